Source: an optimization exercise on an open RTL-to-GDS flow (aim: small area and a short achievable clock period). Production flows keep margins and buffers that such runs may drop. Where RTL was checked, it was by simulation tests only, not by an equivalence proof against the original. Order is by start time. A run may have started before the one above it ended, and the first run may already hold edits. The series may have gaps, and a smaller design here may also do less where the tests do not look. Only the layout flow was run in runs 3 to 12, 15, 17, 19 and 28; the RTL was not checked for function there.

==> config.mk <==
export PLATFORM = sky130hd
export DESIGN_NAME = top_level
export DESIGN_NICKNAME = top_level
export VERILOG_FILES = /design/flow/design.v
export SDC_FILE = /design/flow/constraint.sdc
export NUM_CORES = 4
export LEC_CHECK = 0
export CAP_MARGIN = 20
export CORE_MARGIN = 2
export CORE_UTILIZATION = 40
export SLEW_MARGIN = 20
==> constraint.sdc <==
create_clock -name core_clock -period 13.5 [get_ports {clk}]
set_input_delay 2.7000 -clock core_clock [delete_from_list [all_inputs] [get_ports {clk}]]
set_output_delay 2.7000 -clock core_clock [all_outputs]
set_load 0.01 [all_outputs]
==> design.v <==
module top_level(f1,f2,p,in_1,in_2,out,clk,clk2);
input [7:0]in_1, in_2;
input clk;
input clk2;
input [15:0]p;   
input [15:0]f1,f2;  
output [15:0]out;
wire [15:0]a,b;
wire [15:0]r1,r2,r3,r4,r5;
convert inst_1(.float(a), .int8(in_1), .clk(clk));  
convert inst_2(.float(b), .int8(in_2), .clk(clk));
mult inst_3(.B(f1), .C(r1), .A(a), .clk(clk));   
mult inst_4(.B(f2), .C(r2), .A(b), .clk(clk));
main_adder inst_5 (.AA(r1), .BB(r2),.clk(clk), .R_add(r3)); 
mux inst_6(.in1(r4), .in2(p), .sel(clk2), .out(r5));  
main_adder inst_7 (.AA(r3), .BB(r5),.clk(clk), .R_add(r4));  
assign out=r4;
endmodule
module convert( float, int8,clk);
input clk;
output [15:0] float;
input [7:0] int8;
reg [4:0] exp;
reg [9:0] mantissa;
integer i;
always @(negedge clk)
begin
if(int8 != 8'b0) 
begin
for(i = 0; i < 8; i = i + 1)
    if(int8[i]) 
      exp = i;
      if(exp < 10)
      mantissa = int8 << (10 - exp);
      else
      mantissa = int8;
      exp = exp + 15;
 end
else begin
 mantissa=0;
exp=0;
    end
end
assign float = {1'b0, exp, mantissa};
endmodule
module mult(B,C, A, clk);
input  [15:0]A;
input clk;
input [15:0]B;
output reg    [15:0]C;
wire          [5:0]e;   
wire           [21:0]m;  
wire            [10:0]A_m;     
wire            [10:0]B_m;     
reg           [4:0]C_e;  
wire            C_sign;  
reg           [9:0]C_m;  
assign C_sign=(A[15]^B[15]); 
assign e[5:0]=(A[14:10]+B[14:10]-4'b1111); 
assign A_m[10:0]={1'b1, A[9:0]};
assign B_m[10:0]={1'b1, B[9:0]};
assign m[21:0]=(A_m[10:0])*(B_m[10:0]);   
always@(posedge clk)
begin
if (A==0)   
  begin
  C<=16'b0;
  end
else begin
    if (m[21]==1'b1) 
    begin
    C_m=m[20:11];
    C_e=e[4:0]+m[21];
    C<={C_sign,C_e[4:0],C_m[9:0]};
    end 
    else begin
    C_m=m[19:10];
    C_e=e[4:0]+m[21];
    C<={C_sign,C_e[4:0],C_m[9:0]};
    end
end
end
endmodule
module main_adder (AA, BB,clk, R_add);
input [15:0] AA, BB; 
input clk;             
output  [15:0] R_add;                
wire [14:0]temp_Sum_M_C; 
wire [13:0]temp_Sub_M_C, temp_lza_count_reg;
wire [15:0]temp_L, temp_S;
compare_adder inst_1  (.C_L(temp_L), .C_S(temp_S), .A(AA), .B(BB),.clk(clk));  
shift_adder inst_2    ( temp_sign, temp_Sum_M_C, temp_Sub_M_C, temp_lza_count_reg, temp_L, temp_S,clk);
adder inst_3          (R_add, temp_L, temp_S, temp_sign, temp_Sum_M_C, temp_Sub_M_C, temp_lza_count_reg,clk );
endmodule
module compare_adder (C_L, C_S, A, B,clk);
input [15:0] A, B;
input clk;
output reg[15:0] C_L, C_S;
always@ (posedge clk)
if (A[14:0]>=B[14:0])
 begin
C_L<=A[15:0]; C_S<=B[15:0];
 end
 else begin
C_L<=B[15:0]; C_S<=A[15:0];
 end
endmodule
module shift_adder ( sign, Sum_M_C, Sub_M_C, lza_count_reg,L, S,clk);
input [15:0] L, S;  
input clk;             
output reg sign;                       
reg [13:0] M_C_L, M_C_S;        
reg [13:0]M_C_Lnew, M_C_Snew;   
output  reg[14:0] Sum_M_C;             
output  reg[13:0] Sub_M_C;            
reg [13:0] Sub_M_CS;                     
output reg [13:0] lza_count_reg;                
reg [4:0] count; 
always@ (*)
begin
M_C_L[13:0]={1'b1, L[9:0], 3'b000};                      
M_C_S[13:0]={1'b1, S[9:0], 3'b000};
sign=L[15];                                              
M_C_Snew[13:0]=M_C_S[13:0]>>(L[14:10]-S[14:10]);         
M_C_Lnew[13:0]=M_C_L[13:0];                              
Sum_M_C[14:0]=M_C_Lnew[13:0]+ M_C_Snew[13:0];            
Sub_M_C[13:0]=M_C_Lnew[13:0]- M_C_Snew[13:0];            
begin 
lza_count_reg=14;                                            
for( count=0; count<14; count=count+1 ) 
if( Sub_M_C[ count ] ) 
lza_count_reg=13-count; 
end 
end
endmodule
module adder(R_add, L, S, sign, Sum_M_C, Sub_M_C,lza_count_reg,clk );
input clk;
input [15:0] L, S;               
input sign;                       
input [14:0] Sum_M_C;             
input [13:0] Sub_M_C;            
reg [13:0] Sub_M_CS;                     
input [13:0] lza_count_reg;                
output reg [15:0] R_add;                
always @(posedge clk)
begin
if (L==0 &  S==0)
  begin
  R_add<=16'b0;
  end
  else begin
if (L[15]^S[15]==0)            
 begin
R_add[15]<=sign;                      
R_add[14:10]<=L[14:10]+Sum_M_C[14];   
 if (Sum_M_C[14]==1)
 begin
 R_add[9:0]<=Sum_M_C[13:4];
 end 
 else begin
 R_add[9:0]<=Sum_M_C[12:3];             
 end
 end 
 else begin                         
R_add[15]<=sign;
R_add[14:10]<=L[14:10]-lza_count_reg;
Sub_M_CS[13:0]=(Sub_M_C[13:0]<<lza_count_reg);
R_add[9:0]<=Sub_M_CS[12:3];          
end
end
end
endmodule
module mux(in1, in2, sel, out);  
input [15:0]in1,in2;
input sel;
output reg [15:0]out;
 always @ (*)  
 begin : MUX        
   if (sel == 1'b0) begin
      out = in1;
   end else begin
       out = in2 ;
   end
end
endmodule  
==> run.sh <==
#!/bin/bash
# synth_recipe.tcl (not shown) runs the flow's synth.tcl, then flattens the netlist and writes it again
# the make line also repeats each setting of config.mk as NAME=value (left out here)
make -C /OpenROAD-flow-scripts/flow DESIGN_CONFIG=/design/flow/config.mk WORK_HOME=/design/flow/orfs CLKGATE_MAP_FILE= SYNTH_SCRIPT=/design/flow/synth_recipe.tcl finish
==> metrics.json, run 1 <==
{
  "run_status": {"value": "timing/DRC/antenna clean"},
  "setup_viol": {"value": 0},
  "drt-vias-per-instance": {"value": 5.44},
  "groute.layer.met3.usage": {"value": 0.0260},
  "floorplan.die.height": {"value": 231, "unit": "um"},
  "tightestPinTransition": {"value": 1.00, "unit": "ns"},
  "layout.cells.most_common": {"value": "inv_1"},
  "hold_violations": {"value": 0},
  "io_buffer_count": {"value": 81},
  "slew_headroom": {"value": 0.327},
  "place_hpwl": {"value": 46600, "unit": "um"},
  "globalRouteMet2Util": {"value": 0.381},
  "grtUsageTotal": {"value": 0.214},
  "synth.net_count": {"value": 2990},
  "clock_pin_slew_of_the_registers_on_the_worst_case_setup_and_hold_paths": {"value": 0.07, "unit": "ns"},
  "drc": {"value": 0},
  "grt_setup_unrepaired": {"value": "true"},
  "initial_utilization": {"value": 0.403},
  "most_used_cells_in_the_layout_excluding_fill_and_tap_cells": {"value": "inv_1 (368), nand2_1 (234), ha_1 (225), nor2_1 (180), fa_1 (165)"},
  "kind_of_end_point_of_the_critical_path": {"value": "flop"},
  "drt.antenna.violating_nets": {"value": 0},
  "dpl_worst_slack": {"value": -0.0516, "unit": "ns"},
  "gr-max-usage-layer": {"value": "met2"},
  "antenna_found_initial": {"value": 0},
  "drt-initial-drc-count": {"value": 1156},
  "drt-wirelength-per-cell": {"value": 17.1, "unit": "um"},
  "design.final.nets": {"value": 3061},
  "numCtsBuffers": {"value": 17},
  "clockBufferDepth": {"value": 2},
  "worst_ep_arrival_time": {"value": 13.58, "unit": "ns"},
  "syn-cell-area": {"value": 0.0206, "unit": "mm^2"},
  "synth_flop_cell": {"value": "dfxtp_1"},
  "regToRegStartpoint": {"value": "inst_1.mantissa[6]"},
  "fill_cells": {"value": 5063},
  "cts_sinks": {"value": 158},
  "netlist-cell-type-count": {"value": 110},
  "rows": {"value": 83},
  "final.setup_skew": {"value": 0.0337, "unit": "ns"},
  "grt_first_pass_wirelength": {"value": 92600, "unit": "um"},
  "insertion_delay": {"value": 0.48, "unit": "ns"},
  "timing.critical_path.buf_inv": {"value": 5},
  "cpMaxStageDelayCell": {"value": "fa_1"},
  "antenna-diode-count": {"value": 0},
  "finalWirelength": {"value": 56300, "unit": "um"},
  "design.core.area": {"value": 0.0512, "unit": "mm^2"},
  "via_count": {"value": 17900},
  "criticalPathCategory": {"value": "flop to flop"},
  "grt_max_degree": {"value": 64},
  "floorplan.io_pins": {"value": 82},
  "syn2layout_area_growth": {"value": 11.9, "unit": "%"},
  "cp-start-kind": {"value": "flop"},
  "seqCellArea": {"value": 0.00318, "unit": "mm^2"},
  "gpl.final_weighted_congestion": {"value": 0.976},
  "crit_required": {"value": 13.82, "unit": "ns"},
  "via_count_of_the_first_global_routing_pass": {"value": 18200},
  "synthesis.area_per_instance": {"value": 8.15, "unit": "um^2"},
  "synth.yosys.warnings": {"value": 7},
  "portion_of_the_post_synthesis_area_used_by_sequential_elements": {"value": 0.153},
  "crit_start": {"value": "inst_1.mantissa[6]"},
  "synth_edf_count": {"value": 0},
  "die-width": {"value": 231, "unit": "um"},
  "layout-drive-gt1-share": {"value": 0.0833},
  "dr.pass1.iters": {"value": 5},
  "synth_cells": {"value": 2532},
  "multiInputGateArea": {"value": 0.0158, "unit": "mm^2"},
  "cts_root_buffer": {"value": "clkbuf_16"},
  "cpLargestDelayFamily": {"value": "adder cells"},
  "postLayoutCoreUtil": {"value": 0.451},
  "grt_use_met1": {"value": 0.267},
  "grt_overflow": {"value": 0},
  "die-area": {"value": 0.0534, "unit": "mm^2"},
  "tritoncts": {"value": "built"},
  "hold_class": {"value": "flop to flop"},
  "maxCapViolCount": {"value": 0},
  "holdBufCountCts": {"value": 0},
  "min-delay-start": {"value": "inst_5.inst_1.C_L[15]"},
  "post-route-worst-setup-slack": {"value": 0.238, "unit": "ns"},
  "drv_slew": {"value": 0},
  "async_reset_ff_frac": {"value": 0},
  "critical-path-max-stage-delay": {"value": 0.53, "unit": "ns"},
  "worst-path-max-fanout": {"value": 3},
  "postSynthRegisterBits": {"value": 158},
  "clock_tree.htree_level_count": {"value": 4}
}
-- worst register-to-register path: cells and delay by family (launching register included) --
kind / cells / cell delay (ns)
XOR/XNOR: 1 / 0.12
adder cells (fa/ha/maj): 8 / 3.31
buffers and inverters: 5 / 0.26
flip-flops: 1 / 0.37
AO/OA/AOI/OAI: 7 / 1.23
AND/OR/NAND/NOR: 7 / 1.06
-- repair_timing --
action | 4_1_cts | 5_1_grt
setup buffers | 0 | 1
resized for setup | 3 | 23
pin swaps | 0 | 4
endpoints found under the setup margin | 1 | 6
-- final cells by class --
class,count,area share
Multi-Input combinational cell,1920,0.685
Sequential cell,158,0.138
Inverter,343,0.0557
Timing Repair Buffer,133,0.0529
Tap cell,680,0.0368
Clock buffer,21,0.0213
Clock inverter,41,0.0107
-- stage by stage --
| stage | area (um^2) | std cells | hold WS (ns) | setup TNS [ns] |
|---|---|---|---|---|
| global route | 23100 | 3296 | 0.439 | -0.0315 |
| global placement | 22300 | 3234 | 0.407 | 0 |
| CTS | 23000 | 3295 | 0.425 | 0 |
| finish | 23100 | 3296 | 0.425 | 0 |
| detailed placement | 22300 | 3234 | 0.414 | -0.0516 |
| floorplan | 20700 | 2532 | 0.426 | 0 |
-- final timing paths --
kind | end | slack (ns) | cells after the start
worst max-delay path | inst_3.C[14] | 0.24 | 28
worst min-delay path | inst_5.inst_3.R_add[15] | 0.43 | 0
worst max register to register | inst_3.C[14] | 0.24 | 28
worst min register to register | inst_5.inst_3.R_add[15] | 0.43 | 0
-- sequential cells by signal (all words and copies together) (netlist names) --
name                 cells
inst_7.inst_3.R_add     16
inst_5.inst_1.C_L       16
inst_4.C                16
inst_7.inst_1.C_S       16
inst_5.inst_3.R_add     16
inst_7.inst_1.C_L       16
inst_1.exp               5
inst_3.C                16
inst_5.inst_1.C_S       16
inst_2.mantissa         10
inst_2.exp               5
inst_1.mantissa         10
-- cells in the mapped netlist, types with 25 or more instances --
cell	n	area [um^2]
o211ai_1	29	218
nand3_1	34	170
o21ai_0	112	561
xor2_1	29	254
inv_1	339	1270
fa_1	166	3320
nor2b_1	25	156
ha_1	226	2830
nand2_1	235	882
mux2_2	53	597
dfxtp_1	158	3160
a21o_1	40	300
clkbuf_1	83	312
nor2_1	181	679
mux2i_1	60	601
a21oi_1	144	721
and2_1	87	544
xnor2_1	56	490
nor3_1	57	285
nor4_1	34	213
nand2b_1	30	188
-- cells by family after synthesis --
logic type | after synthesis | share of synthesized area
compound gates | 541 | 0.178
xor+xnor | 87 | 0.0376
fa+ha+maj | 392 | 0.298
buf+inv | 454 | 0.0846
flops | 158 | 0.153
mux | 115 | 0.0598
simple gates | 785 | 0.188
-- routing by layer --
layer	vias up	routed length (um)
met5	-	0
met4	0	1680
met3	91	2270
met2	498	27600
met1	8572	24800
li1	8767	-
Power of run 1 is not shown: default switching activity piles up to over one toggle a cycle in this logic, so the estimate is an artifact.
==> run 2: changes to the inputs <==
==> design.v (replaced) <==
module top_level(f1,f2,p,in_1,in_2,out,clk,clk2);
input [7:0]in_1, in_2;
input clk;
input clk2;
input [15:0]p;   
input [15:0]f1,f2;  
output [15:0]out;
wire       nz1_d, nz2_d;
wire [2:0] k1_d, k2_d;
wire [6:0] xf1_d, xf2_d;
convert cv1 (.int8(in_1), .nz(nz1_d), .k(k1_d), .xf(xf1_d));
convert cv2 (.int8(in_2), .nz(nz2_d), .k(k2_d), .xf(xf2_d));
reg        nz1, nz2, s1, s2;
reg  [4:0] e1, e2;
reg  [6:0] xf1, xf2;
reg  [9:0] bm1, bm2;
always @(posedge clk) begin
  nz1 <= nz1_d;  nz2 <= nz2_d;
  s1  <= f1[15]; s2  <= f2[15];
  e1  <= f1[14:10] + {2'b00, k1_d};
  e2  <= f2[14:10] + {2'b00, k2_d};
  xf1 <= xf1_d;  xf2 <= xf2_d;
  bm1 <= f1[9:0]; bm2 <= f2[9:0];
end
wire [15:0] m1_d, m2_d;
mult mu1 (.nz(nz1), .xf(xf1), .e(e1), .s(s1), .bm(bm1), .C(m1_d));
mult mu2 (.nz(nz2), .xf(xf2), .e(e2), .s(s2), .bm(bm2), .C(m2_d));
reg [15:0] m1, m2;
always @(posedge clk) begin
  m1 <= m1_d;
  m2 <= m2_d;
end
wire [14:0] sR_d;
wire [4:0]  sLe_d;
wire        sLs_d, sbz_d;
main_adder ad1 (.AA(m1), .BB(m2), .R(sR_d), .Le(sLe_d), .Ls(sLs_d), .bz(sbz_d));
reg [14:0] sR;
reg [4:0]  sLe;
reg        sLs, sbz;
always @(posedge clk) begin
  sR  <= sR_d;
  sLe <= sLe_d;
  sLs <= sLs_d;
  sbz <= sbz_d;
end
wire [3:0]  slz;
wire [15:0] S_sum;
lzc15 lz1 (.R(sR), .lz(slz));
adder no1 (.R(sR), .Le(sLe), .Ls(sLs), .bz(sbz), .lz(slz), .R_add(S_sum));
wire [15:0] Y;
mux mx (.in1(out), .in2(p), .sel(clk2), .out(Y));
wire ge_d;
compare_adder cp2 (.A(S_sum), .B(Y), .ge(ge_d));
reg [15:0] aA, aB;
reg        age;
always @(posedge clk) begin
  aA  <= S_sum;
  aB  <= Y;
  age <= ge_d;
end
wire [14:0] oR_d;
wire [4:0]  oLe_d;
wire        oLs_d, obz_d;
wire [3:0]  olz_d;
shift_adder sa2 (.A(aA), .B(aB), .ge(age), .R(oR_d), .Le(oLe_d), .Ls(oLs_d), .bz(obz_d));
lzc15 lz2 (.R(oR_d), .lz(olz_d));
reg [14:0] oR;
reg [4:0]  oLe;
reg        oLs, obz;
reg [3:0]  olz;
always @(posedge clk) begin
  oR  <= oR_d;
  oLe <= oLe_d;
  oLs <= oLs_d;
  obz <= obz_d;
  olz <= olz_d;
end
adder no2 (.R(oR), .Le(oLe), .Ls(oLs), .bz(obz), .lz(olz), .R_add(out));
endmodule
module convert(int8, nz, k, xf);
input  [7:0] int8;
output       nz;
output reg [2:0] k;
output [6:0] xf;
integer i;
always @(*) begin
  k = 3'd0;
  for (i = 0; i < 8; i = i + 1)
    if (int8[i]) k = i;
end
wire [7:0] sh = int8 << (3'd7 - k);
assign nz = |int8;
assign xf = sh[6:0];
endmodule
module mult(nz, xf, e, s, bm, C);
input        nz;
input  [6:0] xf;
input  [4:0] e;
input        s;
input  [9:0] bm;
output [15:0] C;
wire [18:0] P = {1'b1, xf} * {1'b1, bm};
wire        n = P[18];
wire [9:0]  m = n ? P[17:8] : P[16:7];
wire [4:0]  E = e + n;
assign C = nz ? {s, E, m} : 16'h0000;
endmodule
module main_adder(AA, BB, R, Le, Ls, bz);
input  [15:0] AA, BB;
output [14:0] R;
output [4:0]  Le;
output        Ls;
output        bz;
wire ge;
compare_adder u_c (.A(AA), .B(BB), .ge(ge));
shift_adder   u_s (.A(AA), .B(BB), .ge(ge), .R(R), .Le(Le), .Ls(Ls), .bz(bz));
endmodule
module compare_adder(A, B, ge);
input  [15:0] A, B;
output        ge;
assign ge = A[14:0] >= B[14:0];
endmodule
module shift_adder(A, B, ge, R, Le, Ls, bz);
input  [15:0] A, B;
input         ge;
output [14:0] R;
output [4:0]  Le;
output        Ls;
output        bz;
wire [15:0] L = ge ? A : B;
wire [15:0] S = ge ? B : A;
wire [4:0]  d_ab = A[14:10] - B[14:10];
wire [4:0]  d_ba = B[14:10] - A[14:10];
wire [4:0]  sh = ge ? d_ab : d_ba;
wire [13:0] ML = {1'b1, L[9:0], 3'b000};
wire [13:0] MS = {1'b1, S[9:0], 3'b000} >> sh;
wire        op = A[15] ^ B[15];
assign R  = op ? {1'b0, ML - MS} : ({1'b0, ML} + {1'b0, MS});
assign Le = L[14:10];
assign Ls = L[15];
assign bz = (A == 16'h0000) & (B == 16'h0000);
endmodule
module lzc15(R, lz);
input  [14:0] R;
output reg [3:0] lz;
integer i;
always @(*) begin
  lz = 4'd15;
  for (i = 0; i < 15; i = i + 1)
    if (R[i]) lz = 14 - i;
end
endmodule
module adder(R, Le, Ls, bz, lz, R_add);
input  [14:0] R;
input  [4:0]  Le;
input         Ls;
input         bz;
input  [3:0]  lz;
output [15:0] R_add;
wire [14:0] Rn = R << lz;
wire [4:0]  E  = Le + 5'd1 - {1'b0, lz};
assign R_add = bz ? 16'h0000 : {Ls, E, Rn[13:4]};
endmodule
module mux(in1, in2, sel, out);
input  [15:0] in1, in2;
input         sel;
output [15:0] out;
assign out = sel ? in2 : in1;
endmodule
==> metrics.json, run 2 <==
{
  "run_status": {"value": "timing/DRC/antenna clean"},
  "drt-wirelength-per-cell": {"value": 15.9, "unit": "um"},
  "numCtsBuffers": {"value": 17},
  "synth_top_cells_by_count": {"value": "inv_1 (275), ha_1 (179), nand2_1 (175)"},
  "antenna_found_initial": {"value": 2},
  "grt_overflow": {"value": 0},
  "maxCapViolCount": {"value": 0},
  "cp-start-kind": {"value": "flop"},
  "synth_cells": {"value": 2090},
  "hold_violations": {"value": 0},
  "initial_utilization": {"value": 0.404},
  "via_count_of_the_first_global_routing_pass": {"value": 14100},
  "cts_sinks": {"value": 160},
  "grt_setup_unrepaired": {"value": "false"},
  "multiInputGateArea": {"value": 0.0128, "unit": "mm^2"},
  "synth_top_cell_by_area": {"value": "dfxtp_1"},
  "fill_cells": {"value": 4301},
  "post_cts.resized_instances": {"value": 0},
  "synthesis.area_per_instance": {"value": 8.29, "unit": "um^2"},
  "tightestPinTransition": {"value": 1.02, "unit": "ns"},
  "final.setup_skew": {"value": 0.0216, "unit": "ns"},
  "design.core.area": {"value": 0.0429, "unit": "mm^2"},
  "grtUsageTotal": {"value": 0.197},
  "insertion_delay": {"value": 0.45, "unit": "ns"},
  "portion_of_the_post_synthesis_area_used_by_sequential_elements": {"value": 0.185},
  "worst-path-max-fanout": {"value": 13},
  "gpl.final_weighted_congestion": {"value": 0.892},
  "design.final.nets": {"value": 2492},
  "criticalPathCategory": {"value": "flop to flop"},
  "synth_flop_cell": {"value": "dfxtp_1"},
  "async_reset_ff_frac": {"value": 0},
  "final_period_utilization": {"value": 0.510},
  "seqCellArea": {"value": 0.00320, "unit": "mm^2"},
  "holdBufCountCts": {"value": 0},
  "synthMostInstantiatedCell": {"value": "inv_1"},
  "placement.cell_area": {"value": 0.0187, "unit": "mm^2"},
  "clockBufferDepth": {"value": 2},
  "tritoncts": {"value": "built"},
  "synth_edf_count": {"value": 0},
  "die-area": {"value": 0.0450, "unit": "mm^2"},
  "place_hpwl": {"value": 35000, "unit": "um"},
  "drt.antenna.violating_nets": {"value": 0},
  "setup.reg_to_reg.worst_slack": {"value": 6.62, "unit": "ns"},
  "rows": {"value": 76},
  "syn-cell-area": {"value": 0.0173, "unit": "mm^2"},
  "clock_tree.htree_level_count": {"value": 4},
  "period_minus_slack": {"value": 6.88, "unit": "ns"},
  "layout.cells.most_common": {"value": "inv_1"},
  "clock_pin_slew_of_the_registers_on_the_worst_case_setup_and_hold_paths": {"value": 0.08, "unit": "ns"},
  "synth.net_count": {"value": 2451},
  "drt-vias-per-instance": {"value": 5.38},
  "layout.cell_area.non_filler": {"value": 0.0193, "unit": "mm^2"},
  "die-width": {"value": 212, "unit": "um"},
  "io_buffer_count": {"value": 81},
  "drv_slew": {"value": 0},
  "clock.fmax": {"value": 145, "unit": "MHz"},
  "layout-drive-gt1-share": {"value": 0.0555},
  "via_count": {"value": 14700},
  "antenna-diode-count": {"value": 0},
  "cts_root_buffer": {"value": "clkbuf_16"},
  "dr.pass1.iters": {"value": 5},
  "crit_required": {"value": 13.84, "unit": "ns"},
  "kind_of_end_point_of_the_critical_path": {"value": "flop"},
  "most_used_cells_in_the_layout_excluding_fill_and_tap_cells": {"value": "inv_1 (275), ha_1 (179), nand2_1 (175), dfxtp_1 (160), nor2_1 (151)"},
  "totalNegativeSetupSlack": {"value": 0, "unit": "ns"},
  "netlist-cell-type-count": {"value": 92},
  "finalWirelength": {"value": 43300, "unit": "um"},
  "slew_headroom": {"value": 0.321},
  "yosysTopAreaCellShare": {"value": 0.185},
  "worst_ep_arrival_time": {"value": 7.22, "unit": "ns"},
  "postCtsSetupBuffers": {"value": 0},
  "drt-initial-drc-count": {"value": 878},
  "syn2layout_area_growth": {"value": 11.4, "unit": "%"},
  "synth.yosys.warnings": {"value": 3},
  "floorplan.die.height": {"value": 212, "unit": "um"},
  "floorplan.io_pins": {"value": 82},
  "hold_class": {"value": "flop to flop"},
  "grt_max_degree": {"value": 50},
  "postSynthRegisterBits": {"value": 160},
  "netlist_top_cells_area": {"value": "dfxtp_1 (18%), fa_1 (13%), ha_1 (13%), inv_1 (6.0%), mux2i_1 (4.4%)"},
  "grt_first_pass_wirelength": {"value": 71200, "unit": "um"},
  "setup_viol": {"value": 0},
  "drc": {"value": 0}
}
-- run 2: cell count changes after synthesis, sizes merged, moves of 24 or more --
cell,before,now
clkbuf,84,49
a21oi,147,114
inv,343,279
o21ai,125,101
nand2,236,175
nor2,183,151
ha,226,179
fa,166,116
and2,87,113
-- run 2: worst max-delay path, cell delays in order, from the launching register on --
cell and delay (ns):
dfxtp_1 0.42, and2_1 0.20, fa_1 0.45, fa_1 0.54, inv_1 0.05, fa_1 0.46
fa_1 0.55, inv_1 0.05, ha_1 0.29, o21ai_0 0.10, nand2b_1 0.13, a311o_1 0.37
a2111oi_0 0.61, o31ai_1 0.29, a31oi_1 0.34, o21bai_1 0.11, xor2_1 0.59, inv_1 0.39
ha_1 0.32, ha_1 0.21, nand3_1 0.10, xnor2_1 0.06, and2_1 0.14
-- run 2: layout make-up --
type | count | share of cell area
Clock buffer | 18 | 0.0222
Clock inverter | 14 | 0.0111
Inverter | 281 | 0.0547
Multi-Input combinational cell | 1577 | 0.661
Sequential cell | 160 | 0.166
Tap cell | 585 | 0.0379
Timing Repair Buffer | 94 | 0.0471
-- run 2: per-stage QoR --
stage	cells	setup slack [ns]	utilization	hold WS, ns
2_1_floorplan	2090	7.77	-	0.406
3_3_place_gp	2697	6.93	0.435	0.428
3_5_place_dp	2697	6.72	0.435	0.434
4_1_cts	2729	6.64	0.450	0.449
5_1_grt	2729	6.06	0.450	0.465
6_report	2729	6.62	0.450	0.446
-- run 2: final timing paths --
path / to / depth (start not counted) / startpoint
worst max-delay path: m2[14] / 22 / xf2[4]
worst min-delay path: m2[15] / 1 / s2
worst max register to register: m2[14] / 22 / xf2[4]
worst min register to register: m2[15] / 1 / s2
-- run 2: cells by family (layout without fill, tap and decap cells) --
logic type / after synthesis / count (layout) / share of synthesized area
AO/OA/AOI/OAI: 451 / 451 / 0.172
XOR/XNOR: 63 / 63 / 0.0323
adder cells (fa/ha/maj): 295 / 295 / 0.263
buffers and inverters: 353 / 407 / 0.0790
flip-flops: 160 / 160 / 0.185
multiplexers: 121 / 121 / 0.0823
AND/OR/NAND/NOR: 647 / 647 / 0.186
-- run 2: metal layers --
metal,wire length [um],vias up,track usage
met5,13,-,0
met1,20400,6976,0.270
met4,1070,2,0.0663
met2,19700,384,0.318
li1,-,7249,-
met3,2060,71,0.0264
Power of run 2 is left out for the same reason.
==> run 3: changes to the inputs <==
==> design.v (replaced) <==
module top_level(f1,f2,p,in_1,in_2,out,clk,clk2);
input [7:0]in_1, in_2;
input clk;
input clk2;
input [15:0]p;   
input [15:0]f1,f2;  
output [15:0]out;
wire       nz1_d, nz2_d;
wire [2:0] k1_d, k2_d;
wire [6:0] xf1_d, xf2_d;
convert cv1 (.int8(in_1), .nz(nz1_d), .k(k1_d), .xf(xf1_d));
convert cv2 (.int8(in_2), .nz(nz2_d), .k(k2_d), .xf(xf2_d));
reg        nz1, nz2, s1, s2;
reg  [2:0] k1, k2;
reg  [4:0] be1, be2;
reg  [6:0] xf1, xf2;
reg  [9:0] bm1, bm2;
always @(posedge clk) begin
  nz1 <= nz1_d;  nz2 <= nz2_d;
  k1  <= k1_d;   k2  <= k2_d;
  xf1 <= xf1_d;  xf2 <= xf2_d;
  s1  <= f1[15]; s2  <= f2[15];
  be1 <= f1[14:10]; be2 <= f2[14:10];
  bm1 <= f1[9:0]; bm2 <= f2[9:0];
end
wire [18:7] P1_d, P2_d;
mult mu1 (.xf(xf1), .bm(bm1), .P(P1_d));
mult mu2 (.xf(xf2), .bm(bm2), .P(P2_d));
reg [18:7] P1, P2;
reg [4:0]  e1, e2;
reg        z1, z2, t1, t2;
always @(posedge clk) begin
  P1 <= P1_d;  P2 <= P2_d;
  e1 <= be1 + {2'b00, k1};
  e2 <= be2 + {2'b00, k2};
  z1 <= nz1;   z2 <= nz2;
  t1 <= s1;    t2 <= s2;
end
wire [15:0] m1, m2;
mult_norm mn1 (.nz(z1), .s(t1), .e0(e1), .P(P1), .C(m1));
mult_norm mn2 (.nz(z2), .s(t2), .e0(e2), .P(P2), .C(m2));
wire        sge;
wire [13:0] sML_d, sMS_d;
wire [4:0]  sLe_d;
wire        sLs_d, sop_d, sbz_d;
compare_adder #(.W(15)) cp1 (.A(m1[14:0]), .B(m2[14:0]), .ge(sge));
shift_adder sa1 (.A(m1), .B(m2), .ge(sge), .ML(sML_d), .MS(sMS_d), .Le(sLe_d), .Ls(sLs_d), .op(sop_d), .bz(sbz_d));
reg [13:0] sML, sMS;
reg [4:0]  sLe;
reg        sLs, sop, sbz;
always @(posedge clk) begin
  sML <= sML_d;
  sMS <= sMS_d;
  sLe <= sLe_d;
  sLs <= sLs_d;
  sop <= sop_d;
  sbz <= sbz_d;
end
wire [14:0] sR;
wire [15:0] S_sum;
main_adder ma1 (.ML(sML), .MS(sMS), .op(sop), .R(sR));
normalize  no1 (.R(sR), .Le(sLe), .Ls(sLs), .bz(sbz), .Z(S_sum));
wire [15:0] Y;
mux mx (.in1(out), .in2(p), .sel(clk2), .out(Y));
wire ge_p, ge_o;
compare_adder #(.W(15)) cpp (.A(S_sum[14:0]), .B(p[14:0]),   .ge(ge_p));
compare_adder #(.W(15)) cpo (.A(S_sum[14:0]), .B(out[14:0]), .ge(ge_o));
reg [15:0] aA, aB;
reg        age;
always @(posedge clk) begin
  aA  <= S_sum;
  aB  <= Y;
  age <= clk2 ? ge_p : ge_o;
end
wire [13:0] oML, oMS;
wire [4:0]  oLe_d, oE1_d;
wire        oLs_d, oop, obz_d;
wire [14:0] oR_d, oR2_d;
shift_adder sa2 (.A(aA), .B(aB), .ge(age), .ML(oML), .MS(oMS), .Le(oLe_d), .Ls(oLs_d), .op(oop), .bz(obz_d));
main_adder  ma2 (.ML(oML), .MS(oMS), .op(oop), .R(oR_d));
norm_hi     nh2 (.R(oR_d), .Le(oLe_d), .R2(oR2_d), .E1(oE1_d));
reg [14:0] oR2;
reg [4:0]  oE1;
reg        oLs, obz;
always @(posedge clk) begin
  oR2 <= oR2_d;
  oE1 <= oE1_d;
  oLs <= oLs_d;
  obz <= obz_d;
end
norm_lo nl2 (.R2(oR2), .E1(oE1), .Ls(oLs), .bz(obz), .Z(out));
endmodule
module convert(int8, nz, k, xf);
input  [7:0] int8;
output       nz;
output [2:0] k;
output [6:0] xf;
wire [7:0] x = int8;
wire [7:0] h;
assign h[7] = x[7];
assign h[6] = ~x[7] & x[6];
assign h[5] = ~|x[7:6] & x[5];
assign h[4] = ~|x[7:5] & x[4];
assign h[3] = ~|x[7:4] & x[3];
assign h[2] = ~|x[7:3] & x[2];
assign h[1] = ~|x[7:2] & x[1];
assign h[0] = ~|x[7:1] & x[0];
genvar j, q;
generate
  for (j = 0; j < 7; j = j + 1) begin : bitj
    wire [7:0] t;
    for (q = 0; q < 8; q = q + 1) begin : pos
      if (j - 7 + q >= 0) begin : v
        assign t[q] = h[q] & x[j - 7 + q];
      end else begin : z
        assign t[q] = 1'b0;
      end
    end
    assign xf[j] = |t;
  end
endgenerate
assign nz = |x;
assign k[2] = |x[7:4];
assign k[1] = h[7] | h[6] | h[3] | h[2];
assign k[0] = h[7] | h[5] | h[3] | h[1];
endmodule
module mult(xf, bm, P);
input  [6:0]  xf;
input  [9:0]  bm;
output [18:7] P;
wire [18:0] p = {1'b1, xf} * {1'b1, bm};
assign P = p[18:7];
endmodule
module mult_norm(nz, s, e0, P, C);
input         nz;
input         s;
input  [4:0]  e0;
input  [18:7] P;
output [15:0] C;
wire       n  = P[18];
wire [4:0] e1;
adder #(.W(5)) u_e1 (.A(e0), .B(5'd0), .ci(1'b1), .S(e1));
wire [9:0] m  = n ? P[17:8] : P[16:7];
wire [4:0] E  = n ? e1 : e0;
assign C = nz ? {s, E, m} : 16'h0000;
endmodule
module main_adder(ML, MS, op, R);
input  [13:0] ML, MS;
input         op;
output [14:0] R;
adder #(.W(15)) u_add (.A({1'b0, ML}), .B({op, MS ^ {14{op}}}), .ci(op), .S(R));
endmodule
module norm_hi(R, Le, R2, E1);
input  [14:0] R;
input  [4:0]  Le;
output [14:0] R2;
output [4:0]  E1;
wire        z8 = ~|R[14:7];
wire [14:0] R1 = z8 ? {R[6:0], 8'b0} : R;
wire        z4 = ~|R1[14:11];
assign R2 = z4 ? {R1[10:0], 4'b0} : R1;
wire [4:0]  c0, c1, c2, c3;
adder #(.W(5)) u_c0 (.A(Le), .B(5'd1),  .ci(1'b0), .S(c0));
adder #(.W(5)) u_c1 (.A(Le), .B(5'd29), .ci(1'b0), .S(c1));
adder #(.W(5)) u_c2 (.A(Le), .B(5'd25), .ci(1'b0), .S(c2));
adder #(.W(5)) u_c3 (.A(Le), .B(5'd21), .ci(1'b0), .S(c3));
assign E1 = z8 ? (z4 ? c3 : c2) : (z4 ? c1 : c0);
endmodule
module norm_lo(R2, E1, Ls, bz, Z);
input  [14:0] R2;
input  [4:0]  E1;
input         Ls;
input         bz;
output [15:0] Z;
wire        z2 = ~|R2[14:13];
wire [14:0] R3 = z2 ? {R2[12:0], 2'b0} : R2;
wire        z1 = ~R3[14];
wire [9:0]  mt = z1 ? R3[12:3] : R3[13:4];
wire [4:0]  d1, d2, d3;
adder #(.W(5)) u_d1 (.A(E1), .B(5'd31), .ci(1'b0), .S(d1));
adder #(.W(5)) u_d2 (.A(E1), .B(5'd30), .ci(1'b0), .S(d2));
adder #(.W(5)) u_d3 (.A(E1), .B(5'd29), .ci(1'b0), .S(d3));
wire [4:0]  E  = z2 ? (z1 ? d3 : d2) : (z1 ? d1 : E1);
assign Z = bz ? 16'h0000 : {Ls, E, mt};
endmodule
module normalize(R, Le, Ls, bz, Z);
input  [14:0] R;
input  [4:0]  Le;
input         Ls;
input         bz;
output [15:0] Z;
wire [14:0] R2;
wire [4:0]  E1;
norm_hi u_h (.R(R), .Le(Le), .R2(R2), .E1(E1));
norm_lo u_l (.R2(R2), .E1(E1), .Ls(Ls), .bz(bz), .Z(Z));
endmodule
module compare_adder #(parameter W = 15) (A, B, ge);
input  [W-1:0] A, B;
output         ge;
localparam N = (W <= 1) ? 1 : (W <= 2) ? 2 : (W <= 4) ? 4 : (W <= 8) ? 8 : (W <= 16) ? 16 : 32;
localparam LV = (N == 1) ? 0 : (N == 2) ? 1 : (N == 4) ? 2 : (N == 8) ? 3 : (N == 16) ? 4 : 5;
wire [N-1:0] gt0, lt0;
genvar i, l;
generate
  for (i = 0; i < N; i = i + 1) begin : leaf
    if (i < W) begin : b
      assign gt0[i] = A[i] & ~B[i];
      assign lt0[i] = ~A[i] & B[i];
    end else begin : z
      assign gt0[i] = 1'b0;
      assign lt0[i] = 1'b0;
    end
  end
  for (l = 0; l <= LV; l = l + 1) begin : lvl
    wire [(N >> l)-1:0] gt, lt;
    if (l == 0) begin : base
      assign gt = gt0;
      assign lt = lt0;
    end else begin : comb
      for (i = 0; i < (N >> l); i = i + 1) begin : node
        wire gh = lvl[l-1].gt[2*i+1], lh = lvl[l-1].lt[2*i+1];
        wire gl = lvl[l-1].gt[2*i],   ll = lvl[l-1].lt[2*i];
        assign gt[i] = gh | (~lh & gl);
        assign lt[i] = lh | (~gh & ll);
      end
    end
  end
endgenerate
assign ge = ~lvl[LV].lt[0];
endmodule
module shift_adder(A, B, ge, ML, MS, Le, Ls, op, bz);
input  [15:0] A, B;
input         ge;
output [13:0] ML, MS;
output [4:0]  Le;
output        Ls;
output        op;
output        bz;
wire [15:0] L = ge ? A : B;
wire [9:0]  Sm = ge ? B[9:0] : A[9:0];
wire [4:0]  d_ab, d_ba;
adder #(.W(5)) u_ab (.A(A[14:10]), .B(~B[14:10]), .ci(1'b1), .S(d_ab));
adder #(.W(5)) u_ba (.A(B[14:10]), .B(~A[14:10]), .ci(1'b1), .S(d_ba));
wire [4:0]  sh = ge ? d_ab : d_ba;
assign ML = {1'b1, L[9:0], 3'b000};
assign MS = {1'b1, Sm, 3'b000} >> sh;
assign Le = L[14:10];
assign Ls = L[15];
assign op = A[15] ^ B[15];
assign bz = (A == 16'h0000) & (B == 16'h0000);
endmodule
module adder #(parameter W = 15) (A, B, ci, S);
input  [W-1:0] A, B;
input          ci;
output [W-1:0] S;
localparam LV = (W <= 2) ? 1 : (W <= 4) ? 2 : (W <= 8) ? 3 : (W <= 16) ? 4 : 5;
wire [W:0] g0 = {A & B, ci};
wire [W:0] p0 = {A ^ B, 1'b0};
genvar i, l;
generate
  for (l = 0; l <= LV; l = l + 1) begin : lvl
    wire [W:0] g, p;
    if (l == 0) begin : base
      assign g = g0;
      assign p = p0;
    end else begin : comb
      for (i = 0; i <= W; i = i + 1) begin : node
        if ((i >> (l-1)) & 1) begin : op
          localparam integer J = ((i >> (l-1)) << (l-1)) - 1;
          assign g[i] = lvl[l-1].g[i] | (lvl[l-1].p[i] & lvl[l-1].g[J]);
          assign p[i] = lvl[l-1].p[i] & lvl[l-1].p[J];
        end else begin : pass
          assign g[i] = lvl[l-1].g[i];
          assign p[i] = lvl[l-1].p[i];
        end
      end
    end
  end
endgenerate
assign S = p0[W:1] ^ lvl[LV].g[W-1:0];
endmodule
module mux(in1, in2, sel, out);
input  [15:0] in1, in2;
input         sel;
output [15:0] out;
assign out = sel ? in2 : in1;
endmodule
--- a/config.mk
+++ b/config.mk
@@ -6,4 +6,5 @@
 export NUM_CORES = 4
 export LEC_CHECK = 0
+export ABC_AREA = 1
 export CAP_MARGIN = 20
 export CORE_MARGIN = 2
==> metrics.json, run 3 <==
{
  "run_status": {"value": "timing/DRC/antenna clean"},
  "layout.cells.most_common": {"value": "nand2_1"},
  "syn2layout_area_growth": {"value": 10.6, "unit": "%"},
  "layout.cell_area.non_filler": {"value": 0.0187, "unit": "mm^2"},
  "hold_violations": {"value": 0},
  "totalNegativeSetupSlack": {"value": 0, "unit": "ns"},
  "min-delay-start": {"value": "nz1"},
  "synth.net_count": {"value": 2747},
  "via_count": {"value": 14700},
  "layout-drive-gt1-share": {"value": 0.0433},
  "dp.cells": {"value": 2978},
  "layout.cells.non_filler": {"value": 3009},
  "clock_tree.htree_level_count": {"value": 4},
  "critical_path.reg2reg.endpoint": {"value": "age"},
  "crit_required": {"value": 10.80, "unit": "ns"},
  "die-area": {"value": 0.0440, "unit": "mm^2"},
  "yosysTopAreaCellShare": {"value": 0.211},
  "kind_of_end_point_of_the_critical_path": {"value": "output pin"},
  "final.setup_skew": {"value": 0.0109, "unit": "ns"},
  "path_cells": {"value": "inv_1, a21oi_1, inv_1, nor2_1, o21ai_0, nor2_1, clkdlybuf4s50_1"},
  "finalWirelength": {"value": 43000, "unit": "um"},
  "synth_top_family_by_area": {"value": "simple AND/OR/NAND/NOR gates"},
  "criticalPathCategory": {"value": "flop to output pin"},
  "grt_first_pass_wirelength": {"value": 71700, "unit": "um"},
  "postSynthRegisterBits": {"value": 178},
  "synth_cells": {"value": 2415},
  "synth_top_cell_by_area": {"value": "dfxtp_1"},
  "design.final.nets": {"value": 2790},
  "async_reset_ff_frac": {"value": 0},
  "seqCellArea": {"value": 0.00356, "unit": "mm^2"},
  "grt_max_degree": {"value": 54},
  "place_hpwl": {"value": 35600, "unit": "um"},
  "finalHoldWorstSlack": {"value": 0.329, "unit": "ns"},
  "dr.pass1.iters": {"value": 7},
  "holdPathEnd": {"value": "z1"},
  "portion_of_the_post_synthesis_area_used_by_sequential_elements": {"value": 0.211},
  "hold_class": {"value": "flop to flop"},
  "cts_root_buffer": {"value": "clkbuf_16"},
  "synth-compound-area-share": {"value": 0.108},
  "synth_top_cells_by_count": {"value": "nand2_1 (614), inv_1 (463), dfxtp_1 (178)"},
  "post_cts.resized_instances": {"value": 0},
  "yosys-mux-area-fraction": {"value": 0.00414},
  "cts_sinks": {"value": 178},
  "grt_setup_unrepaired": {"value": "false"},
  "grt_overflow": {"value": 0},
  "rows": {"value": 75},
  "drt.antenna.violating_nets": {"value": 0},
  "cells_on_worst_hold_path": {"value": 0},
  "cp-start-kind": {"value": "flop"},
  "synth_flop_cell": {"value": "dfxtp_1"},
  "placement.cell_area": {"value": 0.0181, "unit": "mm^2"},
  "synthesis.area_per_instance": {"value": 7.01, "unit": "um^2"},
  "grtUsageTotal": {"value": 0.204},
  "holdBufCountCts": {"value": 0},
  "worst_ep_arrival_time": {"value": 3.35, "unit": "ns"},
  "top_regs": {"value": "aA x16, aB x16"},
  "drc": {"value": 0},
  "clockBufferDepth": {"value": 2},
  "regToRegStartpoint": {"value": "sop"},
  "drt-initial-drc-count": {"value": 748},
  "setup_viol": {"value": 0},
  "antenna-diode-count": {"value": 0},
  "reg2reg_depth": {"value": 36},
  "antenna_found_initial": {"value": 0},
  "setup.reg_to_reg.worst_slack": {"value": 7.77, "unit": "ns"},
  "multiInputGateArea": {"value": 0.0112, "unit": "mm^2"},
  "post_synth_xor_area_fraction": {"value": 0.0461},
  "timing.critical_path.buf_inv": {"value": 3},
  "postCtsSetupBuffers": {"value": 0},
  "netlist-cell-type-count": {"value": 60},
  "syn-cell-area": {"value": 0.0169, "unit": "mm^2"},
  "tritoncts": {"value": "built"},
  "cpMaxStageDelayCell": {"value": "a21oi_1"},
  "critical-path-max-stage-delay": {"value": 0.72, "unit": "ns"},
  "die-width": {"value": 210, "unit": "um"},
  "worst-path-max-fanout": {"value": 15},
  "clock_pin_slew_of_the_registers_on_the_worst_case_setup_and_hold_paths": {"value": 0.07, "unit": "ns"},
  "post_synth_fa_ha_maj_area_fraction": {"value": 0.250},
  "initial_utilization": {"value": 0.404},
  "synth_simple_gate_area_frac": {"value": 0.256},
  "netlist_top_cells_area": {"value": "dfxtp_1 (21%), fa_1 (14%), nand2_1 (14%), ha_1 (11%), inv_1 (10%)"},
  "floorplan.io_pins": {"value": 82},
  "cpLargestDelayFamily": {"value": "buffers and inverters"},
  "tightestPinTransition": {"value": 0.918, "unit": "ns"},
  "numCtsBuffers": {"value": 17},
  "slew_headroom": {"value": 0.388},
  "final_period_utilization": {"value": 0.448},
  "gpl.final_weighted_congestion": {"value": 0.963},
  "fill_cells": {"value": 4248},
  "most_used_cells_in_the_layout_excluding_fill_and_tap_cells": {"value": "nand2_1 (614), inv_1 (463), dfxtp_1 (178), nor2_1 (177), ha_1 (146)"},
  "period_minus_slack": {"value": 6.05, "unit": "ns"},
  "insertion_delay": {"value": 0.48, "unit": "ns"},
  "floorplan.die.height": {"value": 210, "unit": "um"},
  "synth.yosys.warnings": {"value": 1},
  "drt-vias-per-instance": {"value": 4.90},
  "synth_edf_count": {"value": 0},
  "via_count_of_the_first_global_routing_pass": {"value": 14800},
  "clock.fmax": {"value": 165, "unit": "MHz"},
  "drv_slew": {"value": 0},
  "io_buffer_count": {"value": 81},
  "drt-wirelength-per-cell": {"value": 14.3, "unit": "um"},
  "synthMostInstantiatedCell": {"value": "nand2_1"},
  "design.core.area": {"value": 0.0419, "unit": "mm^2"},
  "maxCapViolCount": {"value": 0}
}
[run 3: changes by cell type after synthesis, sizes merged, moves of 40 or more]
cell / delta
inv: +198
mux2i: -69
xor2: +40
o21ai: +72
nand3: +84
and2: -110
nand2: +456
[run 3: cell families after synthesis]
| group | Yosys count |
|---|---|
| AOI/OAI and AO/OA | 317 |
| DFF | 178 |
| muxes | 7 |
| buffers and inverters | 538 |
| adders and majority gates | 266 |
| xor gates and xnor gates | 86 |
| and+or+nand+nor | 1023 |
[run 3: layout make-up]
class / instances / area share
tap: 539 / 0.0360
multi-input combinational: 1699 / 0.601
sequential: 178 / 0.190
clock inverter: 13 / 0.00909
timing repair buffer: 82 / 0.0437
inverter: 480 / 0.0967
clock buffer: 18 / 0.0235
[run 3: stage by stage]
stage	utilization	setup slack [ns]
floorplan	-	8.72
global route	0.447	7.13
detailed placement	0.433	7.81
finish	0.447	7.45
global placement	0.433	7.94
CTS	0.447	7.50
[run 3: worst max-delay path by stage]
stage | cells past startpoint | from | end
6_report | 7 | oR2[13] | out[13]
5_1_grt | 36 | sop | age
4_1_cts | 6 | oR2[14] | out[8]
3_5_place_dp | 36 | sop | age
3_3_place_gp | 36 | sop | age
2_1_floorplan | 28 | aA[12] | oR2[7]
[run 3: metal layers]
layer	wire, um	track usage
met5	0	0
met4	1090	0.0704
met3	1580	0.0355
met2	21700	0.370
met1	18700	0.242
Power of run 3 is left out for the same reason.
==> run 4: changes to the inputs <==
==> flow/run.sh (new file) <==
#!/bin/bash
set -euo pipefail
bash standard.sh synth > synth.log 2>&1
bash standard.sh SETUP_SLACK_MARGIN=9 "BUFFER_PORTS_ARGS=-buffer_cell sky130_fd_sc_hd__buf_2" finish > layout.log 2>&1
==> standard.sh (new file) <==
#!/bin/bash
# synth_recipe.tcl (not shown) runs the flow's synth.tcl, then flattens the netlist and writes it again
# the make line also repeats each setting of config.mk as NAME=value (left out here)
make -C /OpenROAD-flow-scripts/flow DESIGN_CONFIG=/design/flow/config.mk WORK_HOME=/design/flow/orfs CLKGATE_MAP_FILE= SYNTH_SCRIPT=/design/flow/synth_recipe.tcl "${@:-finish}"
removed: run.sh
==> metrics.json, run 4 <==
{
  "synth_flop_cell": {"value": "dfxtp_1"},
  "die-area": {"value": 0.0440, "unit": "mm^2"},
  "via_count_of_the_first_global_routing_pass": {"value": 15400},
  "antenna_found_initial": {"value": 0},
  "cts_sinks": {"value": 178},
  "synth.net_count": {"value": 2747},
  "design.final.nets": {"value": 2978},
  "gpl.final_weighted_congestion": {"value": 0.926},
  "kind_of_end_point_of_the_critical_path": {"value": "flop"},
  "worst_ep_arrival_time": {"value": 5.44, "unit": "ns"},
  "max_used_layer": {"value": "met4"},
  "synthMostInstantiatedCell": {"value": "nand2_1"},
  "run_status": {"value": "timing/DRC/antenna clean"},
  "via_count": {"value": 15900},
  "netlist_top_cells_area": {"value": "dfxtp_1 (21%), fa_1 (14%), nand2_1 (14%), ha_1 (11%), inv_1 (10%)"},
  "layout.cells.most_common": {"value": "nand2_1"},
  "criticalPathCategory": {"value": "flop to flop"},
  "postLayoutCoreUtil": {"value": 0.506},
  "finalWirelength": {"value": 47300, "unit": "um"},
  "hold_class": {"value": "flop to flop"},
  "final.setup_skew": {"value": 0.00974, "unit": "ns"},
  "die-width": {"value": 210, "unit": "um"},
  "top_regs": {"value": "aA x16, aB x16"},
  "met2_routed_wirelength": {"value": 24100, "unit": "um"},
  "synthesis.area_per_instance": {"value": 7.01, "unit": "um^2"},
  "async_reset_ff_frac": {"value": 0},
  "postSynthRegisterBits": {"value": 178},
  "drc": {"value": 0},
  "grt_first_pass_wirelength": {"value": 74100, "unit": "um"},
  "numCtsBuffers": {"value": 17},
  "grtUsageTotal": {"value": 0.211},
  "maxCapViolCount": {"value": 0},
  "tightestPinTransition": {"value": 0.815, "unit": "ns"},
  "critical-path-max-stage-delay": {"value": 0.48, "unit": "ns"},
  "place_hpwl": {"value": 33900, "unit": "um"},
  "syn-cell-area": {"value": 0.0169, "unit": "mm^2"},
  "cpMaxStageDelayCell": {"value": "fa_1"},
  "clock_pin_slew_of_the_registers_on_the_worst_case_setup_and_hold_paths": {"value": 0.07, "unit": "ns"},
  "grt_max_degree": {"value": 54},
  "syn2layout_area_growth": {"value": 25.0, "unit": "%"},
  "drv_slew": {"value": 0},
  "period_minus_slack": {"value": 5.05, "unit": "ns"},
  "drt-met1-wl": {"value": 19300, "unit": "um"},
  "insertion_delay": {"value": 0.49, "unit": "ns"},
  "layout-drive-gt1-share": {"value": 0.233},
  "totalNegativeSetupSlack": {"value": 0, "unit": "ns"},
  "yosysTopAreaCellShare": {"value": 0.211},
  "grt_overflow": {"value": 0},
  "hold_violations": {"value": 0},
  "rows": {"value": 75},
  "initial_utilization": {"value": 0.404},
  "slew_headroom": {"value": 0.456},
  "finalHoldWorstSlack": {"value": 0.330, "unit": "ns"},
  "synth_top_cells_by_count": {"value": "nand2_1 (614), inv_1 (463), dfxtp_1 (178)"},
  "tritoncts": {"value": "built"},
  "crit_required": {"value": 13.88, "unit": "ns"},
  "floorplan.die.height": {"value": 210, "unit": "um"},
  "setup_viol": {"value": 0},
  "drt-wirelength-per-cell": {"value": 14.8, "unit": "um"},
  "drt-initial-drc-count": {"value": 900},
  "floorplan.io_pins": {"value": 82},
  "io_buffer_count": {"value": 81},
  "most_used_cells_in_the_layout_excluding_fill_and_tap_cells": {"value": "nand2_1 (577), inv_1 (429), nor2_1 (150), dfxtp_1 (142), buf_4 (141)"},
  "worst-path-max-fanout": {"value": 8},
  "drt.antenna.violating_nets": {"value": 0},
  "synth_top_cell_by_area": {"value": "dfxtp_1"},
  "critical_path.most_common_cell": {"value": "nand2_2"},
  "drt-vias-per-instance": {"value": 4.98},
  "dr.pass1.iters": {"value": 5},
  "fill_cells": {"value": 4015},
  "antenna-diode-count": {"value": 0},
  "netlist-cell-type-count": {"value": 60},
  "design.core.area": {"value": 0.0419, "unit": "mm^2"},
  "synth_cells": {"value": 2415},
  "final_period_utilization": {"value": 0.374},
  "synth_edf_count": {"value": 0},
  "cts_root_buffer": {"value": "clkbuf_16"},
  "clock_tree.htree_level_count": {"value": 4},
  "portion_of_the_post_synthesis_area_used_by_sequential_elements": {"value": 0.211},
  "met3WireLength": {"value": 2220, "unit": "um"},
  "synth.yosys.warnings": {"value": 1},
  "clockBufferDepth": {"value": 2},
  "cp-start-kind": {"value": "flop"},
  "grt_setup_unrepaired": {"value": "true"},
  "clock.fmax": {"value": 198, "unit": "MHz"}
}
run 4: cell count changes in the layout (fill, tap and decap cells not counted), moves of 24 or more:
cell / delta
nand2_1: -37
buf_2: +80
nor2_1: -27
o21ai_0: -33
clkdlybuf4s50_1: -81
buf_6: +32
dfxtp_4: +26
inv_1: -34
a21oi_1: -24
buf_4: +140
nand2_2: +25
dfxtp_1: -36
run 4: cells by family (layout without fill, tap and decap cells):
kind of cell    Yosys count  after routing  synth area share
simple gates           1023           1026             0.256
flops                   178            178             0.211
compound gates          317            318             0.108
fa+ha+maj               266            266             0.250
buf+inv                 538            777             0.125
mux                       7              7           0.00414
xor+xnor                 86             86            0.0461
run 4: worst max-delay path: cells and delay by family, from the launching register on:
family          cells  cell delay, ns
fa+ha+maj           4            1.21
buf+inv             7            0.81
compound gates      6            0.95
simple gates       12            1.23
flops               1            0.34
xor+xnor            2            0.40
run 4: stage by stage:
stage / worst slack [ns] / cell area, um^2 / cells
2_1_floorplan: 8.98 / 17000 / 2415
4_1_cts: 8.62 / 19900 / 3127
3_5_place_dp: 7.85 / 17800 / 2979
5_1_grt: 8.21 / 21200 / 3197
3_3_place_gp: 8.04 / 17800 / 2979
6_report: 8.45 / 21200 / 3197
run 4: final cells by class:
type | instances | area, um^2 | area share
Multi-Input combinational cell | 1703 | 12300 | 0.583
Timing Repair inverter | 1 | 8.76 | 0.000414
Sequential cell | 178 | 3670 | 0.174
Clock inverter | 12 | 123 | 0.00580
Inverter | 480 | 1850 | 0.0876
Clock buffer | 19 | 433 | 0.0205
Tap cell | 539 | 674 | 0.0319
Timing Repair Buffer | 265 | 2060 | 0.0976
run 4: final timing paths:
kind	end	from	slack [ns]	cells past startpoint
worst max-delay path	oE1[4]	aA[10]	8.45	31
worst min-delay path	z2	nz2	0.33	0
worst max register to register	oE1[4]	aA[10]	8.45	31
worst min register to register	z2	nz2	0.33	0
run 4: layer usage:
layer	vias to the layer above	global-route usage
li1	7975	-
met1	7426	0.243
met2	424	0.381
met3	111	0.0416
met4	0	0.0893
met5	-	0
run 4: repair_timing:
action | CTS | global route
buffers inserted | 113 | 65
setup endpoints to repair | 66 | 54
pin swaps | 59 | 127
hold buffers | 0 | 0
gates cloned | 4 | 5
gates resized for setup | 187 | 209
Power of run 4 is left out for the same reason.
==> run 5: changes to the inputs <==
==> flow/run.sh (replaced) <==
#!/bin/bash
set -euo pipefail
bash standard.sh synth > synth.log 2>&1
bash standard.sh SETUP_SLACK_MARGIN=8 TNS_END_PERCENT=0 "BUFFER_PORTS_ARGS=-buffer_cell sky130_fd_sc_hd__buf_2" finish > layout.log 2>&1
==> metrics.json, run 5 <==
{
  "run_status": {"value": "timing/DRC/antenna clean"},
  "kind_of_end_point_of_the_critical_path": {"value": "output pin"},
  "place_hpwl": {"value": 34600, "unit": "um"},
  "portion_of_the_post_synthesis_area_used_by_sequential_elements": {"value": 0.211},
  "min-delay-start": {"value": "nz2"},
  "layout-drive-gt1-share": {"value": 0.0855},
  "layout.cells.most_common": {"value": "nand2_1"},
  "clock_pin_slew_of_the_registers_on_the_worst_case_setup_and_hold_paths": {"value": 0.08, "unit": "ns"},
  "hold_violations": {"value": 0},
  "period_minus_slack": {"value": 5.29, "unit": "ns"},
  "floorplan.io_pins": {"value": 82},
  "crit_required": {"value": 10.80, "unit": "ns"},
  "netlist-cell-type-count": {"value": 60},
  "synthesis.area_per_instance": {"value": 7.01, "unit": "um^2"},
  "async_reset_ff_frac": {"value": 0},
  "grt_first_pass_wirelength": {"value": 70200, "unit": "um"},
  "totalNegativeSetupSlack": {"value": 0, "unit": "ns"},
  "synth_top_family_by_area": {"value": "simple AND/OR/NAND/NOR gates"},
  "met3WireLength": {"value": 1410, "unit": "um"},
  "cpMaxStageDelayCell": {"value": "nor3_1"},
  "critical-path-max-stage-delay": {"value": 0.42, "unit": "ns"},
  "design.final.nets": {"value": 2799},
  "die-area": {"value": 0.0440, "unit": "mm^2"},
  "setup_viol": {"value": 0},
  "antenna-diode-count": {"value": 0},
  "grtUsageTotal": {"value": 0.199},
  "worst_ep_arrival_time": {"value": 2.59, "unit": "ns"},
  "dr.pass1.iters": {"value": 5},
  "post_synth_xor_area_fraction": {"value": 0.0461},
  "final.setup_skew": {"value": 0.0110, "unit": "ns"},
  "clockBufferDepth": {"value": 2},
  "grt_max_degree": {"value": 54},
  "via_count_of_the_first_global_routing_pass": {"value": 14500},
  "regToRegStartpoint": {"value": "xf1[2]"},
  "drt-initial-drc-count": {"value": 728},
  "post_synth_fa_ha_maj_area_fraction": {"value": 0.250},
  "cts_sinks": {"value": 178},
  "setup.reg_to_reg.worst_slack": {"value": 8.43, "unit": "ns"},
  "most_used_cells_in_the_layout_excluding_fill_and_tap_cells": {"value": "nand2_1 (613), inv_1 (463), dfxtp_1 (175), nor2_1 (172), ha_1 (144)"},
  "top_regs": {"value": "aA x16, aB x16"},
  "reg2reg_depth": {"value": 22},
  "drt-met1-wl": {"value": 18600, "unit": "um"},
  "numCtsBuffers": {"value": 17},
  "syn2layout_area_growth": {"value": 9.18, "unit": "%"},
  "tightestPinTransition": {"value": 0.813, "unit": "ns"},
  "postSynthRegisterBits": {"value": 178},
  "synth_top_cells_by_count": {"value": "nand2_1 (614), inv_1 (463), dfxtp_1 (178)"},
  "via_count": {"value": 14800},
  "critical_path.reg2reg.endpoint": {"value": "P1[16]"},
  "slew_headroom": {"value": 0.454},
  "holdBufCountCts": {"value": 0},
  "synthMostInstantiatedCell": {"value": "nand2_1"},
  "antenna_found_initial": {"value": 0},
  "tritoncts": {"value": "built"},
  "path_cells": {"value": "nor2_4, inv_1, o21ai_0, nor2_1, nor3_1, buf_2"},
  "drt.antenna.violating_nets": {"value": 0},
  "drt-vias-per-instance": {"value": 4.91},
  "yosysTopAreaCellShare": {"value": 0.211},
  "synth.net_count": {"value": 2747},
  "synth_simple_gate_area_frac": {"value": 0.256},
  "insertion_delay": {"value": 0.48, "unit": "ns"},
  "cpLargestDelayFamily": {"value": "simple AND/OR/NAND/NOR gates"},
  "synth_flop_cell": {"value": "dfxtp_1"},
  "grt_overflow": {"value": 0},
  "finalWirelength": {"value": 42000, "unit": "um"},
  "clock_tree.htree_level_count": {"value": 4},
  "initial_utilization": {"value": 0.404},
  "maxCapViolCount": {"value": 0},
  "worst-path-max-fanout": {"value": 17},
  "clock.fmax": {"value": 189, "unit": "MHz"},
  "die-width": {"value": 210, "unit": "um"},
  "drc": {"value": 0},
  "synth_top_cell_by_area": {"value": "dfxtp_1"},
  "drt-wirelength-per-cell": {"value": 13.9, "unit": "um"},
  "yosys-mux-area-fraction": {"value": 0.00414},
  "netlist_top_cells_area": {"value": "dfxtp_1 (21%), fa_1 (14%), nand2_1 (14%), ha_1 (11%), inv_1 (10%)"},
  "hold_class": {"value": "flop to flop"},
  "grt_setup_unrepaired": {"value": "true"},
  "syn-cell-area": {"value": 0.0169, "unit": "mm^2"},
  "floorplan.die.height": {"value": 210, "unit": "um"},
  "cells_on_worst_hold_path": {"value": 0},
  "crit_start": {"value": "oR2[14]"},
  "timing.critical_path.buf_inv": {"value": 2},
  "synth-compound-area-share": {"value": 0.108},
  "design.core.area": {"value": 0.0419, "unit": "mm^2"},
  "io_buffer_count": {"value": 81},
  "cp-start-kind": {"value": "flop"},
  "met2_routed_wirelength": {"value": 20900, "unit": "um"},
  "final_period_utilization": {"value": 0.392},
  "cts_root_buffer": {"value": "clkbuf_16"},
  "rows": {"value": 75},
  "synth_cells": {"value": 2415},
  "criticalPathCategory": {"value": "flop to output pin"},
  "gpl.final_weighted_congestion": {"value": 0.933},
  "drv_slew": {"value": 0},
  "synth_edf_count": {"value": 0},
  "max_used_layer": {"value": "met4"},
  "holdPathEnd": {"value": "z2"},
  "synth.yosys.warnings": {"value": 1}
}
==> run 5: cell counts after synthesis <==
Identical to the previous run, type by type.
==> run 5: through the flow <==
step / cell area [um^2] / util / std cells / setup slack, ns / hold slack (ns)
4_1_cts: 18300 / 0.438 / 3012 / 7.97 / 0.336
2_1_floorplan: 16900 / - / 2415 / 8.72 / 0.310
3_3_place_gp: 17700 / 0.423 / 2980 / 7.98 / 0.317
3_5_place_dp: 17700 / 0.423 / 2980 / 7.75 / 0.316
5_1_grt: 18500 / 0.441 / 3019 / 7.97 / 0.346
6_report: 18500 / 0.441 / 3019 / 8.21 / 0.333
==> run 5: kinds of logic after synthesis <==
| family | count (synthesis) |
|---|---|
| AOI/OAI and AO/OA | 317 |
| xor gates and xnor gates | 86 |
| adders and majority gates | 266 |
| buffers and inverters | 538 |
| DFF | 178 |
| muxes | 7 |
| and+or+nand+nor | 1023 |
==> run 5: metal layers <==
layer	global-route usage	vias to the layer above
met5	0	-
met4	0.0690	0
met3	0.0331	60
met2	0.357	276
met1	0.240	6896
li1	-	7605
==> run 5: worst reg2reg max path, cell delays in order, from the launching register on <==
cell and delay [ns]:
dfxtp_1 0.49, nand2_1 0.13, inv_1 0.06, fa_1 0.44, fa_1 0.49, inv_1 0.05, fa_1 0.52, inv_1 0.05
fa_1 0.45, ha_1 0.30, nand2_1 0.05, o21ai_0 0.37, a21o_1 0.21, a21oi_1 0.09, o21bai_1 0.21, a21oi_1 0.13
o21bai_1 0.21, a21oi_1 0.15, o21bai_1 0.21, nand2_1 0.07, nand2_1 0.09, a21oi_1 0.08, xnor2_1 0.12
==> run 5: layout make-up <==
cell class / instances / area [um^2]
Multi-Input combinational cell: 1699 / 11400
Fill cell: 4368 / 23400
Clock inverter: 15 / 160
Inverter: 480 / 1810
Timing Repair Buffer: 91 / 480
Tap cell: 539 / 674
Sequential cell: 178 / 3570
Clock buffer: 17 / 425
==> run 5: worst max-delay path by stage <==
stage              to  slack, ns  depth (start not counted)
5_1_grt           age       7.97                         37
3_3_place_gp      age       7.98                         36
4_1_cts           age       7.97                         33
6_report       out[7]       8.21                          6
3_5_place_dp      age       7.75                         33
2_1_floorplan  oR2[7]       8.72                         28
==> run 5: what timing repair did <==
item | CTS | global route
pin swaps | 0 | 6
resized for setup | 3 | 25
setup buffers | 0 | 7
setup endpoints to repair | 6 | 19
cloned | 0 | 0
Power of run 5 is left out for the same reason.
==> run 6: changes to the inputs <==
==> flow/run.sh (replaced) <==
#!/bin/bash
set -euo pipefail
bash standard.sh synth > synth.log 2>&1
bash standard.sh SETUP_SLACK_MARGIN=9 TNS_END_PERCENT=0 "BUFFER_PORTS_ARGS=-buffer_cell sky130_fd_sc_hd__buf_2" finish > layout.log 2>&1
==> metrics.json, run 6 <==
{
  "io_buffer_count": {"value": 81},
  "cts_root_buffer": {"value": "clkbuf_16"},
  "min-delay-start": {"value": "nz1"},
  "synth_flop_cell": {"value": "dfxtp_1"},
  "met3WireLength": {"value": 1680, "unit": "um"},
  "netlist_top_cells_area": {"value": "dfxtp_1 (21%), fa_1 (14%), nand2_1 (14%), ha_1 (11%), inv_1 (10%)"},
  "floorplan.die.height": {"value": 210, "unit": "um"},
  "drv_slew": {"value": 0},
  "cells_on_worst_hold_path": {"value": 0},
  "synth_cells": {"value": 2415},
  "drt-vias-per-instance": {"value": 4.95},
  "met2_routed_wirelength": {"value": 21600, "unit": "um"},
  "synthMostInstantiatedCell": {"value": "nand2_1"},
  "clock_tree.htree_level_count": {"value": 4},
  "cp-start-kind": {"value": "flop"},
  "worst_ep_arrival_time": {"value": 5.25, "unit": "ns"},
  "finalWirelength": {"value": 42800, "unit": "um"},
  "critical_path.most_common_cell": {"value": "nand2_1"},
  "portion_of_the_post_synthesis_area_used_by_sequential_elements": {"value": 0.211},
  "clock.fmax": {"value": 205, "unit": "MHz"},
  "initial_utilization": {"value": 0.404},
  "drt-initial-drc-count": {"value": 902},
  "grt_setup_unrepaired": {"value": "true"},
  "setup.reg_to_reg.worst_slack": {"value": 8.61, "unit": "ns"},
  "maxCapViolCount": {"value": 0},
  "synth_top_cells_by_count": {"value": "nand2_1 (614), inv_1 (463), dfxtp_1 (178)"},
  "tightestPinTransition": {"value": 0.877, "unit": "ns"},
  "design.final.nets": {"value": 2838},
  "grt_first_pass_wirelength": {"value": 70500, "unit": "um"},
  "place_hpwl": {"value": 34300, "unit": "um"},
  "totalNegativeSetupSlack": {"value": 0, "unit": "ns"},
  "crit_required": {"value": 13.87, "unit": "ns"},
  "final.setup_skew": {"value": 0.00971, "unit": "ns"},
  "via_count": {"value": 15100},
  "hold_violations": {"value": 0},
  "period_minus_slack": {"value": 4.89, "unit": "ns"},
  "gpl.final_weighted_congestion": {"value": 0.923},
  "syn2layout_area_growth": {"value": 13.0, "unit": "%"},
  "antenna_found_initial": {"value": 0},
  "clock_pin_slew_of_the_registers_on_the_worst_case_setup_and_hold_paths": {"value": 0.07, "unit": "ns"},
  "grtUsageTotal": {"value": 0.199},
  "layout.cells.most_common": {"value": "nand2_1"},
  "critical-path-max-stage-delay": {"value": 0.55, "unit": "ns"},
  "synth_edf_count": {"value": 0},
  "holdPathEnd": {"value": "z1"},
  "drc": {"value": 0},
  "via_count_of_the_first_global_routing_pass": {"value": 14800},
  "hold_class": {"value": "flop to flop"},
  "synth_top_cell_by_area": {"value": "dfxtp_1"},
  "run_status": {"value": "timing/DRC/antenna clean"},
  "drt.antenna.violating_nets": {"value": 0},
  "synthesis.area_per_instance": {"value": 7.01, "unit": "um^2"},
  "critical_path.reg2reg.endpoint": {"value": "oE1[3]"},
  "worst-path-max-fanout": {"value": 11},
  "cts_sinks": {"value": 178},
  "drt-wirelength-per-cell": {"value": 14.0, "unit": "um"},
  "design.core.area": {"value": 0.0419, "unit": "mm^2"},
  "reg2reg_depth": {"value": 26},
  "final_period_utilization": {"value": 0.362},
  "drt-met1-wl": {"value": 18300, "unit": "um"},
  "postSynthRegisterBits": {"value": 178},
  "yosysTopAreaCellShare": {"value": 0.211},
  "rows": {"value": 75},
  "grt_overflow": {"value": 0},
  "slew_headroom": {"value": 0.411},
  "most_used_cells_in_the_layout_excluding_fill_and_tap_cells": {"value": "nand2_1 (607), inv_1 (458), nor2_1 (172), dfxtp_1 (156), ha_1 (139)"},
  "die-width": {"value": 210, "unit": "um"},
  "clockBufferDepth": {"value": 2},
  "top_regs": {"value": "aA x16, aB x16"},
  "netlist-cell-type-count": {"value": 60},
  "layout.cell_area.non_filler": {"value": 0.0191, "unit": "mm^2"},
  "cpMaxStageDelayCell": {"value": "fa_2"},
  "layout-drive-gt1-share": {"value": 0.125},
  "tritoncts": {"value": "built"},
  "max_used_layer": {"value": "met4"},
  "async_reset_ff_frac": {"value": 0},
  "grt_max_degree": {"value": 54},
  "dr.pass1.iters": {"value": 5},
  "numCtsBuffers": {"value": 17},
  "layout.cells.non_filler": {"value": 3057},
  "antenna-diode-count": {"value": 0},
  "setup_viol": {"value": 0},
  "die-area": {"value": 0.0440, "unit": "mm^2"},
  "synth.yosys.warnings": {"value": 1},
  "floorplan.io_pins": {"value": 82},
  "syn-cell-area": {"value": 0.0169, "unit": "mm^2"},
  "placement.cell_area": {"value": 0.0178, "unit": "mm^2"},
  "insertion_delay": {"value": 0.48, "unit": "ns"},
  "kind_of_end_point_of_the_critical_path": {"value": "flop"},
  "regToRegStartpoint": {"value": "aA[10]"},
  "holdBufCountCts": {"value": 0},
  "dp.cells": {"value": 2978},
  "synth.net_count": {"value": 2747},
  "criticalPathCategory": {"value": "flop to flop"}
}
run 6: cell counts after synthesis:
No cell type changed its count.
run 6: cells by family after synthesis:
logic type                 after synthesis  synth area share
xor gates and xnor gates                86            0.0461
and+or+nand+nor                       1023             0.256
AOI/OAI and AO/OA                      317             0.108
DFF                                    178             0.211
muxes                                    7           0.00414
adders and majority gates              266             0.250
buffers and inverters                  538             0.125
run 6: routing by layer:
layer  vias to the layer above  GRT usage
li1                       7679          -
met1                      7072      0.234
met2                       308      0.358
met3                        80     0.0323
met4                         0     0.0844
met5                         -          0
run 6: metrics by stage:
step,setup WS [ns],util,hold slack [ns]
after floorplan,8.98,-,0.310
final,8.61,0.457,0.329
after global routing,8.35,0.457,0.339
after CTS,8.63,0.450,0.332
after global placement,8.06,0.424,0.315
after detailed placement,7.95,0.424,0.313
run 6: layout make-up:
cell class / count / area (um^2)
Multi-Input combinational cell: 1700 / 11600
Tap cell: 539 / 674
Clock inverter: 14 / 181
Fill cell: 4265 / 22700
Sequential cell: 178 / 3600
Timing Repair Buffer: 129 / 822
Inverter: 480 / 1820
Clock buffer: 17 / 425
run 6: worst max-delay path: cells and delay by family, from the launching register on:
kind	cells	cell delay, ns
buf+inv	4	0.56
compound gates	6	1.07
flops	1	0.34
xor+xnor	1	0.15
fa+ha+maj	3	1.43
simple gates	12	1.21
run 6: worst max-delay path by stage:
stage	from	endpoint	slack [ns]	cells past startpoint
6_report	aA[10]	oE1[3]	8.61	26
3_5_place_dp	sop	age	7.95	35
3_3_place_gp	sop	age	8.06	35
4_1_cts	oE1[2]	out[14]	8.63	10
5_1_grt	aA[10]	oE1[3]	8.35	30
2_1_floorplan	xf1[2]	P1[16]	8.98	23
run 6: timing repair:
action / 4_1_cts / 5_1_grt
endpoints found under the setup margin: 68 / 67
resized for setup: 72 / 32
cloned: 0 / 1
setup buffers: 28 / 19
pin swaps: 26 / 21
Power of run 6 is left out for the same reason.
==> run 7: changes to the inputs <==
==> flow/run.sh (replaced) <==
#!/bin/bash
# Own layout flow: the standard synthesis, then the standard layout
# with port buffers as buf_2 cells and a larger repair_timing setup margin.
set -euo pipefail
bash standard.sh synth > synth.log 2>&1
bash standard.sh SETUP_SLACK_MARGIN=9 TNS_END_PERCENT=20 "BUFFER_PORTS_ARGS=-buffer_cell sky130_fd_sc_hd__buf_2" finish > layout.log 2>&1
==> metrics.json, run 7 <==
{
  "final_period_utilization": {"value": 0.367},
  "synthMostInstantiatedCell": {"value": "nand2_1"},
  "finalWirelength": {"value": 43800, "unit": "um"},
  "grt_first_pass_wirelength": {"value": 71600, "unit": "um"},
  "design.core.area": {"value": 0.0419, "unit": "mm^2"},
  "io_buffer_count": {"value": 81},
  "die-area": {"value": 0.0440, "unit": "mm^2"},
  "clock_pin_slew_of_the_registers_on_the_worst_case_setup_and_hold_paths": {"value": 0.08, "unit": "ns"},
  "synth_top_cell_by_area": {"value": "dfxtp_1"},
  "totalNegativeSetupSlack": {"value": 0, "unit": "ns"},
  "via_count_of_the_first_global_routing_pass": {"value": 14900},
  "clock.fmax": {"value": 202, "unit": "MHz"},
  "placement.cell_area": {"value": 0.0178, "unit": "mm^2"},
  "slew_headroom": {"value": 0.439},
  "drt-wirelength-per-cell": {"value": 14.1, "unit": "um"},
  "layout-drive-gt1-share": {"value": 0.165},
  "holdBufCountCts": {"value": 0},
  "antenna-diode-count": {"value": 0},
  "grt_max_degree": {"value": 54},
  "postSynthRegisterBits": {"value": 178},
  "rows": {"value": 75},
  "clockBufferDepth": {"value": 2},
  "synth.net_count": {"value": 2747},
  "insertion_delay": {"value": 0.49, "unit": "ns"},
  "cells_on_worst_hold_path": {"value": 0},
  "drt-met1-wl": {"value": 18400, "unit": "um"},
  "met2_routed_wirelength": {"value": 22100, "unit": "um"},
  "clock_tree.htree_level_count": {"value": 4},
  "drv_slew": {"value": 0},
  "hold_class": {"value": "flop to flop"},
  "cts_root_buffer": {"value": "clkbuf_16"},
  "worst_ep_arrival_time": {"value": 2.25, "unit": "ns"},
  "portion_of_the_post_synthesis_area_used_by_sequential_elements": {"value": 0.211},
  "async_reset_ff_frac": {"value": 0},
  "syn2layout_area_growth": {"value": 16.5, "unit": "%"},
  "place_hpwl": {"value": 34000, "unit": "um"},
  "top_regs": {"value": "aA x16, aB x16"},
  "drt.antenna.violating_nets": {"value": 0},
  "via_count": {"value": 15400},
  "criticalPathCategory": {"value": "flop to output pin"},
  "most_used_cells_in_the_layout_excluding_fill_and_tap_cells": {"value": "nand2_1 (596), inv_1 (440), nor2_1 (159), dfxtp_1 (150), ha_1 (133)"},
  "kind_of_end_point_of_the_critical_path": {"value": "output pin"},
  "layout.cells.most_common": {"value": "nand2_1"},
  "layout.cell_area.non_filler": {"value": 0.0197, "unit": "mm^2"},
  "tightestPinTransition": {"value": 0.834, "unit": "ns"},
  "drt-initial-drc-count": {"value": 1000},
  "grtUsageTotal": {"value": 0.202},
  "reg2reg_depth": {"value": 29},
  "synth_top_cells_by_count": {"value": "nand2_1 (614), inv_1 (463), dfxtp_1 (178)"},
  "cp-start-kind": {"value": "flop"},
  "tritoncts": {"value": "built"},
  "cts_sinks": {"value": 178},
  "hold_violations": {"value": 0},
  "floorplan.die.height": {"value": 210, "unit": "um"},
  "run_status": {"value": "timing/DRC/antenna clean"},
  "final.setup_skew": {"value": 0.0136, "unit": "ns"},
  "design.final.nets": {"value": 2875},
  "antenna_found_initial": {"value": 0},
  "maxCapViolCount": {"value": 0},
  "synth_flop_cell": {"value": "dfxtp_1"},
  "grt_setup_unrepaired": {"value": "true"},
  "syn-cell-area": {"value": 0.0169, "unit": "mm^2"},
  "synth_edf_count": {"value": 0},
  "yosysTopAreaCellShare": {"value": 0.211},
  "fill_cells": {"value": 4127},
  "dpl_worst_slack": {"value": 7.88, "unit": "ns"},
  "gpl.final_weighted_congestion": {"value": 0.945},
  "setup_viol": {"value": 0},
  "period_minus_slack": {"value": 4.95, "unit": "ns"},
  "floorplan.io_pins": {"value": 82},
  "post-route-worst-setup-slack": {"value": 8.55, "unit": "ns"},
  "dr.pass1.iters": {"value": 7},
  "initial_utilization": {"value": 0.404},
  "drc": {"value": 0},
  "crit_required": {"value": 10.80, "unit": "ns"},
  "layout.cells.non_filler": {"value": 3095},
  "grt_overflow": {"value": 0},
  "numCtsBuffers": {"value": 17},
  "synth.yosys.warnings": {"value": 1},
  "max_used_layer": {"value": "met4"},
  "die-width": {"value": 210, "unit": "um"},
  "netlist_top_cells_area": {"value": "dfxtp_1 (21%), fa_1 (14%), nand2_1 (14%), ha_1 (11%), inv_1 (10%)"},
  "synth_cells": {"value": 2415},
  "synthesis.area_per_instance": {"value": 7.01, "unit": "um^2"},
  "worst-path-max-fanout": {"value": 3},
  "netlist-cell-type-count": {"value": 60},
  "dp.cells": {"value": 2979},
  "drt-vias-per-instance": {"value": 4.98},
  "met3WireLength": {"value": 1780, "unit": "um"}
}
==> run 7: cell types whose count changed in the layout (fill, tap and decap cells not counted), sizes merged <==
cell	delta
bufinv	-3
inv	+2
buf	+33
clkinvlp	+3
clkbuf	+4
nor2	+2
clkinv	-3
==> run 7: path summary, 6_finish.rpt <==
check                            start  slack (ns)       to
worst max-delay path            oE1[1]        8.55  out[14]
worst min-delay path                s2        0.33       t2
worst max register to register  aA[12]        8.71   oE1[3]
worst min register to register      s2        0.33       t2
==> run 7: final cells by class <==
cell class,instances,area [um^2],area share
Timing Repair Buffer,164,1110,0.0564
Clock buffer,19,443,0.0225
Clock inverter,13,138,0.00698
Tap cell,539,674,0.0342
Sequential cell,178,3640,0.184
Inverter,480,1830,0.0930
Multi-Input combinational cell,1702,11900,0.603
==> run 7: routing by layer <==
| metal | vias to the layer above | global-route usage |
|---|---|---|
| met5 | - | 0 |
| met4 | 0 | 0.0873 |
| met3 | 101 | 0.0322 |
| met2 | 415 | 0.359 |
| met1 | 7150 | 0.241 |
| li1 | 7758 | - |
==> run 7: critical path, cell delays in order, from the launching register on <==
cell and delay (ns):
dfxtp_2 0.33, buf_4 0.13, ha_1 0.20, a21oi_2 0.17
ha_2 0.20, nand2_1 0.05, nand3_1 0.06, o211ai_1 0.09
inv_1 0.10, or2_4 0.13, nand3_4 0.10, inv_4 0.10
buf_6 0.10
==> run 7: what timing repair did <==
item                                    CTS  global route
setup buffers                            52            27
resized for setup                        96           115
gates cloned                              4             1
endpoints found under the setup margin   67            61
pin swaps                                39            53
==> run 7: through the flow <==
step                      hold slack [ns]   util
final                               0.332  0.471
after floorplan                     0.310      -
after global placement              0.315  0.425
after detailed placement            0.313  0.425
after CTS                           0.332  0.457
after global routing                0.340  0.471
==> run 7: cells by family after synthesis <==
family,Yosys count,share of synthesized area
and+or+nand+nor,1023,0.256
DFF,178,0.211
adders and majority gates,266,0.250
AOI/OAI and AO/OA,317,0.108
muxes,7,0.00414
xor gates and xnor gates,86,0.0461
buffers and inverters,538,0.125
Power of run 7 is left out for the same reason.
==> run 8: changes to the inputs <==
==> flow/run.sh (replaced) <==
#!/bin/bash
# Own layout flow: the standard synthesis, then the standard layout
# with port buffers as buf_2 cells and a larger repair_timing setup margin.
set -euo pipefail
bash standard.sh synth > synth.log 2>&1
bash standard.sh SETUP_SLACK_MARGIN=10 TNS_END_PERCENT=0 "BUFFER_PORTS_ARGS=-buffer_cell sky130_fd_sc_hd__buf_2" finish > layout.log 2>&1
==> metrics.json, run 8 <==
{
  "run_status": {"value": "timing/DRC/antenna clean"},
  "grt_first_pass_wirelength": {"value": 72600, "unit": "um"},
  "dpl_worst_slack": {"value": 7.90, "unit": "ns"},
  "crit_required": {"value": 10.80, "unit": "ns"},
  "holdBufCountCts": {"value": 0},
  "floorplan.die.height": {"value": 210, "unit": "um"},
  "syn-cell-area": {"value": 0.0169, "unit": "mm^2"},
  "tightestPinTransition": {"value": 0.794, "unit": "ns"},
  "drt-wirelength-per-cell": {"value": 14.2, "unit": "um"},
  "syn2layout_area_growth": {"value": 14.7, "unit": "%"},
  "top_regs": {"value": "aA x16, aB x16"},
  "initial_utilization": {"value": 0.404},
  "synth.yosys.warnings": {"value": 1},
  "grtUsageTotal": {"value": 0.203},
  "layout.cells.most_common": {"value": "nand2_1"},
  "cts_sinks": {"value": 178},
  "synthMostInstantiatedCell": {"value": "nand2_1"},
  "grt_setup_unrepaired": {"value": "true"},
  "slew_headroom": {"value": 0.467},
  "worst-path-max-fanout": {"value": 10},
  "via_count": {"value": 15300},
  "io_buffer_count": {"value": 81},
  "hold_violations": {"value": 0},
  "postSynthRegisterBits": {"value": 178},
  "grt_overflow": {"value": 0},
  "period_minus_slack": {"value": 4.94, "unit": "ns"},
  "seqCellArea": {"value": 0.00361, "unit": "mm^2"},
  "drt.antenna.violating_nets": {"value": 0},
  "grt_max_degree": {"value": 54},
  "worst_ep_arrival_time": {"value": 2.24, "unit": "ns"},
  "final_period_utilization": {"value": 0.366},
  "multiInputGateArea": {"value": 0.0117, "unit": "mm^2"},
  "most_used_cells_in_the_layout_excluding_fill_and_tap_cells": {"value": "nand2_1 (601), inv_1 (449), nor2_1 (167), dfxtp_1 (155), ha_1 (138)"},
  "layout-drive-gt1-share": {"value": 0.143},
  "synthesis.area_per_instance": {"value": 7.01, "unit": "um^2"},
  "synth.net_count": {"value": 2747},
  "async_reset_ff_frac": {"value": 0},
  "drt-vias-per-instance": {"value": 4.98},
  "synth_top_cells_by_count": {"value": "nand2_1 (614), inv_1 (463), dfxtp_1 (178)"},
  "clock_tree.htree_level_count": {"value": 4},
  "maxCapViolCount": {"value": 0},
  "kind_of_end_point_of_the_critical_path": {"value": "output pin"},
  "fill_cells": {"value": 4178},
  "placement.cell_area": {"value": 0.0178, "unit": "mm^2"},
  "insertion_delay": {"value": 0.48, "unit": "ns"},
  "die-width": {"value": 210, "unit": "um"},
  "clock.fmax": {"value": 203, "unit": "MHz"},
  "yosysTopAreaCellShare": {"value": 0.211},
  "gpl.final_weighted_congestion": {"value": 0.928},
  "place_hpwl": {"value": 34300, "unit": "um"},
  "die-area": {"value": 0.0440, "unit": "mm^2"},
  "setup_viol": {"value": 0},
  "netlist-cell-type-count": {"value": 60},
  "path_cells": {"value": "nor2_4, buf_4, o21ai_0, o21ai_0, a21oi_1, buf_2"},
  "drt-initial-drc-count": {"value": 932},
  "netlist_top_cells_area": {"value": "dfxtp_1 (21%), fa_1 (14%), nand2_1 (14%), ha_1 (11%), inv_1 (10%)"},
  "clock_pin_slew_of_the_registers_on_the_worst_case_setup_and_hold_paths": {"value": 0.07, "unit": "ns"},
  "totalNegativeSetupSlack": {"value": 0, "unit": "ns"},
  "finalWirelength": {"value": 43600, "unit": "um"},
  "post-route-worst-setup-slack": {"value": 8.56, "unit": "ns"},
  "criticalPathCategory": {"value": "flop to output pin"},
  "drv_slew": {"value": 0},
  "layout.cell_area.non_filler": {"value": 0.0194, "unit": "mm^2"},
  "antenna-diode-count": {"value": 0},
  "design.core.area": {"value": 0.0419, "unit": "mm^2"},
  "synth_top_cell_by_area": {"value": "dfxtp_1"},
  "floorplan.io_pins": {"value": 82},
  "antenna_found_initial": {"value": 0},
  "dr.pass1.iters": {"value": 5},
  "critical_path.most_common_cell": {"value": "o21ai_0"},
  "final.setup_skew": {"value": 0.0152, "unit": "ns"},
  "synth_edf_count": {"value": 0},
  "synth_cells": {"value": 2415},
  "portion_of_the_post_synthesis_area_used_by_sequential_elements": {"value": 0.211},
  "clockBufferDepth": {"value": 2},
  "synth_flop_cell": {"value": "dfxtp_1"},
  "hold_class": {"value": "flop to flop"},
  "cpMaxStageDelayCell": {"value": "dfxtp_1"},
  "via_count_of_the_first_global_routing_pass": {"value": 15100},
  "numCtsBuffers": {"value": 17},
  "cts_root_buffer": {"value": "clkbuf_16"},
  "drc": {"value": 0},
  "design.final.nets": {"value": 2856},
  "tritoncts": {"value": "built"},
  "critical-path-max-stage-delay": {"value": 0.54, "unit": "ns"},
  "rows": {"value": 75},
  "cp-start-kind": {"value": "flop"}
}
## run 8: timing repair
item,in CTS,in global routing
pin swaps,32,43
buffers inserted,31,32
endpoints found under the setup margin,92,107
hold endpoints to repair,0,0
gates resized for setup,79,67
cloned,1,1
## run 8: routing by layer
layer  GRT usage  part of all wire
met5           0                 0
met4      0.0861             0.033
met3      0.0289             0.036
met2       0.366              0.50
met1       0.241              0.43
## run 8: logic make-up after synthesis
logic type                 synth area share
DFF                                   0.211
muxes                               0.00414
adders and majority gates             0.250
AOI/OAI and AO/OA                     0.108
xor gates and xnor gates             0.0461
buffers and inverters                 0.125
and+or+nand+nor                       0.256
## run 8: path summary, 6_finish.rpt
check | depth (start not counted) | slack [ns] | endpoint | from
setup / recovery | 6 | 8.56 | out[0] | oR2[14]
hold reg to reg | 0 | 0.33 | z2 | nz2
setup reg to reg | 29 | 8.57 | oE1[3] | aA[12]
hold / removal | 0 | 0.33 | z2 | nz2
## run 8: final cells by class
class	instances	area share
Clock buffer	17	0.0219
Clock inverter	15	0.00851
Inverter	480	0.0944
Multi-Input combinational cell	1700	0.603
Sequential cell	178	0.186
Tap cell	539	0.0347
Timing Repair Buffer	147	0.0513
## run 8: worst max-delay path: cells and delay by family, from the launching register on
kind / cells / cell delay [ns]
compound gates: 3 / 0.75
simple gates: 1 / 0.09
buf+inv: 2 / 0.39
flops: 1 / 0.54
## run 8: metrics by stage
stage          hold slack, ns  utilization  instances
2_1_floorplan           0.310            -       2415
3_3_place_gp            0.313        0.424       2979
3_5_place_dp            0.318        0.424       2979
4_1_cts                 0.334        0.452       3043
5_1_grt                 0.350        0.464       3076
6_report                0.330        0.464       3076
Power of run 8 is left out for the same reason.
==> run 9: changes to the inputs <==
--- a/design.v
+++ b/design.v
@@ -40,25 +40,19 @@
 mult_norm mn1 (.nz(z1), .s(t1), .e0(e1), .P(P1), .C(m1));
 mult_norm mn2 (.nz(z2), .s(t2), .e0(e2), .P(P2), .C(m2));
-wire        sge;
-wire [13:0] sML_d, sMS_d;
+wire [14:0] sR_d;
 wire [4:0]  sLe_d;
-wire        sLs_d, sop_d, sbz_d;
-compare_adder #(.W(15)) cp1 (.A(m1[14:0]), .B(m2[14:0]), .ge(sge));
-shift_adder sa1 (.A(m1), .B(m2), .ge(sge), .ML(sML_d), .MS(sMS_d), .Le(sLe_d), .Ls(sLs_d), .op(sop_d), .bz(sbz_d));
-reg [13:0] sML, sMS;
+wire        sLs_d, sbz_d;
+shift_adder sa1 (.A(m1), .B(m2), .R(sR_d), .Le(sLe_d), .Ls(sLs_d), .bz(sbz_d));
+reg [14:0] sR;
 reg [4:0]  sLe;
-reg        sLs, sop, sbz;
+reg        sLs, sbz;
 always @(posedge clk) begin
-  sML <= sML_d;
-  sMS <= sMS_d;
+  sR  <= sR_d;
   sLe <= sLe_d;
   sLs <= sLs_d;
-  sop <= sop_d;
   sbz <= sbz_d;
 end
-wire [14:0] sR;
 wire [15:0] S_sum;
-main_adder ma1 (.ML(sML), .MS(sMS), .op(sop), .R(sR));
-normalize  no1 (.R(sR), .Le(sLe), .Ls(sLs), .bz(sbz), .Z(S_sum));
+normalize no1 (.R(sR), .Le(sLe), .Ls(sLs), .bz(sbz), .Z(S_sum));
 wire [15:0] Y;
 mux mx (.in1(out), .in2(p), .sel(clk2), .out(Y));
@@ -73,21 +67,18 @@
   age <= clk2 ? ge_p : ge_o;
 end
-wire [13:0] oML, oMS;
-wire [4:0]  oLe_d, oE1_d;
-wire        oLs_d, oop, obz_d;
-wire [14:0] oR_d, oR2_d;
-shift_adder sa2 (.A(aA), .B(aB), .ge(age), .ML(oML), .MS(oMS), .Le(oLe_d), .Ls(oLs_d), .op(oop), .bz(obz_d));
-main_adder  ma2 (.ML(oML), .MS(oMS), .op(oop), .R(oR_d));
-norm_hi     nh2 (.R(oR_d), .Le(oLe_d), .R2(oR2_d), .E1(oE1_d));
-reg [14:0] oR2;
-reg [4:0]  oE1;
-reg        oLs, obz;
+wire [15:0] far_d, near_r;
+wire        near_d;
+acc_far  af (.A(aA), .B(aB), .ge(age), .Z(far_d));
+acc_near an (.A(aA), .B(aB), .ge(age), .Z(near_r), .near(near_d));
+wire bz_d = (aA == 16'h0000) & (aB == 16'h0000);
+reg [15:0] rfar, rnear;
+reg        selF, selN;
 always @(posedge clk) begin
-  oR2 <= oR2_d;
-  oE1 <= oE1_d;
-  oLs <= oLs_d;
-  obz <= obz_d;
+  rfar  <= far_d;
+  rnear <= near_r;
+  selF  <= ~near_d & ~bz_d;
+  selN  <= near_d & ~bz_d;
 end
-norm_lo nl2 (.R2(oR2), .E1(oE1), .Ls(oLs), .bz(obz), .Z(out));
+assign out = ({16{selF}} & rfar) | ({16{selN}} & rnear);
 endmodule
 module convert(int8, nz, k, xf);
@@ -125,9 +116,33 @@
 assign k[0] = h[7] | h[5] | h[3] | h[1];
 endmodule
+module csa #(parameter W = 19) (A, B, D, S, C);
+input  [W-1:0] A, B, D;
+output [W-1:0] S, C;
+assign S = A ^ B ^ D;
+wire [W-1:0] m = (A & B) | (A & D) | (B & D);
+assign C = {m[W-2:0], 1'b0};
+endmodule
 module mult(xf, bm, P);
 input  [6:0]  xf;
 input  [9:0]  bm;
 output [18:7] P;
-wire [18:0] p = {1'b1, xf} * {1'b1, bm};
+wire [7:0]  a = {1'b1, xf};
+wire [10:0] b = {1'b1, bm};
+wire [18:0] r0 = {8'd0, b & {11{a[0]}}};
+wire [18:0] r1 = {7'd0, b & {11{a[1]}}, 1'd0};
+wire [18:0] r2 = {6'd0, b & {11{a[2]}}, 2'd0};
+wire [18:0] r3 = {5'd0, b & {11{a[3]}}, 3'd0};
+wire [18:0] r4 = {4'd0, b & {11{a[4]}}, 4'd0};
+wire [18:0] r5 = {3'd0, b & {11{a[5]}}, 5'd0};
+wire [18:0] r6 = {2'd0, b & {11{a[6]}}, 6'd0};
+wire [18:0] r7 = {1'd0, b, 7'd0};
+wire [18:0] s1a, c1a, s1b, c1b, s2a, c2a, s2b, c2b, s3, c3, s4, c4;
+csa l1a (.A(r0),  .B(r1),  .D(r2),  .S(s1a), .C(c1a));
+csa l1b (.A(r3),  .B(r4),  .D(r5),  .S(s1b), .C(c1b));
+csa l2a (.A(s1a), .B(c1a), .D(s1b), .S(s2a), .C(c2a));
+csa l2b (.A(c1b), .B(r6),  .D(r7),  .S(s2b), .C(c2b));
+csa l3  (.A(s2a), .B(c2a), .D(s2b), .S(s3),  .C(c3));
+csa l4  (.A(s3),  .B(c3),  .D(c2b), .S(s4),  .C(c4));
+wire [18:0] p = s4 + c4;
 assign P = p[18:7];
 endmodule
@@ -195,4 +210,44 @@
 norm_lo u_l (.R2(R2), .E1(E1), .Ls(Ls), .bz(bz), .Z(Z));
 endmodule
+module acc_far(A, B, ge, Z);
+input  [15:0] A, B;
+input         ge;
+output [15:0] Z;
+wire [4:0] sha, shb;
+adder #(.W(5)) u_ab (.A(A[14:10]), .B(~B[14:10]), .ci(1'b1), .S(sha));
+adder #(.W(5)) u_ba (.A(B[14:10]), .B(~A[14:10]), .ci(1'b1), .S(shb));
+wire [15:0] L  = ge ? A : B;
+wire [9:0]  Sm = ge ? B[9:0] : A[9:0];
+wire [4:0]  sh = ge ? sha : shb;
+wire        op = A[15] ^ B[15];
+wire [13:0] ML = {1'b1, L[9:0], 3'b000};
+wire [13:0] MS = {1'b1, Sm, 3'b000} >> sh;
+wire [14:0] R;
+main_adder u_add (.ML(ML), .MS(MS), .op(op), .R(R));
+wire [4:0] Le = L[14:10];
+wire [4:0] eu, ed;
+adder #(.W(5)) u_eu (.A(Le), .B(5'd1),  .ci(1'b0), .S(eu));
+adder #(.W(5)) u_ed (.A(Le), .B(5'd31), .ci(1'b0), .S(ed));
+wire [9:0] mt = R[14] ? R[13:4] : R[13] ? R[12:3] : R[11:2];
+wire [4:0] E  = R[14] ? eu : R[13] ? Le : ed;
+assign Z = {L[15], E, mt};
+endmodule
+module acc_near(A, B, ge, Z, near);
+input  [15:0] A, B;
+input         ge;
+output [15:0] Z;
+output        near;
+wire [5:0] dd;
+adder #(.W(6)) u_d (.A({1'b0, A[14:10]}), .B(~{1'b0, B[14:10]}), .ci(1'b1), .S(dd));
+assign near = (A[15] ^ B[15]) & ((dd == 6'd0) | (dd == 6'd1) | (dd == 6'h3f));
+wire sh0 = A[10] ^ B[10];
+wire [15:0] L  = ge ? A : B;
+wire [9:0]  Sm = ge ? B[9:0] : A[9:0];
+wire [11:0] NL = {1'b1, L[9:0], 1'b0};
+wire [11:0] NS = sh0 ? {2'b01, Sm} : {1'b1, Sm, 1'b0};
+wire [11:0] D;
+adder #(.W(12)) u_sub (.A(NL), .B(~NS), .ci(1'b1), .S(D));
+normalize u_n (.R({1'b0, D, 2'b00}), .Le(L[14:10]), .Ls(L[15]), .bz(1'b0), .Z(Z));
+endmodule
 module compare_adder #(parameter W = 15) (A, B, ge);
 input  [W-1:0] A, B;
@@ -229,23 +284,23 @@
 assign ge = ~lvl[LV].lt[0];
 endmodule
-module shift_adder(A, B, ge, ML, MS, Le, Ls, op, bz);
+module shift_adder(A, B, R, Le, Ls, bz);
 input  [15:0] A, B;
-input         ge;
-output [13:0] ML, MS;
+output [14:0] R;
 output [4:0]  Le;
 output        Ls;
-output        op;
 output        bz;
-wire [15:0] L = ge ? A : B;
-wire [9:0]  Sm = ge ? B[9:0] : A[9:0];
-wire [4:0]  d_ab, d_ba;
+wire ge;
+compare_adder #(.W(15)) u_c (.A(A[14:0]), .B(B[14:0]), .ge(ge));
+wire [4:0] d_ab, d_ba;
 adder #(.W(5)) u_ab (.A(A[14:10]), .B(~B[14:10]), .ci(1'b1), .S(d_ab));
 adder #(.W(5)) u_ba (.A(B[14:10]), .B(~A[14:10]), .ci(1'b1), .S(d_ba));
-wire [4:0]  sh = ge ? d_ab : d_ba;
-assign ML = {1'b1, L[9:0], 3'b000};
-assign MS = {1'b1, Sm, 3'b000} >> sh;
+wire [13:0] MSa = {1'b1, B[9:0], 3'b000} >> d_ab;
+wire [13:0] MSb = {1'b1, A[9:0], 3'b000} >> d_ba;
+wire [15:0] L  = ge ? A : B;
+wire [13:0] MS = ge ? MSa : MSb;
+wire        op = A[15] ^ B[15];
+main_adder u_add (.ML({1'b1, L[9:0], 3'b000}), .MS(MS), .op(op), .R(R));
 assign Le = L[14:10];
 assign Ls = L[15];
-assign op = A[15] ^ B[15];
 assign bz = (A == 16'h0000) & (B == 16'h0000);
 endmodule
==> flow/run.sh (replaced) <==
#!/bin/bash
set -euo pipefail
bash standard.sh synth > synth.log 2>&1
bash standard.sh SETUP_SLACK_MARGIN=9 TNS_END_PERCENT=0 "BUFFER_PORTS_ARGS=-buffer_cell sky130_fd_sc_hd__buf_2" finish > layout.log 2>&1
==> metrics.json, run 9 <==
{
  "run_status": {"value": "timing/DRC/antenna clean"},
  "numCtsBuffers": {"value": 17},
  "yosys-mux-area-fraction": {"value": 0.00495},
  "post-route-worst-setup-slack": {"value": 8.86, "unit": "ns"},
  "synth.net_count": {"value": 2999},
  "post_synth_xor_area_fraction": {"value": 0.0419},
  "die-width": {"value": 217, "unit": "um"},
  "hold_class": {"value": "flop to flop"},
  "via_count": {"value": 16900},
  "finalWirelength": {"value": 49800, "unit": "um"},
  "netlist-cell-type-count": {"value": 63},
  "setup_viol": {"value": 0},
  "fill_cells": {"value": 4553},
  "post_synth_fa_ha_maj_area_fraction": {"value": 0.229},
  "drt-vias-per-instance": {"value": 4.95},
  "synth_top_cells_by_count": {"value": "nand2_1 (739), inv_1 (513), dfxtp_1 (180)"},
  "hold_violations": {"value": 0},
  "place_hpwl": {"value": 39400, "unit": "um"},
  "floorplan.die.height": {"value": 217, "unit": "um"},
  "synth-compound-area-share": {"value": 0.116},
  "floorplan.io_pins": {"value": 82},
  "clock_tree.htree_level_count": {"value": 4},
  "design.core.area": {"value": 0.0452, "unit": "mm^2"},
  "rows": {"value": 78},
  "period_minus_slack": {"value": 4.64, "unit": "ns"},
  "tritoncts": {"value": "built"},
  "grt_setup_unrepaired": {"value": "true"},
  "clock_pin_slew_of_the_registers_on_the_worst_case_setup_and_hold_paths": {"value": 0.07, "unit": "ns"},
  "synth_cells": {"value": 2676},
  "synth_edf_count": {"value": 0},
  "grt_overflow": {"value": 0},
  "top_regs": {"value": "aA x16, aB x16, rfar x16"},
  "initial_utilization": {"value": 0.403},
  "gpl.final_weighted_congestion": {"value": 0.944},
  "cells_on_worst_hold_path": {"value": 0},
  "slew_headroom": {"value": 0.369},
  "tightestPinTransition": {"value": 0.937, "unit": "ns"},
  "maxCapViolCount": {"value": 0},
  "grt_first_pass_wirelength": {"value": 80500, "unit": "um"},
  "kind_of_end_point_of_the_critical_path": {"value": "flop"},
  "synth_top_family_by_area": {"value": "simple AND/OR/NAND/NOR gates"},
  "yosysTopAreaCellShare": {"value": 0.198},
  "clock.fmax": {"value": 216, "unit": "MHz"},
  "cts_root_buffer": {"value": "clkbuf_16"},
  "cp-start-kind": {"value": "flop"},
  "synthMostInstantiatedCell": {"value": "nand2_1"},
  "layout-drive-gt1-share": {"value": 0.151},
  "io_buffer_count": {"value": 81},
  "worst_ep_arrival_time": {"value": 5.01, "unit": "ns"},
  "reg2reg_depth": {"value": 23},
  "worst-path-max-fanout": {"value": 8},
  "finalHoldWorstSlack": {"value": 0.327, "unit": "ns"},
  "criticalPathCategory": {"value": "flop to flop"},
  "synth_top_cell_by_area": {"value": "dfxtp_1"},
  "insertion_delay": {"value": 0.48, "unit": "ns"},
  "synth.yosys.warnings": {"value": 1},
  "drt.antenna.violating_nets": {"value": 0},
  "synth_flop_cell": {"value": "dfxtp_1"},
  "syn2layout_area_growth": {"value": 15.2, "unit": "%"},
  "synth_simple_gate_area_frac": {"value": 0.278},
  "netlist_top_cells_area": {"value": "dfxtp_1 (20%), nand2_1 (15%), fa_1 (14%), inv_1 (11%), ha_1 (8.9%)"},
  "dr.pass1.iters": {"value": 7},
  "crit_required": {"value": 13.87, "unit": "ns"},
  "portion_of_the_post_synthesis_area_used_by_sequential_elements": {"value": 0.198},
  "via_count_of_the_first_global_routing_pass": {"value": 16100},
  "postSynthRegisterBits": {"value": 180},
  "design.final.nets": {"value": 3119},
  "die-area": {"value": 0.0472, "unit": "mm^2"},
  "antenna_found_initial": {"value": 1},
  "totalNegativeSetupSlack": {"value": 0, "unit": "ns"},
  "postLayoutCoreUtil": {"value": 0.464},
  "grtUsageTotal": {"value": 0.212},
  "drt-initial-drc-count": {"value": 1146},
  "dpl_worst_slack": {"value": 7.66, "unit": "ns"},
  "syn-cell-area": {"value": 0.0182, "unit": "mm^2"},
  "final_period_utilization": {"value": 0.344},
  "drc": {"value": 0},
  "final.setup_skew": {"value": 0.0143, "unit": "ns"},
  "drt-wirelength-per-cell": {"value": 14.6, "unit": "um"},
  "most_used_cells_in_the_layout_excluding_fill_and_tap_cells": {"value": "nand2_1 (728), inv_1 (501), nor2_1 (163), dfxtp_1 (152), o21ai_0 (135)"},
  "synthesis.area_per_instance": {"value": 6.80, "unit": "um^2"},
  "layout.cells.most_common": {"value": "nand2_1"},
  "clockBufferDepth": {"value": 2},
  "drv_slew": {"value": 0},
  "cts_sinks": {"value": 180},
  "async_reset_ff_frac": {"value": 0},
  "grt_max_degree": {"value": 41}
}
run 9: changes by cell type after synthesis, moves of 10 or more:
cell,delta
inv_1,+50
nand3b_1,-10
nand3_1,+33
a22o_1,+11
ha_1,-16
nand2_1,+125
run 9: timing repair:
item | in CTS | in global routing
resized for setup | 135 | 56
setup endpoints to repair | 59 | 59
hold buffers | 0 | 0
gates cloned | 2 | 4
pin swaps | 22 | 48
buffers inserted | 41 | 35
run 9: cell families after synthesis:
group,Yosys count
multiplexers,9
flip-flops,180
AND/OR/NAND/NOR,1187
buffers and inverters,600
XOR/XNOR,85
AO/OA/AOI/OAI,358
adder cells (fa/ha/maj),257
run 9: path summary, 6_finish.rpt:
kind                            endpoint  slack [ns]   start
worst min-delay path                  z2        0.33     nz2
worst min register to register        z2        0.33     nz2
worst max-delay path              P1[17]        8.86  xf1[2]
worst max register to register    P1[17]        8.86  xf1[2]
run 9: area by class of cell:
type | instances | area, um^2 | share of cell area
multi-input combinational | 1898 | 12800 | 0.610
sequential | 180 | 3660 | 0.175
inverter | 532 | 2050 | 0.0976
timing repair buffer | 164 | 1100 | 0.0524
tap | 600 | 751 | 0.0358
clock buffer | 17 | 425 | 0.0203
clock inverter | 13 | 176 | 0.00841
timing repair inverter | 3 | 20.0 | 0.000955
antenna | 1 | 2.50 | 0.000119
run 9: worst max-delay path, stage by stage (launching register included):
cell and delay (ns):
dfxtp_4 0.38, nand2_1 0.07, inv_1 0.06, fa_1 0.53
inv_1 0.05, fa_1 0.57, fa_1 0.45, fa_1 0.49
inv_1 0.06, ha_4 0.24, a21oi_2 0.13, inv_1 0.06
nand2_1 0.05, inv_1 0.04, or2_2 0.31, a21oi_4 0.15
o21bai_2 0.09, nand2_1 0.08, nand2_2 0.08, inv_1 0.08
o21ai_2 0.06, a21o_1 0.21, buf_4 0.13, xor2_1 0.13
run 9: stage by stage:
stage,cells,area [um^2]
after floorplan,2676,18200
after global placement,3295,19000
after detailed placement,3295,19000
after CTS,3368,20400
after global routing,3407,21000
final,3408,21000
run 9: routing by layer:
metal | GRT usage | vias to the layer above | part of all wire
met5 | 0 | - | 0
met4 | 0.0589 | 0 | 0.018
met3 | 0.0386 | 60 | 0.048
met2 | 0.368 | 408 | 0.49
met1 | 0.269 | 7846 | 0.45
li1 | - | 8561 | -
Power of run 9 is left out for the same reason.
==> run 10: changes to the inputs <==
--- a/config.mk
+++ b/config.mk
@@ -9,4 +9,5 @@
 export CAP_MARGIN = 20
 export CORE_MARGIN = 2
-export CORE_UTILIZATION = 40
+export CORE_UTILIZATION = 65
+export PLACE_DENSITY = 0.75
 export SLEW_MARGIN = 20
==> metrics.json, run 10 <==
{
  "rows": {"value": 61},
  "totalNegativeSetupSlack": {"value": 0, "unit": "ns"},
  "synth-compound-area-share": {"value": 0.116},
  "die-width": {"value": 171, "unit": "um"},
  "cells_on_worst_hold_path": {"value": 0},
  "hold_violations": {"value": 0},
  "via_count": {"value": 17600},
  "synth_simple_gate_area_frac": {"value": 0.278},
  "grt_use_met1": {"value": 0.441},
  "synth.yosys.warnings": {"value": 1},
  "gr-max-usage-layer": {"value": "met2"},
  "min-delay-start": {"value": "nz2"},
  "clock_tree.htree_level_count": {"value": 4},
  "cpLargestDelayFamily": {"value": "flip-flops"},
  "floorplan.die.height": {"value": 171, "unit": "um"},
  "critical-path-max-stage-delay": {"value": 0.62, "unit": "ns"},
  "grt_setup_unrepaired": {"value": "true"},
  "place_hpwl": {"value": 37600, "unit": "um"},
  "async_reset_ff_frac": {"value": 0},
  "drc": {"value": 0},
  "floorplan.io_pins": {"value": 82},
  "syn-cell-area": {"value": 0.0182, "unit": "mm^2"},
  "netlist_top_cells_area": {"value": "dfxtp_1 (20%), nand2_1 (15%), fa_1 (14%), inv_1 (11%), ha_1 (8.9%)"},
  "design.core.area": {"value": 0.0277, "unit": "mm^2"},
  "maxCapViolCount": {"value": 0},
  "insertion_delay": {"value": 0.46, "unit": "ns"},
  "setup.reg_to_reg.worst_slack": {"value": 8.96, "unit": "ns"},
  "synthMostInstantiatedCell": {"value": "nand2_1"},
  "clock.fmax": {"value": 220, "unit": "MHz"},
  "holdBufCountCts": {"value": 0},
  "cp-start-kind": {"value": "flop"},
  "timing.critical_path.buf_inv": {"value": 2},
  "path_cells": {"value": "inv_1, o22ai_1, buf_2"},
  "dr.pass1.iters": {"value": 5},
  "io_buffer_count": {"value": 81},
  "slew_headroom": {"value": 0.373},
  "synth_top_cell_by_area": {"value": "dfxtp_1"},
  "reg2reg_depth": {"value": 20},
  "period_minus_slack": {"value": 4.55, "unit": "ns"},
  "initial_utilization": {"value": 0.657},
  "drt-vias-per-instance": {"value": 5.53},
  "top_regs": {"value": "aA x16, aB x16, rfar x16"},
  "synth.net_count": {"value": 2999},
  "crit_required": {"value": 10.80, "unit": "ns"},
  "die-area": {"value": 0.0294, "unit": "mm^2"},
  "final_period_utilization": {"value": 0.337},
  "grt_first_pass_wirelength": {"value": 77900, "unit": "um"},
  "crit_start": {"value": "selN"},
  "via_count_of_the_first_global_routing_pass": {"value": 16400},
  "regToRegStartpoint": {"value": "xf2[5]"},
  "numCtsBuffers": {"value": 17},
  "tritoncts": {"value": "built"},
  "yosysTopAreaCellShare": {"value": 0.198},
  "clock_pin_slew_of_the_registers_on_the_worst_case_setup_and_hold_paths": {"value": 0.07, "unit": "ns"},
  "cpMaxStageDelayCell": {"value": "dfxtp_1"},
  "postSynthRegisterBits": {"value": 180},
  "tightestPinTransition": {"value": 0.930, "unit": "ns"},
  "run_status": {"value": "timing/DRC/antenna clean"},
  "setup_viol": {"value": 0},
  "globalRouteMet2Util": {"value": 0.549},
  "finalWirelength": {"value": 49100, "unit": "um"},
  "gpl.final_weighted_congestion": {"value": 1.07},
  "layout-drive-gt1-share": {"value": 0.151},
  "grtUsageTotal": {"value": 0.332},
  "post_synth_fa_ha_maj_area_fraction": {"value": 0.229},
  "design.final.nets": {"value": 3105},
  "drt-initial-drc-count": {"value": 1509},
  "post_synth_xor_area_fraction": {"value": 0.0419},
  "critical_path.reg2reg.endpoint": {"value": "P2[18]"},
  "yosys-mux-area-fraction": {"value": 0.00495},
  "final.setup_skew": {"value": 0.00760, "unit": "ns"},
  "syn2layout_area_growth": {"value": 12.9, "unit": "%"},
  "synth_top_cells_by_count": {"value": "nand2_1 (739), inv_1 (513), dfxtp_1 (180)"},
  "criticalPathCategory": {"value": "flop to output pin"},
  "most_used_cells_in_the_layout_excluding_fill_and_tap_cells": {"value": "nand2_1 (731), inv_1 (503), nor2_1 (162), dfxtp_1 (145), o21ai_0 (134)"},
  "holdPathEnd": {"value": "z2"},
  "drv_slew": {"value": 0},
  "synth_edf_count": {"value": 0},
  "antenna-diode-count": {"value": 0},
  "drt-wirelength-per-cell": {"value": 15.5, "unit": "um"},
  "worst-path-max-fanout": {"value": 13},
  "hold_class": {"value": "flop to flop"},
  "worst_ep_arrival_time": {"value": 1.85, "unit": "ns"},
  "antenna_found_initial": {"value": 0},
  "synth_cells": {"value": 2676},
  "grt_overflow": {"value": 0},
  "synth_top_family_by_area": {"value": "simple AND/OR/NAND/NOR gates"},
  "cts_sinks": {"value": 180},
  "kind_of_end_point_of_the_critical_path": {"value": "output pin"},
  "clockBufferDepth": {"value": 2},
  "groute.layer.met3.usage": {"value": 0.0513},
  "synthesis.area_per_instance": {"value": 6.80, "unit": "um^2"},
  "synth_flop_cell": {"value": "dfxtp_1"},
  "netlist-cell-type-count": {"value": 63},
  "portion_of_the_post_synthesis_area_used_by_sequential_elements": {"value": 0.198},
  "fill_cells": {"value": 2256},
  "grt_max_degree": {"value": 49},
  "drt.antenna.violating_nets": {"value": 0},
  "layout.cells.most_common": {"value": "nand2_1"},
  "cts_root_buffer": {"value": "clkbuf_16"}
}
## run 10: cell counts after synthesis
No cell type changed its count.
## run 10: cells by family after synthesis
kind of cell / count (synthesis)
compound gates: 358
xor+xnor: 85
fa+ha+maj: 257
buf+inv: 600
flops: 180
mux: 9
simple gates: 1187
## run 10: layout make-up
class	count	area, um^2	share of cell area
timing repair inverter	1	7.51	0.000365
inverter	532	2040	0.0991
timing repair buffer	154	992	0.0483
clock buffer	20	457	0.0222
tap	378	473	0.0230
multi-input combinational	1896	12700	0.620
clock inverter	12	168	0.00816
sequential	180	3680	0.179
## run 10: how the worst max path moves through the flow
| stage | to | slack (ns) | depth (start not counted) |
|---|---|---|---|
| detailed placement | sR[7] | 8.15 | 20 |
| floorplan | P1[18] | 8.97 | 26 |
| CTS | sR[8] | 8.91 | 24 |
| global route | P1[18] | 8.70 | 27 |
| global placement | sR[8] | 8.35 | 22 |
| finish | out[14] | 8.95 | 3 |
## run 10: metal layers
metal | routed length [um] | share of wire
met3 | 3670 | 0.075
met1 | 21000 | 0.43
met5 | 0 | 0
met4 | 1640 | 0.033
met2 | 22800 | 0.46
## run 10: metrics by stage
stage	cells	util	hold slack (ns)	setup WS, ns	area, um^2
after floorplan	2676	-	0.310	8.97	18200
after global placement	3072	0.677	0.316	8.35	18800
after detailed placement	3072	0.677	0.312	8.15	18800
after CTS	3126	0.718	0.330	8.91	19900
after global routing	3173	0.742	0.336	8.70	20600
final	3173	0.742	0.331	8.95	20600
## run 10: repair_timing
item                       CTS  global route
cloned                       1             1
setup endpoints to repair   57            56
setup buffers               21            46
resized for setup          110            83
pin swaps                   16            40
Power of run 10 is left out for the same reason.
==> run 11: changes to the inputs <==
--- a/config.mk
+++ b/config.mk
@@ -9,5 +9,5 @@
 export CAP_MARGIN = 20
 export CORE_MARGIN = 2
-export CORE_UTILIZATION = 65
-export PLACE_DENSITY = 0.75
+export CORE_UTILIZATION = 75
+export PLACE_DENSITY = 0.85
 export SLEW_MARGIN = 20
==> metrics.json, run 11 <==
{
  "run_status": {"value": "timing/DRC/antenna clean"},
  "cts_root_buffer": {"value": "clkbuf_16"},
  "clock_pin_slew_of_the_registers_on_the_worst_case_setup_and_hold_paths": {"value": 0.07, "unit": "ns"},
  "via_count_of_the_first_global_routing_pass": {"value": 18000},
  "synth_top_cell_by_area": {"value": "dfxtp_1"},
  "antenna-diode-count": {"value": 0},
  "netlist-cell-type-count": {"value": 63},
  "top_regs": {"value": "aA x16, aB x16, rfar x16"},
  "worst_ep_arrival_time": {"value": 5.19, "unit": "ns"},
  "grt_max_degree": {"value": 34},
  "portion_of_the_post_synthesis_area_used_by_sequential_elements": {"value": 0.198},
  "dpl_worst_slack": {"value": 8.04, "unit": "ns"},
  "final_period_utilization": {"value": 0.359},
  "worst-path-max-fanout": {"value": 11},
  "design.final.nets": {"value": 3121},
  "syn2layout_area_growth": {"value": 12.9, "unit": "%"},
  "maxCapViolCount": {"value": 0},
  "io_buffer_count": {"value": 81},
  "gpl.final_weighted_congestion": {"value": 0.988},
  "place_hpwl": {"value": 38000, "unit": "um"},
  "synthMostInstantiatedCell": {"value": "nand2_1"},
  "drv_slew": {"value": 0},
  "drt-initial-drc-count": {"value": 2306},
  "synth_cells": {"value": 2676},
  "period_minus_slack": {"value": 4.85, "unit": "ns"},
  "clock.fmax": {"value": 206, "unit": "MHz"},
  "design.core.area": {"value": 0.0241, "unit": "mm^2"},
  "postSynthRegisterBits": {"value": 180},
  "die-area": {"value": 0.0255, "unit": "mm^2"},
  "netlist_top_cells_area": {"value": "dfxtp_1 (20%), nand2_1 (15%), fa_1 (14%), inv_1 (11%), ha_1 (8.9%)"},
  "clockBufferDepth": {"value": 2},
  "crit_start": {"value": "xf2[5]"},
  "yosysTopAreaCellShare": {"value": 0.198},
  "via_count": {"value": 18900},
  "crit_required": {"value": 13.85, "unit": "ns"},
  "synth_top_cells_by_count": {"value": "nand2_1 (739), inv_1 (513), dfxtp_1 (180)"},
  "antenna_found_initial": {"value": 0},
  "totalNegativeSetupSlack": {"value": 0, "unit": "ns"},
  "layout.cells.non_filler": {"value": 3135},
  "grt_first_pass_wirelength": {"value": 85200, "unit": "um"},
  "drt.antenna.violating_nets": {"value": 0},
  "synth_edf_count": {"value": 0},
  "setup.reg_to_reg.worst_slack": {"value": 8.65, "unit": "ns"},
  "kind_of_end_point_of_the_critical_path": {"value": "flop"},
  "numCtsBuffers": {"value": 17},
  "most_used_cells_in_the_layout_excluding_fill_and_tap_cells": {"value": "nand2_1 (729), inv_1 (498), nor2_1 (162), dfxtp_1 (146), o21ai_0 (134)"},
  "min-delay-start": {"value": "s1"},
  "initial_utilization": {"value": 0.755},
  "final.setup_skew": {"value": 0.0194, "unit": "ns"},
  "grt_setup_unrepaired": {"value": "true"},
  "synth_flop_cell": {"value": "dfxtp_1"},
  "dp.cells": {"value": 3019},
  "layout.cells.most_common": {"value": "nand2_1"},
  "syn-cell-area": {"value": 0.0182, "unit": "mm^2"},
  "synthesis.area_per_instance": {"value": 6.80, "unit": "um^2"},
  "regToRegStartpoint": {"value": "xf2[5]"},
  "clock_tree.htree_level_count": {"value": 4},
  "layout-drive-gt1-share": {"value": 0.156},
  "async_reset_ff_frac": {"value": 0},
  "drc": {"value": 0},
  "finalHoldWorstSlack": {"value": 0.337, "unit": "ns"},
  "insertion_delay": {"value": 0.46, "unit": "ns"},
  "die-width": {"value": 160, "unit": "um"},
  "setup_viol": {"value": 0},
  "drt-wirelength-per-cell": {"value": 18.0, "unit": "um"},
  "hold_violations": {"value": 0},
  "drt-vias-per-instance": {"value": 6.03},
  "grt_overflow": {"value": 0},
  "grtUsageTotal": {"value": 0.408},
  "synth.yosys.warnings": {"value": 1},
  "synth.net_count": {"value": 2999},
  "floorplan.io_pins": {"value": 82},
  "cp-start-kind": {"value": "flop"},
  "hold_class": {"value": "flop to flop"},
  "tightestPinTransition": {"value": 0.981, "unit": "ns"},
  "tritoncts": {"value": "built"},
  "finalWirelength": {"value": 56500, "unit": "um"},
  "cts_sinks": {"value": 180},
  "rows": {"value": 57},
  "dr.pass1.iters": {"value": 14},
  "post-route-worst-setup-slack": {"value": 8.65, "unit": "ns"},
  "criticalPathCategory": {"value": "flop to flop"},
  "slew_headroom": {"value": 0.339},
  "floorplan.die.height": {"value": 160, "unit": "um"}
}
[run 11: cell types whose count changed in the layout (fill, tap and decap cells not counted), sizes merged]
cell	delta
clkinv	+2
clkbuf	-1
bufinv	-3
clkinvlp	+4
buf	+13
nand2	+1
[run 11: stage by stage]
stage,util,instance area (um^2)
floorplan,-,18200
global placement,0.776,18700
detailed placement,0.776,18700
CTS,0.824,19900
global route,0.853,20600
finish,0.853,20600
[run 11: critical path, cell delays in order, from the launching register on]
cell	delay [ns]
dfxtp_4	0.40
nand2_1	0.08
inv_1	0.05
fa_1	0.54
inv_1	0.07
fa_1	0.57
fa_1	0.44
fa_1	0.49
inv_1	0.04
ha_1	0.31
a21o_1	0.21
a21o_1	0.21
a21oi_4	0.21
o21bai_4	0.12
a21oi_4	0.21
o21ai_2	0.10
a21o_1	0.22
a21oi_1	0.24
xor2_1	0.24
[run 11: worst paths after layout]
path                            depth (start not counted)  endpoint
worst max-delay path                                   18    P2[18]
worst min-delay path                                    0        t1
worst max register to register                         18    P2[18]
worst min register to register                          0        t1
[run 11: cell type report]
cell class              instances  area (um^2)
repair buffers                168         1080
fillers                      1435         3550
clock inverters                14          141
inverters                     532         2040
well taps                     324          405
clock buffers                  18          439
multi-input cells            1897        12800
flip-flops and latches        180         3680
repair inverters                2         15.0
[run 11: what timing repair did]
| item | in CTS | in global routing |
|---|---|---|
| pin swaps | 20 | 42 |
| buffers inserted | 30 | 51 |
| cloned | 2 | 1 |
| hold buffers | 0 | 0 |
| resized for setup | 109 | 87 |
| setup endpoints to repair | 58 | 59 |
[run 11: logic make-up after synthesis]
family | after synthesis | share of synthesized area
XOR/XNOR | 85 | 0.0419
AND/OR/NAND/NOR | 1187 | 0.278
AO/OA/AOI/OAI | 358 | 0.116
multiplexers | 9 | 0.00495
flip-flops | 180 | 0.198
buffers and inverters | 600 | 0.132
adder cells (fa/ha/maj) | 257 | 0.229
[run 11: routing by layer]
layer	vias up	global-route usage	share of wire
li1	8579	-	-
met1	8606	0.497	0.37
met2	1354	0.703	0.47
met3	377	0.0678	0.098
met4	0	0.202	0.066
met5	-	0	0
Power of run 11 is left out for the same reason.
==> run 12: changes to the inputs <==
--- a/design.v
+++ b/design.v
@@ -12,15 +12,16 @@
 convert cv2 (.int8(in_2), .nz(nz2_d), .k(k2_d), .xf(xf2_d));
 reg        nz1, nz2, s1, s2;
-reg  [2:0] k1, k2;
-reg  [4:0] be1, be2;
+reg  [4:0] e1, e2;
 reg  [6:0] xf1, xf2;
 reg  [9:0] bm1, bm2;
 always @(posedge clk) begin
   nz1 <= nz1_d;  nz2 <= nz2_d;
-  k1  <= k1_d;   k2  <= k2_d;
+  e1  <= f1[14:10] + {2'b00, k1_d};
+  e2  <= f2[14:10] + {2'b00, k2_d};
   xf1 <= xf1_d;  xf2 <= xf2_d;
-  s1  <= f1[15]; s2  <= f2[15];
-  be1 <= f1[14:10]; be2 <= f2[14:10];
-  bm1 <= f1[9:0]; bm2 <= f2[9:0];
+  s1  <= f1[15] & nz1_d;
+  s2  <= f2[15] & nz2_d;
+  bm1 <= f1[9:0] & {10{nz1_d}};
+  bm2 <= f2[9:0] & {10{nz2_d}};
 end
 wire [18:7] P1_d, P2_d;
@@ -28,31 +29,36 @@
 mult mu2 (.xf(xf2), .bm(bm2), .P(P2_d));
 reg [18:7] P1, P2;
-reg [4:0]  e1, e2;
-reg        z1, z2, t1, t2;
+reg [4:0]  g1, g2;
+reg        t1, t2;
 always @(posedge clk) begin
   P1 <= P1_d;  P2 <= P2_d;
-  e1 <= be1 + {2'b00, k1};
-  e2 <= be2 + {2'b00, k2};
-  z1 <= nz1;   z2 <= nz2;
+  g1 <= e1 & {5{nz1}};
+  g2 <= e2 & {5{nz2}};
   t1 <= s1;    t2 <= s2;
 end
 wire [15:0] m1, m2;
-mult_norm mn1 (.nz(z1), .s(t1), .e0(e1), .P(P1), .C(m1));
-mult_norm mn2 (.nz(z2), .s(t2), .e0(e2), .P(P2), .C(m2));
-wire [14:0] sR_d;
+mult_norm mn1 (.s(t1), .e0(g1), .P(P1), .C(m1));
+mult_norm mn2 (.s(t2), .e0(g2), .P(P2), .C(m2));
+wire        sge;
+wire [13:0] sML_d, sMS_d;
 wire [4:0]  sLe_d;
-wire        sLs_d, sbz_d;
-shift_adder sa1 (.A(m1), .B(m2), .R(sR_d), .Le(sLe_d), .Ls(sLs_d), .bz(sbz_d));
-reg [14:0] sR;
+wire        sLs_d, sop_d, sbz_d;
+compare_adder #(.W(15)) cp1 (.A(m1[14:0]), .B(m2[14:0]), .ge(sge));
+shift_adder sa1 (.A(m1), .B(m2), .ge(sge), .ML(sML_d), .MS(sMS_d), .Le(sLe_d), .Ls(sLs_d), .op(sop_d), .bz(sbz_d));
+reg [13:0] sML, sMS;
 reg [4:0]  sLe;
-reg        sLs, sbz;
+reg        sLs, sop, sbz;
 always @(posedge clk) begin
-  sR  <= sR_d;
+  sML <= sML_d;
+  sMS <= sMS_d;
   sLe <= sLe_d;
   sLs <= sLs_d;
+  sop <= sop_d;
   sbz <= sbz_d;
 end
+wire [14:0] sR;
 wire [15:0] S_sum;
-normalize no1 (.R(sR), .Le(sLe), .Ls(sLs), .bz(sbz), .Z(S_sum));
+main_adder ma1 (.ML(sML), .MS(sMS), .op(sop), .R(sR));
+normalize  no1 (.R(sR), .Le(sLe), .Ls(sLs), .bz(sbz), .Z(S_sum));
 wire [15:0] Y;
 mux mx (.in1(out), .in2(p), .sel(clk2), .out(Y));
@@ -67,18 +73,21 @@
   age <= clk2 ? ge_p : ge_o;
 end
-wire [15:0] far_d, near_r;
-wire        near_d;
-acc_far  af (.A(aA), .B(aB), .ge(age), .Z(far_d));
-acc_near an (.A(aA), .B(aB), .ge(age), .Z(near_r), .near(near_d));
-wire bz_d = (aA == 16'h0000) & (aB == 16'h0000);
-reg [15:0] rfar, rnear;
-reg        selF, selN;
+wire [13:0] oML, oMS;
+wire [4:0]  oLe_d, oE1_d;
+wire        oLs_d, oop, obz_d;
+wire [14:0] oR_d, oR2_d;
+shift_adder sa2 (.A(aA), .B(aB), .ge(age), .ML(oML), .MS(oMS), .Le(oLe_d), .Ls(oLs_d), .op(oop), .bz(obz_d));
+main_adder  ma2 (.ML(oML), .MS(oMS), .op(oop), .R(oR_d));
+norm_hi     nh2 (.R(oR_d), .Le(oLe_d), .R2(oR2_d), .E1(oE1_d));
+reg [14:0] oR2;
+reg [4:0]  oE1;
+reg        oLs, obz;
 always @(posedge clk) begin
-  rfar  <= far_d;
-  rnear <= near_r;
-  selF  <= ~near_d & ~bz_d;
-  selN  <= near_d & ~bz_d;
+  oR2 <= oR2_d;
+  oE1 <= oE1_d;
+  oLs <= oLs_d;
+  obz <= obz_d;
 end
-assign out = ({16{selF}} & rfar) | ({16{selN}} & rnear);
+norm_lo nl2 (.R2(oR2), .E1(oE1), .Ls(oLs), .bz(obz), .Z(out));
 endmodule
 module convert(int8, nz, k, xf);
@@ -147,6 +156,5 @@
 assign P = p[18:7];
 endmodule
-module mult_norm(nz, s, e0, P, C);
-input         nz;
+module mult_norm(s, e0, P, C);
 input         s;
 input  [4:0]  e0;
@@ -158,5 +166,5 @@
 wire [9:0] m  = n ? P[17:8] : P[16:7];
 wire [4:0] E  = n ? e1 : e0;
-assign C = nz ? {s, E, m} : 16'h0000;
+assign C = {s, E, m};
 endmodule
 module main_adder(ML, MS, op, R);
@@ -210,44 +218,4 @@
 norm_lo u_l (.R2(R2), .E1(E1), .Ls(Ls), .bz(bz), .Z(Z));
 endmodule
-module acc_far(A, B, ge, Z);
-input  [15:0] A, B;
-input         ge;
-output [15:0] Z;
-wire [4:0] sha, shb;
-adder #(.W(5)) u_ab (.A(A[14:10]), .B(~B[14:10]), .ci(1'b1), .S(sha));
-adder #(.W(5)) u_ba (.A(B[14:10]), .B(~A[14:10]), .ci(1'b1), .S(shb));
-wire [15:0] L  = ge ? A : B;
-wire [9:0]  Sm = ge ? B[9:0] : A[9:0];
-wire [4:0]  sh = ge ? sha : shb;
-wire        op = A[15] ^ B[15];
-wire [13:0] ML = {1'b1, L[9:0], 3'b000};
-wire [13:0] MS = {1'b1, Sm, 3'b000} >> sh;
-wire [14:0] R;
-main_adder u_add (.ML(ML), .MS(MS), .op(op), .R(R));
-wire [4:0] Le = L[14:10];
-wire [4:0] eu, ed;
-adder #(.W(5)) u_eu (.A(Le), .B(5'd1),  .ci(1'b0), .S(eu));
-adder #(.W(5)) u_ed (.A(Le), .B(5'd31), .ci(1'b0), .S(ed));
-wire [9:0] mt = R[14] ? R[13:4] : R[13] ? R[12:3] : R[11:2];
-wire [4:0] E  = R[14] ? eu : R[13] ? Le : ed;
-assign Z = {L[15], E, mt};
-endmodule
-module acc_near(A, B, ge, Z, near);
-input  [15:0] A, B;
-input         ge;
-output [15:0] Z;
-output        near;
-wire [5:0] dd;
-adder #(.W(6)) u_d (.A({1'b0, A[14:10]}), .B(~{1'b0, B[14:10]}), .ci(1'b1), .S(dd));
-assign near = (A[15] ^ B[15]) & ((dd == 6'd0) | (dd == 6'd1) | (dd == 6'h3f));
-wire sh0 = A[10] ^ B[10];
-wire [15:0] L  = ge ? A : B;
-wire [9:0]  Sm = ge ? B[9:0] : A[9:0];
-wire [11:0] NL = {1'b1, L[9:0], 1'b0};
-wire [11:0] NS = sh0 ? {2'b01, Sm} : {1'b1, Sm, 1'b0};
-wire [11:0] D;
-adder #(.W(12)) u_sub (.A(NL), .B(~NS), .ci(1'b1), .S(D));
-normalize u_n (.R({1'b0, D, 2'b00}), .Le(L[14:10]), .Ls(L[15]), .bz(1'b0), .Z(Z));
-endmodule
 module compare_adder #(parameter W = 15) (A, B, ge);
 input  [W-1:0] A, B;
@@ -284,23 +252,23 @@
 assign ge = ~lvl[LV].lt[0];
 endmodule
-module shift_adder(A, B, R, Le, Ls, bz);
+module shift_adder(A, B, ge, ML, MS, Le, Ls, op, bz);
 input  [15:0] A, B;
-output [14:0] R;
+input         ge;
+output [13:0] ML, MS;
 output [4:0]  Le;
 output        Ls;
+output        op;
 output        bz;
-wire ge;
-compare_adder #(.W(15)) u_c (.A(A[14:0]), .B(B[14:0]), .ge(ge));
-wire [4:0] d_ab, d_ba;
+wire [15:0] L = ge ? A : B;
+wire [9:0]  Sm = ge ? B[9:0] : A[9:0];
+wire [4:0]  d_ab, d_ba;
 adder #(.W(5)) u_ab (.A(A[14:10]), .B(~B[14:10]), .ci(1'b1), .S(d_ab));
 adder #(.W(5)) u_ba (.A(B[14:10]), .B(~A[14:10]), .ci(1'b1), .S(d_ba));
-wire [13:0] MSa = {1'b1, B[9:0], 3'b000} >> d_ab;
-wire [13:0] MSb = {1'b1, A[9:0], 3'b000} >> d_ba;
-wire [15:0] L  = ge ? A : B;
-wire [13:0] MS = ge ? MSa : MSb;
-wire        op = A[15] ^ B[15];
-main_adder u_add (.ML({1'b1, L[9:0], 3'b000}), .MS(MS), .op(op), .R(R));
+wire [4:0]  sh = ge ? d_ab : d_ba;
+assign ML = {1'b1, L[9:0], 3'b000};
+assign MS = {1'b1, Sm, 3'b000} >> sh;
 assign Le = L[14:10];
 assign Ls = L[15];
+assign op = A[15] ^ B[15];
 assign bz = (A == 16'h0000) & (B == 16'h0000);
 endmodule
--- a/config.mk
+++ b/config.mk
@@ -9,5 +9,5 @@
 export CAP_MARGIN = 20
 export CORE_MARGIN = 2
-export CORE_UTILIZATION = 75
-export PLACE_DENSITY = 0.85
+export CORE_UTILIZATION = 65
+export PLACE_DENSITY = 0.75
 export SLEW_MARGIN = 20
==> metrics.json, run 12 <==
{
  "slew_headroom": {"value": 0.457},
  "tritoncts": {"value": "built"},
  "finalWirelength": {"value": 44000, "unit": "um"},
  "criticalPathCategory": {"value": "flop to output pin"},
  "antenna_found_initial": {"value": 0},
  "synth_cells": {"value": 2397},
  "fill_cells": {"value": 1908},
  "hold_class": {"value": "flop to flop"},
  "drt.antenna.violating_nets": {"value": 0},
  "synth_top_cell_by_area": {"value": "dfxtp_1"},
  "most_used_cells_in_the_layout_excluding_fill_and_tap_cells": {"value": "nand2_1 (625), inv_1 (484), dfxtp_1 (134), nor2_1 (129)"},
  "insertion_delay": {"value": 0.44, "unit": "ns"},
  "maxCapViolCount": {"value": 0},
  "final_period_utilization": {"value": 0.363},
  "cts_root_buffer": {"value": "clkbuf_16"},
  "final.setup_skew": {"value": 0.0163, "unit": "ns"},
  "drc": {"value": 0},
  "floorplan.io_pins": {"value": 82},
  "layout-drive-gt1-share": {"value": 0.169},
  "kind_of_end_point_of_the_critical_path": {"value": "output pin"},
  "io_buffer_count": {"value": 81},
  "netlist_top_cells_area": {"value": "dfxtp_1 (21%), fa_1 (15%), nand2_1 (15%), inv_1 (11%), ha_1 (9.1%)"},
  "grt_overflow": {"value": 0},
  "grt_setup_unrepaired": {"value": "true"},
  "holdBufCountCts": {"value": 0},
  "clockBufferDepth": {"value": 2},
  "antenna-diode-count": {"value": 0},
  "die-width": {"value": 164, "unit": "um"},
  "drt-vias-per-instance": {"value": 5.38},
  "post-route-worst-setup-slack": {"value": 8.60, "unit": "ns"},
  "synthMostInstantiatedCell": {"value": "nand2_1"},
  "finalHoldWorstSlack": {"value": 0.331, "unit": "ns"},
  "run_status": {"value": "timing/DRC/antenna clean"},
  "clock.fmax": {"value": 204, "unit": "MHz"},
  "via_count_of_the_first_global_routing_pass": {"value": 14900},
  "setup_viol": {"value": 0},
  "place_hpwl": {"value": 32100, "unit": "um"},
  "placement.cell_area": {"value": 0.0171, "unit": "mm^2"},
  "via_count": {"value": 15600},
  "synth.net_count": {"value": 2709},
  "synth.yosys.warnings": {"value": 1},
  "grt_max_degree": {"value": 52},
  "layout.cells.most_common": {"value": "nand2_1"},
  "netlist-cell-type-count": {"value": 61},
  "totalNegativeSetupSlack": {"value": 0, "unit": "ns"},
  "yosysTopAreaCellShare": {"value": 0.205},
  "clock_tree.htree_level_count": {"value": 4},
  "design.final.nets": {"value": 2865},
  "async_reset_ff_frac": {"value": 0},
  "initial_utilization": {"value": 0.660},
  "top_regs": {"value": "aA x16, aB x16"},
  "min-delay-start": {"value": "s1"},
  "period_minus_slack": {"value": 4.90, "unit": "ns"},
  "syn2layout_area_growth": {"value": 16.0, "unit": "%"},
  "cts_sinks": {"value": 170},
  "hold_violations": {"value": 0},
  "drt-wirelength-per-cell": {"value": 15.2, "unit": "um"},
  "drt-initial-drc-count": {"value": 1427},
  "crit_start": {"value": "oR2[13]"},
  "grt_first_pass_wirelength": {"value": 69800, "unit": "um"},
  "dr.pass1.iters": {"value": 6},
  "worst-path-max-fanout": {"value": 12},
  "grtUsageTotal": {"value": 0.326},
  "worst_ep_arrival_time": {"value": 2.20, "unit": "ns"},
  "synthesis.area_per_instance": {"value": 6.91, "unit": "um^2"},
  "portion_of_the_post_synthesis_area_used_by_sequential_elements": {"value": 0.205},
  "numCtsBuffers": {"value": 17},
  "gpl.final_weighted_congestion": {"value": 0.929},
  "postSynthRegisterBits": {"value": 170},
  "regToRegStartpoint": {"value": "xf1[5]"},
  "clock_pin_slew_of_the_registers_on_the_worst_case_setup_and_hold_paths": {"value": 0.07, "unit": "ns"},
  "die-area": {"value": 0.0268, "unit": "mm^2"},
  "dpl_worst_slack": {"value": 8.16, "unit": "ns"},
  "synth_top_cells_by_count": {"value": "nand2_1 (649), inv_1 (503), dfxtp_1 (170)"},
  "syn-cell-area": {"value": 0.0166, "unit": "mm^2"},
  "floorplan.die.height": {"value": 164, "unit": "um"},
  "drv_slew": {"value": 0},
  "tightestPinTransition": {"value": 0.809, "unit": "ns"},
  "cp-start-kind": {"value": "flop"},
  "synth_flop_cell": {"value": "dfxtp_1"},
  "crit_required": {"value": 10.80, "unit": "ns"},
  "design.core.area": {"value": 0.0251, "unit": "mm^2"},
  "rows": {"value": 58},
  "synth_edf_count": {"value": 0},
  "layout.cell_area.non_filler": {"value": 0.0192, "unit": "mm^2"}
}
## run 12: changes by cell type after synthesis, sizes merged, moves of 10 or more
cell,before,now
buf,36,22
o21ai,188,177
a22o,11,0
a21oi,72,62
nand3b,4,17
ha,130,120
dfxtp,180,170
nand2,770,662
nor2,182,147
nor3,28,10
xor2,63,73
nand3,146,111
inv,530,517
## run 12: final cells by class
type / count / area (um^2) / area share
well taps: 330 / 413 / 0.0215
flip-flops and latches: 170 / 3520 / 0.183
clock buffers: 17 / 425 / 0.0221
multi-input cells: 1647 / 11400 / 0.593
repair buffers: 197 / 1320 / 0.0686
clock inverters: 15 / 169 / 0.00879
inverters: 520 / 1980 / 0.103
## run 12: final timing paths
path | end | slack (ns) | cells after the start
worst max register to register | P1[18] | 8.73 | 27
worst min register to register | t1 | 0.33 | 0
worst max-delay path | out[7] | 8.60 | 7
worst min-delay path | t1 | 0.33 | 0
## run 12: stage by stage
| step | utilization | cells |
|---|---|---|
| after detailed placement | 0.682 | 2751 |
| after global routing | 0.765 | 2896 |
| after floorplan | - | 2397 |
| final | 0.765 | 2896 |
| after global placement | 0.682 | 2751 |
| after CTS | 0.741 | 2861 |
## run 12: routing by layer
layer  track usage  up-vias  share of wire
met5             0        -              0
met4         0.110        0          0.032
met3        0.0439      108          0.055
met2         0.583      559           0.50
met1         0.402     7237           0.41
li1              -     7669              -
## run 12: what timing repair did
action                     4_1_cts  5_1_grt
gates resized for setup        108       92
pin swaps                       65       73
setup buffers                   77       34
gates cloned                     1        1
setup endpoints to repair       46       61
## run 12: cells by family (layout without fill, tap and decap cells)
| group | after synthesis | count (layout) | synth area share |
|---|---|---|---|
| muxes | 4 | 4 | 0.00242 |
| buffers and inverters | 582 | 749 | 0.137 |
| DFF | 170 | 170 | 0.205 |
| adders and majority gates | 246 | 246 | 0.243 |
| and+or+nand+nor | 990 | 991 | 0.253 |
| xor gates and xnor gates | 92 | 92 | 0.0502 |
| AOI/OAI and AO/OA | 313 | 314 | 0.109 |
## run 12: worst max-delay path, cell delays in order, from the launching register on
cell,delay (ns)
dfxtp_1,0.40
inv_1,0.14
a21oi_4,0.29
clkinvlp_4,0.19
buf_12,0.17
o21ai_1,0.27
nor2_1,0.16
buf_2,0.17
Power of run 12 is left out for the same reason.
==> run 13: changes to the inputs <==
--- a/design.v
+++ b/design.v
@@ -20,8 +20,6 @@
   e2  <= f2[14:10] + {2'b00, k2_d};
   xf1 <= xf1_d;  xf2 <= xf2_d;
-  s1  <= f1[15] & nz1_d;
-  s2  <= f2[15] & nz2_d;
-  bm1 <= f1[9:0] & {10{nz1_d}};
-  bm2 <= f2[9:0] & {10{nz2_d}};
+  s1  <= f1[15]; s2  <= f2[15];
+  bm1 <= f1[9:0]; bm2 <= f2[9:0];
 end
 wire [18:7] P1_d, P2_d;
@@ -30,14 +28,14 @@
 reg [18:7] P1, P2;
 reg [4:0]  g1, g2;
-reg        t1, t2;
+reg        z1, z2, t1, t2;
 always @(posedge clk) begin
   P1 <= P1_d;  P2 <= P2_d;
-  g1 <= e1 & {5{nz1}};
-  g2 <= e2 & {5{nz2}};
+  g1 <= e1;    g2 <= e2;
+  z1 <= nz1;   z2 <= nz2;
   t1 <= s1;    t2 <= s2;
 end
 wire [15:0] m1, m2;
-mult_norm mn1 (.s(t1), .e0(g1), .P(P1), .C(m1));
-mult_norm mn2 (.s(t2), .e0(g2), .P(P2), .C(m2));
+mult_norm mn1 (.nz(z1), .s(t1), .e0(g1), .P(P1), .C(m1));
+mult_norm mn2 (.nz(z2), .s(t2), .e0(g2), .P(P2), .C(m2));
 wire        sge;
 wire [13:0] sML_d, sMS_d;
@@ -156,5 +154,6 @@
 assign P = p[18:7];
 endmodule
-module mult_norm(s, e0, P, C);
+module mult_norm(nz, s, e0, P, C);
+input         nz;
 input         s;
 input  [4:0]  e0;
@@ -166,5 +165,5 @@
 wire [9:0] m  = n ? P[17:8] : P[16:7];
 wire [4:0] E  = n ? e1 : e0;
-assign C = {s, E, m};
+assign C = nz ? {s, E, m} : 16'h0000;
 endmodule
 module main_adder(ML, MS, op, R);
==> metrics.json, run 13 <==
{
  "run_status": {"value": "timing/DRC/antenna clean"},
  "insertion_delay": {"value": 0.45, "unit": "ns"},
  "finalWirelength": {"value": 41200, "unit": "um"},
  "tightestPinTransition": {"value": 0.808, "unit": "ns"},
  "regToRegStartpoint": {"value": "xf2[4]"},
  "place_hpwl": {"value": 30900, "unit": "um"},
  "hold_violations": {"value": 0},
  "synth.net_count": {"value": 2649},
  "io_buffer_count": {"value": 81},
  "synth.yosys.warnings": {"value": 1},
  "dr.pass1.iters": {"value": 6},
  "clock.fmax": {"value": 200, "unit": "MHz"},
  "clock_pin_slew_of_the_registers_on_the_worst_case_setup_and_hold_paths": {"value": 0.08, "unit": "ns"},
  "worst-path-max-fanout": {"value": 4},
  "gpl.final_weighted_congestion": {"value": 0.967},
  "min-delay-start": {"value": "e2[2]"},
  "setup_viol": {"value": 0},
  "syn-cell-area": {"value": 0.0162, "unit": "mm^2"},
  "postSynthRegisterBits": {"value": 172},
  "grt_max_degree": {"value": 46},
  "portion_of_the_post_synthesis_area_used_by_sequential_elements": {"value": 0.212},
  "layout.cells.most_common": {"value": "nand2_1"},
  "post-route-worst-setup-slack": {"value": 8.49, "unit": "ns"},
  "period_minus_slack": {"value": 5.01, "unit": "ns"},
  "drt.antenna.violating_nets": {"value": 0},
  "synth_top_cells_by_count": {"value": "nand2_1 (630), inv_1 (450), dfxtp_1 (172)"},
  "grt_first_pass_wirelength": {"value": 66700, "unit": "um"},
  "netlist_top_cells_area": {"value": "dfxtp_1 (21%), fa_1 (16%), nand2_1 (15%), inv_1 (10%), ha_1 (9.2%)"},
  "maxCapViolCount": {"value": 0},
  "die-area": {"value": 0.0263, "unit": "mm^2"},
  "multiInputGateArea": {"value": 0.0112, "unit": "mm^2"},
  "async_reset_ff_frac": {"value": 0},
  "cts_sinks": {"value": 172},
  "design.final.nets": {"value": 2755},
  "rows": {"value": 57},
  "syn2layout_area_growth": {"value": 12.8, "unit": "%"},
  "critical_path.most_common_cell": {"value": "nand2_1"},
  "postLayoutCoreUtil": {"value": 0.749},
  "via_count_of_the_first_global_routing_pass": {"value": 14400},
  "numCtsBuffers": {"value": 17},
  "initial_utilization": {"value": 0.664},
  "netlist-cell-type-count": {"value": 59},
  "totalNegativeSetupSlack": {"value": 0, "unit": "ns"},
  "drc": {"value": 0},
  "layout.cells.non_filler": {"value": 2780},
  "crit_start": {"value": "xf2[4]"},
  "synth_cells": {"value": 2337},
  "synthMostInstantiatedCell": {"value": "nand2_1"},
  "antenna-diode-count": {"value": 0},
  "fill_cells": {"value": 1949},
  "cp-start-kind": {"value": "flop"},
  "final_period_utilization": {"value": 0.371},
  "clock_tree.htree_level_count": {"value": 4},
  "most_used_cells_in_the_layout_excluding_fill_and_tap_cells": {"value": "nand2_1 (606), inv_1 (444), nor2_1 (149), dfxtp_1 (142), o21ai_0 (137)"},
  "crit_required": {"value": 13.84, "unit": "ns"},
  "grt_setup_unrepaired": {"value": "true"},
  "drv_slew": {"value": 0},
  "cpMaxStageDelayCell": {"value": "fa_1"},
  "grt_overflow": {"value": 0},
  "seqCellArea": {"value": 0.00352, "unit": "mm^2"},
  "worst_ep_arrival_time": {"value": 5.35, "unit": "ns"},
  "holdBufCountCts": {"value": 0},
  "slew_headroom": {"value": 0.457},
  "floorplan.io_pins": {"value": 82},
  "critical-path-max-stage-delay": {"value": 0.55, "unit": "ns"},
  "tritoncts": {"value": "built"},
  "clockBufferDepth": {"value": 2},
  "dpl_worst_slack": {"value": 8.15, "unit": "ns"},
  "kind_of_end_point_of_the_critical_path": {"value": "flop"},
  "yosysTopAreaCellShare": {"value": 0.212},
  "drt-wirelength-per-cell": {"value": 14.8, "unit": "um"},
  "synth_edf_count": {"value": 0},
  "top_regs": {"value": "aA x16, aB x16"},
  "dp.cells": {"value": 2687},
  "layout-drive-gt1-share": {"value": 0.132},
  "antenna_found_initial": {"value": 0},
  "synthesis.area_per_instance": {"value": 6.95, "unit": "um^2"},
  "cts_root_buffer": {"value": "clkbuf_16"},
  "final.setup_skew": {"value": 0.0218, "unit": "ns"},
  "grtUsageTotal": {"value": 0.313},
  "criticalPathCategory": {"value": "flop to flop"},
  "synth_top_cell_by_area": {"value": "dfxtp_1"},
  "drt-vias-per-instance": {"value": 5.43},
  "synth_flop_cell": {"value": "dfxtp_1"},
  "drt-initial-drc-count": {"value": 1250},
  "die-width": {"value": 162, "unit": "um"},
  "floorplan.die.height": {"value": 162, "unit": "um"},
  "hold_class": {"value": "flop to flop"},
  "via_count": {"value": 15100},
  "design.core.area": {"value": 0.0245, "unit": "mm^2"}
}
run 13: final cells by class:
cell class | count | area share
sequential | 172 | 0.192
timing repair buffer | 143 | 0.0484
clock inverter | 15 | 0.00915
inverter | 467 | 0.0964
clock buffer | 17 | 0.0232
multi-input combinational | 1642 | 0.609
tap | 324 | 0.0221
run 13: worst max-delay path: cells and delay by family (launching register included):
kind | cells | cell delay, ns
AO/OA/AOI/OAI | 5 | 0.85
AND/OR/NAND/NOR | 15 | 1.01
adder cells (fa/ha/maj) | 5 | 2.32
buffers and inverters | 4 | 0.32
flip-flops | 1 | 0.38
run 13: cell families after synthesis:
logic type               count (synthesis)  synth area share
XOR/XNOR                                87            0.0491
flip-flops                             172             0.212
adder cells (fa/ha/maj)                246             0.248
multiplexers                             3           0.00185
AND/OR/NAND/NOR                       1001             0.257
AO/OA/AOI/OAI                          303             0.108
buffers and inverters                  525             0.124
run 13: what timing repair did:
item / 4_1_cts / 5_1_grt
setup endpoints to repair: 71 / 72
pin swaps: 11 / 37
gates resized for setup: 60 / 68
gates cloned: 0 / 2
buffers inserted: 23 / 36
run 13: stage by stage:
step           cell area, um^2  hold slack [ns]
6_report                 18300            0.328
5_1_grt                  18300            0.334
4_1_cts                  17800            0.331
3_5_place_dp             16900            0.312
3_3_place_gp             16900            0.311
2_1_floorplan            16300            0.310
run 13: per-layer routing:
metal	part of all wire	vias to the layer above	global-route usage
met5	0	-	0
met4	0.026	0	0.0994
met3	0.062	93	0.0424
met2	0.48	543	0.544
met1	0.43	6989	0.405
li1	-	7465	-
run 13: worst paths after layout:
kind | end | slack, ns | depth (start not counted)
max | P2[18] | 8.49 | 29
min | g2[2] | 0.33 | 0
max reg2reg | P2[18] | 8.49 | 29
min reg2reg | g2[2] | 0.33 | 0
Power of run 13 is left out for the same reason.
==> run 14: changes to the inputs <==
--- a/design.v
+++ b/design.v
@@ -15,5 +15,8 @@
 reg  [6:0] xf1, xf2;
 reg  [9:0] bm1, bm2;
+reg  [12:0] t31, t32;    
 always @(posedge clk) begin
+  t31 <= {2'b00, 1'b1, f1[9:0]} + {1'b0, 1'b1, f1[9:0], 1'b0};
+  t32 <= {2'b00, 1'b1, f2[9:0]} + {1'b0, 1'b1, f2[9:0], 1'b0};
   nz1 <= nz1_d;  nz2 <= nz2_d;
   e1  <= f1[14:10] + {2'b00, k1_d};
@@ -24,50 +27,42 @@
 end
 wire [18:7] P1_d, P2_d;
-mult mu1 (.xf(xf1), .bm(bm1), .P(P1_d));
-mult mu2 (.xf(xf2), .bm(bm2), .P(P2_d));
-reg [18:7] P1, P2;
-reg [4:0]  g1, g2;
-reg        z1, z2, t1, t2;
+mult mu1 (.xf(xf1), .bm(bm1), .B3(t31), .P(P1_d));
+mult mu2 (.xf(xf2), .bm(bm2), .B3(t32), .P(P2_d));
+wire [15:0] m1_d, m2_d;
+mult_norm mn1 (.nz(nz1), .s(s1), .e0(e1), .P(P1_d), .C(m1_d));
+mult_norm mn2 (.nz(nz2), .s(s2), .e0(e2), .P(P2_d), .C(m2_d));
+reg [15:0] m1, m2;
 always @(posedge clk) begin
-  P1 <= P1_d;  P2 <= P2_d;
-  g1 <= e1;    g2 <= e2;
-  z1 <= nz1;   z2 <= nz2;
-  t1 <= s1;    t2 <= s2;
+  m1 <= m1_d;
+  m2 <= m2_d;
 end
-wire [15:0] m1, m2;
-mult_norm mn1 (.nz(z1), .s(t1), .e0(g1), .P(P1), .C(m1));
-mult_norm mn2 (.nz(z2), .s(t2), .e0(g2), .P(P2), .C(m2));
-wire        sge;
-wire [13:0] sML_d, sMS_d;
+wire [14:0] sR_d;
 wire [4:0]  sLe_d;
-wire        sLs_d, sop_d, sbz_d;
-compare_adder #(.W(15)) cp1 (.A(m1[14:0]), .B(m2[14:0]), .ge(sge));
-shift_adder sa1 (.A(m1), .B(m2), .ge(sge), .ML(sML_d), .MS(sMS_d), .Le(sLe_d), .Ls(sLs_d), .op(sop_d), .bz(sbz_d));
-reg [13:0] sML, sMS;
+wire        sLs_d, sbz_d;
+sadd_front sa1 (.A(m1), .B(m2), .R(sR_d), .Le(sLe_d), .Ls(sLs_d), .bz(sbz_d));
+reg [14:0] sR;
 reg [4:0]  sLe;
-reg        sLs, sop, sbz;
+reg        sLs, sbz;
 always @(posedge clk) begin
-  sML <= sML_d;
-  sMS <= sMS_d;
+  sR  <= sR_d;
   sLe <= sLe_d;
   sLs <= sLs_d;
-  sop <= sop_d;
   sbz <= sbz_d;
 end
-wire [14:0] sR;
 wire [15:0] S_sum;
-main_adder ma1 (.ML(sML), .MS(sMS), .op(sop), .R(sR));
 normalize  no1 (.R(sR), .Le(sLe), .Ls(sLs), .bz(sbz), .Z(S_sum));
 wire [15:0] Y;
-mux mx (.in1(out), .in2(p), .sel(clk2), .out(Y));
-wire ge_p, ge_o;
-compare_adder #(.W(15)) cpp (.A(S_sum[14:0]), .B(p[14:0]),   .ge(ge_p));
-compare_adder #(.W(15)) cpo (.A(S_sum[14:0]), .B(out[14:0]), .ge(ge_o));
+wire        ge_d;
+wire [4:0]  sha_d, shb_d;
+acc_pre ap (.T(S_sum), .p(p), .o(out), .sel(clk2), .Y(Y), .ge(ge_d), .sha(sha_d), .shb(shb_d));
 reg [15:0] aA, aB;
 reg        age;
+reg [4:0]  asha, ashb;
 always @(posedge clk) begin
-  aA  <= S_sum;
-  aB  <= Y;
-  age <= clk2 ? ge_p : ge_o;
+  aA   <= S_sum;
+  aB   <= Y;
+  age  <= ge_d;
+  asha <= sha_d;
+  ashb <= shb_d;
 end
 wire [13:0] oML, oMS;
@@ -75,5 +70,5 @@
 wire        oLs_d, oop, obz_d;
 wire [14:0] oR_d, oR2_d;
-shift_adder sa2 (.A(aA), .B(aB), .ge(age), .ML(oML), .MS(oMS), .Le(oLe_d), .Ls(oLs_d), .op(oop), .bz(obz_d));
+shift_adder sa2 (.A(aA), .B(aB), .ge(age), .sha(asha), .shb(ashb), .ML(oML), .MS(oMS), .Le(oLe_d), .Ls(oLs_d), .op(oop), .bz(obz_d));
 main_adder  ma2 (.ML(oML), .MS(oMS), .op(oop), .R(oR_d));
 norm_hi     nh2 (.R(oR_d), .Le(oLe_d), .R2(oR2_d), .E1(oE1_d));
@@ -130,28 +125,36 @@
 assign C = {m[W-2:0], 1'b0};
 endmodule
-module mult(xf, bm, P);
+module mult(xf, bm, B3, P);
 input  [6:0]  xf;
 input  [9:0]  bm;
+input  [12:0] B3;
 output [18:7] P;
 wire [7:0]  a = {1'b1, xf};
-wire [10:0] b = {1'b1, bm};
-wire [18:0] r0 = {8'd0, b & {11{a[0]}}};
-wire [18:0] r1 = {7'd0, b & {11{a[1]}}, 1'd0};
-wire [18:0] r2 = {6'd0, b & {11{a[2]}}, 2'd0};
-wire [18:0] r3 = {5'd0, b & {11{a[3]}}, 3'd0};
-wire [18:0] r4 = {4'd0, b & {11{a[4]}}, 4'd0};
-wire [18:0] r5 = {3'd0, b & {11{a[5]}}, 5'd0};
-wire [18:0] r6 = {2'd0, b & {11{a[6]}}, 6'd0};
-wire [18:0] r7 = {1'd0, b, 7'd0};
-wire [18:0] s1a, c1a, s1b, c1b, s2a, c2a, s2b, c2b, s3, c3, s4, c4;
-csa l1a (.A(r0),  .B(r1),  .D(r2),  .S(s1a), .C(c1a));
-csa l1b (.A(r3),  .B(r4),  .D(r5),  .S(s1b), .C(c1b));
-csa l2a (.A(s1a), .B(c1a), .D(s1b), .S(s2a), .C(c2a));
-csa l2b (.A(c1b), .B(r6),  .D(r7),  .S(s2b), .C(c2b));
-csa l3  (.A(s2a), .B(c2a), .D(s2b), .S(s3),  .C(c3));
-csa l4  (.A(s3),  .B(c3),  .D(c2b), .S(s4),  .C(c4));
-wire [18:0] p = s4 + c4;
+wire [12:0] B1 = {2'b00, 1'b1, bm};
+wire [12:0] B2 = {1'b0, 1'b1, bm, 1'b0};
+wire [12:0] q0, q1, q2, q3;
+rowsel u_r0 (.d(a[1:0]), .B1(B1), .B2(B2), .B3(B3), .R(q0));
+rowsel u_r1 (.d(a[3:2]), .B1(B1), .B2(B2), .B3(B3), .R(q1));
+rowsel u_r2 (.d(a[5:4]), .B1(B1), .B2(B2), .B3(B3), .R(q2));
+assign q3 = a[6] ? B3 : B2;
+wire [18:0] r0 = {6'd0, q0};
+wire [18:0] r1 = {4'd0, q1, 2'd0};
+wire [18:0] r2 = {2'd0, q2, 4'd0};
+wire [18:0] r3 = {q3[12:0], 6'd0};
+wire [18:0] s1, c1, s2, c2;
+csa l1 (.A(r0), .B(r1), .D(r2), .S(s1), .C(c1));
+csa l2 (.A(s1), .B(c1), .D(r3), .S(s2), .C(c2));
+wire [18:0] p = s2 + c2;
 assign P = p[18:7];
 endmodule
+module rowsel(d, B1, B2, B3, R);
+input  [1:0]  d;
+input  [12:0] B1, B2, B3;
+output [12:0] R;
+wire h1 = ~d[1] &  d[0];
+wire h2 =  d[1] & ~d[0];
+wire h3 =  d[1] &  d[0];
+assign R = ({13{h1}} & B1) | ({13{h2}} & B2) | ({13{h3}} & B3);
+endmodule
 module mult_norm(nz, s, e0, P, C);
 input         nz;
@@ -179,13 +182,19 @@
 output [4:0]  E1;
 wire        z8 = ~|R[14:7];
-wire [14:0] R1 = z8 ? {R[6:0], 8'b0} : R;
-wire        z4 = ~|R1[14:11];
-assign R2 = z4 ? {R1[10:0], 4'b0} : R1;
-wire [4:0]  c0, c1, c2, c3;
-adder #(.W(5)) u_c0 (.A(Le), .B(5'd1),  .ci(1'b0), .S(c0));
-adder #(.W(5)) u_c1 (.A(Le), .B(5'd29), .ci(1'b0), .S(c1));
-adder #(.W(5)) u_c2 (.A(Le), .B(5'd25), .ci(1'b0), .S(c2));
-adder #(.W(5)) u_c3 (.A(Le), .B(5'd21), .ci(1'b0), .S(c3));
-assign E1 = z8 ? (z4 ? c3 : c2) : (z4 ? c1 : c0);
+wire [14:0] Ra = z8 ? {R[6:0], 8'b0} : R;
+wire        z4 = ~|Ra[14:11];
+wire [14:0] Rb = z4 ? {Ra[10:0], 4'b0} : Ra;
+wire        z2 = ~|Rb[14:13];
+assign R2 = z2 ? {Rb[12:0], 2'b0} : Rb;
+wire [4:0] c [0:7];
+genvar j;
+generate
+  for (j = 0; j < 8; j = j + 1) begin : cand
+    adder #(.W(5)) u_c (.A(Le), .B(5'd1 - 5'd2 * j), .ci(1'b0), .S(c[j]));
+  end
+endgenerate
+wire [4:0] e0 = z8 ? (z4 ? c[6] : c[4]) : (z4 ? c[2] : c[0]);
+wire [4:0] e1 = z8 ? (z4 ? c[7] : c[5]) : (z4 ? c[3] : c[1]);
+assign E1 = z2 ? e1 : e0;
 endmodule
 module norm_lo(R2, E1, Ls, bz, Z);
@@ -195,13 +204,9 @@
 input         bz;
 output [15:0] Z;
-wire        z2 = ~|R2[14:13];
-wire [14:0] R3 = z2 ? {R2[12:0], 2'b0} : R2;
-wire        z1 = ~R3[14];
-wire [9:0]  mt = z1 ? R3[12:3] : R3[13:4];
-wire [4:0]  d1, d2, d3;
+wire        z1 = ~R2[14];
+wire [9:0]  mt = z1 ? R2[12:3] : R2[13:4];
+wire [4:0]  d1;
 adder #(.W(5)) u_d1 (.A(E1), .B(5'd31), .ci(1'b0), .S(d1));
-adder #(.W(5)) u_d2 (.A(E1), .B(5'd30), .ci(1'b0), .S(d2));
-adder #(.W(5)) u_d3 (.A(E1), .B(5'd29), .ci(1'b0), .S(d3));
-wire [4:0]  E  = z2 ? (z1 ? d3 : d2) : (z1 ? d1 : E1);
+wire [4:0]  E  = z1 ? d1 : E1;
 assign Z = bz ? 16'h0000 : {Ls, E, mt};
 endmodule
@@ -217,4 +222,23 @@
 norm_lo u_l (.R2(R2), .E1(E1), .Ls(Ls), .bz(bz), .Z(Z));
 endmodule
+module acc_pre(T, p, o, sel, Y, ge, sha, shb);
+input  [15:0] T, p, o;
+input         sel;
+output [15:0] Y;
+output        ge;
+output [4:0]  sha, shb;
+wire ge_p, ge_o;
+compare_adder #(.W(15)) u_cp (.A(T[14:0]), .B(p[14:0]), .ge(ge_p));
+compare_adder #(.W(15)) u_co (.A(T[14:0]), .B(o[14:0]), .ge(ge_o));
+wire [4:0] dtp, dpt, dto, dot;
+adder #(.W(5)) u_tp (.A(T[14:10]), .B(~p[14:10]), .ci(1'b1), .S(dtp));
+adder #(.W(5)) u_pt (.A(p[14:10]), .B(~T[14:10]), .ci(1'b1), .S(dpt));
+adder #(.W(5)) u_to (.A(T[14:10]), .B(~o[14:10]), .ci(1'b1), .S(dto));
+adder #(.W(5)) u_ot (.A(o[14:10]), .B(~T[14:10]), .ci(1'b1), .S(dot));
+assign Y   = sel ? p : o;
+assign ge  = sel ? ge_p : ge_o;
+assign sha = sel ? dtp : dto;
+assign shb = sel ? dpt : dot;
+endmodule
 module compare_adder #(parameter W = 15) (A, B, ge);
 input  [W-1:0] A, B;
@@ -251,7 +275,8 @@
 assign ge = ~lvl[LV].lt[0];
 endmodule
-module shift_adder(A, B, ge, ML, MS, Le, Ls, op, bz);
+module shift_adder(A, B, ge, sha, shb, ML, MS, Le, Ls, op, bz);
 input  [15:0] A, B;
 input         ge;
+input  [4:0]  sha, shb;
 output [13:0] ML, MS;
 output [4:0]  Le;
@@ -261,8 +286,5 @@
 wire [15:0] L = ge ? A : B;
 wire [9:0]  Sm = ge ? B[9:0] : A[9:0];
-wire [4:0]  d_ab, d_ba;
-adder #(.W(5)) u_ab (.A(A[14:10]), .B(~B[14:10]), .ci(1'b1), .S(d_ab));
-adder #(.W(5)) u_ba (.A(B[14:10]), .B(~A[14:10]), .ci(1'b1), .S(d_ba));
-wire [4:0]  sh = ge ? d_ab : d_ba;
+wire [4:0]  sh = ge ? sha : shb;
 assign ML = {1'b1, L[9:0], 3'b000};
 assign MS = {1'b1, Sm, 3'b000} >> sh;
@@ -272,4 +294,25 @@
 assign bz = (A == 16'h0000) & (B == 16'h0000);
 endmodule
+module sadd_front(A, B, R, Le, Ls, bz);
+input  [15:0] A, B;
+output [14:0] R;
+output [4:0]  Le;
+output        Ls;
+output        bz;
+wire ge;
+compare_adder #(.W(15)) u_c (.A(A[14:0]), .B(B[14:0]), .ge(ge));
+wire [4:0] d_ab, d_ba;
+adder #(.W(5)) u_ab (.A(A[14:10]), .B(~B[14:10]), .ci(1'b1), .S(d_ab));
+adder #(.W(5)) u_ba (.A(B[14:10]), .B(~A[14:10]), .ci(1'b1), .S(d_ba));
+wire [13:0] MSa = {1'b1, B[9:0], 3'b000} >> d_ab;
+wire [13:0] MSb = {1'b1, A[9:0], 3'b000} >> d_ba;
+wire [15:0] L  = ge ? A : B;
+wire [13:0] MS = ge ? MSa : MSb;
+wire        op = A[15] ^ B[15];
+main_adder u_add (.ML({1'b1, L[9:0], 3'b000}), .MS(MS), .op(op), .R(R));
+assign Le = L[14:10];
+assign Ls = L[15];
+assign bz = (A == 16'h0000) & (B == 16'h0000);
+endmodule
 module adder #(parameter W = 15) (A, B, ci, S);
 input  [W-1:0] A, B;
==> metrics.json, run 14 <==
{
  "run_status": {"value": "timing/DRC/antenna clean"},
  "most_used_cells_in_the_layout_excluding_fill_and_tap_cells": {"value": "nand2_1 (561), inv_1 (366), o21ai_0 (205), nor2_1 (198), dfxtp_1 (179)"},
  "antenna-diode-count": {"value": 0},
  "syn2layout_area_growth": {"value": 11.9, "unit": "%"},
  "totalNegativeSetupSlack": {"value": 0, "unit": "ns"},
  "clock_tree.htree_level_count": {"value": 4},
  "synth.yosys.warnings": {"value": 2},
  "maxCapViolCount": {"value": 0},
  "period_minus_slack": {"value": 4.52, "unit": "ns"},
  "reg2reg_depth": {"value": 20},
  "cpLargestDelayFamily": {"value": "simple AND/OR/NAND/NOR gates"},
  "post_synth_fa_ha_maj_area_fraction": {"value": 0.182},
  "io_buffer_count": {"value": 81},
  "antenna_found_initial": {"value": 2},
  "post-route-worst-setup-slack": {"value": 8.98, "unit": "ns"},
  "cts_sinks": {"value": 187},
  "cells_on_worst_hold_path": {"value": 2},
  "postSynthRegisterBits": {"value": 187},
  "worst-path-max-fanout": {"value": 19},
  "grtUsageTotal": {"value": 0.343},
  "initial_utilization": {"value": 0.661},
  "drt-initial-drc-count": {"value": 1605},
  "timing.critical_path.buf_inv": {"value": 2},
  "holdBufCountCts": {"value": 0},
  "portion_of_the_post_synthesis_area_used_by_sequential_elements": {"value": 0.225},
  "gpl.final_weighted_congestion": {"value": 0.983},
  "worst_ep_arrival_time": {"value": 1.82, "unit": "ns"},
  "syn-cell-area": {"value": 0.0166, "unit": "mm^2"},
  "yosysTopAreaCellShare": {"value": 0.225},
  "criticalPathCategory": {"value": "flop to output pin"},
  "final.setup_skew": {"value": 0.0124, "unit": "ns"},
  "hold_violations": {"value": 0},
  "finalWirelength": {"value": 47200, "unit": "um"},
  "yosys-mux-area-fraction": {"value": 0.0108},
  "grt_overflow": {"value": 0},
  "via_count": {"value": 16900},
  "die-area": {"value": 0.0269, "unit": "mm^2"},
  "layout.cell_area.non_filler": {"value": 0.0186, "unit": "mm^2"},
  "drt-wirelength-per-cell": {"value": 16.2, "unit": "um"},
  "rows": {"value": 58},
  "cts_root_buffer": {"value": "clkbuf_16"},
  "design.core.area": {"value": 0.0252, "unit": "mm^2"},
  "synth-compound-area-share": {"value": 0.173},
  "synth_top_cells_by_count": {"value": "nand2_1 (571), inv_1 (373), nor2_1 (217)"},
  "drc": {"value": 0},
  "synth_top_cell_by_area": {"value": "dfxtp_1"},
  "via_count_of_the_first_global_routing_pass": {"value": 15500},
  "layout.cells.most_common": {"value": "nand2_1"},
  "synthMostInstantiatedCell": {"value": "nand2_1"},
  "path_cells": {"value": "inv_4, nor2_1, nor3_1, buf_2"},
  "clock_pin_slew_of_the_registers_on_the_worst_case_setup_and_hold_paths": {"value": 0.07, "unit": "ns"},
  "clockBufferDepth": {"value": 2},
  "tritoncts": {"value": "built"},
  "dr.pass1.iters": {"value": 9},
  "final_period_utilization": {"value": 0.335},
  "floorplan.io_pins": {"value": 82},
  "numCtsBuffers": {"value": 17},
  "hold_class": {"value": "flop to flop"},
  "netlist-cell-type-count": {"value": 52},
  "cp-start-kind": {"value": "flop"},
  "clock.fmax": {"value": 221, "unit": "MHz"},
  "critical_path_depth_in_cells": {"value": 4},
  "synth_flop_cell": {"value": "dfxtp_1"},
  "synthesis.area_per_instance": {"value": 6.72, "unit": "um^2"},
  "async_reset_ff_frac": {"value": 0},
  "floorplan.die.height": {"value": 164, "unit": "um"},
  "synth_top_family_by_area": {"value": "simple AND/OR/NAND/NOR gates"},
  "fill_cells": {"value": 2049},
  "kind_of_end_point_of_the_critical_path": {"value": "output pin"},
  "tightestPinTransition": {"value": 1.12, "unit": "ns"},
  "crit_required": {"value": 10.80, "unit": "ns"},
  "dpl_worst_slack": {"value": 7.58, "unit": "ns"},
  "setup_viol": {"value": 0},
  "die-width": {"value": 164, "unit": "um"},
  "finalHoldWorstSlack": {"value": 0.416, "unit": "ns"},
  "synth.net_count": {"value": 2747},
  "placement.cell_area": {"value": 0.0172, "unit": "mm^2"},
  "design.final.nets": {"value": 2841},
  "place_hpwl": {"value": 36200, "unit": "um"},
  "grt_first_pass_wirelength": {"value": 74100, "unit": "um"},
  "cpMaxStageDelayCell": {"value": "nor3_1"},
  "layout-drive-gt1-share": {"value": 0.111},
  "synth_simple_gate_area_frac": {"value": 0.249},
  "synth_cells": {"value": 2474},
  "drt-vias-per-instance": {"value": 5.81},
  "post_synth_xor_area_fraction": {"value": 0.0553},
  "netlist_top_cells_area": {"value": "dfxtp_1 (23%), nand2_1 (13%), ha_1 (11%), inv_1 (8.4%), fa_1 (7.0%)"},
  "critical-path-max-stage-delay": {"value": 0.47, "unit": "ns"},
  "setup.reg_to_reg.worst_slack": {"value": 8.98, "unit": "ns"},
  "insertion_delay": {"value": 0.45, "unit": "ns"},
  "drt.antenna.violating_nets": {"value": 0},
  "grt_setup_unrepaired": {"value": "true"},
  "slew_headroom": {"value": 0.249},
  "drv_slew": {"value": 0},
  "grt_max_degree": {"value": 42},
  "synth_edf_count": {"value": 0}
}
-- run 14: changes by cell type after synthesis, sizes merged, moves of 15 or more --
cell,before,now
a21oi,61,145
inv,460,384
fa,126,58
nor2,165,225
nand2,638,582
o21ai,168,223
o22ai,10,50
ha,120,149
xnor2,14,34
o221ai,4,22
nand3,107,124
dfxtp,172,187
mux2i,3,18
-- run 14: layer usage --
layer  track usage  wire length (um)  vias up  part of all wire
li1              -                 -     8253                 -
met1         0.415             18900     7789              0.40
met2         0.594             22500      719              0.48
met3        0.0593              3530      154             0.075
met4         0.161              2210        4             0.047
met5             0                27        -           0.00057
-- run 14: what timing repair did --
action                     4_1_cts  5_1_grt
cloned                           0        3
pin swaps                        1       25
resized for setup               40       79
setup endpoints to repair       74       71
setup buffers                    7       43
-- run 14: cells by family (layout without fill, tap and decap cells) --
logic type      count (synthesis)  count (layout)
compound gates                510             510
xor+xnor                      105             105
fa+ha+maj                     207             207
buf+inv                       448             554
flops                         187             187
mux                            18              18
simple gates                  999            1000
-- run 14: stage by stage --
stage / util / cells
after CTS: 0.715 / 2865
after global placement: 0.683 / 2826
after detailed placement: 0.683 / 2826
after floorplan: - / 2474
after global routing: 0.739 / 2911
final: 0.739 / 2911
-- run 14: final timing paths --
| path | from | end |
|---|---|---|
| worst min register to register | s1 | m1[15] |
| worst min-delay path | s1 | m1[15] |
| worst max-delay path | oR2[14] | out[9] |
| worst max register to register | m1[12] | sR[8] |
-- run 14: area by class of cell --
cell class                 instances  area (um^2)  share of cell area
multi-input combinational       1840        11500               0.618
sequential                       187         3760               0.202
inverter                         386         1490              0.0798
timing repair buffer             134          820              0.0440
clock buffer                      20          467              0.0251
tap                              330          413              0.0222
clock inverter                    12          151             0.00813
timing repair inverter             2         15.0            0.000806
-- run 14: worst min-delay path, stage by stage (launching register included) --
cell and delay (ns):
dfxtp_1 0.31, nand2_1 0.05, inv_1 0.04
Power of run 14 is left out for the same reason.
==> run 15: changes to the inputs <==
--- a/design.v
+++ b/design.v
@@ -228,7 +228,6 @@
 output        ge;
 output [4:0]  sha, shb;
-wire ge_p, ge_o;
-compare_adder #(.W(15)) u_cp (.A(T[14:0]), .B(p[14:0]), .ge(ge_p));
-compare_adder #(.W(15)) u_co (.A(T[14:0]), .B(o[14:0]), .ge(ge_o));
+assign Y = sel ? p : o;
+compare_adder #(.W(15)) u_c (.A(T[14:0]), .B(Y[14:0]), .ge(ge));
 wire [4:0] dtp, dpt, dto, dot;
 adder #(.W(5)) u_tp (.A(T[14:10]), .B(~p[14:10]), .ci(1'b1), .S(dtp));
@@ -236,6 +235,4 @@
 adder #(.W(5)) u_to (.A(T[14:10]), .B(~o[14:10]), .ci(1'b1), .S(dto));
 adder #(.W(5)) u_ot (.A(o[14:10]), .B(~T[14:10]), .ci(1'b1), .S(dot));
-assign Y   = sel ? p : o;
-assign ge  = sel ? ge_p : ge_o;
 assign sha = sel ? dtp : dto;
 assign shb = sel ? dpt : dot;
==> metrics.json, run 15 <==
{
  "run_status": {"value": "timing/DRC/antenna clean"},
  "grt_setup_unrepaired": {"value": "true"},
  "tritoncts": {"value": "built"},
  "syn2layout_area_growth": {"value": 11.4, "unit": "%"},
  "place_hpwl": {"value": 33600, "unit": "um"},
  "netlist-cell-type-count": {"value": 58},
  "crit_required": {"value": 10.80, "unit": "ns"},
  "layout.cells.most_common": {"value": "nand2_1"},
  "antenna_found_initial": {"value": 1},
  "globalRouteMet2Util": {"value": 0.558},
  "via_count_of_the_first_global_routing_pass": {"value": 15000},
  "design.final.nets": {"value": 2775},
  "worst-path-max-fanout": {"value": 19},
  "drt-vias-per-instance": {"value": 5.72},
  "layout-drive-gt1-share": {"value": 0.118},
  "clock.fmax": {"value": 216, "unit": "MHz"},
  "cts_root_buffer": {"value": "clkbuf_16"},
  "final.setup_skew": {"value": 0.0155, "unit": "ns"},
  "synth_top_cell_by_area": {"value": "dfxtp_1"},
  "final_period_utilization": {"value": 0.342},
  "period_minus_slack": {"value": 4.62, "unit": "ns"},
  "portion_of_the_post_synthesis_area_used_by_sequential_elements": {"value": 0.226},
  "totalNegativeSetupSlack": {"value": 0, "unit": "ns"},
  "drv_slew": {"value": 0},
  "setup_viol": {"value": 0},
  "grtUsageTotal": {"value": 0.325},
  "clock_tree.htree_level_count": {"value": 4},
  "gpl.final_weighted_congestion": {"value": 0.955},
  "synth_cells": {"value": 2431},
  "rows": {"value": 58},
  "syn-cell-area": {"value": 0.0165, "unit": "mm^2"},
  "post-route-worst-setup-slack": {"value": 8.88, "unit": "ns"},
  "initial_utilization": {"value": 0.659},
  "worst_ep_arrival_time": {"value": 1.92, "unit": "ns"},
  "design.core.area": {"value": 0.0251, "unit": "mm^2"},
  "gr-max-usage-layer": {"value": "met2"},
  "cp-start-kind": {"value": "flop"},
  "most_used_cells_in_the_layout_excluding_fill_and_tap_cells": {"value": "nand2_1 (540), inv_1 (350), nor2_1 (190), o21ai_0 (189), dfxtp_1 (180)"},
  "synth.yosys.warnings": {"value": 2},
  "synth.net_count": {"value": 2694},
  "die-area": {"value": 0.0267, "unit": "mm^2"},
  "dr.pass1.iters": {"value": 8},
  "netlist_top_cells_area": {"value": "dfxtp_1 (23%), nand2_1 (13%), ha_1 (11%), inv_1 (8.1%), fa_1 (7.0%)"},
  "groute.layer.met3.usage": {"value": 0.0449},
  "maxCapViolCount": {"value": 0},
  "io_buffer_count": {"value": 81},
  "drt-wirelength-per-cell": {"value": 15.3, "unit": "um"},
  "via_count": {"value": 16300},
  "grt_max_degree": {"value": 41},
  "grt_overflow": {"value": 0},
  "kind_of_end_point_of_the_critical_path": {"value": "output pin"},
  "insertion_delay": {"value": 0.45, "unit": "ns"},
  "die-width": {"value": 164, "unit": "um"},
  "hold_class": {"value": "flop to flop"},
  "grt_use_met1": {"value": 0.424},
  "grt_first_pass_wirelength": {"value": 70900, "unit": "um"},
  "synthMostInstantiatedCell": {"value": "nand2_1"},
  "holdBufCountCts": {"value": 0},
  "synthesis.area_per_instance": {"value": 6.80, "unit": "um^2"},
  "dpl_worst_slack": {"value": 8.14, "unit": "ns"},
  "hold_violations": {"value": 0},
  "floorplan.die.height": {"value": 164, "unit": "um"},
  "slew_headroom": {"value": 0.357},
  "drc": {"value": 0},
  "drt-initial-drc-count": {"value": 1653},
  "async_reset_ff_frac": {"value": 0},
  "numCtsBuffers": {"value": 17},
  "finalWirelength": {"value": 43800, "unit": "um"},
  "synth_flop_cell": {"value": "dfxtp_1"},
  "yosysTopAreaCellShare": {"value": 0.226},
  "synth_edf_count": {"value": 0},
  "postSynthRegisterBits": {"value": 187},
  "synth_top_cells_by_count": {"value": "nand2_1 (557), inv_1 (356), nor2_1 (201)"},
  "criticalPathCategory": {"value": "flop to output pin"},
  "postLayoutCoreUtil": {"value": 0.734},
  "floorplan.io_pins": {"value": 82},
  "cts_sinks": {"value": 187},
  "clockBufferDepth": {"value": 2},
  "clock_pin_slew_of_the_registers_on_the_worst_case_setup_and_hold_paths": {"value": 0.07, "unit": "ns"},
  "drt.antenna.violating_nets": {"value": 0},
  "finalHoldWorstSlack": {"value": 0.413, "unit": "ns"},
  "tightestPinTransition": {"value": 0.955, "unit": "ns"}
}
run 15: worst paths after layout:
kind	from	end	slack [ns]	depth (start not counted)
worst max-delay path	oR2[14]	out[10]	8.88	4
worst min-delay path	s1	m1[15]	0.41	2
worst max register to register	age	oR2[10]	8.95	29
worst min register to register	s1	m1[15]	0.41	2
run 15: worst max-delay path: stages, from the launching register on:
cell and delay (ns):
dfxtp_2 0.41, clkinv_4 0.17, nor2_1 0.06, nor3_1 0.57, buf_2 0.25
run 15: cell type report:
class	count	area, um^2
antenna	2	5.00
sequential	187	3760
timing repair inverter	2	15.0
fill	2093	6680
clock inverter	14	166
multi-input combinational	1810	11400
clock buffer	17	425
timing repair buffer	125	823
tap	330	413
inverter	369	1420
run 15: timing repair:
| item | 4_1_cts | 5_1_grt |
|---|---|---|
| buffers inserted | 11 | 26 |
| pin swaps | 6 | 19 |
| gates resized for setup | 35 | 77 |
| setup endpoints to repair | 66 | 74 |
| cloned | 2 | 2 |
run 15: kinds of logic (layout without fill, tap and decap cells):
logic type,Yosys count,after routing,synth area share
muxes,16,16,0.00968
adders and majority gates,197,197,0.175
and+or+nand+nor,988,988,0.253
AOI/OAI and AO/OA,489,489,0.169
buffers and inverters,434,527,0.102
other,0,2,0
DFF,187,187,0.226
xor gates and xnor gates,120,120,0.0635
run 15: layer usage:
metal | share of wire | routed length (um) | vias to the layer above
met1 | 0.43 | 18800 | 7412
met2 | 0.47 | 20600 | 722
met5 | 0 | 0 | -
met4 | 0.033 | 1460 | 0
li1 | - | - | 8092
met3 | 0.067 | 2910 | 121
run 15: stage by stage:
stage                     instance area, um^2  instances
after floorplan                         16500       2431
after global placement                  17100       2782
after detailed placement                17100       2782
after CTS                               17900       2826
after global routing                    18400       2854
final                                   18400       2856
Power of run 15 is left out for the same reason.
==> run 16: changes to the inputs <==
--- a/design.v
+++ b/design.v
@@ -228,6 +228,7 @@
 output        ge;
 output [4:0]  sha, shb;
-assign Y = sel ? p : o;
-compare_adder #(.W(15)) u_c (.A(T[14:0]), .B(Y[14:0]), .ge(ge));
+wire ge_p, ge_o;
+compare_adder #(.W(15)) u_cp (.A(T[14:0]), .B(p[14:0]), .ge(ge_p));
+compare_adder #(.W(15)) u_co (.A(T[14:0]), .B(o[14:0]), .ge(ge_o));
 wire [4:0] dtp, dpt, dto, dot;
 adder #(.W(5)) u_tp (.A(T[14:10]), .B(~p[14:10]), .ci(1'b1), .S(dtp));
@@ -235,4 +236,6 @@
 adder #(.W(5)) u_to (.A(T[14:10]), .B(~o[14:10]), .ci(1'b1), .S(dto));
 adder #(.W(5)) u_ot (.A(o[14:10]), .B(~T[14:10]), .ci(1'b1), .S(dot));
+assign Y   = sel ? p : o;
+assign ge  = sel ? ge_p : ge_o;
 assign sha = sel ? dtp : dto;
 assign shb = sel ? dpt : dot;
==> flow/run.sh (replaced) <==
#!/bin/bash
set -euo pipefail
bash standard.sh synth > synth.log 2>&1
bash standard.sh SETUP_SLACK_MARGIN=9.2 TNS_END_PERCENT=10 "BUFFER_PORTS_ARGS=-buffer_cell sky130_fd_sc_hd__buf_2" finish > layout.log 2>&1
==> metrics.json, run 16 <==
{
  "final_period_utilization": {"value": 0.333},
  "insertion_delay": {"value": 0.46, "unit": "ns"},
  "via_count": {"value": 17400},
  "grt_max_degree": {"value": 42},
  "path_cells": {"value": "clkinv_4, nor2_1, nor3_2, buf_2"},
  "yosysTopAreaCellShare": {"value": 0.225},
  "synth_top_cells_by_count": {"value": "nand2_1 (571), inv_1 (373), nor2_1 (217)"},
  "hold_class": {"value": "flop to flop"},
  "antenna-diode-count": {"value": 0},
  "drc": {"value": 0},
  "cts_sinks": {"value": 187},
  "clockBufferDepth": {"value": 2},
  "place_hpwl": {"value": 36200, "unit": "um"},
  "grt_setup_unrepaired": {"value": "true"},
  "initial_utilization": {"value": 0.661},
  "critical_path.reg2reg.endpoint": {"value": "oE1[3]"},
  "drt-wirelength-per-cell": {"value": 16.7, "unit": "um"},
  "synth.yosys.warnings": {"value": 2},
  "netlist_top_cells_area": {"value": "dfxtp_1 (23%), nand2_1 (13%), ha_1 (11%), inv_1 (8.4%), fa_1 (7.0%)"},
  "floorplan.die.height": {"value": 164, "unit": "um"},
  "clock_tree.htree_level_count": {"value": 4},
  "grtUsageTotal": {"value": 0.348},
  "rows": {"value": 58},
  "antenna_found_initial": {"value": 2},
  "holdPathEnd": {"value": "m1[15]"},
  "synth_flop_cell": {"value": "dfxtp_1"},
  "syn-cell-area": {"value": 0.0166, "unit": "mm^2"},
  "netlist-cell-type-count": {"value": 52},
  "syn2layout_area_growth": {"value": 15.6, "unit": "%"},
  "tightestPinTransition": {"value": 1.13, "unit": "ns"},
  "layout.cells.most_common": {"value": "nand2_1"},
  "synth.net_count": {"value": 2747},
  "critical-path-max-stage-delay": {"value": 0.46, "unit": "ns"},
  "drt.antenna.violating_nets": {"value": 0},
  "cpLargestDelayFamily": {"value": "simple AND/OR/NAND/NOR gates"},
  "synthMostInstantiatedCell": {"value": "nand2_1"},
  "portion_of_the_post_synthesis_area_used_by_sequential_elements": {"value": 0.225},
  "setup.reg_to_reg.worst_slack": {"value": 9.02, "unit": "ns"},
  "worst-path-max-fanout": {"value": 19},
  "holdBufCountCts": {"value": 0},
  "drt-vias-per-instance": {"value": 5.88},
  "drt-initial-drc-count": {"value": 1582},
  "synth_edf_count": {"value": 0},
  "layout-drive-gt1-share": {"value": 0.141},
  "cp-start-kind": {"value": "flop"},
  "design.core.area": {"value": 0.0252, "unit": "mm^2"},
  "timing.critical_path.buf_inv": {"value": 2},
  "cells_on_worst_hold_path": {"value": 2},
  "dr.pass1.iters": {"value": 8},
  "clock.fmax": {"value": 223, "unit": "MHz"},
  "clock_pin_slew_of_the_registers_on_the_worst_case_setup_and_hold_paths": {"value": 0.08, "unit": "ns"},
  "hold_violations": {"value": 0},
  "gpl.final_weighted_congestion": {"value": 0.983},
  "numCtsBuffers": {"value": 17},
  "criticalPathCategory": {"value": "flop to output pin"},
  "async_reset_ff_frac": {"value": 0},
  "cpMaxStageDelayCell": {"value": "nor3_2"},
  "design.final.nets": {"value": 2881},
  "synth_cells": {"value": 2474},
  "maxCapViolCount": {"value": 0},
  "crit_required": {"value": 10.80, "unit": "ns"},
  "reg2reg_depth": {"value": 27},
  "via_count_of_the_first_global_routing_pass": {"value": 15700},
  "fill_cells": {"value": 1915},
  "tritoncts": {"value": "built"},
  "min-delay-start": {"value": "s1"},
  "run_status": {"value": "timing/DRC/antenna clean"},
  "finalWirelength": {"value": 49300, "unit": "um"},
  "most_used_cells_in_the_layout_excluding_fill_and_tap_cells": {"value": "nand2_1 (554), inv_1 (361), nor2_1 (194), o21ai_0 (191), dfxtp_1 (174)"},
  "die-width": {"value": 164, "unit": "um"},
  "worst_ep_arrival_time": {"value": 1.79, "unit": "ns"},
  "grt_overflow": {"value": 0},
  "setup_viol": {"value": 0},
  "grt_first_pass_wirelength": {"value": 75000, "unit": "um"},
  "floorplan.io_pins": {"value": 82},
  "period_minus_slack": {"value": 4.49, "unit": "ns"},
  "final.setup_skew": {"value": 0.0151, "unit": "ns"},
  "kind_of_end_point_of_the_critical_path": {"value": "output pin"},
  "slew_headroom": {"value": 0.240},
  "synth_top_cell_by_area": {"value": "dfxtp_1"},
  "synthesis.area_per_instance": {"value": 6.72, "unit": "um^2"},
  "postSynthRegisterBits": {"value": 187},
  "regToRegStartpoint": {"value": "age"},
  "cts_root_buffer": {"value": "clkbuf_16"},
  "io_buffer_count": {"value": 81},
  "drv_slew": {"value": 0},
  "totalNegativeSetupSlack": {"value": 0, "unit": "ns"},
  "die-area": {"value": 0.0269, "unit": "mm^2"}
}
-- run 16: kinds of logic (layout without fill, tap and decap cells) --
logic type	Yosys count	count (layout)	share of synthesized area
buffers and inverters	448	594	0.104
adders and majority gates	207	207	0.182
AOI/OAI and AO/OA	510	510	0.173
and+or+nand+nor	999	1000	0.249
xor gates and xnor gates	105	105	0.0553
DFF	187	187	0.225
muxes	18	18	0.0108
-- run 16: how the worst max path moves through the flow --
stage,from,endpoint,cells past startpoint
after floorplan,in_2[7],e2[4],15
after CTS,xf1[4],m1[8],18
after detailed placement,age,oR2[10],27
after global placement,age,oE1[4],27
after global routing,age,oE1[3],31
final,oR2[14],out[10],4
-- run 16: metrics by stage --
step            util  hold slack [ns]  cell area (um^2)  instances  worst slack [ns]
2_1_floorplan      -            0.388             16600       2474              9.22
3_3_place_gp   0.683            0.398             17200       2826              7.85
3_5_place_dp   0.683            0.402             17200       2826              7.58
4_1_cts        0.726            0.416             18300       2884              9.05
5_1_grt        0.764            0.443             19200       2951              8.84
6_report       0.764            0.415             19200       2951              9.01
-- run 16: metal layers --
metal	vias up	share of wire	global-route usage
met3	213	0.081	0.0649
met5	-	0.00024	0
met1	7968	0.39	0.415
met4	2	0.053	0.177
met2	855	0.47	0.597
li1	8326	-	-
-- run 16: cell type report --
type / count / area [um^2] / area share
multi-input combinational: 1840 / 11700 / 0.609
sequential: 187 / 3770 / 0.196
inverter: 386 / 1500 / 0.0781
timing repair buffer: 173 / 1180 / 0.0615
clock buffer: 20 / 467 / 0.0243
tap: 330 / 413 / 0.0215
clock inverter: 12 / 151 / 0.00787
timing repair inverter: 3 / 22.5 / 0.00117
-- run 16: what timing repair did --
item	4_1_cts	5_1_grt
setup buffers	25	62
gates resized for setup	71	124
pin swaps	16	51
endpoints found under the setup margin	78	84
gates cloned	1	5
-- run 16: worst register-to-register path, stage by stage (launching register included) --
cell	delay [ns]
dfxtp_4	0.38
buf_6	0.14
o21ai_4	0.28
clkbuf_16	0.20
o21ai_2	0.07
o21ai_2	0.16
nor2_2	0.07
xor2_1	0.14
ha_1	0.33
buf_4	0.12
buf_4	0.12
nand2_1	0.11
nor2_1	0.23
nand2_1	0.13
nor3_1	0.30
a21oi_1	0.13
nand2_1	0.15
nand2_1	0.13
nor2_4	0.18
buf_6	0.14
nand2_8	0.07
o21ai_4	0.20
nand3_2	0.13
nand2_4	0.12
nor2_4	0.06
clkbuf_16	0.15
nand2_1	0.08
nand2_1	0.06
Power of run 16 is left out for the same reason.
==> run 17: changes to the inputs <==
--- a/design.v
+++ b/design.v
@@ -228,7 +228,6 @@
 output        ge;
 output [4:0]  sha, shb;
-wire ge_p, ge_o;
-compare_adder #(.W(15)) u_cp (.A(T[14:0]), .B(p[14:0]), .ge(ge_p));
-compare_adder #(.W(15)) u_co (.A(T[14:0]), .B(o[14:0]), .ge(ge_o));
+assign Y = sel ? p : o;
+compare_adder #(.W(15)) u_c (.A(T[14:0]), .B(Y[14:0]), .ge(ge));
 wire [4:0] dtp, dpt, dto, dot;
 adder #(.W(5)) u_tp (.A(T[14:10]), .B(~p[14:10]), .ci(1'b1), .S(dtp));
@@ -236,6 +235,4 @@
 adder #(.W(5)) u_to (.A(T[14:10]), .B(~o[14:10]), .ci(1'b1), .S(dto));
 adder #(.W(5)) u_ot (.A(o[14:10]), .B(~T[14:10]), .ci(1'b1), .S(dot));
-assign Y   = sel ? p : o;
-assign ge  = sel ? ge_p : ge_o;
 assign sha = sel ? dtp : dto;
 assign shb = sel ? dpt : dot;
@@ -302,12 +299,16 @@
 wire ge;
 compare_adder #(.W(15)) u_c (.A(A[14:0]), .B(B[14:0]), .ge(ge));
-wire [4:0] d_ab, d_ba;
-adder #(.W(5)) u_ab (.A(A[14:10]), .B(~B[14:10]), .ci(1'b1), .S(d_ab));
+wire [5:0] d_ab;
+wire [4:0] d_ba;
+adder #(.W(6)) u_ab (.A({1'b0, A[14:10]}), .B(~{1'b0, B[14:10]}), .ci(1'b1), .S(d_ab));
 adder #(.W(5)) u_ba (.A(B[14:10]), .B(~A[14:10]), .ci(1'b1), .S(d_ba));
-wire [13:0] MSa = {1'b1, B[9:0], 3'b000} >> d_ab;
-wire [13:0] MSb = {1'b1, A[9:0], 3'b000} >> d_ba;
-wire [15:0] L  = ge ? A : B;
-wire [13:0] MS = ge ? MSa : MSb;
-wire        op = A[15] ^ B[15];
+wire        gE  = ~d_ab[5];                     
+wire        eqE = (A[14:10] == B[14:10]);
+wire [9:0]  Xm  = gE ? B[9:0] : A[9:0];
+wire [4:0]  sh  = gE ? d_ab[4:0] : d_ba;
+wire [13:0] MX  = {1'b1, Xm, 3'b000} >> sh;
+wire [15:0] L   = ge ? A : B;
+wire [13:0] MS  = (eqE & ~ge) ? {1'b1, A[9:0], 3'b000} : MX;
+wire        op  = A[15] ^ B[15];
 main_adder u_add (.ML({1'b1, L[9:0], 3'b000}), .MS(MS), .op(op), .R(R));
 assign Le = L[14:10];
==> flow/run.sh (replaced) <==
#!/bin/bash
set -euo pipefail
bash standard.sh synth > synth.log 2>&1
bash standard.sh SETUP_SLACK_MARGIN=9 TNS_END_PERCENT=0 "BUFFER_PORTS_ARGS=-buffer_cell sky130_fd_sc_hd__buf_2" finish > layout.log 2>&1
==> metrics.json, run 17 <==
{
  "run_status": {"value": "timing/DRC/antenna clean"},
  "clockBufferDepth": {"value": 2},
  "synth.net_count": {"value": 2611},
  "most_used_cells_in_the_layout_excluding_fill_and_tap_cells": {"value": "nand2_1 (523), inv_1 (342), dfxtp_1 (179), nor2_1 (177), o21ai_0 (164)"},
  "final.setup_skew": {"value": 0.0162, "unit": "ns"},
  "die-area": {"value": 0.0261, "unit": "mm^2"},
  "clock.fmax": {"value": 221, "unit": "MHz"},
  "syn2layout_area_growth": {"value": 12.7, "unit": "%"},
  "grt_setup_unrepaired": {"value": "true"},
  "post_synth_fa_ha_maj_area_fraction": {"value": 0.180},
  "critical-path-max-stage-delay": {"value": 0.43, "unit": "ns"},
  "syn-cell-area": {"value": 0.0161, "unit": "mm^2"},
  "hold_violations": {"value": 0},
  "yosys-mux-area-fraction": {"value": 0.00823},
  "critical_path.most_common_cell": {"value": "inv_1"},
  "totalNegativeSetupSlack": {"value": 0, "unit": "ns"},
  "synth_top_cell_by_area": {"value": "dfxtp_1"},
  "floorplan.die.height": {"value": 161, "unit": "um"},
  "synth_flop_cell": {"value": "dfxtp_1"},
  "cp-start-kind": {"value": "flop"},
  "cells_on_worst_hold_path": {"value": 2},
  "synth_cells": {"value": 2348},
  "drt.antenna.violating_nets": {"value": 0},
  "netlist_top_cells_area": {"value": "dfxtp_1 (23%), nand2_1 (12%), ha_1 (11%), inv_1 (8.1%), fa_1 (7.2%)"},
  "synth.yosys.warnings": {"value": 2},
  "grt_overflow": {"value": 0},
  "tightestPinTransition": {"value": 0.879, "unit": "ns"},
  "min-delay-start": {"value": "s2"},
  "antenna_found_initial": {"value": 4},
  "synth_simple_gate_area_frac": {"value": 0.252},
  "design.core.area": {"value": 0.0243, "unit": "mm^2"},
  "slew_headroom": {"value": 0.412},
  "cts_sinks": {"value": 187},
  "synth_edf_count": {"value": 0},
  "initial_utilization": {"value": 0.662},
  "clock_tree.htree_level_count": {"value": 4},
  "floorplan.io_pins": {"value": 82},
  "drv_slew": {"value": 0},
  "kind_of_end_point_of_the_critical_path": {"value": "flop"},
  "gpl.final_weighted_congestion": {"value": 1.00},
  "grt_first_pass_wirelength": {"value": 69800, "unit": "um"},
  "layout-drive-gt1-share": {"value": 0.121},
  "fill_cells": {"value": 1969},
  "worst-path-max-fanout": {"value": 9},
  "tritoncts": {"value": "built"},
  "grtUsageTotal": {"value": 0.326},
  "synth_top_family_by_area": {"value": "simple AND/OR/NAND/NOR gates"},
  "clock_pin_slew_of_the_registers_on_the_worst_case_setup_and_hold_paths": {"value": 0.08, "unit": "ns"},
  "finalWirelength": {"value": 44200, "unit": "um"},
  "maxCapViolCount": {"value": 0},
  "final_period_utilization": {"value": 0.335},
  "drt-vias-per-instance": {"value": 5.77},
  "setup_viol": {"value": 0},
  "rows": {"value": 57},
  "reg2reg_depth": {"value": 21},
  "path_cells": {"value": "inv_1, ha_1, nand2_1, o21ai_4, nand2_1, o21ai_4, clkinvlp_4, buf_4, o21ai_0, o21ai_0, o211ai_1, o21ai_0, xor2_1, ha_1, a21oi_2, inv_1, a221oi_4, o21ai_4, inv_1, fa_1, inv_1"},
  "synthesis.area_per_instance": {"value": 6.86, "unit": "um^2"},
  "grt_max_degree": {"value": 32},
  "post_synth_xor_area_fraction": {"value": 0.0576},
  "portion_of_the_post_synthesis_area_used_by_sequential_elements": {"value": 0.232},
  "period_minus_slack": {"value": 4.52, "unit": "ns"},
  "drt-initial-drc-count": {"value": 1544},
  "cpMaxStageDelayCell": {"value": "dfxtp_1"},
  "hold_class": {"value": "flop to flop"},
  "drc": {"value": 0},
  "crit_required": {"value": 13.88, "unit": "ns"},
  "design.final.nets": {"value": 2707},
  "synth_top_cells_by_count": {"value": "nand2_1 (535), inv_1 (348), nor2_1 (192)"},
  "io_buffer_count": {"value": 81},
  "critical_path.reg2reg.endpoint": {"value": "sR[7]"},
  "yosysTopAreaCellShare": {"value": 0.232},
  "finalHoldWorstSlack": {"value": 0.423, "unit": "ns"},
  "synthMostInstantiatedCell": {"value": "nand2_1"},
  "holdPathEnd": {"value": "m2[15]"},
  "drt-wirelength-per-cell": {"value": 15.9, "unit": "um"},
  "regToRegStartpoint": {"value": "m1[13]"},
  "numCtsBuffers": {"value": 17},
  "worst_ep_arrival_time": {"value": 4.90, "unit": "ns"},
  "layout.cells.most_common": {"value": "nand2_1"},
  "async_reset_ff_frac": {"value": 0},
  "criticalPathCategory": {"value": "flop to flop"},
  "netlist-cell-type-count": {"value": 59},
  "postSynthRegisterBits": {"value": 187},
  "place_hpwl": {"value": 33100, "unit": "um"},
  "via_count_of_the_first_global_routing_pass": {"value": 14800},
  "die-width": {"value": 161, "unit": "um"},
  "insertion_delay": {"value": 0.45, "unit": "ns"},
  "setup.reg_to_reg.worst_slack": {"value": 8.98, "unit": "ns"},
  "dr.pass1.iters": {"value": 10},
  "synth-compound-area-share": {"value": 0.169},
  "cts_root_buffer": {"value": "clkbuf_16"},
  "via_count": {"value": 16100}
}
[run 17: cell count changes in the layout (fill, tap and decap cells not counted), sizes merged, moves of 12 or more]
cell and delta:
inv -21, o21ai -26, nand2 -30, buf -46
nor2 -22, a21oi -12
[run 17: logic make-up after synthesis]
family | count (synthesis)
AND/OR/NAND/NOR | 956
AO/OA/AOI/OAI | 472
buffers and inverters | 417
adder cells (fa/ha/maj) | 197
flip-flops | 187
XOR/XNOR | 106
multiplexers | 13
[run 17: worst max-delay path: cells and delay by family, from the launching register on]
kind / cells / cell delay [ns]
adders and majority gates: 3 / 1.04
xor gates and xnor gates: 1 / 0.16
and+or+nand+nor: 2 / 0.36
buffers and inverters: 6 / 0.72
AOI/OAI and AO/OA: 9 / 1.74
DFF: 1 / 0.43
[run 17: routing by layer]
| metal | wire length [um] | track usage | vias to the layer above |
|---|---|---|---|
| met1 | 18100 | 0.402 | 7346 |
| met3 | 3110 | 0.0565 | 142 |
| met5 | 13 | 0 | - |
| met4 | 1820 | 0.136 | 2 |
| met2 | 21100 | 0.563 | 705 |
| li1 | - | - | 7881 |
[run 17: repair_timing]
item | in CTS | in global routing
pin swaps | 5 | 29
gates resized for setup | 33 | 91
setup buffers | 8 | 31
setup endpoints to repair | 77 | 80
hold buffers | 0 | 0
gates cloned | 3 | 6
[run 17: stage by stage]
step	area, um^2	utilization	std cells	worst slack (ns)
2_1_floorplan	16100	-	2348	9.14
3_3_place_gp	16700	0.686	2701	8.15
3_5_place_dp	16700	0.686	2701	8.01
4_1_cts	17600	0.722	2744	8.72
5_1_grt	18100	0.746	2781	8.75
6_report	18200	0.746	2784	8.98
[run 17: how the worst max path moves through the flow]
stage / depth (start not counted) / start / endpoint
after floorplan: 30 / age / oE1[4]
after global placement: 26 / age / oE1[2]
after detailed placement: 26 / age / oE1[2]
after CTS: 23 / xf1[4] / m1[12]
after global routing: 33 / age / oE1[3]
final: 21 / m1[13] / sR[7]
[run 17: layout make-up]
type	count	area [um^2]	area share
antenna	3	7.51	0.000414
multi-input combinational	1747	11100	0.612
sequential	187	3760	0.207
timing repair buffer	128	845	0.0465
clock buffer	17	425	0.0234
inverter	360	1380	0.0762
timing repair inverter	3	17.5	0.000965
tap	324	405	0.0223
clock inverter	15	199	0.0110
Power of run 17 is left out for the same reason.
==> run 18: changes to the inputs <==
--- a/design.v
+++ b/design.v
@@ -228,6 +228,7 @@
 output        ge;
 output [4:0]  sha, shb;
-assign Y = sel ? p : o;
-compare_adder #(.W(15)) u_c (.A(T[14:0]), .B(Y[14:0]), .ge(ge));
+wire ge_p, ge_o;
+compare_adder #(.W(15)) u_cp (.A(T[14:0]), .B(p[14:0]), .ge(ge_p));
+compare_adder #(.W(15)) u_co (.A(T[14:0]), .B(o[14:0]), .ge(ge_o));
 wire [4:0] dtp, dpt, dto, dot;
 adder #(.W(5)) u_tp (.A(T[14:10]), .B(~p[14:10]), .ci(1'b1), .S(dtp));
@@ -235,4 +236,6 @@
 adder #(.W(5)) u_to (.A(T[14:10]), .B(~o[14:10]), .ci(1'b1), .S(dto));
 adder #(.W(5)) u_ot (.A(o[14:10]), .B(~T[14:10]), .ci(1'b1), .S(dot));
+assign Y   = sel ? p : o;
+assign ge  = sel ? ge_p : ge_o;
 assign sha = sel ? dtp : dto;
 assign shb = sel ? dpt : dot;
@@ -299,16 +302,12 @@
 wire ge;
 compare_adder #(.W(15)) u_c (.A(A[14:0]), .B(B[14:0]), .ge(ge));
-wire [5:0] d_ab;
-wire [4:0] d_ba;
-adder #(.W(6)) u_ab (.A({1'b0, A[14:10]}), .B(~{1'b0, B[14:10]}), .ci(1'b1), .S(d_ab));
+wire [4:0] d_ab, d_ba;
+adder #(.W(5)) u_ab (.A(A[14:10]), .B(~B[14:10]), .ci(1'b1), .S(d_ab));
 adder #(.W(5)) u_ba (.A(B[14:10]), .B(~A[14:10]), .ci(1'b1), .S(d_ba));
-wire        gE  = ~d_ab[5];                     
-wire        eqE = (A[14:10] == B[14:10]);
-wire [9:0]  Xm  = gE ? B[9:0] : A[9:0];
-wire [4:0]  sh  = gE ? d_ab[4:0] : d_ba;
-wire [13:0] MX  = {1'b1, Xm, 3'b000} >> sh;
-wire [15:0] L   = ge ? A : B;
-wire [13:0] MS  = (eqE & ~ge) ? {1'b1, A[9:0], 3'b000} : MX;
-wire        op  = A[15] ^ B[15];
+wire [13:0] MSa = {1'b1, B[9:0], 3'b000} >> d_ab;
+wire [13:0] MSb = {1'b1, A[9:0], 3'b000} >> d_ba;
+wire [15:0] L  = ge ? A : B;
+wire [13:0] MS = ge ? MSa : MSb;
+wire        op = A[15] ^ B[15];
 main_adder u_add (.ML({1'b1, L[9:0], 3'b000}), .MS(MS), .op(op), .R(R));
 assign Le = L[14:10];
--- a/config.mk
+++ b/config.mk
@@ -9,5 +9,5 @@
 export CAP_MARGIN = 20
 export CORE_MARGIN = 2
-export CORE_UTILIZATION = 65
-export PLACE_DENSITY = 0.75
+export CORE_UTILIZATION = 55
+export PLACE_DENSITY = 0.7
 export SLEW_MARGIN = 20
==> metrics.json, run 18 <==
{
  "grt_first_pass_wirelength": {"value": 72900, "unit": "um"},
  "most_used_cells_in_the_layout_excluding_fill_and_tap_cells": {"value": "nand2_1 (556), inv_1 (366), o21ai_0 (202), nor2_1 (199), dfxtp_1 (182)"},
  "antenna_found_initial": {"value": 0},
  "final_period_utilization": {"value": 0.333},
  "totalNegativeSetupSlack": {"value": 0, "unit": "ns"},
  "synth.net_count": {"value": 2747},
  "async_reset_ff_frac": {"value": 0},
  "gpl.final_weighted_congestion": {"value": 0.961},
  "cpLargestDelayFamily": {"value": "flip-flops"},
  "min-delay-start": {"value": "sLs"},
  "tightestPinTransition": {"value": 0.983, "unit": "ns"},
  "reg2reg_depth": {"value": 26},
  "clock_pin_slew_of_the_registers_on_the_worst_case_setup_and_hold_paths": {"value": 0.07, "unit": "ns"},
  "cp-start-kind": {"value": "flop"},
  "final.setup_skew": {"value": 0.0107, "unit": "ns"},
  "design.core.area": {"value": 0.0297, "unit": "mm^2"},
  "layout-drive-gt1-share": {"value": 0.120},
  "die-width": {"value": 178, "unit": "um"},
  "holdBufCountCts": {"value": 0},
  "setup_viol": {"value": 0},
  "netlist-cell-type-count": {"value": 52},
  "cts_root_buffer": {"value": "clkbuf_16"},
  "setup.reg_to_reg.worst_slack": {"value": 9.05, "unit": "ns"},
  "synth_flop_cell": {"value": "dfxtp_1"},
  "netlist_top_cells_area": {"value": "dfxtp_1 (23%), nand2_1 (13%), ha_1 (11%), inv_1 (8.4%), fa_1 (7.0%)"},
  "cells_on_worst_hold_path": {"value": 2},
  "io_buffer_count": {"value": 81},
  "design.final.nets": {"value": 2858},
  "criticalPathCategory": {"value": "flop to output pin"},
  "syn2layout_area_growth": {"value": 13.7, "unit": "%"},
  "synth_edf_count": {"value": 0},
  "grt_overflow": {"value": 0},
  "die-area": {"value": 0.0317, "unit": "mm^2"},
  "via_count_of_the_first_global_routing_pass": {"value": 14800},
  "grt_max_degree": {"value": 42},
  "initial_utilization": {"value": 0.560},
  "hold_violations": {"value": 0},
  "synth_cells": {"value": 2474},
  "grtUsageTotal": {"value": 0.290},
  "finalWirelength": {"value": 47100, "unit": "um"},
  "fill_cells": {"value": 2791},
  "cts_sinks": {"value": 187},
  "clockBufferDepth": {"value": 2},
  "maxCapViolCount": {"value": 0},
  "worst_ep_arrival_time": {"value": 1.80, "unit": "ns"},
  "synthesis.area_per_instance": {"value": 6.72, "unit": "um^2"},
  "period_minus_slack": {"value": 4.50, "unit": "ns"},
  "worst-path-max-fanout": {"value": 10},
  "tritoncts": {"value": "built"},
  "critical_path.reg2reg.endpoint": {"value": "oR2[6]"},
  "timing.critical_path.buf_inv": {"value": 2},
  "dr.pass1.iters": {"value": 6},
  "antenna-diode-count": {"value": 0},
  "critical-path-max-stage-delay": {"value": 0.42, "unit": "ns"},
  "floorplan.io_pins": {"value": 82},
  "synth_top_cell_by_area": {"value": "dfxtp_1"},
  "drt-initial-drc-count": {"value": 1344},
  "drc": {"value": 0},
  "regToRegStartpoint": {"value": "age"},
  "synth_top_cells_by_count": {"value": "nand2_1 (571), inv_1 (373), nor2_1 (217)"},
  "postSynthRegisterBits": {"value": 187},
  "slew_headroom": {"value": 0.338},
  "drt-wirelength-per-cell": {"value": 15.8, "unit": "um"},
  "layout.cells.most_common": {"value": "nand2_1"},
  "path_cells": {"value": "inv_2, o21ai_0, nor2_1, buf_2"},
  "syn-cell-area": {"value": 0.0166, "unit": "mm^2"},
  "via_count": {"value": 16500},
  "drv_slew": {"value": 0},
  "numCtsBuffers": {"value": 17},
  "portion_of_the_post_synthesis_area_used_by_sequential_elements": {"value": 0.225},
  "floorplan.die.height": {"value": 178, "unit": "um"},
  "drt-vias-per-instance": {"value": 5.53},
  "synthMostInstantiatedCell": {"value": "nand2_1"},
  "insertion_delay": {"value": 0.45, "unit": "ns"},
  "clock.fmax": {"value": 222, "unit": "MHz"},
  "synth.yosys.warnings": {"value": 2},
  "holdPathEnd": {"value": "aA[15]"},
  "place_hpwl": {"value": 36700, "unit": "um"},
  "kind_of_end_point_of_the_critical_path": {"value": "output pin"},
  "cpMaxStageDelayCell": {"value": "dfxtp_1"},
  "hold_class": {"value": "flop to flop"},
  "grt_setup_unrepaired": {"value": "true"},
  "clock_tree.htree_level_count": {"value": 4},
  "yosysTopAreaCellShare": {"value": 0.225},
  "rows": {"value": 63},
  "drt.antenna.violating_nets": {"value": 0},
  "run_status": {"value": "timing/DRC/antenna clean"},
  "crit_required": {"value": 10.80, "unit": "ns"}
}
run 18: cell count changes after synthesis, moves of 8 or more:
cell / previous run / this run
a21oi_1: 133 / 145
clkbuf_1: 34 / 47
ha_1: 139 / 149
inv_1: 348 / 373
nand2_1: 535 / 571
nor2_1: 192 / 217
o211ai_1: 21 / 13
o21ai_0: 177 / 208
o221ai_1: 13 / 22
xor2_1: 79 / 71
run 18: worst max path at each step:
stage / start / end / slack, ns / cells past startpoint
floorplan: in_2[7] / e2[4] / 9.22 / 15
global placement: age / oR2[9] / 8.46 / 28
detailed placement: age / oR2[12] / 8.28 / 26
CTS: sR[14] / age / 8.80 / 25
global route: age / oR2[11] / 8.76 / 32
finish: obz / out[6] / 9.00 / 4
run 18: repair_timing:
| action | 4_1_cts | 5_1_grt |
|---|---|---|
| buffers inserted | 4 | 59 |
| pin swaps | 2 | 28 |
| hold endpoints to repair | 0 | 0 |
| cloned | 1 | 4 |
| setup endpoints to repair | 75 | 77 |
| resized for setup | 35 | 97 |
run 18: layout make-up:
type / instances / area, um^2 / share of cell area
timing repair inverter: 1 / 7.51 / 0.000397
inverter: 386 / 1490 / 0.0790
sequential: 187 / 3750 / 0.198
tap: 390 / 488 / 0.0258
timing repair buffer: 152 / 1030 / 0.0543
multi-input combinational: 1840 / 11600 / 0.612
clock inverter: 12 / 144 / 0.00760
clock buffer: 17 / 425 / 0.0225
run 18: cells by family (layout without fill, tap and decap cells):
| group | count (synthesis) | count (layout) | synth area share |
|---|---|---|---|
| adder cells (fa/ha/maj) | 207 | 207 | 0.182 |
| flip-flops | 187 | 187 | 0.225 |
| buffers and inverters | 448 | 568 | 0.104 |
| multiplexers | 18 | 18 | 0.0108 |
| AO/OA/AOI/OAI | 510 | 511 | 0.173 |
| XOR/XNOR | 105 | 105 | 0.0553 |
| AND/OR/NAND/NOR | 999 | 999 | 0.249 |
run 18: routing by layer:
metal	global-route usage	share of wire
met3	0.0452	0.056
met5	0	0
met4	0.105	0.034
met1	0.372	0.44
met2	0.491	0.47
run 18: worst register-to-register path, cell delays in order (launching register included):
cell       delay [ns]
dfxtp_4          0.38
clkbuf_16        0.17
o21ai_4          0.27
buf_6            0.16
nand3_1          0.11
nand3_1          0.11
a32o_1           0.19
xor2_1           0.15
inv_1            0.06
ha_1             0.32
inv_1            0.11
o21ai_2          0.09
a21oi_2          0.19
nand2_4          0.08
fa_1             0.43
xor2_1           0.18
nor2_1           0.15
inv_1            0.10
nor2_4           0.18
nand2_4          0.12
o21ai_1          0.20
nand3_1          0.13
nand2_2          0.13
nor2_4           0.05
buf_12           0.13
nand2_1          0.05
nand2_1          0.06
run 18: metrics by stage:
step | instances | instance area, um^2 | setup slack, ns | utilization | hold WS [ns]
global route | 2985 | 18900 | 8.76 | 0.637 | 0.427
floorplan | 2474 | 16600 | 9.22 | - | 0.388
global placement | 2888 | 17300 | 8.46 | 0.582 | 0.390
CTS | 2922 | 18100 | 8.80 | 0.608 | 0.408
finish | 2985 | 18900 | 9.00 | 0.637 | 0.405
detailed placement | 2888 | 17300 | 8.28 | 0.582 | 0.399
Power of run 18 is left out for the same reason.
==> run 19: changes to the inputs <==
--- a/design.v
+++ b/design.v
@@ -12,14 +12,12 @@
 convert cv2 (.int8(in_2), .nz(nz2_d), .k(k2_d), .xf(xf2_d));
 reg        nz1, nz2, s1, s2;
-reg  [4:0] e1, e2;
+reg  [4:0] be1, be2;
+reg  [2:0] k1, k2;
 reg  [6:0] xf1, xf2;
 reg  [9:0] bm1, bm2;
-reg  [12:0] t31, t32;    
 always @(posedge clk) begin
-  t31 <= {2'b00, 1'b1, f1[9:0]} + {1'b0, 1'b1, f1[9:0], 1'b0};
-  t32 <= {2'b00, 1'b1, f2[9:0]} + {1'b0, 1'b1, f2[9:0], 1'b0};
   nz1 <= nz1_d;  nz2 <= nz2_d;
-  e1  <= f1[14:10] + {2'b00, k1_d};
-  e2  <= f2[14:10] + {2'b00, k2_d};
+  be1 <= f1[14:10]; be2 <= f2[14:10];
+  k1  <= k1_d;      k2  <= k2_d;
   xf1 <= xf1_d;  xf2 <= xf2_d;
   s1  <= f1[15]; s2  <= f2[15];
@@ -27,9 +25,9 @@
 end
 wire [18:7] P1_d, P2_d;
-mult mu1 (.xf(xf1), .bm(bm1), .B3(t31), .P(P1_d));
-mult mu2 (.xf(xf2), .bm(bm2), .B3(t32), .P(P2_d));
+mult mu1 (.xf(xf1), .bm(bm1), .P(P1_d));
+mult mu2 (.xf(xf2), .bm(bm2), .P(P2_d));
 wire [15:0] m1_d, m2_d;
-mult_norm mn1 (.nz(nz1), .s(s1), .e0(e1), .P(P1_d), .C(m1_d));
-mult_norm mn2 (.nz(nz2), .s(s2), .e0(e2), .P(P2_d), .C(m2_d));
+mult_norm mn1 (.nz(nz1), .s(s1), .e0(be1 + {2'b00, k1}), .P(P1_d), .C(m1_d));
+mult_norm mn2 (.nz(nz2), .s(s2), .e0(be2 + {2'b00, k2}), .P(P2_d), .C(m2_d));
 reg [15:0] m1, m2;
 always @(posedge clk) begin
@@ -54,33 +52,23 @@
 wire [15:0] Y;
 wire        ge_d;
-wire [4:0]  sha_d, shb_d;
-acc_pre ap (.T(S_sum), .p(p), .o(out), .sel(clk2), .Y(Y), .ge(ge_d), .sha(sha_d), .shb(shb_d));
+acc_pre ap (.T(S_sum), .p(p), .o(out), .sel(clk2), .Y(Y), .ge(ge_d));
 reg [15:0] aA, aB;
 reg        age;
-reg [4:0]  asha, ashb;
 always @(posedge clk) begin
   aA   <= S_sum;
   aB   <= Y;
   age  <= ge_d;
-  asha <= sha_d;
-  ashb <= shb_d;
 end
 wire [13:0] oML, oMS;
-wire [4:0]  oLe_d, oE1_d;
-wire        oLs_d, oop, obz_d;
-wire [14:0] oR_d, oR2_d;
-shift_adder sa2 (.A(aA), .B(aB), .ge(age), .sha(asha), .shb(ashb), .ML(oML), .MS(oMS), .Le(oLe_d), .Ls(oLs_d), .op(oop), .bz(obz_d));
-main_adder  ma2 (.ML(oML), .MS(oMS), .op(oop), .R(oR_d));
-norm_hi     nh2 (.R(oR_d), .Le(oLe_d), .R2(oR2_d), .E1(oE1_d));
-reg [14:0] oR2;
-reg [4:0]  oE1;
-reg        oLs, obz;
-always @(posedge clk) begin
-  oR2 <= oR2_d;
-  oE1 <= oE1_d;
-  oLs <= oLs_d;
-  obz <= obz_d;
-end
-norm_lo nl2 (.R2(oR2), .E1(oE1), .Ls(oLs), .bz(obz), .Z(out));
+wire [4:0]  oLe;
+wire        oLs, oop, obz;
+wire [14:0] oR;
+wire [15:0] out_d;
+shift_adder sa2 (.A(aA), .B(aB), .ge(age), .ML(oML), .MS(oMS), .Le(oLe), .Ls(oLs), .op(oop), .bz(obz));
+main_adder  ma2 (.ML(oML), .MS(oMS), .op(oop), .R(oR));
+normalize   no2 (.R(oR), .Le(oLe), .Ls(oLs), .bz(obz), .Z(out_d));
+reg [15:0] rout;
+always @(posedge clk) rout <= out_d;
+assign out = rout;
 endmodule
 module convert(int8, nz, k, xf);
@@ -125,36 +113,28 @@
 assign C = {m[W-2:0], 1'b0};
 endmodule
-module mult(xf, bm, B3, P);
+module mult(xf, bm, P);
 input  [6:0]  xf;
 input  [9:0]  bm;
-input  [12:0] B3;
 output [18:7] P;
 wire [7:0]  a = {1'b1, xf};
-wire [12:0] B1 = {2'b00, 1'b1, bm};
-wire [12:0] B2 = {1'b0, 1'b1, bm, 1'b0};
-wire [12:0] q0, q1, q2, q3;
-rowsel u_r0 (.d(a[1:0]), .B1(B1), .B2(B2), .B3(B3), .R(q0));
-rowsel u_r1 (.d(a[3:2]), .B1(B1), .B2(B2), .B3(B3), .R(q1));
-rowsel u_r2 (.d(a[5:4]), .B1(B1), .B2(B2), .B3(B3), .R(q2));
-assign q3 = a[6] ? B3 : B2;
-wire [18:0] r0 = {6'd0, q0};
-wire [18:0] r1 = {4'd0, q1, 2'd0};
-wire [18:0] r2 = {2'd0, q2, 4'd0};
-wire [18:0] r3 = {q3[12:0], 6'd0};
-wire [18:0] s1, c1, s2, c2;
-csa l1 (.A(r0), .B(r1), .D(r2), .S(s1), .C(c1));
-csa l2 (.A(s1), .B(c1), .D(r3), .S(s2), .C(c2));
-wire [18:0] p = s2 + c2;
+wire [10:0] b = {1'b1, bm};
+wire [18:0] r0 = {8'd0, b & {11{a[0]}}};
+wire [18:0] r1 = {7'd0, b & {11{a[1]}}, 1'd0};
+wire [18:0] r2 = {6'd0, b & {11{a[2]}}, 2'd0};
+wire [18:0] r3 = {5'd0, b & {11{a[3]}}, 3'd0};
+wire [18:0] r4 = {4'd0, b & {11{a[4]}}, 4'd0};
+wire [18:0] r5 = {3'd0, b & {11{a[5]}}, 5'd0};
+wire [18:0] r6 = {2'd0, b & {11{a[6]}}, 6'd0};
+wire [18:0] r7 = {1'd0, b, 7'd0};
+wire [18:0] s1a, c1a, s1b, c1b, s2a, c2a, s2b, c2b, s3, c3, s4, c4;
+csa l1a (.A(r0),  .B(r1),  .D(r2),  .S(s1a), .C(c1a));
+csa l1b (.A(r3),  .B(r4),  .D(r5),  .S(s1b), .C(c1b));
+csa l2a (.A(s1a), .B(c1a), .D(s1b), .S(s2a), .C(c2a));
+csa l2b (.A(c1b), .B(r6),  .D(r7),  .S(s2b), .C(c2b));
+csa l3  (.A(s2a), .B(c2a), .D(s2b), .S(s3),  .C(c3));
+csa l4  (.A(s3),  .B(c3),  .D(c2b), .S(s4),  .C(c4));
+wire [18:0] p = s4 + c4;
 assign P = p[18:7];
 endmodule
-module rowsel(d, B1, B2, B3, R);
-input  [1:0]  d;
-input  [12:0] B1, B2, B3;
-output [12:0] R;
-wire h1 = ~d[1] &  d[0];
-wire h2 =  d[1] & ~d[0];
-wire h3 =  d[1] &  d[0];
-assign R = ({13{h1}} & B1) | ({13{h2}} & B2) | ({13{h3}} & B3);
-endmodule
 module mult_norm(nz, s, e0, P, C);
 input         nz;
@@ -222,22 +202,14 @@
 norm_lo u_l (.R2(R2), .E1(E1), .Ls(Ls), .bz(bz), .Z(Z));
 endmodule
-module acc_pre(T, p, o, sel, Y, ge, sha, shb);
+module acc_pre(T, p, o, sel, Y, ge);
 input  [15:0] T, p, o;
 input         sel;
 output [15:0] Y;
 output        ge;
-output [4:0]  sha, shb;
 wire ge_p, ge_o;
 compare_adder #(.W(15)) u_cp (.A(T[14:0]), .B(p[14:0]), .ge(ge_p));
 compare_adder #(.W(15)) u_co (.A(T[14:0]), .B(o[14:0]), .ge(ge_o));
-wire [4:0] dtp, dpt, dto, dot;
-adder #(.W(5)) u_tp (.A(T[14:10]), .B(~p[14:10]), .ci(1'b1), .S(dtp));
-adder #(.W(5)) u_pt (.A(p[14:10]), .B(~T[14:10]), .ci(1'b1), .S(dpt));
-adder #(.W(5)) u_to (.A(T[14:10]), .B(~o[14:10]), .ci(1'b1), .S(dto));
-adder #(.W(5)) u_ot (.A(o[14:10]), .B(~T[14:10]), .ci(1'b1), .S(dot));
-assign Y   = sel ? p : o;
-assign ge  = sel ? ge_p : ge_o;
-assign sha = sel ? dtp : dto;
-assign shb = sel ? dpt : dot;
+assign Y  = sel ? p : o;
+assign ge = sel ? ge_p : ge_o;
 endmodule
 module compare_adder #(parameter W = 15) (A, B, ge);
@@ -275,8 +247,7 @@
 assign ge = ~lvl[LV].lt[0];
 endmodule
-module shift_adder(A, B, ge, sha, shb, ML, MS, Le, Ls, op, bz);
+module shift_adder(A, B, ge, ML, MS, Le, Ls, op, bz);
 input  [15:0] A, B;
 input         ge;
-input  [4:0]  sha, shb;
 output [13:0] ML, MS;
 output [4:0]  Le;
@@ -286,4 +257,7 @@
 wire [15:0] L = ge ? A : B;
 wire [9:0]  Sm = ge ? B[9:0] : A[9:0];
+wire [4:0]  sha, shb;
+adder #(.W(5)) u_ab (.A(A[14:10]), .B(~B[14:10]), .ci(1'b1), .S(sha));
+adder #(.W(5)) u_ba (.A(B[14:10]), .B(~A[14:10]), .ci(1'b1), .S(shb));
 wire [4:0]  sh = ge ? sha : shb;
 assign ML = {1'b1, L[9:0], 3'b000};
@@ -302,12 +276,16 @@
 wire ge;
 compare_adder #(.W(15)) u_c (.A(A[14:0]), .B(B[14:0]), .ge(ge));
-wire [4:0] d_ab, d_ba;
-adder #(.W(5)) u_ab (.A(A[14:10]), .B(~B[14:10]), .ci(1'b1), .S(d_ab));
+wire [5:0] d_ab;
+wire [4:0] d_ba;
+adder #(.W(6)) u_ab (.A({1'b0, A[14:10]}), .B(~{1'b0, B[14:10]}), .ci(1'b1), .S(d_ab));
 adder #(.W(5)) u_ba (.A(B[14:10]), .B(~A[14:10]), .ci(1'b1), .S(d_ba));
-wire [13:0] MSa = {1'b1, B[9:0], 3'b000} >> d_ab;
-wire [13:0] MSb = {1'b1, A[9:0], 3'b000} >> d_ba;
-wire [15:0] L  = ge ? A : B;
-wire [13:0] MS = ge ? MSa : MSb;
-wire        op = A[15] ^ B[15];
+wire        gE  = ~d_ab[5];                     
+wire        eqE = (A[14:10] == B[14:10]);
+wire [9:0]  Xm  = gE ? B[9:0] : A[9:0];
+wire [4:0]  sh  = gE ? d_ab[4:0] : d_ba;
+wire [13:0] MX  = {1'b1, Xm, 3'b000} >> sh;
+wire [15:0] L   = ge ? A : B;
+wire [13:0] MS  = (eqE & ~ge) ? {1'b1, A[9:0], 3'b000} : MX;
+wire        op  = A[15] ^ B[15];
 main_adder u_add (.ML({1'b1, L[9:0], 3'b000}), .MS(MS), .op(op), .R(R));
 assign Le = L[14:10];
==> flow/run.sh (replaced) <==
#!/bin/bash
# Own layout flow: the standard flow's synthesis script and layout, with these changes
# in how the layout is made:
#  - synthesis leaves the arithmetic to ABC instead of first mapping full
#    and half adders to fixed adder cells (ADDER_MAP_FILE empty); the
#    registers, their names and cell types are the same as the standard
#    synthesis gives;
#  - the port buffers are buf_2 cells instead of the resizer's default pick;
set -euo pipefail
bash standard.sh ADDER_MAP_FILE= synth > synth.log 2>&1
bash standard.sh ADDER_MAP_FILE= SETUP_SLACK_MARGIN=9.7 TNS_END_PERCENT=0 "BUFFER_PORTS_ARGS=-buffer_cell sky130_fd_sc_hd__buf_2" finish > layout.log 2>&1
--- a/config.mk
+++ b/config.mk
@@ -9,5 +9,5 @@
 export CAP_MARGIN = 20
 export CORE_MARGIN = 2
-export CORE_UTILIZATION = 55
-export PLACE_DENSITY = 0.7
+export CORE_UTILIZATION = 65
+export PLACE_DENSITY = 0.75
 export SLEW_MARGIN = 20
==> metrics.json, run 19 <==
{
  "criticalPathCategory": {"value": "flop to flop"},
  "cts_root_buffer": {"value": "clkbuf_16"},
  "async_reset_ff_frac": {"value": 0},
  "drt-wirelength-per-cell": {"value": 13.9, "unit": "um"},
  "clock_pin_slew_of_the_registers_on_the_worst_case_setup_and_hold_paths": {"value": 0.07, "unit": "ns"},
  "numCtsBuffers": {"value": 17},
  "grt_first_pass_wirelength": {"value": 74000, "unit": "um"},
  "die-width": {"value": 163, "unit": "um"},
  "period_minus_slack": {"value": 4.19, "unit": "ns"},
  "yosysTopAreaCellShare": {"value": 0.246},
  "design.final.nets": {"value": 3163},
  "synthMostInstantiatedCell": {"value": "nand2_1"},
  "cpMaxStageDelayCell": {"value": "dfxtp_4"},
  "dr.pass1.iters": {"value": 8},
  "synth.yosys.warnings": {"value": 2},
  "cells_on_worst_hold_path": {"value": 2},
  "synth_top_cell_by_area": {"value": "nand2_1"},
  "most_used_cells_in_the_layout_excluding_fill_and_tap_cells": {"value": "nand2_1 (1021), inv_1 (382), nor2_1 (272), o21ai_0 (192), xor2_1 (128)"},
  "drc": {"value": 0},
  "drt-initial-drc-count": {"value": 1715},
  "via_count_of_the_first_global_routing_pass": {"value": 16600},
  "drt-vias-per-instance": {"value": 5.52},
  "postLayoutCoreUtil": {"value": 0.775},
  "hold_class": {"value": "flop to flop"},
  "holdPathEnd": {"value": "aA[15]"},
  "tightestPinTransition": {"value": 0.930, "unit": "ns"},
  "holdBufCountCts": {"value": 0},
  "setup.reg_to_reg.worst_slack": {"value": 9.31, "unit": "ns"},
  "multiInputGateArea": {"value": 0.0122, "unit": "mm^2"},
  "finalWirelength": {"value": 47800, "unit": "um"},
  "worst_ep_arrival_time": {"value": 4.52, "unit": "ns"},
  "setup_viol": {"value": 0},
  "cp-start-kind": {"value": "flop"},
  "die-area": {"value": 0.0265, "unit": "mm^2"},
  "synth_flop_cell": {"value": "dfxtp_1"},
  "layout.cells.most_common": {"value": "nand2_1"},
  "maxCapViolCount": {"value": 0},
  "critical_path.reg2reg.endpoint": {"value": "rout[5]"},
  "netlist-cell-type-count": {"value": 67},
  "clockBufferDepth": {"value": 2},
  "worst-path-max-fanout": {"value": 10},
  "crit_required": {"value": 13.83, "unit": "ns"},
  "antenna_found_initial": {"value": 0},
  "synth_cells": {"value": 2963},
  "slew_headroom": {"value": 0.374},
  "layout-drive-gt1-share": {"value": 0.172},
  "synthesis.area_per_instance": {"value": 5.54, "unit": "um^2"},
  "portion_of_the_post_synthesis_area_used_by_sequential_elements": {"value": 0.191},
  "clock.fmax": {"value": 238, "unit": "MHz"},
  "reg2reg_depth": {"value": 35},
  "grtUsageTotal": {"value": 0.335},
  "grt_max_degree": {"value": 31},
  "critical-path-max-stage-delay": {"value": 0.36, "unit": "ns"},
  "floorplan.die.height": {"value": 163, "unit": "um"},
  "initial_utilization": {"value": 0.658},
  "synth.net_count": {"value": 3029},
  "finalHoldWorstSlack": {"value": 0.416, "unit": "ns"},
  "dpl_worst_slack": {"value": 8.24, "unit": "ns"},
  "grt_setup_unrepaired": {"value": "true"},
  "synth_top_cells_by_count": {"value": "nand2_1 (1077), inv_1 (393), nor2_1 (293)"},
  "via_count": {"value": 19000},
  "grt_overflow": {"value": 0},
  "seqCellArea": {"value": 0.00324, "unit": "mm^2"},
  "kind_of_end_point_of_the_critical_path": {"value": "flop"},
  "hold_violations": {"value": 0},
  "rows": {"value": 58},
  "gpl.final_weighted_congestion": {"value": 0.949},
  "tritoncts": {"value": "built"},
  "insertion_delay": {"value": 0.44, "unit": "ns"},
  "io_buffer_count": {"value": 81},
  "netlist_top_cells_area": {"value": "nand2_1 (25%), dfxtp_1 (19%), inv_1 (9.0%), xor2_1 (7.3%), nor2_1 (6.7%)"},
  "syn-cell-area": {"value": 0.0164, "unit": "mm^2"},
  "regToRegStartpoint": {"value": "aB[10]"},
  "run_status": {"value": "timing/DRC/antenna clean"},
  "design.core.area": {"value": 0.0250, "unit": "mm^2"},
  "final.setup_skew": {"value": 0.0173, "unit": "ns"},
  "clock_tree.htree_level_count": {"value": 4},
  "post-route-worst-setup-slack": {"value": 9.31, "unit": "ns"},
  "place_hpwl": {"value": 34200, "unit": "um"},
  "postSynthRegisterBits": {"value": 157},
  "totalNegativeSetupSlack": {"value": 0, "unit": "ns"},
  "synth_edf_count": {"value": 0},
  "final_period_utilization": {"value": 0.311},
  "syn2layout_area_growth": {"value": 17.8, "unit": "%"},
  "floorplan.io_pins": {"value": 82},
  "fill_cells": {"value": 1982},
  "drv_slew": {"value": 0},
  "min-delay-start": {"value": "sLs"},
  "drt.antenna.violating_nets": {"value": 0},
  "cts_sinks": {"value": 157}
}
==> run 19: cell count changes after synthesis, moves of 36 or more <==
cell	previous run	this run
fa_1	58	0
xor2_1	71	136
ha_1	149	0
nand2_1	571	1077
nor2_1	217	293
o22ai_1	50	14
a21oi_1	145	79
==> run 19: metrics by stage <==
stage / std cells / cell area [um^2]
floorplan: 2963 / 16400
global placement: 3297 / 16800
detailed placement: 3297 / 16800
CTS: 3389 / 18400
global route: 3439 / 19300
finish: 3440 / 19300
==> run 19: layer usage <==
layer	wire length [um]	GRT usage	share of wire	vias to the layer above
met3	2960	0.0354	0.062	143
met5	0	0	0	-
met4	1870	0.134	0.039	0
met1	20000	0.416	0.42	8572
li1	-	-	-	9585
met2	23000	0.594	0.48	684
==> run 19: cell families (layout without fill, tap and decap cells) <==
group                      Yosys count  in the layout  synth area share
xor gates and xnor gates           190            190             0.102
and+or+nand+nor                   1671           1678             0.429
other                                0              1                 0
muxes                                6              6           0.00373
DFF                                157            157             0.191
AOI/OAI and AO/OA                  446            446             0.153
adders and majority gates            1              1          0.000610
buffers and inverters              492            631             0.120
==> run 19: how the worst max path moves through the flow <==
stage | start | to | slack, ns | cells after the start
3_3_place_gp | age | rout[0] | 8.41 | 29
5_1_grt | aB[10] | rout[13] | 9.06 | 37
2_1_floorplan | in_2[7] | xf2[5] | 9.69 | 9
6_report | aB[10] | rout[5] | 9.31 | 35
3_5_place_dp | age | rout[0] | 8.24 | 29
4_1_cts | m1[13] | sR[13] | 9.61 | 26
==> run 19: what timing repair did <==
item / in CTS / in global routing
hold endpoints to repair: 0 / 0
buffers inserted: 55 / 48
cloned: 6 / 2
pin swaps: 58 / 61
endpoints found under the setup margin: 61 / 57
resized for setup: 160 / 154
==> run 19: cell type report <==
type / instances / share of cell area
multi-input combinational: 2321 / 0.631
sequential: 157 / 0.168
inverter: 413 / 0.0830
timing repair buffer: 186 / 0.0651
clock buffer: 19 / 0.0229
tap: 330 / 0.0213
clock inverter: 12 / 0.00841
timing repair inverter: 1 / 0.000453
antenna: 1 / 0.000129
==> run 19: critical path, delay by kind of cell, from the launching register on <==
kind | cells | cell delay (ns)
and+or+nand+nor | 28 | 2.75
DFF | 1 | 0.36
buffers and inverters | 4 | 0.51
AOI/OAI and AO/OA | 2 | 0.26
muxes | 1 | 0.17
Power of run 19 is left out for the same reason.
==> run 20: changes to the inputs <==
--- a/design.v
+++ b/design.v
@@ -16,5 +16,8 @@
 reg  [6:0] xf1, xf2;
 reg  [9:0] bm1, bm2;
+reg  [12:0] t31, t32;    
 always @(posedge clk) begin
+  t31 <= {2'b00, 1'b1, f1[9:0]} + {1'b0, 1'b1, f1[9:0], 1'b0};
+  t32 <= {2'b00, 1'b1, f2[9:0]} + {1'b0, 1'b1, f2[9:0], 1'b0};
   nz1 <= nz1_d;  nz2 <= nz2_d;
   be1 <= f1[14:10]; be2 <= f2[14:10];
@@ -25,6 +28,6 @@
 end
 wire [18:7] P1_d, P2_d;
-mult mu1 (.xf(xf1), .bm(bm1), .P(P1_d));
-mult mu2 (.xf(xf2), .bm(bm2), .P(P2_d));
+mult mu1 (.xf(xf1), .bm(bm1), .B3(t31), .P(P1_d));
+mult mu2 (.xf(xf2), .bm(bm2), .B3(t32), .P(P2_d));
 wire [15:0] m1_d, m2_d;
 mult_norm mn1 (.nz(nz1), .s(s1), .e0(be1 + {2'b00, k1}), .P(P1_d), .C(m1_d));
@@ -52,11 +55,15 @@
 wire [15:0] Y;
 wire        ge_d;
-acc_pre ap (.T(S_sum), .p(p), .o(out), .sel(clk2), .Y(Y), .ge(ge_d));
+wire [4:0]  sha_d, shb_d;
+acc_pre ap (.T(S_sum), .p(p), .o(out), .sel(clk2), .Y(Y), .ge(ge_d), .sha(sha_d), .shb(shb_d));
 reg [15:0] aA, aB;
 reg        age;
+reg [4:0]  asha, ashb;
 always @(posedge clk) begin
   aA   <= S_sum;
   aB   <= Y;
   age  <= ge_d;
+  asha <= sha_d;
+  ashb <= shb_d;
 end
 wire [13:0] oML, oMS;
@@ -65,5 +72,5 @@
 wire [14:0] oR;
 wire [15:0] out_d;
-shift_adder sa2 (.A(aA), .B(aB), .ge(age), .ML(oML), .MS(oMS), .Le(oLe), .Ls(oLs), .op(oop), .bz(obz));
+shift_adder sa2 (.A(aA), .B(aB), .ge(age), .sha(asha), .shb(ashb), .ML(oML), .MS(oMS), .Le(oLe), .Ls(oLs), .op(oop), .bz(obz));
 main_adder  ma2 (.ML(oML), .MS(oMS), .op(oop), .R(oR));
 normalize   no2 (.R(oR), .Le(oLe), .Ls(oLs), .bz(obz), .Z(out_d));
@@ -113,28 +120,36 @@
 assign C = {m[W-2:0], 1'b0};
 endmodule
-module mult(xf, bm, P);
+module mult(xf, bm, B3, P);
 input  [6:0]  xf;
 input  [9:0]  bm;
+input  [12:0] B3;
 output [18:7] P;
 wire [7:0]  a = {1'b1, xf};
-wire [10:0] b = {1'b1, bm};
-wire [18:0] r0 = {8'd0, b & {11{a[0]}}};
-wire [18:0] r1 = {7'd0, b & {11{a[1]}}, 1'd0};
-wire [18:0] r2 = {6'd0, b & {11{a[2]}}, 2'd0};
-wire [18:0] r3 = {5'd0, b & {11{a[3]}}, 3'd0};
-wire [18:0] r4 = {4'd0, b & {11{a[4]}}, 4'd0};
-wire [18:0] r5 = {3'd0, b & {11{a[5]}}, 5'd0};
-wire [18:0] r6 = {2'd0, b & {11{a[6]}}, 6'd0};
-wire [18:0] r7 = {1'd0, b, 7'd0};
-wire [18:0] s1a, c1a, s1b, c1b, s2a, c2a, s2b, c2b, s3, c3, s4, c4;
-csa l1a (.A(r0),  .B(r1),  .D(r2),  .S(s1a), .C(c1a));
-csa l1b (.A(r3),  .B(r4),  .D(r5),  .S(s1b), .C(c1b));
-csa l2a (.A(s1a), .B(c1a), .D(s1b), .S(s2a), .C(c2a));
-csa l2b (.A(c1b), .B(r6),  .D(r7),  .S(s2b), .C(c2b));
-csa l3  (.A(s2a), .B(c2a), .D(s2b), .S(s3),  .C(c3));
-csa l4  (.A(s3),  .B(c3),  .D(c2b), .S(s4),  .C(c4));
-wire [18:0] p = s4 + c4;
+wire [12:0] B1 = {2'b00, 1'b1, bm};
+wire [12:0] B2 = {1'b0, 1'b1, bm, 1'b0};
+wire [12:0] q0, q1, q2, q3;
+rowsel u_r0 (.d(a[1:0]), .B1(B1), .B2(B2), .B3(B3), .R(q0));
+rowsel u_r1 (.d(a[3:2]), .B1(B1), .B2(B2), .B3(B3), .R(q1));
+rowsel u_r2 (.d(a[5:4]), .B1(B1), .B2(B2), .B3(B3), .R(q2));
+assign q3 = a[6] ? B3 : B2;
+wire [18:0] r0 = {6'd0, q0};
+wire [18:0] r1 = {4'd0, q1, 2'd0};
+wire [18:0] r2 = {2'd0, q2, 4'd0};
+wire [18:0] r3 = {q3[12:0], 6'd0};
+wire [18:0] s1, c1, s2, c2;
+csa l1 (.A(r0), .B(r1), .D(r2), .S(s1), .C(c1));
+csa l2 (.A(s1), .B(c1), .D(r3), .S(s2), .C(c2));
+wire [18:0] p = s2 + c2;
 assign P = p[18:7];
 endmodule
+module rowsel(d, B1, B2, B3, R);
+input  [1:0]  d;
+input  [12:0] B1, B2, B3;
+output [12:0] R;
+wire h1 = ~d[1] &  d[0];
+wire h2 =  d[1] & ~d[0];
+wire h3 =  d[1] &  d[0];
+assign R = ({13{h1}} & B1) | ({13{h2}} & B2) | ({13{h3}} & B3);
+endmodule
 module mult_norm(nz, s, e0, P, C);
 input         nz;
@@ -202,14 +217,22 @@
 norm_lo u_l (.R2(R2), .E1(E1), .Ls(Ls), .bz(bz), .Z(Z));
 endmodule
-module acc_pre(T, p, o, sel, Y, ge);
+module acc_pre(T, p, o, sel, Y, ge, sha, shb);
 input  [15:0] T, p, o;
 input         sel;
 output [15:0] Y;
 output        ge;
+output [4:0]  sha, shb;
 wire ge_p, ge_o;
 compare_adder #(.W(15)) u_cp (.A(T[14:0]), .B(p[14:0]), .ge(ge_p));
 compare_adder #(.W(15)) u_co (.A(T[14:0]), .B(o[14:0]), .ge(ge_o));
-assign Y  = sel ? p : o;
-assign ge = sel ? ge_p : ge_o;
+wire [4:0] dtp, dpt, dto, dot;
+adder #(.W(5)) u_tp (.A(T[14:10]), .B(~p[14:10]), .ci(1'b1), .S(dtp));
+adder #(.W(5)) u_pt (.A(p[14:10]), .B(~T[14:10]), .ci(1'b1), .S(dpt));
+adder #(.W(5)) u_to (.A(T[14:10]), .B(~o[14:10]), .ci(1'b1), .S(dto));
+adder #(.W(5)) u_ot (.A(o[14:10]), .B(~T[14:10]), .ci(1'b1), .S(dot));
+assign Y   = sel ? p : o;
+assign ge  = sel ? ge_p : ge_o;
+assign sha = sel ? dtp : dto;
+assign shb = sel ? dpt : dot;
 endmodule
 module compare_adder #(parameter W = 15) (A, B, ge);
@@ -247,7 +270,8 @@
 assign ge = ~lvl[LV].lt[0];
 endmodule
-module shift_adder(A, B, ge, ML, MS, Le, Ls, op, bz);
+module shift_adder(A, B, ge, sha, shb, ML, MS, Le, Ls, op, bz);
 input  [15:0] A, B;
 input         ge;
+input  [4:0]  sha, shb;
 output [13:0] ML, MS;
 output [4:0]  Le;
@@ -257,7 +281,4 @@
 wire [15:0] L = ge ? A : B;
 wire [9:0]  Sm = ge ? B[9:0] : A[9:0];
-wire [4:0]  sha, shb;
-adder #(.W(5)) u_ab (.A(A[14:10]), .B(~B[14:10]), .ci(1'b1), .S(sha));
-adder #(.W(5)) u_ba (.A(B[14:10]), .B(~A[14:10]), .ci(1'b1), .S(shb));
 wire [4:0]  sh = ge ? sha : shb;
 assign ML = {1'b1, L[9:0], 3'b000};
==> metrics.json, run 20 <==
{
  "kind_of_end_point_of_the_critical_path": {"value": "flop"},
  "clock_pin_slew_of_the_registers_on_the_worst_case_setup_and_hold_paths": {"value": 0.07, "unit": "ns"},
  "totalNegativeSetupSlack": {"value": 0, "unit": "ns"},
  "syn2layout_area_growth": {"value": 14.1, "unit": "%"},
  "gpl.final_weighted_congestion": {"value": 0.975},
  "critical-path-max-stage-delay": {"value": 0.40, "unit": "ns"},
  "period_minus_slack": {"value": 3.98, "unit": "ns"},
  "worst_ep_arrival_time": {"value": 4.36, "unit": "ns"},
  "synth_top_cell_by_area": {"value": "dfxtp_1"},
  "finalWirelength": {"value": 46900, "unit": "um"},
  "maxCapViolCount": {"value": 0},
  "criticalPathCategory": {"value": "flop to flop"},
  "via_count": {"value": 18400},
  "final.setup_skew": {"value": 0.0151, "unit": "ns"},
  "layout.cells.most_common": {"value": "nand2_1"},
  "postSynthRegisterBits": {"value": 190},
  "netlist_top_cells_area": {"value": "dfxtp_1 (23%), nand2_1 (20%), inv_1 (9.0%), nor2_1 (7.7%), o21ai_0 (6.5%)"},
  "grtUsageTotal": {"value": 0.342},
  "grt_overflow": {"value": 0},
  "synth_cells": {"value": 2820},
  "multiInputGateArea": {"value": 0.0112, "unit": "mm^2"},
  "die-width": {"value": 162, "unit": "um"},
  "clock.fmax": {"value": 251, "unit": "MHz"},
  "drc": {"value": 0},
  "synth.net_count": {"value": 2886},
  "synth_edf_count": {"value": 0},
  "slew_headroom": {"value": 0.346},
  "cpLargestDelayFamily": {"value": "simple AND/OR/NAND/NOR gates"},
  "cpMaxStageDelayCell": {"value": "dfxtp_4"},
  "synth_top_cells_by_count": {"value": "nand2_1 (848), inv_1 (390), nor2_1 (334)"},
  "io_buffer_count": {"value": 81},
  "cts_sinks": {"value": 190},
  "floorplan.io_pins": {"value": 82},
  "cts_root_buffer": {"value": "clkbuf_16"},
  "hold_violations": {"value": 0},
  "clockBufferDepth": {"value": 2},
  "netlist-cell-type-count": {"value": 63},
  "synth_flop_cell": {"value": "dfxtp_1"},
  "drt-wirelength-per-cell": {"value": 14.3, "unit": "um"},
  "dr.pass1.iters": {"value": 9},
  "synth.yosys.warnings": {"value": 2},
  "grt_max_degree": {"value": 31},
  "die-area": {"value": 0.0263, "unit": "mm^2"},
  "fill_cells": {"value": 1963},
  "drt.antenna.violating_nets": {"value": 0},
  "initial_utilization": {"value": 0.666},
  "critical_path.most_common_cell": {"value": "nand2_1"},
  "run_status": {"value": "timing/DRC/antenna clean"},
  "tritoncts": {"value": "built"},
  "antenna-diode-count": {"value": 0},
  "rows": {"value": 57},
  "drv_slew": {"value": 0},
  "timing.critical_path.buf_inv": {"value": 4},
  "cp-start-kind": {"value": "flop"},
  "synthesis.area_per_instance": {"value": 5.77, "unit": "um^2"},
  "antenna_found_initial": {"value": 0},
  "setup_viol": {"value": 0},
  "drt-initial-drc-count": {"value": 1846},
  "clock_tree.htree_level_count": {"value": 4},
  "numCtsBuffers": {"value": 17},
  "layout-drive-gt1-share": {"value": 0.141},
  "seqCellArea": {"value": 0.00382, "unit": "mm^2"},
  "final_period_utilization": {"value": 0.295},
  "floorplan.die.height": {"value": 162, "unit": "um"},
  "most_used_cells_in_the_layout_excluding_fill_and_tap_cells": {"value": "nand2_1 (801), inv_1 (385), nor2_1 (314), o21ai_0 (200), dfxtp_1 (183)"},
  "crit_required": {"value": 13.87, "unit": "ns"},
  "worst-path-max-fanout": {"value": 21},
  "place_hpwl": {"value": 35500, "unit": "um"},
  "drt-vias-per-instance": {"value": 5.62},
  "grt_setup_unrepaired": {"value": "true"},
  "yosysTopAreaCellShare": {"value": 0.234},
  "async_reset_ff_frac": {"value": 0},
  "hold_class": {"value": "flop to flop"},
  "tightestPinTransition": {"value": 0.972, "unit": "ns"},
  "portion_of_the_post_synthesis_area_used_by_sequential_elements": {"value": 0.234},
  "design.final.nets": {"value": 3009},
  "grt_first_pass_wirelength": {"value": 74400, "unit": "um"},
  "syn-cell-area": {"value": 0.0163, "unit": "mm^2"},
  "holdBufCountCts": {"value": 0},
  "insertion_delay": {"value": 0.44, "unit": "ns"},
  "synthMostInstantiatedCell": {"value": "nand2_1"},
  "via_count_of_the_first_global_routing_pass": {"value": 16300},
  "design.core.area": {"value": 0.0245, "unit": "mm^2"}
}
==> run 20: changes by cell type after synthesis, sizes merged, moves of 10 or more <==
cell | previous run | this run
buf | 45 | 26
xor2 | 138 | 90
o22ai | 15 | 41
dfxtp | 157 | 190
nor2 | 303 | 349
or2 | 37 | 49
nor3 | 19 | 29
nand3 | 118 | 178
a21oi | 82 | 105
o21ai | 261 | 245
o221ai | 2 | 17
nand2 | 1117 | 865
==> run 20: cell families (layout without fill, tap and decap cells) <==
group / Yosys count / after routing / synth area share
buffers and inverters: 467 / 600 / 0.113
multiplexers: 11 / 11 / 0.00684
AO/OA/AOI/OAI: 482 / 483 / 0.172
XOR/XNOR: 138 / 138 / 0.0752
flip-flops: 190 / 190 / 0.234
AND/OR/NAND/NOR: 1532 / 1534 / 0.399
==> run 20: timing repair <==
item,4_1_cts,5_1_grt
setup buffers,39,29
pin swaps,27,32
endpoints found under the setup margin,68,73
gates resized for setup,80,88
endpoints found under the hold margin,0,0
cloned,4,1
==> run 20: layer usage <==
metal	GRT usage	share of wire	vias up
li1	-	-	9262
met1	0.423	0.41	8156
met2	0.604	0.48	861
met3	0.0449	0.075	151
met4	0.135	0.036	0
met5	0	0	-
==> run 20: worst paths after layout <==
| path | from | to | slack (ns) | depth (start not counted) |
|---|---|---|---|---|
| max reg2reg | age | rout[6] | 9.52 | 30 |
| max | age | rout[6] | 9.52 | 30 |
| min reg2reg | sLs | aA[15] | 0.42 | 2 |
| min | sLs | aA[15] | 0.42 | 2 |
==> run 20: cell type report <==
| class | instances | area share |
|---|---|---|
| timing repair inverter | 1 | 0.000269 |
| sequential | 190 | 0.206 |
| clock inverter | 12 | 0.00532 |
| timing repair buffer | 151 | 0.0542 |
| inverter | 416 | 0.0858 |
| tap | 324 | 0.0218 |
| clock buffer | 20 | 0.0240 |
| multi-input combinational | 2166 | 0.603 |
==> run 20: worst reg2reg max path: cells and delay by family (launching register included) <==
| kind | cells | cell delay [ns] |
|---|---|---|
| DFF | 1 | 0.40 |
| AOI/OAI and AO/OA | 3 | 0.45 |
| and+or+nand+nor | 23 | 2.63 |
| buffers and inverters | 4 | 0.44 |
==> run 20: metrics by stage <==
| stage | setup WS (ns) | instance area, um^2 | utilization | hold WS [ns] | std cells |
|---|---|---|---|---|---|
| 3_5_place_dp | 8.58 | 16800 | 0.688 | 0.417 | 3175 |
| 5_1_grt | 9.27 | 18600 | 0.759 | 0.455 | 3280 |
| 4_1_cts | 9.58 | 18100 | 0.738 | 0.423 | 3250 |
| 6_report | 9.52 | 18600 | 0.759 | 0.424 | 3280 |
| 3_3_place_gp | 8.77 | 16800 | 0.688 | 0.405 | 3175 |
| 2_1_floorplan | 9.69 | 16300 | - | 0.388 | 2820 |
Power of run 20 is left out for the same reason.
==> run 21: changes to the inputs <==
--- a/config.mk
+++ b/config.mk
@@ -10,4 +10,5 @@
 export CORE_MARGIN = 2
 export CORE_UTILIZATION = 65
+export CTS_BUF_LIST = sky130_fd_sc_hd__clkbuf_8
 export PLACE_DENSITY = 0.75
 export SLEW_MARGIN = 20
==> metrics.json, run 21 <==
{
  "run_status": {"value": "timing/DRC/antenna clean"},
  "gpl.final_weighted_congestion": {"value": 0.975},
  "setup.reg_to_reg.worst_slack": {"value": 9.39, "unit": "ns"},
  "grt_max_degree": {"value": 31},
  "finalWirelength": {"value": 47600, "unit": "um"},
  "timing.critical_path.buf_inv": {"value": 2},
  "netlist-cell-type-count": {"value": 63},
  "cp-start-kind": {"value": "flop"},
  "insertion_delay": {"value": 0.48, "unit": "ns"},
  "clock.fmax": {"value": 244, "unit": "MHz"},
  "synth_edf_count": {"value": 0},
  "drc": {"value": 0},
  "clock_tree.htree_level_count": {"value": 4},
  "netlist_top_cells_area": {"value": "dfxtp_1 (23%), nand2_1 (20%), inv_1 (9.0%), nor2_1 (7.7%), o21ai_0 (6.5%)"},
  "postSynthRegisterBits": {"value": 190},
  "clock_pin_slew_of_the_registers_on_the_worst_case_setup_and_hold_paths": {"value": 0.10, "unit": "ns"},
  "floorplan.io_pins": {"value": 82},
  "cpMaxStageDelayCell": {"value": "dfxtp_4"},
  "final.setup_skew": {"value": 0.0187, "unit": "ns"},
  "clockBufferDepth": {"value": 2},
  "drt.antenna.violating_nets": {"value": 0},
  "synth.yosys.warnings": {"value": 2},
  "reg2reg_depth": {"value": 28},
  "die-area": {"value": 0.0263, "unit": "mm^2"},
  "most_used_cells_in_the_layout_excluding_fill_and_tap_cells": {"value": "nand2_1 (785), inv_1 (386), nor2_1 (312), o21ai_0 (200), dfxtp_1 (181)"},
  "synth.net_count": {"value": 2886},
  "slew_headroom": {"value": 0.359},
  "period_minus_slack": {"value": 4.11, "unit": "ns"},
  "hold_violations": {"value": 0},
  "syn-cell-area": {"value": 0.0163, "unit": "mm^2"},
  "synth_top_cells_by_count": {"value": "nand2_1 (848), inv_1 (390), nor2_1 (334)"},
  "drt-vias-per-instance": {"value": 5.65},
  "tightestPinTransition": {"value": 0.953, "unit": "ns"},
  "cts_sinks": {"value": 190},
  "critical-path-max-stage-delay": {"value": 0.41, "unit": "ns"},
  "cells_on_worst_hold_path": {"value": 2},
  "synthMostInstantiatedCell": {"value": "nand2_1"},
  "kind_of_end_point_of_the_critical_path": {"value": "flop"},
  "die-width": {"value": 162, "unit": "um"},
  "synth_top_cell_by_area": {"value": "dfxtp_1"},
  "critical_path.most_common_cell": {"value": "nand2_2"},
  "setup_viol": {"value": 0},
  "design.final.nets": {"value": 3030},
  "holdBufCountCts": {"value": 0},
  "min-delay-start": {"value": "sLs"},
  "synth_flop_cell": {"value": "dfxtp_1"},
  "synth_cells": {"value": 2820},
  "holdPathEnd": {"value": "aA[15]"},
  "layout.cells.most_common": {"value": "nand2_1"},
  "cts_root_buffer": {"value": "clkbuf_8"},
  "grt_setup_unrepaired": {"value": "true"},
  "initial_utilization": {"value": 0.666},
  "design.core.area": {"value": 0.0245, "unit": "mm^2"},
  "crit_start": {"value": "ashb[0]"},
  "place_hpwl": {"value": 35500, "unit": "um"},
  "grt_first_pass_wirelength": {"value": 73600, "unit": "um"},
  "drv_slew": {"value": 0},
  "cpLargestDelayFamily": {"value": "simple AND/OR/NAND/NOR gates"},
  "antenna_found_initial": {"value": 0},
  "syn2layout_area_growth": {"value": 15.0, "unit": "%"},
  "maxCapViolCount": {"value": 0},
  "drt-wirelength-per-cell": {"value": 14.4, "unit": "um"},
  "io_buffer_count": {"value": 81},
  "rows": {"value": 57},
  "worst_ep_arrival_time": {"value": 4.48, "unit": "ns"},
  "via_count": {"value": 18700},
  "hold_class": {"value": "flop to flop"},
  "drt-initial-drc-count": {"value": 1982},
  "crit_required": {"value": 13.87, "unit": "ns"},
  "tritoncts": {"value": "built"},
  "via_count_of_the_first_global_routing_pass": {"value": 16200},
  "floorplan.die.height": {"value": 162, "unit": "um"},
  "critical_path.reg2reg.endpoint": {"value": "rout[13]"},
  "layout-drive-gt1-share": {"value": 0.159},
  "portion_of_the_post_synthesis_area_used_by_sequential_elements": {"value": 0.234},
  "dr.pass1.iters": {"value": 8},
  "regToRegStartpoint": {"value": "ashb[0]"},
  "async_reset_ff_frac": {"value": 0},
  "worst-path-max-fanout": {"value": 7},
  "totalNegativeSetupSlack": {"value": 0, "unit": "ns"},
  "yosysTopAreaCellShare": {"value": 0.234},
  "antenna-diode-count": {"value": 0},
  "grt_overflow": {"value": 0},
  "grtUsageTotal": {"value": 0.338},
  "numCtsBuffers": {"value": 17},
  "final_period_utilization": {"value": 0.304},
  "synthesis.area_per_instance": {"value": 5.77, "unit": "um^2"},
  "criticalPathCategory": {"value": "flop to flop"}
}
run 21: tightest hold or removal path, stage by stage, from the launching register on:
cell	delay [ns]
dfxtp_1	0.31
inv_1	0.04
nor2_1	0.03
run 21: metrics by stage:
stage | cells | setup WS (ns) | utilization | instance area [um^2] | hold WS, ns
after floorplan | 2820 | 9.69 | - | 16300 | 0.388
after global placement | 3175 | 8.77 | 0.688 | 16800 | 0.405
after detailed placement | 3175 | 8.58 | 0.688 | 16800 | 0.417
after CTS | 3252 | 9.63 | 0.732 | 17900 | 0.420
after global routing | 3301 | 9.18 | 0.765 | 18700 | 0.451
final | 3301 | 9.39 | 0.765 | 18700 | 0.416
run 21: cell families (layout without fill, tap and decap cells):
kind of cell	count (synthesis)	count (layout)	share of synthesized area
buffers and inverters	467	622	0.113
DFF	190	190	0.234
muxes	11	11	0.00684
xor gates and xnor gates	138	138	0.0752
and+or+nand+nor	1532	1533	0.399
AOI/OAI and AO/OA	482	483	0.172
run 21: repair_timing:
action,CTS,global route
endpoints found under the setup margin,73,76
buffers inserted,40,47
resized for setup,88,134
pin swaps,30,67
gates cloned,5,2
run 21: area by class of cell:
| class | instances | area [um^2] |
|---|---|---|
| clock buffers | 18 | 248 |
| clock inverters | 14 | 106 |
| fillers | 1975 | 5740 |
| inverters | 416 | 1600 |
| multi-input cells | 2165 | 11400 |
| flip-flops and latches | 190 | 3820 |
| well taps | 324 | 405 |
| repair buffers | 171 | 1160 |
| repair inverters | 3 | 18.8 |
run 21: metal layers:
layer  part of all wire  track usage  vias to the layer above
li1                   -            -                     9303
met4              0.036        0.135                        0
met2               0.48        0.591                      934
met1               0.41        0.426                     8258
met5                  0            0                        -
met3              0.073       0.0388                      160
run 21: worst max-delay path by stage:
| stage | endpoint | slack (ns) | cells after the start |
|---|---|---|---|
| 2_1_floorplan | t31[10] | 9.69 | 12 |
| 3_5_place_dp | rout[6] | 8.58 | 29 |
| 6_report | rout[13] | 9.39 | 28 |
| 3_3_place_gp | rout[0] | 8.77 | 29 |
| 4_1_cts | m1[1] | 9.63 | 28 |
| 5_1_grt | rout[13] | 9.18 | 30 |
Power of run 21 is left out for the same reason.
==> run 22: changes to the inputs <==
--- a/flow/run.sh
+++ b/flow/run.sh
@@ -9,3 +9,3 @@
 set -euo pipefail
 bash standard.sh ADDER_MAP_FILE= synth > synth.log 2>&1
-bash standard.sh ADDER_MAP_FILE= SETUP_SLACK_MARGIN=9.7 TNS_END_PERCENT=0 "BUFFER_PORTS_ARGS=-buffer_cell sky130_fd_sc_hd__buf_2" finish > layout.log 2>&1
+bash standard.sh ADDER_MAP_FILE= SETUP_SLACK_MARGIN=10 TNS_END_PERCENT=0 "BUFFER_PORTS_ARGS=-buffer_cell sky130_fd_sc_hd__buf_2" finish > layout.log 2>&1
--- a/config.mk
+++ b/config.mk
@@ -10,5 +10,4 @@
 export CORE_MARGIN = 2
 export CORE_UTILIZATION = 65
-export CTS_BUF_LIST = sky130_fd_sc_hd__clkbuf_8
 export PLACE_DENSITY = 0.75
 export SLEW_MARGIN = 20
==> metrics.json, run 22 <==
{
  "run_status": {"value": "timing/DRC/antenna clean"},
  "synth_top_cells_by_count": {"value": "nand2_1 (848), inv_1 (390), nor2_1 (334)"},
  "drt-wirelength-per-cell": {"value": 15.7, "unit": "um"},
  "design.final.nets": {"value": 3029},
  "synth.yosys.warnings": {"value": 2},
  "multiInputGateArea": {"value": 0.0117, "unit": "mm^2"},
  "final_period_utilization": {"value": 0.321},
  "setup_viol": {"value": 0},
  "synthesis.area_per_instance": {"value": 5.77, "unit": "um^2"},
  "grtUsageTotal": {"value": 0.358},
  "synth_cells": {"value": 2820},
  "fill_cells": {"value": 1842},
  "dp.cells": {"value": 3175},
  "grt_setup_unrepaired": {"value": "true"},
  "clock_pin_slew_of_the_registers_on_the_worst_case_setup_and_hold_paths": {"value": 0.07, "unit": "ns"},
  "yosysTopAreaCellShare": {"value": 0.234},
  "kind_of_end_point_of_the_critical_path": {"value": "flop"},
  "layout.cells.most_common": {"value": "nand2_1"},
  "floorplan.die.height": {"value": 162, "unit": "um"},
  "most_used_cells_in_the_layout_excluding_fill_and_tap_cells": {"value": "nand2_1 (772), inv_1 (379), nor2_1 (308), o21ai_0 (199), dfxtp_1 (180)"},
  "io_buffer_count": {"value": 81},
  "drt-initial-drc-count": {"value": 2399},
  "cp-start-kind": {"value": "flop"},
  "layout-drive-gt1-share": {"value": 0.174},
  "cts_sinks": {"value": 190},
  "grt_first_pass_wirelength": {"value": 78000, "unit": "um"},
  "via_count_of_the_first_global_routing_pass": {"value": 17000},
  "floorplan.io_pins": {"value": 82},
  "maxCapViolCount": {"value": 0},
  "drc": {"value": 0},
  "numCtsBuffers": {"value": 17},
  "synth_edf_count": {"value": 0},
  "tritoncts": {"value": "built"},
  "synth_top_cell_by_area": {"value": "dfxtp_1"},
  "grt_overflow": {"value": 0},
  "critical_path.most_common_cell": {"value": "nand2_2"},
  "synth_flop_cell": {"value": "dfxtp_1"},
  "drt-vias-per-instance": {"value": 5.87},
  "antenna-diode-count": {"value": 0},
  "antenna_found_initial": {"value": 2},
  "synthMostInstantiatedCell": {"value": "nand2_1"},
  "design.core.area": {"value": 0.0245, "unit": "mm^2"},
  "slew_headroom": {"value": 0.167},
  "seqCellArea": {"value": 0.00382, "unit": "mm^2"},
  "die-area": {"value": 0.0263, "unit": "mm^2"},
  "netlist_top_cells_area": {"value": "dfxtp_1 (23%), nand2_1 (20%), inv_1 (9.0%), nor2_1 (7.7%), o21ai_0 (6.5%)"},
  "synth.net_count": {"value": 2886},
  "worst_ep_arrival_time": {"value": 4.66, "unit": "ns"},
  "critical-path-max-stage-delay": {"value": 0.39, "unit": "ns"},
  "layout.cells.non_filler": {"value": 3297},
  "clockBufferDepth": {"value": 2},
  "syn-cell-area": {"value": 0.0163, "unit": "mm^2"},
  "final.setup_skew": {"value": 0.0202, "unit": "ns"},
  "tightestPinTransition": {"value": 1.24, "unit": "ns"},
  "via_count": {"value": 19400},
  "drv_slew": {"value": 0},
  "holdBufCountCts": {"value": 0},
  "finalHoldWorstSlack": {"value": 0.405, "unit": "ns"},
  "grt_max_degree": {"value": 31},
  "netlist-cell-type-count": {"value": 63},
  "die-width": {"value": 162, "unit": "um"},
  "cts_root_buffer": {"value": "clkbuf_16"},
  "portion_of_the_post_synthesis_area_used_by_sequential_elements": {"value": 0.234},
  "worst-path-max-fanout": {"value": 9},
  "totalNegativeSetupSlack": {"value": 0, "unit": "ns"},
  "rows": {"value": 57},
  "clock.fmax": {"value": 230, "unit": "MHz"},
  "async_reset_ff_frac": {"value": 0},
  "cpMaxStageDelayCell": {"value": "dfxtp_4"},
  "finalWirelength": {"value": 51600, "unit": "um"},
  "gpl.final_weighted_congestion": {"value": 0.974},
  "hold_class": {"value": "flop to flop"},
  "period_minus_slack": {"value": 4.34, "unit": "ns"},
  "drt.antenna.violating_nets": {"value": 0},
  "postSynthRegisterBits": {"value": 190},
  "insertion_delay": {"value": 0.44, "unit": "ns"},
  "clock_tree.htree_level_count": {"value": 4},
  "criticalPathCategory": {"value": "flop to flop"},
  "initial_utilization": {"value": 0.666},
  "crit_required": {"value": 13.82, "unit": "ns"},
  "place_hpwl": {"value": 35800, "unit": "um"},
  "hold_violations": {"value": 0},
  "dr.pass1.iters": {"value": 10},
  "syn2layout_area_growth": {"value": 18.5, "unit": "%"}
}
[run 22: cell counts after synthesis]
No cell type changed its count.
[run 22: layout make-up]
class,instances,share of cell area
clock buffers,19,0.0235
clock inverters,10,0.00668
inverters,416,0.0837
multi-input cells,2168,0.605
flip-flops and latches,190,0.198
well taps,324,0.0210
repair buffers,169,0.0613
repair inverters,1,0.000454
[run 22: cells by family (layout without fill, tap and decap cells)]
logic type	after synthesis	count (layout)	share of synthesized area
simple gates	1532	1535	0.399
xor+xnor	138	138	0.0752
flops	190	190	0.234
buf+inv	467	615	0.113
mux	11	11	0.00684
compound gates	482	484	0.172
[run 22: timing repair]
| action | 4_1_cts | 5_1_grt |
|---|---|---|
| pin swaps | 59 | 69 |
| endpoints found under the setup margin | 110 | 113 |
| setup buffers | 52 | 33 |
| resized for setup | 146 | 119 |
| gates cloned | 5 | 3 |
[run 22: path summary, 6_finish.rpt]
| kind | start | end | slack [ns] | depth (start not counted) |
|---|---|---|---|---|
| max reg2reg | age | rout[6] | 9.16 | 32 |
| min | sLs | aA[15] | 0.40 | 2 |
| min reg2reg | sLs | aA[15] | 0.40 | 2 |
| max | age | rout[6] | 9.16 | 32 |
[run 22: worst max-delay path: cells and delay by family, from the launching register on]
kind	cells	cell delay, ns
AND/OR/NAND/NOR	25	3.05
AO/OA/AOI/OAI	2	0.27
buffers and inverters	5	0.48
flip-flops	1	0.39
[run 22: layer usage]
metal / global-route usage / routed length [um] / up-vias
met3: 0.0465 / 4830 / 299
met4: 0.168 / 2880 / 4
met1: 0.435 / 19800 / 8550
li1: - / - / 9323
met5: 0 / 30 / -
met2: 0.629 / 24100 / 1185
[run 22: stage by stage]
| stage | utilization | setup slack [ns] | instance area, um^2 |
|---|---|---|---|
| global placement | 0.693 | 8.86 | 17000 |
| floorplan | - | 9.77 | 16400 |
| CTS | 0.759 | 9.69 | 18600 |
| detailed placement | 0.693 | 8.66 | 17000 |
| finish | 0.789 | 9.16 | 19300 |
| global route | 0.789 | 8.89 | 19300 |
Power of run 22 is left out for the same reason.
==> run 23: changes to the inputs <==
--- a/flow/run.sh
+++ b/flow/run.sh
@@ -9,3 +9,3 @@
 set -euo pipefail
 bash standard.sh ADDER_MAP_FILE= synth > synth.log 2>&1
-bash standard.sh ADDER_MAP_FILE= SETUP_SLACK_MARGIN=10 TNS_END_PERCENT=0 "BUFFER_PORTS_ARGS=-buffer_cell sky130_fd_sc_hd__buf_2" finish > layout.log 2>&1
+bash standard.sh ADDER_MAP_FILE= SETUP_SLACK_MARGIN=9.7 TNS_END_PERCENT=0 "BUFFER_PORTS_ARGS=-buffer_cell sky130_fd_sc_hd__buf_2" finish > layout.log 2>&1
--- a/config.mk
+++ b/config.mk
@@ -9,5 +9,5 @@
 export CAP_MARGIN = 20
 export CORE_MARGIN = 2
-export CORE_UTILIZATION = 65
-export PLACE_DENSITY = 0.75
+export CORE_UTILIZATION = 55
+export PLACE_DENSITY = 0.7
 export SLEW_MARGIN = 20
==> metrics.json, run 23 <==
{
  "clock_pin_slew_of_the_registers_on_the_worst_case_setup_and_hold_paths": {"value": 0.08, "unit": "ns"},
  "antenna-diode-count": {"value": 0},
  "design.final.nets": {"value": 3023},
  "yosysTopAreaCellShare": {"value": 0.234},
  "die-area": {"value": 0.0310, "unit": "mm^2"},
  "worst-path-max-fanout": {"value": 7},
  "critical-path-max-stage-delay": {"value": 0.37, "unit": "ns"},
  "netlist-cell-type-count": {"value": 63},
  "layout.cells.most_common": {"value": "nand2_1"},
  "dr.pass1.iters": {"value": 5},
  "slew_headroom": {"value": 0.340},
  "floorplan.die.height": {"value": 176, "unit": "um"},
  "async_reset_ff_frac": {"value": 0},
  "gpl.final_weighted_congestion": {"value": 0.963},
  "drc": {"value": 0},
  "synth_cells": {"value": 2820},
  "io_buffer_count": {"value": 81},
  "synth_top_cells_by_count": {"value": "nand2_1 (848), inv_1 (390), nor2_1 (334)"},
  "crit_required": {"value": 13.84, "unit": "ns"},
  "synth_flop_cell": {"value": "dfxtp_1"},
  "design.core.area": {"value": 0.0289, "unit": "mm^2"},
  "cells_on_worst_hold_path": {"value": 2},
  "synth.net_count": {"value": 2886},
  "final.setup_skew": {"value": 0.0166, "unit": "ns"},
  "grt_first_pass_wirelength": {"value": 75200, "unit": "um"},
  "setup_viol": {"value": 0},
  "hold_class": {"value": "flop to flop"},
  "layout-drive-gt1-share": {"value": 0.150},
  "drt-wirelength-per-cell": {"value": 13.8, "unit": "um"},
  "drv_slew": {"value": 0},
  "critical_path.reg2reg.endpoint": {"value": "rout[6]"},
  "antenna_found_initial": {"value": 1},
  "drt-vias-per-instance": {"value": 5.40},
  "setup.reg_to_reg.worst_slack": {"value": 9.51, "unit": "ns"},
  "clock.fmax": {"value": 251, "unit": "MHz"},
  "regToRegStartpoint": {"value": "age"},
  "rows": {"value": 62},
  "tightestPinTransition": {"value": 0.982, "unit": "ns"},
  "grt_setup_unrepaired": {"value": "true"},
  "synth.yosys.warnings": {"value": 2},
  "synth_edf_count": {"value": 0},
  "place_hpwl": {"value": 35000, "unit": "um"},
  "maxCapViolCount": {"value": 0},
  "drt.antenna.violating_nets": {"value": 0},
  "finalWirelength": {"value": 46400, "unit": "um"},
  "cts_root_buffer": {"value": "clkbuf_16"},
  "synth_top_cell_by_area": {"value": "dfxtp_1"},
  "insertion_delay": {"value": 0.46, "unit": "ns"},
  "run_status": {"value": "timing/DRC/antenna clean"},
  "drt-initial-drc-count": {"value": 1539},
  "via_count": {"value": 18100},
  "hold_violations": {"value": 0},
  "grt_max_degree": {"value": 31},
  "initial_utilization": {"value": 0.563},
  "finalHoldWorstSlack": {"value": 0.433, "unit": "ns"},
  "cp-start-kind": {"value": "flop"},
  "holdBufCountCts": {"value": 0},
  "grt_overflow": {"value": 0},
  "reg2reg_depth": {"value": 32},
  "die-width": {"value": 176, "unit": "um"},
  "period_minus_slack": {"value": 3.99, "unit": "ns"},
  "floorplan.io_pins": {"value": 82},
  "worst_ep_arrival_time": {"value": 4.33, "unit": "ns"},
  "via_count_of_the_first_global_routing_pass": {"value": 16000},
  "critical_path.most_common_cell": {"value": "nand2_1"},
  "synthMostInstantiatedCell": {"value": "nand2_1"},
  "holdPathEnd": {"value": "m2[15]"},
  "most_used_cells_in_the_layout_excluding_fill_and_tap_cells": {"value": "nand2_1 (797), inv_1 (384), nor2_1 (316), o21ai_0 (203), dfxtp_1 (183)"},
  "portion_of_the_post_synthesis_area_used_by_sequential_elements": {"value": 0.234},
  "tritoncts": {"value": "built"},
  "syn2layout_area_growth": {"value": 16.5, "unit": "%"},
  "postSynthRegisterBits": {"value": 190},
  "final_period_utilization": {"value": 0.296},
  "netlist_top_cells_area": {"value": "dfxtp_1 (23%), nand2_1 (20%), inv_1 (9.0%), nor2_1 (7.7%), o21ai_0 (6.5%)"},
  "clock_tree.htree_level_count": {"value": 4},
  "criticalPathCategory": {"value": "flop to flop"},
  "numCtsBuffers": {"value": 17},
  "synthesis.area_per_instance": {"value": 5.77, "unit": "um^2"},
  "clockBufferDepth": {"value": 2},
  "min-delay-start": {"value": "s2"},
  "kind_of_end_point_of_the_critical_path": {"value": "flop"},
  "cpMaxStageDelayCell": {"value": "dfxtp_4"},
  "grtUsageTotal": {"value": 0.293},
  "syn-cell-area": {"value": 0.0163, "unit": "mm^2"},
  "totalNegativeSetupSlack": {"value": 0, "unit": "ns"},
  "cts_sinks": {"value": 190},
  "fill_cells": {"value": 2714}
}
-- run 23: final cells by class --
cell class | instances | area (um^2) | share of cell area
clock buffers | 18 | 439 | 0.0231
clock inverters | 13 | 169 | 0.00890
inverters | 416 | 1600 | 0.0841
multi-input cells | 2168 | 11300 | 0.597
flip-flops and latches | 190 | 3820 | 0.201
well taps | 384 | 480 | 0.0253
repair buffers | 163 | 1150 | 0.0605
repair inverters | 1 | 7.51 | 0.000396
-- run 23: worst max-delay path by stage --
stage | from | endpoint | slack [ns] | cells after the start
2_1_floorplan | f1[3] | t31[10] | 9.69 | 12
3_3_place_gp | age | rout[6] | 8.91 | 29
3_5_place_dp | age | rout[6] | 8.78 | 29
4_1_cts | xf1[2] | m1[3] | 9.65 | 24
5_1_grt | age | rout[3] | 9.27 | 28
6_report | age | rout[6] | 9.51 | 32
-- run 23: cells by family after synthesis --
logic type	synth area share
and+or+nand+nor	0.399
muxes	0.00684
AOI/OAI and AO/OA	0.172
xor gates and xnor gates	0.0752
DFF	0.234
buffers and inverters	0.113
-- run 23: critical path: cells and delay by family, from the launching register on --
family | cells | cell delay (ns)
simple gates | 21 | 2.12
buf+inv | 7 | 0.98
compound gates | 4 | 0.40
flops | 1 | 0.37
-- run 23: per-layer routing --
layer  vias to the layer above  GRT usage  wire (um)
met3                       115     0.0553       2900
met5                         -          0         13
met2                       639      0.504      21900
met4                         2     0.0937       1260
li1                       9310          -          -
met1                      8042      0.371      20400
-- run 23: metrics by stage --
| stage | setup slack, ns | cells | util | area (um^2) |
|---|---|---|---|---|
| global placement | 8.91 | 3236 | 0.585 | 16900 |
| detailed placement | 8.78 | 3236 | 0.585 | 16900 |
| finish | 9.51 | 3353 | 0.656 | 19000 |
| global route | 9.27 | 3353 | 0.656 | 19000 |
| CTS | 9.65 | 3323 | 0.640 | 18500 |
| floorplan | 9.69 | 2820 | - | 16300 |
-- run 23: timing repair --
| action | 4_1_cts | 5_1_grt |
|---|---|---|
| buffers inserted | 48 | 30 |
| pin swaps | 54 | 30 |
| gates resized for setup | 127 | 62 |
| endpoints found under the setup margin | 67 | 77 |
| gates cloned | 8 | 0 |
Power of run 23 is left out for the same reason.
==> run 24: changes to the inputs <==
--- a/flow/run.sh
+++ b/flow/run.sh
@@ -9,3 +9,3 @@
 set -euo pipefail
 bash standard.sh ADDER_MAP_FILE= synth > synth.log 2>&1
-bash standard.sh ADDER_MAP_FILE= SETUP_SLACK_MARGIN=9.7 TNS_END_PERCENT=0 "BUFFER_PORTS_ARGS=-buffer_cell sky130_fd_sc_hd__buf_2" finish > layout.log 2>&1
+bash standard.sh ADDER_MAP_FILE= SETUP_SLACK_MARGIN=9.5 TNS_END_PERCENT=0 "BUFFER_PORTS_ARGS=-buffer_cell sky130_fd_sc_hd__buf_2" finish > layout.log 2>&1
--- a/config.mk
+++ b/config.mk
@@ -9,5 +9,5 @@
 export CAP_MARGIN = 20
 export CORE_MARGIN = 2
-export CORE_UTILIZATION = 55
-export PLACE_DENSITY = 0.7
+export CORE_UTILIZATION = 65
+export PLACE_DENSITY = 0.75
 export SLEW_MARGIN = 20
==> metrics.json, run 24 <==
{
  "drt.antenna.violating_nets": {"value": 0},
  "cts_sinks": {"value": 190},
  "dr.pass1.iters": {"value": 7},
  "place_hpwl": {"value": 35600, "unit": "um"},
  "die-area": {"value": 0.0263, "unit": "mm^2"},
  "syn2layout_area_growth": {"value": 15.5, "unit": "%"},
  "postSynthRegisterBits": {"value": 190},
  "drv_slew": {"value": 0},
  "final.setup_skew": {"value": 0.0134, "unit": "ns"},
  "numCtsBuffers": {"value": 17},
  "synth_cells": {"value": 2820},
  "cp-start-kind": {"value": "flop"},
  "antenna_found_initial": {"value": 0},
  "grtUsageTotal": {"value": 0.336},
  "synth_top_cell_by_area": {"value": "dfxtp_1"},
  "clockBufferDepth": {"value": 2},
  "tightestPinTransition": {"value": 1.07, "unit": "ns"},
  "hold_class": {"value": "flop to flop"},
  "kind_of_end_point_of_the_critical_path": {"value": "flop"},
  "via_count_of_the_first_global_routing_pass": {"value": 16200},
  "syn-cell-area": {"value": 0.0163, "unit": "mm^2"},
  "criticalPathCategory": {"value": "flop to flop"},
  "synth.net_count": {"value": 2886},
  "synth_flop_cell": {"value": "dfxtp_1"},
  "crit_required": {"value": 13.83, "unit": "ns"},
  "critical-path-max-stage-delay": {"value": 0.37, "unit": "ns"},
  "synth_edf_count": {"value": 0},
  "tritoncts": {"value": "built"},
  "worst_ep_arrival_time": {"value": 4.58, "unit": "ns"},
  "design.core.area": {"value": 0.0245, "unit": "mm^2"},
  "worst-path-max-fanout": {"value": 6},
  "cpMaxStageDelayCell": {"value": "dfxtp_4"},
  "design.final.nets": {"value": 3006},
  "setup_viol": {"value": 0},
  "synth_top_cells_by_count": {"value": "nand2_1 (848), inv_1 (390), nor2_1 (334)"},
  "grt_max_degree": {"value": 31},
  "drc": {"value": 0},
  "cpLargestDelayFamily": {"value": "simple AND/OR/NAND/NOR gates"},
  "io_buffer_count": {"value": 81},
  "rows": {"value": 57},
  "layout.cells.most_common": {"value": "nand2_1"},
  "drt-vias-per-instance": {"value": 5.68},
  "via_count": {"value": 18600},
  "timing.critical_path.buf_inv": {"value": 7},
  "clock_tree.htree_level_count": {"value": 4},
  "grt_first_pass_wirelength": {"value": 73400, "unit": "um"},
  "grt_overflow": {"value": 0},
  "drt-initial-drc-count": {"value": 1918},
  "clock_pin_slew_of_the_registers_on_the_worst_case_setup_and_hold_paths": {"value": 0.07, "unit": "ns"},
  "gpl.final_weighted_congestion": {"value": 0.977},
  "portion_of_the_post_synthesis_area_used_by_sequential_elements": {"value": 0.234},
  "synth.yosys.warnings": {"value": 2},
  "netlist-cell-type-count": {"value": 63},
  "initial_utilization": {"value": 0.666},
  "run_status": {"value": "timing/DRC/antenna clean"},
  "clock.fmax": {"value": 235, "unit": "MHz"},
  "floorplan.die.height": {"value": 162, "unit": "um"},
  "synthesis.area_per_instance": {"value": 5.77, "unit": "um^2"},
  "floorplan.io_pins": {"value": 82},
  "slew_headroom": {"value": 0.278},
  "maxCapViolCount": {"value": 0},
  "netlist_top_cells_area": {"value": "dfxtp_1 (23%), nand2_1 (20%), inv_1 (9.0%), nor2_1 (7.7%), o21ai_0 (6.5%)"},
  "most_used_cells_in_the_layout_excluding_fill_and_tap_cells": {"value": "nand2_1 (788), inv_1 (389), nor2_1 (314), o21ai_0 (204), dfxtp_1 (184)"},
  "insertion_delay": {"value": 0.44, "unit": "ns"},
  "antenna-diode-count": {"value": 0},
  "yosysTopAreaCellShare": {"value": 0.234},
  "critical_path.most_common_cell": {"value": "nand2_1"},
  "die-width": {"value": 162, "unit": "um"},
  "finalWirelength": {"value": 48000, "unit": "um"},
  "hold_violations": {"value": 0},
  "cts_root_buffer": {"value": "clkbuf_16"},
  "totalNegativeSetupSlack": {"value": 0, "unit": "ns"},
  "period_minus_slack": {"value": 4.25, "unit": "ns"},
  "drt-wirelength-per-cell": {"value": 14.7, "unit": "um"},
  "layout-drive-gt1-share": {"value": 0.149},
  "async_reset_ff_frac": {"value": 0},
  "fill_cells": {"value": 1971},
  "grt_setup_unrepaired": {"value": "true"},
  "synthMostInstantiatedCell": {"value": "nand2_1"},
  "final_period_utilization": {"value": 0.315}
}
## run 24: final cells by class
cell class	count	area [um^2]	area share
repair buffers	150	1060	0.0564
flip-flops and latches	190	3810	0.203
clock inverters	12	160	0.00851
inverters	416	1570	0.0837
multi-input cells	2165	11400	0.604
clock buffers	20	437	0.0232
well taps	324	405	0.0215
## run 24: routing by layer
| metal | vias up | wire length, um | track usage |
|---|---|---|---|
| li1 | 9269 | - | - |
| met1 | 8289 | 19300 | 0.414 |
| met2 | 875 | 23000 | 0.594 |
| met3 | 179 | 3590 | 0.0386 |
| met4 | 0 | 2200 | 0.138 |
| met5 | - | 0 | 0 |
## run 24: metrics by stage
stage	util	area, um^2	cells	hold WS, ns	setup slack, ns
2_1_floorplan	-	16300	2820	0.388	9.64
3_3_place_gp	0.688	16800	3175	0.397	8.77
3_5_place_dp	0.688	16800	3175	0.398	8.60
4_1_cts	0.725	17700	3225	0.398	9.44
5_1_grt	0.769	18800	3277	0.421	9.04
6_report	0.769	18800	3277	0.394	9.25
## run 24: what timing repair did
action / CTS / global route
cloned: 1 / 4
setup buffers: 17 / 48
resized for setup: 33 / 164
pin swaps: 13 / 61
hold buffers: 0 / 0
endpoints found under the setup margin: 50 / 65
## run 24: worst paths after layout
kind	from	to	slack [ns]	cells past startpoint
max	age	rout[14]	9.25	33
min	sLs	aA[15]	0.39	2
max reg2reg	age	rout[14]	9.25	33
min reg2reg	sLs	aA[15]	0.39	2
## run 24: worst register-to-register path: cells and delay by family, from the launching register on
kind	cells	cell delay (ns)
simple gates	25	2.72
buf+inv	7	0.88
flops	1	0.37
compound gates	1	0.19
## run 24: logic make-up after synthesis
family	count (synthesis)	synth area share
AO/OA/AOI/OAI	482	0.172
XOR/XNOR	138	0.0752
buffers and inverters	467	0.113
flip-flops	190	0.234
multiplexers	11	0.00684
AND/OR/NAND/NOR	1532	0.399
Power of run 24 is left out for the same reason.
==> run 25: changes to the inputs <==
--- a/flow/run.sh
+++ b/flow/run.sh
@@ -9,3 +9,3 @@
 set -euo pipefail
 bash standard.sh ADDER_MAP_FILE= synth > synth.log 2>&1
-bash standard.sh ADDER_MAP_FILE= SETUP_SLACK_MARGIN=9.5 TNS_END_PERCENT=0 "BUFFER_PORTS_ARGS=-buffer_cell sky130_fd_sc_hd__buf_2" finish > layout.log 2>&1
+bash standard.sh ADDER_MAP_FILE= SETUP_SLACK_MARGIN=9.85 TNS_END_PERCENT=0 "BUFFER_PORTS_ARGS=-buffer_cell sky130_fd_sc_hd__buf_2" finish > layout.log 2>&1
==> metrics.json, run 25 <==
{
  "run_status": {"value": "timing/DRC/antenna clean"},
  "slew_headroom": {"value": 0.167},
  "most_used_cells_in_the_layout_excluding_fill_and_tap_cells": {"value": "nand2_1 (772), inv_1 (379), nor2_1 (308), o21ai_0 (199), dfxtp_1 (180)"},
  "hold_class": {"value": "flop to flop"},
  "hold_violations": {"value": 0},
  "grt_use_met1": {"value": 0.435},
  "min-delay-start": {"value": "sLs"},
  "netlist_top_cells_area": {"value": "dfxtp_1 (23%), nand2_1 (20%), inv_1 (9.0%), nor2_1 (7.7%), o21ai_0 (6.5%)"},
  "drt.antenna.violating_nets": {"value": 0},
  "totalNegativeSetupSlack": {"value": 0, "unit": "ns"},
  "final_period_utilization": {"value": 0.321},
  "kind_of_end_point_of_the_critical_path": {"value": "flop"},
  "holdBufCountCts": {"value": 0},
  "design.final.nets": {"value": 3029},
  "setup.reg_to_reg.worst_slack": {"value": 9.16, "unit": "ns"},
  "die-width": {"value": 162, "unit": "um"},
  "finalWirelength": {"value": 51600, "unit": "um"},
  "synth_simple_gate_area_frac": {"value": 0.399},
  "floorplan.io_pins": {"value": 82},
  "clockBufferDepth": {"value": 2},
  "worst-path-max-fanout": {"value": 9},
  "synth.net_count": {"value": 2886},
  "async_reset_ff_frac": {"value": 0},
  "cpMaxStageDelayCell": {"value": "dfxtp_4"},
  "synth-compound-area-share": {"value": 0.172},
  "tightestPinTransition": {"value": 1.24, "unit": "ns"},
  "holdPathEnd": {"value": "aA[15]"},
  "netlist-cell-type-count": {"value": 63},
  "globalRouteMet2Util": {"value": 0.629},
  "syn2layout_area_growth": {"value": 18.5, "unit": "%"},
  "clock_pin_slew_of_the_registers_on_the_worst_case_setup_and_hold_paths": {"value": 0.07, "unit": "ns"},
  "portion_of_the_post_synthesis_area_used_by_sequential_elements": {"value": 0.234},
  "critical-path-max-stage-delay": {"value": 0.39, "unit": "ns"},
  "grt_max_degree": {"value": 31},
  "numCtsBuffers": {"value": 17},
  "synth_top_family_by_area": {"value": "simple AND/OR/NAND/NOR gates"},
  "tritoncts": {"value": "built"},
  "synth_flop_cell": {"value": "dfxtp_1"},
  "clock_tree.htree_level_count": {"value": 4},
  "design.core.area": {"value": 0.0245, "unit": "mm^2"},
  "antenna-diode-count": {"value": 0},
  "period_minus_slack": {"value": 4.34, "unit": "ns"},
  "setup_viol": {"value": 0},
  "postSynthRegisterBits": {"value": 190},
  "die-area": {"value": 0.0263, "unit": "mm^2"},
  "antenna_found_initial": {"value": 2},
  "synth_edf_count": {"value": 0},
  "synthesis.area_per_instance": {"value": 5.77, "unit": "um^2"},
  "maxCapViolCount": {"value": 0},
  "reg2reg_depth": {"value": 32},
  "grt_first_pass_wirelength": {"value": 78000, "unit": "um"},
  "yosysTopAreaCellShare": {"value": 0.234},
  "gr-max-usage-layer": {"value": "met2"},
  "crit_required": {"value": 13.82, "unit": "ns"},
  "dr.pass1.iters": {"value": 10},
  "insertion_delay": {"value": 0.44, "unit": "ns"},
  "drt-wirelength-per-cell": {"value": 15.7, "unit": "um"},
  "layout.cells.most_common": {"value": "nand2_1"},
  "synth.yosys.warnings": {"value": 2},
  "drc": {"value": 0},
  "drv_slew": {"value": 0},
  "synth_cells": {"value": 2820},
  "rows": {"value": 57},
  "place_hpwl": {"value": 35800, "unit": "um"},
  "synth_top_cells_by_count": {"value": "nand2_1 (848), inv_1 (390), nor2_1 (334)"},
  "gpl.final_weighted_congestion": {"value": 0.974},
  "critical_path.most_common_cell": {"value": "nand2_2"},
  "cts_root_buffer": {"value": "clkbuf_16"},
  "via_count_of_the_first_global_routing_pass": {"value": 17000},
  "critical_path.reg2reg.endpoint": {"value": "rout[6]"},
  "post_synth_fa_ha_maj_area_fraction": {"value": 0},
  "synthMostInstantiatedCell": {"value": "nand2_1"},
  "worst_ep_arrival_time": {"value": 4.66, "unit": "ns"},
  "grt_overflow": {"value": 0},
  "cells_on_worst_hold_path": {"value": 2},
  "initial_utilization": {"value": 0.666},
  "layout-drive-gt1-share": {"value": 0.174},
  "post_synth_xor_area_fraction": {"value": 0.0752},
  "grt_setup_unrepaired": {"value": "true"},
  "criticalPathCategory": {"value": "flop to flop"},
  "clock.fmax": {"value": 230, "unit": "MHz"},
  "drt-initial-drc-count": {"value": 2399},
  "syn-cell-area": {"value": 0.0163, "unit": "mm^2"},
  "regToRegStartpoint": {"value": "age"},
  "final.setup_skew": {"value": 0.0202, "unit": "ns"},
  "fill_cells": {"value": 1842},
  "io_buffer_count": {"value": 81},
  "cts_sinks": {"value": 190},
  "via_count": {"value": 19400},
  "drt-vias-per-instance": {"value": 5.87},
  "floorplan.die.height": {"value": 162, "unit": "um"},
  "cp-start-kind": {"value": "flop"},
  "yosys-mux-area-fraction": {"value": 0.00684},
  "groute.layer.met3.usage": {"value": 0.0465},
  "synth_top_cell_by_area": {"value": "dfxtp_1"},
  "postLayoutCoreUtil": {"value": 0.789},
  "grtUsageTotal": {"value": 0.358}
}
-- run 25: cell counts after synthesis --
Identical to the previous run, type by type.
-- run 25: worst max path at each step --
stage	from	to	slack, ns	cells after the start
2_1_floorplan	f2[4]	t32[10]	9.77	12
3_3_place_gp	age	rout[6]	8.86	29
3_5_place_dp	age	rout[6]	8.66	29
4_1_cts	age	rout[4]	9.69	34
5_1_grt	age	rout[9]	8.89	32
6_report	age	rout[6]	9.16	32
-- run 25: timing repair --
action,CTS,global route
gates resized for setup,146,119
cloned,5,3
pin swaps,59,69
buffers inserted,52,33
endpoints found under the setup margin,89,97
-- run 25: critical path, delay by kind of cell (launching register included) --
kind	cells	cell delay, ns
compound gates	2	0.27
simple gates	25	3.05
buf+inv	5	0.48
flops	1	0.39
-- run 25: per-stage QoR --
step | instance area (um^2) | instances | hold WS [ns] | worst slack (ns)
after floorplan | 16400 | 2820 | 0.388 | 9.77
after global placement | 17000 | 3175 | 0.401 | 8.86
after detailed placement | 17000 | 3175 | 0.395 | 8.66
after CTS | 18600 | 3261 | 0.404 | 9.69
after global routing | 19300 | 3297 | 0.416 | 8.89
final | 19300 | 3297 | 0.405 | 9.16
-- run 25: routing by layer --
metal  wire (um)  vias up
li1            -     9323
met1       19800     8550
met4        2880        4
met2       24100     1185
met5          30        -
met3        4830      299
-- run 25: cell type report --
| class | count | area (um^2) | area share |
|---|---|---|---|
| Tap cell | 324 | 405 | 0.0210 |
| Clock inverter | 10 | 129 | 0.00668 |
| Clock buffer | 19 | 453 | 0.0235 |
| Inverter | 416 | 1620 | 0.0837 |
| Multi-Input combinational cell | 2168 | 11700 | 0.605 |
| Timing Repair Buffer | 169 | 1180 | 0.0613 |
| Timing Repair inverter | 1 | 8.76 | 0.000454 |
| Sequential cell | 190 | 3820 | 0.198 |
-- run 25: cell families (layout without fill, tap and decap cells) --
family / count (synthesis) / count (layout)
AOI/OAI and AO/OA: 482 / 484
buffers and inverters: 467 / 615
DFF: 190 / 190
xor gates and xnor gates: 138 / 138
muxes: 11 / 11
and+or+nand+nor: 1532 / 1535
Power of run 25 is left out for the same reason.
==> run 26: changes to the inputs <==
--- a/design.v
+++ b/design.v
@@ -182,14 +182,12 @@
 wire        z2 = ~|Rb[14:13];
 assign R2 = z2 ? {Rb[12:0], 2'b0} : Rb;
-wire [4:0] c [0:7];
-genvar j;
-generate
-  for (j = 0; j < 8; j = j + 1) begin : cand
-    adder #(.W(5)) u_c (.A(Le), .B(5'd1 - 5'd2 * j), .ci(1'b0), .S(c[j]));
-  end
-endgenerate
-wire [4:0] e0 = z8 ? (z4 ? c[6] : c[4]) : (z4 ? c[2] : c[0]);
-wire [4:0] e1 = z8 ? (z4 ? c[7] : c[5]) : (z4 ? c[3] : c[1]);
-assign E1 = z2 ? e1 : e0;
+wire [4:0] u, u8, v, v4, w, w2;
+adder #(.W(5)) u_u  (.A(Le), .B(5'd1),  .ci(1'b0), .S(u));
+adder #(.W(5)) u_u8 (.A(u),  .B(5'd24), .ci(1'b0), .S(u8));
+assign v = z8 ? u8 : u;
+adder #(.W(5)) u_v4 (.A(v),  .B(5'd28), .ci(1'b0), .S(v4));
+assign w = z4 ? v4 : v;
+adder #(.W(5)) u_w2 (.A(w),  .B(5'd30), .ci(1'b0), .S(w2));
+assign E1 = z2 ? w2 : w;
 endmodule
 module norm_lo(R2, E1, Ls, bz, Z);
--- a/flow/run.sh
+++ b/flow/run.sh
@@ -9,3 +9,3 @@
 set -euo pipefail
 bash standard.sh ADDER_MAP_FILE= synth > synth.log 2>&1
-bash standard.sh ADDER_MAP_FILE= SETUP_SLACK_MARGIN=9.85 TNS_END_PERCENT=0 "BUFFER_PORTS_ARGS=-buffer_cell sky130_fd_sc_hd__buf_2" finish > layout.log 2>&1
+bash standard.sh ADDER_MAP_FILE= SETUP_SLACK_MARGIN=9.7 TNS_END_PERCENT=0 "BUFFER_PORTS_ARGS=-buffer_cell sky130_fd_sc_hd__buf_2" finish > layout.log 2>&1
==> metrics.json, run 26 <==
{
  "hold_class": {"value": "flop to flop"},
  "critical-path-max-stage-delay": {"value": 0.36, "unit": "ns"},
  "totalNegativeSetupSlack": {"value": 0, "unit": "ns"},
  "insertion_delay": {"value": 0.44, "unit": "ns"},
  "grt_overflow": {"value": 0},
  "kind_of_end_point_of_the_critical_path": {"value": "flop"},
  "grt_max_degree": {"value": 32},
  "async_reset_ff_frac": {"value": 0},
  "run_status": {"value": "timing/DRC/antenna clean"},
  "synth.yosys.warnings": {"value": 1},
  "grtUsageTotal": {"value": 0.359},
  "synth_edf_count": {"value": 0},
  "synth_top_cell_by_area": {"value": "dfxtp_1"},
  "most_used_cells_in_the_layout_excluding_fill_and_tap_cells": {"value": "nand2_1 (828), inv_1 (369), nor2_1 (296), dfxtp_1 (180), o21ai_0 (168)"},
  "syn2layout_area_growth": {"value": 16.3, "unit": "%"},
  "design.core.area": {"value": 0.0243, "unit": "mm^2"},
  "worst-path-max-fanout": {"value": 8},
  "design.final.nets": {"value": 2968},
  "die-area": {"value": 0.0260, "unit": "mm^2"},
  "slew_headroom": {"value": 0.418},
  "crit_required": {"value": 13.85, "unit": "ns"},
  "post-route-worst-setup-slack": {"value": 9.26, "unit": "ns"},
  "syn-cell-area": {"value": 0.0161, "unit": "mm^2"},
  "postSynthRegisterBits": {"value": 190},
  "tritoncts": {"value": "built"},
  "initial_utilization": {"value": 0.662},
  "drv_slew": {"value": 0},
  "hold_violations": {"value": 0},
  "dr.pass1.iters": {"value": 9},
  "via_count_of_the_first_global_routing_pass": {"value": 17000},
  "layout.cells.most_common": {"value": "nand2_1"},
  "timing.critical_path.buf_inv": {"value": 7},
  "postLayoutCoreUtil": {"value": 0.770},
  "via_count": {"value": 18700},
  "drt.antenna.violating_nets": {"value": 0},
  "drt-vias-per-instance": {"value": 5.77},
  "antenna-diode-count": {"value": 0},
  "cts_root_buffer": {"value": "clkbuf_16"},
  "gpl.final_weighted_congestion": {"value": 1.04},
  "maxCapViolCount": {"value": 0},
  "rows": {"value": 57},
  "criticalPathCategory": {"value": "flop to flop"},
  "cpLargestDelayFamily": {"value": "simple AND/OR/NAND/NOR gates"},
  "netlist_top_cells_area": {"value": "dfxtp_1 (24%), nand2_1 (21%), inv_1 (8.8%), nor2_1 (7.3%), o21ai_0 (5.7%)"},
  "period_minus_slack": {"value": 4.24, "unit": "ns"},
  "floorplan.die.height": {"value": 161, "unit": "um"},
  "synthesis.area_per_instance": {"value": 5.83, "unit": "um^2"},
  "numCtsBuffers": {"value": 17},
  "cts_sinks": {"value": 190},
  "grt_setup_unrepaired": {"value": "true"},
  "synth_flop_cell": {"value": "dfxtp_1"},
  "layout-drive-gt1-share": {"value": 0.156},
  "setup_viol": {"value": 0},
  "grt_first_pass_wirelength": {"value": 77600, "unit": "um"},
  "final.setup_skew": {"value": 0.0168, "unit": "ns"},
  "clockBufferDepth": {"value": 2},
  "drt-initial-drc-count": {"value": 2074},
  "antenna_found_initial": {"value": 0},
  "drt-wirelength-per-cell": {"value": 15.1, "unit": "um"},
  "tightestPinTransition": {"value": 0.864, "unit": "ns"},
  "final_period_utilization": {"value": 0.314},
  "finalHoldWorstSlack": {"value": 0.413, "unit": "ns"},
  "clock_pin_slew_of_the_registers_on_the_worst_case_setup_and_hold_paths": {"value": 0.08, "unit": "ns"},
  "netlist-cell-type-count": {"value": 63},
  "die-width": {"value": 161, "unit": "um"},
  "place_hpwl": {"value": 35600, "unit": "um"},
  "clock_tree.htree_level_count": {"value": 4},
  "floorplan.io_pins": {"value": 82},
  "io_buffer_count": {"value": 81},
  "finalWirelength": {"value": 49000, "unit": "um"},
  "yosysTopAreaCellShare": {"value": 0.236},
  "dpl_worst_slack": {"value": 8.65, "unit": "ns"},
  "holdBufCountCts": {"value": 0},
  "synth_cells": {"value": 2764},
  "clock.fmax": {"value": 236, "unit": "MHz"},
  "portion_of_the_post_synthesis_area_used_by_sequential_elements": {"value": 0.236},
  "synth.net_count": {"value": 2830},
  "cp-start-kind": {"value": "flop"},
  "synthMostInstantiatedCell": {"value": "nand2_1"},
  "drc": {"value": 0},
  "synth_top_cells_by_count": {"value": "nand2_1 (881), inv_1 (379), nor2_1 (315)"},
  "critical_path.most_common_cell": {"value": "nand2_1"},
  "cpMaxStageDelayCell": {"value": "dfxtp_4"},
  "worst_ep_arrival_time": {"value": 4.59, "unit": "ns"}
}
==> run 26: cell types whose count changed in the layout (fill, tap and decap cells not counted), sizes merged, moves of 4 or more <==
cell / before / now
a21oi: 106 / 114
a221oi: 7 / 14
buf: 167 / 159
clkinv: 4 / 8
inv: 415 / 394
nand2: 867 / 903
nand3: 178 / 154
nand3b: 7 / 11
nor2: 350 / 333
nor3: 29 / 25
o21ai: 246 / 203
o22ai: 41 / 31
==> run 26: routing by layer <==
layer,GRT usage,wire [um]
met1,0.413,18800
met2,0.640,23700
met3,0.0483,3800
met4,0.201,2710
met5,0,0
==> run 26: final cells by class <==
cell class              instances  area [um^2]
well taps                     324          405
repair buffers                161         1100
fillers                      1958         5590
repair inverters                1         7.51
clock inverters                13          116
flip-flops and latches        190         3820
inverters                     392         1510
clock buffers                  19          443
multi-input cells            2139        11300
==> run 26: per-stage QoR <==
step	instance area (um^2)	instances
floorplan	16100	2764
global placement	16700	3121
detailed placement	16700	3121
CTS	18200	3207
global route	18700	3239
finish	18700	3239
==> run 26: repair_timing <==
action                                  in CTS  in global routing
pin swaps                                   44                 47
buffers inserted                            46                 31
gates cloned                                 8                  1
resized for setup                          122                103
endpoints found under the setup margin      72                 77
==> run 26: cells by family after synthesis <==
| kind of cell | count (synthesis) | synth area share |
|---|---|---|
| compound gates | 458 | 0.169 |
| xor+xnor | 139 | 0.0786 |
| buf+inv | 442 | 0.109 |
| flops | 190 | 0.236 |
| mux | 14 | 0.00878 |
| simple gates | 1521 | 0.399 |
==> run 26: worst paths after layout <==
| kind | from | endpoint | slack (ns) | cells past startpoint |
|---|---|---|---|---|
| max | age | rout[1] | 9.26 | 30 |
| min | sLs | aA[15] | 0.41 | 2 |
| max reg2reg | age | rout[1] | 9.26 | 30 |
| min reg2reg | sLs | aA[15] | 0.41 | 2 |
==> run 26: worst register-to-register path, delay by kind of cell (launching register included) <==
kind	cells	cell delay [ns]
DFF	1	0.36
and+or+nand+nor	18	2.10
AOI/OAI and AO/OA	5	0.88
buffers and inverters	7	0.82
Power of run 26 is left out for the same reason.
==> run 27: changes to the inputs <==
--- a/flow/run.sh
+++ b/flow/run.sh
@@ -9,3 +9,3 @@
 set -euo pipefail
 bash standard.sh ADDER_MAP_FILE= synth > synth.log 2>&1
-bash standard.sh ADDER_MAP_FILE= SETUP_SLACK_MARGIN=9.7 TNS_END_PERCENT=0 "BUFFER_PORTS_ARGS=-buffer_cell sky130_fd_sc_hd__buf_2" finish > layout.log 2>&1
+bash standard.sh ADDER_MAP_FILE= SETUP_SLACK_MARGIN=9.6 TNS_END_PERCENT=0 "BUFFER_PORTS_ARGS=-buffer_cell sky130_fd_sc_hd__buf_2" finish > layout.log 2>&1
==> metrics.json, run 27 <==
{
  "die-area": {"value": 0.0260, "unit": "mm^2"},
  "synth_cells": {"value": 2764},
  "grt_use_met1": {"value": 0.406},
  "clock_pin_slew_of_the_registers_on_the_worst_case_setup_and_hold_paths": {"value": 0.08, "unit": "ns"},
  "drc": {"value": 0},
  "grtUsageTotal": {"value": 0.344},
  "netlist_top_cells_area": {"value": "dfxtp_1 (24%), nand2_1 (21%), inv_1 (8.8%), nor2_1 (7.3%), o21ai_0 (5.7%)"},
  "drt-wirelength-per-cell": {"value": 14.3, "unit": "um"},
  "clock.fmax": {"value": 246, "unit": "MHz"},
  "gr-max-usage-layer": {"value": "met2"},
  "cts_sinks": {"value": 190},
  "layout-drive-gt1-share": {"value": 0.123},
  "clock_tree.htree_level_count": {"value": 4},
  "synthesis.area_per_instance": {"value": 5.83, "unit": "um^2"},
  "synthMostInstantiatedCell": {"value": "nand2_1"},
  "antenna-diode-count": {"value": 0},
  "cts_root_buffer": {"value": "clkbuf_16"},
  "run_status": {"value": "timing/DRC/antenna clean"},
  "period_minus_slack": {"value": 4.06, "unit": "ns"},
  "worst-path-max-fanout": {"value": 16},
  "gpl.final_weighted_congestion": {"value": 1.00},
  "rows": {"value": 57},
  "dp.cells": {"value": 3121},
  "grt_setup_unrepaired": {"value": "true"},
  "crit_required": {"value": 13.84, "unit": "ns"},
  "setup_viol": {"value": 0},
  "synth.net_count": {"value": 2830},
  "syn-cell-area": {"value": 0.0161, "unit": "mm^2"},
  "die-width": {"value": 161, "unit": "um"},
  "dr.pass1.iters": {"value": 9},
  "via_count": {"value": 17900},
  "drt-initial-drc-count": {"value": 2074},
  "synth_top_cells_by_count": {"value": "nand2_1 (881), inv_1 (379), nor2_1 (315)"},
  "tritoncts": {"value": "built"},
  "grt_max_degree": {"value": 32},
  "design.final.nets": {"value": 2933},
  "numCtsBuffers": {"value": 17},
  "cpMaxStageDelayCell": {"value": "dfxtp_4"},
  "tightestPinTransition": {"value": 0.725, "unit": "ns"},
  "holdBufCountCts": {"value": 0},
  "maxCapViolCount": {"value": 0},
  "layout.cells.non_filler": {"value": 3204},
  "layout.cells.most_common": {"value": "nand2_1"},
  "grt_overflow": {"value": 0},
  "syn2layout_area_growth": {"value": 12.7, "unit": "%"},
  "antenna_found_initial": {"value": 0},
  "globalRouteMet2Util": {"value": 0.605},
  "design.core.area": {"value": 0.0243, "unit": "mm^2"},
  "insertion_delay": {"value": 0.45, "unit": "ns"},
  "hold_violations": {"value": 0},
  "critical_path.most_common_cell": {"value": "nand2_1"},
  "slew_headroom": {"value": 0.512},
  "grt_first_pass_wirelength": {"value": 74400, "unit": "um"},
  "cp-start-kind": {"value": "flop"},
  "totalNegativeSetupSlack": {"value": 0, "unit": "ns"},
  "io_buffer_count": {"value": 81},
  "clockBufferDepth": {"value": 2},
  "drv_slew": {"value": 0},
  "final.setup_skew": {"value": 0.0214, "unit": "ns"},
  "initial_utilization": {"value": 0.662},
  "drt.antenna.violating_nets": {"value": 0},
  "synth_top_cell_by_area": {"value": "dfxtp_1"},
  "yosysTopAreaCellShare": {"value": 0.236},
  "finalWirelength": {"value": 45700, "unit": "um"},
  "postSynthRegisterBits": {"value": 190},
  "hold_class": {"value": "flop to flop"},
  "async_reset_ff_frac": {"value": 0},
  "place_hpwl": {"value": 35400, "unit": "um"},
  "synth.yosys.warnings": {"value": 1},
  "criticalPathCategory": {"value": "flop to flop"},
  "synth_flop_cell": {"value": "dfxtp_1"},
  "most_used_cells_in_the_layout_excluding_fill_and_tap_cells": {"value": "nand2_1 (847), inv_1 (373), nor2_1 (304), dfxtp_1 (186), o21ai_0 (177)"},
  "critical-path-max-stage-delay": {"value": 0.38, "unit": "ns"},
  "portion_of_the_post_synthesis_area_used_by_sequential_elements": {"value": 0.236},
  "postLayoutCoreUtil": {"value": 0.746},
  "floorplan.die.height": {"value": 161, "unit": "um"},
  "via_count_of_the_first_global_routing_pass": {"value": 16400},
  "kind_of_end_point_of_the_critical_path": {"value": "flop"},
  "floorplan.io_pins": {"value": 82},
  "synth_edf_count": {"value": 0},
  "finalHoldWorstSlack": {"value": 0.451, "unit": "ns"},
  "netlist-cell-type-count": {"value": 63},
  "groute.layer.met3.usage": {"value": 0.0467},
  "final_period_utilization": {"value": 0.301},
  "drt-vias-per-instance": {"value": 5.60},
  "worst_ep_arrival_time": {"value": 4.40, "unit": "ns"}
}
## run 27: cell counts after synthesis
No cell type changed its count.
## run 27: what timing repair did
item | 4_1_cts | 5_1_grt
pin swaps | 10 | 38
setup endpoints to repair | 67 | 70
gates resized for setup | 53 | 67
buffers inserted | 20 | 27
cloned | 3 | 1
## run 27: path summary, 6_finish.rpt
| path | depth (start not counted) | slack (ns) | startpoint | end |
|---|---|---|---|---|
| max | 29 | 9.44 | age | rout[14] |
| min | 2 | 0.45 | sLs | aA[15] |
| min reg2reg | 2 | 0.45 | sLs | aA[15] |
| max reg2reg | 29 | 9.44 | age | rout[14] |
## run 27: per-layer routing
| layer | up-vias | share of wire |
|---|---|---|
| li1 | 9048 | - |
| met4 | 0 | 0.051 |
| met2 | 821 | 0.47 |
| met5 | - | 0 |
| met1 | 7914 | 0.41 |
| met3 | 162 | 0.068 |
## run 27: logic make-up (layout without fill, tap and decap cells)
| logic type | count (synthesis) | in the layout | synth area share |
|---|---|---|---|
| mux | 14 | 14 | 0.00878 |
| flops | 190 | 190 | 0.236 |
| buf+inv | 442 | 555 | 0.109 |
| xor+xnor | 139 | 139 | 0.0786 |
| compound gates | 458 | 459 | 0.169 |
| simple gates | 1521 | 1523 | 0.399 |
## run 27: through the flow
stage	setup slack [ns]	area [um^2]
6_report	9.44	18200
5_1_grt	9.16	18200
4_1_cts	9.50	17700
3_5_place_dp	8.59	16700
3_3_place_gp	8.69	16700
2_1_floorplan	9.60	16100
## run 27: cell type report
class / instances / area (um^2)
repair buffers: 131 / 868
fillers: 2051 / 6170
multi-input cells: 2135 / 11000
flip-flops and latches: 190 / 3810
clock buffers: 17 / 425
well taps: 324 / 405
inverters: 392 / 1510
clock inverters: 15 / 185
## run 27: worst max-delay path: cells and delay by family, from the launching register on
| kind | cells | cell delay (ns) |
|---|---|---|
| buffers and inverters | 4 | 0.36 |
| DFF | 1 | 0.38 |
| xor gates and xnor gates | 1 | 0.25 |
| AOI/OAI and AO/OA | 2 | 0.36 |
| and+or+nand+nor | 22 | 2.59 |
Power of run 27 is left out for the same reason.
==> run 28: changes to the inputs <==
--- a/design.v
+++ b/design.v
@@ -221,7 +221,6 @@
 output        ge;
 output [4:0]  sha, shb;
-wire ge_p, ge_o;
-compare_adder #(.W(15)) u_cp (.A(T[14:0]), .B(p[14:0]), .ge(ge_p));
-compare_adder #(.W(15)) u_co (.A(T[14:0]), .B(o[14:0]), .ge(ge_o));
+mux u_m (.in1(o), .in2(p), .sel(sel), .out(Y));
+compare_adder #(.W(15)) u_c (.A(T[14:0]), .B(Y[14:0]), .ge(ge));
 wire [4:0] dtp, dpt, dto, dot;
 adder #(.W(5)) u_tp (.A(T[14:10]), .B(~p[14:10]), .ci(1'b1), .S(dtp));
@@ -229,6 +228,4 @@
 adder #(.W(5)) u_to (.A(T[14:10]), .B(~o[14:10]), .ci(1'b1), .S(dto));
 adder #(.W(5)) u_ot (.A(o[14:10]), .B(~T[14:10]), .ci(1'b1), .S(dot));
-assign Y   = sel ? p : o;
-assign ge  = sel ? ge_p : ge_o;
 assign sha = sel ? dtp : dto;
 assign shb = sel ? dpt : dot;
==> metrics.json, run 28 <==
{
  "cpMaxStageDelayCell": {"value": "dfxtp_4"},
  "slew_headroom": {"value": 0.402},
  "synth_top_cells_by_count": {"value": "nand2_1 (871), inv_1 (363), nor2_1 (293)"},
  "regToRegStartpoint": {"value": "age"},
  "cp-start-kind": {"value": "flop"},
  "cells_on_worst_hold_path": {"value": 2},
  "synth_flop_cell": {"value": "dfxtp_1"},
  "via_count": {"value": 18100},
  "clock_pin_slew_of_the_registers_on_the_worst_case_setup_and_hold_paths": {"value": 0.07, "unit": "ns"},
  "grt_first_pass_wirelength": {"value": 72300, "unit": "um"},
  "grt_setup_unrepaired": {"value": "true"},
  "finalWirelength": {"value": 46000, "unit": "um"},
  "clock.fmax": {"value": 248, "unit": "MHz"},
  "postLayoutCoreUtil": {"value": 0.768},
  "dr.pass1.iters": {"value": 6},
  "postSynthRegisterBits": {"value": 190},
  "multiInputGateArea": {"value": 0.0111, "unit": "mm^2"},
  "clock_tree.htree_level_count": {"value": 4},
  "drt-wirelength-per-cell": {"value": 14.3, "unit": "um"},
  "grt_max_degree": {"value": 32},
  "period_minus_slack": {"value": 4.03, "unit": "ns"},
  "critical-path-max-stage-delay": {"value": 0.36, "unit": "ns"},
  "seqCellArea": {"value": 0.00382, "unit": "mm^2"},
  "synthesis.area_per_instance": {"value": 5.81, "unit": "um^2"},
  "reg2reg_depth": {"value": 39},
  "setup_viol": {"value": 0},
  "numCtsBuffers": {"value": 17},
  "via_count_of_the_first_global_routing_pass": {"value": 16100},
  "synth_top_cell_by_area": {"value": "dfxtp_1"},
  "synthMostInstantiatedCell": {"value": "nand2_1"},
  "grt_overflow": {"value": 0},
  "netlist-cell-type-count": {"value": 62},
  "most_used_cells_in_the_layout_excluding_fill_and_tap_cells": {"value": "nand2_1 (829), inv_1 (352), nor2_1 (276), o21ai_0 (188), dfxtp_1 (183)"},
  "fill_cells": {"value": 1900},
  "yosysTopAreaCellShare": {"value": 0.239},
  "maxCapViolCount": {"value": 0},
  "portion_of_the_post_synthesis_area_used_by_sequential_elements": {"value": 0.239},
  "antenna_found_initial": {"value": 1},
  "synth.yosys.warnings": {"value": 1},
  "die-area": {"value": 0.0258, "unit": "mm^2"},
  "worst-path-max-fanout": {"value": 19},
  "worst_ep_arrival_time": {"value": 4.36, "unit": "ns"},
  "tritoncts": {"value": "built"},
  "layout-drive-gt1-share": {"value": 0.157},
  "syn2layout_area_growth": {"value": 16.5, "unit": "%"},
  "synth_edf_count": {"value": 0},
  "setup.reg_to_reg.worst_slack": {"value": 9.47, "unit": "ns"},
  "synth.net_count": {"value": 2808},
  "design.core.area": {"value": 0.0242, "unit": "mm^2"},
  "hold_class": {"value": "flop to flop"},
  "final.setup_skew": {"value": 0.0122, "unit": "ns"},
  "crit_start": {"value": "age"},
  "hold_violations": {"value": 0},
  "drt-vias-per-instance": {"value": 5.62},
  "insertion_delay": {"value": 0.43, "unit": "ns"},
  "place_hpwl": {"value": 34100, "unit": "um"},
  "io_buffer_count": {"value": 81},
  "gpl.final_weighted_congestion": {"value": 0.971},
  "floorplan.io_pins": {"value": 82},
  "kind_of_end_point_of_the_critical_path": {"value": "flop"},
  "critical_path.most_common_cell": {"value": "nand2_1"},
  "netlist_top_cells_area": {"value": "dfxtp_1 (24%), nand2_1 (21%), inv_1 (8.5%), nor2_1 (6.9%), o21ai_0 (6.1%)"},
  "holdPathEnd": {"value": "aA[15]"},
  "syn-cell-area": {"value": 0.0159, "unit": "mm^2"},
  "cts_root_buffer": {"value": "clkbuf_16"},
  "floorplan.die.height": {"value": 161, "unit": "um"},
  "layout.cells.most_common": {"value": "nand2_1"},
  "grtUsageTotal": {"value": 0.334},
  "critical_path.reg2reg.endpoint": {"value": "rout[14]"},
  "dpl_worst_slack": {"value": 8.59, "unit": "ns"},
  "drt.antenna.violating_nets": {"value": 0},
  "criticalPathCategory": {"value": "flop to flop"},
  "synth_cells": {"value": 2742},
  "rows": {"value": 57},
  "post-route-worst-setup-slack": {"value": 9.47, "unit": "ns"},
  "min-delay-start": {"value": "sLs"},
  "cts_sinks": {"value": 190},
  "run_status": {"value": "timing/DRC/antenna clean"},
  "drt-initial-drc-count": {"value": 1870},
  "tightestPinTransition": {"value": 0.888, "unit": "ns"},
  "drv_slew": {"value": 0},
  "initial_utilization": {"value": 0.659},
  "crit_required": {"value": 13.83, "unit": "ns"},
  "async_reset_ff_frac": {"value": 0},
  "design.final.nets": {"value": 2948},
  "die-width": {"value": 161, "unit": "um"},
  "clockBufferDepth": {"value": 2},
  "totalNegativeSetupSlack": {"value": 0, "unit": "ns"},
  "final_period_utilization": {"value": 0.299},
  "drc": {"value": 0}
}
==> run 28: cell count changes in the layout (fill, tap and decap cells not counted), moves of 9 or more <==
cell,change
nand3_1,-16
a221oi_1,-9
nand2_1,-18
o21a_1,+10
inv_1,-21
o21ai_0,+11
nor2_1,-28
nand2_4,+14
nand3_2,+18
or2_2,+10
buf_4,+37
==> run 28: worst max-delay path by stage <==
stage / slack (ns) / depth (start not counted) / to
6_report: 9.47 / 39 / rout[14]
5_1_grt: 9.21 / 36 / rout[14]
3_3_place_gp: 8.68 / 12 / age
2_1_floorplan: 9.59 / 8 / age
3_5_place_dp: 8.59 / 12 / age
4_1_cts: 9.48 / 33 / rout[14]
==> run 28: cell type report <==
cell class                      instances  share of cell area
Clock buffer                           18              0.0231
Inverter                              385              0.0807
Timing Repair Buffer                  170              0.0628
Sequential cell                       190               0.206
Clock inverter                         12              0.0100
Multi-Input combinational cell       2117               0.595
Tap cell                              324              0.0218
Timing Repair inverter                  1            0.000270
Antenna cell                            1            0.000135
==> run 28: cells by family after synthesis <==
logic type,after synthesis,share of synthesized area
and+or+nand+nor,1505,0.404
AOI/OAI and AO/OA,465,0.169
buffers and inverters,437,0.107
DFF,190,0.239
xor gates and xnor gates,133,0.0740
muxes,12,0.00761
==> run 28: routing by layer <==
| metal | share of wire | global-route usage |
|---|---|---|
| met2 | 0.48 | 0.595 |
| met4 | 0.041 | 0.147 |
| met1 | 0.41 | 0.403 |
| met3 | 0.068 | 0.0455 |
| met5 | 0 | 0 |
==> run 28: worst max-delay path, delay by kind of cell, from the launching register on <==
| kind | cells | cell delay (ns) |
|---|---|---|
| AOI/OAI and AO/OA | 1 | 0.10 |
| buffers and inverters | 9 | 0.72 |
| DFF | 1 | 0.36 |
| and+or+nand+nor | 29 | 2.70 |
==> run 28: timing repair <==
action,4_1_cts,5_1_grt
resized for setup,55,139
cloned,1,3
buffers inserted,30,56
endpoints found under the setup margin,67,69
hold buffers,0,0
pin swaps,18,66
==> run 28: through the flow <==
step           instance area (um^2)  hold WS, ns  std cells
6_report                      18600        0.429       3218
5_1_grt                       18600        0.435       3217
4_1_cts                       17600        0.422       3158
3_5_place_dp                  16500        0.411       3097
3_3_place_gp                  16500        0.410       3097
2_1_floorplan                 15900        0.386       2742
Power of run 28 is left out for the same reason.
==> run 29: changes to the inputs <==
--- a/design.v
+++ b/design.v
@@ -221,6 +221,7 @@
 output        ge;
 output [4:0]  sha, shb;
-mux u_m (.in1(o), .in2(p), .sel(sel), .out(Y));
-compare_adder #(.W(15)) u_c (.A(T[14:0]), .B(Y[14:0]), .ge(ge));
+wire ge_p, ge_o;
+compare_adder #(.W(15)) u_cp (.A(T[14:0]), .B(p[14:0]), .ge(ge_p));
+compare_adder #(.W(15)) u_co (.A(T[14:0]), .B(o[14:0]), .ge(ge_o));
 wire [4:0] dtp, dpt, dto, dot;
 adder #(.W(5)) u_tp (.A(T[14:10]), .B(~p[14:10]), .ci(1'b1), .S(dtp));
@@ -228,4 +229,6 @@
 adder #(.W(5)) u_to (.A(T[14:10]), .B(~o[14:10]), .ci(1'b1), .S(dto));
 adder #(.W(5)) u_ot (.A(o[14:10]), .B(~T[14:10]), .ci(1'b1), .S(dot));
+assign Y   = sel ? p : o;
+assign ge  = sel ? ge_p : ge_o;
 assign sha = sel ? dtp : dto;
 assign shb = sel ? dpt : dot;
--- a/config.mk
+++ b/config.mk
@@ -9,5 +9,5 @@
 export CAP_MARGIN = 20
 export CORE_MARGIN = 2
-export CORE_UTILIZATION = 65
-export PLACE_DENSITY = 0.75
+export CORE_UTILIZATION = 70
+export PLACE_DENSITY = 0.8
 export SLEW_MARGIN = 20
==> metrics.json, run 29 <==
{
  "initial_utilization": {"value": 0.711},
  "floorplan.die.height": {"value": 156, "unit": "um"},
  "netlist-cell-type-count": {"value": 63},
  "layout-drive-gt1-share": {"value": 0.125},
  "tritoncts": {"value": "built"},
  "drc": {"value": 0},
  "period_minus_slack": {"value": 4.15, "unit": "ns"},
  "synth_cells": {"value": 2764},
  "maxCapViolCount": {"value": 0},
  "most_used_cells_in_the_layout_excluding_fill_and_tap_cells": {"value": "nand2_1 (848), inv_1 (372), nor2_1 (297), dfxtp_1 (186), o21ai_0 (176)"},
  "run_status": {"value": "timing/DRC/antenna clean"},
  "numCtsBuffers": {"value": 17},
  "layout.cells.non_filler": {"value": 3163},
  "drt-vias-per-instance": {"value": 5.87},
  "cpMaxStageDelayCell": {"value": "dfxtp_4"},
  "clockBufferDepth": {"value": 2},
  "syn-cell-area": {"value": 0.0161, "unit": "mm^2"},
  "io_buffer_count": {"value": 81},
  "grt_max_degree": {"value": 32},
  "grt_setup_unrepaired": {"value": "true"},
  "synth_top_cells_by_count": {"value": "nand2_1 (881), inv_1 (379), nor2_1 (315)"},
  "crit_required": {"value": 13.84, "unit": "ns"},
  "rows": {"value": 55},
  "drt-wirelength-per-cell": {"value": 14.9, "unit": "um"},
  "via_count_of_the_first_global_routing_pass": {"value": 16600},
  "synthMostInstantiatedCell": {"value": "nand2_1"},
  "yosysTopAreaCellShare": {"value": 0.236},
  "critical-path-max-stage-delay": {"value": 0.38, "unit": "ns"},
  "synth_top_cell_by_area": {"value": "dfxtp_1"},
  "floorplan.io_pins": {"value": 82},
  "totalNegativeSetupSlack": {"value": 0, "unit": "ns"},
  "tightestPinTransition": {"value": 0.984, "unit": "ns"},
  "drt.antenna.violating_nets": {"value": 0},
  "fill_cells": {"value": 1722},
  "die-width": {"value": 156, "unit": "um"},
  "grt_first_pass_wirelength": {"value": 74900, "unit": "um"},
  "portion_of_the_post_synthesis_area_used_by_sequential_elements": {"value": 0.236},
  "insertion_delay": {"value": 0.45, "unit": "ns"},
  "design.final.nets": {"value": 2932},
  "cpLargestDelayFamily": {"value": "simple AND/OR/NAND/NOR gates"},
  "dp.cells": {"value": 3082},
  "grt_overflow": {"value": 0},
  "cts_root_buffer": {"value": "clkbuf_16"},
  "cts_sinks": {"value": 190},
  "clock_tree.htree_level_count": {"value": 4},
  "postSynthRegisterBits": {"value": 190},
  "clock_pin_slew_of_the_registers_on_the_worst_case_setup_and_hold_paths": {"value": 0.07, "unit": "ns"},
  "async_reset_ff_frac": {"value": 0},
  "finalHoldWorstSlack": {"value": 0.454, "unit": "ns"},
  "criticalPathCategory": {"value": "flop to flop"},
  "drt-met1-wl": {"value": 18400, "unit": "um"},
  "final.setup_skew": {"value": 0.0183, "unit": "ns"},
  "dr.pass1.iters": {"value": 6},
  "max_used_layer": {"value": "met4"},
  "drv_slew": {"value": 0},
  "netlist_top_cells_area": {"value": "dfxtp_1 (24%), nand2_1 (21%), inv_1 (8.8%), nor2_1 (7.3%), o21ai_0 (5.7%)"},
  "synth_edf_count": {"value": 0},
  "slew_headroom": {"value": 0.343},
  "finalWirelength": {"value": 47200, "unit": "um"},
  "syn2layout_area_growth": {"value": 12.3, "unit": "%"},
  "hold_class": {"value": "flop to flop"},
  "place_hpwl": {"value": 34500, "unit": "um"},
  "critical_path.most_common_cell": {"value": "nand2_1"},
  "grtUsageTotal": {"value": 0.373},
  "synth.yosys.warnings": {"value": 1},
  "hold_violations": {"value": 0},
  "kind_of_end_point_of_the_critical_path": {"value": "flop"},
  "timing.critical_path.buf_inv": {"value": 4},
  "antenna-diode-count": {"value": 0},
  "via_count": {"value": 18600},
  "die-area": {"value": 0.0242, "unit": "mm^2"},
  "synth_flop_cell": {"value": "dfxtp_1"},
  "worst_ep_arrival_time": {"value": 4.49, "unit": "ns"},
  "design.core.area": {"value": 0.0226, "unit": "mm^2"},
  "gpl.final_weighted_congestion": {"value": 1.00},
  "synthesis.area_per_instance": {"value": 5.83, "unit": "um^2"},
  "worst-path-max-fanout": {"value": 16},
  "drt-initial-drc-count": {"value": 1958},
  "final_period_utilization": {"value": 0.307},
  "antenna_found_initial": {"value": 0},
  "cp-start-kind": {"value": "flop"},
  "synth.net_count": {"value": 2830},
  "clock.fmax": {"value": 241, "unit": "MHz"},
  "met3WireLength": {"value": 4050, "unit": "um"},
  "setup_viol": {"value": 0},
  "layout.cells.most_common": {"value": "nand2_1"},
  "met2_routed_wirelength": {"value": 22500, "unit": "um"}
}
-- run 29: cell count changes after synthesis, moves of 7 or more --
cell and change:
a221oi_1 +9, inv_1 +16, inv_2 -9, nand2_1 +10, nor2_1 +22, o21a_1 -10
o21ai_0 -10, o221ai_1 -7, or2_2 -10
-- run 29: logic make-up (layout without fill, tap and decap cells) --
kind of cell	count (synthesis)	count (layout)	synth area share
flops	190	190	0.236
mux	14	14	0.00878
xor+xnor	139	139	0.0786
compound gates	458	459	0.169
buf+inv	442	554	0.109
simple gates	1521	1522	0.399
-- run 29: worst min-delay path, cell delays in order, from the launching register on --
cell and delay (ns):
dfxtp_1 0.30, inv_1 0.04, nor2_1 0.06
-- run 29: final cells by class --
class,count,area (um^2),area share
Sequential cell,190,3810,0.211
Inverter,392,1500,0.0828
Timing Repair inverter,1,7.51,0.000415
Multi-Input combinational cell,2134,11000,0.606
Clock buffer,20,447,0.0247
Clock inverter,11,128,0.00706
Tap cell,285,357,0.0197
Timing Repair Buffer,130,875,0.0484
-- run 29: repair_timing --
| item | 4_1_cts | 5_1_grt |
|---|---|---|
| setup endpoints to repair | 67 | 68 |
| gates cloned | 2 | 2 |
| pin swaps | 14 | 24 |
| setup buffers | 25 | 21 |
| hold buffers | 0 | 0 |
| resized for setup | 44 | 84 |
-- run 29: worst paths after layout --
| kind | end | depth (start not counted) | slack (ns) | startpoint |
|---|---|---|---|---|
| max reg2reg | rout[14] | 30 | 9.35 | age |
| max | rout[14] | 30 | 9.35 | age |
| min reg2reg | aA[15] | 2 | 0.45 | sLs |
| min | aA[15] | 2 | 0.45 | sLs |
-- run 29: layer usage --
layer | vias up | track usage
met2 | 1058 | 0.649
met5 | - | 0
met3 | 225 | 0.0661
met4 | 0 | 0.186
met1 | 8228 | 0.444
li1 | 9051 | -
-- run 29: through the flow --
step                       util  worst slack (ns)  area (um^2)
after detailed placement  0.734              8.81        16600
after global placement    0.734              8.91        16600
final                     0.799              9.35        18100
after CTS                 0.778              9.50        17600
after global routing      0.799              9.10        18100
after floorplan               -              9.60        16100
Power of run 29 is left out for the same reason.

## afterwards: timing with drivers on the ports
In the flow no input, the clock included, has a driving cell. The finished layouts below were timed again as built, in two steps.
Step 1, drivers: a clkbuf_16 drives clk and a buf_2 each remaining input, both assumed.
Step 2 adds t to the input delays and takes it off the output delays; t is the mean of the earliest and latest rising clock arrival at the registers after step 1. Input paths then give back, and output paths get back, about the clock's delay inside the block.
a / b / c = ideal ports / drivers / drivers and shift; a / b = the first two.
run | t, ns | setup slack, ns | latest minus earliest clock arrival (ns) | worst data-port slew with drivers (ns) | pins driven straight from the clock port
run 2 | 0.495 | 6.622 / 6.622 / 6.622 | 0.022 / 0.022 | 0.04 | 1
run 3 | 0.536 | 7.446 / 7.388 / 7.774 | 0.014 / 0.014 | 0.05 | 1
run 4 | 0.541 | 8.449 / 8.449 / 8.449 | 0.009 / 0.010 | 0.06 | 1
run 5 | 0.535 | 8.213 / 8.153 / 8.431 | 0.015 / 0.014 | 0.06 | 1
run 6 | 0.525 | 8.615 / 8.576 / 8.615 | 0.010 / 0.010 | 0.05 | 1
run 7 | 0.540 | 8.548 / 8.491 / 8.712 | 0.013 / 0.013 | 0.05 | 1
run 8 | 0.528 | 8.562 / 8.507 / 8.566 | 0.019 / 0.019 | 0.07 | 1
run 9 | 0.532 | 8.861 / 8.811 / 8.861 | 0.020 / 0.020 | 0.04 | 1
run 10 | 0.503 | 8.952 / 8.902 / 8.958 | 0.009 / 0.010 | 0.04 | 1
run 11 | 0.502 | 8.654 / 8.654 / 8.654 | 0.020 / 0.020 | 0.04 | 1
run 12 | 0.479 | 8.596 / 8.544 / 8.707 | 0.019 / 0.019 | 0.04 | 1
run 13 | 0.493 | 8.494 / 8.494 / 8.494 | 0.023 / 0.023 | 0.04 | 1
run 14 | 0.492 | 8.976 / 8.922 / 8.743 | 0.014 / 0.015 | 0.04 | 1
run 15 | 0.491 | 8.881 / 8.826 / 8.599 | 0.019 / 0.019 | 0.09 | 1
run 16 | 0.505 | 9.008 / 8.952 / 8.761 | 0.018 / 0.018 | 0.04 | 1
run 17 | 0.493 | 8.984 / 8.959 / 8.739 | 0.018 / 0.018 | 0.04 | 1
run 18 | 0.499 | 9.003 / 8.948 / 8.809 | 0.013 / 0.013 | 0.04 | 1
run 19 | 0.485 | 9.306 / 9.306 / 9.306 | 0.017 / 0.017 | 0.09 | 1
run 20 | 0.482 | 9.516 / 9.516 / 9.307 | 0.016 / 0.016 | 0.05 | 1
run 21 | 0.518 | 9.393 / 9.393 / 9.310 | 0.019 / 0.019 | 0.05 | 1
run 22 | 0.482 | 9.161 / 9.161 / 9.161 | 0.020 / 0.021 | 0.04 | 1
run 23 | 0.504 | 9.509 / 9.509 / 9.175 | 0.017 / 0.018 | 0.06 | 1
run 24 | 0.482 | 9.250 / 9.250 / 9.237 | 0.014 / 0.014 | 0.05 | 1
run 25 | 0.482 | 9.161 / 9.161 / 9.161 | 0.020 / 0.021 | 0.04 | 1
run 26 | 0.490 | 9.257 / 9.257 / 9.027 | 0.018 / 0.018 | 0.05 | 1
run 27 | 0.486 | 9.435 / 9.435 / 8.994 | 0.021 / 0.021 | 0.04 | 1
run 28 | 0.478 | 9.466 / 9.466 / 9.125 | 0.012 / 0.012 | 0.07 | 1
run 29 | 0.493 | 9.352 / 9.352 / 9.227 | 0.020 / 0.020 | 0.04 | 1
After both steps every run listed still meets setup and hold. The setup slack of run 27, which loses most, moves by 0.000 ns with the drivers and by -0.441 ns with both steps.
